This is an optimization exercise on Yosys and OpenROAD, whose aim is small area, a short achievable clock period and few clock cycles, not a production implementation.
Only simulation tests tie the RTL to the original design; equivalence was not proved.
Runs are listed by start time; runs that overlapped did not see each other's results, and the first one shown may already differ from the original design.
Not every run is shown, and edits may drop behaviour that the tests do not exercise.
Power figures rest on the tool's default switching activity, not on a simulated workload.

[design.v]
module calc (
    input [7:0] a,
    input [7:0] b,
    output [14:0] res
);
wire [15:0] p1 = a * b[6:0];
wire [15:0] sq = a * a[6:0];
wire [15:0] p3 = sq[7:0] * a[6:0];
assign res = p1[14:0] + p3[14:0];
endmodule
module gun(
    input rst_i,
    input clk_i,
    input [15:0] sw_i,
    output busy,
    output [14:0] leds
);
wire [7:0] a = sw_i[15:8];
wire [7:0] b = sw_i[7:0];
reg first;       
reg [14:0] r;    
wire [14:0] f;
calc u_calc(.a(a), .b(b), .res(f));
assign busy = rst_i;
assign leds = first ? f : r;
always @(posedge clk_i) begin
    first <= rst_i;
    r <= leds;
end
endmodule
[run.sh]
#!/bin/bash
# synth_recipe.tcl (not shown) runs the flow's synth.tcl, then flattens the netlist and writes it again
# the make line also repeats each setting of config.mk as NAME=value (left out here)
make -C /OpenROAD-flow-scripts/flow DESIGN_CONFIG=/design/flow/config.mk WORK_HOME=/design/flow/orfs CLKGATE_MAP_FILE= SYNTH_SCRIPT=/design/flow/synth_recipe.tcl finish
[config.mk]
export PLATFORM = sky130hd
export DESIGN_NAME = gun
export DESIGN_NICKNAME = gun
export VERILOG_FILES = /design/flow/design.v
export SDC_FILE = /design/flow/constraint.sdc
export NUM_CORES = 4
export LEC_CHECK = 0
export CAP_MARGIN = 20
export CORE_MARGIN = 2
export CORE_UTILIZATION = 40
export SLEW_MARGIN = 20
[constraint.sdc]
create_clock -name core_clock -period 4.0 [get_ports {clk_i}]
set_input_delay 0.8000 -clock core_clock [delete_from_list [all_inputs] [get_ports {clk_i}]]
set_output_delay 0.8000 -clock core_clock [all_outputs]
set_load 0.01 [all_outputs]
==> results of run 1 <==
==> final timing paths <==
kind | end | slack (ns) | cells past startpoint
max reg2reg | r[12]$_DFF_P_ | 2.29 | 6
min reg2reg | r[8]$_DFF_P_ | 0.46 | 2
max | leds[13] | -5.25 | 29
min | r[8]$_DFF_P_ | 0.46 | 2
==> cell families (layout without fill, tap and decap cells) <==
group,Yosys count,after routing,share of synthesized area [%]
xor+xnor,18,18,3.40
simple gates,156,156,17.5
other cells,2,2,0.162
fa+ha+maj,150,150,53.6
flops,16,16,6.90
compound gates,49,49,7.12
buf+inv,118,241,9.63
mux,7,7,1.70
==> worst register-to-register path, delay by kind of cell, from the launching register on <==
family	cells	cell delay, ns
AND/OR/NAND/NOR	1	0.39
buffers and inverters	4	0.75
flip-flops	1	0.31
AO/OA/AOI/OAI	1	0.21
==> area by class of cell <==
class / count / area share, %
multi-input combinational: 382 / 67.3
sequential: 16 / 4.70
inverter: 103 / 5.79
clock buffer: 3 / 1.10
tap: 143 / 2.63
timing repair buffer: 135 / 18.4
==> sequential cells by signal (all words and copies together), names as in the netlist <==
| name | flops |
|---|---|
| r | 15 |
| first | 1 |
==> timing repair <==
action | 4_1_cts | 5_1_grt
resized for setup | 182 | 46
buffers inserted | 13 | 19
pin swaps | 66 | 30
cloned | 0 | 1
endpoints found under the setup margin | 26 | 25
==> per-stage QoR <==
step	util [%]	hold slack [ns]	setup TNS, ns
final	59.9	0.458	-95.26
after global routing	59.9	0.482	-100.09
after CTS	57.0	0.461	-95.30
after detailed placement	52.5	0.445	-118.60
after global placement	52.5	0.449	-117.40
after floorplan	-	0.467	-90.44
==> routing by layer <==
layer / track usage [%] / vias to the layer above
li1: - / 1863
met1: 26.3 / 1913
met2: 33.9 / 46
met3: 1.74 / 2
met4: 0.823 / 0
met5: 0 / -
==> placed cells by master, fill, tap and decap left out, types with 7 or more instances in the layout <==
cell type / n
inv_1: 86
fa_1: 77
buf_4: 72
nand2_1: 50
and2_1: 47
ha_1: 43
buf_6: 34
ha_4: 25
dfxtp_1: 16
inv_2: 15
nor2_1: 13
xnor2_1: 12
and2_4: 10
clkdlybuf4s50_1: 8
buf_2: 8
a21oi_1: 7
==> metrics.md, run 1 <==
| Metric | Value |
|---|---|
| Status | finished with violations |
| SO Viols | setup timing |
| DRC Markers | 0 |
| First-pass GRT wire length | between 15 and 20 mm |
| Via density | ~5 |
| Layout cells sized above 1 | 36.3% |
| Initial Utilization | about two fifths |
| Placer Congestion | 0.831 |
| Family with the most delay on the worst path | adder cells |
| Critical path data arrival time | 8.45 ns |
| FF+latch area | 320 sq um |
| Max-slew violation count | 0 |
| PnR worst setup slack | -5.25 ns |
| DRT iter0 DRCs | 123 |
| DIE AREA | 0.0125 sq mm |
| CTS Hold Buffers Added | 0 |
| Avg Cell Area, Syn | 8.99 sq um |
| Syn_nets | 684 |
| Final WL | 11.5 mm |
| Yosys top cell by area | fa_1 |
| Synth Flop Type | dfxtp_1 |
| Port Buffers | 32 |
| Synth cell types | 43 |
| GRT Total Usage | roughly a fifth |
| Dpl cell area | 0.00597 sq mm |
| Hold/Removal Path Class | flip-flop to flip-flop |
| Worst reg2reg startpoint | first$_DFF_P_ |
| Sequential share of the synthesized area | 6.90% |
| Max incr delay on CP | ~0.5 ns |
| Top cells by area, synth | fa_1, ha_1, inv_1 |
| Fill count | ~1,000 |
| Final net count | 809 |
| Mapped Cells | 516 |
| DP Wirelength | 9.04 mm |
| CTS Sinks | 16 |
| Place WS | -6.21 ns |
| Cell with the most instances after synthesis | inv_1 |
| Hold Path Origin | r[8]$_DFF_P_ |
| Commonest cells post-synth | inv_1, fa_1, ha_1, and2_1, nand2_1 |
| Most used cell, CP | fa_1 |
| Tcrit/Tclk final | 231% |
| Clock Path Buffers | 2 |
| Die X | 112 microns |
| Post-Place Cells | 749 |
| Tmin final | 9.25 ns |
| Area of the multi-input gates | about 0.0046 sq mm |
| Worst-path clk slew | 0.05 ns |
| Vias in the first global route | ~4,200 |
| Routed wire length per instance | 14.7 microns |
| CP Launch Point | sw_i[8] |
| Ant diodes | 0 |
| I/O Pins | 34 |
| Max cap viols | 0 |
| Rows | 39 |
| Initial antenna violation count | 0 |
| Final Non-Filler Cells | between 700 and 800 |
| M1 WL | 5.28 mm |
| CTS root buf | clkbuf_16 |
| Overflow after GRT | 0 |
| Skew-Pair Late Insertion Delay | 0.24 ns |
| Crit path capture type | output port |
| Slowest CP cell | fa_1 |
| CTS tree | built |
| Die Y | 112 microns |
| Top Layer Used | met4 |
| P&R area growth vs syn | 46.8% |
| Worst Skew | approximately 0.0024 ns |
| CTS buffer count | 3 |
| Worst EP required | 3.20 ns |
| Final Instance Area | between 0.006 and 0.007 sq mm |
| Yosys warns | 1 |
| Largest net degree at the start of global routing | 28 |
| RSZ-0062 raised after global routing | true |
| Ys async rst share | 0% |
| Largest fanout on the critical path | 4 |
| CP bufs+invs | 9 |
| Core area | 0.0114 sq mm |
| Top cell type's share of synthesized area | 35.0% |
| Via count | ~3,800 |
| Mapped Area | 0.00464 sq mm |
| Finish-stage setup viols | 26 |
| Worst setup SP type | input pin |
| H-tree levels | 1 |
| Drt pass-1 iters | 5 |
| Fmax | 108 MHz |
| Final hold violation count | 0 |
| DRT antenna net count | 0 |
| Met2 WL | 5.94 mm |
| Yosys reg bits | 16 |
| Post-synth EDFFs | 0 |
| CP Class | input pin to output port |
| Metal3 WL | 259 microns |
Testbench counts, summed over its fixed seeds: cycles 3,200.
Power of run 1 is left out: the tool's default activity adds up to more than one toggle a clock period on the data nets, which glitch-free logic cannot reach.
==> run 2: changes to the inputs <==
==> design.v (replaced) <==
module gun_st1(input [7:0] a, input [6:0] b, output [8:0] v);
    reg [7:0] s;
    always @(*) begin
        case (a)
            8'd0: s = 8'd0;
            8'd1: s = 8'd1;
            8'd2: s = 8'd4;
            8'd3: s = 8'd9;
            8'd4: s = 8'd16;
            8'd5: s = 8'd25;
            8'd6: s = 8'd36;
            8'd7: s = 8'd49;
            8'd8: s = 8'd64;
            8'd9: s = 8'd81;
            8'd10: s = 8'd100;
            8'd11: s = 8'd121;
            8'd12: s = 8'd144;
            8'd13: s = 8'd169;
            8'd14: s = 8'd196;
            8'd15: s = 8'd225;
            8'd16: s = 8'd0;
            8'd17: s = 8'd33;
            8'd18: s = 8'd68;
            8'd19: s = 8'd105;
            8'd20: s = 8'd144;
            8'd21: s = 8'd185;
            8'd22: s = 8'd228;
            8'd23: s = 8'd17;
            8'd24: s = 8'd64;
            8'd25: s = 8'd113;
            8'd26: s = 8'd164;
            8'd27: s = 8'd217;
            8'd28: s = 8'd16;
            8'd29: s = 8'd73;
            8'd30: s = 8'd132;
            8'd31: s = 8'd193;
            8'd32: s = 8'd0;
            8'd33: s = 8'd65;
            8'd34: s = 8'd132;
            8'd35: s = 8'd201;
            8'd36: s = 8'd16;
            8'd37: s = 8'd89;
            8'd38: s = 8'd164;
            8'd39: s = 8'd241;
            8'd40: s = 8'd64;
            8'd41: s = 8'd145;
            8'd42: s = 8'd228;
            8'd43: s = 8'd57;
            8'd44: s = 8'd144;
            8'd45: s = 8'd233;
            8'd46: s = 8'd68;
            8'd47: s = 8'd161;
            8'd48: s = 8'd0;
            8'd49: s = 8'd97;
            8'd50: s = 8'd196;
            8'd51: s = 8'd41;
            8'd52: s = 8'd144;
            8'd53: s = 8'd249;
            8'd54: s = 8'd100;
            8'd55: s = 8'd209;
            8'd56: s = 8'd64;
            8'd57: s = 8'd177;
            8'd58: s = 8'd36;
            8'd59: s = 8'd153;
            8'd60: s = 8'd16;
            8'd61: s = 8'd137;
            8'd62: s = 8'd4;
            8'd63: s = 8'd129;
            8'd64: s = 8'd0;
            8'd65: s = 8'd129;
            8'd66: s = 8'd4;
            8'd67: s = 8'd137;
            8'd68: s = 8'd16;
            8'd69: s = 8'd153;
            8'd70: s = 8'd36;
            8'd71: s = 8'd177;
            8'd72: s = 8'd64;
            8'd73: s = 8'd209;
            8'd74: s = 8'd100;
            8'd75: s = 8'd249;
            8'd76: s = 8'd144;
            8'd77: s = 8'd41;
            8'd78: s = 8'd196;
            8'd79: s = 8'd97;
            8'd80: s = 8'd0;
            8'd81: s = 8'd161;
            8'd82: s = 8'd68;
            8'd83: s = 8'd233;
            8'd84: s = 8'd144;
            8'd85: s = 8'd57;
            8'd86: s = 8'd228;
            8'd87: s = 8'd145;
            8'd88: s = 8'd64;
            8'd89: s = 8'd241;
            8'd90: s = 8'd164;
            8'd91: s = 8'd89;
            8'd92: s = 8'd16;
            8'd93: s = 8'd201;
            8'd94: s = 8'd132;
            8'd95: s = 8'd65;
            8'd96: s = 8'd0;
            8'd97: s = 8'd193;
            8'd98: s = 8'd132;
            8'd99: s = 8'd73;
            8'd100: s = 8'd16;
            8'd101: s = 8'd217;
            8'd102: s = 8'd164;
            8'd103: s = 8'd113;
            8'd104: s = 8'd64;
            8'd105: s = 8'd17;
            8'd106: s = 8'd228;
            8'd107: s = 8'd185;
            8'd108: s = 8'd144;
            8'd109: s = 8'd105;
            8'd110: s = 8'd68;
            8'd111: s = 8'd33;
            8'd112: s = 8'd0;
            8'd113: s = 8'd225;
            8'd114: s = 8'd196;
            8'd115: s = 8'd169;
            8'd116: s = 8'd144;
            8'd117: s = 8'd121;
            8'd118: s = 8'd100;
            8'd119: s = 8'd81;
            8'd120: s = 8'd64;
            8'd121: s = 8'd49;
            8'd122: s = 8'd36;
            8'd123: s = 8'd25;
            8'd124: s = 8'd16;
            8'd125: s = 8'd9;
            8'd126: s = 8'd4;
            8'd127: s = 8'd1;
            8'd128: s = 8'd0;
            8'd129: s = 8'd129;
            8'd130: s = 8'd4;
            8'd131: s = 8'd137;
            8'd132: s = 8'd16;
            8'd133: s = 8'd153;
            8'd134: s = 8'd36;
            8'd135: s = 8'd177;
            8'd136: s = 8'd64;
            8'd137: s = 8'd209;
            8'd138: s = 8'd100;
            8'd139: s = 8'd249;
            8'd140: s = 8'd144;
            8'd141: s = 8'd41;
            8'd142: s = 8'd196;
            8'd143: s = 8'd97;
            8'd144: s = 8'd0;
            8'd145: s = 8'd161;
            8'd146: s = 8'd68;
            8'd147: s = 8'd233;
            8'd148: s = 8'd144;
            8'd149: s = 8'd57;
            8'd150: s = 8'd228;
            8'd151: s = 8'd145;
            8'd152: s = 8'd64;
            8'd153: s = 8'd241;
            8'd154: s = 8'd164;
            8'd155: s = 8'd89;
            8'd156: s = 8'd16;
            8'd157: s = 8'd201;
            8'd158: s = 8'd132;
            8'd159: s = 8'd65;
            8'd160: s = 8'd0;
            8'd161: s = 8'd193;
            8'd162: s = 8'd132;
            8'd163: s = 8'd73;
            8'd164: s = 8'd16;
            8'd165: s = 8'd217;
            8'd166: s = 8'd164;
            8'd167: s = 8'd113;
            8'd168: s = 8'd64;
            8'd169: s = 8'd17;
            8'd170: s = 8'd228;
            8'd171: s = 8'd185;
            8'd172: s = 8'd144;
            8'd173: s = 8'd105;
            8'd174: s = 8'd68;
            8'd175: s = 8'd33;
            8'd176: s = 8'd0;
            8'd177: s = 8'd225;
            8'd178: s = 8'd196;
            8'd179: s = 8'd169;
            8'd180: s = 8'd144;
            8'd181: s = 8'd121;
            8'd182: s = 8'd100;
            8'd183: s = 8'd81;
            8'd184: s = 8'd64;
            8'd185: s = 8'd49;
            8'd186: s = 8'd36;
            8'd187: s = 8'd25;
            8'd188: s = 8'd16;
            8'd189: s = 8'd9;
            8'd190: s = 8'd4;
            8'd191: s = 8'd1;
            8'd192: s = 8'd0;
            8'd193: s = 8'd1;
            8'd194: s = 8'd4;
            8'd195: s = 8'd9;
            8'd196: s = 8'd16;
            8'd197: s = 8'd25;
            8'd198: s = 8'd36;
            8'd199: s = 8'd49;
            8'd200: s = 8'd64;
            8'd201: s = 8'd81;
            8'd202: s = 8'd100;
            8'd203: s = 8'd121;
            8'd204: s = 8'd144;
            8'd205: s = 8'd169;
            8'd206: s = 8'd196;
            8'd207: s = 8'd225;
            8'd208: s = 8'd0;
            8'd209: s = 8'd33;
            8'd210: s = 8'd68;
            8'd211: s = 8'd105;
            8'd212: s = 8'd144;
            8'd213: s = 8'd185;
            8'd214: s = 8'd228;
            8'd215: s = 8'd17;
            8'd216: s = 8'd64;
            8'd217: s = 8'd113;
            8'd218: s = 8'd164;
            8'd219: s = 8'd217;
            8'd220: s = 8'd16;
            8'd221: s = 8'd73;
            8'd222: s = 8'd132;
            8'd223: s = 8'd193;
            8'd224: s = 8'd0;
            8'd225: s = 8'd65;
            8'd226: s = 8'd132;
            8'd227: s = 8'd201;
            8'd228: s = 8'd16;
            8'd229: s = 8'd89;
            8'd230: s = 8'd164;
            8'd231: s = 8'd241;
            8'd232: s = 8'd64;
            8'd233: s = 8'd145;
            8'd234: s = 8'd228;
            8'd235: s = 8'd57;
            8'd236: s = 8'd144;
            8'd237: s = 8'd233;
            8'd238: s = 8'd68;
            8'd239: s = 8'd161;
            8'd240: s = 8'd0;
            8'd241: s = 8'd97;
            8'd242: s = 8'd196;
            8'd243: s = 8'd41;
            8'd244: s = 8'd144;
            8'd245: s = 8'd249;
            8'd246: s = 8'd100;
            8'd247: s = 8'd209;
            8'd248: s = 8'd64;
            8'd249: s = 8'd177;
            8'd250: s = 8'd36;
            8'd251: s = 8'd153;
            8'd252: s = 8'd16;
            8'd253: s = 8'd137;
            8'd254: s = 8'd4;
            8'd255: s = 8'd129;
        endcase
    end
    assign v = {2'b00, b} + {1'b0, s};
endmodule
module gun_st2(input [8:0] v, input [6:0] ap, input [6:0] y, output [14:0] sum, output [14:0] car);
    wire p1 = ap[0] & v[0];
    wire p2 = ap[0] & v[1];
    wire p3 = ap[0] & v[2];
    wire p4 = ap[0] & v[3];
    wire p5 = ap[0] & v[4];
    wire p6 = ap[0] & v[5];
    wire p7 = ap[0] & v[6];
    wire p8 = ap[0] & v[7];
    wire p9 = ap[0] & v[8];
    wire p10 = ap[1] & v[0];
    wire p11 = ap[1] & v[1];
    wire p12 = ap[1] & v[2];
    wire p13 = ap[1] & v[3];
    wire p14 = ap[1] & v[4];
    wire p15 = ap[1] & v[5];
    wire p16 = ap[1] & v[6];
    wire p17 = ap[1] & v[7];
    wire p18 = ap[1] & v[8];
    wire p19 = ap[2] & v[0];
    wire p20 = ap[2] & v[1];
    wire p21 = ap[2] & v[2];
    wire p22 = ap[2] & v[3];
    wire p23 = ap[2] & v[4];
    wire p24 = ap[2] & v[5];
    wire p25 = ap[2] & v[6];
    wire p26 = ap[2] & v[7];
    wire p27 = ap[2] & v[8];
    wire p28 = ap[3] & v[0];
    wire p29 = ap[3] & v[1];
    wire p30 = ap[3] & v[2];
    wire p31 = ap[3] & v[3];
    wire p32 = ap[3] & v[4];
    wire p33 = ap[3] & v[5];
    wire p34 = ap[3] & v[6];
    wire p35 = ap[3] & v[7];
    wire p36 = ap[3] & v[8];
    wire p37 = ap[4] & v[0];
    wire p38 = ap[4] & v[1];
    wire p39 = ap[4] & v[2];
    wire p40 = ap[4] & v[3];
    wire p41 = ap[4] & v[4];
    wire p42 = ap[4] & v[5];
    wire p43 = ap[4] & v[6];
    wire p44 = ap[4] & v[7];
    wire p45 = ap[4] & v[8];
    wire p46 = ap[5] & v[0];
    wire p47 = ap[5] & v[1];
    wire p48 = ap[5] & v[2];
    wire p49 = ap[5] & v[3];
    wire p50 = ap[5] & v[4];
    wire p51 = ap[5] & v[5];
    wire p52 = ap[5] & v[6];
    wire p53 = ap[5] & v[7];
    wire p54 = ap[5] & v[8];
    wire p55 = ap[6] & v[0];
    wire p56 = ap[6] & v[1];
    wire p57 = ap[6] & v[2];
    wire p58 = ap[6] & v[3];
    wire p59 = ap[6] & v[4];
    wire p60 = ap[6] & v[5];
    wire p61 = ap[6] & v[6];
    wire p62 = ap[6] & v[7];
    wire p63 = ap[6] & v[8];
    wire s64 = p7 ^ p15;
    wire c65 = p7 & p15;
    wire s66 = p8 ^ p16 ^ p24;
    wire c67 = (p8 & p16) | (p8 & p24) | (p16 & p24);
    wire s68 = p32 ^ p40;
    wire c69 = p32 & p40;
    wire s70 = p9 ^ p17 ^ p25;
    wire c71 = (p9 & p17) | (p9 & p25) | (p17 & p25);
    wire s72 = p33 ^ p41 ^ p49;
    wire c73 = (p33 & p41) | (p33 & p49) | (p41 & p49);
    wire s74 = p18 ^ p26 ^ p34;
    wire c75 = (p18 & p26) | (p18 & p34) | (p26 & p34);
    wire s76 = p42 ^ p50;
    wire c77 = p42 & p50;
    wire s78 = p27 ^ p35 ^ p43;
    wire c79 = (p27 & p35) | (p27 & p43) | (p35 & p43);
    wire s80 = p5 ^ p13;
    wire c81 = p5 & p13;
    wire s82 = p6 ^ p14 ^ p22;
    wire c83 = (p6 & p14) | (p6 & p22) | (p14 & p22);
    wire s84 = p30 ^ p38;
    wire c85 = p30 & p38;
    wire s86 = s64 ^ p23 ^ p31;
    wire c87 = (s64 & p23) | (s64 & p31) | (p23 & p31);
    wire s88 = p39 ^ p47 ^ p55;
    wire c89 = (p39 & p47) | (p39 & p55) | (p47 & p55);
    wire s90 = s66 ^ s68 ^ p48;
    wire c91 = (s66 & s68) | (s66 & p48) | (s68 & p48);
    wire s92 = p56 ^ y[0] ^ c65;
    wire c93 = (p56 & y[0]) | (p56 & c65) | (y[0] & c65);
    wire s94 = s70 ^ s72 ^ p57;
    wire c95 = (s70 & s72) | (s70 & p57) | (s72 & p57);
    wire s96 = y[1] ^ c67 ^ c69;
    wire c97 = (y[1] & c67) | (y[1] & c69) | (c67 & c69);
    wire s98 = s74 ^ s76 ^ p58;
    wire c99 = (s74 & s76) | (s74 & p58) | (s76 & p58);
    wire s100 = y[2] ^ c71 ^ c73;
    wire c101 = (y[2] & c71) | (y[2] & c73) | (c71 & c73);
    wire s102 = s78 ^ p51 ^ p59;
    wire c103 = (s78 & p51) | (s78 & p59) | (p51 & p59);
    wire s104 = y[3] ^ c75 ^ c77;
    wire c105 = (y[3] & c75) | (y[3] & c77) | (c75 & c77);
    wire s106 = p36 ^ p44 ^ p52;
    wire c107 = (p36 & p44) | (p36 & p52) | (p44 & p52);
    wire s108 = p60 ^ y[4] ^ c79;
    wire c109 = (p60 & y[4]) | (p60 & c79) | (y[4] & c79);
    wire s110 = p45 ^ p53 ^ p61;
    wire c111 = (p45 & p53) | (p45 & p61) | (p53 & p61);
    wire s112 = p4 ^ p12;
    wire c113 = p4 & p12;
    wire s114 = s80 ^ p21 ^ p29;
    wire c115 = (s80 & p21) | (s80 & p29) | (p21 & p29);
    wire s116 = s82 ^ s84 ^ p46;
    wire c117 = (s82 & s84) | (s82 & p46) | (s84 & p46);
    wire s118 = s86 ^ s88 ^ c83;
    wire c119 = (s86 & s88) | (s86 & c83) | (s88 & c83);
    wire s120 = s90 ^ s92 ^ c87;
    wire c121 = (s90 & s92) | (s90 & c87) | (s92 & c87);
    wire s122 = s94 ^ s96 ^ c91;
    wire c123 = (s94 & s96) | (s94 & c91) | (s96 & c91);
    wire s124 = s98 ^ s100 ^ c95;
    wire c125 = (s98 & s100) | (s98 & c95) | (s100 & c95);
    wire s126 = s102 ^ s104 ^ c99;
    wire c127 = (s102 & s104) | (s102 & c99) | (s104 & c99);
    wire s128 = s106 ^ s108 ^ c103;
    wire c129 = (s106 & s108) | (s106 & c103) | (s108 & c103);
    wire s130 = s110 ^ y[5] ^ c107;
    wire c131 = (s110 & y[5]) | (s110 & c107) | (y[5] & c107);
    wire s132 = p54 ^ p62 ^ y[6];
    wire c133 = (p54 & p62) | (p54 & y[6]) | (p62 & y[6]);
    wire s134 = p3 ^ p11;
    wire c135 = p3 & p11;
    wire s136 = s112 ^ p20 ^ p28;
    wire c137 = (s112 & p20) | (s112 & p28) | (p20 & p28);
    wire s138 = s114 ^ p37 ^ c113;
    wire c139 = (s114 & p37) | (s114 & c113) | (p37 & c113);
    wire s140 = s116 ^ c81 ^ c115;
    wire c141 = (s116 & c81) | (s116 & c115) | (c81 & c115);
    wire s142 = s118 ^ c85 ^ c117;
    wire c143 = (s118 & c85) | (s118 & c117) | (c85 & c117);
    wire s144 = s120 ^ c89 ^ c119;
    wire c145 = (s120 & c89) | (s120 & c119) | (c89 & c119);
    wire s146 = s122 ^ c93 ^ c121;
    wire c147 = (s122 & c93) | (s122 & c121) | (c93 & c121);
    wire s148 = s124 ^ c97 ^ c123;
    wire c149 = (s124 & c97) | (s124 & c123) | (c97 & c123);
    wire s150 = s126 ^ c101 ^ c125;
    wire c151 = (s126 & c101) | (s126 & c125) | (c101 & c125);
    wire s152 = s128 ^ c105 ^ c127;
    wire c153 = (s128 & c105) | (s128 & c127) | (c105 & c127);
    wire s154 = s130 ^ c109 ^ c129;
    wire c155 = (s130 & c109) | (s130 & c129) | (c109 & c129);
    wire s156 = s132 ^ c111 ^ c131;
    wire c157 = (s132 & c111) | (s132 & c131) | (c111 & c131);
    wire t158 = p63 ^ c133 ^ c157;
    assign sum = {t158, s156, s154, s152, s150, s148, s146, s144, s142, s140, s138, s136, s134, p2, p1};
    assign car = {1'b0, c155, c153, c151, c149, c147, c145, c143, c141, c139, c137, c135, p19, p10, 1'b0};
endmodule
module gun(
    input rst_i,
    input clk_i,
    input [15:0] sw_i,
    output busy,
    output [14:0] leds
);
wire [7:0] a = sw_i[15:8];
wire [6:0] b = sw_i[6:0];
reg c1, c2;           
reg [14:0] r0, r1;    
wire [8:0] v;
wire [14:0] sum, car;
gun_st1 st1(.a(a), .b(b), .v(v));
gun_st2 st2(.v(r0[8:0]), .ap(r1[6:0]), .y(r1[13:7]), .sum(sum), .car(car));
assign busy = rst_i | c1 | c2;
assign leds = r0 + r1;
always @(posedge clk_i) begin
    c1 <= rst_i;
    c2 <= c1 & ~rst_i;
    if (c2) begin
        r0 <= sum;
        r1 <= car;
    end else if (c1) begin
        r0[8:0] <= v;
        r1[13:0] <= {b & {7{a[7]}}, a[6:0]};
    end
end
endmodule
==> metrics.md, run 2 <==
| Metric | Value |
|---|---|
| Yosys reg bits | 31 |
| Synth Area in Adders | between 30% and 40% |
| Max-slew violation count | 0 |
| Worst-path clk slew | 0.07 ns |
| Slew headroom | around 58% |
| Via count | approximately 3,200 |
| Largest fanout on the critical path | 4 |
| Tightest Pin Transition | 0.631 ns |
| Synth Flop Type | edfxtp_1 |
| Max cap viols | 0 |
| Synth cell types | 62 |
| First-pass GRT wire length | 15.6 mm |
| Largest register FFs | 15 |
| Tmin final | between 3 and 4 ns |
| Skew-Pair Late Insertion Delay | ~0.29 ns |
| Die Y | 104 microns |
| Ant diodes | 0 |
| CP bufs+invs | 2 |
| Drt pass-1 iters | 4 |
| Finish-stage setup viols | 0 |
| RSZ-0062 raised after global routing | false |
| CTS root buf | clkbuf_8 |
| GRT Total Usage | ~18% |
| Hold/Removal Path Class | flip-flop to flip-flop |
| Initial antenna violation count | 0 |
| Cell with the most instances after synthesis | inv_1 |
| Most frequent cells in the layout | inv_1, and2_1, fa_1 |
| Ys async rst share | 0% |
| Tcrit/Tclk final | 94.7% |
| H-tree levels | 2 |
| Worst Skew | roughly 0.0082 ns |
| Dpl cell area | 0.00456 sq mm |
| CTS buffer count | 5 |
| CTS tree | built |
| Status | no timing/DRC/antenna violations |
| Avg Cell Area, Syn | 9.44 sq um |
| Largest net degree at the start of global routing | 48 |
| Post-Synth Simple-Gate Area | 18.6% |
| Final Instance Area | approximately 0.0047 sq mm |
| Routed wire length per instance | 15.4 microns |
| Fmax | 264 MHz |
| CP Class | input pin to flip-flop |
| Commonest non-fill, non-tap cell in the layout | inv_1 |
| I/O Pins | 34 |
| DP Wirelength | between 7 and 8 mm |
| Synth Area in XOR/XNOR | approximately 4% |
| Placer Congestion | 0.853 |
| Critical path data arrival time | a little under 4 ns |
| Final hold violation count | 0 |
| Worst setup SP type | input pin |
| P&R area growth vs syn | 16.4% |
| Rows | 36 |
| Mapped Cells | 423 |
| Layout cells sized above 1 | 7.46% |
| Hold Path Origin | c1$_DFF_P_ |
| Max incr delay on CP | around 0.48 ns |
| Syn_nets | between 500 and 600 |
| CP Launch Point | sw_i[8] |
| Post-synthesis compound-gate area fraction | 14.8% |
| Final net count | between 500 and 600 |
| Yosys top cell by area | edfxtp_1 |
| Crit path capture type | flip-flop |
| DRC Markers | 0 |
| Slowest CP cell | clkdlybuf4s50_1 |
| Via density | 5.23 |
| DRT antenna net count | 0 |
| Commonest cells post-synth | inv_1, and2_1, fa_1, ha_1, nand2_1 |
| Initial Utilization | 41.1% |
| WHS | 0.550 ns |
| Top cells by area, synth | edfxtp_1, fa_1, ha_1 |
| Largest Register | r0 |
| Post-synthesis mux area share | 1.97% |
| Worst VDD drop | 0.000224 V |
| Postcts setup bufs | 0 |
| Crit path cell chain | clkdlybuf4s50_1 -> inv_1 -> ha_1 -> and3_1 -> a2111oi_0 -> a21oi_1 -> mux2_2 -> ha_1 -> nand3_1 -> a21oi_1 -> a2111o_1 -> and4_4 -> o31ai_2 |
| Worst reg2reg startpoint | r0[7]$_DFFE_PP_ |
| Port Buffers | 32 |
| DRT iter0 DRCs | 104 |
| DIE AREA | 0.0108 sq mm |
| Sequential share of the synthesized area | a little under a quarter |
| Family with the most delay on the worst path | compound AO/OA/AOI/OAI gates |
| Worst EP required | 4.12 ns |
| Clock Path Buffers | 2 |
| Core area | 0.00973 sq mm |
| Static Leak | 2.06 nW |
| Largest family of logic cells by synthesized area | adder cells |
| PD cells | 454 mW/mm^2 |
| Vias in the first global route | 3,175 |
| Post-synth EDFFs | 28 |
| Mapped Area | between 0.003 and 0.004 sq mm |
| Final WL | 9.29 mm |
| CTS Sinks | 31 |
| Top cell type's share of synthesized area | 21.0% |
| Die X | just over 100 microns |
| Yosys warns | 2 |
| Overflow after GRT | 0 |
[run 2: metrics by stage]
step / setup slack [ns] / TNS, ns / util, % / power, mW / cells
after global routing: 0.00373 / 0 / 47.8 / 2.32 / 602
after floorplan: 0.640 / 0 / - / 1.37 / 423
after detailed placement: -0.100 / -0.100 / 46.9 / 1.89 / 594
final: 0.212 / 0 / 47.8 / 2.11 / 602
after global placement: 0.0113 / 0 / 46.9 / 1.85 / 594
after CTS: 0.120 / 0 / 47.7 / 2.15 / 602
[run 2: logic make-up (layout without fill, tap and decap cells)]
| kind of cell | count (synthesis) | count (layout) |
|---|---|---|
| XOR/XNOR | 18 | 18 |
| multiplexers | 7 | 7 |
| buffers and inverters | 64 | 110 |
| AO/OA/AOI/OAI | 87 | 87 |
| adder cells (fa/ha/maj) | 77 | 77 |
| flip-flops | 31 | 31 |
| AND/OR/NAND/NOR | 139 | 139 |
[run 2: path summary, 6_finish.rpt]
kind	slack, ns	end	cells past startpoint
hold reg to reg	0.55	c2$_DFF_P_	1
setup / recovery	0.21	r0[7]$_DFFE_PP_	13
setup reg to reg	0.67	r0[7]$_DFFE_PP_	7
hold / removal	0.55	c2$_DFF_P_	1
[run 2: cell type report]
cell class | instances | area [sq um]
Multi-Input combinational cell | 328 | 2850
Sequential cell | 31 | 901
Clock inverter | 3 | 15.0
Clock buffer | 5 | 68.8
Tap cell | 133 | 166
Fill cell | 975 | 5080
Inverter | 52 | 195
Timing Repair Buffer | 50 | 458
[run 2: timing repair]
| action | 4_1_cts | 5_1_grt |
|---|---|---|
| gates resized for setup | 0 | 2 |
| endpoints found under the setup margin | 0 | 2 |
| hold buffers | 0 | 0 |
[run 2: report_power, final]
part           internal, mW  switching (mW)  leakage [nW]
Sequential            0.455          0.0713         0.311
Combinational         0.662           0.672          1.71
Clock                 0.118           0.135        0.0392
[run 2: layer usage]
layer  vias to the layer above  wire length [microns]  GRT usage [%]
met4                         0                     66           3.96
met1                      1560                   4090           22.2
met3                         4                    327           2.69
met2                        48                   4810           33.1
li1                       1538                      -              -
met5                         -                      0              0
Testbench counts for the RTL of run 2, summed over its fixed seeds: cycles 6,400.
==> run 3: changes to the inputs <==
--- a/config.mk
+++ b/config.mk
@@ -8,4 +8,5 @@
 export CAP_MARGIN = 20
 export CORE_MARGIN = 2
 export CORE_UTILIZATION = 40
+export SETUP_SLACK_MARGIN = 0.5
 export SLEW_MARGIN = 20
==> metrics.md, run 3 <==
| Metric | Value |
|---|---|
| Status | no timing/DRC/antenna violations |
| CTS buffer count | 5 |
| GRT Total Usage | 18.8% |
| Via count | 3,250 |
| Metal3 WL | 452 microns |
| DRT antenna net count | 0 |
| Vias in the first global route | 3,265 |
| WHS | 0.554 ns |
| Rows | 36 |
| Routed wire length per instance | roughly 16 microns |
| First-pass GRT wire length | 16.1 mm |
| DIE AREA | between 0.01 and 0.015 sq mm |
| Worst setup SP type | input pin |
| Largest net degree at the start of global routing | between 40 and 50 |
| Met2 WL | 5.05 mm |
| Top Layer Used | met4 |
| Ant diodes | 0 |
| Static Leak | around 2.2 nW |
| Clock Path Buffers | 2 |
| R2R setup slack | 0.64 ns |
| Worst VDD drop | 0.000197 V |
| Port Buffers | 32 |
| CP Depth | 12 |
| Skew-Pair Late Insertion Delay | about 0.29 ns |
| Crit path capture type | flip-flop |
| Post-synth EDFFs | 28 |
| Via density | 5.25 |
| Final Power | about 2.2 mW |
| Final net count | 580 |
| Tmin final | 3.41 ns |
| Yosys top cell by area | edfxtp_1 |
| CTS Sinks | 31 |
| Max incr delay on CP | 0.49 ns |
| CP bufs+invs | 2 |
| Yosys reg bits | 31 |
| Initial antenna violation count | 0 |
| Max-slew violation count | 0 |
| Most frequent cells in the layout | and2_1, inv_1, fa_1 |
| Top cells by area, synth | edfxtp_1, fa_1, ha_1 |
| Worst reg2reg startpoint | r1[3]$_DFFE_PP_ |
| CP Class | input pin to flip-flop |
| Yosys warns | 2 |
| DP Wirelength | 7.50 mm |
| Overflow after GRT | 0 |
| Tightest Pin Transition | roughly 0.53 ns |
| H-tree levels | 2 |
| R2r worst-path depth | 8 |
| Worst-path clk slew | 0.07 ns |
| Worst Skew | around 0.0029 ns |
| Die Y | between 100 and 150 microns |
| Core area | 0.00973 sq mm |
| Initial Utilization | 41.1% |
| Final hold violation count | 0 |
| DRT iter0 DRCs | 121 |
| Largest Register | r0 |
| CTS root buf | clkbuf_8 |
| Critical path data arrival time | around 3.5 ns |
| Mapped Area | around 0.004 sq mm |
| Top cell type's share of synthesized area | 21.0% |
| DRC Markers | 0 |
| Crit path cell chain | clkdlybuf4s50_1 -> inv_2 -> ha_4 -> and3_1 -> a2111oi_4 -> a21oi_1 -> mux2_4 -> ha_4 -> and3_1 -> a2111o_1 -> and4_4 -> o31ai_2 |
| Slowest CP cell | clkdlybuf4s50_1 |
| I/O Pins | 34 |
| Commonest cells post-synth | inv_1, and2_1, fa_1, ha_1, nand2_1 |
| CTS tree | built |
| Drt pass-1 iters | 4 |
| PD cells | around 450 mW/mm^2 |
| Synth cell types | 62 |
| End of the critical path | r0[7]$_DFFE_PP_ |
| P&R area growth vs syn | 22.8% |
| M1 WL | 4.29 mm |
| Sequential share of the synthesized area | 22.5% |
| Hold/Removal Path Class | flip-flop to flip-flop |
| Slew headroom | 64.6% |
| Synth Flop Type | edfxtp_1 |
| Mapped Cells | between 400 and 500 |
| Syn_nets | 518 |
| Die X | 104 microns |
| Ys async rst share | 0% |
| Max cap viols | 0 |
| Fmax | around 290 MHz |
| Layout cells sized above 1 | 15.0% |
| CP Launch Point | sw_i[9] |
| Cell with the most instances after synthesis | inv_1 |
| Final WL | 9.94 mm |
| Worst EP required | 4.13 ns |
| Largest fanout on the critical path | 4 |
| Placer Congestion | 0.853 |
| Finish-stage setup viols | 0 |
| Tcrit/Tclk final | between 80% and 90% |
| Largest register FFs | 15 |
| Family with the most delay on the worst path | compound AO/OA/AOI/OAI gates |
| FF-to-FF End | r0[8]$_DFFE_PP_ |
| RSZ-0062 raised after global routing | true |
| Avg Cell Area, Syn | approximately 9.4 sq um |
-- run 3: report_power, final --
part	switching, mW	leakage, nW	internal, mW
Sequential	0.0496	0.311	0.454
Clock	0.138	0.0392	0.118
Combinational	0.734	1.81	0.691
Total	0.921	2.16	1.26
-- run 3: layout make-up --
cell class	count	area (sq um)
fillers	948	4820
repair buffers	67	573
multi-input cells	328	2990
well taps	133	166
inverters	52	195
flip-flops and latches	31	901
clock inverters	3	15.0
clock buffers	5	68.8
-- run 3: per-layer routing --
layer | track usage [%] | vias up
met1 | 23.4 | 1597
met4 | 4.15 | 0
met3 | 2.76 | 10
li1 | - | 1573
met5 | 0 | -
met2 | 34.6 | 70
-- run 3: worst min-delay path by stage --
stage,cells past startpoint,start,end,slack (ns)
6_report,1,c1$_DFF_P_,c2$_DFF_P_,0.55
5_1_grt,1,c1$_DFF_P_,c2$_DFF_P_,0.59
4_1_cts,1,c1$_DFF_P_,c2$_DFF_P_,0.57
3_5_place_dp,1,c1$_DFF_P_,c2$_DFF_P_,0.56
3_3_place_gp,1,c1$_DFF_P_,c2$_DFF_P_,0.57
2_1_floorplan,1,c1$_DFF_P_,c2$_DFF_P_,0.49
-- run 3: timing repair --
item,in CTS,in global routing
buffers inserted,8,9
pin swaps,3,5
gates resized for setup,15,22
setup endpoints to repair,9,8
hold buffers,0,0
-- run 3: kinds of logic (layout without fill, tap and decap cells) --
logic type,after synthesis,in the layout,synth area share (%)
simple gates,139,139,18.6
compound gates,87,87,14.8
fa+ha+maj,77,77,31.8
buf+inv,64,127,6.26
flops,31,31,22.5
xor+xnor,18,18,3.95
mux,7,7,1.97
-- run 3: through the flow --
stage | area [sq um] | instances | TNS [ns] | setup slack [ns] | util (%)
2_1_floorplan | 4000 | 423 | 0 | 0.640 | -
3_3_place_gp | 4560 | 594 | 0 | 0.0113 | 46.9
3_5_place_dp | 4560 | 594 | -0.100 | -0.100 | 46.9
4_1_cts | 4750 | 610 | 0 | 0.501 | 48.8
5_1_grt | 4910 | 619 | 0 | 0.448 | 50.4
6_report | 4910 | 619 | 0 | 0.594 | 50.4
==> run 4: changes to the inputs <==
--- a/config.mk
+++ b/config.mk
@@ -5,8 +5,9 @@
 export SDC_FILE = /design/flow/constraint.sdc
 export NUM_CORES = 4
 export LEC_CHECK = 0
+export ABC_CLOCK_PERIOD_IN_PS = 3000
 export CAP_MARGIN = 20
 export CORE_MARGIN = 2
 export CORE_UTILIZATION = 40
-export SETUP_SLACK_MARGIN = 0.5
+export SETUP_SLACK_MARGIN = 1.0
 export SLEW_MARGIN = 20
==> metrics.md, run 4 <==
| Metric | Value |
|---|---|
| Status | no timing/DRC/antenna violations |
| Synth Flop Type | edfxtp_1 |
| Routed wire length per instance | 16.1 microns |
| Commonest cells post-synth | inv_1, and2_1, fa_1, ha_1, nand2_1 |
| CTS Sinks | 31 |
| DIE AREA | 0.0108 sq mm |
| CTS root buf | clkbuf_8 |
| DRT antenna net count | 0 |
| Yosys warns | 2 |
| Mapped Area | 0.00400 sq mm |
| Initial antenna violation count | 0 |
| Commonest non-fill, non-tap cell in the layout | inv_1 |
| Via density | 5.19 |
| Initial Utilization | a little over 40% |
| Core area | 0.00973 sq mm |
| Ant diodes | 0 |
| Ys async rst share | 0% |
| H-tree levels | 2 |
| Final setup TNS | 0 ns |
| Top cell type's share of synthesized area | 21.0% |
| Max-slew violation count | 0 |
| Synth cell types | 62 |
| Drt pass-1 iters | 4 |
| Hold/Removal Path Class | flip-flop to flip-flop |
| Post-synth EDFFs | 28 |
| Crit path capture type | flip-flop |
| Largest register FFs | 15 |
| P&R area growth vs syn | 31.7% |
| Overflow after GRT | 0 |
| Yosys reg bits | 31 |
| CP Class | flip-flop to flip-flop |
| CTS tree | built |
| Tmin final | around 3.2 ns |
| RSZ-0062 raised after global routing | true |
| Worst EP required | 4.03 ns |
| Clock Path Buffers | 2 |
| Port Buffers | 32 |
| Most frequent cells in the layout | inv_1, and2_1, buf_4 |
| Syn_nets | 518 |
| Largest fanout on the critical path | 4 |
| DP Wirelength | 7.54 mm |
| DRC Markers | 0 |
| Worst VDD drop | 0.000199 V |
| Worst setup SP type | flip-flop |
| Via count | around 3,300 |
| Sequential share of the synthesized area | between 20% and 30% |
| Max cap viols | 0 |
| Placer Congestion | 0.858 |
| Tightest Pin Transition | 0.548 ns |
| Finish-stage setup viols | 0 |
| Final net count | 598 |
| Worst Skew | 0.00850 ns |
| First-pass GRT wire length | 17.0 mm |
| Final WL | 10.3 mm |
| Largest Register | r0 |
| Most used cell, CP | fa_1 |
| Final Non-Filler Cells | roughly 640 |
| Largest net degree at the start of global routing | 47 |
| Fmax | 311 MHz |
| Top cells by area, synth | edfxtp_1, fa_1, ha_1 |
| Crit path cell chain | buf_6 -> buf_6 -> and2_4 -> fa_1 -> fa_1 -> fa_1 -> fa_2 -> nand2_1 -> o21ai_2 |
| Layout cells sized above 1 | 28.2% |
| I/O Pins | 34 |
| PD cells | 442 mW/mm^2 |
| Slowest CP cell | fa_1 |
| GRT Total Usage | 19.6% |
| Final hold violation count | 0 |
| Critical path data arrival time | 3.24 ns |
| Die X | 104 microns |
| Post-Place Cells | just under 600 |
| DRT iter0 DRCs | between 100 and 150 |
| Mapped Cells | around 420 |
| Yosys top cell by area | edfxtp_1 |
| Vias in the first global route | 3,411 |
| Static Leak | 2.27 nW |
| Avg Cell Area, Syn | 9.44 sq um |
| CTS buffer count | 5 |
| Worst-path clk slew | 0.07 ns |
| Slew headroom | 63.4% |
| Rows | 36 |
| Skew-Pair Late Insertion Delay | between 0.2 and 0.3 ns |
| Die Y | approximately 100 microns |
| Cell with the most instances after synthesis | inv_1 |
| Max incr delay on CP | 0.58 ns |
| Tcrit/Tclk final | 80.3% |
## run 4: cell counts after synthesis
Identical to the previous run, type by type.
## run 4: report_power, final
part	internal [mW]	leakage, nW	switching [mW]
Clock	0.138	0.0459	0.125
Sequential	0.455	0.311	0.0485
Combinational	0.756	1.92	0.804
## run 4: area by class of cell
cell class	instances	area, sq um
Clock buffer	7	86.3
Clock inverter	1	3.75
Fill cell	898	4470
Inverter	52	203
Multi-Input combinational cell	328	3180
Sequential cell	31	901
Tap cell	133	166
Timing Repair Buffer	85	722
## run 4: critical path, delay by kind of cell (launching register included)
kind,cells,cell delay (ns)
flops,1,0.43
simple gates,2,0.21
buf+inv,2,0.27
fa+ha+maj,4,1.99
compound gates,1,0.06
## run 4: logic make-up (layout without fill, tap and decap cells)
logic type	Yosys count	after routing	share of synthesized area [%]
compound gates	87	87	14.8
xor+xnor	18	18	3.95
fa+ha+maj	77	77	31.8
buf+inv	64	145	6.26
flops	31	31	22.5
mux	7	7	1.97
simple gates	139	139	18.6
## run 4: worst paths after layout
path / startpoint / endpoint / slack, ns / cells after the start
max reg2reg: r1[1]$_DFFE_PP_ / r0[8]$_DFFE_PP_ / 0.79 / 9
min reg2reg: c1$_DFF_P_ / c2$_DFF_P_ / 0.57 / 1
max: r1[1]$_DFFE_PP_ / r0[8]$_DFFE_PP_ / 0.79 / 9
min: c1$_DFF_P_ / c2$_DFF_P_ / 0.57 / 1
## run 4: per-layer routing
| layer | track usage, % | vias to the layer above | part of all wire (%) |
|---|---|---|---|
| li1 | - | 1615 | - |
| met1 | 24.2 | 1634 | 44 |
| met2 | 35.6 | 41 | 52 |
| met3 | 2.94 | 13 | 2.4 |
| met4 | 5.21 | 0 | 1.9 |
| met5 | 0 | - | 0 |
## run 4: per-stage QoR
step	hold WS [ns]	utilization, %	area, sq um	setup WS (ns)	power [mW]
floorplan	0.489	-	4070	0.861	1.39
finish	0.571	54.1	5260	0.787	2.33
global placement	0.563	47.4	4610	0.175	1.86
detailed placement	0.573	47.4	4610	0.154	1.90
global route	0.598	54.1	5260	0.727	2.54
CTS	0.587	52.8	5140	0.815	2.28
## run 4: timing repair
action | 4_1_cts | 5_1_grt
resized for setup | 93 | 33
hold buffers | 0 | 0
setup endpoints to repair | 23 | 23
pin swaps | 39 | 27
buffers inserted | 34 | 4
==> run 5: changes to the inputs <==
--- a/design.v
+++ b/design.v
@@ -262,7 +262,7 @@
     end
     assign v = {2'b00, b} + {1'b0, s};
 endmodule
-module gun_st2(input [8:0] v, input [6:0] ap, input [6:0] y, output [14:0] sum, output [14:0] car);
+module gun_st2(input [8:0] v, input [6:0] ap, input a7, input [6:0] b, output [14:0] sum, output [14:0] car);
     wire p1 = ap[0] & v[0];
     wire p2 = ap[0] & v[1];
     wire p3 = ap[0] & v[2];
@@ -326,103 +326,110 @@
     wire p61 = ap[6] & v[6];
     wire p62 = ap[6] & v[7];
     wire p63 = ap[6] & v[8];
-    wire s64 = p7 ^ p15;
-    wire c65 = p7 & p15;
-    wire s66 = p8 ^ p16 ^ p24;
-    wire c67 = (p8 & p16) | (p8 & p24) | (p16 & p24);
-    wire s68 = p32 ^ p40;
-    wire c69 = p32 & p40;
-    wire s70 = p9 ^ p17 ^ p25;
-    wire c71 = (p9 & p17) | (p9 & p25) | (p17 & p25);
-    wire s72 = p33 ^ p41 ^ p49;
-    wire c73 = (p33 & p41) | (p33 & p49) | (p41 & p49);
-    wire s74 = p18 ^ p26 ^ p34;
-    wire c75 = (p18 & p26) | (p18 & p34) | (p26 & p34);
-    wire s76 = p42 ^ p50;
-    wire c77 = p42 & p50;
-    wire s78 = p27 ^ p35 ^ p43;
-    wire c79 = (p27 & p35) | (p27 & p43) | (p35 & p43);
-    wire s80 = p5 ^ p13;
-    wire c81 = p5 & p13;
-    wire s82 = p6 ^ p14 ^ p22;
-    wire c83 = (p6 & p14) | (p6 & p22) | (p14 & p22);
-    wire s84 = p30 ^ p38;
-    wire c85 = p30 & p38;
-    wire s86 = s64 ^ p23 ^ p31;
-    wire c87 = (s64 & p23) | (s64 & p31) | (p23 & p31);
-    wire s88 = p39 ^ p47 ^ p55;
-    wire c89 = (p39 & p47) | (p39 & p55) | (p47 & p55);
-    wire s90 = s66 ^ s68 ^ p48;
-    wire c91 = (s66 & s68) | (s66 & p48) | (s68 & p48);
-    wire s92 = p56 ^ y[0] ^ c65;
-    wire c93 = (p56 & y[0]) | (p56 & c65) | (y[0] & c65);
-    wire s94 = s70 ^ s72 ^ p57;
-    wire c95 = (s70 & s72) | (s70 & p57) | (s72 & p57);
-    wire s96 = y[1] ^ c67 ^ c69;
-    wire c97 = (y[1] & c67) | (y[1] & c69) | (c67 & c69);
-    wire s98 = s74 ^ s76 ^ p58;
-    wire c99 = (s74 & s76) | (s74 & p58) | (s76 & p58);
-    wire s100 = y[2] ^ c71 ^ c73;
-    wire c101 = (y[2] & c71) | (y[2] & c73) | (c71 & c73);
-    wire s102 = s78 ^ p51 ^ p59;
-    wire c103 = (s78 & p51) | (s78 & p59) | (p51 & p59);
-    wire s104 = y[3] ^ c75 ^ c77;
-    wire c105 = (y[3] & c75) | (y[3] & c77) | (c75 & c77);
-    wire s106 = p36 ^ p44 ^ p52;
-    wire c107 = (p36 & p44) | (p36 & p52) | (p44 & p52);
-    wire s108 = p60 ^ y[4] ^ c79;
-    wire c109 = (p60 & y[4]) | (p60 & c79) | (y[4] & c79);
-    wire s110 = p45 ^ p53 ^ p61;
-    wire c111 = (p45 & p53) | (p45 & p61) | (p53 & p61);
-    wire s112 = p4 ^ p12;
-    wire c113 = p4 & p12;
-    wire s114 = s80 ^ p21 ^ p29;
-    wire c115 = (s80 & p21) | (s80 & p29) | (p21 & p29);
-    wire s116 = s82 ^ s84 ^ p46;
-    wire c117 = (s82 & s84) | (s82 & p46) | (s84 & p46);
-    wire s118 = s86 ^ s88 ^ c83;
-    wire c119 = (s86 & s88) | (s86 & c83) | (s88 & c83);
-    wire s120 = s90 ^ s92 ^ c87;
-    wire c121 = (s90 & s92) | (s90 & c87) | (s92 & c87);
-    wire s122 = s94 ^ s96 ^ c91;
-    wire c123 = (s94 & s96) | (s94 & c91) | (s96 & c91);
-    wire s124 = s98 ^ s100 ^ c95;
-    wire c125 = (s98 & s100) | (s98 & c95) | (s100 & c95);
-    wire s126 = s102 ^ s104 ^ c99;
-    wire c127 = (s102 & s104) | (s102 & c99) | (s104 & c99);
-    wire s128 = s106 ^ s108 ^ c103;
-    wire c129 = (s106 & s108) | (s106 & c103) | (s108 & c103);
-    wire s130 = s110 ^ y[5] ^ c107;
-    wire c131 = (s110 & y[5]) | (s110 & c107) | (y[5] & c107);
-    wire s132 = p54 ^ p62 ^ y[6];
-    wire c133 = (p54 & p62) | (p54 & y[6]) | (p62 & y[6]);
-    wire s134 = p3 ^ p11;
-    wire c135 = p3 & p11;
-    wire s136 = s112 ^ p20 ^ p28;
-    wire c137 = (s112 & p20) | (s112 & p28) | (p20 & p28);
-    wire s138 = s114 ^ p37 ^ c113;
-    wire c139 = (s114 & p37) | (s114 & c113) | (p37 & c113);
-    wire s140 = s116 ^ c81 ^ c115;
-    wire c141 = (s116 & c81) | (s116 & c115) | (c81 & c115);
-    wire s142 = s118 ^ c85 ^ c117;
-    wire c143 = (s118 & c85) | (s118 & c117) | (c85 & c117);
-    wire s144 = s120 ^ c89 ^ c119;
-    wire c145 = (s120 & c89) | (s120 & c119) | (c89 & c119);
-    wire s146 = s122 ^ c93 ^ c121;
-    wire c147 = (s122 & c93) | (s122 & c121) | (c93 & c121);
-    wire s148 = s124 ^ c97 ^ c123;
-    wire c149 = (s124 & c97) | (s124 & c123) | (c97 & c123);
-    wire s150 = s126 ^ c101 ^ c125;
-    wire c151 = (s126 & c101) | (s126 & c125) | (c101 & c125);
-    wire s152 = s128 ^ c105 ^ c127;
-    wire c153 = (s128 & c105) | (s128 & c127) | (c105 & c127);
-    wire s154 = s130 ^ c109 ^ c129;
-    wire c155 = (s130 & c109) | (s130 & c129) | (c109 & c129);
-    wire s156 = s132 ^ c111 ^ c131;
-    wire c157 = (s132 & c111) | (s132 & c131) | (c111 & c131);
-    wire t158 = p63 ^ c133 ^ c157;
-    assign sum = {t158, s156, s154, s152, s150, s148, s146, s144, s142, s140, s138, s136, s134, p2, p1};
-    assign car = {1'b0, c155, c153, c151, c149, c147, c145, c143, c141, c139, c137, c135, p19, p10, 1'b0};
+    wire q64 = a7 & b[0];
+    wire q65 = a7 & b[1];
+    wire q66 = a7 & b[2];
+    wire q67 = a7 & b[3];
+    wire q68 = a7 & b[4];
+    wire q69 = a7 & b[5];
+    wire q70 = a7 & b[6];
+    wire s71 = p11 ^ p19 ^ p3;
+    wire c72 = (p11 & p19) | (p11 & p3) | (p19 & p3);
+    wire s73 = p12 ^ p20 ^ p28;
+    wire c74 = (p12 & p20) | (p12 & p28) | (p20 & p28);
+    wire s75 = p4 ^ c72 ^ s73;
+    wire c76 = (p4 & c72) | (p4 & s73) | (c72 & s73);
+    wire s77 = p13 ^ p21 ^ p29;
+    wire c78 = (p13 & p21) | (p13 & p29) | (p21 & p29);
+    wire s79 = p37 ^ p5 ^ c74;
+    wire c80 = (p37 & p5) | (p37 & c74) | (p5 & c74);
+    wire s81 = s77 ^ c76 ^ s79;
+    wire c82 = (s77 & c76) | (s77 & s79) | (c76 & s79);
+    wire s83 = p14 ^ p22 ^ p30;
+    wire c84 = (p14 & p22) | (p14 & p30) | (p22 & p30);
+    wire s85 = p38 ^ p46 ^ p6;
+    wire c86 = (p38 & p46) | (p38 & p6) | (p46 & p6);
+    wire s87 = c78 ^ s83 ^ s85;
+    wire c88 = (c78 & s83) | (c78 & s85) | (s83 & s85);
+    wire s89 = c80 ^ s87 ^ c82;
+    wire c90 = (c80 & s87) | (c80 & c82) | (s87 & c82);
+    wire s91 = p15 ^ p23 ^ p31;
+    wire c92 = (p15 & p23) | (p15 & p31) | (p23 & p31);
+    wire s93 = p39 ^ p47 ^ p55;
+    wire c94 = (p39 & p47) | (p39 & p55) | (p47 & p55);
+    wire s95 = p7 ^ c84 ^ c86;
+    wire c96 = (p7 & c84) | (p7 & c86) | (c84 & c86);
+    wire s97 = s91 ^ s93 ^ c88;
+    wire c98 = (s91 & s93) | (s91 & c88) | (s93 & c88);
+    wire s99 = s95 ^ s97 ^ c90;
+    wire c100 = (s95 & s97) | (s95 & c90) | (s97 & c90);
+    wire s101 = p16 ^ p24 ^ p32;
+    wire c102 = (p16 & p24) | (p16 & p32) | (p24 & p32);
+    wire s103 = p40 ^ p48 ^ p56;
+    wire c104 = (p40 & p48) | (p40 & p56) | (p48 & p56);
+    wire s105 = p8 ^ c92 ^ c94;
+    wire c106 = (p8 & c92) | (p8 & c94) | (c92 & c94);
+    wire s107 = s101 ^ s103 ^ c96;
+    wire c108 = (s101 & s103) | (s101 & c96) | (s103 & c96);
+    wire s109 = q64 ^ s105 ^ s107;
+    wire c110 = (q64 & s105) | (q64 & s107) | (s105 & s107);
+    wire s111 = c98 ^ s109 ^ c100;
+    wire c112 = (c98 & s109) | (c98 & c100) | (s109 & c100);
+    wire s113 = p17 ^ p25 ^ p33;
+    wire c114 = (p17 & p25) | (p17 & p33) | (p25 & p33);
+    wire s115 = p41 ^ p49 ^ p57;
+    wire c116 = (p41 & p49) | (p41 & p57) | (p49 & p57);
+    wire s117 = p9 ^ c102 ^ c104;
+    wire c118 = (p9 & c102) | (p9 & c104) | (c102 & c104);
+    wire s119 = s113 ^ s115 ^ c106;
+    wire c120 = (s113 & s115) | (s113 & c106) | (s115 & c106);
+    wire s121 = q65 ^ s117 ^ c108;
+    wire c122 = (q65 & s117) | (q65 & c108) | (s117 & c108);
+    wire s123 = s119 ^ c110 ^ s121;
+    wire c124 = (s119 & c110) | (s119 & s121) | (c110 & s121);
+    wire s125 = p18 ^ p26 ^ p34;
+    wire c126 = (p18 & p26) | (p18 & p34) | (p26 & p34);
+    wire s127 = p42 ^ p50 ^ p58;
+    wire c128 = (p42 & p50) | (p42 & p58) | (p50 & p58);
+    wire s129 = c114 ^ c116 ^ s125;
+    wire c130 = (c114 & c116) | (c114 & s125) | (c116 & s125);
+    wire s131 = s127 ^ c118 ^ q66;
+    wire c132 = (s127 & c118) | (s127 & q66) | (c118 & q66);
+    wire s133 = s129 ^ c120 ^ s131;
+    wire c134 = (s129 & c120) | (s129 & s131) | (c120 & s131);
+    wire s135 = c122 ^ s133 ^ c124;
+    wire c136 = (c122 & s133) | (c122 & c124) | (s133 & c124);
+    wire s137 = p27 ^ p35 ^ p43;
+    wire c138 = (p27 & p35) | (p27 & p43) | (p35 & p43);
+    wire s139 = p51 ^ p59 ^ c126;
+    wire c140 = (p51 & p59) | (p51 & c126) | (p59 & c126);
+    wire s141 = c128 ^ s137 ^ q67;
+    wire c142 = (c128 & s137) | (c128 & q67) | (s137 & q67);
+    wire s143 = c130 ^ s139 ^ c132;
+    wire c144 = (c130 & s139) | (c130 & c132) | (s139 & c132);
+    wire s145 = s141 ^ c134 ^ s143;
+    wire c146 = (s141 & c134) | (s141 & s143) | (c134 & s143);
+    wire s147 = p36 ^ p44 ^ p52;
+    wire c148 = (p36 & p44) | (p36 & p52) | (p44 & p52);
+    wire s149 = p60 ^ c138 ^ s147;
+    wire c150 = (p60 & c138) | (p60 & s147) | (c138 & s147);
+    wire s151 = c140 ^ q68 ^ s149;
+    wire c152 = (c140 & q68) | (c140 & s149) | (q68 & s149);
+    wire s153 = c142 ^ s151 ^ c144;
+    wire c154 = (c142 & s151) | (c142 & c144) | (s151 & c144);
+    wire s155 = p45 ^ p53 ^ p61;
+    wire c156 = (p45 & p53) | (p45 & p61) | (p53 & p61);
+    wire s157 = c148 ^ s155 ^ q69;
+    wire c158 = (c148 & s155) | (c148 & q69) | (s155 & q69);
+    wire s159 = c150 ^ s157 ^ c152;
+    wire c160 = (c150 & s157) | (c150 & c152) | (s157 & c152);
+    wire s161 = p54 ^ p62 ^ c156;
+    wire c162 = (p54 & p62) | (p54 & c156) | (p62 & c156);
+    wire s163 = q70 ^ s161 ^ c158;
+    wire c164 = (q70 & s161) | (q70 & c158) | (s161 & c158);
+    wire t165 = p63 ^ c162 ^ c164;
+    assign sum = {t165, s163, s159, c146, s145, s135, s123, s111, s99, s89, s81, s75, s71, p10, p1};
+    assign car = {1'b0, c160, c154, s153, c136, 1'b0, c112, 1'b0, 1'b0, 1'b0, 1'b0, 1'b0, 1'b0, p2, 1'b0};
 endmodule
 module gun(
     input rst_i,
@@ -433,23 +440,32 @@
 );
 wire [7:0] a = sw_i[15:8];
 wire [6:0] b = sw_i[6:0];
-reg c1, c2;           
-reg [14:0] r0, r1;    
+reg c1, c2;          
+reg [14:0] r0;
+reg [14:0] r1;        
 wire [8:0] v;
 wire [14:0] sum, car;
 gun_st1 st1(.a(a), .b(b), .v(v));
-gun_st2 st2(.v(r0[8:0]), .ap(r1[6:0]), .y(r1[13:7]), .sum(sum), .car(car));
+gun_st2 st2(.v(r0[8:0]), .ap({r1[0], r1[13], r1[12], r1[11], r1[10], r1[8], r1[1]}), .a7(a[7]), .b(b), .sum(sum), .car(car));
 assign busy = rst_i | c1 | c2;
-assign leds = r0 + r1;
+assign leds = r0 + {1'b0, r1[13], r1[12], r1[11], r1[10], 1'b0, r1[8], 1'b0, 1'b0, 1'b0, 1'b0, 1'b0, 1'b0, r1[1], 1'b0};
 always @(posedge clk_i) begin
     c1 <= rst_i;
     c2 <= c1 & ~rst_i;
-    if (c2) begin
+end
+always @(posedge clk_i) begin
+    if (c2)
         r0 <= sum;
-        r1 <= car;
-    end else if (c1) begin
+    else if (c1)
         r0[8:0] <= v;
-        r1[13:0] <= {b & {7{a[7]}}, a[6:0]};
-    end
+end
+always @(posedge clk_i) begin
+    if (c2) r1[0] <= 1'b0; else if (c1) r1[0] <= a[6];
+    if (c2) r1[1] <= car[1]; else if (c1) r1[1] <= a[0];
+    if (c2) r1[8] <= car[8]; else if (c1) r1[8] <= a[1];
+    if (c2) r1[10] <= car[10]; else if (c1) r1[10] <= a[2];
+    if (c2) r1[11] <= car[11]; else if (c1) r1[11] <= a[3];
+    if (c2) r1[12] <= car[12]; else if (c1) r1[12] <= a[4];
+    if (c2) r1[13] <= car[13]; else if (c1) r1[13] <= a[5];
 end
 endmodule
==> flow/run.sh (new file) <==
#!/bin/bash
set -euo pipefail
cd "$(dirname "${BASH_SOURCE[0]}")/.."
export ADDER_MAP_FILE=
bash standard.sh finish > standard_flow.log 2>&1
==> standard.sh (new file) <==
#!/bin/bash
# synth_recipe.tcl (not shown) runs the flow's synth.tcl, then flattens the netlist and writes it again
# the make line also repeats each setting of config.mk as NAME=value (left out here)
make -C /OpenROAD-flow-scripts/flow DESIGN_CONFIG=/design/flow/config.mk WORK_HOME=/design/flow/orfs CLKGATE_MAP_FILE= SYNTH_SCRIPT=/design/flow/synth_recipe.tcl "${@:-finish}"
==> config.mk (replaced) <==
export PLATFORM = sky130hd
export DESIGN_NAME = gun
export DESIGN_NICKNAME = gun
export VERILOG_FILES = /design/flow/design.v
export SDC_FILE = /design/flow/constraint.sdc
export NUM_CORES = 4
export LEC_CHECK = 0
export CAP_MARGIN = 20
export CORE_MARGIN = 2
export CORE_UTILIZATION = 40
export SLEW_MARGIN = 20
removed: run.sh
==> metrics.md, run 5 <==
| Metric | Value |
|---|---|
| DRC Markers | 0 |
| Fmax | 266 MHz |
| Hold/Removal Path Class | flip-flop to flip-flop |
| Synth cell types | 51 |
| Max-slew violation count | 0 |
| Port Buffers | 32 |
| Layout cells sized above 1 | approximately 8.4% |
| Ant diodes | 0 |
| Worst Skew | around 0.0024 ns |
| Crit path cell chain | and4_1 -> and4_1 -> maj3_2 -> a31oi_2 -> maj3_2 -> a21oi_1 -> maj3_1 -> xor2_1 -> dlygate4sd2_1 |
| Rows | 34 |
| Worst hold path depth | 1 |
| Slowest CP cell | edfxtp_1 |
| Final Non-Filler Cells | 572 |
| Largest register FFs | 15 |
| Clock Path Buffers | 2 |
| Mapped Cells | between 400 and 500 |
| Final Power | 3.52 mW |
| GRT Total Usage | 18.3% |
| Commonest non-fill, non-tap cell in the layout | xnor2_1 |
| Worst VDD drop | 0.000310 V |
| Avg Cell Area, Syn | 8.06 sq um |
| Yosys warns | 2 |
| H-tree levels | 1 |
| Synth Flop Type | edfxtp_1 |
| Static Leak | 1.45 nW |
| I/O Pins | 34 |
| Via density | approximately 5.4 |
| Via count | around 3,000 |
| Die X | 98.4 microns |
| First-pass GRT wire length | 14.5 mm |
| DP Wirelength | a little under 7 mm |
| Drt pass-1 iters | 4 |
| CTS Sinks | 24 |
| DIE AREA | 0.00967 sq mm |
| Top cell type's share of synthesized area | 20.2% |
| Max cap viols | 0 |
| Post-Place Cells | 567 |
| Core area | 0.00868 sq mm |
| Worst setup SP type | flip-flop |
| PD cells | approximately 860 mW/mm^2 |
| Placer Congestion | 0.805 |
| Final WL | slightly below 9 mm |
| Largest fanout on the critical path | 4 |
| R2r worst-path depth | 7 |
| Crit path capture type | output port |
| Yosys reg bits | 24 |
| Slew headroom | 55.6% |
| Syn_nets | 460 |
| Top cells by area, synth | xnor2_1, edfxtp_1, maj3_1 |
| Ys async rst share | 0% |
| Most frequent cells in the layout | xnor2_1, nand2_1, maj3_1 |
| Post-synth EDFFs | 21 |
| CTS Hold Buffers Added | 0 |
| Finish-stage setup viols | 0 |
| Overflow after GRT | 0 |
| Fin util | 46.9% |
| Die Y | 98.4 microns |
| DRT iter0 DRCs | 128 |
| Mapped Area | about 0.0036 sq mm |
| Final hold violation count | 0 |
| Tcrit/Tclk final | 93.9% |
| Status | no timing/DRC/antenna violations |
| Worst EP required | approximately 3.2 ns |
| Tightest Pin Transition | 0.664 ns |
| Commonest cells post-synth | xnor2_1, nand2_1, maj3_1, xor2_1, edfxtp_1 |
| Initial Utilization | 41.0% |
| Skew-Pair Late Insertion Delay | 0.27 ns |
| CP Class | flip-flop to output port |
| Final net count | 483 |
| DRT antenna net count | 0 |
| Largest net degree at the start of global routing | 26 |
| P&R area growth vs syn | 14.3% |
| Routed wire length per instance | between 15 and 20 microns |
| Worst-path clk slew | 0.09 ns |
| CTS root buf | clkbuf_8 |
| Max incr delay on CP | 0.39 ns |
| Largest Register | r0 |
| Sequential share of the synthesized area | 19.4% |
| CTS buffer count | 3 |
| Cell with the most instances after synthesis | xnor2_1 |
| R2R setup slack | 0.85 ns |
| RSZ-0062 raised after global routing | false |
| Final setup TNS | 0 ns |
| CTS tree | built |
| Yosys top cell by area | xnor2_1 |
| Initial antenna violation count | 0 |
| Critical path data arrival time | 2.95 ns |
| Vias in the first global route | 3,005 |
| Tmin final | 3.75 ns |
[run 5: cell count changes after synthesis, moves of 6 or more]
cell      before  now
edfxtp_1      28   21
maj3_2         0    7
buf_2          2   11
inv_1         51   14
and2_1        50    6
xnor2_1        9   82
fa_1          41    0
xor2_1         9   30
nand2_1       35   81
a31oi_1        2    8
ha_1          36    0
maj3_1         0   34
[run 5: worst paths after layout]
kind,start,endpoint
worst max-delay path,r0[3]$_DFFE_PP_,leds[14]
worst min-delay path,c1$_DFF_P_,c2$_DFF_P_
worst max register to register,r1[11]$_DFFE_PP_,r1[11]$_DFFE_PP_
worst min register to register,c1$_DFF_P_,c2$_DFF_P_
[run 5: repair_timing]
action,CTS,global route
setup buffers,1,0
resized for setup,4,0
setup endpoints to repair,1,0
endpoints found under the hold margin,0,0
[run 5: layout make-up]
| type | count | area (sq um) |
|---|---|---|
| flip-flops and latches | 24 | 691 |
| well taps | 108 | 135 |
| fillers | 875 | 4610 |
| clock buffers | 3 | 41.3 |
| multi-input cells | 374 | 2680 |
| clock inverters | 1 | 30.0 |
| inverters | 14 | 52.6 |
| repair buffers | 48 | 439 |
[run 5: critical path, delay by kind of cell, from the launching register on]
kind | cells | cell delay, ns
adder cells (fa/ha/maj) | 3 | 1.00
AND/OR/NAND/NOR | 2 | 0.51
XOR/XNOR | 1 | 0.15
buffers and inverters | 1 | 0.28
AO/OA/AOI/OAI | 2 | 0.35
flip-flops | 1 | 0.39
[run 5: logic make-up (layout without fill, tap and decap cells)]
group	count (synthesis)	in the layout	share of synthesized area, %
flops	24	24	19.4
simple gates	139	139	18.0
compound gates	69	69	11.8
xor+xnor	118	118	31.4
mux	7	7	2.07
buf+inv	44	66	5.55
fa+ha+maj	41	41	11.8
[run 5: metal layers]
metal	wire [microns]	GRT usage (%)
met3	377	2.00
met1	4120	24.5
met5	0	0
met2	4120	31.7
met4	72	4.64
[run 5: report_power, final]
| group | switching (mW) | total (mW) | internal [mW] |
|---|---|---|---|
| clock | 0.0878 | 0.222 | 0.134 |
| combinational | 1.42 | 2.79 | 1.37 |
| sequential | 0.0800 | 0.504 | 0.424 |
| total | 1.59 | 3.52 | 1.93 |
[run 5: per-stage QoR]
stage               cell area (sq um)  hold slack, ns  setup slack, ns
floorplan                        3560           0.474            0.642
global route                     4070           0.547           0.0779
finish                           4070           0.514            0.245
CTS                              4070           0.520            0.213
detailed placement               3980           0.500           0.0964
global placement                 3980           0.498            0.147
Testbench counts for the RTL of run 5, summed over its fixed seeds: cycles 6,400.
==> run 6: changes to the inputs <==
--- a/design.v
+++ b/design.v
@@ -333,103 +333,119 @@
     wire q68 = a7 & b[4];
     wire q69 = a7 & b[5];
     wire q70 = a7 & b[6];
-    wire s71 = p11 ^ p19 ^ p3;
-    wire c72 = (p11 & p19) | (p11 & p3) | (p19 & p3);
-    wire s73 = p12 ^ p20 ^ p28;
-    wire c74 = (p12 & p20) | (p12 & p28) | (p20 & p28);
-    wire s75 = p4 ^ c72 ^ s73;
-    wire c76 = (p4 & c72) | (p4 & s73) | (c72 & s73);
-    wire s77 = p13 ^ p21 ^ p29;
-    wire c78 = (p13 & p21) | (p13 & p29) | (p21 & p29);
-    wire s79 = p37 ^ p5 ^ c74;
-    wire c80 = (p37 & p5) | (p37 & c74) | (p5 & c74);
-    wire s81 = s77 ^ c76 ^ s79;
-    wire c82 = (s77 & c76) | (s77 & s79) | (c76 & s79);
-    wire s83 = p14 ^ p22 ^ p30;
-    wire c84 = (p14 & p22) | (p14 & p30) | (p22 & p30);
-    wire s85 = p38 ^ p46 ^ p6;
-    wire c86 = (p38 & p46) | (p38 & p6) | (p46 & p6);
-    wire s87 = c78 ^ s83 ^ s85;
-    wire c88 = (c78 & s83) | (c78 & s85) | (s83 & s85);
-    wire s89 = c80 ^ s87 ^ c82;
-    wire c90 = (c80 & s87) | (c80 & c82) | (s87 & c82);
-    wire s91 = p15 ^ p23 ^ p31;
-    wire c92 = (p15 & p23) | (p15 & p31) | (p23 & p31);
-    wire s93 = p39 ^ p47 ^ p55;
-    wire c94 = (p39 & p47) | (p39 & p55) | (p47 & p55);
-    wire s95 = p7 ^ c84 ^ c86;
-    wire c96 = (p7 & c84) | (p7 & c86) | (c84 & c86);
-    wire s97 = s91 ^ s93 ^ c88;
-    wire c98 = (s91 & s93) | (s91 & c88) | (s93 & c88);
-    wire s99 = s95 ^ s97 ^ c90;
-    wire c100 = (s95 & s97) | (s95 & c90) | (s97 & c90);
-    wire s101 = p16 ^ p24 ^ p32;
-    wire c102 = (p16 & p24) | (p16 & p32) | (p24 & p32);
-    wire s103 = p40 ^ p48 ^ p56;
-    wire c104 = (p40 & p48) | (p40 & p56) | (p48 & p56);
-    wire s105 = p8 ^ c92 ^ c94;
-    wire c106 = (p8 & c92) | (p8 & c94) | (c92 & c94);
+    wire s71 = p10 ^ p2;
+    wire c72 = p10 & p2;
+    wire s73 = p11 ^ p19 ^ p3;
+    wire c74 = (p11 & p19) | (p11 & p3) | (p19 & p3);
+    wire s75 = c72 ^ s73;
+    wire c76 = c72 & s73;
+    wire s77 = p12 ^ p20 ^ p28;
+    wire c78 = (p12 & p20) | (p12 & p28) | (p20 & p28);
+    wire s79 = p4 ^ c74 ^ s77;
+    wire c80 = (p4 & c74) | (p4 & s77) | (c74 & s77);
+    wire s81 = c76 ^ s79;
+    wire c82 = c76 & s79;
+    wire s83 = p13 ^ p21 ^ p29;
+    wire c84 = (p13 & p21) | (p13 & p29) | (p21 & p29);
+    wire s85 = p37 ^ p5 ^ c78;
+    wire c86 = (p37 & p5) | (p37 & c78) | (p5 & c78);
+    wire s87 = s83 ^ c80 ^ s85;
+    wire c88 = (s83 & c80) | (s83 & s85) | (c80 & s85);
+    wire s89 = c82 ^ s87;
+    wire c90 = c82 & s87;
+    wire s91 = p14 ^ p22 ^ p30;
+    wire c92 = (p14 & p22) | (p14 & p30) | (p22 & p30);
+    wire s93 = p38 ^ p46 ^ p6;
+    wire c94 = (p38 & p46) | (p38 & p6) | (p46 & p6);
+    wire s95 = c84 ^ s91 ^ s93;
+    wire c96 = (c84 & s91) | (c84 & s93) | (s91 & s93);
+    wire s97 = c86 ^ s95 ^ c88;
+    wire c98 = (c86 & s95) | (c86 & c88) | (s95 & c88);
+    wire s99 = c90 ^ s97;
+    wire c100 = c90 & s97;
+    wire s101 = p15 ^ p23 ^ p31;
+    wire c102 = (p15 & p23) | (p15 & p31) | (p23 & p31);
+    wire s103 = p39 ^ p47 ^ p55;
+    wire c104 = (p39 & p47) | (p39 & p55) | (p47 & p55);
+    wire s105 = p7 ^ c92 ^ c94;
+    wire c106 = (p7 & c92) | (p7 & c94) | (c92 & c94);
     wire s107 = s101 ^ s103 ^ c96;
     wire c108 = (s101 & s103) | (s101 & c96) | (s103 & c96);
-    wire s109 = q64 ^ s105 ^ s107;
-    wire c110 = (q64 & s105) | (q64 & s107) | (s105 & s107);
-    wire s111 = c98 ^ s109 ^ c100;
-    wire c112 = (c98 & s109) | (c98 & c100) | (s109 & c100);
-    wire s113 = p17 ^ p25 ^ p33;
-    wire c114 = (p17 & p25) | (p17 & p33) | (p25 & p33);
-    wire s115 = p41 ^ p49 ^ p57;
-    wire c116 = (p41 & p49) | (p41 & p57) | (p49 & p57);
-    wire s117 = p9 ^ c102 ^ c104;
-    wire c118 = (p9 & c102) | (p9 & c104) | (c102 & c104);
+    wire s109 = s105 ^ s107 ^ c98;
+    wire c110 = (s105 & s107) | (s105 & c98) | (s107 & c98);
+    wire s111 = c100 ^ s109;
+    wire c112 = c100 & s109;
+    wire s113 = p16 ^ p24 ^ p32;
+    wire c114 = (p16 & p24) | (p16 & p32) | (p24 & p32);
+    wire s115 = p40 ^ p48 ^ p56;
+    wire c116 = (p40 & p48) | (p40 & p56) | (p48 & p56);
+    wire s117 = p8 ^ c102 ^ c104;
+    wire c118 = (p8 & c102) | (p8 & c104) | (c102 & c104);
     wire s119 = s113 ^ s115 ^ c106;
     wire c120 = (s113 & s115) | (s113 & c106) | (s115 & c106);
-    wire s121 = q65 ^ s117 ^ c108;
-    wire c122 = (q65 & s117) | (q65 & c108) | (s117 & c108);
-    wire s123 = s119 ^ c110 ^ s121;
-    wire c124 = (s119 & c110) | (s119 & s121) | (c110 & s121);
-    wire s125 = p18 ^ p26 ^ p34;
-    wire c126 = (p18 & p26) | (p18 & p34) | (p26 & p34);
-    wire s127 = p42 ^ p50 ^ p58;
-    wire c128 = (p42 & p50) | (p42 & p58) | (p50 & p58);
-    wire s129 = c114 ^ c116 ^ s125;
-    wire c130 = (c114 & c116) | (c114 & s125) | (c116 & s125);
-    wire s131 = s127 ^ c118 ^ q66;
-    wire c132 = (s127 & c118) | (s127 & q66) | (c118 & q66);
-    wire s133 = s129 ^ c120 ^ s131;
-    wire c134 = (s129 & c120) | (s129 & s131) | (c120 & s131);
-    wire s135 = c122 ^ s133 ^ c124;
-    wire c136 = (c122 & s133) | (c122 & c124) | (s133 & c124);
-    wire s137 = p27 ^ p35 ^ p43;
-    wire c138 = (p27 & p35) | (p27 & p43) | (p35 & p43);
-    wire s139 = p51 ^ p59 ^ c126;
-    wire c140 = (p51 & p59) | (p51 & c126) | (p59 & c126);
-    wire s141 = c128 ^ s137 ^ q67;
-    wire c142 = (c128 & s137) | (c128 & q67) | (s137 & q67);
-    wire s143 = c130 ^ s139 ^ c132;
-    wire c144 = (c130 & s139) | (c130 & c132) | (s139 & c132);
-    wire s145 = s141 ^ c134 ^ s143;
-    wire c146 = (s141 & c134) | (s141 & s143) | (c134 & s143);
-    wire s147 = p36 ^ p44 ^ p52;
-    wire c148 = (p36 & p44) | (p36 & p52) | (p44 & p52);
-    wire s149 = p60 ^ c138 ^ s147;
-    wire c150 = (p60 & c138) | (p60 & s147) | (c138 & s147);
-    wire s151 = c140 ^ q68 ^ s149;
-    wire c152 = (c140 & q68) | (c140 & s149) | (q68 & s149);
-    wire s153 = c142 ^ s151 ^ c144;
-    wire c154 = (c142 & s151) | (c142 & c144) | (s151 & c144);
-    wire s155 = p45 ^ p53 ^ p61;
-    wire c156 = (p45 & p53) | (p45 & p61) | (p53 & p61);
-    wire s157 = c148 ^ s155 ^ q69;
-    wire c158 = (c148 & s155) | (c148 & q69) | (s155 & q69);
-    wire s159 = c150 ^ s157 ^ c152;
-    wire c160 = (c150 & s157) | (c150 & c152) | (s157 & c152);
-    wire s161 = p54 ^ p62 ^ c156;
-    wire c162 = (p54 & p62) | (p54 & c156) | (p62 & c156);
-    wire s163 = q70 ^ s161 ^ c158;
-    wire c164 = (q70 & s161) | (q70 & c158) | (s161 & c158);
-    wire t165 = p63 ^ c162 ^ c164;
-    assign sum = {t165, s163, s159, c146, s145, s135, s123, s111, s99, s89, s81, s75, s71, p10, p1};
-    assign car = {1'b0, c160, c154, s153, c136, 1'b0, c112, 1'b0, 1'b0, 1'b0, 1'b0, 1'b0, 1'b0, p2, 1'b0};
+    wire s121 = q64 ^ s117 ^ s119;
+    wire c122 = (q64 & s117) | (q64 & s119) | (s117 & s119);
+    wire s123 = c108 ^ s121 ^ c110;
+    wire c124 = (c108 & s121) | (c108 & c110) | (s121 & c110);
+    wire s125 = c112 ^ s123;
+    wire c126 = c112 & s123;
+    wire s127 = p17 ^ p25 ^ p33;
+    wire c128 = (p17 & p25) | (p17 & p33) | (p25 & p33);
+    wire s129 = p41 ^ p49 ^ p57;
+    wire c130 = (p41 & p49) | (p41 & p57) | (p49 & p57);
+    wire s131 = p9 ^ c114 ^ c116;
+    wire c132 = (p9 & c114) | (p9 & c116) | (c114 & c116);
+    wire s133 = s127 ^ s129 ^ c118;
+    wire c134 = (s127 & s129) | (s127 & c118) | (s129 & c118);
+    wire s135 = q65 ^ s131 ^ c120;
+    wire c136 = (q65 & s131) | (q65 & c120) | (s131 & c120);
+    wire s137 = s133 ^ c122 ^ s135;
+    wire c138 = (s133 & c122) | (s133 & s135) | (c122 & s135);
+    wire s139 = s137 ^ c124 ^ c126;
+    wire c140 = (s137 & c124) | (s137 & c126) | (c124 & c126);
+    wire s141 = p18 ^ p26 ^ p34;
+    wire c142 = (p18 & p26) | (p18 & p34) | (p26 & p34);
+    wire s143 = p42 ^ p50 ^ p58;
+    wire c144 = (p42 & p50) | (p42 & p58) | (p50 & p58);
+    wire s145 = c128 ^ c130 ^ s141;
+    wire c146 = (c128 & c130) | (c128 & s141) | (c130 & s141);
+    wire s147 = s143 ^ c132 ^ q66;
+    wire c148 = (s143 & c132) | (s143 & q66) | (c132 & q66);
+    wire s149 = s145 ^ c134 ^ s147;
+    wire c150 = (s145 & c134) | (s145 & s147) | (c134 & s147);
+    wire s151 = c136 ^ s149 ^ c138;
+    wire c152 = (c136 & s149) | (c136 & c138) | (s149 & c138);
+    wire s153 = p27 ^ p35 ^ p43;
+    wire c154 = (p27 & p35) | (p27 & p43) | (p35 & p43);
+    wire s155 = p51 ^ p59 ^ c142;
+    wire c156 = (p51 & p59) | (p51 & c142) | (p59 & c142);
+    wire s157 = c144 ^ s153 ^ q67;
+    wire c158 = (c144 & s153) | (c144 & q67) | (s153 & q67);
+    wire s159 = c146 ^ s155 ^ c148;
+    wire c160 = (c146 & s155) | (c146 & c148) | (s155 & c148);
+    wire s161 = s157 ^ c150 ^ s159;
+    wire c162 = (s157 & c150) | (s157 & s159) | (c150 & s159);
+    wire s163 = p36 ^ p44 ^ p52;
+    wire c164 = (p36 & p44) | (p36 & p52) | (p44 & p52);
+    wire s165 = p60 ^ c154 ^ s163;
+    wire c166 = (p60 & c154) | (p60 & s163) | (c154 & s163);
+    wire s167 = c156 ^ q68 ^ s165;
+    wire c168 = (c156 & q68) | (c156 & s165) | (q68 & s165);
+    wire s169 = c158 ^ s167 ^ c160;
+    wire c170 = (c158 & s167) | (c158 & c160) | (s167 & c160);
+    wire s171 = p45 ^ p53 ^ p61;
+    wire c172 = (p45 & p53) | (p45 & p61) | (p53 & p61);
+    wire s173 = c164 ^ s171 ^ q69;
+    wire c174 = (c164 & s171) | (c164 & q69) | (s171 & q69);
+    wire s175 = c166 ^ s173 ^ c168;
+    wire c176 = (c166 & s173) | (c166 & c168) | (s173 & c168);
+    wire s177 = p54 ^ p62 ^ c172;
+    wire c178 = (p54 & p62) | (p54 & c172) | (p62 & c172);
+    wire s179 = q70 ^ s177 ^ c174;
+    wire c180 = (q70 & s177) | (q70 & c174) | (s177 & c174);
+    wire t181 = p63 ^ c178 ^ c180;
+    assign sum = {t181, s179, s175, c162, s161, s151, s139, s125, s111, s99, s89, s81, s75, s71, p1};
+    assign car = {1'b0, c176, c170, s169, c152, c140, 1'b0, 1'b0, 1'b0, 1'b0, 1'b0, 1'b0, 1'b0, 1'b0, 1'b0};
 endmodule
 module gun(
     input rst_i,
@@ -446,9 +462,9 @@
 wire [8:0] v;
 wire [14:0] sum, car;
 gun_st1 st1(.a(a), .b(b), .v(v));
-gun_st2 st2(.v(r0[8:0]), .ap({r1[0], r1[13], r1[12], r1[11], r1[10], r1[8], r1[1]}), .a7(a[7]), .b(b), .sum(sum), .car(car));
+gun_st2 st2(.v(r0[8:0]), .ap({r1[1], r1[0], r1[13], r1[12], r1[11], r1[10], r1[9]}), .a7(a[7]), .b(b), .sum(sum), .car(car));
 assign busy = rst_i | c1 | c2;
-assign leds = r0 + {1'b0, r1[13], r1[12], r1[11], r1[10], 1'b0, r1[8], 1'b0, 1'b0, 1'b0, 1'b0, 1'b0, 1'b0, r1[1], 1'b0};
+assign leds = r0 + {1'b0, r1[13], r1[12], r1[11], r1[10], r1[9], 1'b0, 1'b0, 1'b0, 1'b0, 1'b0, 1'b0, 1'b0, 1'b0, 1'b0};
 always @(posedge clk_i) begin
     c1 <= rst_i;
     c2 <= c1 & ~rst_i;
@@ -460,12 +476,12 @@
         r0[8:0] <= v;
 end
 always @(posedge clk_i) begin
-    if (c2) r1[0] <= 1'b0; else if (c1) r1[0] <= a[6];
-    if (c2) r1[1] <= car[1]; else if (c1) r1[1] <= a[0];
-    if (c2) r1[8] <= car[8]; else if (c1) r1[8] <= a[1];
-    if (c2) r1[10] <= car[10]; else if (c1) r1[10] <= a[2];
-    if (c2) r1[11] <= car[11]; else if (c1) r1[11] <= a[3];
-    if (c2) r1[12] <= car[12]; else if (c1) r1[12] <= a[4];
-    if (c2) r1[13] <= car[13]; else if (c1) r1[13] <= a[5];
+    if (c2) r1[0] <= 1'b0; else if (c1) r1[0] <= a[5];
+    if (c2) r1[1] <= 1'b0; else if (c1) r1[1] <= a[6];
+    if (c2) r1[9] <= car[9]; else if (c1) r1[9] <= a[0];
+    if (c2) r1[10] <= car[10]; else if (c1) r1[10] <= a[1];
+    if (c2) r1[11] <= car[11]; else if (c1) r1[11] <= a[2];
+    if (c2) r1[12] <= car[12]; else if (c1) r1[12] <= a[3];
+    if (c2) r1[13] <= car[13]; else if (c1) r1[13] <= a[4];
 end
 endmodule
==> metrics.md, run 6 <==
| Metric | Value |
|---|---|
| CTS buffer count | 3 |
| R2r worst-path depth | 11 |
| Internal power | 1.75 mW |
| Most frequent cells in the layout | nand2_1, xnor2_1, maj3_1, xor2_1, clkdlybuf4s50_1 |
| Yosys warns | 2 |
| Mapped Cells | 452 |
| FF+latch area | around 680 sq um |
| First-pass GRT wire length | 14.4 mm |
| CP Launch Point | r1[10]$_DFFE_PP_ |
| Worst EP required | 3.20 ns |
| Mapped Area | 0.00363 sq mm |
| Sequential power share | 16.9% |
| Sw power | 1.52 mW |
| Clock Path Buffers | 2 |
| DRT antenna net count | 0 |
| Drt pass-1 iters | 4 |
| Synth Flop Type | edfxtp_1 |
| Final WL | 8.99 mm |
| Avg Cell Area, Syn | 8.04 sq um |
| Logic pwr share | 78.5% |
| Sequential share of the synthesized area | 18.7% |
| Worst hold path depth | 1 |
| Ant diodes | 0 |
| Worst VDD drop | 0.000339 V |
| Skew-Pair Late Insertion Delay | 0.26 ns |
| Tmin final | 3.59 ns |
| Area of the multi-input gates | 0.00271 sq mm |
| Final setup TNS | 0 ns |
| Rows | 34 |
| CTS resizes | 0 |
| Die Y | 99.3 microns |
| Commonest non-fill, non-tap cell in the layout | nand2_1 |
| Hold Path Origin | c1$_DFF_P_ |
| Core area | ~0.0088 sq mm |
| Fmax | 279 MHz |
| DIE AREA | 0.00986 sq mm |
| Top cell type's share of synthesized area | 16.5% |
| Largest Register | r0 |
| Commonest cells post-synth | nand2_1, xnor2_1, maj3_1, xor2_1 |
| DRT iter0 DRCs | 105 |
| Worst setup SP type | flip-flop |
| Initial antenna violation count | 0 |
| Ys async rst share | 0% |
| Finish-stage setup viols | 0 |
| GRT Total Usage | 17.8% |
| Clock power share | under 10% |
| Crit path capture type | output port |
| Max-slew violation count | 0 |
| Layout cells sized above 1 | 6.65% |
| Overflow after GRT | 0 |
| Status | no timing/DRC/antenna violations |
| Postcts setup bufs | 0 |
| Synth cell types | 54 |
| Yosys top cell by area | edfxtp_1 |
| Static Leak | 1.51 nW |
| Fin util | 46.2% |
| Vias in the first global route | between 2,000 and 3,000 |
| Slew headroom | 63.8% |
| Largest register FFs | 15 |
| Hold/Removal Path Class | flip-flop to flip-flop |
| H-tree levels | 1 |
| Tcrit/Tclk final | 89.6% |
| RSZ-0062 raised after global routing | false |
| Largest net degree at the start of global routing | 30 |
| Via density | 5.39 |
| Fill count | 872 |
| Sw frac | between 40% and 50% |
| P&R area growth vs syn | 11.5% |
| I/O Pins | 34 |
| CTS tree | built |
| Critical path data arrival time | 2.79 ns |
| Cell with the most instances after synthesis | nand2_1 |
| DP Wirelength | 6.90 mm |
| PD cells | 806 mW/mm^2 |
| DRC Markers | 0 |
| Port Buffers | 32 |
| Worst Skew | 0.00325 ns |
| CTS Sinks | 24 |
| Worst reg2reg startpoint | r1[11]$_DFFE_PP_ |
| CTS root buf | clkbuf_8 |
| Routed wire length per instance | 15.7 microns |
| Tightest Pin Transition | 0.543 ns |
| Final hold violation count | 0 |
| Initial Utilization | approximately two fifths |
| CP Class | flip-flop to output port |
| Largest fanout on the critical path | 3 |
| CTS Hold Buffers Added | 0 |
| Die X | between 90 and 100 microns |
| Max cap viols | 0 |
| Worst-path clk slew | 0.09 ns |
| Placer Congestion | 0.837 |
| Post-synth EDFFs | 20 |
| Yosys reg bits | 24 |
| Via count | 3,095 |
| Syn_nets | 470 |
| Top cells by area, synth | edfxtp_1, xnor2_1, maj3_1 |
| Final net count | 485 |
-- run 6: worst max-delay path, cell delays in order (launching register included) --
cell	delay, ns
edfxtp_1	0.46
nor2_1	0.12
a21oi_1	0.07
maj3_1	0.40
maj3_1	0.41
maj3_1	0.38
xor2_1	0.13
clkdlybuf4s50_1	0.54
-- run 6: power by group through the flow --
stage          sequential, mW  clock (mW)  combinational, mW
2_1_floorplan           0.450           0               2.12
3_3_place_gp            0.551           0               2.48
3_5_place_dp            0.552           0               2.53
4_1_cts                 0.548       0.154               2.56
5_1_grt                 0.560       0.161               2.79
6_report                0.551       0.152               2.57
-- run 6: path summary, 6_finish.rpt --
check | slack (ns) | end
hold reg to reg | 0.55 | c2$_DFF_P_
setup reg to reg | 0.56 | r0[8]$_DFFE_PP_
setup / recovery | 0.41 | leds[14]
hold / removal | 0.55 | c2$_DFF_P_
-- run 6: cells by family (layout without fill, tap and decap cells) --
group / after synthesis / in the layout / share of synthesized area [%]
AND/OR/NAND/NOR: 146 / 146 / 17.5
multiplexers: 6 / 6 / 1.69
flip-flops: 24 / 24 / 18.7
buffers and inverters: 50 / 64 / 6.58
AO/OA/AOI/OAI: 74 / 74 / 12.7
XOR/XNOR: 111 / 111 / 31.1
adder cells (fa/ha/maj): 41 / 41 / 11.7
-- run 6: final cells by class --
class / instances / share of cell area, %
Multi-Input combinational cell: 378 / 67.0
Clock buffer: 4 / 1.11
Timing Repair Buffer: 46 / 10.5
Tap cell: 108 / 3.33
Sequential cell: 24 / 16.8
Inverter: 14 / 1.30
-- run 6: per-layer routing --
metal,GRT usage [%],up-vias,part of all wire (%)
met1,24.4,1480,47
met5,0,-,0
met4,2.42,0,0.41
li1,-,1555,-
met2,31.3,58,48
met3,1.69,2,4.9
-- run 6: stage by stage --
| step | hold slack [ns] | instance area, sq um | cells | power, mW | setup slack (ns) |
|---|---|---|---|---|---|
| 2_1_floorplan | 0.498 | 3630 | 452 | 2.57 | 0.607 |
| 3_3_place_gp | 0.528 | 4010 | 570 | 3.03 | 0.109 |
| 3_5_place_dp | 0.534 | 4010 | 570 | 3.08 | 0.106 |
| 4_1_cts | 0.548 | 4050 | 574 | 3.26 | 0.385 |
| 5_1_grt | 0.565 | 4050 | 574 | 3.51 | 0.248 |
| 6_report | 0.547 | 4050 | 574 | 3.27 | 0.415 |
Testbench counts for the RTL of run 6, summed over its fixed seeds: cycles 6,400.
==> run 7: changes to the inputs <==
==> design.v (replaced) <==
module gun_st1(input [7:0] a, input [6:0] b, output [8:0] v);
    reg [7:0] s;
    always @(*) begin
        case (a)
            8'd0: s = 8'd0;
            8'd1: s = 8'd1;
            8'd2: s = 8'd4;
            8'd3: s = 8'd9;
            8'd4: s = 8'd16;
            8'd5: s = 8'd25;
            8'd6: s = 8'd36;
            8'd7: s = 8'd49;
            8'd8: s = 8'd64;
            8'd9: s = 8'd81;
            8'd10: s = 8'd100;
            8'd11: s = 8'd121;
            8'd12: s = 8'd144;
            8'd13: s = 8'd169;
            8'd14: s = 8'd196;
            8'd15: s = 8'd225;
            8'd16: s = 8'd0;
            8'd17: s = 8'd33;
            8'd18: s = 8'd68;
            8'd19: s = 8'd105;
            8'd20: s = 8'd144;
            8'd21: s = 8'd185;
            8'd22: s = 8'd228;
            8'd23: s = 8'd17;
            8'd24: s = 8'd64;
            8'd25: s = 8'd113;
            8'd26: s = 8'd164;
            8'd27: s = 8'd217;
            8'd28: s = 8'd16;
            8'd29: s = 8'd73;
            8'd30: s = 8'd132;
            8'd31: s = 8'd193;
            8'd32: s = 8'd0;
            8'd33: s = 8'd65;
            8'd34: s = 8'd132;
            8'd35: s = 8'd201;
            8'd36: s = 8'd16;
            8'd37: s = 8'd89;
            8'd38: s = 8'd164;
            8'd39: s = 8'd241;
            8'd40: s = 8'd64;
            8'd41: s = 8'd145;
            8'd42: s = 8'd228;
            8'd43: s = 8'd57;
            8'd44: s = 8'd144;
            8'd45: s = 8'd233;
            8'd46: s = 8'd68;
            8'd47: s = 8'd161;
            8'd48: s = 8'd0;
            8'd49: s = 8'd97;
            8'd50: s = 8'd196;
            8'd51: s = 8'd41;
            8'd52: s = 8'd144;
            8'd53: s = 8'd249;
            8'd54: s = 8'd100;
            8'd55: s = 8'd209;
            8'd56: s = 8'd64;
            8'd57: s = 8'd177;
            8'd58: s = 8'd36;
            8'd59: s = 8'd153;
            8'd60: s = 8'd16;
            8'd61: s = 8'd137;
            8'd62: s = 8'd4;
            8'd63: s = 8'd129;
            8'd64: s = 8'd0;
            8'd65: s = 8'd129;
            8'd66: s = 8'd4;
            8'd67: s = 8'd137;
            8'd68: s = 8'd16;
            8'd69: s = 8'd153;
            8'd70: s = 8'd36;
            8'd71: s = 8'd177;
            8'd72: s = 8'd64;
            8'd73: s = 8'd209;
            8'd74: s = 8'd100;
            8'd75: s = 8'd249;
            8'd76: s = 8'd144;
            8'd77: s = 8'd41;
            8'd78: s = 8'd196;
            8'd79: s = 8'd97;
            8'd80: s = 8'd0;
            8'd81: s = 8'd161;
            8'd82: s = 8'd68;
            8'd83: s = 8'd233;
            8'd84: s = 8'd144;
            8'd85: s = 8'd57;
            8'd86: s = 8'd228;
            8'd87: s = 8'd145;
            8'd88: s = 8'd64;
            8'd89: s = 8'd241;
            8'd90: s = 8'd164;
            8'd91: s = 8'd89;
            8'd92: s = 8'd16;
            8'd93: s = 8'd201;
            8'd94: s = 8'd132;
            8'd95: s = 8'd65;
            8'd96: s = 8'd0;
            8'd97: s = 8'd193;
            8'd98: s = 8'd132;
            8'd99: s = 8'd73;
            8'd100: s = 8'd16;
            8'd101: s = 8'd217;
            8'd102: s = 8'd164;
            8'd103: s = 8'd113;
            8'd104: s = 8'd64;
            8'd105: s = 8'd17;
            8'd106: s = 8'd228;
            8'd107: s = 8'd185;
            8'd108: s = 8'd144;
            8'd109: s = 8'd105;
            8'd110: s = 8'd68;
            8'd111: s = 8'd33;
            8'd112: s = 8'd0;
            8'd113: s = 8'd225;
            8'd114: s = 8'd196;
            8'd115: s = 8'd169;
            8'd116: s = 8'd144;
            8'd117: s = 8'd121;
            8'd118: s = 8'd100;
            8'd119: s = 8'd81;
            8'd120: s = 8'd64;
            8'd121: s = 8'd49;
            8'd122: s = 8'd36;
            8'd123: s = 8'd25;
            8'd124: s = 8'd16;
            8'd125: s = 8'd9;
            8'd126: s = 8'd4;
            8'd127: s = 8'd1;
            8'd128: s = 8'd0;
            8'd129: s = 8'd129;
            8'd130: s = 8'd4;
            8'd131: s = 8'd137;
            8'd132: s = 8'd16;
            8'd133: s = 8'd153;
            8'd134: s = 8'd36;
            8'd135: s = 8'd177;
            8'd136: s = 8'd64;
            8'd137: s = 8'd209;
            8'd138: s = 8'd100;
            8'd139: s = 8'd249;
            8'd140: s = 8'd144;
            8'd141: s = 8'd41;
            8'd142: s = 8'd196;
            8'd143: s = 8'd97;
            8'd144: s = 8'd0;
            8'd145: s = 8'd161;
            8'd146: s = 8'd68;
            8'd147: s = 8'd233;
            8'd148: s = 8'd144;
            8'd149: s = 8'd57;
            8'd150: s = 8'd228;
            8'd151: s = 8'd145;
            8'd152: s = 8'd64;
            8'd153: s = 8'd241;
            8'd154: s = 8'd164;
            8'd155: s = 8'd89;
            8'd156: s = 8'd16;
            8'd157: s = 8'd201;
            8'd158: s = 8'd132;
            8'd159: s = 8'd65;
            8'd160: s = 8'd0;
            8'd161: s = 8'd193;
            8'd162: s = 8'd132;
            8'd163: s = 8'd73;
            8'd164: s = 8'd16;
            8'd165: s = 8'd217;
            8'd166: s = 8'd164;
            8'd167: s = 8'd113;
            8'd168: s = 8'd64;
            8'd169: s = 8'd17;
            8'd170: s = 8'd228;
            8'd171: s = 8'd185;
            8'd172: s = 8'd144;
            8'd173: s = 8'd105;
            8'd174: s = 8'd68;
            8'd175: s = 8'd33;
            8'd176: s = 8'd0;
            8'd177: s = 8'd225;
            8'd178: s = 8'd196;
            8'd179: s = 8'd169;
            8'd180: s = 8'd144;
            8'd181: s = 8'd121;
            8'd182: s = 8'd100;
            8'd183: s = 8'd81;
            8'd184: s = 8'd64;
            8'd185: s = 8'd49;
            8'd186: s = 8'd36;
            8'd187: s = 8'd25;
            8'd188: s = 8'd16;
            8'd189: s = 8'd9;
            8'd190: s = 8'd4;
            8'd191: s = 8'd1;
            8'd192: s = 8'd0;
            8'd193: s = 8'd1;
            8'd194: s = 8'd4;
            8'd195: s = 8'd9;
            8'd196: s = 8'd16;
            8'd197: s = 8'd25;
            8'd198: s = 8'd36;
            8'd199: s = 8'd49;
            8'd200: s = 8'd64;
            8'd201: s = 8'd81;
            8'd202: s = 8'd100;
            8'd203: s = 8'd121;
            8'd204: s = 8'd144;
            8'd205: s = 8'd169;
            8'd206: s = 8'd196;
            8'd207: s = 8'd225;
            8'd208: s = 8'd0;
            8'd209: s = 8'd33;
            8'd210: s = 8'd68;
            8'd211: s = 8'd105;
            8'd212: s = 8'd144;
            8'd213: s = 8'd185;
            8'd214: s = 8'd228;
            8'd215: s = 8'd17;
            8'd216: s = 8'd64;
            8'd217: s = 8'd113;
            8'd218: s = 8'd164;
            8'd219: s = 8'd217;
            8'd220: s = 8'd16;
            8'd221: s = 8'd73;
            8'd222: s = 8'd132;
            8'd223: s = 8'd193;
            8'd224: s = 8'd0;
            8'd225: s = 8'd65;
            8'd226: s = 8'd132;
            8'd227: s = 8'd201;
            8'd228: s = 8'd16;
            8'd229: s = 8'd89;
            8'd230: s = 8'd164;
            8'd231: s = 8'd241;
            8'd232: s = 8'd64;
            8'd233: s = 8'd145;
            8'd234: s = 8'd228;
            8'd235: s = 8'd57;
            8'd236: s = 8'd144;
            8'd237: s = 8'd233;
            8'd238: s = 8'd68;
            8'd239: s = 8'd161;
            8'd240: s = 8'd0;
            8'd241: s = 8'd97;
            8'd242: s = 8'd196;
            8'd243: s = 8'd41;
            8'd244: s = 8'd144;
            8'd245: s = 8'd249;
            8'd246: s = 8'd100;
            8'd247: s = 8'd209;
            8'd248: s = 8'd64;
            8'd249: s = 8'd177;
            8'd250: s = 8'd36;
            8'd251: s = 8'd153;
            8'd252: s = 8'd16;
            8'd253: s = 8'd137;
            8'd254: s = 8'd4;
            8'd255: s = 8'd129;
        endcase
    end
    assign v = {2'b00, b} + {1'b0, s};
endmodule
module gun_out(input [14:0] r0, input [5:0] c, output [14:0] y);
    assign y = r0 + {1'b0, c[5], c[4], c[3], c[2], 1'b0, c[1], 1'b0, 1'b0, 1'b0, 1'b0, 1'b0, 1'b0, c[0], 1'b0};
endmodule
module gun(
    input rst_i,
    input clk_i,
    input [15:0] sw_i,
    output busy,
    output [14:0] leds
);
wire [7:0] a = sw_i[15:8];
wire [6:0] b = sw_i[6:0];
reg c1, c2;          
reg [14:0] r0;
reg [14:0] r1;       
wire [8:0] v;
wire [14:0] sum, car;
wire [6:0] ap = {r1[0], r1[13], r1[12], r1[11], r1[10], r1[8], r1[1]};
gun_st1 st1(.a(a), .b(b), .v(v));
gun_out out(.r0(r0), .c({r1[13], r1[12], r1[11], r1[10], r1[8], r1[1]}), .y(leds));
wire [8:0] v2 = r0[8:0];
wire xp1 = ap[0] & v2[0];
wire xp2 = ap[0] & v2[1];
wire xp3 = ap[0] & v2[2];
wire xp4 = ap[0] & v2[3];
wire xp5 = ap[0] & v2[4];
wire xp6 = ap[0] & v2[5];
wire xp7 = ap[0] & v2[6];
wire xp8 = ap[0] & v2[7];
wire xp9 = ap[0] & v2[8];
wire xp10 = ap[1] & v2[0];
wire xp11 = ap[1] & v2[1];
wire xp12 = ap[1] & v2[2];
wire xp13 = ap[1] & v2[3];
wire xp14 = ap[1] & v2[4];
wire xp15 = ap[1] & v2[5];
wire xp16 = ap[1] & v2[6];
wire xp17 = ap[1] & v2[7];
wire xp18 = ap[1] & v2[8];
wire xp19 = ap[2] & v2[0];
wire xp20 = ap[2] & v2[1];
wire xp21 = ap[2] & v2[2];
wire xp22 = ap[2] & v2[3];
wire xp23 = ap[2] & v2[4];
wire xp24 = ap[2] & v2[5];
wire xp25 = ap[2] & v2[6];
wire xp26 = ap[2] & v2[7];
wire xp27 = ap[2] & v2[8];
wire xp28 = ap[3] & v2[0];
wire xp29 = ap[3] & v2[1];
wire xp30 = ap[3] & v2[2];
wire xp31 = ap[3] & v2[3];
wire xp32 = ap[3] & v2[4];
wire xp33 = ap[3] & v2[5];
wire xp34 = ap[3] & v2[6];
wire xp35 = ap[3] & v2[7];
wire xp36 = ap[3] & v2[8];
wire xp37 = ap[4] & v2[0];
wire xp38 = ap[4] & v2[1];
wire xp39 = ap[4] & v2[2];
wire xp40 = ap[4] & v2[3];
wire xp41 = ap[4] & v2[4];
wire xp42 = ap[4] & v2[5];
wire xp43 = ap[4] & v2[6];
wire xp44 = ap[4] & v2[7];
wire xp45 = ap[4] & v2[8];
wire xp46 = ap[5] & v2[0];
wire xp47 = ap[5] & v2[1];
wire xp48 = ap[5] & v2[2];
wire xp49 = ap[5] & v2[3];
wire xp50 = ap[5] & v2[4];
wire xp51 = ap[5] & v2[5];
wire xp52 = ap[5] & v2[6];
wire xp53 = ap[5] & v2[7];
wire xp54 = ap[5] & v2[8];
wire xp55 = ap[6] & v2[0];
wire xp56 = ap[6] & v2[1];
wire xp57 = ap[6] & v2[2];
wire xp58 = ap[6] & v2[3];
wire xp59 = ap[6] & v2[4];
wire xp60 = ap[6] & v2[5];
wire xp61 = ap[6] & v2[6];
wire xp62 = ap[6] & v2[7];
wire xp63 = ap[6] & v2[8];
wire xq64 = a[7] & b[0];
wire xq65 = a[7] & b[1];
wire xq66 = a[7] & b[2];
wire xq67 = a[7] & b[3];
wire xq68 = a[7] & b[4];
wire xq69 = a[7] & b[5];
wire xq70 = a[7] & b[6];
wire xs71 = xp11 ^ xp19 ^ xp3;
wire xc72 = (xp11 & xp19) | (xp11 & xp3) | (xp19 & xp3);
wire xs73 = xp12 ^ xp20 ^ xp28;
wire xc74 = (xp12 & xp20) | (xp12 & xp28) | (xp20 & xp28);
wire xs75 = xp4 ^ xc72 ^ xs73;
wire xc76 = (xp4 & xc72) | (xp4 & xs73) | (xc72 & xs73);
wire xs77 = xp13 ^ xp21 ^ xp29;
wire xc78 = (xp13 & xp21) | (xp13 & xp29) | (xp21 & xp29);
wire xs79 = xp37 ^ xp5 ^ xc74;
wire xc80 = (xp37 & xp5) | (xp37 & xc74) | (xp5 & xc74);
wire xs81 = xs77 ^ xc76 ^ xs79;
wire xc82 = (xs77 & xc76) | (xs77 & xs79) | (xc76 & xs79);
wire xs83 = xp14 ^ xp22 ^ xp30;
wire xc84 = (xp14 & xp22) | (xp14 & xp30) | (xp22 & xp30);
wire xs85 = xp38 ^ xp46 ^ xp6;
wire xc86 = (xp38 & xp46) | (xp38 & xp6) | (xp46 & xp6);
wire xs87 = xc78 ^ xs83 ^ xs85;
wire xc88 = (xc78 & xs83) | (xc78 & xs85) | (xs83 & xs85);
wire xs89 = xc80 ^ xs87 ^ xc82;
wire xc90 = (xc80 & xs87) | (xc80 & xc82) | (xs87 & xc82);
wire xs91 = xp15 ^ xp23 ^ xp31;
wire xc92 = (xp15 & xp23) | (xp15 & xp31) | (xp23 & xp31);
wire xs93 = xp39 ^ xp47 ^ xp55;
wire xc94 = (xp39 & xp47) | (xp39 & xp55) | (xp47 & xp55);
wire xs95 = xp7 ^ xc84 ^ xc86;
wire xc96 = (xp7 & xc84) | (xp7 & xc86) | (xc84 & xc86);
wire xs97 = xs91 ^ xs93 ^ xc88;
wire xc98 = (xs91 & xs93) | (xs91 & xc88) | (xs93 & xc88);
wire xs99 = xs95 ^ xs97 ^ xc90;
wire xc100 = (xs95 & xs97) | (xs95 & xc90) | (xs97 & xc90);
wire xs101 = xp16 ^ xp24 ^ xp32;
wire xc102 = (xp16 & xp24) | (xp16 & xp32) | (xp24 & xp32);
wire xs103 = xp40 ^ xp48 ^ xp56;
wire xc104 = (xp40 & xp48) | (xp40 & xp56) | (xp48 & xp56);
wire xs105 = xp8 ^ xc92 ^ xc94;
wire xc106 = (xp8 & xc92) | (xp8 & xc94) | (xc92 & xc94);
wire xs107 = xs101 ^ xs103 ^ xc96;
wire xc108 = (xs101 & xs103) | (xs101 & xc96) | (xs103 & xc96);
wire xs109 = xq64 ^ xs105 ^ xs107;
wire xc110 = (xq64 & xs105) | (xq64 & xs107) | (xs105 & xs107);
wire xs111 = xc98 ^ xs109 ^ xc100;
wire xc112 = (xc98 & xs109) | (xc98 & xc100) | (xs109 & xc100);
wire xs113 = xp17 ^ xp25 ^ xp33;
wire xc114 = (xp17 & xp25) | (xp17 & xp33) | (xp25 & xp33);
wire xs115 = xp41 ^ xp49 ^ xp57;
wire xc116 = (xp41 & xp49) | (xp41 & xp57) | (xp49 & xp57);
wire xs117 = xp9 ^ xc102 ^ xc104;
wire xc118 = (xp9 & xc102) | (xp9 & xc104) | (xc102 & xc104);
wire xs119 = xs113 ^ xs115 ^ xc106;
wire xc120 = (xs113 & xs115) | (xs113 & xc106) | (xs115 & xc106);
wire xs121 = xq65 ^ xs117 ^ xc108;
wire xc122 = (xq65 & xs117) | (xq65 & xc108) | (xs117 & xc108);
wire xs123 = xs119 ^ xc110 ^ xs121;
wire xc124 = (xs119 & xc110) | (xs119 & xs121) | (xc110 & xs121);
wire xs125 = xp18 ^ xp26 ^ xp34;
wire xc126 = (xp18 & xp26) | (xp18 & xp34) | (xp26 & xp34);
wire xs127 = xp42 ^ xp50 ^ xp58;
wire xc128 = (xp42 & xp50) | (xp42 & xp58) | (xp50 & xp58);
wire xs129 = xc114 ^ xc116 ^ xs125;
wire xc130 = (xc114 & xc116) | (xc114 & xs125) | (xc116 & xs125);
wire xs131 = xs127 ^ xc118 ^ xq66;
wire xc132 = (xs127 & xc118) | (xs127 & xq66) | (xc118 & xq66);
wire xs133 = xs129 ^ xc120 ^ xs131;
wire xc134 = (xs129 & xc120) | (xs129 & xs131) | (xc120 & xs131);
wire xs135 = xc122 ^ xs133 ^ xc124;
wire xc136 = (xc122 & xs133) | (xc122 & xc124) | (xs133 & xc124);
wire xs137 = xp27 ^ xp35 ^ xp43;
wire xc138 = (xp27 & xp35) | (xp27 & xp43) | (xp35 & xp43);
wire xs139 = xp51 ^ xp59 ^ xc126;
wire xc140 = (xp51 & xp59) | (xp51 & xc126) | (xp59 & xc126);
wire xs141 = xc128 ^ xs137 ^ xq67;
wire xc142 = (xc128 & xs137) | (xc128 & xq67) | (xs137 & xq67);
wire xs143 = xc130 ^ xs139 ^ xc132;
wire xc144 = (xc130 & xs139) | (xc130 & xc132) | (xs139 & xc132);
wire xs145 = xs141 ^ xc134 ^ xs143;
wire xc146 = (xs141 & xc134) | (xs141 & xs143) | (xc134 & xs143);
wire xs147 = xp36 ^ xp44 ^ xp52;
wire xc148 = (xp36 & xp44) | (xp36 & xp52) | (xp44 & xp52);
wire xs149 = xp60 ^ xc138 ^ xs147;
wire xc150 = (xp60 & xc138) | (xp60 & xs147) | (xc138 & xs147);
wire xs151 = xc140 ^ xq68 ^ xs149;
wire xc152 = (xc140 & xq68) | (xc140 & xs149) | (xq68 & xs149);
wire xs153 = xc142 ^ xs151 ^ xc144;
wire xc154 = (xc142 & xs151) | (xc142 & xc144) | (xs151 & xc144);
wire xs155 = xp45 ^ xp53 ^ xp61;
wire xc156 = (xp45 & xp53) | (xp45 & xp61) | (xp53 & xp61);
wire xs157 = xc148 ^ xs155 ^ xq69;
wire xc158 = (xc148 & xs155) | (xc148 & xq69) | (xs155 & xq69);
wire xs159 = xc150 ^ xs157 ^ xc152;
wire xc160 = (xc150 & xs157) | (xc150 & xc152) | (xs157 & xc152);
wire xs161 = xp54 ^ xp62 ^ xc156;
wire xc162 = (xp54 & xp62) | (xp54 & xc156) | (xp62 & xc156);
wire xs163 = xq70 ^ xs161 ^ xc158;
wire xc164 = (xq70 & xs161) | (xq70 & xc158) | (xs161 & xc158);
wire xt165 = xp63 ^ xc162 ^ xc164;
assign sum = {xt165, xs163, xs159, xc146, xs145, xs135, xs123, xs111, xs99, xs89, xs81, xs75, xs71, xp10, xp1};
assign car = {1'b0, xc160, xc154, xs153, xc136, 1'b0, xc112, 1'b0, 1'b0, 1'b0, 1'b0, 1'b0, 1'b0, xp2, 1'b0};
assign busy = rst_i | c1 | c2;
always @(posedge clk_i) begin
    c1 <= rst_i;
    c2 <= c1 & ~rst_i;
end
always @(posedge clk_i) begin
    if (c2)
        r0 <= sum;
    else if (c1)
        r0[8:0] <= v;
end
always @(posedge clk_i) begin
    if (c2) r1[0] <= 1'b0; else if (c1) r1[0] <= a[6];
    if (c2) r1[1] <= car[1]; else if (c1) r1[1] <= a[0];
    if (c2) r1[8] <= car[8]; else if (c1) r1[8] <= a[1];
    if (c2) r1[10] <= car[10]; else if (c1) r1[10] <= a[2];
    if (c2) r1[11] <= car[11]; else if (c1) r1[11] <= a[3];
    if (c2) r1[12] <= car[12]; else if (c1) r1[12] <= a[4];
    if (c2) r1[13] <= car[13]; else if (c1) r1[13] <= a[5];
end
endmodule
--- a/config.mk
+++ b/config.mk
@@ -9,3 +9,5 @@
 export CORE_MARGIN = 2
 export CORE_UTILIZATION = 40
 export SLEW_MARGIN = 20
+export SYNTH_HIERARCHICAL = 1
+export SYNTH_MINIMUM_KEEP_SIZE = 0
==> metrics.md, run 7 <==
| Metric | Value |
|---|---|
| Worst setup SP type | flip-flop |
| DRT iter0 DRCs | about 140 |
| Sequential share of the synthesized area | between 10% and 20% |
| FF+latch area | between 600 and 700 sq um |
| Mapped Area | 0.00381 sq mm |
| Final setup TNS | 0 ns |
| Sw frac | 46.4% |
| Top cells by area, synth | edfxtp_1, xnor2_1, nand2_1 |
| Largest register FFs | 15 |
| GRT Total Usage | between 10% and 20% |
| CTS root buf | clkbuf_8 |
| Routed wire length per instance | 14.1 microns |
| Via count | 3,228 |
| Met1 Track Usage GR | 25.0% |
| Ant diodes | 0 |
| Via density | 5.26 |
| Sw power | 1.77 mW |
| Static Leak | 1.56 nW |
| Clock power share | 3.9% |
| Ys async rst share | 0% |
| DRT antenna net count | 0 |
| Drt pass-1 iters | 4 |
| Skew-Pair Late Insertion Delay | 0.27 ns |
| I/O Pins | 34 |
| Area of the multi-input gates | 0.00289 sq mm |
| Max cap viols | 0 |
| Tmin final | 3.51 ns |
| Max-slew violation count | 0 |
| CTS Sinks | 24 |
| Tcrit/Tclk final | ~88% |
| Met3 GRT Util | less than 1% |
| Final hold violation count | 0 |
| DP Wirelength | 6.74 mm |
| DIE AREA | 0.0103 sq mm |
| DRC Markers | 0 |
| Initial Utilization | 41.2% |
| Vias in the first global route | 2,970 |
| Synth Flop Type | edfxtp_1 |
| Die X | 102 microns |
| GR peak layer | met2 |
| Worst Skew | 0.00340 ns |
| Sequential power share | 16.1% |
| Die Y | just over 100 microns |
| Top cell type's share of synthesized area | 16.6% |
| Critical path data arrival time | 2.71 ns |
| Port Buffers | 32 |
| Met2 GRT Util | 29.0% |
| Slew headroom | about half |
| Initial antenna violation count | 0 |
| PD cells | 893 mW/mm^2 |
| First-pass GRT wire length | 14.6 mm |
| Largest net degree at the start of global routing | 26 |
| CTS Hold Buffers Added | 0 |
| Yosys reg bits | 24 |
| Status | no timing/DRC/antenna violations |
| Hold/Removal Path Class | flip-flop to flip-flop |
| Overflow after GRT | 0 |
| Placer Congestion | 0.846 |
| Postcts setup bufs | 0 |
| Avg Cell Area, Syn | 8.24 sq um |
| Cell with the most instances after synthesis | nand2_1 |
| Post-synth EDFFs | 21 |
| Final net count | 504 |
| CTS buffer count | 3 |
| Worst-path clk slew | 0.09 ns |
| Most frequent cells in the layout | nand2_1, xnor2_1, xor2_1 |
| H-tree levels | 1 |
| Yosys top cell by area | edfxtp_1 |
| Fmax | roughly 280 MHz |
| Commonest cells post-synth | nand2_1, xnor2_1, xor2_1, maj3_1, nor2_1 |
| Largest fanout on the critical path | 19 |
| Mapped Cells | 462 |
| CTS tree | built |
| Rows | 35 |
| P&R area growth vs syn | 12.3% |
| Synth cell types | between 60 and 70 |
| Tightest Pin Transition | between 0.7 and 0.8 ns |
| Fill count | around 930 |
| Core area | 0.00924 sq mm |
| Finish-stage setup viols | 0 |
| CTS resizes | 0 |
| Dpl cell area | between 0.004 and 0.005 sq mm |
| Worst EP required | 3.20 ns |
| Final WL | 8.68 mm |
| Largest Register | r0 |
| Clock Path Buffers | 2 |
| Final Instance Area | around 0.0043 sq mm |
| CP Class | flip-flop to output port |
| Syn_nets | 480 |
| Yosys warns | 8 |
| Layout cells sized above 1 | 10.5% |
| Worst VDD drop | 0.000385 V |
| Logic pwr share | approximately 80% |
| Internal power | 2.05 mW |
| Commonest non-fill, non-tap cell in the layout | nand2_1 |
| RSZ-0062 raised after global routing | false |
| Crit path capture type | output port |
run 7: final timing paths:
path / end / slack [ns] / depth (start not counted) / start
setup / recovery: leds[14] / 0.49 / 6 / ap[2]$_DFFE_PP_
hold reg to reg: c2$_DFF_P_ / 0.51 / 1 / c1$_DFF_P_
setup reg to reg: ap[2]$_DFFE_PP_ / 0.79 / 8 / ap[2]$_DFFE_PP_
hold / removal: c2$_DFF_P_ / 0.51 / 1 / c1$_DFF_P_
run 7: layout make-up:
| cell class | instances | share of cell area, % |
|---|---|---|
| Multi-Input combinational cell | 395 | 67.5 |
| Sequential cell | 24 | 16.1 |
| Timing Repair Buffer | 48 | 10.3 |
| Tap cell | 129 | 3.77 |
| Inverter | 14 | 1.23 |
| Clock buffer | 4 | 1.05 |
run 7: worst max-delay path: stages, from the launching register on:
cell             delay, ns
edfxtp_1              0.84
xnor2_1               0.23
nor2_1                0.06
a41o_1                0.27
maj3_1                0.37
xor2_1                0.13
clkdlybuf4s50_1       0.55
run 7: Yosys stat by module, one instance, submodules excluded:
module / cells inside / cell area (sq um) / flops+latches / copies in the design
gun: 316 / 2780 / 24 / 1
gun_out: 49 / 375 / 0 / 1
gun_st1: 97 / 657 / 0 / 1
run 7: cells by family after synthesis:
kind of cell	count (synthesis)	synth area share (%)
AND/OR/NAND/NOR	158	19.1
XOR/XNOR	115	30.1
AO/OA/AOI/OAI	76	14.0
buffers and inverters	43	6.05
adder cells (fa/ha/maj)	40	10.9
flip-flops	24	18.1
multiplexers	6	1.74
run 7: power by group through the flow:
| stage | clock network [mW] | registers, mW | logic, mW |
|---|---|---|---|
| after floorplan | 0 | 0.532 | 2.44 |
| after global placement | 0 | 0.619 | 2.97 |
| after detailed placement | 0 | 0.622 | 3.02 |
| after CTS | 0.153 | 0.616 | 3.05 |
| after global routing | 0.162 | 0.636 | 3.35 |
| final | 0.150 | 0.617 | 3.05 |
run 7: through the flow:
stage               instances  hold slack (ns)  util [%]  setup slack (ns)  total power [mW]
global route              614            0.540      46.3             0.340              4.15
detailed placement        610            0.504      45.8             0.529              3.65
floorplan                 462            0.474         -              1.26              2.97
finish                    614            0.513      46.3             0.485              3.82
CTS                       614            0.516      46.3             0.463              3.82
global placement          610            0.495      45.8             0.544              3.58
run 7: per-layer routing:
| metal | share of wire (%) | up-vias |
|---|---|---|
| met2 | 46 | 58 |
| li1 | - | 1644 |
| met3 | 2.5 | 6 |
| met4 | 1.2 | 0 |
| met5 | 0 | - |
| met1 | 50 | 1520 |
Testbench counts for the RTL of run 7, summed over its fixed seeds: cycles 6,400.
==> run 8: changes to the inputs <==
--- a/config.mk
+++ b/config.mk
@@ -8,6 +8,7 @@
 export CAP_MARGIN = 20
 export CORE_MARGIN = 2
 export CORE_UTILIZATION = 40
+export SETUP_SLACK_MARGIN = 0.5
 export SLEW_MARGIN = 20
 export SYNTH_HIERARCHICAL = 1
 export SYNTH_MINIMUM_KEEP_SIZE = 0
==> metrics.md, run 8 <==
| Metric | Value |
|---|---|
| Port Buffers | 32 |
| Crit path capture type | output port |
| Top cells by area, synth | edfxtp_1, xnor2_1, nand2_1 |
| Most frequent cells in the layout | nand2_1, xnor2_1, xor2_1 |
| Tmin final | 3.35 ns |
| Max-slew violation count | 0 |
| Top cell type's share of synthesized area | 16.6% |
| Synth cell types | 68 |
| Max cap viols | 0 |
| Drt pass-1 iters | 5 |
| Fill count | ~930 |
| Max incr delay on CP | 0.59 ns |
| DRT antenna net count | 0 |
| Clock Path Buffers | 2 |
| Syn_nets | 480 |
| Largest Register | r0 |
| DRC Markers | 0 |
| Crit path cell chain | o2111ai_1 -> o211ai_1 -> a41o_1 -> maj3_1 -> xor2_1 -> clkdlybuf4s50_1 |
| Via count | 3,258 |
| Synth Flop Type | edfxtp_1 |
| Ys async rst share | 0% |
| Yosys top cell by area | edfxtp_1 |
| Fmax | 299 MHz |
| Mapped Area | 0.00381 sq mm |
| I/O Pins | 34 |
| Largest fanout on the critical path | 10 |
| CTS root buf | clkbuf_8 |
| Post-synth EDFFs | 21 |
| Worst-path clk slew | about 0.080 ns |
| H-tree levels | 1 |
| PD cells | 896 mW/mm^2 |
| Critical path data arrival time | about 2.6 ns |
| Ant diodes | 0 |
| Fin util | 46.9% |
| Overflow after GRT | 0 |
| Routed wire length per instance | 14.2 microns |
| DP Wirelength | a little under 7 mm |
| Avg Cell Area, Syn | 8.24 sq um |
| Yosys reg bits | 24 |
| P&R area growth vs syn | 13.9% |
| CP Class | flip-flop to output port |
| CTS resizes | 0 |
| CTS buffer count | 3 |
| WHS | 0.511 ns |
| Yosys warns | 8 |
| Rows | 35 |
| Static Leak | 1.60 nW |
| Post-Place Cells | 610 |
| Final Instance Area | 0.00434 sq mm |
| Tightest Pin Transition | 0.657 ns |
| Worst VDD drop | about 0.00038 V |
| Placer Congestion | about 0.85 |
| Cell with the most instances after synthesis | nand2_1 |
| CTS tree | built |
| Status | no timing/DRC/antenna violations |
| Hold/Removal Path Class | flip-flop to flip-flop |
| Sequential share of the synthesized area | a little under a fifth |
| Worst Skew | 0.00312 ns |
| Final WL | 8.84 mm |
| Slew headroom | 56.2% |
| CTS Sinks | 24 |
| Final setup TNS | 0 ns |
| Largest register FFs | 15 |
| Slowest CP cell | edfxtp_1 |
| Layout cells sized above 1 | 12.0% |
| Initial antenna violation count | 0 |
| RSZ-0062 raised after global routing | false |
| Core area | about 0.0092 sq mm |
| Area of the multi-input gates | 0.00289 sq mm |
| DIE AREA | between 0.01 and 0.015 sq mm |
| FF+latch area | 691 sq um |
| Via density | 5.24 |
| Die Y | 102 microns |
| Skew-Pair Late Insertion Delay | 0.27 ns |
| Dpl cell area | 0.00423 sq mm |
| Vias in the first global route | 2,997 |
| Mapped Cells | about 460 |
| Commonest cells post-synth | nand2_1, xnor2_1, xor2_1, maj3_1, nor2_1 |
| Commonest non-fill, non-tap cell in the layout | nand2_1 |
| Finish-stage setup viols | 0 |
| First-pass GRT wire length | 14.7 mm |
| Tcrit/Tclk final | 83.7% |
| GRT Total Usage | 17.6% |
| Largest net degree at the start of global routing | 26 |
| Final net count | between 500 and 600 |
| Die X | 102 microns |
| Final hold violation count | 0 |
| Worst EP required | 3.20 ns |
| Initial Utilization | 41.2% |
| DRT iter0 DRCs | 159 |
| Worst setup SP type | flip-flop |
| Final Non-Filler Cells | between 600 and 700 |
run 8: report_power, final:
part | switching (mW) | leakage [nW] | internal (mW) | total (mW)
Sequential | 0.133 | 0.234 | 0.440 | 0.572
Clock | 0.0791 | 0.0228 | 0.0712 | 0.150
Combinational | 1.59 | 1.34 | 1.58 | 3.16
run 8: critical path: cells and delay by family (launching register included):
family	cells	cell delay (ns)
buf+inv	1	0.55
fa+ha+maj	1	0.37
flops	1	0.59
xor+xnor	1	0.13
compound gates	3	0.65
run 8: path summary, 6_finish.rpt:
path	slack (ns)	depth (start not counted)	start	end
min	0.51	1	c1$_DFF_P_	c2$_DFF_P_
max reg2reg	0.88	8	ap[5]$_DFFE_PP_	ap[2]$_DFFE_PP_
max	0.65	6	ap[4]$_DFFE_PP_	leds[14]
min reg2reg	0.51	1	c1$_DFF_P_	c2$_DFF_P_
run 8: logic make-up (layout without fill, tap and decap cells):
logic type | count (synthesis) | after routing | share of synthesized area, %
buffers and inverters | 43 | 74 | 6.05
DFF | 24 | 24 | 18.1
AOI/OAI and AO/OA | 76 | 76 | 14.0
adders and majority gates | 40 | 40 | 10.9
and+or+nand+nor | 158 | 158 | 19.1
xor gates and xnor gates | 115 | 115 | 30.1
muxes | 6 | 6 | 1.74
run 8: Yosys stat by module, one instance, submodules excluded:
module	flops+latches	cell area, sq um	cells	times used
gun	24	2780	316	1
gun_out	0	375	49	1
gun_st1	0	657	97	1
run 8: metrics by stage:
step,power (mW),worst slack [ns]
global placement,3.58,0.544
CTS,3.83,0.567
global route,4.21,0.505
floorplan,2.97,1.26
detailed placement,3.65,0.529
finish,3.88,0.652
run 8: final cells by class:
type / count / share of cell area (%)
multi-input combinational: 395 / 66.6
sequential: 24 / 15.9
timing repair buffer: 56 / 11.5
tap: 129 / 3.72
inverter: 14 / 1.21
clock buffer: 4 / 1.04
run 8: metal layers:
layer | GRT usage (%) | share of wire [%] | vias up
met5 | 0 | 0 | -
met4 | 5.20 | 1.7 | 0
met3 | 1.38 | 4.0 | 8
met2 | 28.6 | 46 | 66
met1 | 25.0 | 49 | 1527
li1 | - | - | 1657
run 8: what timing repair did:
action / 4_1_cts / 5_1_grt
setup endpoints to repair: 1 / 2
hold buffers: 0 / 0
setup buffers: 1 / 7
==> run 9: changes to the inputs <==
--- a/design.v
+++ b/design.v
@@ -279,7 +279,7 @@
 reg [14:0] r1;       
 wire [8:0] v;
 wire [14:0] sum, car;
-wire [6:0] ap = {r1[0], r1[13], r1[12], r1[11], r1[10], r1[8], r1[1]};
+wire [6:0] ap = {r1[13], r0[14], r0[13], r0[12], r0[11], r0[10], r0[9]};
 gun_st1 st1(.a(a), .b(b), .v(v));
 gun_out out(.r0(r0), .c({r1[13], r1[12], r1[11], r1[10], r1[8], r1[1]}), .y(leds));
 wire [8:0] v2 = r0[8:0];
@@ -459,15 +459,14 @@
     if (c2)
         r0 <= sum;
     else if (c1)
-        r0[8:0] <= v;
+        r0 <= {a[5:0], v};
 end
 always @(posedge clk_i) begin
-    if (c2) r1[0] <= 1'b0; else if (c1) r1[0] <= a[6];
-    if (c2) r1[1] <= car[1]; else if (c1) r1[1] <= a[0];
-    if (c2) r1[8] <= car[8]; else if (c1) r1[8] <= a[1];
-    if (c2) r1[10] <= car[10]; else if (c1) r1[10] <= a[2];
-    if (c2) r1[11] <= car[11]; else if (c1) r1[11] <= a[3];
-    if (c2) r1[12] <= car[12]; else if (c1) r1[12] <= a[4];
-    if (c2) r1[13] <= car[13]; else if (c1) r1[13] <= a[5];
+    if (c2) r1[1] <= car[1];
+    if (c2) r1[8] <= car[8];
+    if (c2) r1[10] <= car[10];
+    if (c2) r1[11] <= car[11];
+    if (c2) r1[12] <= car[12];
+    if (c2) r1[13] <= car[13]; else if (c1) r1[13] <= a[6];
 end
 endmodule
==> flow/run.sh (replaced) <==
#!/bin/bash
set -euo pipefail
cd "$(dirname "${BASH_SOURCE[0]}")/.."
bash standard.sh finish ADDER_MAP_FILE= "BUFFER_PORTS_ARGS=-buffer_cell sky130_fd_sc_hd__buf_2" > standard_flow.log 2>&1
==> metrics.md, run 9 <==
| Metric | Value |
|---|---|
| Yosys top cell by area | edfxtp_1 |
| Worst setup SP type | flip-flop |
| Commonest non-fill, non-tap cell in the layout | nand2_1 |
| Tcrit/Tclk final | 82.9% |
| Ant diodes | 0 |
| Overflow after GRT | 0 |
| Core area | approximately 0.0092 sq mm |
| Worst Skew | 0.00895 ns |
| Finish-stage setup viols | 0 |
| Syn_nets | 462 |
| Crit path cell chain | nand4_4 -> o41ai_4 -> a41o_1 -> maj3_1 -> xor2_1 -> buf_2 |
| GRT Total Usage | between 10% and 20% |
| DRT iter0 DRCs | 159 |
| DRC Markers | 0 |
| Top cell type's share of synthesized area | 16.9% |
| Final net count | 475 |
| Largest register FFs | 15 |
| Max cap viols | 0 |
| H-tree levels | 1 |
| Avg Cell Area, Syn | 8.41 sq um |
| Worst-path clk slew | around 0.10 ns |
| Place WS | 0.819 ns |
| DP Wirelength | 6.86 mm |
| Die Y | just over 100 microns |
| Status | no timing/DRC/antenna violations |
| Final setup TNS | 0 ns |
| DRT antenna net count | 0 |
| Largest fanout on the critical path | 11 |
| Critical path data arrival time | 2.52 ns |
| DIE AREA | 0.0101 sq mm |
| Vias in the first global route | 3,001 |
| Final WL | ~9 mm |
| Cell with the most instances after synthesis | nand2_1 |
| Routed wire length per instance | 16.2 microns |
| Clock Path Buffers | 2 |
| Via density | 5.67 |
| Port Buffers | 32 |
| Worst EP required | 3.20 ns |
| Family with the most delay on the worst path | compound AO/OA/AOI/OAI gates |
| Fmax | 301 MHz |
| First-pass GRT wire length | 14.9 mm |
| CTS root buf | clkbuf_8 |
| Initial antenna violation count | 0 |
| Postcts setup bufs | 0 |
| Commonest cells post-synth | nand2_1, xnor2_1, xor2_1, maj3_1, nor2_1 |
| Via count | 3,214 |
| Max incr delay on CP | about 0.69 ns |
| Largest Register | r0 |
| Drt pass-1 iters | 4 |
| Die X | 101 microns |
| Tightest Pin Transition | 0.659 ns |
| I/O Pins | 34 |
| Mapped Area | 0.00373 sq mm |
| Synth cell types | 65 |
| CP Class | flip-flop to output port |
| Yosys reg bits | 23 |
| CP bufs+invs | 1 |
| Ys async rst share | 0% |
| Initial Utilization | 40.8% |
| Most frequent cells in the layout | nand2_1, xnor2_1, buf_2 |
| Yosys warns | 8 |
| Largest net degree at the start of global routing | 30 |
| Fill count | 929 |
| CTS tree | built |
| PnR worst setup slack | 0.683 ns |
| Slowest CP cell | edfxtp_1 |
| RSZ-0062 raised after global routing | false |
| Skew-Pair Late Insertion Delay | 0.28 ns |
| CTS buffer count | 3 |
| CTS Hold Buffers Added | 0 |
| Max-slew violation count | 0 |
| Top cells by area, synth | edfxtp_1, xnor2_1, nand2_1 |
| P&R area growth vs syn | 5.63% |
| Mapped Cells | 444 |
| Slew headroom | 56.1% |
| Crit path capture type | output port |
| Rows | 35 |
| CTS Sinks | 23 |
| Layout cells sized above 1 | 15.8% |
| Final hold violation count | 0 |
| CTS resizes | 0 |
| Placer Congestion | just over 0.8 |
| Synth Flop Type | edfxtp_1 |
| Hold/Removal Path Class | flip-flop to flip-flop |
| Sequential share of the synthesized area | 18.0% |
| Post-synth EDFFs | 21 |
| Tmin final | 3.32 ns |
run 9: changes by cell type after synthesis, moves of 3 or more:
cell | previous run | this run
nand2_1 | 91 | 86
xor2_1 | 35 | 30
o21ai_0 | 16 | 20
o21ai_1 | 6 | 2
nor3_1 | 4 | 1
run 9: routing by layer:
layer | GRT usage, % | share of wire [%] | up-vias
met1 | 25.2 | 45 | 1580
met2 | 32.9 | 51 | 67
met5 | 0 | 0 | -
met3 | 1.60 | 3.6 | 6
met4 | 1.90 | 0.35 | 0
li1 | - | - | 1561
run 9: per-module statistics from Yosys (local to each module, per instance):
module	copies in the design	cells	flip-flops and latches	area, sq um
gun	1	298	23	2700
gun_st1	1	97	0	657
gun_out	1	49	0	375
run 9: kinds of logic after synthesis:
group,after synthesis,share of synthesized area (%)
simple gates,147,17.9
xor+xnor,114,31.8
compound gates,72,13.5
buf+inv,41,5.63
fa+ha+maj,40,11.2
flops,23,18.0
mux,7,2.11
run 9: per-stage QoR:
| stage | util, % | instance area, sq um | cells | hold slack [ns] |
|---|---|---|---|---|
| final | 43.1 | 3950 | 567 | 0.479 |
| after global routing | 43.1 | 3950 | 567 | 0.506 |
| after CTS | 43.1 | 3950 | 567 | 0.482 |
| after detailed placement | 42.6 | 3900 | 563 | 0.469 |
| after global placement | 42.6 | 3900 | 563 | 0.457 |
| after floorplan | - | 3730 | 444 | 0.446 |
run 9: final timing paths:
kind	start	endpoint	slack, ns	depth (start not counted)
max	r0[3]$_DFFE_PP_	leds[14]	0.68	6
min	c1$_DFF_P_	c2$_DFF_P_	0.48	1
max reg2reg	r0[10]$_DFFE_PP_	r0[9]$_DFFE_PP_	0.78	8
min reg2reg	c1$_DFF_P_	c2$_DFF_P_	0.48	1
run 9: area by class of cell:
cell class	instances	area [sq um]	share of cell area, %
Timing Repair Buffer	35	183	4.63
Multi-Input combinational cell	380	2850	72.3
Tap cell	111	139	3.52
Sequential cell	23	671	17.0
Clock inverter	1	5.00	0.127
Inverter	14	52.6	1.33
Clock buffer	3	41.3	1.05
Testbench counts for the RTL of run 9, summed over its fixed seeds: cycles 6,400.
Power of run 9 is not shown: the default activity estimate is doubtful for this run.
==> run 10: changes to the inputs <==
--- a/config.mk
+++ b/config.mk
@@ -8,7 +8,6 @@
 export CAP_MARGIN = 20
 export CORE_MARGIN = 2
 export CORE_UTILIZATION = 40
-export SETUP_SLACK_MARGIN = 0.5
 export SLEW_MARGIN = 20
 export SYNTH_HIERARCHICAL = 1
 export SYNTH_MINIMUM_KEEP_SIZE = 0
==> metrics.md, run 10 <==
| Metric | Value |
|---|---|
| Fmax | around 300 MHz |
| Layout cells sized above 1 | 15.8% |
| Hold endpoint | c2$_DFF_P_ |
| Slowest CP cell | edfxtp_1 |
| Initial antenna violation count | 0 |
| Largest register FFs | 15 |
| Synth Flop Type | edfxtp_1 |
| CTS buffer count | 3 |
| CP bufs+invs | 1 |
| Mapped Area | between 0.003 and 0.004 sq mm |
| Largest fanout on the critical path | 11 |
| CTS Hold Buffers Added | 0 |
| Ant diodes | 0 |
| Top cells by area, synth | edfxtp_1, xnor2_1, nand2_1 |
| CTS Sinks | 23 |
| Ys async rst share | 0% |
| Vias in the first global route | 3,001 |
| Worst Skew | approximately 0.0089 ns |
| Largest Register | r0 |
| DP Wirelength | about 6.9 mm |
| Final hold violation count | 0 |
| Commonest cells post-synth | nand2_1, xnor2_1, xor2_1, maj3_1, nor2_1 |
| CTS tree | built |
| Yosys warns | 8 |
| Cell with the most instances after synthesis | nand2_1 |
| Die X | 101 microns |
| Die Y | 101 microns |
| Synth cell types | 65 |
| Skew-Pair Late Insertion Delay | between 0.2 and 0.3 ns |
| Clock Path Buffers | 2 |
| Post-synth EDFFs | 21 |
| RSZ-0062 raised after global routing | false |
| Routed wire length per instance | 16.2 microns |
| Max-slew violation count | 0 |
| First-pass GRT wire length | 14.9 mm |
| DRT iter0 DRCs | 159 |
| Max cap viols | 0 |
| Worst reg2reg startpoint | r0[10]$_DFFE_PP_ |
| DRT antenna net count | 0 |
| Tmin final | roughly 3.3 ns |
| Initial Utilization | ~41% |
| Placer Congestion | 0.828 |
| Commonest non-fill, non-tap cell in the layout | nand2_1 |
| Hold/Removal Path Class | flip-flop to flip-flop |
| Mapped Cells | 444 |
| Worst EP required | between 3 and 4 ns |
| Slew headroom | between 50% and 60% |
| Final WL | 9.16 mm |
| Max incr delay on CP | 0.69 ns |
| Crit path capture type | output port |
| Fill count | 929 |
| Yosys reg bits | 23 |
| Postcts setup bufs | 0 |
| Via count | roughly 3,200 |
| P&R area growth vs syn | 5.63% |
| Worst setup SP type | flip-flop |
| Avg Cell Area, Syn | around 8.4 sq um |
| R2R setup slack | ~0.8 ns |
| Largest net degree at the start of global routing | 30 |
| Final setup TNS | 0 ns |
| Syn_nets | 462 |
| Port Buffers | 32 |
| H-tree levels | 1 |
| Drt pass-1 iters | 4 |
| DIE AREA | between 0.01 and 0.015 sq mm |
| Finish-stage setup viols | 0 |
| Status | no timing/DRC/antenna violations |
| Via density | 5.67 |
| Hold Path Origin | c1$_DFF_P_ |
| Tcrit/Tclk final | 82.9% |
| Top cell type's share of synthesized area | 16.9% |
| Tightest Pin Transition | between 0.6 and 0.7 ns |
| FF-to-FF End | r0[9]$_DFFE_PP_ |
| Final net count | 475 |
| Overflow after GRT | 0 |
| CTS root buf | clkbuf_8 |
| Yosys top cell by area | edfxtp_1 |
| WHS | 0.479 ns |
| Worst hold path depth | 1 |
| CTS resizes | 0 |
| Rows | 35 |
| R2r worst-path depth | 8 |
| DRC Markers | 0 |
| Family with the most delay on the worst path | compound AO/OA/AOI/OAI gates |
| Sequential share of the synthesized area | ~18% |
| GRT Total Usage | 18.5% |
| Core area | 0.00915 sq mm |
| CP Class | flip-flop to output port |
| Worst-path clk slew | 0.10 ns |
| Critical path data arrival time | roughly 2.5 ns |
| I/O Pins | 34 |
| Crit path cell chain | nand4_4 -> o41ai_4 -> a41o_1 -> maj3_1 -> xor2_1 -> buf_2 |
| Most frequent cells in the layout | nand2_1, xnor2_1, buf_2 |
run 10: cell counts after synthesis:
Identical to the previous run, type by type.
run 10: cell type report:
type                            count  area, sq um  share of cell area (%)
Multi-Input combinational cell    380         2850                    72.3
Sequential cell                    23          671                    17.0
Timing Repair Buffer               35          183                    4.63
Tap cell                          111          139                    3.52
Inverter                           14         52.6                    1.33
Clock buffer                        3         41.3                    1.05
Clock inverter                      1         5.00                   0.127
run 10: kinds of logic after synthesis:
family | after synthesis | share of synthesized area, %
and+or+nand+nor | 147 | 17.9
xor gates and xnor gates | 114 | 31.8
AOI/OAI and AO/OA | 72 | 13.5
buffers and inverters | 41 | 5.63
adders and majority gates | 40 | 11.2
DFF | 23 | 18.0
muxes | 7 | 2.11
run 10: worst max path at each step:
stage	from	to	slack [ns]	cells past startpoint
after global placement	r0[10]$_DFFE_PP_	r0[9]$_DFFE_PP_	0.83	8
after CTS	r0[3]$_DFFE_PP_	leds[14]	0.66	6
after floorplan	r0[3]$_DFFE_PP_	r0[9]$_DFFE_PP_	1.20	9
final	r0[3]$_DFFE_PP_	leds[14]	0.68	6
after global routing	r0[3]$_DFFE_PP_	leds[14]	0.56	6
after detailed placement	r0[10]$_DFFE_PP_	r0[9]$_DFFE_PP_	0.82	8
run 10: metrics by stage:
step | setup WS (ns) | util, % | cell area [sq um] | instances
after floorplan | 1.20 | - | 3730 | 444
after global placement | 0.826 | 42.6 | 3900 | 563
after detailed placement | 0.819 | 42.6 | 3900 | 563
after CTS | 0.664 | 43.1 | 3950 | 567
after global routing | 0.560 | 43.1 | 3950 | 567
final | 0.683 | 43.1 | 3950 | 567
run 10: modules after synthesis (local to each module, per instance):
module | cell area (sq um) | flip-flops and latches
gun | 2700 | 23
gun_out | 375 | 0
gun_st1 | 657 | 0
run 10: metal layers:
layer  up-vias  GRT usage [%]  part of all wire (%)
li1       1561              -                     -
met1      1580           25.2                    45
met2        67           32.9                    51
met3         6           1.60                   3.6
met4         0           1.90                  0.35
met5         -              0                     0
Power of run 10 is not shown: the default activity estimate is doubtful for this run.
==> run 11: changes to the inputs <==
==> design.v (replaced) <==
module gun_st1(input [7:0] a, input [6:0] b, output [8:0] v);
    reg [5:0] sq;    
    reg [4:0] tr;    
    always @(*) begin
        case (a[5:1])
            5'd0: sq = 6'd0;
            5'd1: sq = 6'd1;
            5'd2: sq = 6'd4;
            5'd3: sq = 6'd9;
            5'd4: sq = 6'd16;
            5'd5: sq = 6'd25;
            5'd6: sq = 6'd36;
            5'd7: sq = 6'd49;
            5'd8: sq = 6'd0;
            5'd9: sq = 6'd17;
            5'd10: sq = 6'd36;
            5'd11: sq = 6'd57;
            5'd12: sq = 6'd16;
            5'd13: sq = 6'd41;
            5'd14: sq = 6'd4;
            5'd15: sq = 6'd33;
            5'd16: sq = 6'd0;
            5'd17: sq = 6'd33;
            5'd18: sq = 6'd4;
            5'd19: sq = 6'd41;
            5'd20: sq = 6'd16;
            5'd21: sq = 6'd57;
            5'd22: sq = 6'd36;
            5'd23: sq = 6'd17;
            5'd24: sq = 6'd0;
            5'd25: sq = 6'd49;
            5'd26: sq = 6'd36;
            5'd27: sq = 6'd25;
            5'd28: sq = 6'd16;
            5'd29: sq = 6'd9;
            5'd30: sq = 6'd4;
            5'd31: sq = 6'd1;
        endcase
        case (a[6:1])
            6'd0: tr = 5'd0;
            6'd1: tr = 5'd1;
            6'd2: tr = 5'd3;
            6'd3: tr = 5'd6;
            6'd4: tr = 5'd10;
            6'd5: tr = 5'd15;
            6'd6: tr = 5'd21;
            6'd7: tr = 5'd28;
            6'd8: tr = 5'd4;
            6'd9: tr = 5'd13;
            6'd10: tr = 5'd23;
            6'd11: tr = 5'd2;
            6'd12: tr = 5'd14;
            6'd13: tr = 5'd27;
            6'd14: tr = 5'd9;
            6'd15: tr = 5'd24;
            6'd16: tr = 5'd8;
            6'd17: tr = 5'd25;
            6'd18: tr = 5'd11;
            6'd19: tr = 5'd30;
            6'd20: tr = 5'd18;
            6'd21: tr = 5'd7;
            6'd22: tr = 5'd29;
            6'd23: tr = 5'd20;
            6'd24: tr = 5'd12;
            6'd25: tr = 5'd5;
            6'd26: tr = 5'd31;
            6'd27: tr = 5'd26;
            6'd28: tr = 5'd22;
            6'd29: tr = 5'd19;
            6'd30: tr = 5'd17;
            6'd31: tr = 5'd16;
            6'd32: tr = 5'd16;
            6'd33: tr = 5'd17;
            6'd34: tr = 5'd19;
            6'd35: tr = 5'd22;
            6'd36: tr = 5'd26;
            6'd37: tr = 5'd31;
            6'd38: tr = 5'd5;
            6'd39: tr = 5'd12;
            6'd40: tr = 5'd20;
            6'd41: tr = 5'd29;
            6'd42: tr = 5'd7;
            6'd43: tr = 5'd18;
            6'd44: tr = 5'd30;
            6'd45: tr = 5'd11;
            6'd46: tr = 5'd25;
            6'd47: tr = 5'd8;
            6'd48: tr = 5'd24;
            6'd49: tr = 5'd9;
            6'd50: tr = 5'd27;
            6'd51: tr = 5'd14;
            6'd52: tr = 5'd2;
            6'd53: tr = 5'd23;
            6'd54: tr = 5'd13;
            6'd55: tr = 5'd4;
            6'd56: tr = 5'd28;
            6'd57: tr = 5'd21;
            6'd58: tr = 5'd15;
            6'd59: tr = 5'd10;
            6'd60: tr = 5'd6;
            6'd61: tr = 5'd3;
            6'd62: tr = 5'd1;
            6'd63: tr = 5'd0;
        endcase
    end
    wire [7:0] s = a[0] ? {tr ^ {a[7], 4'b0000}, 3'b001} : {sq, 2'b00};
    assign v = {2'b00, b} + {1'b0, s};
endmodule
module gun_out(input [14:0] r0, input [5:0] c, output [14:0] y);
    assign y = r0 + {1'b0, c[5], c[4], c[3], c[2], 1'b0, c[1], 1'b0, 1'b0, 1'b0, 1'b0, 1'b0, 1'b0, c[0], 1'b0};
endmodule
module gun(
    input rst_i,
    input clk_i,
    input [15:0] sw_i,
    output busy,
    output [14:0] leds
);
wire [7:0] a = sw_i[15:8];
wire [6:0] b = sw_i[6:0];
reg c1, c2;          
reg [14:0] r0;
reg [14:0] r1;       
wire [8:0] v;
wire [14:0] sum, car;
reg [8:0] vq;         
reg [6:0] aq;         
wire [6:0] ap = {aq[6], aq[5], aq[4], aq[3], aq[2], aq[1], aq[0]};
gun_st1 st1(.a(a), .b(b), .v(v));
gun_out out(.r0(r0), .c({r1[13], r1[12], r1[11], r1[10], r1[8], r1[1]}), .y(leds));
wire [8:0] v2 = vq;
wire xp1 = ap[0] & v2[0];
wire xp2 = ap[0] & v2[1];
wire xp3 = ap[0] & v2[2];
wire xp4 = ap[0] & v2[3];
wire xp5 = ap[0] & v2[4];
wire xp6 = ap[0] & v2[5];
wire xp7 = ap[0] & v2[6];
wire xp8 = ap[0] & v2[7];
wire xp9 = ap[0] & v2[8];
wire xp10 = ap[1] & v2[0];
wire xp11 = ap[1] & v2[1];
wire xp12 = ap[1] & v2[2];
wire xp13 = ap[1] & v2[3];
wire xp14 = ap[1] & v2[4];
wire xp15 = ap[1] & v2[5];
wire xp16 = ap[1] & v2[6];
wire xp17 = ap[1] & v2[7];
wire xp18 = ap[1] & v2[8];
wire xp19 = ap[2] & v2[0];
wire xp20 = ap[2] & v2[1];
wire xp21 = ap[2] & v2[2];
wire xp22 = ap[2] & v2[3];
wire xp23 = ap[2] & v2[4];
wire xp24 = ap[2] & v2[5];
wire xp25 = ap[2] & v2[6];
wire xp26 = ap[2] & v2[7];
wire xp27 = ap[2] & v2[8];
wire xp28 = ap[3] & v2[0];
wire xp29 = ap[3] & v2[1];
wire xp30 = ap[3] & v2[2];
wire xp31 = ap[3] & v2[3];
wire xp32 = ap[3] & v2[4];
wire xp33 = ap[3] & v2[5];
wire xp34 = ap[3] & v2[6];
wire xp35 = ap[3] & v2[7];
wire xp36 = ap[3] & v2[8];
wire xp37 = ap[4] & v2[0];
wire xp38 = ap[4] & v2[1];
wire xp39 = ap[4] & v2[2];
wire xp40 = ap[4] & v2[3];
wire xp41 = ap[4] & v2[4];
wire xp42 = ap[4] & v2[5];
wire xp43 = ap[4] & v2[6];
wire xp44 = ap[4] & v2[7];
wire xp45 = ap[4] & v2[8];
wire xp46 = ap[5] & v2[0];
wire xp47 = ap[5] & v2[1];
wire xp48 = ap[5] & v2[2];
wire xp49 = ap[5] & v2[3];
wire xp50 = ap[5] & v2[4];
wire xp51 = ap[5] & v2[5];
wire xp52 = ap[5] & v2[6];
wire xp53 = ap[5] & v2[7];
wire xp54 = ap[5] & v2[8];
wire xp55 = ap[6] & v2[0];
wire xp56 = ap[6] & v2[1];
wire xp57 = ap[6] & v2[2];
wire xp58 = ap[6] & v2[3];
wire xp59 = ap[6] & v2[4];
wire xp60 = ap[6] & v2[5];
wire xp61 = ap[6] & v2[6];
wire xp62 = ap[6] & v2[7];
wire xp63 = ap[6] & v2[8];
wire xq64 = a[7] & b[0];
wire xq65 = a[7] & b[1];
wire xq66 = a[7] & b[2];
wire xq67 = a[7] & b[3];
wire xq68 = a[7] & b[4];
wire xq69 = a[7] & b[5];
wire xq70 = a[7] & b[6];
wire xs71 = xp11 ^ xp19 ^ xp3;
wire xc72 = (xp11 & xp19) | (xp11 & xp3) | (xp19 & xp3);
wire xs73 = xp12 ^ xp20 ^ xp28;
wire xc74 = (xp12 & xp20) | (xp12 & xp28) | (xp20 & xp28);
wire xs75 = xp4 ^ xc72 ^ xs73;
wire xc76 = (xp4 & xc72) | (xp4 & xs73) | (xc72 & xs73);
wire xs77 = xp13 ^ xp21 ^ xp29;
wire xc78 = (xp13 & xp21) | (xp13 & xp29) | (xp21 & xp29);
wire xs79 = xp37 ^ xp5 ^ xc74;
wire xc80 = (xp37 & xp5) | (xp37 & xc74) | (xp5 & xc74);
wire xs81 = xs77 ^ xc76 ^ xs79;
wire xc82 = (xs77 & xc76) | (xs77 & xs79) | (xc76 & xs79);
wire xs83 = xp14 ^ xp22 ^ xp30;
wire xc84 = (xp14 & xp22) | (xp14 & xp30) | (xp22 & xp30);
wire xs85 = xp38 ^ xp46 ^ xp6;
wire xc86 = (xp38 & xp46) | (xp38 & xp6) | (xp46 & xp6);
wire xs87 = xc78 ^ xs83 ^ xs85;
wire xc88 = (xc78 & xs83) | (xc78 & xs85) | (xs83 & xs85);
wire xs89 = xc80 ^ xs87 ^ xc82;
wire xc90 = (xc80 & xs87) | (xc80 & xc82) | (xs87 & xc82);
wire xs91 = xp15 ^ xp23 ^ xp31;
wire xc92 = (xp15 & xp23) | (xp15 & xp31) | (xp23 & xp31);
wire xs93 = xp39 ^ xp47 ^ xp55;
wire xc94 = (xp39 & xp47) | (xp39 & xp55) | (xp47 & xp55);
wire xs95 = xp7 ^ xc84 ^ xc86;
wire xc96 = (xp7 & xc84) | (xp7 & xc86) | (xc84 & xc86);
wire xs97 = xs91 ^ xs93 ^ xc88;
wire xc98 = (xs91 & xs93) | (xs91 & xc88) | (xs93 & xc88);
wire xs99 = xs95 ^ xs97 ^ xc90;
wire xc100 = (xs95 & xs97) | (xs95 & xc90) | (xs97 & xc90);
wire xs101 = xp16 ^ xp24 ^ xp32;
wire xc102 = (xp16 & xp24) | (xp16 & xp32) | (xp24 & xp32);
wire xs103 = xp40 ^ xp48 ^ xp56;
wire xc104 = (xp40 & xp48) | (xp40 & xp56) | (xp48 & xp56);
wire xs105 = xp8 ^ xc92 ^ xc94;
wire xc106 = (xp8 & xc92) | (xp8 & xc94) | (xc92 & xc94);
wire xs107 = xs101 ^ xs103 ^ xc96;
wire xc108 = (xs101 & xs103) | (xs101 & xc96) | (xs103 & xc96);
wire xs109 = xq64 ^ xs105 ^ xs107;
wire xc110 = (xq64 & xs105) | (xq64 & xs107) | (xs105 & xs107);
wire xs111 = xc98 ^ xs109 ^ xc100;
wire xc112 = (xc98 & xs109) | (xc98 & xc100) | (xs109 & xc100);
wire xs113 = xp17 ^ xp25 ^ xp33;
wire xc114 = (xp17 & xp25) | (xp17 & xp33) | (xp25 & xp33);
wire xs115 = xp41 ^ xp49 ^ xp57;
wire xc116 = (xp41 & xp49) | (xp41 & xp57) | (xp49 & xp57);
wire xs117 = xp9 ^ xc102 ^ xc104;
wire xc118 = (xp9 & xc102) | (xp9 & xc104) | (xc102 & xc104);
wire xs119 = xs113 ^ xs115 ^ xc106;
wire xc120 = (xs113 & xs115) | (xs113 & xc106) | (xs115 & xc106);
wire xs121 = xq65 ^ xs117 ^ xc108;
wire xc122 = (xq65 & xs117) | (xq65 & xc108) | (xs117 & xc108);
wire xs123 = xs119 ^ xc110 ^ xs121;
wire xc124 = (xs119 & xc110) | (xs119 & xs121) | (xc110 & xs121);
wire xs125 = xp18 ^ xp26 ^ xp34;
wire xc126 = (xp18 & xp26) | (xp18 & xp34) | (xp26 & xp34);
wire xs127 = xp42 ^ xp50 ^ xp58;
wire xc128 = (xp42 & xp50) | (xp42 & xp58) | (xp50 & xp58);
wire xs129 = xc114 ^ xc116 ^ xs125;
wire xc130 = (xc114 & xc116) | (xc114 & xs125) | (xc116 & xs125);
wire xs131 = xs127 ^ xc118 ^ xq66;
wire xc132 = (xs127 & xc118) | (xs127 & xq66) | (xc118 & xq66);
wire xs133 = xs129 ^ xc120 ^ xs131;
wire xc134 = (xs129 & xc120) | (xs129 & xs131) | (xc120 & xs131);
wire xs135 = xc122 ^ xs133 ^ xc124;
wire xc136 = (xc122 & xs133) | (xc122 & xc124) | (xs133 & xc124);
wire xs137 = xp27 ^ xp35 ^ xp43;
wire xc138 = (xp27 & xp35) | (xp27 & xp43) | (xp35 & xp43);
wire xs139 = xp51 ^ xp59 ^ xc126;
wire xc140 = (xp51 & xp59) | (xp51 & xc126) | (xp59 & xc126);
wire xs141 = xc128 ^ xs137 ^ xq67;
wire xc142 = (xc128 & xs137) | (xc128 & xq67) | (xs137 & xq67);
wire xs143 = xc130 ^ xs139 ^ xc132;
wire xc144 = (xc130 & xs139) | (xc130 & xc132) | (xs139 & xc132);
wire xs145 = xs141 ^ xc134 ^ xs143;
wire xc146 = (xs141 & xc134) | (xs141 & xs143) | (xc134 & xs143);
wire xs147 = xp36 ^ xp44 ^ xp52;
wire xc148 = (xp36 & xp44) | (xp36 & xp52) | (xp44 & xp52);
wire xs149 = xp60 ^ xc138 ^ xs147;
wire xc150 = (xp60 & xc138) | (xp60 & xs147) | (xc138 & xs147);
wire xs151 = xc140 ^ xq68 ^ xs149;
wire xc152 = (xc140 & xq68) | (xc140 & xs149) | (xq68 & xs149);
wire xs153 = xc142 ^ xs151 ^ xc144;
wire xc154 = (xc142 & xs151) | (xc142 & xc144) | (xs151 & xc144);
wire xs155 = xp45 ^ xp53 ^ xp61;
wire xc156 = (xp45 & xp53) | (xp45 & xp61) | (xp53 & xp61);
wire xs157 = xc148 ^ xs155 ^ xq69;
wire xc158 = (xc148 & xs155) | (xc148 & xq69) | (xs155 & xq69);
wire xs159 = xc150 ^ xs157 ^ xc152;
wire xc160 = (xc150 & xs157) | (xc150 & xc152) | (xs157 & xc152);
wire xs161 = xp54 ^ xp62 ^ xc156;
wire xc162 = (xp54 & xp62) | (xp54 & xc156) | (xp62 & xc156);
wire xs163 = xq70 ^ xs161 ^ xc158;
wire xc164 = (xq70 & xs161) | (xq70 & xc158) | (xs161 & xc158);
wire xt165 = xp63 ^ xc162 ^ xc164;
assign sum = {xt165, xs163, xs159, xc146, xs145, xs135, xs123, xs111, xs99, xs89, xs81, xs75, xs71, xp10, xp1};
assign car = {1'b0, xc160, xc154, xs153, xc136, 1'b0, xc112, 1'b0, 1'b0, 1'b0, 1'b0, 1'b0, 1'b0, xp2, 1'b0};
always @(posedge clk_i) begin
    vq <= v;
    aq <= a[6:0];
end
assign busy = rst_i | c1 | c2;
always @(posedge clk_i) begin
    c1 <= rst_i;
    c2 <= c1 & ~rst_i;
end
always @(posedge clk_i) begin
    if (c2)
        r0 <= sum;
end
always @(posedge clk_i) begin
    if (c2) r1[1] <= car[1];
    if (c2) r1[8] <= car[8];
    if (c2) r1[10] <= car[10];
    if (c2) r1[11] <= car[11];
    if (c2) r1[12] <= car[12];
    if (c2) r1[13] <= car[13];
end
endmodule
--- a/config.mk
+++ b/config.mk
@@ -8,6 +8,7 @@
 export CAP_MARGIN = 20
 export CORE_MARGIN = 2
 export CORE_UTILIZATION = 40
+export SETUP_SLACK_MARGIN = 0.5
 export SLEW_MARGIN = 20
 export SYNTH_HIERARCHICAL = 1
 export SYNTH_MINIMUM_KEEP_SIZE = 0
==> metrics.md, run 11 <==
| Metric | Value |
|---|---|
| Finish-stage setup viols | 0 |
| R2r worst-path depth | 9 |
| Synth Area in XOR/XNOR | between 20 and 30% |
| Core area | 0.00964 sq mm |
| Fmax | 317 MHz |
| Post-synthesis mux area share | 1.38% |
| GRT Total Usage | around 17% |
| Clock Path Buffers | 2 |
| Postcts setup bufs | 0 |
| PD cells | 589 mW/mm^2 |
| Post-Synth Simple-Gate Area | 20.0% |
| DRC Markers | 0 |
| DRT iter0 DRCs | 141 |
| Max-slew violation count | 0 |
| Die Y | ~100 microns |
| Worst Skew | around 0.0091 ns |
| Most frequent cells in the layout | nand2_1, xnor2_1, xor2_1 |
| I/O Pins | 34 |
| DP Wirelength | between 6 and 7 mm |
| Synth Flop Type | edfxtp_1 |
| Largest register FFs | 15 |
| CTS resizes | 0 |
| Yosys reg bits | 39 |
| Placer Congestion | about 0.84 |
| Cell with the most instances after synthesis | nand2_1 |
| Fin util | a little over two fifths |
| Initial antenna violation count | 0 |
| Avg Cell Area, Syn | 8.31 sq um |
| CTS Hold Buffers Added | 0 |
| Overflow after GRT | 0 |
| Max cap viols | 0 |
| CTS tree | built |
| Worst EP required | 4.06 ns |
| Layout cells sized above 1 | 13.2% |
| Worst-path clk slew | 0.09 ns |
| Post-synth EDFFs | 21 |
| Drt pass-1 iters | 4 |
| Tmin final | ~3.2 ns |
| Ys async rst share | 0% |
| Worst setup SP type | flip-flop |
| Slew headroom | between 30 and 40% |
| CTS buffer count | 5 |
| P&R area growth vs syn | 7.05% |
| DIE AREA | 0.0106 sq mm |
| Worst VDD drop | 0.000226 V |
| Largest fanout on the critical path | 15 |
| Tcrit/Tclk final | between 70 and 80% |
| Mapped Area | 0.00391 sq mm |
| Initial Utilization | 40.5% |
| Yosys top cell by area | xnor2_1 |
| Final setup TNS | 0 ns |
| Largest net degree at the start of global routing | 23 |
| Rows | 36 |
| Hold Path Origin | c1$_DFF_P_ |
| Vias in the first global route | 3,068 |
| Hold/Removal Path Class | flip-flop to flip-flop |
| CP Class | flip-flop to flip-flop |
| Synth cell types | 59 |
| Mapped Cells | between 400 and 500 |
| RSZ-0062 raised after global routing | false |
| Crit path capture type | flip-flop |
| Final net count | 503 |
| Hold endpoint | c2$_DFF_P_ |
| Worst hold path depth | 1 |
| Static Leak | 1.53 nW |
| Tightest Pin Transition | just over 0.9 ns |
| CTS root buf | clkbuf_8 |
| First-pass GRT wire length | 14.1 mm |
| CTS Sinks | 39 |
| Final WL | 8.22 mm |
| H-tree levels | 2 |
| Via density | 5.11 |
| Commonest cells post-synth | nand2_1, xnor2_1, xor2_1, maj3_1, nor2_1 |
| Die X | 103 microns |
| Sequential share of the synthesized area | 25.4% |
| Ant diodes | 0 |
| R2R setup slack | 0.85 ns |
| FF-to-FF End | r0[9]$_DFFE_PP_ |
| Worst reg2reg startpoint | aq[5]$_DFF_P_ |
| Synth Area in Adders | under 10% |
| Post-synthesis compound-gate area fraction | 12.3% |
| Routed wire length per instance | 13.3 microns |
| Critical path data arrival time | 3.21 ns |
| Port Buffers | 32 |
| Top cells by area, synth | xnor2_1, edfxtp_1, nand2_1 |
| Via count | 3,163 |
| Largest family of logic cells by synthesized area | XOR/XNOR gates |
| Top cell type's share of synthesized area | between 10% and 20% |
| Yosys warns | 8 |
| Status | no timing/DRC/antenna violations |
| Syn_nets | 488 |
| DRT antenna net count | 0 |
| Fill count | 976 |
| Commonest non-fill, non-tap cell in the layout | nand2_1 |
| Largest Register | r0 |
| Final hold violation count | 0 |
| Skew-Pair Late Insertion Delay | 0.30 ns |
==> run 11: cell types whose count changed in the layout (fill, tap and decap cells not counted), sizes merged, moves of 8 or more <==
cell,previous run,this run
xnor2,72,84
maj3,40,32
o21ai,23,15
dfxtp,2,18
nand2,87,102
==> run 11: kinds of logic after synthesis <==
group / Yosys count
flops: 39
fa+ha+maj: 32
mux: 5
xor+xnor: 120
compound gates: 69
buf+inv: 34
simple gates: 171
==> run 11: metrics by stage <==
step / setup slack, ns / hold WS [ns] / instances / total power [mW] / cell area, sq um
detailed placement: 0.870 / 0.453 / 611 / 2.20 / 4090
floorplan: 1.38 / 0.431 / 470 / 1.91 / 3910
global route: 0.551 / 0.488 / 619 / 2.69 / 4180
CTS: 0.871 / 0.468 / 619 / 2.48 / 4180
global placement: 0.965 / 0.451 / 611 / 2.15 / 4090
finish: 0.846 / 0.467 / 619 / 2.46 / 4180
==> run 11: final cells by class <==
class,count,area [sq um],area share (%)
Multi-Input combinational cell,397,2740,65.4
Clock inverter,3,21.3,0.509
Inverter,10,37.5,0.898
Clock buffer,5,68.8,1.65
Timing Repair Buffer,32,160,3.83
Sequential cell,39,991,23.7
Tap cell,133,166,3.98
==> run 11: critical path, cell delays in order (launching register included) <==
cell and delay [ns]:
dfxtp_1 0.68, nand2_1 0.17, maj3_2 0.36, maj3_2 0.32, xor3_2 0.46, nor3_1 0.37
a22oi_1 0.19, o2111ai_1 0.13, nand2_1 0.10, xnor2_1 0.13
==> run 11: metal layers <==
layer | part of all wire [%] | global-route usage (%)
met4 | 1.3 | 4.76
met2 | 48 | 30.0
met5 | 0 | 0
met1 | 46 | 21.6
met3 | 4.4 | 2.31
==> run 11: worst max path at each step <==
stage | start | end | cells after the start
5_1_grt | aq[5]$_DFF_P_ | r0[9]$_DFFE_PP_ | 9
3_5_place_dp | aq[5]$_DFF_P_ | r0[9]$_DFFE_PP_ | 9
6_report | aq[5]$_DFF_P_ | r0[9]$_DFFE_PP_ | 9
3_3_place_gp | aq[5]$_DFF_P_ | r0[9]$_DFFE_PP_ | 9
2_1_floorplan | aq[2]$_DFF_P_ | r0[9]$_DFFE_PP_ | 10
4_1_cts | aq[5]$_DFF_P_ | r0[9]$_DFFE_PP_ | 9
==> run 11: report_power, final <==
part / total, mW / switching, mW / internal (mW)
clock network: 0.282 / 0.157 / 0.126
logic: 1.47 / 0.761 / 0.712
registers: 0.708 / 0.130 / 0.578
==> run 11: modules after synthesis (local to each module, per instance) <==
module / flip-flops and latches / cell area, sq um
gun: 39 / 2950
gun_out: 0 / 380
gun_st1: 0 / 576
Testbench counts for the RTL of run 11, summed over its fixed seeds: cycles 6,400.
==> run 12: changes to the inputs <==
--- a/design.v
+++ b/design.v
@@ -107,7 +107,7 @@
     assign v = {2'b00, b} + {1'b0, s};
 endmodule
 module gun_out(input [14:0] r0, input [5:0] c, output [14:0] y);
-    assign y = r0 + {1'b0, c[5], c[4], c[3], c[2], 1'b0, c[1], 1'b0, 1'b0, 1'b0, 1'b0, 1'b0, 1'b0, c[0], 1'b0};
+    assign y = r0 + {1'b0, c[5], c[4], c[3], c[2], 1'b0, c[1], 1'b0, 1'b0, c[0], 1'b0, 1'b0, 1'b0, 1'b0, 1'b0};
 endmodule
 module gun(
     input rst_i,
@@ -127,7 +127,7 @@
 reg [6:0] aq;         
 wire [6:0] ap = {aq[6], aq[5], aq[4], aq[3], aq[2], aq[1], aq[0]};
 gun_st1 st1(.a(a), .b(b), .v(v));
-gun_out out(.r0(r0), .c({r1[13], r1[12], r1[11], r1[10], r1[8], r1[1]}), .y(leds));
+gun_out out(.r0(r0), .c({r1[13], r1[12], r1[11], r1[10], r1[8], r1[5]}), .y(leds));
 wire [8:0] v2 = vq;
 wire xp1 = ap[0] & v2[0];
 wire xp2 = ap[0] & v2[1];
@@ -199,103 +199,111 @@
 wire xq68 = a[7] & b[4];
 wire xq69 = a[7] & b[5];
 wire xq70 = a[7] & b[6];
-wire xs71 = xp11 ^ xp19 ^ xp3;
-wire xc72 = (xp11 & xp19) | (xp11 & xp3) | (xp19 & xp3);
-wire xs73 = xp12 ^ xp20 ^ xp28;
-wire xc74 = (xp12 & xp20) | (xp12 & xp28) | (xp20 & xp28);
-wire xs75 = xp4 ^ xc72 ^ xs73;
-wire xc76 = (xp4 & xc72) | (xp4 & xs73) | (xc72 & xs73);
-wire xs77 = xp13 ^ xp21 ^ xp29;
-wire xc78 = (xp13 & xp21) | (xp13 & xp29) | (xp21 & xp29);
-wire xs79 = xp37 ^ xp5 ^ xc74;
-wire xc80 = (xp37 & xp5) | (xp37 & xc74) | (xp5 & xc74);
-wire xs81 = xs77 ^ xc76 ^ xs79;
-wire xc82 = (xs77 & xc76) | (xs77 & xs79) | (xc76 & xs79);
-wire xs83 = xp14 ^ xp22 ^ xp30;
-wire xc84 = (xp14 & xp22) | (xp14 & xp30) | (xp22 & xp30);
-wire xs85 = xp38 ^ xp46 ^ xp6;
-wire xc86 = (xp38 & xp46) | (xp38 & xp6) | (xp46 & xp6);
-wire xs87 = xc78 ^ xs83 ^ xs85;
-wire xc88 = (xc78 & xs83) | (xc78 & xs85) | (xs83 & xs85);
-wire xs89 = xc80 ^ xs87 ^ xc82;
-wire xc90 = (xc80 & xs87) | (xc80 & xc82) | (xs87 & xc82);
-wire xs91 = xp15 ^ xp23 ^ xp31;
-wire xc92 = (xp15 & xp23) | (xp15 & xp31) | (xp23 & xp31);
-wire xs93 = xp39 ^ xp47 ^ xp55;
-wire xc94 = (xp39 & xp47) | (xp39 & xp55) | (xp47 & xp55);
-wire xs95 = xp7 ^ xc84 ^ xc86;
-wire xc96 = (xp7 & xc84) | (xp7 & xc86) | (xc84 & xc86);
-wire xs97 = xs91 ^ xs93 ^ xc88;
-wire xc98 = (xs91 & xs93) | (xs91 & xc88) | (xs93 & xc88);
-wire xs99 = xs95 ^ xs97 ^ xc90;
-wire xc100 = (xs95 & xs97) | (xs95 & xc90) | (xs97 & xc90);
-wire xs101 = xp16 ^ xp24 ^ xp32;
-wire xc102 = (xp16 & xp24) | (xp16 & xp32) | (xp24 & xp32);
-wire xs103 = xp40 ^ xp48 ^ xp56;
-wire xc104 = (xp40 & xp48) | (xp40 & xp56) | (xp48 & xp56);
-wire xs105 = xp8 ^ xc92 ^ xc94;
-wire xc106 = (xp8 & xc92) | (xp8 & xc94) | (xc92 & xc94);
-wire xs107 = xs101 ^ xs103 ^ xc96;
-wire xc108 = (xs101 & xs103) | (xs101 & xc96) | (xs103 & xc96);
-wire xs109 = xq64 ^ xs105 ^ xs107;
-wire xc110 = (xq64 & xs105) | (xq64 & xs107) | (xs105 & xs107);
-wire xs111 = xc98 ^ xs109 ^ xc100;
-wire xc112 = (xc98 & xs109) | (xc98 & xc100) | (xs109 & xc100);
-wire xs113 = xp17 ^ xp25 ^ xp33;
-wire xc114 = (xp17 & xp25) | (xp17 & xp33) | (xp25 & xp33);
-wire xs115 = xp41 ^ xp49 ^ xp57;
-wire xc116 = (xp41 & xp49) | (xp41 & xp57) | (xp49 & xp57);
-wire xs117 = xp9 ^ xc102 ^ xc104;
-wire xc118 = (xp9 & xc102) | (xp9 & xc104) | (xc102 & xc104);
-wire xs119 = xs113 ^ xs115 ^ xc106;
-wire xc120 = (xs113 & xs115) | (xs113 & xc106) | (xs115 & xc106);
-wire xs121 = xq65 ^ xs117 ^ xc108;
-wire xc122 = (xq65 & xs117) | (xq65 & xc108) | (xs117 & xc108);
-wire xs123 = xs119 ^ xc110 ^ xs121;
-wire xc124 = (xs119 & xc110) | (xs119 & xs121) | (xc110 & xs121);
-wire xs125 = xp18 ^ xp26 ^ xp34;
-wire xc126 = (xp18 & xp26) | (xp18 & xp34) | (xp26 & xp34);
-wire xs127 = xp42 ^ xp50 ^ xp58;
-wire xc128 = (xp42 & xp50) | (xp42 & xp58) | (xp50 & xp58);
-wire xs129 = xc114 ^ xc116 ^ xs125;
-wire xc130 = (xc114 & xc116) | (xc114 & xs125) | (xc116 & xs125);
-wire xs131 = xs127 ^ xc118 ^ xq66;
-wire xc132 = (xs127 & xc118) | (xs127 & xq66) | (xc118 & xq66);
-wire xs133 = xs129 ^ xc120 ^ xs131;
-wire xc134 = (xs129 & xc120) | (xs129 & xs131) | (xc120 & xs131);
-wire xs135 = xc122 ^ xs133 ^ xc124;
-wire xc136 = (xc122 & xs133) | (xc122 & xc124) | (xs133 & xc124);
-wire xs137 = xp27 ^ xp35 ^ xp43;
-wire xc138 = (xp27 & xp35) | (xp27 & xp43) | (xp35 & xp43);
-wire xs139 = xp51 ^ xp59 ^ xc126;
-wire xc140 = (xp51 & xp59) | (xp51 & xc126) | (xp59 & xc126);
-wire xs141 = xc128 ^ xs137 ^ xq67;
-wire xc142 = (xc128 & xs137) | (xc128 & xq67) | (xs137 & xq67);
-wire xs143 = xc130 ^ xs139 ^ xc132;
-wire xc144 = (xc130 & xs139) | (xc130 & xc132) | (xs139 & xc132);
-wire xs145 = xs141 ^ xc134 ^ xs143;
-wire xc146 = (xs141 & xc134) | (xs141 & xs143) | (xc134 & xs143);
-wire xs147 = xp36 ^ xp44 ^ xp52;
-wire xc148 = (xp36 & xp44) | (xp36 & xp52) | (xp44 & xp52);
-wire xs149 = xp60 ^ xc138 ^ xs147;
-wire xc150 = (xp60 & xc138) | (xp60 & xs147) | (xc138 & xs147);
-wire xs151 = xc140 ^ xq68 ^ xs149;
-wire xc152 = (xc140 & xq68) | (xc140 & xs149) | (xq68 & xs149);
-wire xs153 = xc142 ^ xs151 ^ xc144;
-wire xc154 = (xc142 & xs151) | (xc142 & xc144) | (xs151 & xc144);
-wire xs155 = xp45 ^ xp53 ^ xp61;
-wire xc156 = (xp45 & xp53) | (xp45 & xp61) | (xp53 & xp61);
-wire xs157 = xc148 ^ xs155 ^ xq69;
-wire xc158 = (xc148 & xs155) | (xc148 & xq69) | (xs155 & xq69);
-wire xs159 = xc150 ^ xs157 ^ xc152;
-wire xc160 = (xc150 & xs157) | (xc150 & xc152) | (xs157 & xc152);
-wire xs161 = xp54 ^ xp62 ^ xc156;
-wire xc162 = (xp54 & xp62) | (xp54 & xc156) | (xp62 & xc156);
-wire xs163 = xq70 ^ xs161 ^ xc158;
-wire xc164 = (xq70 & xs161) | (xq70 & xc158) | (xs161 & xc158);
-wire xt165 = xp63 ^ xc162 ^ xc164;
-assign sum = {xt165, xs163, xs159, xc146, xs145, xs135, xs123, xs111, xs99, xs89, xs81, xs75, xs71, xp10, xp1};
-assign car = {1'b0, xc160, xc154, xs153, xc136, 1'b0, xc112, 1'b0, 1'b0, 1'b0, 1'b0, 1'b0, 1'b0, xp2, 1'b0};
+wire xs71 = xp10 ^ xp2;
+wire xc72 = xp10 & xp2;
+wire xs73 = xp11 ^ xp19 ^ xp3;
+wire xc74 = (xp11 & xp19) | (xp11 & xp3) | (xp19 & xp3);
+wire xs75 = xc72 ^ xs73;
+wire xc76 = xc72 & xs73;
+wire xs77 = xp12 ^ xp20 ^ xp28;
+wire xc78 = (xp12 & xp20) | (xp12 & xp28) | (xp20 & xp28);
+wire xs79 = xp4 ^ xc74 ^ xs77;
+wire xc80 = (xp4 & xc74) | (xp4 & xs77) | (xc74 & xs77);
+wire xs81 = xc76 ^ xs79;
+wire xc82 = xc76 & xs79;
+wire xs83 = xp13 ^ xp21 ^ xp29;
+wire xc84 = (xp13 & xp21) | (xp13 & xp29) | (xp21 & xp29);
+wire xs85 = xp37 ^ xp5 ^ xc78;
+wire xc86 = (xp37 & xp5) | (xp37 & xc78) | (xp5 & xc78);
+wire xs87 = xs83 ^ xc80 ^ xs85;
+wire xc88 = (xs83 & xc80) | (xs83 & xs85) | (xc80 & xs85);
+wire xs89 = xc82 ^ xs87;
+wire xc90 = xc82 & xs87;
+wire xs91 = xp14 ^ xp22 ^ xp30;
+wire xc92 = (xp14 & xp22) | (xp14 & xp30) | (xp22 & xp30);
+wire xs93 = xp38 ^ xp46 ^ xp6;
+wire xc94 = (xp38 & xp46) | (xp38 & xp6) | (xp46 & xp6);
+wire xs95 = xc84 ^ xs91 ^ xs93;
+wire xc96 = (xc84 & xs91) | (xc84 & xs93) | (xs91 & xs93);
+wire xs97 = xc86 ^ xs95 ^ xc88;
+wire xc98 = (xc86 & xs95) | (xc86 & xc88) | (xs95 & xc88);
+wire xs99 = xp15 ^ xp23 ^ xp31;
+wire xc100 = (xp15 & xp23) | (xp15 & xp31) | (xp23 & xp31);
+wire xs101 = xp39 ^ xp47 ^ xp55;
+wire xc102 = (xp39 & xp47) | (xp39 & xp55) | (xp47 & xp55);
+wire xs103 = xp7 ^ xc92 ^ xc94;
+wire xc104 = (xp7 & xc92) | (xp7 & xc94) | (xc92 & xc94);
+wire xs105 = xs101 ^ xs99 ^ xc96;
+wire xc106 = (xs101 & xs99) | (xs101 & xc96) | (xs99 & xc96);
+wire xs107 = xs103 ^ xs105 ^ xc98;
+wire xc108 = (xs103 & xs105) | (xs103 & xc98) | (xs105 & xc98);
+wire xs109 = xp16 ^ xp24 ^ xp32;
+wire xc110 = (xp16 & xp24) | (xp16 & xp32) | (xp24 & xp32);
+wire xs111 = xp40 ^ xp48 ^ xp56;
+wire xc112 = (xp40 & xp48) | (xp40 & xp56) | (xp48 & xp56);
+wire xs113 = xp8 ^ xc100 ^ xc102;
+wire xc114 = (xp8 & xc100) | (xp8 & xc102) | (xc100 & xc102);
+wire xs115 = xs109 ^ xs111 ^ xc104;
+wire xc116 = (xs109 & xs111) | (xs109 & xc104) | (xs111 & xc104);
+wire xs117 = xq64 ^ xs113 ^ xs115;
+wire xc118 = (xq64 & xs113) | (xq64 & xs115) | (xs113 & xs115);
+wire xs119 = xc106 ^ xs117 ^ xc108;
+wire xc120 = (xc106 & xs117) | (xc106 & xc108) | (xs117 & xc108);
+wire xs121 = xp17 ^ xp25 ^ xp33;
+wire xc122 = (xp17 & xp25) | (xp17 & xp33) | (xp25 & xp33);
+wire xs123 = xp41 ^ xp49 ^ xp57;
+wire xc124 = (xp41 & xp49) | (xp41 & xp57) | (xp49 & xp57);
+wire xs125 = xp9 ^ xc110 ^ xc112;
+wire xc126 = (xp9 & xc110) | (xp9 & xc112) | (xc110 & xc112);
+wire xs127 = xs121 ^ xs123 ^ xc114;
+wire xc128 = (xs121 & xs123) | (xs121 & xc114) | (xs123 & xc114);
+wire xs129 = xq65 ^ xs125 ^ xc116;
+wire xc130 = (xq65 & xs125) | (xq65 & xc116) | (xs125 & xc116);
+wire xs131 = xs127 ^ xc118 ^ xs129;
+wire xc132 = (xs127 & xc118) | (xs127 & xs129) | (xc118 & xs129);
+wire xs133 = xp18 ^ xp26 ^ xp34;
+wire xc134 = (xp18 & xp26) | (xp18 & xp34) | (xp26 & xp34);
+wire xs135 = xp42 ^ xp50 ^ xp58;
+wire xc136 = (xp42 & xp50) | (xp42 & xp58) | (xp50 & xp58);
+wire xs137 = xc122 ^ xc124 ^ xs133;
+wire xc138 = (xc122 & xc124) | (xc122 & xs133) | (xc124 & xs133);
+wire xs139 = xs135 ^ xc126 ^ xq66;
+wire xc140 = (xs135 & xc126) | (xs135 & xq66) | (xc126 & xq66);
+wire xs141 = xs137 ^ xc128 ^ xs139;
+wire xc142 = (xs137 & xc128) | (xs137 & xs139) | (xc128 & xs139);
+wire xs143 = xc130 ^ xs141 ^ xc132;
+wire xc144 = (xc130 & xs141) | (xc130 & xc132) | (xs141 & xc132);
+wire xs145 = xp27 ^ xp35 ^ xp43;
+wire xc146 = (xp27 & xp35) | (xp27 & xp43) | (xp35 & xp43);
+wire xs147 = xp51 ^ xp59 ^ xc134;
+wire xc148 = (xp51 & xp59) | (xp51 & xc134) | (xp59 & xc134);
+wire xs149 = xc136 ^ xs145 ^ xq67;
+wire xc150 = (xc136 & xs145) | (xc136 & xq67) | (xs145 & xq67);
+wire xs151 = xc138 ^ xs147 ^ xc140;
+wire xc152 = (xc138 & xs147) | (xc138 & xc140) | (xs147 & xc140);
+wire xs153 = xs149 ^ xc142 ^ xs151;
+wire xc154 = (xs149 & xc142) | (xs149 & xs151) | (xc142 & xs151);
+wire xs155 = xp36 ^ xp44 ^ xp52;
+wire xc156 = (xp36 & xp44) | (xp36 & xp52) | (xp44 & xp52);
+wire xs157 = xp60 ^ xc146 ^ xs155;
+wire xc158 = (xp60 & xc146) | (xp60 & xs155) | (xc146 & xs155);
+wire xs159 = xc148 ^ xq68 ^ xs157;
+wire xc160 = (xc148 & xq68) | (xc148 & xs157) | (xq68 & xs157);
+wire xs161 = xc150 ^ xs159 ^ xc152;
+wire xc162 = (xc150 & xs159) | (xc150 & xc152) | (xs159 & xc152);
+wire xs163 = xp45 ^ xp53 ^ xp61;
+wire xc164 = (xp45 & xp53) | (xp45 & xp61) | (xp53 & xp61);
+wire xs165 = xc156 ^ xs163 ^ xq69;
+wire xc166 = (xc156 & xs163) | (xc156 & xq69) | (xs163 & xq69);
+wire xs167 = xc158 ^ xs165 ^ xc160;
+wire xc168 = (xc158 & xs165) | (xc158 & xc160) | (xs165 & xc160);
+wire xs169 = xp54 ^ xp62 ^ xc164;
+wire xc170 = (xp54 & xp62) | (xp54 & xc164) | (xp62 & xc164);
+wire xs171 = xq70 ^ xs169 ^ xc166;
+wire xc172 = (xq70 & xs169) | (xq70 & xc166) | (xs169 & xc166);
+wire xt173 = xp63 ^ xc170 ^ xc172;
+assign sum = {xt173, xs171, xs167, xc154, xs153, xs143, xs131, xs119, xs107, xc90, xs89, xs81, xs75, xs71, xp1};
+assign car = {1'b0, xc168, xc162, xs161, xc144, 1'b0, xc120, 1'b0, 1'b0, xs97, 1'b0, 1'b0, 1'b0, 1'b0, 1'b0};
 always @(posedge clk_i) begin
     vq <= v;
     aq <= a[6:0];
@@ -310,7 +318,7 @@
         r0 <= sum;
 end
 always @(posedge clk_i) begin
-    if (c2) r1[1] <= car[1];
+    if (c2) r1[5] <= car[5];
     if (c2) r1[8] <= car[8];
     if (c2) r1[10] <= car[10];
     if (c2) r1[11] <= car[11];
==> metrics.md, run 12 <==
| Metric | Value |
|---|---|
| Status | no timing/DRC/antenna violations |
| Avg Cell Area, Syn | 8.57 sq um |
| Top cell type's share of synthesized area | roughly 15% |
| Worst EP required | 4.15 ns |
| Worst-path clk slew | 0.08 ns |
| Fmax | 333 MHz |
| Final WL | between 8 and 9 mm |
| Synth Area in XOR/XNOR | about 28% |
| Layout cells sized above 1 | ~12% |
| Post-synth EDFFs | 21 |
| Final Power | 2.56 mW |
| Largest family of logic cells by synthesized area | XOR/XNOR gates |
| Synth Flop Type | edfxtp_1 |
| Largest Register | r0 |
| Synth cell types | 66 |
| Clock power share | around a tenth |
| Largest net degree at the start of global routing | 23 |
| Mapped Area | 0.00414 sq mm |
| Commonest cells post-synth | nand2_1, xnor2_1, xor2_1, maj3_1, edfxtp_1 |
| Port Buffers | 32 |
| Post-synthesis mux area share | 1.57% |
| DRT iter0 DRCs | 224 |
| Ys async rst share | 0% |
| GRT Total Usage | 15.5% |
| Largest fanout on the critical path | 13 |
| Most frequent cells in the layout | nand2_1, xnor2_1, xor2_1, buf_2, maj3_1 |
| Worst Skew | 0.00742 ns |
| Max incr delay on CP | approximately 0.61 ns |
| Slowest CP cell | dfxtp_1 |
| Sw power | roughly 1.0 mW |
| Internal power | 1.51 mW |
| First-pass GRT wire length | 14.2 mm |
| Sequential power share | 28.3% |
| Initial antenna violation count | 0 |
| Max-slew violation count | 0 |
| Initial Utilization | between 40 and 50% |
| Placer Congestion | 0.789 |
| DP Wirelength | ~6.4 mm |
| Synth Area in Adders | a little under a tenth |
| Worst setup SP type | flip-flop |
| DIE AREA | 0.0112 sq mm |
| Worst VDD drop | 0.000210 V |
| Max cap viols | 0 |
| Final setup TNS | 0 ns |
| Crit path cell chain | nand2_1 -> xnor3_1 -> maj3_2 -> maj3_2 -> maj3_2 -> maj3_2 -> inv_2 -> maj3_1 |
| Crit path capture type | flip-flop |
| CP Class | flip-flop to flip-flop |
| Yosys warns | 8 |
| Tmin final | 3.00 ns |
| Largest register FFs | 15 |
| WHS | 0.458 ns |
| I/O Pins | 34 |
| RSZ-0062 raised after global routing | false |
| Final net count | 509 |
| Sequential share of the synthesized area | 23.9% |
| Rows | 37 |
| Final hold violation count | 0 |
| Logic pwr share | 61.7% |
| CTS tree | built |
| Hold/Removal Path Class | flip-flop to flip-flop |
| CTS buffer count | 5 |
| Die X | 106 microns |
| Finish-stage setup viols | 0 |
| Via count | 3,215 |
| Yosys reg bits | 39 |
| Place WS | just under 1 ns |
| Overflow after GRT | 0 |
| H-tree levels | 2 |
| Routed wire length per instance | 13.0 microns |
| CTS Hold Buffers Added | 0 |
| Slew headroom | about two fifths |
| Commonest non-fill, non-tap cell in the layout | nand2_1 |
| CTS resizes | 0 |
| CP bufs+invs | 1 |
| Drt pass-1 iters | 5 |
| Die Y | 106 microns |
| Via density | 5.12 |
| Mapped Cells | a little under 500 |
| Most used cell, CP | maj3_2 |
| Static Leak | 1.73 nW |
| PnR worst setup slack | 0.995 ns |
| Core area | 0.0102 sq mm |
| Family with the most delay on the worst path | adder cells |
| Syn_nets | 501 |
| Ant diodes | 0 |
| Tcrit/Tclk final | 75.1% |
| Cell with the most instances after synthesis | nand2_1 |
| Critical path data arrival time | 3.15 ns |
| Clock Path Buffers | 2 |
| DRT antenna net count | 0 |
| Post-Synth Simple-Gate Area | 19.3% |
| Postcts setup bufs | 0 |
| Top cells by area, synth | edfxtp_1, xnor2_1, dfxtp_1 |
| Tightest Pin Transition | ~0.89 ns |
| Sw frac | 40.8% |
| Skew-Pair Late Insertion Delay | 0.30 ns |
| Post-synthesis compound-gate area fraction | 12.3% |
| CTS root buf | clkbuf_8 |
| P&R area growth vs syn | 5.38% |
| Yosys top cell by area | edfxtp_1 |
| DRC Markers | 0 |
| Vias in the first global route | 3,007 |
| CTS Sinks | 39 |
| PD cells | 586 mW/mm^2 |
## run 12: stage by stage
| step | instances | area (sq um) | util [%] |
|---|---|---|---|
| global placement | 620 | 4280 | 42.0 |
| global route | 628 | 4360 | 42.8 |
| finish | 628 | 4360 | 42.8 |
| detailed placement | 620 | 4280 | 42.0 |
| floorplan | 483 | 4140 | - |
| CTS | 628 | 4360 | 42.8 |
## run 12: Yosys stat by module, one instance, submodules excluded
module   times used  flops+latches  cell area, sq um
gun               1             39              3200
gun_st1           1              0               576
gun_out           1              0               365
## run 12: layout make-up
type	count	area (sq um)
Fill cell	1032	5820
Multi-Input combinational cell	403	2920
Sequential cell	39	991
Tap cell	136	170
Timing Repair Buffer	32	160
Clock buffer	6	72.6
Inverter	10	37.5
Clock inverter	2	8.76
## run 12: final timing paths
kind,from,endpoint,slack (ns),depth (start not counted)
setup / recovery,aq[3]$_DFF_P_,r1[8]$_DFFE_PP_,1.0,8
hold / removal,c1$_DFF_P_,c2$_DFF_P_,0.46,1
setup reg to reg,aq[3]$_DFF_P_,r1[8]$_DFFE_PP_,1.0,8
hold reg to reg,c1$_DFF_P_,c2$_DFF_P_,0.46,1
## run 12: cells by family (layout without fill, tap and decap cells)
kind of cell | Yosys count | count (layout)
simple gates | 171 | 171
xor+xnor | 110 | 110
compound gates | 78 | 78
buf+inv | 41 | 50
flops | 39 | 39
fa+ha+maj | 38 | 38
mux | 6 | 6
## run 12: power by group through the flow
| stage | sequential [mW] | clock (mW) | combinational [mW] |
|---|---|---|---|
| floorplan | 0.657 | 0 | 1.38 |
| finish | 0.725 | 0.255 | 1.58 |
| CTS | 0.724 | 0.262 | 1.60 |
| global placement | 0.730 | 0 | 1.56 |
| detailed placement | 0.734 | 0 | 1.59 |
| global route | 0.746 | 0.281 | 1.77 |
## run 12: per-layer routing
layer	GRT usage [%]	vias up	part of all wire, %
li1	-	1679	-
met2	25.2	63	46
met4	6.20	0	1.9
met1	20.7	1465	47
met5	0	-	0
met3	2.35	8	4.3
Testbench counts for the RTL of run 12, summed over its fixed seeds: cycles 6,400.
==> run 13: changes to the inputs <==
--- a/config.mk
+++ b/config.mk
@@ -8,7 +8,7 @@
 export CAP_MARGIN = 20
 export CORE_MARGIN = 2
 export CORE_UTILIZATION = 40
-export SETUP_SLACK_MARGIN = 0.5
+export SETUP_SLACK_MARGIN = 1.0
 export SLEW_MARGIN = 20
 export SYNTH_HIERARCHICAL = 1
 export SYNTH_MINIMUM_KEEP_SIZE = 0
==> metrics.md, run 13 <==
| Metric | Value |
|---|---|
| Layout cells sized above 1 | 14.4% |
| Worst-path clk slew | 0.08 ns |
| PD cells | 585 mW/mm^2 |
| Final hold violation count | 0 |
| CP Depth | 8 |
| Syn_nets | 501 |
| CTS Hold Buffers Added | 0 |
| Rows | 37 |
| Largest fanout on the critical path | 10 |
| Top cells by area, synth | edfxtp_1, xnor2_1, dfxtp_1 |
| Final net count | 509 |
| Tmin final | 2.87 ns |
| Via density | 5.13 |
| Critical path data arrival time | 3.02 ns |
| Yosys top cell by area | edfxtp_1 |
| Sequential share of the synthesized area | 23.9% |
| Cell with the most instances after synthesis | nand2_1 |
| Skew-Pair Late Insertion Delay | 0.30 ns |
| First-pass GRT wire length | 14.2 mm |
| Most used cell, CP | maj3_2 |
| Mapped Area | 0.00414 sq mm |
| Core area | 0.0102 sq mm |
| Crit path cell chain | nand2_1 -> maj3_2 -> maj3_2 -> maj3_2 -> maj3_2 -> maj3_2 -> inv_2 -> maj3_1 |
| Static Leak | 1.73 nW |
| Met3 GRT Util | 2.35% |
| Yosys warns | 8 |
| P&R area growth vs syn | 5.68% |
| Top cell type's share of synthesized area | 15.2% |
| DIE AREA | about 0.011 sq mm |
| Worst EP required | 4.15 ns |
| Synth cell types | 66 |
| Finish-stage setup viols | 0 |
| Worst reg2reg startpoint | vq[1]$_DFF_P_ |
| Slew headroom | about two fifths |
| FF-to-FF End | r1[8]$_DFFE_PP_ |
| Slowest CP cell | dfxtp_1 |
| CTS tree | built |
| RSZ-0062 raised after global routing | false |
| I/O Pins | 34 |
| DRT iter0 DRCs | 185 |
| CP bufs+invs | 1 |
| Worst setup SP type | flip-flop |
| Overflow after GRT | 0 |
| Met1 Track Usage GR | 20.7% |
| H-tree levels | 2 |
| Largest Register | r0 |
| Max cap viols | 0 |
| GRT Total Usage | 15.5% |
| Synth Flop Type | edfxtp_1 |
| DRC Markers | 0 |
| End of the critical path | r1[8]$_DFFE_PP_ |
| DRT antenna net count | 0 |
| Worst Skew | 0.00774 ns |
| Status | no timing/DRC/antenna violations |
| Postcts setup bufs | 0 |
| Largest net degree at the start of global routing | 23 |
| Crit path capture type | flip-flop |
| Yosys reg bits | 39 |
| DP Wirelength | 6.38 mm |
| Via count | 3,219 |
| CTS buffer count | 5 |
| Most frequent cells in the layout | nand2_1, xnor2_1, xor2_1, buf_2, maj3_1 |
| Placer Congestion | 0.789 |
| R2r worst-path depth | 8 |
| Commonest cells post-synth | nand2_1, xnor2_1, xor2_1, maj3_1, edfxtp_1 |
| Initial Utilization | 40.7% |
| CTS resizes | 2 |
| Largest register FFs | 15 |
| Routed wire length per instance | about 13 microns |
| GR peak layer | met2 |
| Worst hold path depth | 1 |
| Place WS | 0.971 ns |
| Avg Cell Area, Syn | 8.57 sq um |
| Final WL | around 8 mm |
| PnR worst setup slack | 1.13 ns |
| Tightest Pin Transition | 0.895 ns |
| Tcrit/Tclk final | between 70% and 80% |
| Port Buffers | 32 |
| Vias in the first global route | 3,007 |
| R2R setup slack | 1.13 ns |
| Max-slew violation count | 0 |
| Family with the most delay on the worst path | adder cells |
| Commonest non-fill, non-tap cell in the layout | nand2_1 |
| CTS root buf | clkbuf_8 |
| Max incr delay on CP | between 0.5 and 0.6 ns |
| Worst VDD drop | between 0.0002 and 0.00025 V |
| Ys async rst share | 0% |
| Initial antenna violation count | 0 |
| Met2 GRT Util | 25.2% |
| Post-synth EDFFs | 21 |
| Drt pass-1 iters | 5 |
| Hold/Removal Path Class | flip-flop to flip-flop |
| Final setup TNS | 0 ns |
| Die X | ~110 microns |
| Fmax | 348 MHz |
| CP Launch Point | vq[1]$_DFF_P_ |
| Ant diodes | 0 |
| Clock Path Buffers | 2 |
| CP Class | flip-flop to flip-flop |
| CTS Sinks | 39 |
| Die Y | roughly 110 microns |
| Mapped Cells | 483 |
run 13: cell counts after synthesis:
Identical to the previous run, type by type.
run 13: area by class of cell:
class / instances / area, sq um
repair buffers: 32 / 160
inverters: 10 / 37.5
multi-input cells: 403 / 2920
well taps: 136 / 170
flip-flops and latches: 39 / 1000
clock buffers: 6 / 72.6
fillers: 1030 / 5810
clock inverters: 2 / 8.76
run 13: cells by family after synthesis:
group | share of synthesized area [%]
AOI/OAI and AO/OA | 12.3
xor gates and xnor gates | 27.9
adders and majority gates | 9.55
buffers and inverters | 5.47
DFF | 23.9
muxes | 1.57
and+or+nand+nor | 19.3
run 13: worst min path at each step:
stage,to,start,slack [ns]
after global placement,c2$_DFF_P_,c1$_DFF_P_,0.45
after global routing,c2$_DFF_P_,c1$_DFF_P_,0.47
final,c2$_DFF_P_,c1$_DFF_P_,0.46
after floorplan,c2$_DFF_P_,c1$_DFF_P_,0.43
after CTS,c2$_DFF_P_,c1$_DFF_P_,0.46
after detailed placement,c2$_DFF_P_,c1$_DFF_P_,0.45
run 13: layer usage:
layer	up-vias	wire, microns
met2	66	3750
met4	0	153
li1	1680	-
met3	8	363
met1	1465	3830
met5	-	0
run 13: worst reg2reg max path: stages (launching register included):
cell,delay (ns)
dfxtp_1,0.55
nand2_1,0.21
maj3_2,0.40
maj3_2,0.32
maj3_2,0.33
maj3_2,0.33
maj3_2,0.34
inv_2,0.05
maj3_1,0.20
run 13: stage by stage:
step           hold slack [ns]  instances  total power, mW  util, %  cell area [sq um]
2_1_floorplan            0.431        483             2.04        -               4140
3_3_place_gp             0.449        620             2.29     42.0               4280
3_5_place_dp             0.449        620             2.33     42.0               4280
4_1_cts                  0.461        628             2.58     42.9               4370
5_1_grt                  0.472        628             2.80     43.0               4380
6_report                 0.458        628             2.56     43.0               4380
run 13: modules after synthesis, one instance, submodules excluded:
module   area, sq um  times used
gun_out          365           1
gun_st1          576           1
gun             3200           1
run 13: power by group:
part	internal, mW	switching, mW	total, mW
Sequential	0.587	0.141	0.728
Combinational	0.811	0.768	1.58
Clock	0.120	0.134	0.253
Total	1.52	1.04	2.56
==> run 14: changes to the inputs <==
--- a/config.mk
+++ b/config.mk
@@ -7,8 +7,8 @@
 export LEC_CHECK = 0
 export CAP_MARGIN = 20
 export CORE_MARGIN = 2
-export CORE_UTILIZATION = 40
-export SETUP_SLACK_MARGIN = 1.0
+export CORE_UTILIZATION = 60
+export SETUP_SLACK_MARGIN = 0.5
 export SLEW_MARGIN = 20
 export SYNTH_HIERARCHICAL = 1
 export SYNTH_MINIMUM_KEEP_SIZE = 0
==> metrics.md, run 14 <==
| Metric | Value |
|---|---|
| Status | no timing/DRC/antenna violations |
| Post-synth EDFFs | 21 |
| Syn_nets | roughly 500 |
| P&R area growth vs syn | 4.53% |
| Synth Flop Type | edfxtp_1 |
| Routed wire length per instance | 13.9 microns |
| CTS tree | built |
| Ant diodes | 0 |
| Sw frac | 40.9% |
| DRT antenna net count | 0 |
| Largest family of logic cells by synthesized area | XOR/XNOR gates |
| Rows | 30 |
| Finish-stage setup viols | 0 |
| Post-synthesis compound-gate area fraction | 12.3% |
| Hold/Removal Path Class | flip-flop to flip-flop |
| Worst VDD drop | 0.000407 V |
| Clock Path Buffers | 2 |
| Slew headroom | 43.3% |
| Overflow after GRT | 0 |
| Max cap viols | 0 |
| Via density | 5.69 |
| Final net count | 509 |
| DIE AREA | about 0.0076 sq mm |
| Vias in the first global route | 2,932 |
| Synth cell types | 66 |
| Clock power share | 12.0% |
| Crit path capture type | flip-flop |
| Fmax | 324 MHz |
| Die X | 87.1 microns |
| Internal power | ~1.6 mW |
| Placer Congestion | 0.852 |
| Yosys reg bits | 39 |
| Largest register FFs | 15 |
| Mapped Area | 0.00414 sq mm |
| Sequential power share | 27.0% |
| Top cell type's share of synthesized area | between 15 and 20% |
| I/O Pins | 34 |
| CTS Hold Buffers Added | 0 |
| CTS resizes | 0 |
| Port Buffers | 32 |
| Core area | around 0.0067 sq mm |
| CP Class | flip-flop to flip-flop |
| Worst setup SP type | flip-flop |
| Sequential share of the synthesized area | 23.9% |
| Layout cells sized above 1 | 12.8% |
| DRT iter0 DRCs | between 150 and 200 |
| Fin util | 64.4% |
| Commonest non-fill, non-tap cell in the layout | nand2_1 |
| CTS buffer count | 5 |
| Initial Utilization | 61.6% |
| First-pass GRT wire length | roughly 14 mm |
| Critical path data arrival time | 3.17 ns |
| Commonest cells post-synth | nand2_1, xnor2_1, xor2_1, maj3_1, edfxtp_1 |
| Sw power | 1.09 mW |
| Mapped Cells | 483 |
| Worst Skew | 0.00806 ns |
| Post-synthesis mux area share | about 1.6% |
| Largest fanout on the critical path | 16 |
| Worst EP required | about 4 ns |
| Tightest Pin Transition | 0.850 ns |
| Tmin final | 3.09 ns |
| DRC Markers | 0 |
| Final hold violation count | 0 |
| Logic pwr share | 61.0% |
| Yosys top cell by area | edfxtp_1 |
| Postcts setup bufs | 0 |
| Max-slew violation count | 0 |
| Drt pass-1 iters | 5 |
| Top cells by area, synth | edfxtp_1, xnor2_1, dfxtp_1 |
| Skew-Pair Late Insertion Delay | 0.30 ns |
| Initial antenna violation count | 0 |
| CTS Sinks | 39 |
| Synth Area in Adders | under 10% |
| RSZ-0062 raised after global routing | false |
| Final WL | 7.93 mm |
| Largest Register | r0 |
| Die Y | 87.1 microns |
| Cell with the most instances after synthesis | nand2_1 |
| Largest net degree at the start of global routing | 23 |
| Ys async rst share | 0% |
| GRT Total Usage | 22.6% |
| Most frequent cells in the layout | nand2_1, xnor2_1, xor2_1, buf_2, maj3_1 |
| Static Leak | 1.74 nW |
| Avg Cell Area, Syn | 8.57 sq um |
| Tcrit/Tclk final | between 70 and 80% |
| PD cells | 616 mW/mm^2 |
| H-tree levels | 2 |
| DP Wirelength | 6.06 mm |
| Worst-path clk slew | ~0.080 ns |
| Synth Area in XOR/XNOR | 27.9% |
| Via count | 3,256 |
| Final setup TNS | 0 ns |
| Post-Synth Simple-Gate Area | 19.3% |
| Yosys warns | 8 |
| CTS root buf | clkbuf_8 |
-- run 14: cells by family after synthesis --
kind of cell	count (synthesis)
xor+xnor	110
fa+ha+maj	38
buf+inv	41
flops	39
simple gates	171
compound gates	78
mux	6
-- run 14: power by group through the flow --
stage / sequential [mW] / combinational [mW] / clock, mW
finish: 0.719 / 1.63 / 0.320
detailed placement: 0.728 / 1.63 / 0
CTS: 0.719 / 1.64 / 0.325
global route: 0.737 / 1.81 / 0.341
global placement: 0.725 / 1.59 / 0
floorplan: 0.657 / 1.38 / 0
-- run 14: path summary, 6_finish.rpt --
kind | startpoint | endpoint | slack (ns) | cells after the start
max | aq[2]$_DFF_P_ | r0[9]$_DFFE_PP_ | 0.91 | 8
min | c1$_DFF_P_ | c2$_DFF_P_ | 0.46 | 1
max reg2reg | aq[2]$_DFF_P_ | r0[9]$_DFFE_PP_ | 0.91 | 8
min reg2reg | c1$_DFF_P_ | c2$_DFF_P_ | 0.46 | 1
-- run 14: layout make-up --
| cell class | count | area, sq um |
|---|---|---|
| clock inverters | 1 | 8.76 |
| well taps | 80 | 100 |
| repair buffers | 32 | 160 |
| multi-input cells | 403 | 2920 |
| clock buffers | 7 | 108 |
| flip-flops and latches | 39 | 991 |
| fillers | 603 | 2390 |
| inverters | 10 | 37.5 |
-- run 14: stage by stage --
step                      total power [mW]  setup WS [ns]  area [sq um]  instances  hold WS, ns
after detailed placement              2.36          0.911          4210        564        0.452
after global routing                  2.89          0.620          4330        572        0.474
after CTS                             2.68          0.896          4330        572        0.466
after global placement                2.32          0.959          4210        564        0.451
final                                 2.67          0.909          4330        572        0.463
after floorplan                       2.04           1.43          4140        483        0.431
-- run 14: worst max-delay path, cell delays in order (launching register included) --
cell and delay [ns]:
dfxtp_1 0.70, a22oi_1 0.22, o21a_1 0.22, a221oi_1 0.50, and3_1 0.29, o31a_1 0.24
mux2i_1 0.20, o221ai_1 0.15, xnor2_1 0.35
-- run 14: per-module statistics from Yosys, one instance, submodules excluded --
module | cell area, sq um | times used
gun | 3200 | 1
gun_out | 365 | 1
gun_st1 | 576 | 1
-- run 14: metal layers --
layer  global-route usage, %  up-vias  wire length (microns)
met1                    30.8     1484                   3730
met4                    5.54        0                     90
met2                    38.4       89                   3730
li1                        -     1675                      -
met3                    2.56        8                    375
met5                       0        -                      0
==> run 15: changes to the inputs <==
--- a/config.mk
+++ b/config.mk
@@ -7,8 +7,8 @@
 export LEC_CHECK = 0
 export CAP_MARGIN = 20
 export CORE_MARGIN = 2
-export CORE_UTILIZATION = 60
-export SETUP_SLACK_MARGIN = 0.5
+export CORE_UTILIZATION = 40
+export SETUP_SLACK_MARGIN = 1.5
 export SLEW_MARGIN = 20
 export SYNTH_HIERARCHICAL = 1
 export SYNTH_MINIMUM_KEEP_SIZE = 0
==> metrics.md, run 15 <==
| Metric | Value |
|---|---|
| Tmin final | 2.69 ns |
| DIE AREA | 0.0112 sq mm |
| CTS Sinks | 39 |
| Finish-stage setup viols | 0 |
| Worst EP required | between 3 and 4 ns |
| Ys async rst share | 0% |
| Initial antenna violation count | 0 |
| DRT antenna net count | 0 |
| Drt pass-1 iters | 4 |
| Fill count | 932 |
| Initial Utilization | about two fifths |
| Tcrit/Tclk final | slightly below 70% |
| Skew-Pair Late Insertion Delay | 0.29 ns |
| Top cells by area, synth | edfxtp_1, xnor2_1, dfxtp_1 |
| PD cells | slightly below 600 mW/mm^2 |
| Largest Register | r0 |
| Largest net degree at the start of global routing | 23 |
| Final Instance Area | 0.00525 sq mm |
| Final WL | 9.80 mm |
| Top cell type's share of synthesized area | 15.2% |
| Syn_nets | between 500 and 600 |
| CTS root buf | clkbuf_8 |
| Static Leak | between 2 and 2.5 nW |
| Mapped Area | roughly 0.0041 sq mm |
| CTS Hold Buffers Added | 0 |
| CP bufs+invs | 1 |
| Final setup TNS | 0 ns |
| Max-slew violation count | 0 |
| Final net count | 570 |
| Synth Flop Type | edfxtp_1 |
| Max cap viols | 0 |
| R2R setup slack | 1.37 ns |
| Clock Path Buffers | 2 |
| Placer Congestion | 0.810 |
| Slew headroom | 66.7% |
| Routed wire length per instance | 14.2 microns |
| DP Wirelength | 6.50 mm |
| Port Buffers | 32 |
| Worst VDD drop | 0.000259 V |
| Rows | 37 |
| Yosys warns | 8 |
| Crit path cell chain | o21ai_2 -> a21oi_4 -> maj3_4 -> maj3_2 -> xor2_1 -> buf_2 |
| DRT iter0 DRCs | between 200 and 250 |
| Vias in the first global route | between 3,000 and 4,000 |
| Cell with the most instances after synthesis | nand2_1 |
| First-pass GRT wire length | 15.7 mm |
| Commonest non-fill, non-tap cell in the layout | nand2_1 |
| Via density | 5.21 |
| Post-Place Cells | 620 |
| Layout cells sized above 1 | 35.6% |
| Tightest Pin Transition | 0.499 ns |
| RSZ-0062 raised after global routing | true |
| Ant diodes | 0 |
| Max incr delay on CP | roughly 0.43 ns |
| Crit path capture type | output port |
| H-tree levels | 2 |
| GRT Total Usage | 17.4% |
| Largest register FFs | 15 |
| Fmax | around 370 MHz |
| Slowest CP cell | edfxtp_1 |
| Status | no timing/DRC/antenna violations |
| Sequential share of the synthesized area | 23.9% |
| CP Class | flip-flop to output port |
| CTS buffer count | 5 |
| DRC Markers | 0 |
| Worst Skew | 0.00402 ns |
| Largest fanout on the critical path | 3 |
| Worst setup SP type | flip-flop |
| Die X | around 110 microns |
| Commonest cells post-synth | nand2_1, xnor2_1, xor2_1, maj3_1, edfxtp_1 |
| Overflow after GRT | 0 |
| Avg Cell Area, Syn | 8.57 sq um |
| Yosys reg bits | 39 |
| Core area | 0.0102 sq mm |
| Post-synth EDFFs | 21 |
| CTS tree | built |
| Most frequent cells in the layout | nand2_1, xnor2_1, buf_4 |
| Worst-path clk slew | 0.08 ns |
| Critical path data arrival time | between 1.5 and 2 ns |
| Die Y | 106 microns |
| Final hold violation count | 0 |
| WHS | roughly 0.45 ns |
| Dpl cell area | 0.00429 sq mm |
| Hold/Removal Path Class | flip-flop to flip-flop |
| Final Non-Filler Cells | just under 700 |
| Mapped Cells | 483 |
| Family with the most delay on the worst path | adder cells |
| P&R area growth vs syn | 26.8% |
| Synth cell types | 66 |
| Via count | 3,590 |
| I/O Pins | 34 |
| Yosys top cell by area | edfxtp_1 |
run 15: cell counts after synthesis:
Identical to the previous run, type by type.
run 15: modules after synthesis (local to each module, per instance):
module | area (sq um) | cells inside
gun | 3200 | 349
gun_st1 | 576 | 84
gun_out | 365 | 50
run 15: worst paths after layout:
| check | endpoint | depth (start not counted) | from |
|---|---|---|---|
| max | leds[12] | 6 | r1[8]$_DFFE_PP_ |
| min | c2$_DFF_P_ | 1 | c1$_DFF_P_ |
| max reg2reg | r1[8]$_DFFE_PP_ | 8 | vq[0]$_DFF_P_ |
| min reg2reg | c2$_DFF_P_ | 1 | c1$_DFF_P_ |
run 15: final cells by class:
| class | instances | area (sq um) | area share (%) |
|---|---|---|---|
| multi-input combinational | 403 | 3200 | 60.9 |
| sequential | 39 | 1050 | 20.0 |
| timing repair buffer | 93 | 689 | 13.1 |
| tap | 136 | 170 | 3.24 |
| clock buffer | 8 | 105 | 2.00 |
| inverter | 10 | 37.5 | 0.715 |
run 15: metrics by stage:
step / setup WS (ns) / power [mW] / util [%]
after CTS: 1.29 / 2.92 / 48.6
after global routing: 1.24 / 3.36 / 51.5
final: 1.31 / 3.12 / 51.5
after global placement: 1.04 / 2.29 / 42.1
after floorplan: 1.47 / 2.04 / -
after detailed placement: 0.986 / 2.33 / 42.1
run 15: metal layers:
metal / up-vias / share of wire, % / track usage [%]
met5: - / 0 / 0
met4: 0 / 2.2 / 4.98
met3: 14 / 4.7 / 3.28
met2: 85 / 49 / 30.5
met1: 1688 / 44 / 21.6
li1: 1803 / - / -
run 15: cell families after synthesis:
family | synth area share (%)
adders and majority gates | 9.55
and+or+nand+nor | 19.3
AOI/OAI and AO/OA | 12.3
muxes | 1.57
buffers and inverters | 5.47
DFF | 23.9
xor gates and xnor gates | 27.9
run 15: worst register-to-register path, cell delays in order (launching register included):
cell     delay (ns)
dfxtp_4        0.41
and2_1         0.19
xor3_1         0.49
xor2_1         0.24
xnor2_2        0.16
maj3_2         0.25
maj3_2         0.21
inv_2          0.03
maj3_1         0.38
run 15: what timing repair did:
item,in CTS,in global routing
gates cloned,1,0
setup endpoints to repair,18,20
buffers inserted,41,19
pin swaps,39,33
gates resized for setup,67,46
run 15: power by group:
group / switching [mW] / internal (mW) / total, mW
Combinational: 0.970 / 1.12 / 2.09
Clock: 0.139 / 0.168 / 0.308
Sequential: 0.130 / 0.591 / 0.720
==> run 16: changes to the inputs <==
--- a/config.mk
+++ b/config.mk
@@ -8,7 +8,7 @@
 export CAP_MARGIN = 20
 export CORE_MARGIN = 2
 export CORE_UTILIZATION = 40
-export SETUP_SLACK_MARGIN = 1.5
+export SETUP_SLACK_MARGIN = 2.0
 export SLEW_MARGIN = 20
 export SYNTH_HIERARCHICAL = 1
 export SYNTH_MINIMUM_KEEP_SIZE = 0
==> metrics.md, run 16 <==
| Metric | Value |
|---|---|
| Most frequent cells in the layout | nand2_1, buf_4, xnor2_1 |
| Yosys reg bits | 39 |
| Max cap viols | 0 |
| CTS buffer count | 5 |
| Final hold violation count | 0 |
| Die Y | approximately 110 microns |
| Slowest CP cell | edfxtp_1 |
| CTS Hold Buffers Added | 0 |
| Routed wire length per instance | 14.7 microns |
| DRT antenna net count | 0 |
| Cell with the most instances after synthesis | nand2_1 |
| Mapped Area | around 0.0041 sq mm |
| Yosys top cell by area | edfxtp_1 |
| Drt pass-1 iters | 7 |
| GRT Total Usage | 19.0% |
| Via count | 3,732 |
| Largest fanout on the critical path | 3 |
| Max-slew violation count | 0 |
| Skew-Pair Late Insertion Delay | 0.30 ns |
| Dpl cell area | between 0.004 and 0.005 sq mm |
| P&R area growth vs syn | 44.6% |
| Placer Congestion | 0.821 |
| Slew headroom | 67.0% |
| Final Power | 3.42 mW |
| Largest register FFs | 15 |
| Yosys warns | 8 |
| First-pass GRT wire length | 17.2 mm |
| Overflow after GRT | 0 |
| Ant diodes | 0 |
| Worst VDD drop | about 0.00026 V |
| Ys async rst share | 0% |
| Fmax | ~360 MHz |
| PnR worst setup slack | 1.26 ns |
| Hold/Removal Path Class | flip-flop to flip-flop |
| RSZ-0062 raised after global routing | true |
| Syn_nets | 501 |
| Final setup TNS | 0 ns |
| Port Buffers | 32 |
| Status | no timing/DRC/antenna violations |
| H-tree levels | 2 |
| Place WS | between 1 and 1.5 ns |
| Initial antenna violation count | 0 |
| Clock power share | 7.7% |
| CP bufs+invs | 1 |
| Worst Skew | 0.00826 ns |
| Crit path capture type | output port |
| Static Leak | 2.50 nW |
| Avg Cell Area, Syn | around 8.6 sq um |
| Clock Path Buffers | 2 |
| Commonest cells post-synth | nand2_1, xnor2_1, xor2_1, maj3_1, edfxtp_1 |
| Largest net degree at the start of global routing | 23 |
| Max incr delay on CP | 0.47 ns |
| Tcrit/Tclk final | between 60 and 70% |
| DP Wirelength | 6.68 mm |
| Layout cells sized above 1 | 47.6% |
| CTS root buf | clkbuf_8 |
| DIE AREA | 0.0112 sq mm |
| Sequential power share | 21.2% |
| Commonest non-fill, non-tap cell in the layout | nand2_1 |
| PD cells | 571 mW/mm^2 |
| Rows | 37 |
| Synth Flop Type | edfxtp_1 |
| Final WL | between 10 and 15 mm |
| Top cells by area, synth | edfxtp_1, xnor2_1, dfxtp_1 |
| Finish-stage setup viols | 0 |
| Fin util | 58.8% |
| Final Instance Area | 0.00599 sq mm |
| DRT iter0 DRCs | 174 |
| CTS Sinks | 39 |
| Crit path cell chain | o21ai_2 -> a21oi_2 -> maj3_4 -> maj3_2 -> xor2_2 -> buf_2 |
| Vias in the first global route | ~3,700 |
| Largest Register | r0 |
| Via density | around 5.2 |
| Sequential share of the synthesized area | 23.9% |
| Logic pwr share | 71.0% |
| Sw power | 1.36 mW |
| Tmin final | between 2 and 3 ns |
| Critical path data arrival time | 1.94 ns |
| Post-synth EDFFs | 21 |
| Initial Utilization | 40.7% |
| Tightest Pin Transition | between 0.4 and 0.5 ns |
| Fill count | 870 |
| Family with the most delay on the worst path | adder cells |
| Die X | about 110 microns |
| Worst setup SP type | flip-flop |
| I/O Pins | 34 |
| Top cell type's share of synthesized area | between 10% and 20% |
| Sw frac | roughly two fifths |
| Internal power | 2.06 mW |
| Core area | between 0.01 and 0.015 sq mm |
| DRC Markers | 0 |
| Worst EP required | 3.20 ns |
| Worst-path clk slew | 0.07 ns |
| Mapped Cells | between 400 and 500 |
| Final net count | 603 |
| CTS tree | built |
| CP Class | flip-flop to output port |
| Synth cell types | 66 |
[run 16: cell counts after synthesis]
No cell type changed its count.
[run 16: logic make-up after synthesis]
logic type               Yosys count  share of synthesized area (%)
AO/OA/AOI/OAI                     78                           12.3
XOR/XNOR                         110                           27.9
adder cells (fa/ha/maj)           38                           9.55
buffers and inverters             41                           5.47
flip-flops                        39                           23.9
multiplexers                       6                           1.57
AND/OR/NAND/NOR                  171                           19.3
[run 16: power groups by stage]
stage | Sequential, mW | Combinational [mW] | Clock (mW)
3_5_place_dp | 0.748 | 1.70 | 0
5_1_grt | 0.737 | 2.64 | 0.288
4_1_cts | 0.717 | 2.15 | 0.271
2_1_floorplan | 0.663 | 1.51 | 0
6_report | 0.726 | 2.43 | 0.265
3_3_place_gp | 0.743 | 1.65 | 0
[run 16: what timing repair did]
| item | in CTS | in global routing |
|---|---|---|
| resized for setup | 101 | 50 |
| endpoints found under the setup margin | 29 | 30 |
| buffers inserted | 65 | 27 |
| pin swaps | 56 | 51 |
| cloned | 1 | 1 |
| endpoints found under the hold margin | 0 | 0 |
[run 16: per-module statistics from Yosys (local to each module, per instance)]
module   area (sq um)  copies in the design  cells inside  flops+latches
gun              3200                     1           349             39
gun_st1           576                     1            84              0
gun_out           365                     1            50              0
[run 16: final cells by class]
| cell class | count | area, sq um | area share [%] |
|---|---|---|---|
| clock buffers | 6 | 72.6 | 1.21 |
| clock inverters | 2 | 12.5 | 0.209 |
| inverters | 10 | 37.5 | 0.627 |
| multi-input cells | 403 | 3520 | 58.9 |
| flip-flops and latches | 39 | 1050 | 17.5 |
| well taps | 136 | 170 | 2.84 |
| repair buffers | 126 | 1120 | 18.7 |
[run 16: worst register-to-register path: stages (launching register included)]
cell     delay, ns
dfxtp_4       0.36
buf_6         0.11
nand2_4       0.07
xnor3_1       0.41
maj3_2        0.35
maj3_2        0.34
maj3_2        0.34
maj3_2        0.34
xnor2_1       0.12
[run 16: worst paths after layout]
kind                                 startpoint         endpoint  slack (ns)  cells after the start
worst min-delay path                 c1$_DFF_P_       c2$_DFF_P_        0.45                      1
worst max-delay path            r1[8]$_DFFE_PP_         leds[12]        1.26                      6
worst min register to register       c1$_DFF_P_       c2$_DFF_P_        0.45                      1
worst max register to register    aq[3]$_DFF_P_  r0[7]$_DFFE_PP_        1.31                      8
[run 16: metrics by stage]
step,std cells,hold WS (ns)
after CTS,694,0.458
after global placement,620,0.449
after global routing,722,0.470
final,722,0.453
after floorplan,483,0.431
after detailed placement,620,0.453
[run 16: routing by layer]
| layer | wire (microns) | vias to the layer above | track usage (%) | part of all wire [%] |
|---|---|---|---|---|
| met5 | 0 | - | 0 | 0 |
| met4 | 233 | 0 | 7.33 | 2.2 |
| met3 | 282 | 15 | 2.78 | 2.7 |
| met2 | 5590 | 61 | 34.1 | 53 |
| met1 | 4530 | 1799 | 22.8 | 43 |
| li1 | - | 1857 | - | - |
==> run 17: changes to the inputs <==
--- a/design.v
+++ b/design.v
@@ -124,8 +124,7 @@
 wire [8:0] v;
 wire [14:0] sum, car;
 reg [8:0] vq;         
-reg [6:0] aq;         
-wire [6:0] ap = {aq[6], aq[5], aq[4], aq[3], aq[2], aq[1], aq[0]};
+wire [6:0] ap = {a[6], a[5], a[4], a[3], a[2], a[1], a[0]};
 gun_st1 st1(.a(a), .b(b), .v(v));
 gun_out out(.r0(r0), .c({r1[13], r1[12], r1[11], r1[10], r1[8], r1[5]}), .y(leds));
 wire [8:0] v2 = vq;
@@ -306,7 +305,6 @@
 assign car = {1'b0, xc168, xc162, xs161, xc144, 1'b0, xc120, 1'b0, 1'b0, xs97, 1'b0, 1'b0, 1'b0, 1'b0, 1'b0};
 always @(posedge clk_i) begin
     vq <= v;
-    aq <= a[6:0];
 end
 assign busy = rst_i | c1 | c2;
 always @(posedge clk_i) begin
--- a/config.mk
+++ b/config.mk
@@ -8,7 +8,7 @@
 export CAP_MARGIN = 20
 export CORE_MARGIN = 2
 export CORE_UTILIZATION = 40
-export SETUP_SLACK_MARGIN = 2.0
+export SETUP_SLACK_MARGIN = 1.0
 export SLEW_MARGIN = 20
 export SYNTH_HIERARCHICAL = 1
 export SYNTH_MINIMUM_KEEP_SIZE = 0
==> metrics.md, run 17 <==
| Metric | Value |
|---|---|
| Status | no timing/DRC/antenna violations |
| Postcts setup bufs | 0 |
| CTS root buf | clkbuf_8 |
| Syn_nets | 494 |
| CTS Hold Buffers Added | 0 |
| Top cells by area, synth | edfxtp_1, xnor2_1, nand2_1 |
| Worst reg2reg startpoint | vq[1]$_DFF_P_ |
| Die X | 104 microns |
| Worst hold path depth | 1 |
| Largest Register | r0 |
| Commonest non-fill, non-tap cell in the layout | nand2_1 |
| Cell with the most instances after synthesis | nand2_1 |
| Post-synth EDFFs | 21 |
| Logic pwr share | between 60% and 70% |
| CTS Sinks | 32 |
| Worst-path clk slew | 0.07 ns |
| Port Buffers | 32 |
| Fin util | 44.7% |
| P&R area growth vs syn | 8.66% |
| Yosys warns | 8 |
| Synth Flop Type | edfxtp_1 |
| Tightest Pin Transition | ~0.9 ns |
| Final setup TNS | 0 ns |
| Max cap viols | 0 |
| Worst EP required | 4.03 ns |
| Final hold violation count | 0 |
| Top cell type's share of synthesized area | 15.8% |
| DIE AREA | ~0.011 sq mm |
| First-pass GRT wire length | 14.1 mm |
| Post-Place Cells | 613 |
| Max incr delay on CP | 0.43 ns |
| I/O Pins | 34 |
| Crit path capture type | flip-flop |
| Place WS | approximately 0.50 ns |
| Final Power | around 2.6 mW |
| Final WL | 8.27 mm |
| Fill count | 1,013 |
| DRT antenna net count | 0 |
| Worst Skew | between 0.005 and 0.006 ns |
| FF-to-FF End | r0[7]$_DFFE_PP_ |
| Drt pass-1 iters | 4 |
| Sequential share of the synthesized area | 21.3% |
| Sequential power share | 24.4% |
| Largest fanout on the critical path | 16 |
| Routed wire length per instance | 13.3 microns |
| Sw power | 1.07 mW |
| Yosys reg bits | 32 |
| Static Leak | 1.71 nW |
| Slew headroom | 39.7% |
| Rows | 36 |
| Ant diodes | 0 |
| Mapped Cells | 476 |
| Tmin final | 2.94 ns |
| H-tree levels | 2 |
| Hold endpoint | c2$_DFF_P_ |
| Final Instance Area | between 0.004 and 0.005 sq mm |
| Commonest cells post-synth | nand2_1, xnor2_1, xor2_1, maj3_1, edfxtp_1 |
| DRT iter0 DRCs | 133 |
| Max-slew violation count | 0 |
| GRT Total Usage | 15.7% |
| Critical path data arrival time | 2.97 ns |
| Internal power | 1.55 mW |
| WHS | 0.459 ns |
| Fmax | 340 MHz |
| Skew-Pair Late Insertion Delay | 0.28 ns |
| Sw frac | approximately 41% |
| Via density | 5.30 |
| Slowest CP cell | xnor3_1 |
| Initial Utilization | 41.1% |
| CTS tree | built |
| Crit path cell chain | clkbuf_4 -> nand2_1 -> xnor3_1 -> or2_0 -> a31o_2 -> maj3_1 -> a21oi_1 -> o221ai_1 -> xnor2_1 |
| Tcrit/Tclk final | 73.4% |
| Largest net degree at the start of global routing | 29 |
| DP Wirelength | between 6 and 7 mm |
| Largest register FFs | 15 |
| Final net count | 505 |
| RSZ-0062 raised after global routing | true |
| Worst setup SP type | input pin |
| Initial antenna violation count | 0 |
| Family with the most delay on the worst path | compound AO/OA/AOI/OAI gates |
| Overflow after GRT | 0 |
| Hold/Removal Path Class | flip-flop to flip-flop |
| Vias in the first global route | 3,064 |
| CTS buffer count | 5 |
| Synth cell types | 66 |
| Worst VDD drop | 0.000218 V |
| Finish-stage setup viols | 0 |
| PnR worst setup slack | 1.06 ns |
| Avg Cell Area, Syn | 8.40 sq um |
| R2R setup slack | 1.12 ns |
| Via count | 3,292 |
| Placer Congestion | 0.786 |
| Final Non-Filler Cells | 621 |
| PD cells | slightly above 600 mW/mm^2 |
| CP bufs+invs | 1 |
| Ys async rst share | 0% |
| DRC Markers | 0 |
| R2r worst-path depth | 7 |
| Core area | between 0.009 and 0.01 sq mm |
| Clock Path Buffers | 2 |
| Clock power share | 11.7% |
| CP Class | input pin to flip-flop |
| Most frequent cells in the layout | nand2_1, xnor2_1, xor2_1 |
| Layout cells sized above 1 | 15.4% |
| Dpl cell area | 0.00416 sq mm |
| Die Y | 104 microns |
| Yosys top cell by area | edfxtp_1 |
| Hold Path Origin | c1$_DFF_P_ |
| Mapped Area | between 0.004 and 0.005 sq mm |
==> run 17: worst reg2reg max path, stage by stage (launching register included) <==
cell	delay, ns
dfxtp_1	0.58
and2_4	0.25
xnor3_2	0.36
maj3_2	0.33
maj3_2	0.34
maj3_2	0.32
maj3_2	0.33
xnor2_1	0.13
==> run 17: timing repair <==
action,in CTS,in global routing
resized for setup,7,12
setup endpoints to repair,7,6
pin swaps,1,0
cloned,0,0
==> run 17: power by group through the flow <==
stage,clock network (mW),registers [mW],logic (mW)
2_1_floorplan,0,0.581,1.42
3_3_place_gp,0,0.644,1.61
3_5_place_dp,0,0.648,1.65
4_1_cts,0.315,0.641,1.67
5_1_grt,0.331,0.657,1.86
6_report,0.308,0.641,1.68
==> run 17: metal layers <==
layer  vias to the layer above  part of all wire [%]  track usage, %
met5                         -                     0               0
met2                        73                    48            27.8
met4                         0                   1.6            4.73
li1                       1659                     -               -
met1                      1551                    46            19.8
met3                         9                   4.5            2.32
==> run 17: worst max path at each step <==
stage | from | to | slack, ns | depth (start not counted)
5_1_grt | sw_i[14] | r0[9]$_DFFE_PP_ | 0.98 | 9
4_1_cts | sw_i[12] | r1[10]$_DFFE_PP_ | 1.0 | 9
3_5_place_dp | sw_i[12] | r1[10]$_DFFE_PP_ | 0.50 | 9
6_report | sw_i[14] | r0[9]$_DFFE_PP_ | 1.06 | 9
2_1_floorplan | sw_i[10] | r0[7]$_DFFE_PP_ | 1.01 | 7
3_3_place_gp | sw_i[9] | r0[7]$_DFFE_PP_ | 0.54 | 8
==> run 17: layout make-up <==
type	instances	area, sq um	share of cell area (%)
clock buffers	6	72.6	1.67
well taps	133	166	3.83
inverters	10	37.5	0.864
multi-input cells	403	2970	68.2
flip-flops and latches	32	852	19.6
clock inverters	2	35.0	0.806
repair buffers	35	216	4.98
==> run 17: logic make-up (layout without fill, tap and decap cells) <==
logic type | Yosys count | count (layout) | share of synthesized area, %
and+or+nand+nor | 171 | 171 | 20.0
xor gates and xnor gates | 110 | 110 | 28.9
AOI/OAI and AO/OA | 78 | 78 | 12.7
buffers and inverters | 41 | 53 | 5.66
adders and majority gates | 38 | 38 | 9.88
DFF | 32 | 32 | 21.3
muxes | 6 | 6 | 1.63
==> run 17: per-module statistics from Yosys (local to each module, per instance) <==
module	cells	flops+latches	times used
gun	342	32	1
gun_out	50	0	1
gun_st1	84	0	1
Testbench counts for the RTL of run 17, summed over its fixed seeds: cycles 6,400.
==> run 18: changes to the inputs <==
--- a/design.v
+++ b/design.v
@@ -124,7 +124,8 @@
 wire [8:0] v;
 wire [14:0] sum, car;
 reg [8:0] vq;         
-wire [6:0] ap = {a[6], a[5], a[4], a[3], a[2], a[1], a[0]};
+reg [6:0] aq;         
+wire [6:0] ap = {aq[6], aq[5], aq[4], aq[3], aq[2], aq[1], aq[0]};
 gun_st1 st1(.a(a), .b(b), .v(v));
 gun_out out(.r0(r0), .c({r1[13], r1[12], r1[11], r1[10], r1[8], r1[5]}), .y(leds));
 wire [8:0] v2 = vq;
@@ -305,6 +306,7 @@
 assign car = {1'b0, xc168, xc162, xs161, xc144, 1'b0, xc120, 1'b0, 1'b0, xs97, 1'b0, 1'b0, 1'b0, 1'b0, 1'b0};
 always @(posedge clk_i) begin
     vq <= v;
+    aq <= a[6:0];
 end
 assign busy = rst_i | c1 | c2;
 always @(posedge clk_i) begin
--- a/config.mk
+++ b/config.mk
@@ -8,7 +8,7 @@
 export CAP_MARGIN = 20
 export CORE_MARGIN = 2
 export CORE_UTILIZATION = 40
-export SETUP_SLACK_MARGIN = 1.0
+export SETUP_SLACK_MARGIN = 1.2
 export SLEW_MARGIN = 20
 export SYNTH_HIERARCHICAL = 1
 export SYNTH_MINIMUM_KEEP_SIZE = 0
==> metrics.md, run 18 <==
| Metric | Value |
|---|---|
| Status | no timing/DRC/antenna violations |
| Initial antenna violation count | 0 |
| Synth cell types | 66 |
| Mapped Cells | 483 |
| CP Class | flip-flop to flip-flop |
| CTS root buf | clkbuf_8 |
| Largest Register | r0 |
| Worst-path clk slew | ~0.080 ns |
| Top cells by area, synth | edfxtp_1, xnor2_1, dfxtp_1 |
| Placer Congestion | between 0.7 and 0.8 |
| RSZ-0062 raised after global routing | false |
| PD cells | 574 mW/mm^2 |
| CTS Sinks | 39 |
| Max-slew violation count | 0 |
| Most frequent cells in the layout | nand2_1, xnor2_1, buf_2 |
| Final hold violation count | 0 |
| Worst Skew | 0.00697 ns |
| Drt pass-1 iters | 4 |
| Final setup TNS | 0 ns |
| Die X | 106 microns |
| Post-Synth Simple-Gate Area | 19.3% |
| Fmax | 368 MHz |
| GRT Total Usage | 15.6% |
| Post-synthesis mux area share | 1.57% |
| Tmin final | 2.72 ns |
| DIE AREA | 0.0112 sq mm |
| Initial Utilization | 40.7% |
| Critical path data arrival time | 2.86 ns |
| Overflow after GRT | 0 |
| Largest family of logic cells by synthesized area | XOR/XNOR gates |
| Yosys reg bits | 39 |
| Port Buffers | 32 |
| Post-synthesis compound-gate area fraction | 12.3% |
| Layout cells sized above 1 | 18.8% |
| Top cell type's share of synthesized area | about 15% |
| Commonest cells post-synth | nand2_1, xnor2_1, xor2_1, maj3_1, edfxtp_1 |
| Yosys top cell by area | edfxtp_1 |
| DRT antenna net count | 0 |
| Slowest CP cell | xnor3_2 |
| Post-synth EDFFs | 21 |
| Max cap viols | 0 |
| CTS tree | built |
| Largest register FFs | 15 |
| Final net count | roughly 520 |
| Via count | 3,332 |
| Yosys warns | 8 |
| Max incr delay on CP | ~0.43 ns |
| DRT iter0 DRCs | around 210 |
| Sequential share of the synthesized area | 23.9% |
| Static Leak | between 1.5 and 2 nW |
| Final WL | 8.39 mm |
| Slew headroom | roughly 40% |
| Avg Cell Area, Syn | about 8.6 sq um |
| DRC Markers | 0 |
| Cell with the most instances after synthesis | nand2_1 |
| Synth Flop Type | edfxtp_1 |
| Core area | 0.0102 sq mm |
| P&R area growth vs syn | 9.64% |
| Rows | 37 |
| Hold/Removal Path Class | flip-flop to flip-flop |
| Crit path cell chain | and2_4 -> xnor3_2 -> maj3_2 -> maj3_2 -> maj3_2 -> maj3_2 -> inv_2 -> maj3_1 |
| Tcrit/Tclk final | 67.9% |
| Most used cell, CP | maj3_2 |
| Ant diodes | 0 |
| Mapped Area | ~0.0041 sq mm |
| Skew-Pair Late Insertion Delay | 0.29 ns |
| Largest fanout on the critical path | 6 |
| Dpl cell area | 0.00428 sq mm |
| I/O Pins | 34 |
| Commonest non-fill, non-tap cell in the layout | nand2_1 |
| Final Instance Area | about 0.0045 sq mm |
| Finish-stage setup viols | 0 |
| Worst EP required | 4.14 ns |
| Routed wire length per instance | 13.1 microns |
| Via density | approximately 5.2 |
| H-tree levels | 2 |
| Clock Path Buffers | 2 |
| Worst setup SP type | flip-flop |
| Die Y | 106 microns |
| First-pass GRT wire length | 14.2 mm |
| Worst VDD drop | slightly above 0.0002 V |
| Tightest Pin Transition | ~0.89 ns |
| Synth Area in XOR/XNOR | 27.9% |
| Ys async rst share | 0% |
| DP Wirelength | approximately 6.4 mm |
| Synth Area in Adders | 9.55% |
| Crit path capture type | flip-flop |
| Vias in the first global route | 3,033 |
| CTS buffer count | 5 |
| Syn_nets | 501 |
| Largest net degree at the start of global routing | 23 |
## run 18: cell type report
class                   instances  area, sq um
flip-flops and latches         39         1040
fillers                      1018         5650
multi-input cells             403         2940
well taps                     136          170
clock buffers                   6         72.6
repair buffers                 45          268
inverters                      10         37.5
clock inverters                 2         8.76
## run 18: what timing repair did
item	CTS	global route
hold buffers	0	0
resized for setup	16	17
endpoints found under the setup margin	7	6
buffers inserted	0	13
pin swaps	0	4
## run 18: path summary, 6_finish.rpt
check	depth (start not counted)	to	slack [ns]	from
setup / recovery	8	r1[8]$_DFFE_PP_	1.28	aq[2]$_DFF_P_
hold / removal	1	c2$_DFF_P_	0.46	c1$_DFF_P_
setup reg to reg	8	r1[8]$_DFFE_PP_	1.28	aq[2]$_DFF_P_
hold reg to reg	1	c2$_DFF_P_	0.46	c1$_DFF_P_
## run 18: modules after synthesis (local to each module, per instance)
module,cells inside,copies in the design,area (sq um),flip-flops and latches
gun_out,50,1,365,0
gun_st1,84,1,576,0
gun,349,1,3200,39
## run 18: cell families after synthesis
logic type / Yosys count
xor+xnor: 110
buf+inv: 41
compound gates: 78
simple gates: 171
fa+ha+maj: 38
mux: 6
flops: 39
## run 18: worst max-delay path, delay by kind of cell (launching register included)
family / cells / cell delay, ns
adders and majority gates: 5 / 1.54
xor gates and xnor gates: 1 / 0.43
and+or+nand+nor: 1 / 0.16
DFF: 1 / 0.39
buffers and inverters: 1 / 0.05
## run 18: report_power, final
part           internal, mW  switching (mW)  total [mW]  leakage (nW)
registers             0.590           0.136       0.726         0.358
logic                 0.840           0.787        1.63          1.41
clock network         0.120           0.132       0.252        0.0426
## run 18: layer usage
layer / GRT usage (%) / wire length, microns / vias to the layer above
li1: - / - / 1706
met3: 2.54 / 343 / 12
met4: 6.39 / 203 / 0
met2: 25.4 / 3850 / 79
met1: 20.5 / 3990 / 1535
met5: 0 / 0 / -
## run 18: per-stage QoR
stage               std cells  power [mW]  util [%]  worst slack [ns]  hold WS, ns
CTS                       628        2.59      43.1              1.20        0.461
finish                    641        2.60      44.6              1.28        0.458
detailed placement        620        2.33      42.0             0.971        0.449
global route              641        2.85      44.6              1.20        0.472
global placement          620        2.29      42.0              1.04        0.449
floorplan                 483        2.04         -              1.43        0.431
Testbench counts for the RTL of run 18, summed over its fixed seeds: cycles 6,400.
==> run 19: changes to the inputs <==
--- a/config.mk
+++ b/config.mk
@@ -8,7 +8,7 @@
 export CAP_MARGIN = 20
 export CORE_MARGIN = 2
 export CORE_UTILIZATION = 40
-export SETUP_SLACK_MARGIN = 1.2
+export SETUP_SLACK_MARGIN = 1.3
 export SLEW_MARGIN = 20
 export SYNTH_HIERARCHICAL = 1
 export SYNTH_MINIMUM_KEEP_SIZE = 0
==> metrics.md, run 19 <==
| Metric | Value |
|---|---|
| Top cell type's share of synthesized area | 15.2% |
| Largest net degree at the start of global routing | 23 |
| Sequential share of the synthesized area | between 20% and 30% |
| Syn_nets | 501 |
| Worst-path clk slew | 0.08 ns |
| Max cap viols | 0 |
| Yosys warns | 8 |
| PD cells | 578 mW/mm^2 |
| Worst VDD drop | 0.000223 V |
| DIE AREA | 0.0112 sq mm |
| P&R area growth vs syn | 12.7% |
| Synth Area in XOR/XNOR | around 28% |
| Initial Utilization | 40.7% |
| Commonest non-fill, non-tap cell in the layout | nand2_1 |
| Clock Path Buffers | 2 |
| Routed wire length per instance | 13.3 microns |
| Yosys reg bits | 39 |
| Via count | 3,378 |
| Die Y | between 100 and 150 microns |
| Final net count | between 500 and 600 |
| Placer Congestion | 0.789 |
| Worst reg2reg startpoint | aq[3]$_DFF_P_ |
| Crit path capture type | output port |
| CTS buffer count | 5 |
| Critical path data arrival time | 1.88 ns |
| Skew-Pair Late Insertion Delay | 0.30 ns |
| Post-Synth Simple-Gate Area | 19.3% |
| Mapped Area | just over 0.004 sq mm |
| Rows | 37 |
| PnR worst setup slack | approximately 1.3 ns |
| DRC Markers | 0 |
| Via density | 5.16 |
| Post-synthesis mux area share | 1.57% |
| Worst setup SP type | flip-flop |
| Worst EP required | 3.20 ns |
| Dpl cell area | 0.00428 sq mm |
| Post-Place Cells | slightly above 600 |
| Commonest cells post-synth | nand2_1, xnor2_1, xor2_1, maj3_1, edfxtp_1 |
| Largest register FFs | 15 |
| Post-synth EDFFs | 21 |
| DP Wirelength | 6.38 mm |
| First-pass GRT wire length | 14.5 mm |
| Max-slew violation count | 0 |
| H-tree levels | 2 |
| Post-synthesis compound-gate area fraction | 12.3% |
| Yosys top cell by area | edfxtp_1 |
| Top cells by area, synth | edfxtp_1, xnor2_1, dfxtp_1 |
| Port Buffers | 32 |
| Worst Skew | 0.00631 ns |
| Die X | between 100 and 150 microns |
| DRT iter0 DRCs | 208 |
| Layout cells sized above 1 | about 22% |
| Final setup TNS | 0 ns |
| Avg Cell Area, Syn | 8.57 sq um |
| Place WS | around 0.97 ns |
| Overflow after GRT | 0 |
| Most frequent cells in the layout | nand2_1, xnor2_1, buf_2 |
| Largest fanout on the critical path | 3 |
| Slew headroom | 40.1% |
| Tcrit/Tclk final | 67.1% |
| I/O Pins | 34 |
| Tmin final | 2.68 ns |
| Synth Flop Type | edfxtp_1 |
| Initial antenna violation count | 0 |
| CTS root buf | clkbuf_8 |
| GRT Total Usage | 15.9% |
| Drt pass-1 iters | 5 |
| CTS Sinks | 39 |
| R2r worst-path depth | 8 |
| Final Instance Area | ~0.0047 sq mm |
| Vias in the first global route | between 3,000 and 4,000 |
| Worst hold path depth | 1 |
| Final Power | around 2.7 mW |
| Largest Register | r0 |
| Ant diodes | 0 |
| CP Class | flip-flop to output port |
| RSZ-0062 raised after global routing | true |
| Synth Area in Adders | 9.55% |
| Synth cell types | 66 |
| Largest family of logic cells by synthesized area | XOR/XNOR gates |
| CP Launch Point | r1[8]$_DFFE_PP_ |
| Ys async rst share | 0% |
| Status | no timing/DRC/antenna violations |
| Final WL | 8.70 mm |
| DRT antenna net count | 0 |
| Final Non-Filler Cells | 655 |
| Fin util | a little under half |
| WHS | 0.458 ns |
| Fmax | 373 MHz |
| Finish-stage setup viols | 0 |
| Core area | around 0.01 sq mm |
| Static Leak | 1.88 nW |
| Mapped Cells | 483 |
| Hold Path Origin | c1$_DFF_P_ |
| Final hold violation count | 0 |
| CTS tree | built |
| Tightest Pin Transition | 0.897 ns |
| Hold/Removal Path Class | flip-flop to flip-flop |
| Cell with the most instances after synthesis | nand2_1 |
[run 19: cell counts after synthesis]
Identical to the previous run, type by type.
[run 19: per-module statistics from Yosys, one instance, submodules excluded]
module	cells	area, sq um
gun_out	50	365
gun	349	3200
gun_st1	84	576
[run 19: logic make-up (layout without fill, tap and decap cells)]
| group | count (synthesis) | after routing |
|---|---|---|
| simple gates | 171 | 171 |
| fa+ha+maj | 38 | 38 |
| compound gates | 78 | 78 |
| buf+inv | 41 | 77 |
| xor+xnor | 110 | 110 |
| mux | 6 | 6 |
| flops | 39 | 39 |
[run 19: worst paths after layout]
path / endpoint / slack [ns]
hold reg to reg: c2$_DFF_P_ / 0.46
setup / recovery: leds[12] / 1.32
setup reg to reg: r1[8]$_DFFE_PP_ / 1.37
hold / removal: c2$_DFF_P_ / 0.46
[run 19: what timing repair did]
action | 4_1_cts | 5_1_grt
pin swaps | 7 | 12
setup buffers | 12 | 15
endpoints found under the setup margin | 9 | 7
hold buffers | 0 | 0
gates resized for setup | 30 | 11
[run 19: final cells by class]
| cell class | instances | area, sq um |
|---|---|---|
| clock buffer | 6 | 72.6 |
| multi-input combinational | 403 | 2970 |
| tap | 136 | 170 |
| inverter | 10 | 37.5 |
| clock inverter | 2 | 8.76 |
| timing repair buffer | 59 | 368 |
| fill | 1010 | 5520 |
| sequential | 39 | 1040 |
[run 19: per-layer routing]
| layer | vias to the layer above | share of wire [%] | track usage [%] |
|---|---|---|---|
| li1 | 1736 | - | - |
| met1 | 1555 | 46 | 20.6 |
| met2 | 74 | 48 | 26.1 |
| met3 | 13 | 3.9 | 2.54 |
| met4 | 0 | 2.3 | 6.67 |
| met5 | - | 0 | 0 |
[run 19: where the power goes]
group	total, mW	switching [mW]	internal (mW)
Clock	0.254	0.135	0.120
Sequential	0.719	0.130	0.589
Combinational	1.73	0.822	0.903
Total	2.70	1.09	1.61
[run 19: critical path, cell delays in order, from the launching register on]
cell and delay [ns]:
edfxtp_1 0.43, o21ai_2 0.20, a21oi_4 0.05, maj3_4 0.33, maj3_2 0.31, xor2_1 0.14, buf_2 0.14
==> run 20: changes to the inputs <==
==> flow/run.sh (replaced) <==
#!/bin/bash
set -euo pipefail
cd "$(dirname "${BASH_SOURCE[0]}")/.."
bash standard.sh finish ADDER_MAP_FILE= "BUFFER_PORTS_ARGS=-buffer_cell sky130_fd_sc_hd__buf_1" > standard_flow.log 2>&1
--- a/config.mk
+++ b/config.mk
@@ -8,7 +8,7 @@
 export CAP_MARGIN = 20
 export CORE_MARGIN = 2
 export CORE_UTILIZATION = 40
-export SETUP_SLACK_MARGIN = 1.3
+export SETUP_SLACK_MARGIN = 1.2
 export SLEW_MARGIN = 20
 export SYNTH_HIERARCHICAL = 1
 export SYNTH_MINIMUM_KEEP_SIZE = 0
==> metrics.md, run 20 <==
| Metric | Value |
|---|---|
| Status | no timing/DRC/antenna violations |
| Yosys warns | 8 |
| Skew-Pair Late Insertion Delay | 0.29 ns |
| Dpl cell area | 0.00424 sq mm |
| Final Non-Filler Cells | 645 |
| Worst EP required | 4.14 ns |
| Via density | 5.16 |
| Slew headroom | 40.5% |
| Worst setup SP type | flip-flop |
| FF+latch area | 0.00105 sq mm |
| Vias in the first global route | 3,081 |
| DIE AREA | between 0.01 and 0.015 sq mm |
| Worst Skew | 0.00569 ns |
| DRC Markers | 0 |
| Top cell type's share of synthesized area | ~15% |
| Final Instance Area | around 0.0045 sq mm |
| RSZ-0062 raised after global routing | true |
| H-tree levels | 2 |
| Ant diodes | 0 |
| CTS tree | built |
| Mapped Area | 0.00414 sq mm |
| GRT Total Usage | 15.9% |
| Fmax | approximately 370 MHz |
| Synth cell types | 66 |
| Placer Congestion | 0.791 |
| Drt pass-1 iters | 4 |
| DP Wirelength | 6.43 mm |
| Most frequent cells in the layout | nand2_1, xnor2_1, xor2_1 |
| Tightest Pin Transition | just under 0.9 ns |
| Critical path data arrival time | around 2.9 ns |
| Final net count | ~530 |
| Worst VDD drop | 0.000212 V |
| Place WS | 0.975 ns |
| Port Buffers | 32 |
| Clock Path Buffers | 2 |
| Syn_nets | around 500 |
| CTS Sinks | 39 |
| CTS root buf | clkbuf_8 |
| Post-Place Cells | slightly above 600 |
| Cell with the most instances after synthesis | nand2_1 |
| Finish-stage setup viols | 0 |
| Commonest non-fill, non-tap cell in the layout | nand2_1 |
| Largest fanout on the critical path | 7 |
| Tcrit/Tclk final | 68.0% |
| P&R area growth vs syn | 9.79% |
| Synth Flop Type | edfxtp_1 |
| Max cap viols | 0 |
| Mapped Cells | ~480 |
| Area of the multi-input gates | 0.00293 sq mm |
| Largest net degree at the start of global routing | 23 |
| Worst-path clk slew | 0.07 ns |
| Layout cells sized above 1 | 13.8% |
| Rows | 37 |
| DRT antenna net count | 0 |
| Static Leak | ~1.8 nW |
| Largest Register | r0 |
| CP Class | flip-flop to flip-flop |
| Initial Utilization | 40.7% |
| Die X | 106 microns |
| Ys async rst share | 0% |
| Initial antenna violation count | 0 |
| CTS buffer count | 5 |
| PnR worst setup slack | between 1 and 1.5 ns |
| Yosys reg bits | 39 |
| Overflow after GRT | 0 |
| Die Y | 106 microns |
| Final Power | roughly 2.7 mW |
| Final hold violation count | 0 |
| PD cells | around 600 mW/mm^2 |
| Via count | ~3,300 |
| Largest register FFs | 15 |
| Fill count | about 1,000 |
| Avg Cell Area, Syn | roughly 8.6 sq um |
| Crit path capture type | flip-flop |
| Tmin final | around 2.7 ns |
| First-pass GRT wire length | 14.6 mm |
| DRT iter0 DRCs | 195 |
| Final setup TNS | 0 ns |
| Yosys top cell by area | edfxtp_1 |
| Final WL | approximately 8.6 mm |
| Top cells by area, synth | edfxtp_1, xnor2_1, dfxtp_1 |
| Max-slew violation count | 0 |
| Hold/Removal Path Class | flip-flop to flip-flop |
| I/O Pins | 34 |
| Sequential share of the synthesized area | 23.9% |
| Commonest cells post-synth | nand2_1, xnor2_1, xor2_1, maj3_1, edfxtp_1 |
| Routed wire length per instance | between 10 and 15 microns |
| Core area | 0.0102 sq mm |
| Post-synth EDFFs | 21 |
run 20: critical path, stage by stage, from the launching register on:
cell and delay, ns:
dfxtp_4 0.39, and2_4 0.16, xnor3_2 0.44, maj3_2 0.34, maj3_2 0.33, maj3_2 0.32
maj3_2 0.34, inv_2 0.05, maj3_1 0.19
run 20: area by class of cell:
class                   count  area share, %
clock buffers               8           2.31
inverters                  10          0.826
multi-input cells         403           64.5
flip-flops and latches     39           23.1
well taps                 136           3.74
repair buffers             49           5.51
run 20: what timing repair did:
action / in CTS / in global routing
pin swaps: 0 / 2
resized for setup: 17 / 22
gates cloned: 0 / 0
hold endpoints to repair: 0 / 0
hold buffers: 0 / 0
buffers inserted: 2 / 15
endpoints found under the setup margin: 8 / 8
run 20: cell families after synthesis:
kind of cell    count (synthesis)  synth area share, %
simple gates                  171                 19.3
mux                             6                 1.57
compound gates                 78                 12.3
xor+xnor                      110                 27.9
flops                          39                 23.9
fa+ha+maj                      38                 9.55
buf+inv                        41                 5.47
run 20: metrics by stage:
step | hold WS (ns) | util, %
final | 0.465 | 44.6
after global routing | 0.490 | 44.6
after CTS | 0.470 | 43.1
after detailed placement | 0.455 | 41.6
after global placement | 0.449 | 41.6
after floorplan | 0.431 | -
run 20: Yosys stat by module (local to each module, per instance):
| module | cell area [sq um] | cells inside | times used | flip-flops and latches |
|---|---|---|---|---|
| gun_st1 | 576 | 84 | 1 | 0 |
| gun | 3200 | 349 | 1 | 39 |
| gun_out | 365 | 50 | 1 | 0 |
run 20: final timing paths:
| check | endpoint | slack (ns) | cells past startpoint | from |
|---|---|---|---|---|
| worst max-delay path | r1[8]$_DFFE_PP_ | 1.28 | 8 | aq[2]$_DFF_P_ |
| worst min-delay path | c2$_DFF_P_ | 0.46 | 1 | c1$_DFF_P_ |
| worst max register to register | r1[8]$_DFFE_PP_ | 1.28 | 8 | aq[2]$_DFF_P_ |
| worst min register to register | c2$_DFF_P_ | 0.46 | 1 | c1$_DFF_P_ |
run 20: power by group:
group	internal, mW	switching [mW]	leakage, nW	total (mW)
clock	0.168	0.138	0.0541	0.307
sequential	0.591	0.130	0.359	0.721
combinational	0.833	0.801	1.34	1.63
total	1.59	1.07	1.76	2.66
run 20: layer usage:
| metal | GRT usage [%] | up-vias | wire, microns |
|---|---|---|---|
| met5 | 0 | - | 0 |
| met1 | 21.4 | 1542 | 4190 |
| li1 | - | 1708 | - |
| met2 | 26.5 | 66 | 3980 |
| met3 | 1.92 | 10 | 266 |
| met4 | 5.36 | 0 | 138 |
==> run 21: changes to the inputs <==
==> design.v: back to that of run 11 <==
==> flow/run.sh (replaced) <==
#!/bin/bash
set -euo pipefail
cd "$(dirname "${BASH_SOURCE[0]}")/.."
bash standard.sh finish ADDER_MAP_FILE= "BUFFER_PORTS_ARGS=-buffer_cell sky130_fd_sc_hd__buf_2" > standard_flow.log 2>&1
==> metrics.md, run 21 <==
| Metric | Value |
|---|---|
| DRC Markers | 0 |
| Post-synth EDFFs | 21 |
| Crit path cell chain | nand2_1 -> maj3_1 -> xnor2_1 -> xnor2_2 -> or4_1 -> o21ai_1 -> nand4bb_1 -> nand2_1 -> xnor2_1 |
| Vias in the first global route | a little over 3,000 |
| Post-synthesis compound-gate area fraction | 12.3% |
| Largest register FFs | 15 |
| GRT Total Usage | 16.9% |
| Area of the multi-input gates | 0.00277 sq mm |
| Final Power | 2.52 mW |
| Fmax | between 300 and 400 MHz |
| Drt pass-1 iters | 4 |
| Synth Flop Type | edfxtp_1 |
| Yosys top cell by area | xnor2_1 |
| Worst EP required | 4.06 ns |
| Yosys reg bits | 39 |
| Largest Register | r0 |
| Family with the most delay on the worst path | simple AND/OR/NAND/NOR gates |
| CP bufs+invs | 0 |
| Top cell type's share of synthesized area | 18.8% |
| Hold/Removal Path Class | flip-flop to flip-flop |
| Post-synthesis mux area share | about 1.4% |
| Post-Synth Simple-Gate Area | 20.0% |
| Mapped Cells | 470 |
| CP Class | flip-flop to flip-flop |
| Max incr delay on CP | 0.55 ns |
| Synth cell types | 59 |
| Tightest Pin Transition | 0.916 ns |
| Clock Path Buffers | 2 |
| CTS root buf | clkbuf_8 |
| Initial antenna violation count | 0 |
| DP Wirelength | 6.33 mm |
| Fin util | 44.4% |
| Largest fanout on the critical path | 13 |
| Final WL | 8.28 mm |
| Crit path capture type | flip-flop |
| Layout cells sized above 1 | roughly 18% |
| CTS Sinks | 39 |
| FF+latch area | 0.00103 sq mm |
| Largest net degree at the start of global routing | 23 |
| Place WS | 0.870 ns |
| Tcrit/Tclk final | about two thirds |
| CTS buffer count | 5 |
| Core area | 0.00964 sq mm |
| Via density | 5.10 |
| Yosys warns | 8 |
| PnR worst setup slack | 1.32 ns |
| PD cells | 590 mW/mm^2 |
| Synth Area in XOR/XNOR | 28.0% |
| Sequential share of the synthesized area | 25.4% |
| Routed wire length per instance | 13.3 microns |
| Die Y | 103 microns |
| CTS Hold Buffers Added | 0 |
| Worst-path clk slew | 0.09 ns |
| Port Buffers | 32 |
| CTS tree | built |
| I/O Pins | 34 |
| Fill count | 973 |
| Avg Cell Area, Syn | 8.31 sq um |
| Skew-Pair Late Insertion Delay | 0.30 ns |
| Tmin final | 2.68 ns |
| Mapped Area | 0.00391 sq mm |
| Synth Area in Adders | under 10% |
| P&R area growth vs syn | 9.58% |
| RSZ-0062 raised after global routing | true |
| Worst Skew | around 0.0096 ns |
| Most frequent cells in the layout | nand2_1, xnor2_1, xor2_1 |
| Ant diodes | 0 |
| Overflow after GRT | 0 |
| Die X | between 100 and 150 microns |
| Slowest CP cell | or4_1 |
| Status | no timing/DRC/antenna violations |
| Rows | 36 |
| Max-slew violation count | 0 |
| Final hold violation count | 0 |
| Top cells by area, synth | xnor2_1, edfxtp_1, nand2_1 |
| First-pass GRT wire length | 14.1 mm |
| Finish-stage setup viols | 0 |
| DRT iter0 DRCs | 113 |
| Worst setup SP type | flip-flop |
| Cell with the most instances after synthesis | nand2_1 |
| Static Leak | 1.57 nW |
| Final net count | 506 |
| Via count | roughly 3,200 |
| DIE AREA | 0.0106 sq mm |
| Commonest cells post-synth | nand2_1, xnor2_1, xor2_1, maj3_1, nor2_1 |
| Placer Congestion | 0.837 |
| Max cap viols | 0 |
| Syn_nets | 488 |
| H-tree levels | 2 |
| DRT antenna net count | 0 |
| Final setup TNS | 0 ns |
| Worst VDD drop | 0.000227 V |
| Ys async rst share | 0% |
| Initial Utilization | about two fifths |
| Largest family of logic cells by synthesized area | XOR/XNOR gates |
| Commonest non-fill, non-tap cell in the layout | nand2_1 |
| Critical path data arrival time | 2.74 ns |
| Slew headroom | 38.8% |
==> run 21: stage by stage <==
stage	instances	hold WS, ns	area (sq um)
after global routing	622	0.488	4280
after detailed placement	611	0.453	4090
after CTS	621	0.468	4230
after floorplan	470	0.431	3910
after global placement	611	0.451	4090
final	622	0.466	4280
==> run 21: metal layers <==
metal	global-route usage, %	share of wire, %	vias up
li1	-	-	1630
met4	4.76	1.1	0
met3	2.31	3.1	7
met5	0	0	-
met2	30.1	49	55
met1	21.6	47	1478
==> run 21: final cells by class <==
cell class / instances / area share [%]
multi-input cells: 397 / 64.7
repair buffers: 35 / 4.27
well taps: 133 / 3.89
inverters: 10 / 0.877
clock inverters: 3 / 0.497
flip-flops and latches: 39 / 24.2
clock buffers: 5 / 1.61
==> run 21: cell families after synthesis <==
family                   Yosys count
AO/OA/AOI/OAI                     69
XOR/XNOR                         120
adder cells (fa/ha/maj)           32
buffers and inverters             34
flip-flops                        39
multiplexers                       5
AND/OR/NAND/NOR                  171
==> run 21: power breakdown <==
group	total, mW	switching [mW]	leakage [nW]	internal (mW)
Sequential	0.710	0.128	0.356	0.582
Clock	0.284	0.158	0.0494	0.126
Combinational	1.53	0.782	1.16	0.747
Total	2.52	1.07	1.57	1.45
==> run 21: timing repair <==
| item | 4_1_cts | 5_1_grt |
|---|---|---|
| buffers inserted | 2 | 1 |
| setup endpoints to repair | 6 | 6 |
| gates resized for setup | 18 | 16 |
| pin swaps | 1 | 3 |
==> run 21: path summary, 6_finish.rpt <==
path	startpoint	endpoint	slack, ns	cells after the start
worst max register to register	vq[6]$_DFF_P_	r0[9]$_DFFE_PP_	1.32	9
worst max-delay path	vq[6]$_DFF_P_	r0[9]$_DFFE_PP_	1.32	9
worst min register to register	c1$_DFF_P_	c2$_DFF_P_	0.47	1
worst min-delay path	c1$_DFF_P_	c2$_DFF_P_	0.47	1
==> run 21: Yosys stat by module, one instance, submodules excluded <==
module	cell area, sq um	cells inside	copies in the design
gun_st1	576	84	1
gun	2950	333	1
gun_out	380	53	1
Testbench counts for the RTL of run 21, summed over its fixed seeds: cycles 6,400.
==> run 22: changes to the inputs <==
==> design.v: back to that of run 12 <==
--- a/config.mk
+++ b/config.mk
@@ -12,3 +12,4 @@
 export SLEW_MARGIN = 20
 export SYNTH_HIERARCHICAL = 1
 export SYNTH_MINIMUM_KEEP_SIZE = 0
+export TNS_END_PERCENT = 10
==> metrics.md, run 22 <==
| Metric | Value |
|---|---|
| Status | no timing/DRC/antenna violations |
| Via count | between 3,000 and 4,000 |
| Worst-path clk slew | approximately 0.080 ns |
| Tightest Pin Transition | 0.897 ns |
| First-pass GRT wire length | ~14 mm |
| Fin util | ~44% |
| Overflow after GRT | 0 |
| GRT Total Usage | 15.6% |
| Fill count | 1,018 |
| Die X | 106 microns |
| Mapped Area | 0.00414 sq mm |
| Largest net degree at the start of global routing | 23 |
| Slowest CP cell | xnor3_2 |
| CTS root buf | clkbuf_8 |
| Largest fanout on the critical path | 10 |
| Rows | 37 |
| Initial antenna violation count | 0 |
| CTS Sinks | 39 |
| Synth Flop Type | edfxtp_1 |
| Crit path cell chain | and2_4 -> xnor3_2 -> maj3_2 -> maj3_2 -> maj3_2 -> maj3_2 -> inv_2 -> maj3_1 |
| Post-synth EDFFs | 21 |
| Worst VDD drop | 0.000206 V |
| Via density | 5.19 |
| Placer Congestion | 0.789 |
| Most frequent cells in the layout | nand2_1, xnor2_1, xor2_1, buf_2, maj3_1 |
| FF+latch area | between 0.001 and 0.0015 sq mm |
| DIE AREA | 0.0112 sq mm |
| Final hold violation count | 0 |
| Finish-stage setup viols | 0 |
| P&R area growth vs syn | 9.34% |
| Sequential share of the synthesized area | 23.9% |
| Worst EP required | 4.14 ns |
| Post-synthesis compound-gate area fraction | 12.3% |
| Top cells by area, synth | edfxtp_1, xnor2_1, dfxtp_1 |
| Max-slew violation count | 0 |
| Vias in the first global route | 3,033 |
| Slew headroom | 40.1% |
| Max cap viols | 0 |
| Yosys reg bits | 39 |
| DP Wirelength | 6.38 mm |
| Critical path data arrival time | 2.90 ns |
| Mapped Cells | 483 |
| Crit path capture type | flip-flop |
| I/O Pins | 34 |
| H-tree levels | 2 |
| CTS buffer count | 5 |
| Avg Cell Area, Syn | between 8 and 9 sq um |
| Largest register FFs | 15 |
| Hold/Removal Path Class | flip-flop to flip-flop |
| Final setup TNS | 0 ns |
| Post-Synth Simple-Gate Area | 19.3% |
| CP bufs+invs | 1 |
| Synth cell types | 66 |
| DRC Markers | 0 |
| Synth Area in Adders | 9.55% |
| DRT antenna net count | 0 |
| Largest Register | r0 |
| Port Buffers | 32 |
| Drt pass-1 iters | 4 |
| Skew-Pair Late Insertion Delay | 0.29 ns |
| Most used cell, CP | maj3_2 |
| CP Class | flip-flop to flip-flop |
| Final WL | 8.33 mm |
| Clock Path Buffers | 2 |
| PD cells | roughly 580 mW/mm^2 |
| Yosys top cell by area | edfxtp_1 |
| Yosys warns | 8 |
| Tmin final | 2.76 ns |
| DRT iter0 DRCs | 201 |
| Ant diodes | 0 |
| Tcrit/Tclk final | 69.0% |
| Fmax | about 360 MHz |
| Post-synthesis mux area share | roughly 1.6% |
| Initial Utilization | 40.7% |
| Max incr delay on CP | about 0.43 ns |
| CTS Hold Buffers Added | 0 |
| Commonest cells post-synth | nand2_1, xnor2_1, xor2_1, maj3_1, edfxtp_1 |
| Cell with the most instances after synthesis | nand2_1 |
| Core area | 0.0102 sq mm |
| Area of the multi-input gates | roughly 0.0029 sq mm |
| Worst Skew | 0.00713 ns |
| Largest family of logic cells by synthesized area | XOR/XNOR gates |
| RSZ-0062 raised after global routing | true |
| Synth Area in XOR/XNOR | about 28% |
| Layout cells sized above 1 | 18.5% |
| Static Leak | 1.80 nW |
| Worst setup SP type | flip-flop |
| Top cell type's share of synthesized area | 15.2% |
| CTS tree | built |
| Final net count | 520 |
| Family with the most delay on the worst path | adder cells |
| Ys async rst share | 0% |
| Syn_nets | 501 |
| Die Y | approximately 110 microns |
| Routed wire length per instance | between 10 and 15 microns |
| Commonest non-fill, non-tap cell in the layout | nand2_1 |
run 22: cell count changes after synthesis, sizes merged, moves of 3 or more:
| cell | change |
|---|---|
| nor2 | -4 |
| maj3 | +6 |
| nand2 | -8 |
| a21oi | +6 |
| xor3 | +3 |
| xnor3 | +7 |
| buf | +5 |
| xnor2 | -19 |
| nor2b | +4 |
| and2 | +3 |
| o21ai | +5 |
run 22: path summary, 6_finish.rpt:
check | start | end | slack (ns) | depth (start not counted)
worst max register to register | vq[1]$_DFF_P_ | r1[8]$_DFFE_PP_ | 1.24 | 8
worst min-delay path | c1$_DFF_P_ | c2$_DFF_P_ | 0.46 | 1
worst max-delay path | vq[1]$_DFF_P_ | r1[8]$_DFFE_PP_ | 1.24 | 8
worst min register to register | c1$_DFF_P_ | c2$_DFF_P_ | 0.46 | 1
run 22: per-layer routing:
| layer | part of all wire, % | global-route usage [%] | wire (microns) | up-vias |
|---|---|---|---|---|
| met2 | 46 | 25.4 | 3860 | 75 |
| met5 | 0 | 0 | 0 | - |
| met1 | 47 | 20.5 | 3880 | 1523 |
| met3 | 4.7 | 2.54 | 390 | 12 |
| li1 | - | - | - | 1704 |
| met4 | 2.4 | 6.39 | 200 | 0 |
run 22: layout make-up:
cell class / count / area share, %
Timing Repair Buffer: 43 / 5.64
Multi-Input combinational cell: 403 / 65.0
Clock inverter: 2 / 0.193
Clock buffer: 6 / 1.60
Inverter: 10 / 0.829
Tap cell: 136 / 3.76
Sequential cell: 39 / 23.0
run 22: timing repair:
action                                  CTS  global route
gates cloned                              0             0
buffers inserted                          0            11
endpoints found under the setup margin    7             6
pin swaps                                 0             4
resized for setup                        16            17
run 22: cell families (layout without fill, tap and decap cells):
family,count (synthesis),after routing
AOI/OAI and AO/OA,78,78
xor gates and xnor gates,110,110
adders and majority gates,38,38
buffers and inverters,41,61
DFF,39,39
muxes,6,6
and+or+nand+nor,171,171
run 22: power breakdown:
part | internal [mW] | leakage [nW] | total [mW] | switching, mW
Combinational | 0.839 | 1.40 | 1.62 | 0.784
Sequential | 0.590 | 0.358 | 0.727 | 0.137
Clock | 0.120 | 0.0426 | 0.254 | 0.134
Total | 1.55 | 1.80 | 2.60 | 1.06
run 22: modules after synthesis, one instance, submodules excluded:
module	cell area, sq um	copies in the design	cells	flops+latches
gun_out	365	1	50	0
gun_st1	576	1	84	0
gun	3200	1	349	39
run 22: per-stage QoR:
step	hold WS, ns	instances	instance area, sq um	worst slack [ns]	total power [mW]
after floorplan	0.431	483	4140	1.43	2.04
after global placement	0.449	620	4280	1.04	2.29
after detailed placement	0.449	620	4280	0.971	2.33
after CTS	0.461	628	4390	1.20	2.59
after global routing	0.472	639	4530	1.18	2.85
final	0.458	639	4530	1.24	2.60
Testbench counts for the RTL of run 22, summed over its fixed seeds: cycles 6,400.
==> run 23: changes to the inputs <==
==> design.v: back to that of run 11 <==
--- a/config.mk
+++ b/config.mk
@@ -8,8 +8,7 @@
 export CAP_MARGIN = 20
 export CORE_MARGIN = 2
 export CORE_UTILIZATION = 40
-export SETUP_SLACK_MARGIN = 1.2
+export SETUP_SLACK_MARGIN = 1.3
 export SLEW_MARGIN = 20
 export SYNTH_HIERARCHICAL = 1
 export SYNTH_MINIMUM_KEEP_SIZE = 0
-export TNS_END_PERCENT = 10
==> metrics.md, run 23 <==
| Metric | Value |
|---|---|
| Status | no timing/DRC/antenna violations |
| Ys async rst share | 0% |
| First-pass GRT wire length | approximately 14 mm |
| Yosys warns | 8 |
| Worst hold path depth | 1 |
| Overflow after GRT | 0 |
| Sw power | approximately 1.1 mW |
| Sequential share of the synthesized area | 25.4% |
| Sequential power share | between 20% and 30% |
| Ant diodes | 0 |
| Fill count | roughly 950 |
| CTS tree | built |
| Port Buffers | 32 |
| Worst VDD drop | 0.000229 V |
| Worst reg2reg startpoint | vq[6]$_DFF_P_ |
| Synth cell types | a little under 60 |
| FF-to-FF End | r0[9]$_DFFE_PP_ |
| Top cell type's share of synthesized area | 18.8% |
| H-tree levels | 2 |
| Rows | 36 |
| Clock power share | 10.8% |
| Most frequent cells in the layout | nand2_1, xnor2_1, xor2_1, buf_2, maj3_1 |
| Tcrit/Tclk final | 65.2% |
| R2R setup slack | 1.39 ns |
| Worst EP required | 4.06 ns |
| Largest net degree at the start of global routing | 23 |
| Max cap viols | 0 |
| Place WS | 0.870 ns |
| Final Power | 2.62 mW |
| Final net count | 526 |
| Post-synthesis compound-gate area fraction | about 12% |
| Final setup TNS | 0 ns |
| CP Class | flip-flop to flip-flop |
| Worst setup SP type | flip-flop |
| Largest fanout on the critical path | 13 |
| Post-Synth Simple-Gate Area | 20.0% |
| Fin util | 47.1% |
| Initial antenna violation count | 0 |
| Core area | 0.00964 sq mm |
| Largest family of logic cells by synthesized area | XOR/XNOR gates |
| Fmax | 384 MHz |
| Yosys reg bits | 39 |
| Tmin final | 2.61 ns |
| Drt pass-1 iters | 4 |
| Clock Path Buffers | 2 |
| Worst Skew | 0.00779 ns |
| Max-slew violation count | 0 |
| Placer Congestion | 0.837 |
| PnR worst setup slack | 1.39 ns |
| Largest register FFs | 15 |
| WHS | 0.467 ns |
| Synth Flop Type | edfxtp_1 |
| Critical path data arrival time | approximately 2.7 ns |
| Commonest non-fill, non-tap cell in the layout | nand2_1 |
| Avg Cell Area, Syn | 8.31 sq um |
| DRT iter0 DRCs | 160 |
| P&R area growth vs syn | 16.1% |
| Vias in the first global route | 3,073 |
| GRT Total Usage | between 10% and 20% |
| CP Launch Point | vq[6]$_DFF_P_ |
| Commonest cells post-synth | nand2_1, xnor2_1, xor2_1, maj3_1, nor2_1 |
| Hold Path Origin | c1$_DFF_P_ |
| Syn_nets | 488 |
| DP Wirelength | between 6 and 7 mm |
| Mapped Cells | 470 |
| Yosys top cell by area | xnor2_1 |
| Cell with the most instances after synthesis | nand2_1 |
| R2r worst-path depth | 9 |
| PD cells | 578 mW/mm^2 |
| Synth Area in Adders | approximately 8.4% |
| DIE AREA | approximately 0.011 sq mm |
| DRT antenna net count | 0 |
| Post-synthesis mux area share | 1.38% |
| Largest Register | r0 |
| CTS buffer count | 5 |
| Final Non-Filler Cells | 642 |
| Crit path capture type | flip-flop |
| Dpl cell area | 0.00409 sq mm |
| CTS Sinks | 39 |
| Synth Area in XOR/XNOR | 28.0% |
| Internal power | 1.53 mW |
| Final hold violation count | 0 |
| Mapped Area | 0.00391 sq mm |
| Worst-path clk slew | 0.08 ns |
| Final Instance Area | 0.00454 sq mm |
| Routed wire length per instance | 13.3 microns |
| CTS root buf | clkbuf_8 |
| Die Y | 103 microns |
| Initial Utilization | about 40% |
| Layout cells sized above 1 | 22.8% |
| Finish-stage setup viols | 0 |
| Skew-Pair Late Insertion Delay | 0.30 ns |
| Hold/Removal Path Class | flip-flop to flip-flop |
| Die X | 103 microns |
| I/O Pins | 34 |
| Post-Place Cells | 611 |
| Logic pwr share | 62.4% |
| Hold endpoint | c2$_DFF_P_ |
| Top cells by area, synth | xnor2_1, edfxtp_1, nand2_1 |
| Final WL | between 8 and 9 mm |
| Sw frac | 41.8% |
| Via count | 3,275 |
| CTS Hold Buffers Added | 0 |
| Via density | 5.10 |
| Slew headroom | between 30% and 40% |
| DRC Markers | 0 |
| Tightest Pin Transition | 0.915 ns |
| Post-synth EDFFs | 21 |
| RSZ-0062 raised after global routing | true |
| Static Leak | 1.70 nW |
## run 23: changes by cell type after synthesis, moves of 5 or more
cell / before / now
o21ai_1: 7 / 2
nand2_1: 93 / 100
xnor2_1: 64 / 84
xnor3_1: 9 / 2
a21oi_1: 17 / 12
## run 23: cell type report
cell class	instances	area (sq um)	area share, %
inverters	10	37.5	0.828
clock inverters	3	21.3	0.469
multi-input cells	397	2820	62.2
well taps	133	166	3.67
clock buffers	5	68.8	1.52
repair buffers	55	380	8.39
flip-flops and latches	39	1040	23.0
## run 23: worst max-delay path: stages (launching register included)
cell and delay [ns]:
dfxtp_4 0.44, nand2_1 0.11, maj3_1 0.42, xnor2_2 0.18
xnor2_2 0.23, or4_1 0.55, o21ai_1 0.08, nand4bb_1 0.13
nand2_1 0.08, xnor2_1 0.13
## run 23: per-layer routing
metal	global-route usage [%]	wire [microns]	vias up	part of all wire (%)
met3	2.31	283	10	3.3
met1	21.6	3950	1534	46
met5	0	0	-	0
met2	30.3	4180	61	49
li1	-	-	1670	-
met4	4.76	133	0	1.6
## run 23: logic make-up after synthesis
kind of cell	Yosys count
DFF	39
and+or+nand+nor	171
adders and majority gates	32
AOI/OAI and AO/OA	69
buffers and inverters	34
xor gates and xnor gates	120
muxes	5
## run 23: timing repair
action	CTS	global route
pin swaps	1	9
setup endpoints to repair	9	8
setup buffers	2	21
gates resized for setup	27	20
## run 23: how the worst max path moves through the flow
stage	to	slack [ns]
3_5_place_dp	r0[9]$_DFFE_PP_	0.87
5_1_grt	r0[9]$_DFFE_PP_	1.24
2_1_floorplan	r0[9]$_DFFE_PP_	1.38
6_report	r0[9]$_DFFE_PP_	1.39
3_3_place_gp	r0[9]$_DFFE_PP_	0.96
4_1_cts	r0[9]$_DFFE_PP_	1.23
## run 23: modules after synthesis (local to each module, per instance)
| module | copies in the design | flops+latches | cells inside |
|---|---|---|---|
| gun_st1 | 1 | 0 | 84 |
| gun_out | 1 | 0 | 53 |
| gun | 1 | 39 | 333 |
## run 23: power groups by stage
stage | sequential (mW) | clock, mW | combinational [mW]
4_1_cts | 0.710 | 0.289 | 1.52
5_1_grt | 0.720 | 0.306 | 1.83
6_report | 0.705 | 0.282 | 1.63
2_1_floorplan | 0.648 | 0 | 1.26
3_3_place_gp | 0.714 | 0 | 1.44
3_5_place_dp | 0.717 | 0 | 1.48
Testbench counts for the RTL of run 23, summed over its fixed seeds: cycles 6,400.
==> run 24: changes to the inputs <==
--- a/config.mk
+++ b/config.mk
@@ -5,10 +5,11 @@
 export SDC_FILE = /design/flow/constraint.sdc
 export NUM_CORES = 4
 export LEC_CHECK = 0
+export ABC_AREA = 1
 export CAP_MARGIN = 20
 export CORE_MARGIN = 2
 export CORE_UTILIZATION = 40
-export SETUP_SLACK_MARGIN = 1.3
+export SETUP_SLACK_MARGIN = 1.2
 export SLEW_MARGIN = 20
 export SYNTH_HIERARCHICAL = 1
 export SYNTH_MINIMUM_KEEP_SIZE = 0
==> metrics.md, run 24 <==
| Metric | Value |
|---|---|
| Rows | 38 |
| PnR worst setup slack | about 1.5 ns |
| Mapped Cells | 779 |
| I/O Pins | 34 |
| Via density | approximately 4.7 |
| DIE AREA | 0.0121 sq mm |
| Sequential share of the synthesized area | 22.1% |
| Routed wire length per instance | 10.5 microns |
| CTS buffer count | 5 |
| Largest fanout on the critical path | 4 |
| Largest net degree at the start of global routing | 23 |
| DRT antenna net count | 0 |
| Clock Path Buffers | 2 |
| Post-synth EDFFs | 21 |
| Max-slew violation count | 0 |
| Core area | 0.0109 sq mm |
| Drt pass-1 iters | 4 |
| Max cap viols | 0 |
| Port Buffers | 32 |
| Place WS | 1.72 ns |
| Status | no timing/DRC/antenna violations |
| Placer Congestion | 0.887 |
| CTS root buf | clkbuf_8 |
| Tmin final | 2.52 ns |
| Met2 GRT Util | a little under a third |
| Sw frac | a little under half |
| Tightest Pin Transition | approximately 0.96 ns |
| PD cells | 427 mW/mm^2 |
| Post-Place Cells | a little over 900 |
| CTS Hold Buffers Added | 0 |
| Final WL | 9.87 mm |
| Mapped Area | 0.00448 sq mm |
| Final Power | 2.04 mW |
| CP Class | flip-flop to output port |
| Die X | 110 microns |
| Layout cells sized above 1 | 16.2% |
| Clock power share | 14.0% |
| Ys async rst share | 0% |
| Avg Cell Area, Syn | 5.75 sq um |
| GR peak layer | met2 |
| Logic pwr share | 55.8% |
| Largest register FFs | 15 |
| Fmax | around 400 MHz |
| Final Non-Filler Cells | 941 |
| Worst-path clk slew | approximately 0.09 ns |
| GRT Total Usage | 17.4% |
| Yosys warns | 8 |
| Yosys top cell by area | nand2_1 |
| P&R area growth vs syn | 6.42% |
| H-tree levels | 2 |
| Critical path data arrival time | roughly 1.7 ns |
| Finish-stage setup viols | 0 |
| Sw power | 970 uW |
| Met1 Track Usage GR | approximately a fifth |
| Initial antenna violation count | 0 |
| Most frequent cells in the layout | nand2_1, inv_1, nand3_1 |
| Tcrit/Tclk final | 62.9% |
| Final setup TNS | 0 ns |
| Slew headroom | 36.0% |
| CTS Sinks | 39 |
| Synth cell types | 34 |
| Final hold violation count | 0 |
| Vias in the first global route | just under 4,000 |
| Worst EP required | 3.20 ns |
| Top cell type's share of synthesized area | 29.7% |
| Crit path capture type | output port |
| Synth Flop Type | edfxtp_1 |
| WHS | approximately 0.43 ns |
| Met3 GRT Util | 1.96% |
| DP Wirelength | 8.10 mm |
| Initial Utilization | 41.2% |
| Fill count | 1,153 |
| Worst setup SP type | flip-flop |
| Skew-Pair Late Insertion Delay | 0.30 ns |
| RSZ-0062 raised after global routing | false |
| DRT iter0 DRCs | ~240 |
| CTS resizes | 0 |
| Via count | about 4,400 |
| First-pass GRT wire length | 16.6 mm |
| Commonest cells post-synth | nand2_1, inv_1, nand3_1, nand2_2, nor2_1 |
| Yosys reg bits | 39 |
| Commonest non-fill, non-tap cell in the layout | nand2_1 |
| Final net count | between 800 and 900 |
| Ant diodes | 0 |
| Postcts setup bufs | 0 |
| Worst Skew | 0.0116 ns |
| Cell with the most instances after synthesis | nand2_1 |
| Overflow after GRT | 0 |
| Die Y | approximately 110 microns |
| CTS tree | built |
| Worst VDD drop | 0.000170 V |
| Sequential power share | 30.2% |
| Internal power | between 1 and 1.5 mW |
| Static Leak | 2.87 nW |
| Syn_nets | 797 |
| Top cells by area, synth | nand2_1, edfxtp_1, dfxtp_1 |
| Largest Register | r0 |
| Hold/Removal Path Class | flip-flop to flip-flop |
| DRC Markers | 0 |
-- run 24: cell types whose count changed in the layout (fill, tap and decap cells not counted), sizes merged, moves of 5 or more --
cell / previous run / this run
nand3: 8 / 73
nand4: 2 / 7
xnor2: 84 / 11
o2111ai: 5 / 0
xor2: 33 / 27
and3: 5 / 0
and2: 7 / 0
nor2: 24 / 48
maj3: 32 / 0
nand2: 102 / 407
inv: 13 / 108
buf: 54 / 32
-- run 24: modules after synthesis, one instance, submodules excluded --
module	copies in the design	cell area, sq um	cells inside
gun_st1	1	596	118
gun_out	1	465	93
gun	1	3420	568
-- run 24: final timing paths --
| kind | startpoint | endpoint | slack [ns] | cells past startpoint |
|---|---|---|---|---|
| setup / recovery | r0[12]$_DFFE_PP_ | leds[13] | 1.48 | 10 |
| hold / removal | c1$_DFF_P_ | c2$_DFF_P_ | 0.43 | 2 |
| setup reg to reg | aq[2]$_DFF_P_ | r0[10]$_DFFE_PP_ | 1.75 | 13 |
| hold reg to reg | c1$_DFF_P_ | c2$_DFF_P_ | 0.43 | 2 |
-- run 24: cell type report --
cell class / instances / area, sq um / share of cell area (%)
repair buffers: 32 / 160 / 3.36
well taps: 140 / 175 / 3.67
multi-input cells: 613 / 2950 / 61.8
inverters: 109 / 409 / 8.58
clock inverters: 3 / 17.5 / 0.367
clock buffers: 5 / 68.8 / 1.44
flip-flops and latches: 39 / 991 / 20.8
-- run 24: cells by family (layout without fill, tap and decap cells) --
kind of cell,count (synthesis),count (layout),synth area share (%)
xor gates and xnor gates,38,38,8.09
DFF,39,39,22.1
AOI/OAI and AO/OA,33,33,4.30
buffers and inverters,127,149,12.1
and+or+nand+nor,542,542,53.4
-- run 24: critical path, stage by stage, from the launching register on --
cell	delay [ns]
edfxtp_1	0.42
nand2_1	0.12
inv_1	0.04
nor2_1	0.22
nand2_1	0.12
o21bai_1	0.16
inv_1	0.07
nand2_1	0.05
nand2_1	0.04
nand2_1	0.05
buf_2	0.12
-- run 24: power by group through the flow --
stage	Sequential (mW)	Clock [mW]	Combinational (mW)
floorplan	0.566	0	0.979
global placement	0.620	0	1.11
detailed placement	0.624	0	1.14
CTS	0.614	0.293	1.14
global route	0.624	0.310	1.33
finish	0.615	0.285	1.14
-- run 24: layer usage --
| layer | wire (microns) | vias to the layer above |
|---|---|---|
| li1 | - | 2418 |
| met1 | 4770 | 1933 |
| met2 | 4750 | 64 |
| met3 | 260 | 6 |
| met4 | 90 | 0 |
| met5 | 0 | - |
-- run 24: stage by stage --
stage,util (%),area [sq um]
floorplan,-,4480
global placement,43.0,4680
detailed placement,43.0,4680
CTS,43.8,4770
global route,43.8,4770
finish,43.8,4770
==> run 25: changes to the inputs <==
--- a/config.mk
+++ b/config.mk
@@ -5,11 +5,10 @@
 export SDC_FILE = /design/flow/constraint.sdc
 export NUM_CORES = 4
 export LEC_CHECK = 0
-export ABC_AREA = 1
 export CAP_MARGIN = 20
 export CORE_MARGIN = 2
 export CORE_UTILIZATION = 40
-export SETUP_SLACK_MARGIN = 1.2
+export SETUP_SLACK_MARGIN = 1.1
 export SLEW_MARGIN = 20
 export SYNTH_HIERARCHICAL = 1
 export SYNTH_MINIMUM_KEEP_SIZE = 0
==> metrics.md, run 25 <==
| Metric | Value |
|---|---|
| Status | no timing/DRC/antenna violations |
| Synth cell types | 59 |
| Largest register FFs | 15 |
| CTS Sinks | 39 |
| Most frequent cells in the layout | nand2_1, xnor2_1, xor2_1 |
| Postcts setup bufs | 0 |
| P&R area growth vs syn | 8.46% |
| Slew headroom | roughly two fifths |
| Syn_nets | 488 |
| DRT antenna net count | 0 |
| Finish-stage setup viols | 0 |
| R2R setup slack | 1.18 ns |
| Largest fanout on the critical path | 9 |
| Cell with the most instances after synthesis | nand2_1 |
| Drt pass-1 iters | 4 |
| DRT iter0 DRCs | 124 |
| I/O Pins | 34 |
| Avg Cell Area, Syn | between 8 and 9 sq um |
| Core area | around 0.0096 sq mm |
| Top cell type's share of synthesized area | 18.8% |
| Critical path data arrival time | around 2.9 ns |
| Sequential share of the synthesized area | 25.4% |
| Worst setup SP type | flip-flop |
| Largest Register | r0 |
| H-tree levels | 2 |
| Fmax | 354 MHz |
| Skew-Pair Late Insertion Delay | 0.30 ns |
| CP Class | flip-flop to flip-flop |
| CTS buffer count | 5 |
| Commonest cells post-synth | nand2_1, xnor2_1, xor2_1, maj3_1, nor2_1 |
| Max-slew violation count | 0 |
| Layout cells sized above 1 | 16.9% |
| Commonest non-fill, non-tap cell in the layout | nand2_1 |
| FF+latch area | 0.00103 sq mm |
| PD cells | 585 mW/mm^2 |
| Via count | 3,161 |
| Final WL | 8.24 mm |
| Hold/Removal Path Class | flip-flop to flip-flop |
| DP Wirelength | about 6.3 mm |
| Post-synth EDFFs | 21 |
| R2r worst-path depth | 9 |
| Yosys top cell by area | xnor2_1 |
| Placer Congestion | 0.837 |
| Final Non-Filler Cells | 619 |
| Final setup TNS | 0 ns |
| Tightest Pin Transition | 0.914 ns |
| Routed wire length per instance | between 10 and 15 microns |
| Hold endpoint | c2$_DFF_P_ |
| Final net count | 503 |
| Worst-path clk slew | 0.09 ns |
| Area of the multi-input gates | between 0.002 and 0.003 sq mm |
| Via density | 5.11 |
| Max cap viols | 0 |
| Clock Path Buffers | 2 |
| First-pass GRT wire length | 14.1 mm |
| Overflow after GRT | 0 |
| Rows | 36 |
| Worst hold path depth | 1 |
| Tcrit/Tclk final | 70.6% |
| Largest net degree at the start of global routing | 23 |
| DIE AREA | 0.0106 sq mm |
| Worst EP required | 4.06 ns |
| Yosys warns | 8 |
| Static Leak | 1.54 nW |
| CTS root buf | clkbuf_8 |
| GRT Total Usage | 17.0% |
| RSZ-0062 raised after global routing | true |
| Mapped Cells | 470 |
| Fill count | 975 |
| Die Y | 103 microns |
| Worst Skew | 0.00978 ns |
| Initial antenna violation count | 0 |
| Post-Place Cells | between 600 and 700 |
| Ys async rst share | 0% |
| Synth Flop Type | edfxtp_1 |
| Final hold violation count | 0 |
| Tmin final | 2.82 ns |
| Fin util | 44.0% |
| Yosys reg bits | 39 |
| Die X | about 100 microns |
| Crit path capture type | flip-flop |
| Hold Path Origin | c1$_DFF_P_ |
| CTS tree | built |
| Vias in the first global route | 3,074 |
| Port Buffers | 32 |
| FF-to-FF End | r0[9]$_DFFE_PP_ |
| Mapped Area | 0.00391 sq mm |
| Ant diodes | 0 |
| Top cells by area, synth | xnor2_1, edfxtp_1, nand2_1 |
| DRC Markers | 0 |
| Worst VDD drop | 0.000226 V |
| Initial Utilization | between 40% and 50% |
| Worst reg2reg startpoint | vq[5]$_DFF_P_ |
-- run 25: cell count changes after synthesis, moves of 6 or more --
cell | before | now
nand3_1 | 65 | 8
inv_1 | 95 | 10
nand2_1 | 355 | 100
inv_2 | 11 | 0
clkbuf_1 | 0 | 6
and2_1 | 0 | 7
nand3_2 | 8 | 0
nor2_1 | 39 | 23
xor2_1 | 23 | 33
nand2_2 | 51 | 2
maj3_1 | 0 | 26
maj3_2 | 0 | 6
xnor2_1 | 11 | 84
-- run 25: worst max path at each step --
stage,start,to,slack (ns)
2_1_floorplan,aq[2]$_DFF_P_,r0[9]$_DFFE_PP_,1.38
3_3_place_gp,aq[5]$_DFF_P_,r0[9]$_DFFE_PP_,0.96
3_5_place_dp,aq[5]$_DFF_P_,r0[9]$_DFFE_PP_,0.87
4_1_cts,aq[5]$_DFF_P_,r0[9]$_DFFE_PP_,1.14
5_1_grt,vq[5]$_DFF_P_,r0[9]$_DFFE_PP_,1.04
6_report,vq[5]$_DFF_P_,r0[9]$_DFFE_PP_,1.18
-- run 25: power by group --
part	switching [mW]	leakage [nW]	total, mW	internal (mW)
clock network	0.158	0.0494	0.284	0.126
registers	0.130	0.355	0.711	0.581
logic	0.768	1.14	1.49	0.718
total	1.06	1.54	2.48	1.42
-- run 25: kinds of logic (layout without fill, tap and decap cells) --
family | count (synthesis) | in the layout | share of synthesized area, %
AND/OR/NAND/NOR | 171 | 171 | 20.0
XOR/XNOR | 120 | 120 | 28.0
AO/OA/AOI/OAI | 69 | 69 | 12.3
flip-flops | 39 | 39 | 25.4
multiplexers | 5 | 5 | 1.38
adder cells (fa/ha/maj) | 32 | 32 | 8.39
buffers and inverters | 34 | 50 | 4.58
-- run 25: per-module statistics from Yosys, one instance, submodules excluded --
module | flops+latches | cell area (sq um) | cells
gun_st1 | 0 | 576 | 84
gun | 39 | 2950 | 333
gun_out | 0 | 380 | 53
-- run 25: final cells by class --
| class | instances | share of cell area, % |
|---|---|---|
| timing repair buffer | 32 | 3.78 |
| multi-input combinational | 397 | 65.1 |
| clock inverter | 3 | 0.502 |
| sequential | 39 | 24.2 |
| tap | 133 | 3.93 |
| clock buffer | 5 | 1.62 |
| inverter | 10 | 0.886 |
-- run 25: metrics by stage --
step | worst slack (ns) | hold WS (ns) | cell area [sq um] | power [mW]
after floorplan | 1.38 | 0.431 | 3910 | 1.91
after global placement | 0.965 | 0.451 | 4090 | 2.15
after detailed placement | 0.870 | 0.453 | 4090 | 2.20
after CTS | 1.14 | 0.468 | 4200 | 2.49
after global routing | 1.04 | 0.488 | 4240 | 2.71
final | 1.18 | 0.467 | 4240 | 2.48
-- run 25: what timing repair did --
action,4_1_cts,5_1_grt
setup endpoints to repair,4,6
hold buffers,0,0
resized for setup,13,12
-- run 25: worst max-delay path, stage by stage, from the launching register on --
cell and delay (ns):
dfxtp_2 0.46, nand2_1 0.13, maj3_2 0.34, maj3_2 0.33
xor3_2 0.47, or4_1 0.42, o21ai_1 0.08, nand4bb_1 0.13
nand2_1 0.08, xnor2_1 0.13
-- run 25: layer usage --
metal | track usage [%] | wire [microns] | part of all wire, % | vias up
met5 | 0 | 0 | 0 | -
met4 | 4.76 | 97 | 1.2 | 0
met3 | 2.31 | 327 | 4.0 | 6
met2 | 30.1 | 3960 | 48 | 63
met1 | 21.6 | 3850 | 47 | 1469
li1 | - | - | - | 1623
==> run 26: changes to the inputs <==
--- a/config.mk
+++ b/config.mk
@@ -8,7 +8,8 @@
 export CAP_MARGIN = 20
 export CORE_MARGIN = 2
 export CORE_UTILIZATION = 40
-export SETUP_SLACK_MARGIN = 1.1
+export PLACE_DENSITY = 0.75
+export SETUP_SLACK_MARGIN = 1.2
 export SLEW_MARGIN = 20
 export SYNTH_HIERARCHICAL = 1
 export SYNTH_MINIMUM_KEEP_SIZE = 0
==> metrics.md, run 26 <==
| Metric | Value |
|---|---|
| Worst Skew | roughly 0.0096 ns |
| Layout cells sized above 1 | 19.0% |
| Final Instance Area | ~0.0043 sq mm |
| Clock Path Buffers | 2 |
| Vias in the first global route | 3,051 |
| Worst VDD drop | ~0.00024 V |
| Max cap viols | 0 |
| CTS tree | built |
| Syn_nets | 488 |
| Crit path capture type | flip-flop |
| FF-to-FF End | r0[9]$_DFFE_PP_ |
| Avg Cell Area, Syn | 8.31 sq um |
| Routed wire length per instance | between 10 and 15 microns |
| Skew-Pair Late Insertion Delay | between 0.2 and 0.3 ns |
| M1 WL | 3.62 mm |
| Top cells by area, synth | xnor2_1, edfxtp_1, nand2_1 |
| Most frequent cells in the layout | nand2_1, xnor2_1, xor2_1 |
| Final Power | approximately 2.5 mW |
| Final Non-Filler Cells | 627 |
| R2R setup slack | 1.33 ns |
| End of the critical path | r0[9]$_DFFE_PP_ |
| Synth Area in Adders | 8.39% |
| Yosys warns | 8 |
| Largest register FFs | 15 |
| Worst setup SP type | flip-flop |
| Placer Congestion | 0.916 |
| Mapped Area | approximately 0.0039 sq mm |
| CP Launch Point | vq[2]$_DFF_P_ |
| Largest fanout on the critical path | 7 |
| Initial antenna violation count | 0 |
| Critical path data arrival time | 2.71 ns |
| CTS Sinks | 39 |
| Hold/Removal Path Class | flip-flop to flip-flop |
| Ys async rst share | 0% |
| Metal3 WL | 363 microns |
| Drt pass-1 iters | 4 |
| Top Layer Used | met4 |
| Yosys reg bits | 39 |
| DP Wirelength | 6.07 mm |
| R2r worst-path depth | 10 |
| Overflow after GRT | 0 |
| First-pass GRT wire length | 13.4 mm |
| Top cell type's share of synthesized area | between 10% and 20% |
| Largest family of logic cells by synthesized area | XOR/XNOR gates |
| Via count | 3,242 |
| Cell with the most instances after synthesis | nand2_1 |
| Worst-path clk slew | 0.08 ns |
| DRC Markers | 0 |
| Slew headroom | between 40% and 50% |
| Initial Utilization | 40.5% |
| Worst EP required | 4.04 ns |
| Worst reg2reg startpoint | vq[2]$_DFF_P_ |
| DRT antenna net count | 0 |
| Core area | 0.00964 sq mm |
| Commonest non-fill, non-tap cell in the layout | nand2_1 |
| WHS | 0.465 ns |
| Synth cell types | 59 |
| CTS Hold Buffers Added | 0 |
| Yosys top cell by area | xnor2_1 |
| DIE AREA | ~0.011 sq mm |
| Logic pwr share | 61.3% |
| Final WL | between 7 and 8 mm |
| Finish-stage setup viols | 0 |
| H-tree levels | 2 |
| Commonest cells post-synth | nand2_1, xnor2_1, xor2_1, maj3_1, nor2_1 |
| CP Class | flip-flop to flip-flop |
| RSZ-0062 raised after global routing | true |
| Internal power | ~1.5 mW |
| Synth Flop Type | edfxtp_1 |
| Sequential share of the synthesized area | 25.4% |
| I/O Pins | 34 |
| Clock power share | 10.4% |
| Post-synthesis mux area share | around 1.4% |
| Static Leak | 1.59 nW |
| Via density | between 5 and 6 |
| Dpl cell area | roughly 0.004 sq mm |
| Port Buffers | 32 |
| CTS root buf | clkbuf_8 |
| Final hold violation count | 0 |
| Final setup TNS | 0 ns |
| Tcrit/Tclk final | 66.7% |
| Rows | 36 |
| Mapped Cells | 470 |
| Sequential power share | 28.3% |
| CTS buffer count | 5 |
| Post-Place Cells | 611 |
| Tightest Pin Transition | 0.881 ns |
| Max-slew violation count | 0 |
| Largest Register | r0 |
| Ant diodes | 0 |
| Final net count | 511 |
| Post-synthesis compound-gate area fraction | 12.3% |
| Synth Area in XOR/XNOR | about 28% |
| Die X | roughly 100 microns |
| Met2 WL | 3.85 mm |
| PD cells | between 500 and 600 mW/mm^2 |
| Fmax | between 300 and 400 MHz |
| Tmin final | 2.67 ns |
| Largest net degree at the start of global routing | 23 |
| Status | no timing/DRC/antenna violations |
| Sw power | 1.04 mW |
| GRT Total Usage | 15.7% |
| Post-Synth Simple-Gate Area | about a fifth |
| Sw frac | 41.5% |
| Post-synth EDFFs | 21 |
| Die Y | 103 microns |
| Fill count | between 900 and 1,000 |
| DRT iter0 DRCs | approximately 200 |
| P&R area growth vs syn | 10.7% |
-- run 26: Yosys stat by module (local to each module, per instance) --
module	cell area [sq um]	flops+latches	cells
gun	2950	39	333
gun_st1	576	0	84
gun_out	380	0	53
-- run 26: cells by family (layout without fill, tap and decap cells) --
| family | Yosys count | in the layout |
|---|---|---|
| xor gates and xnor gates | 120 | 120 |
| and+or+nand+nor | 171 | 171 |
| buffers and inverters | 34 | 58 |
| AOI/OAI and AO/OA | 69 | 69 |
| adders and majority gates | 32 | 32 |
| muxes | 5 | 5 |
| DFF | 39 | 39 |
-- run 26: final cells by class --
class,instances,area [sq um],area share (%)
Timing Repair Buffer,40,220,5.09
Tap cell,133,166,3.85
Multi-Input combinational cell,397,2780,64.3
Inverter,10,37.5,0.868
Clock buffer,6,72.6,1.68
Sequential cell,39,1030,23.9
Clock inverter,2,12.5,0.289
-- run 26: worst min path at each step --
stage / to / cells after the start / startpoint
floorplan: c2$_DFF_P_ / 1 / c1$_DFF_P_
global placement: c2$_DFF_P_ / 1 / c1$_DFF_P_
detailed placement: c2$_DFF_P_ / 1 / c1$_DFF_P_
CTS: c2$_DFF_P_ / 1 / c1$_DFF_P_
global route: c2$_DFF_P_ / 1 / c1$_DFF_P_
finish: c2$_DFF_P_ / 1 / c1$_DFF_P_
-- run 26: critical path: stages, from the launching register on --
cell and delay [ns]:
dfxtp_2 0.41, nand2_1 0.10, maj3_1 0.42, a221oi_2 0.33
nand2_1 0.14, xnor2_2 0.17, maj3_2 0.38, buf_4 0.17
o2111ai_1 0.07, nand2_1 0.09, xnor2_1 0.12
-- run 26: power by group through the flow --
stage | Sequential, mW | Combinational [mW] | Clock (mW)
6_report | 0.711 | 1.54 | 0.262
5_1_grt | 0.724 | 1.72 | 0.286
4_1_cts | 0.707 | 1.48 | 0.267
3_5_place_dp | 0.713 | 1.45 | 0
3_3_place_gp | 0.705 | 1.41 | 0
2_1_floorplan | 0.648 | 1.26 | 0
-- run 26: repair_timing --
item	4_1_cts	5_1_grt
setup buffers	1	7
endpoints found under the setup margin	5	7
gates resized for setup	19	15
pin swaps	1	4
-- run 26: metrics by stage --
| step | setup WS (ns) | util, % |
|---|---|---|
| after floorplan | 1.38 | - |
| after global placement | 1.02 | 42.4 |
| after detailed placement | 0.870 | 42.4 |
| after CTS | 1.20 | 43.8 |
| after global routing | 1.12 | 44.9 |
| final | 1.33 | 44.9 |
-- run 26: per-layer routing --
layer | global-route usage, % | up-vias
li1 | - | 1639
met1 | 19.1 | 1506
met2 | 28.5 | 86
met3 | 1.90 | 11
met4 | 5.67 | 0
met5 | 0 | -
==> run 27: changes to the inputs <==
--- a/config.mk
+++ b/config.mk
@@ -8,7 +8,7 @@
 export CAP_MARGIN = 20
 export CORE_MARGIN = 2
 export CORE_UTILIZATION = 40
-export PLACE_DENSITY = 0.75
+export PLACE_DENSITY = 0.45
 export SETUP_SLACK_MARGIN = 1.2
 export SLEW_MARGIN = 20
 export SYNTH_HIERARCHICAL = 1
==> metrics.md, run 27 <==
| Metric | Value |
|---|---|
| Initial Utilization | 40.5% |
| CTS buffer count | 5 |
| Port Buffers | 32 |
| Area of the multi-input gates | approximately 0.0028 sq mm |
| Slowest CP cell | or4_1 |
| Worst VDD drop | between 0.0002 and 0.00025 V |
| Final WL | 8.68 mm |
| Initial antenna violation count | 0 |
| Vias in the first global route | 2,936 |
| GRT Total Usage | 17.5% |
| Final net count | 514 |
| DRT iter0 DRCs | 133 |
| Tcrit/Tclk final | 67.8% |
| DRT antenna net count | 0 |
| Yosys top cell by area | xnor2_1 |
| Tmin final | 2.71 ns |
| Worst Skew | 0.00618 ns |
| Final Instance Area | 0.00437 sq mm |
| Critical path data arrival time | 2.77 ns |
| Ys async rst share | 0% |
| Synth cell types | 59 |
| Crit path cell chain | nand2_1 -> maj3_2 -> a221oi_4 -> a22oi_2 -> or4_1 -> o21ai_1 -> nand4bb_1 -> nand2_1 -> xnor2_1 |
| Max-slew violation count | 0 |
| CP bufs+invs | 0 |
| Worst EP required | around 4.1 ns |
| Die X | 103 microns |
| Mapped Cells | between 400 and 500 |
| Hold Path Origin | c1$_DFF_P_ |
| Largest Register | r0 |
| Rows | 36 |
| Final setup TNS | 0 ns |
| Clock Path Buffers | 2 |
| Layout cells sized above 1 | between 20% and 30% |
| Hold endpoint | c2$_DFF_P_ |
| Commonest non-fill, non-tap cell in the layout | nand2_1 |
| Crit path capture type | flip-flop |
| Ant diodes | 0 |
| Post-synth EDFFs | 21 |
| CTS Hold Buffers Added | 0 |
| Core area | ~0.0096 sq mm |
| Fmax | 369 MHz |
| Drt pass-1 iters | 5 |
| Static Leak | 1.62 nW |
| DIE AREA | 0.0106 sq mm |
| Hold/Removal Path Class | flip-flop to flip-flop |
| CTS tree | built |
| Via density | a little over 5 |
| Top cells by area, synth | xnor2_1, edfxtp_1, nand2_1 |
| PD cells | around 590 mW/mm^2 |
| Top cell type's share of synthesized area | 18.8% |
| Sequential share of the synthesized area | approximately a quarter |
| Max incr delay on CP | 0.53 ns |
| R2R setup slack | approximately 1.3 ns |
| DRC Markers | 0 |
| Yosys warns | 8 |
| Die Y | 103 microns |
| Largest net degree at the start of global routing | 23 |
| Overflow after GRT | 0 |
| Worst-path clk slew | roughly 0.080 ns |
| CTS Sinks | 39 |
| R2r worst-path depth | 9 |
| Family with the most delay on the worst path | simple AND/OR/NAND/NOR gates |
| Avg Cell Area, Syn | 8.31 sq um |
| Placer Congestion | 0.772 |
| Largest register FFs | 15 |
| Finish-stage setup viols | 0 |
| RSZ-0062 raised after global routing | false |
| PnR worst setup slack | 1.29 ns |
| Max cap viols | 0 |
| DP Wirelength | 6.67 mm |
| Worst reg2reg startpoint | vq[3]$_DFF_P_ |
| Place WS | ~0.8 ns |
| CTS root buf | clkbuf_8 |
| Routed wire length per instance | 13.8 microns |
| I/O Pins | 34 |
| Final hold violation count | 0 |
| Via count | 3,181 |
| Most used cell, CP | nand2_1 |
| Largest fanout on the critical path | 7 |
| Final Non-Filler Cells | 630 |
| FF+latch area | 0.00102 sq mm |
| Worst setup SP type | flip-flop |
| Tightest Pin Transition | 0.941 ns |
| WHS | 0.461 ns |
| H-tree levels | 2 |
| Most frequent cells in the layout | nand2_1, xnor2_1, xor2_1, buf_2 |
| P&R area growth vs syn | 11.9% |
| Syn_nets | about 490 |
| Status | no timing/DRC/antenna violations |
| Yosys reg bits | 39 |
| Fill count | around 1,000 |
| Synth Flop Type | edfxtp_1 |
| Mapped Area | about 0.004 sq mm |
| FF-to-FF End | r0[9]$_DFFE_PP_ |
| Commonest cells post-synth | nand2_1, xnor2_1, xor2_1, maj3_1, nor2_1 |
| Dpl cell area | roughly 0.004 sq mm |
| Post-Place Cells | 613 |
| First-pass GRT wire length | 14.2 mm |
| CP Depth | 9 |
| CP Class | flip-flop to flip-flop |
| Skew-Pair Late Insertion Delay | 0.31 ns |
| Cell with the most instances after synthesis | nand2_1 |
| Worst hold path depth | 1 |
| Slew headroom | 37.2% |
-- run 27: cells by family (layout without fill, tap and decap cells) --
kind of cell / count (synthesis) / count (layout) / synth area share [%]
and+or+nand+nor: 171 / 171 / 20.0
adders and majority gates: 32 / 32 / 8.39
AOI/OAI and AO/OA: 69 / 69 / 12.3
buffers and inverters: 34 / 61 / 4.58
xor gates and xnor gates: 120 / 120 / 28.0
DFF: 39 / 39 / 25.4
muxes: 5 / 5 / 1.38
-- run 27: report_power, final --
part	internal, mW	switching (mW)	leakage, nW
clock network	0.122	0.148	0.0455
logic	0.805	0.806	1.22
registers	0.582	0.126	0.355
total	1.51	1.08	1.62
-- run 27: what timing repair did --
action	CTS	global route
gates resized for setup	26	11
pin swaps	2	6
setup endpoints to repair	7	5
endpoints found under the hold margin	0	0
setup buffers	0	9
-- run 27: worst max-delay path by stage --
stage / end / slack, ns / from
final: r0[9]$_DFFE_PP_ / 1.29 / vq[3]$_DFF_P_
after CTS: r1[10]$_DFFE_PP_ / 1.20 / vq[4]$_DFF_P_
after detailed placement: r1[10]$_DFFE_PP_ / 0.82 / aq[3]$_DFF_P_
after global placement: r0[9]$_DFFE_PP_ / 0.90 / aq[1]$_DFF_P_
after global routing: r1[10]$_DFFE_PP_ / 1.17 / vq[4]$_DFF_P_
after floorplan: r0[9]$_DFFE_PP_ / 1.38 / aq[2]$_DFF_P_
-- run 27: metrics by stage --
stage	util (%)	power, mW
detailed placement	42.6	2.21
global route	45.4	2.81
CTS	44.2	2.52
global placement	42.6	2.18
floorplan	-	1.91
finish	45.4	2.59
-- run 27: modules after synthesis, one instance, submodules excluded --
| module | cells inside | flops+latches | area [sq um] |
|---|---|---|---|
| gun_out | 53 | 0 | 380 |
| gun | 333 | 39 | 2950 |
| gun_st1 | 84 | 0 | 576 |
-- run 27: final cells by class --
class                   instances  share of cell area, %
multi-input cells             397                   64.4
flip-flops and latches         39                   23.4
repair buffers                 43                   5.64
well taps                     133                   3.81
clock buffers                   6                   1.66
inverters                      10                  0.858
clock inverters                 2                  0.258
-- run 27: routing by layer --
metal  part of all wire, %  track usage [%]  up-vias
li1                      -                -     1641
met1                    47             22.3     1476
met2                    47             29.0       49
met3                   3.0             3.39       15
met4                   3.0             7.29        0
met5                     0                0        -
-- run 27: worst register-to-register path: stages, from the launching register on --
cell and delay, ns:
dfxtp_2 0.45, nand2_1 0.12, maj3_2 0.36, a221oi_4 0.37, a22oi_2 0.16, or4_1 0.53, o21ai_1 0.10, nand4bb_1 0.14
nand2_1 0.10, xnor2_1 0.14
==> run 28: changes to the inputs <==
==> flow/run.sh (replaced) <==
#!/bin/bash
set -euo pipefail
cd "$(dirname "${BASH_SOURCE[0]}")/.."
bash standard.sh finish "BUFFER_PORTS_ARGS=-buffer_cell sky130_fd_sc_hd__buf_2" > standard_flow.log 2>&1
--- a/config.mk
+++ b/config.mk
@@ -8,7 +8,6 @@
 export CAP_MARGIN = 20
 export CORE_MARGIN = 2
 export CORE_UTILIZATION = 40
-export PLACE_DENSITY = 0.45
 export SETUP_SLACK_MARGIN = 1.2
 export SLEW_MARGIN = 20
 export SYNTH_HIERARCHICAL = 1
==> metrics.md, run 28 <==
| Metric | Value |
|---|---|
| Status | no timing/DRC/antenna violations |
| Worst setup SP type | flip-flop |
| CP Launch Point | aq[1]$_DFF_P_ |
| Max incr delay on CP | 0.56 ns |
| Syn_nets | approximately 440 |
| Synth cell types | 53 |
| Port Buffers | 32 |
| Hold Path Origin | c1$_DFF_P_ |
| Via count | between 2,000 and 3,000 |
| Routed wire length per instance | 14.0 microns |
| DRC Markers | 0 |
| Ys async rst share | 0% |
| Critical path data arrival time | approximately 3.1 ns |
| Placer Congestion | 0.858 |
| Slew headroom | 43.0% |
| CP Class | flip-flop to flip-flop |
| RSZ-0062 raised after global routing | true |
| Most frequent cells in the layout | inv_1, and2_1, buf_2 |
| Tmin final | 3.08 ns |
| H-tree levels | 2 |
| CTS Sinks | 39 |
| Cell with the most instances after synthesis | inv_1 |
| Yosys top cell by area | fa_1 |
| GRT Total Usage | 15.6% |
| CTS root buf | clkbuf_8 |
| Crit path capture type | flip-flop |
| Final setup TNS | 0 ns |
| DRT antenna net count | 0 |
| Die Y | around 99 microns |
| Tcrit/Tclk final | 77.0% |
| Core area | 0.00872 sq mm |
| Mapped Cells | 346 |
| Final Power | approximately 2.2 mW |
| Layout cells sized above 1 | 32.2% |
| Fin util | between 40% and 50% |
| Initial antenna violation count | 0 |
| Fmax | 325 MHz |
| DP Wirelength | 5.52 mm |
| Ant diodes | 0 |
| Hold/Removal Path Class | flip-flop to flip-flop |
| Dpl cell area | 0.00393 sq mm |
| Largest Register | r0 |
| Crit path cell chain | and2_4 -> fa_2 -> inv_2 -> fa_2 -> fa_1 -> inv_1 -> fa_2 -> fa_2 |
| Skew-Pair Late Insertion Delay | 0.29 ns |
| Via density | 4.91 |
| P&R area growth vs syn | 19.6% |
| Rows | 34 |
| Die X | 98.9 microns |
| I/O Pins | 34 |
| CP bufs+invs | 2 |
| Drt pass-1 iters | 4 |
| Final WL | 7.18 mm |
| WHS | 0.462 ns |
| CTS Hold Buffers Added | 0 |
| Largest fanout on the critical path | 5 |
| Clock Path Buffers | 2 |
| Worst EP required | around 4.0 ns |
| PD cells | 520 mW/mm^2 |
| Static Leak | 1.86 nW |
| Initial Utilization | 41.3% |
| Yosys reg bits | 39 |
| Final Instance Area | 0.00431 sq mm |
| Finish-stage setup viols | 0 |
| Max-slew violation count | 0 |
| Post-synth EDFFs | 21 |
| Sequential share of the synthesized area | 27.5% |
| Avg Cell Area, Syn | 10.4 sq um |
| Top cell type's share of synthesized area | about a quarter |
| Worst reg2reg startpoint | aq[1]$_DFF_P_ |
| DRT iter0 DRCs | between 90 and 100 |
| First-pass GRT wire length | approximately 12 mm |
| CTS tree | built |
| Worst Skew | around 0.0057 ns |
| Yosys warns | 8 |
| Tightest Pin Transition | 0.854 ns |
| Final net count | approximately 490 |
| Max cap viols | 0 |
| Largest register FFs | 15 |
| DIE AREA | between 0.009 and 0.01 sq mm |
| Mapped Area | 0.00360 sq mm |
| Worst-path clk slew | 0.07 ns |
| Worst VDD drop | 0.000205 V |
| Top cells by area, synth | fa_1, edfxtp_1, dfxtp_1 |
| Overflow after GRT | 0 |
| Vias in the first global route | 2,588 |
| Most used cell, CP | fa_2 |
| Slowest CP cell | fa_2 |
| Synth Flop Type | edfxtp_1 |
| Final hold violation count | 0 |
| CTS buffer count | 5 |
| Largest net degree at the start of global routing | 23 |
| Commonest cells post-synth | inv_1, fa_1, and2_1, nand2_1, ha_1 |
| Commonest non-fill, non-tap cell in the layout | inv_1 |
| Family with the most delay on the worst path | adder cells |
## run 28: cell types whose count changed after synthesis, sizes merged, moves of 24 or more
cell   delta
xnor2    -73
nand2    -70
xor2     -25
inv      +38
maj3     -32
ha       +24
fa       +47
and2     +43
## run 28: Yosys stat by module, one instance, submodules excluded
module	cell area, sq um	flip-flops and latches	copies in the design
gun	2500	39	1
gun_out	434	0	1
gun_st1	663	0	1
## run 28: cell families after synthesis
family                     synth area share (%)
DFF                                        27.5
AOI/OAI and AO/OA                          8.44
adders and majority gates                  34.5
muxes                                     0.590
and+or+nand+nor                            18.7
xor gates and xnor gates                   4.62
buffers and inverters                      5.66
## run 28: through the flow
stage,setup slack [ns],std cells
global placement,0.858,481
CTS,0.912,505
global route,0.842,512
detailed placement,0.809,481
floorplan,1.02,346
finish,0.919,512
## run 28: power by group
part / switching (mW) / internal (mW) / leakage [nW]
registers: 0.0861 / 0.594 / 0.356
logic: 0.671 / 0.637 / 1.46
clock network: 0.132 / 0.120 / 0.0426
## run 28: layer usage
| layer | wire (microns) | global-route usage (%) |
|---|---|---|
| met1 | 2970 | 18.6 |
| met2 | 3710 | 27.8 |
| met3 | 378 | 3.48 |
| met4 | 116 | 4.85 |
| met5 | 0 | 0 |
## run 28: area by class of cell
type / instances / area [sq um]
clock buffer: 6 / 72.6
inverter: 48 / 180
multi-input combinational: 254 / 2530
clock inverter: 2 / 8.76
timing repair buffer: 55 / 337
sequential: 39 / 1040
tap: 108 / 135
fill: 797 / 4410
## run 28: path summary, 6_finish.rpt
kind	to	slack [ns]	cells after the start
max reg2reg	r0[9]$_DFFE_PP_	0.92	8
max	r0[9]$_DFFE_PP_	0.92	8
min reg2reg	c2$_DFF_P_	0.46	1
min	c2$_DFF_P_	0.46	1
## run 28: what timing repair did
action	4_1_cts	5_1_grt
buffers inserted	16	7
gates resized for setup	29	13
cloned	0	0
pin swaps	6	11
endpoints found under the setup margin	12	15
## run 28: worst reg2reg max path, stage by stage, from the launching register on
cell     delay, ns
dfxtp_4       0.37
and2_4        0.15
fa_2          0.56
inv_2         0.04
fa_2          0.38
fa_1          0.50
inv_1         0.06
fa_2          0.37
fa_2          0.42
==> run 29: changes to the inputs <==
==> flow/run.sh (replaced) <==
#!/bin/bash
set -euo pipefail
cd "$(dirname "${BASH_SOURCE[0]}")/.."
bash standard.sh finish ADDER_MAP_FILE= "BUFFER_PORTS_ARGS=-buffer_cell sky130_fd_sc_hd__buf_2" > standard_flow.log 2>&1
--- a/config.mk
+++ b/config.mk
@@ -5,10 +5,10 @@
 export SDC_FILE = /design/flow/constraint.sdc
 export NUM_CORES = 4
 export LEC_CHECK = 0
-export CAP_MARGIN = 20
+export CAP_MARGIN = 0
 export CORE_MARGIN = 2
 export CORE_UTILIZATION = 40
 export SETUP_SLACK_MARGIN = 1.2
-export SLEW_MARGIN = 20
+export SLEW_MARGIN = 0
 export SYNTH_HIERARCHICAL = 1
 export SYNTH_MINIMUM_KEEP_SIZE = 0
==> metrics.md, run 29 <==
| Metric | Value |
|---|---|
| Ant diodes | 0 |
| Max-slew violation count | 0 |
| Ys async rst share | 0% |
| Dpl cell area | roughly 0.004 sq mm |
| Final WL | slightly above 8 mm |
| Initial Utilization | between 40% and 50% |
| Vias in the first global route | around 3,100 |
| Post-Synth Simple-Gate Area | 20.0% |
| Largest Register | r0 |
| I/O Pins | 34 |
| CP Class | flip-flop to flip-flop |
| Largest fanout on the critical path | 13 |
| Post-synthesis compound-gate area fraction | 12.3% |
| R2R setup slack | roughly 1.3 ns |
| Syn_nets | 488 |
| Via count | roughly 3,200 |
| Top cells by area, synth | xnor2_1, edfxtp_1, nand2_1 |
| Placer Congestion | 0.837 |
| DP Wirelength | 6.33 mm |
| Final hold violation count | 0 |
| Critical path data arrival time | about 2.7 ns |
| Finish-stage setup viols | 0 |
| Crit path cell chain | nand2_1 -> maj3_1 -> xnor2_1 -> xnor2_2 -> or4_1 -> o21ai_1 -> nand4bb_1 -> nand2_1 -> xnor2_1 |
| Worst setup SP type | flip-flop |
| DRC Markers | 0 |
| Fmax | 373 MHz |
| Crit path capture type | flip-flop |
| Die Y | just over 100 microns |
| CTS root buf | clkbuf_8 |
| Routed wire length per instance | 13.3 microns |
| Post-synthesis mux area share | 1.38% |
| Worst reg2reg startpoint | vq[6]$_DFF_P_ |
| CTS buffer count | 5 |
| Worst Skew | 0.00964 ns |
| Fin util | 44.4% |
| Most frequent cells in the layout | nand2_1, xnor2_1, xor2_1 |
| Drt pass-1 iters | 4 |
| DRT iter0 DRCs | 113 |
| Static Leak | 1.57 nW |
| CTS tree | built |
| Place WS | between 0.8 and 0.9 ns |
| CP bufs+invs | 0 |
| Tmin final | about 2.7 ns |
| Largest family of logic cells by synthesized area | XOR/XNOR gates |
| Final Instance Area | ~0.0043 sq mm |
| Initial antenna violation count | 0 |
| Via density | about 5.1 |
| R2r worst-path depth | 9 |
| Cell with the most instances after synthesis | nand2_1 |
| Hold endpoint | c2$_DFF_P_ |
| Worst VDD drop | 0.000227 V |
| Die X | 103 microns |
| Logic pwr share | 60.6% |
| Clock Path Buffers | 2 |
| CP Launch Point | vq[6]$_DFF_P_ |
| Layout cells sized above 1 | 18.2% |
| Slew headroom | 38.8% |
| GRT Total Usage | approximately 17% |
| Worst EP required | a little over 4 ns |
| Rows | 36 |
| Core area | a little under 0.01 sq mm |
| Sw frac | between 40% and 50% |
| Final net count | 506 |
| DRT antenna net count | 0 |
| Largest register FFs | 15 |
| Synth Flop Type | edfxtp_1 |
| Worst hold path depth | 1 |
| Mapped Cells | 470 |
| Hold Path Origin | c1$_DFF_P_ |
| Synth cell types | 59 |
| Yosys top cell by area | xnor2_1 |
| RSZ-0062 raised after global routing | true |
| Post-Place Cells | about 610 |
| Max cap viols | 0 |
| First-pass GRT wire length | 14.1 mm |
| Final Power | 2.52 mW |
| Final Non-Filler Cells | 622 |
| WHS | 0.466 ns |
| PnR worst setup slack | 1.32 ns |
| Final setup TNS | 0 ns |
| Skew-Pair Late Insertion Delay | 0.30 ns |
| Yosys warns | 8 |
| Sw power | around 1.1 mW |
| Top cell type's share of synthesized area | 18.8% |
| Tcrit/Tclk final | 67.1% |
| Avg Cell Area, Syn | 8.31 sq um |
| FF-to-FF End | r0[9]$_DFFE_PP_ |
| DIE AREA | roughly 0.011 sq mm |
| Yosys reg bits | 39 |
| Hold/Removal Path Class | flip-flop to flip-flop |
| H-tree levels | 2 |
| Max incr delay on CP | 0.55 ns |
| P&R area growth vs syn | 9.58% |
| Synth Area in XOR/XNOR | 28.0% |
| PD cells | 590 mW/mm^2 |
| Status | no timing/DRC/antenna violations |
| CTS Hold Buffers Added | 0 |
| Fill count | 973 |
| Mapped Area | 0.00391 sq mm |
| Synth Area in Adders | 8.39% |
| Post-synth EDFFs | 21 |
| Clock power share | 11.3% |
| Commonest cells post-synth | nand2_1, xnor2_1, xor2_1, maj3_1, nor2_1 |
| Internal power | 1.45 mW |
| Commonest non-fill, non-tap cell in the layout | nand2_1 |
| Sequential power share | 28.2% |
| Tightest Pin Transition | 0.916 ns |
| Slowest CP cell | or4_1 |
| CTS Sinks | 39 |
| Sequential share of the synthesized area | 25.4% |
| Overflow after GRT | 0 |
| Family with the most delay on the worst path | simple AND/OR/NAND/NOR gates |
| Port Buffers | 32 |
| Largest net degree at the start of global routing | 23 |
| Worst-path clk slew | around 0.09 ns |
## run 29: cell types whose count changed in the layout (fill, tap and decap cells not counted), sizes merged, moves of 25 or more
cell	previous run	this run
maj3	0	32
fa	47	0
inv	48	13
nand2	32	102
and2	50	7
xnor2	11	84
xor2	8	33
## run 29: layout make-up
cell class / count / area (sq um) / share of cell area (%)
Multi-Input combinational cell: 397 / 2770 / 64.7
Clock inverter: 3 / 21.3 / 0.497
Timing Repair Buffer: 35 / 183 / 4.27
Sequential cell: 39 / 1030 / 24.2
Clock buffer: 5 / 68.8 / 1.61
Inverter: 10 / 37.5 / 0.877
Tap cell: 133 / 166 / 3.89
## run 29: worst max path at each step
stage                     cells past startpoint  slack, ns         endpoint
after floorplan                              10       1.38  r0[9]$_DFFE_PP_
after CTS                                     9       1.16  r0[9]$_DFFE_PP_
after global placement                        9       0.96  r0[9]$_DFFE_PP_
after detailed placement                      9       0.87  r0[9]$_DFFE_PP_
final                                         9       1.32  r0[9]$_DFFE_PP_
after global routing                          9       1.16  r0[9]$_DFFE_PP_
## run 29: power groups by stage
stage	sequential [mW]	clock, mW	combinational [mW]
2_1_floorplan	0.648	0	1.26
6_report	0.710	0.284	1.53
5_1_grt	0.730	0.306	1.72
3_3_place_gp	0.714	0	1.44
4_1_cts	0.710	0.289	1.51
3_5_place_dp	0.717	0	1.48
## run 29: routing by layer
layer	up-vias	global-route usage [%]	part of all wire [%]
li1	1630	-	-
met4	0	4.76	1.1
met2	55	30.1	49
met5	-	0	0
met3	7	2.31	3.1
met1	1478	21.6	47
## run 29: kinds of logic after synthesis
| logic type | Yosys count |
|---|---|
| AO/OA/AOI/OAI | 69 |
| adder cells (fa/ha/maj) | 32 |
| flip-flops | 39 |
| multiplexers | 5 |
| buffers and inverters | 34 |
| XOR/XNOR | 120 |
| AND/OR/NAND/NOR | 171 |
## run 29: worst reg2reg max path, cell delays in order, from the launching register on
cell and delay (ns):
dfxtp_2 0.48, nand2_1 0.13, maj3_1 0.40, xnor2_1 0.26, xnor2_2 0.19, or4_1 0.55
o21ai_1 0.08, nand4bb_1 0.14, nand2_1 0.08, xnor2_1 0.13
## run 29: Yosys stat by module (local to each module, per instance)
module / area [sq um] / flip-flops and latches / cells inside / copies in the design
gun: 2950 / 39 / 333 / 1
gun_st1: 576 / 0 / 84 / 1
gun_out: 380 / 0 / 53 / 1
## run 29: timing repair
action,4_1_cts,5_1_grt
buffers inserted,2,1
setup endpoints to repair,6,6
pin swaps,1,3
resized for setup,18,16
==> run 30: changes to the inputs <==
--- a/config.mk
+++ b/config.mk
@@ -5,10 +5,12 @@
 export SDC_FILE = /design/flow/constraint.sdc
 export NUM_CORES = 4
 export LEC_CHECK = 0
-export CAP_MARGIN = 0
+export CAP_MARGIN = 20
 export CORE_MARGIN = 2
 export CORE_UTILIZATION = 40
+export CTS_CLUSTER_DIAMETER = 100
+export CTS_CLUSTER_SIZE = 30
 export SETUP_SLACK_MARGIN = 1.2
-export SLEW_MARGIN = 0
+export SLEW_MARGIN = 20
 export SYNTH_HIERARCHICAL = 1
 export SYNTH_MINIMUM_KEEP_SIZE = 0
==> metrics.md, run 30 <==
| Metric | Value |
|---|---|
| CTS Hold Buffers Added | 0 |
| Top cell type's share of synthesized area | 18.8% |
| Post-synthesis compound-gate area fraction | 12.3% |
| Worst-path clk slew | 0.09 ns |
| Worst Skew | between 0.009 and 0.01 ns |
| FF+latch area | roughly 0.0010 sq mm |
| Layout cells sized above 1 | approximately 18% |
| Largest Register | r0 |
| First-pass GRT wire length | between 10 and 15 mm |
| Synth Area in Adders | approximately 8.4% |
| Final hold violation count | 0 |
| DRT iter0 DRCs | 113 |
| CTS tree | built |
| Met2 WL | 4.07 mm |
| Hold Path Origin | c1$_DFF_P_ |
| CP Class | flip-flop to flip-flop |
| I/O Pins | 34 |
| Fmax | roughly 370 MHz |
| Skew-Pair Late Insertion Delay | 0.30 ns |
| Final Power | 2.52 mW |
| Via count | 3,170 |
| CTS Sinks | 39 |
| Largest register FFs | 15 |
| Fin util | 44.4% |
| Ys async rst share | 0% |
| Slowest CP cell | or4_1 |
| Avg Cell Area, Syn | 8.31 sq um |
| Vias in the first global route | 3,073 |
| CTS root buf | clkbuf_8 |
| Largest net degree at the start of global routing | 23 |
| Tightest Pin Transition | 0.916 ns |
| CTS buffer count | 5 |
| GRT Total Usage | 16.9% |
| R2R setup slack | 1.32 ns |
| Tmin final | 2.68 ns |
| Final Instance Area | 0.00428 sq mm |
| Max-slew violation count | 0 |
| DIE AREA | 0.0106 sq mm |
| Top Layer Used | met4 |
| Largest family of logic cells by synthesized area | XOR/XNOR gates |
| FF-to-FF End | r0[9]$_DFFE_PP_ |
| Synth Area in XOR/XNOR | 28.0% |
| Synth cell types | 59 |
| Final setup TNS | 0 ns |
| Worst VDD drop | ~0.00023 V |
| Top cells by area, synth | xnor2_1, edfxtp_1, nand2_1 |
| Hold endpoint | c2$_DFF_P_ |
| Tcrit/Tclk final | 67.1% |
| Yosys reg bits | 39 |
| H-tree levels | 2 |
| Post-synth EDFFs | 21 |
| Critical path data arrival time | 2.74 ns |
| DRT antenna net count | 0 |
| Sequential share of the synthesized area | 25.4% |
| P&R area growth vs syn | 9.58% |
| WHS | 0.466 ns |
| Via density | between 5 and 6 |
| Initial antenna violation count | 0 |
| Port Buffers | 32 |
| Commonest non-fill, non-tap cell in the layout | nand2_1 |
| CP bufs+invs | 0 |
| Area of the multi-input gates | 0.00277 sq mm |
| Hold/Removal Path Class | flip-flop to flip-flop |
| Placer Congestion | 0.837 |
| Mapped Cells | 470 |
| Commonest cells post-synth | nand2_1, xnor2_1, xor2_1, maj3_1, nor2_1 |
| Overflow after GRT | 0 |
| Final net count | 506 |
| R2r worst-path depth | 9 |
| Cell with the most instances after synthesis | nand2_1 |
| Dpl cell area | 0.00409 sq mm |
| Post-synthesis mux area share | 1.38% |
| Die Y | 103 microns |
| Status | no timing/DRC/antenna violations |
| Worst hold path depth | 1 |
| Family with the most delay on the worst path | simple AND/OR/NAND/NOR gates |
| Finish-stage setup viols | 0 |
| Worst reg2reg startpoint | vq[6]$_DFF_P_ |
| Syn_nets | 488 |
| Worst EP required | 4.06 ns |
| Max incr delay on CP | 0.55 ns |
| Initial Utilization | 40.5% |
| Crit path cell chain | nand2_1 -> maj3_1 -> xnor2_1 -> xnor2_2 -> or4_1 -> o21ai_1 -> nand4bb_1 -> nand2_1 -> xnor2_1 |
| RSZ-0062 raised after global routing | true |
| Ant diodes | 0 |
| Post-Synth Simple-Gate Area | 20.0% |
| Largest fanout on the critical path | 13 |
| Drt pass-1 iters | 4 |
| Die X | 103 microns |
| Rows | 36 |
| Most frequent cells in the layout | nand2_1, xnor2_1, xor2_1 |
| DRC Markers | 0 |
| Yosys warns | 8 |
| Mapped Area | roughly 0.004 sq mm |
| Static Leak | 1.57 nW |
| DP Wirelength | 6.33 mm |
| Clock Path Buffers | 2 |
| PD cells | 590 mW/mm^2 |
| Yosys top cell by area | xnor2_1 |
| Worst setup SP type | flip-flop |
| Metal3 WL | 255 microns |
| Slew headroom | 38.8% |
| Fill count | 973 |
| Core area | 0.00964 sq mm |
| Routed wire length per instance | 13.3 microns |
| Synth Flop Type | edfxtp_1 |
| Max cap viols | 0 |
| Final WL | 8.28 mm |
| M1 WL | 3.86 mm |
| Crit path capture type | flip-flop |
-- run 30: how the worst max path moves through the flow --
stage                             start              end  cells after the start
after detailed placement  aq[5]$_DFF_P_  r0[9]$_DFFE_PP_                      9
after floorplan           aq[2]$_DFF_P_  r0[9]$_DFFE_PP_                     10
final                     vq[6]$_DFF_P_  r0[9]$_DFFE_PP_                      9
after global placement    aq[5]$_DFF_P_  r0[9]$_DFFE_PP_                      9
after CTS                 aq[4]$_DFF_P_  r0[9]$_DFFE_PP_                      9
after global routing      vq[6]$_DFF_P_  r0[9]$_DFFE_PP_                      9
-- run 30: repair_timing --
item | 4_1_cts | 5_1_grt
pin swaps | 1 | 3
gates resized for setup | 18 | 16
endpoints found under the setup margin | 6 | 6
buffers inserted | 2 | 1
-- run 30: Yosys stat by module (local to each module, per instance) --
module,cell area (sq um),flops+latches,times used,cells inside
gun_out,380,0,1,53
gun,2950,39,1,333
gun_st1,576,0,1,84
-- run 30: cell type report --
cell class / count / share of cell area, %
Sequential cell: 39 / 24.2
Tap cell: 133 / 3.89
Clock buffer: 5 / 1.61
Clock inverter: 3 / 0.497
Inverter: 10 / 0.877
Timing Repair Buffer: 35 / 4.27
Multi-Input combinational cell: 397 / 64.7
-- run 30: kinds of logic (layout without fill, tap and decap cells) --
| group | count (synthesis) | after routing |
|---|---|---|
| adder cells (fa/ha/maj) | 32 | 32 |
| AO/OA/AOI/OAI | 69 | 69 |
| multiplexers | 5 | 5 |
| XOR/XNOR | 120 | 120 |
| buffers and inverters | 34 | 53 |
| flip-flops | 39 | 39 |
| AND/OR/NAND/NOR | 171 | 171 |
-- run 30: report_power, final --
group	internal (mW)	switching [mW]	leakage, nW
registers	0.582	0.128	0.356
clock network	0.126	0.158	0.0494
logic	0.747	0.782	1.16
total	1.45	1.07	1.57
-- run 30: metal layers --
metal	up-vias	global-route usage, %
met5	-	0
met2	55	30.1
li1	1630	-
met3	7	2.31
met4	0	4.76
met1	1478	21.6
-- run 30: per-stage QoR --
step	worst slack (ns)	std cells
after CTS	1.16	621
after global routing	1.16	622
final	1.32	622
after detailed placement	0.870	611
after global placement	0.965	611
after floorplan	1.38	470
==> run 31: changes to the inputs <==
--- a/design.v
+++ b/design.v
@@ -1,111 +1,3 @@
-module gun_st1(input [7:0] a, input [6:0] b, output [8:0] v);
-    reg [5:0] sq;    
-    reg [4:0] tr;    
-    always @(*) begin
-        case (a[5:1])
-            5'd0: sq = 6'd0;
-            5'd1: sq = 6'd1;
-            5'd2: sq = 6'd4;
-            5'd3: sq = 6'd9;
-            5'd4: sq = 6'd16;
-            5'd5: sq = 6'd25;
-            5'd6: sq = 6'd36;
-            5'd7: sq = 6'd49;
-            5'd8: sq = 6'd0;
-            5'd9: sq = 6'd17;
-            5'd10: sq = 6'd36;
-            5'd11: sq = 6'd57;
-            5'd12: sq = 6'd16;
-            5'd13: sq = 6'd41;
-            5'd14: sq = 6'd4;
-            5'd15: sq = 6'd33;
-            5'd16: sq = 6'd0;
-            5'd17: sq = 6'd33;
-            5'd18: sq = 6'd4;
-            5'd19: sq = 6'd41;
-            5'd20: sq = 6'd16;
-            5'd21: sq = 6'd57;
-            5'd22: sq = 6'd36;
-            5'd23: sq = 6'd17;
-            5'd24: sq = 6'd0;
-            5'd25: sq = 6'd49;
-            5'd26: sq = 6'd36;
-            5'd27: sq = 6'd25;
-            5'd28: sq = 6'd16;
-            5'd29: sq = 6'd9;
-            5'd30: sq = 6'd4;
-            5'd31: sq = 6'd1;
-        endcase
-        case (a[6:1])
-            6'd0: tr = 5'd0;
-            6'd1: tr = 5'd1;
-            6'd2: tr = 5'd3;
-            6'd3: tr = 5'd6;
-            6'd4: tr = 5'd10;
-            6'd5: tr = 5'd15;
-            6'd6: tr = 5'd21;
-            6'd7: tr = 5'd28;
-            6'd8: tr = 5'd4;
-            6'd9: tr = 5'd13;
-            6'd10: tr = 5'd23;
-            6'd11: tr = 5'd2;
-            6'd12: tr = 5'd14;
-            6'd13: tr = 5'd27;
-            6'd14: tr = 5'd9;
-            6'd15: tr = 5'd24;
-            6'd16: tr = 5'd8;
-            6'd17: tr = 5'd25;
-            6'd18: tr = 5'd11;
-            6'd19: tr = 5'd30;
-            6'd20: tr = 5'd18;
-            6'd21: tr = 5'd7;
-            6'd22: tr = 5'd29;
-            6'd23: tr = 5'd20;
-            6'd24: tr = 5'd12;
-            6'd25: tr = 5'd5;
-            6'd26: tr = 5'd31;
-            6'd27: tr = 5'd26;
-            6'd28: tr = 5'd22;
-            6'd29: tr = 5'd19;
-            6'd30: tr = 5'd17;
-            6'd31: tr = 5'd16;
-            6'd32: tr = 5'd16;
-            6'd33: tr = 5'd17;
-            6'd34: tr = 5'd19;
-            6'd35: tr = 5'd22;
-            6'd36: tr = 5'd26;
-            6'd37: tr = 5'd31;
-            6'd38: tr = 5'd5;
-            6'd39: tr = 5'd12;
-            6'd40: tr = 5'd20;
-            6'd41: tr = 5'd29;
-            6'd42: tr = 5'd7;
-            6'd43: tr = 5'd18;
-            6'd44: tr = 5'd30;
-            6'd45: tr = 5'd11;
-            6'd46: tr = 5'd25;
-            6'd47: tr = 5'd8;
-            6'd48: tr = 5'd24;
-            6'd49: tr = 5'd9;
-            6'd50: tr = 5'd27;
-            6'd51: tr = 5'd14;
-            6'd52: tr = 5'd2;
-            6'd53: tr = 5'd23;
-            6'd54: tr = 5'd13;
-            6'd55: tr = 5'd4;
-            6'd56: tr = 5'd28;
-            6'd57: tr = 5'd21;
-            6'd58: tr = 5'd15;
-            6'd59: tr = 5'd10;
-            6'd60: tr = 5'd6;
-            6'd61: tr = 5'd3;
-            6'd62: tr = 5'd1;
-            6'd63: tr = 5'd0;
-        endcase
-    end
-    wire [7:0] s = a[0] ? {tr ^ {a[7], 4'b0000}, 3'b001} : {sq, 2'b00};
-    assign v = {2'b00, b} + {1'b0, s};
-endmodule
 module gun_out(input [14:0] r0, input [5:0] c, output [14:0] y);
     assign y = r0 + {1'b0, c[5], c[4], c[3], c[2], 1'b0, c[1], 1'b0, 1'b0, 1'b0, 1'b0, 1'b0, 1'b0, c[0], 1'b0};
 endmodule
@@ -126,7 +18,112 @@
 reg [8:0] vq;         
 reg [6:0] aq;         
 wire [6:0] ap = {aq[6], aq[5], aq[4], aq[3], aq[2], aq[1], aq[0]};
-gun_st1 st1(.a(a), .b(b), .v(v));
+reg [5:0] sq;    
+reg [4:0] tr;    
+always @(*) begin
+    case (a[5:1])
+        5'd0: sq = 6'd0;
+        5'd1: sq = 6'd1;
+        5'd2: sq = 6'd4;
+        5'd3: sq = 6'd9;
+        5'd4: sq = 6'd16;
+        5'd5: sq = 6'd25;
+        5'd6: sq = 6'd36;
+        5'd7: sq = 6'd49;
+        5'd8: sq = 6'd0;
+        5'd9: sq = 6'd17;
+        5'd10: sq = 6'd36;
+        5'd11: sq = 6'd57;
+        5'd12: sq = 6'd16;
+        5'd13: sq = 6'd41;
+        5'd14: sq = 6'd4;
+        5'd15: sq = 6'd33;
+        5'd16: sq = 6'd0;
+        5'd17: sq = 6'd33;
+        5'd18: sq = 6'd4;
+        5'd19: sq = 6'd41;
+        5'd20: sq = 6'd16;
+        5'd21: sq = 6'd57;
+        5'd22: sq = 6'd36;
+        5'd23: sq = 6'd17;
+        5'd24: sq = 6'd0;
+        5'd25: sq = 6'd49;
+        5'd26: sq = 6'd36;
+        5'd27: sq = 6'd25;
+        5'd28: sq = 6'd16;
+        5'd29: sq = 6'd9;
+        5'd30: sq = 6'd4;
+        5'd31: sq = 6'd1;
+    endcase
+    case (a[6:1])
+        6'd0: tr = 5'd0;
+        6'd1: tr = 5'd1;
+        6'd2: tr = 5'd3;
+        6'd3: tr = 5'd6;
+        6'd4: tr = 5'd10;
+        6'd5: tr = 5'd15;
+        6'd6: tr = 5'd21;
+        6'd7: tr = 5'd28;
+        6'd8: tr = 5'd4;
+        6'd9: tr = 5'd13;
+        6'd10: tr = 5'd23;
+        6'd11: tr = 5'd2;
+        6'd12: tr = 5'd14;
+        6'd13: tr = 5'd27;
+        6'd14: tr = 5'd9;
+        6'd15: tr = 5'd24;
+        6'd16: tr = 5'd8;
+        6'd17: tr = 5'd25;
+        6'd18: tr = 5'd11;
+        6'd19: tr = 5'd30;
+        6'd20: tr = 5'd18;
+        6'd21: tr = 5'd7;
+        6'd22: tr = 5'd29;
+        6'd23: tr = 5'd20;
+        6'd24: tr = 5'd12;
+        6'd25: tr = 5'd5;
+        6'd26: tr = 5'd31;
+        6'd27: tr = 5'd26;
+        6'd28: tr = 5'd22;
+        6'd29: tr = 5'd19;
+        6'd30: tr = 5'd17;
+        6'd31: tr = 5'd16;
+        6'd32: tr = 5'd16;
+        6'd33: tr = 5'd17;
+        6'd34: tr = 5'd19;
+        6'd35: tr = 5'd22;
+        6'd36: tr = 5'd26;
+        6'd37: tr = 5'd31;
+        6'd38: tr = 5'd5;
+        6'd39: tr = 5'd12;
+        6'd40: tr = 5'd20;
+        6'd41: tr = 5'd29;
+        6'd42: tr = 5'd7;
+        6'd43: tr = 5'd18;
+        6'd44: tr = 5'd30;
+        6'd45: tr = 5'd11;
+        6'd46: tr = 5'd25;
+        6'd47: tr = 5'd8;
+        6'd48: tr = 5'd24;
+        6'd49: tr = 5'd9;
+        6'd50: tr = 5'd27;
+        6'd51: tr = 5'd14;
+        6'd52: tr = 5'd2;
+        6'd53: tr = 5'd23;
+        6'd54: tr = 5'd13;
+        6'd55: tr = 5'd4;
+        6'd56: tr = 5'd28;
+        6'd57: tr = 5'd21;
+        6'd58: tr = 5'd15;
+        6'd59: tr = 5'd10;
+        6'd60: tr = 5'd6;
+        6'd61: tr = 5'd3;
+        6'd62: tr = 5'd1;
+        6'd63: tr = 5'd0;
+    endcase
+end
+wire [7:0] s = a[0] ? {tr ^ {a[7], 4'b0000}, 3'b001} : {sq, 2'b00};
+assign v = {2'b00, b} + {1'b0, s};
 gun_out out(.r0(r0), .c({r1[13], r1[12], r1[11], r1[10], r1[8], r1[1]}), .y(leds));
 wire [8:0] v2 = vq;
 wire xp1 = ap[0] & v2[0];
--- a/config.mk
+++ b/config.mk
@@ -8,8 +8,6 @@
 export CAP_MARGIN = 20
 export CORE_MARGIN = 2
 export CORE_UTILIZATION = 40
-export CTS_CLUSTER_DIAMETER = 100
-export CTS_CLUSTER_SIZE = 30
 export SETUP_SLACK_MARGIN = 1.2
 export SLEW_MARGIN = 20
 export SYNTH_HIERARCHICAL = 1
==> metrics.md, run 31 <==
| Metric | Value |
|---|---|
| Final WL | 8.41 mm |
| Worst Skew | roughly 0.012 ns |
| CTS Sinks | 39 |
| Via count | 3,322 |
| Slowest CP cell | dfxtp_2 |
| Hold Path Origin | c1$_DFF_P_ |
| Post-Synth Simple-Gate Area | ~20% |
| Max cap viols | 0 |
| Largest family of logic cells by synthesized area | XOR/XNOR gates |
| Fill count | 990 |
| DP Wirelength | between 6 and 7 mm |
| Initial antenna violation count | 0 |
| Critical path data arrival time | 2.83 ns |
| Worst hold path depth | 1 |
| Vias in the first global route | 3,032 |
| Hold/Removal Path Class | flip-flop to flip-flop |
| Status | no timing/DRC/antenna violations |
| Die X | ~100 microns |
| Finish-stage setup viols | 0 |
| Final Power | 2.70 mW |
| Most frequent cells in the layout | nand2_1, xnor2_1, nor2_1 |
| Avg Cell Area, Syn | 8.16 sq um |
| I/O Pins | 34 |
| CP Class | flip-flop to flip-flop |
| Synth Flop Type | edfxtp_1 |
| Dpl cell area | 0.00410 sq mm |
| Place WS | approximately 0.71 ns |
| Final net count | 526 |
| Synth Area in Adders | under 10% |
| Most used cell, CP | xor2_1 |
| Layout cells sized above 1 | 17.9% |
| Commonest non-fill, non-tap cell in the layout | nand2_1 |
| PnR worst setup slack | 1.20 ns |
| DIE AREA | between 0.01 and 0.015 sq mm |
| Synth cell types | 57 |
| Yosys top cell by area | xnor2_1 |
| CTS root buf | clkbuf_8 |
| Worst setup SP type | flip-flop |
| Yosys reg bits | 39 |
| Max incr delay on CP | 0.44 ns |
| Top cell type's share of synthesized area | between 15 and 20% |
| P&R area growth vs syn | 13.7% |
| Largest Register | r0 |
| R2R setup slack | 1.20 ns |
| GRT Total Usage | ~17% |
| Ant diodes | 0 |
| Worst VDD drop | roughly 0.00021 V |
| Clock Path Buffers | 2 |
| Final Instance Area | between 0.004 and 0.005 sq mm |
| Worst EP required | between 4 and 5 ns |
| Mapped Area | 0.00391 sq mm |
| Static Leak | 1.68 nW |
| Yosys warns | 7 |
| Crit path capture type | flip-flop |
| Post-synthesis mux area share | 0.256% |
| Crit path cell chain | nand2_1 -> xnor3_1 -> xor2_1 -> or3_4 -> a32oi_2 -> or2_4 -> a2111oi_2 -> nor4_2 -> xor2_1 |
| Routed wire length per instance | between 10 and 15 microns |
| Synth Area in XOR/XNOR | 28.3% |
| Tcrit/Tclk final | between 70 and 80% |
| RSZ-0062 raised after global routing | true |
| Skew-Pair Late Insertion Delay | 0.30 ns |
| H-tree levels | 2 |
| Core area | 0.00964 sq mm |
| PD cells | 607 mW/mm^2 |
| FF-to-FF End | r0[9]$_DFFE_PP_ |
| Port Buffers | 32 |
| Tmin final | 2.80 ns |
| Slew headroom | 41.1% |
| Die Y | just over 100 microns |
| Hold endpoint | c2$_DFF_P_ |
| Sequential share of the synthesized area | 25.4% |
| Ys async rst share | 0% |
| DRT iter0 DRCs | 137 |
| DRT antenna net count | 0 |
| DRC Markers | 0 |
| Worst reg2reg startpoint | vq[4]$_DFF_P_ |
| Final hold violation count | 0 |
| Drt pass-1 iters | 4 |
| Commonest cells post-synth | nand2_1, xnor2_1, nor2_1, xor2_1, maj3_1 |
| Largest register FFs | 15 |
| Initial Utilization | 40.5% |
| Post-synthesis compound-gate area fraction | between 10 and 15% |
| Top cells by area, synth | xnor2_1, edfxtp_1, dfxtp_1 |
| Tightest Pin Transition | roughly 0.88 ns |
| Placer Congestion | 0.830 |
| Via density | 5.17 |
| Largest net degree at the start of global routing | 23 |
| CTS buffer count | 5 |
| Post-synth EDFFs | 21 |
| Mapped Cells | 479 |
| Overflow after GRT | 0 |
| Max-slew violation count | 0 |
| Syn_nets | 497 |
| Final setup TNS | 0 ns |
| Cell with the most instances after synthesis | nand2_1 |
| Fmax | 357 MHz |
| Rows | 36 |
| CTS tree | built |
| Worst-path clk slew | 0.08 ns |
| First-pass GRT wire length | 14.1 mm |
| Largest fanout on the critical path | 7 |
| R2r worst-path depth | 9 |
run 31: changes by cell type after synthesis, moves of 6 or more:
cell | previous run | this run
xnor2_1 | 84 | 74
nor2_1 | 23 | 34
clkbuf_1 | 6 | 14
buf_2 | 11 | 5
o21ai_0 | 13 | 25
a21oi_1 | 12 | 23
run 31: cells by family after synthesis:
logic type	Yosys count
AND/OR/NAND/NOR	173
XOR/XNOR	115
AO/OA/AOI/OAI	87
flip-flops	39
buffers and inverters	37
adder cells (fa/ha/maj)	27
multiplexers	1
run 31: modules after synthesis, one instance, submodules excluded:
module | flip-flops and latches | cell area (sq um) | times used
gun | 39 | 3530 | 1
gun_out | 0 | 380 | 1
run 31: report_power, final:
part | total [mW] | switching (mW) | internal [mW]
combinational | 1.67 | 0.867 | 0.807
sequential | 0.717 | 0.131 | 0.585
clock | 0.305 | 0.143 | 0.162
run 31: per-layer routing:
layer	vias to the layer above	wire, microns	track usage, %
li1	1688	-	-
met2	80	3990	28.5
met1	1542	3890	22.7
met4	0	108	4.66
met3	12	414	2.58
met5	-	0	0
run 31: timing repair:
item | CTS | global route
endpoints found under the setup margin | 6 | 6
pin swaps | 5 | 3
hold buffers | 0 | 0
gates resized for setup | 24 | 21
buffers inserted | 7 | 7
run 31: worst max-delay path, delay by kind of cell (launching register included):
kind	cells	cell delay (ns)
compound gates	2	0.50
xor+xnor	3	0.86
flops	1	0.44
simple gates	4	0.72
run 31: how the worst max path moves through the flow:
stage	from	end	slack, ns	cells past startpoint
finish	vq[4]$_DFF_P_	r0[9]$_DFFE_PP_	1.20	9
global placement	aq[5]$_DFF_P_	r0[9]$_DFFE_PP_	0.78	9
global route	vq[6]$_DFF_P_	r0[9]$_DFFE_PP_	1.11	9
CTS	vq[2]$_DFF_P_	r0[9]$_DFFE_PP_	1.20	10
floorplan	aq[2]$_DFF_P_	r1[8]$_DFFE_PP_	1.30	9
detailed placement	aq[5]$_DFF_P_	r0[9]$_DFFE_PP_	0.71	9
run 31: cell type report:
type	instances	area, sq um	area share [%]
Clock buffer	8	101	2.28
Inverter	13	48.8	1.10
Multi-Input combinational cell	403	2820	63.5
Sequential cell	39	1040	23.4
Tap cell	133	166	3.75
Timing Repair Buffer	46	268	6.03
run 31: metrics by stage:
| step | instances | util, % | hold WS, ns |
|---|---|---|---|
| floorplan | 479 | - | 0.431 |
| global placement | 620 | 42.6 | 0.453 |
| detailed placement | 620 | 42.6 | 0.470 |
| CTS | 635 | 44.8 | 0.483 |
| global route | 642 | 46.1 | 0.499 |
| finish | 642 | 46.1 | 0.479 |
Testbench counts for the RTL of run 31, summed over its fixed seeds: cycles 6,400.
==> run 32: changes to the inputs <==
==> design.v (replaced) <==
module gun_st1(input [7:0] a, input [6:0] b, output [8:0] v);
    reg [5:0] sq;    
    reg [4:0] tr;    
    always @(*) begin
        case (a[5:1])
            5'd0: sq = 6'd0;
            5'd1: sq = 6'd1;
            5'd2: sq = 6'd4;
            5'd3: sq = 6'd9;
            5'd4: sq = 6'd16;
            5'd5: sq = 6'd25;
            5'd6: sq = 6'd36;
            5'd7: sq = 6'd49;
            5'd8: sq = 6'd0;
            5'd9: sq = 6'd17;
            5'd10: sq = 6'd36;
            5'd11: sq = 6'd57;
            5'd12: sq = 6'd16;
            5'd13: sq = 6'd41;
            5'd14: sq = 6'd4;
            5'd15: sq = 6'd33;
            5'd16: sq = 6'd0;
            5'd17: sq = 6'd33;
            5'd18: sq = 6'd4;
            5'd19: sq = 6'd41;
            5'd20: sq = 6'd16;
            5'd21: sq = 6'd57;
            5'd22: sq = 6'd36;
            5'd23: sq = 6'd17;
            5'd24: sq = 6'd0;
            5'd25: sq = 6'd49;
            5'd26: sq = 6'd36;
            5'd27: sq = 6'd25;
            5'd28: sq = 6'd16;
            5'd29: sq = 6'd9;
            5'd30: sq = 6'd4;
            5'd31: sq = 6'd1;
        endcase
        case (a[6:1])
            6'd0: tr = 5'd0;
            6'd1: tr = 5'd1;
            6'd2: tr = 5'd3;
            6'd3: tr = 5'd6;
            6'd4: tr = 5'd10;
            6'd5: tr = 5'd15;
            6'd6: tr = 5'd21;
            6'd7: tr = 5'd28;
            6'd8: tr = 5'd4;
            6'd9: tr = 5'd13;
            6'd10: tr = 5'd23;
            6'd11: tr = 5'd2;
            6'd12: tr = 5'd14;
            6'd13: tr = 5'd27;
            6'd14: tr = 5'd9;
            6'd15: tr = 5'd24;
            6'd16: tr = 5'd8;
            6'd17: tr = 5'd25;
            6'd18: tr = 5'd11;
            6'd19: tr = 5'd30;
            6'd20: tr = 5'd18;
            6'd21: tr = 5'd7;
            6'd22: tr = 5'd29;
            6'd23: tr = 5'd20;
            6'd24: tr = 5'd12;
            6'd25: tr = 5'd5;
            6'd26: tr = 5'd31;
            6'd27: tr = 5'd26;
            6'd28: tr = 5'd22;
            6'd29: tr = 5'd19;
            6'd30: tr = 5'd17;
            6'd31: tr = 5'd16;
            6'd32: tr = 5'd16;
            6'd33: tr = 5'd17;
            6'd34: tr = 5'd19;
            6'd35: tr = 5'd22;
            6'd36: tr = 5'd26;
            6'd37: tr = 5'd31;
            6'd38: tr = 5'd5;
            6'd39: tr = 5'd12;
            6'd40: tr = 5'd20;
            6'd41: tr = 5'd29;
            6'd42: tr = 5'd7;
            6'd43: tr = 5'd18;
            6'd44: tr = 5'd30;
            6'd45: tr = 5'd11;
            6'd46: tr = 5'd25;
            6'd47: tr = 5'd8;
            6'd48: tr = 5'd24;
            6'd49: tr = 5'd9;
            6'd50: tr = 5'd27;
            6'd51: tr = 5'd14;
            6'd52: tr = 5'd2;
            6'd53: tr = 5'd23;
            6'd54: tr = 5'd13;
            6'd55: tr = 5'd4;
            6'd56: tr = 5'd28;
            6'd57: tr = 5'd21;
            6'd58: tr = 5'd15;
            6'd59: tr = 5'd10;
            6'd60: tr = 5'd6;
            6'd61: tr = 5'd3;
            6'd62: tr = 5'd1;
            6'd63: tr = 5'd0;
        endcase
    end
    wire [7:0] s = a[0] ? {tr ^ {a[7], 4'b0000}, 3'b001} : {sq, 2'b00};
    assign v = {2'b00, b} + {1'b0, s};
endmodule
module gun_out(input [14:0] r0, input [5:0] c, output [14:0] y);
    assign y = r0 + {1'b0, c[5], c[4], c[3], c[2], 1'b0, c[1], 1'b0, 1'b0, 1'b0, 1'b0, 1'b0, c[0], 1'b0, 1'b0};
endmodule
module gun(
    input rst_i,
    input clk_i,
    input [15:0] sw_i,
    output busy,
    output [14:0] leds
);
wire [7:0] a = sw_i[15:8];
wire [6:0] b = sw_i[6:0];
reg c1, c2;          
reg [14:0] r0;
reg [14:0] r1;       
wire [8:0] v;
wire [14:0] sum, car;
reg [8:0] vq;         
reg [6:0] aq;         
wire [6:0] ap = {aq[6], aq[5], aq[4], aq[3], aq[2], aq[1], aq[0]};
gun_st1 st1(.a(a), .b(b), .v(v));
gun_out out(.r0(r0), .c({r1[13], r1[12], r1[11], r1[10], r1[8], r1[2]}), .y(leds));
wire [8:0] v2 = vq;
wire xp1 = ap[0] & v2[0];
wire xp2 = ap[0] & v2[1];
wire xp3 = ap[0] & v2[2];
wire xp4 = ap[0] & v2[3];
wire xp5 = ap[0] & v2[4];
wire xp6 = ap[0] & v2[5];
wire xp7 = ap[0] & v2[6];
wire xp8 = ap[0] & v2[7];
wire xp9 = ap[0] & v2[8];
wire xp10 = ap[1] & v2[0];
wire xp11 = ap[1] & v2[1];
wire xp12 = ap[1] & v2[2];
wire xp13 = ap[1] & v2[3];
wire xp14 = ap[1] & v2[4];
wire xp15 = ap[1] & v2[5];
wire xp16 = ap[1] & v2[6];
wire xp17 = ap[1] & v2[7];
wire xp18 = ap[1] & v2[8];
wire xp19 = ap[2] & v2[0];
wire xp20 = ap[2] & v2[1];
wire xp21 = ap[2] & v2[2];
wire xp22 = ap[2] & v2[3];
wire xp23 = ap[2] & v2[4];
wire xp24 = ap[2] & v2[5];
wire xp25 = ap[2] & v2[6];
wire xp26 = ap[2] & v2[7];
wire xp27 = ap[2] & v2[8];
wire xp28 = ap[3] & v2[0];
wire xp29 = ap[3] & v2[1];
wire xp30 = ap[3] & v2[2];
wire xp31 = ap[3] & v2[3];
wire xp32 = ap[3] & v2[4];
wire xp33 = ap[3] & v2[5];
wire xp34 = ap[3] & v2[6];
wire xp35 = ap[3] & v2[7];
wire xp36 = ap[3] & v2[8];
wire xp37 = ap[4] & v2[0];
wire xp38 = ap[4] & v2[1];
wire xp39 = ap[4] & v2[2];
wire xp40 = ap[4] & v2[3];
wire xp41 = ap[4] & v2[4];
wire xp42 = ap[4] & v2[5];
wire xp43 = ap[4] & v2[6];
wire xp44 = ap[4] & v2[7];
wire xp45 = ap[4] & v2[8];
wire xp46 = ap[5] & v2[0];
wire xp47 = ap[5] & v2[1];
wire xp48 = ap[5] & v2[2];
wire xp49 = ap[5] & v2[3];
wire xp50 = ap[5] & v2[4];
wire xp51 = ap[5] & v2[5];
wire xp52 = ap[5] & v2[6];
wire xp53 = ap[5] & v2[7];
wire xp54 = ap[5] & v2[8];
wire xp55 = ap[6] & v2[0];
wire xp56 = ap[6] & v2[1];
wire xp57 = ap[6] & v2[2];
wire xp58 = ap[6] & v2[3];
wire xp59 = ap[6] & v2[4];
wire xp60 = ap[6] & v2[5];
wire xp61 = ap[6] & v2[6];
wire xp62 = ap[6] & v2[7];
wire xp63 = ap[6] & v2[8];
wire xq64 = a[7] & b[0];
wire xq65 = a[7] & b[1];
wire xq66 = a[7] & b[2];
wire xq67 = a[7] & b[3];
wire xq68 = a[7] & b[4];
wire xq69 = a[7] & b[5];
wire xq70 = a[7] & b[6];
wire xs71 = xp10 ^ xp2;
wire xc72 = xp10 & xp2;
wire xs73 = xp11 ^ xp19 ^ xp3;
wire xc74 = (xp11 & xp19) | (xp11 & xp3) | (xp19 & xp3);
wire xs75 = xp12 ^ xp20 ^ xp28;
wire xc76 = (xp12 & xp20) | (xp12 & xp28) | (xp20 & xp28);
wire xs77 = xp4 ^ xc74 ^ xs75;
wire xc78 = (xp4 & xc74) | (xp4 & xs75) | (xc74 & xs75);
wire xs79 = xp13 ^ xp21 ^ xp29;
wire xc80 = (xp13 & xp21) | (xp13 & xp29) | (xp21 & xp29);
wire xs81 = xp37 ^ xp5 ^ xc76;
wire xc82 = (xp37 & xp5) | (xp37 & xc76) | (xp5 & xc76);
wire xs83 = xs79 ^ xc78 ^ xs81;
wire xc84 = (xs79 & xc78) | (xs79 & xs81) | (xc78 & xs81);
wire xs85 = xp14 ^ xp22 ^ xp30;
wire xc86 = (xp14 & xp22) | (xp14 & xp30) | (xp22 & xp30);
wire xs87 = xp38 ^ xp46 ^ xp6;
wire xc88 = (xp38 & xp46) | (xp38 & xp6) | (xp46 & xp6);
wire xs89 = xc80 ^ xs85 ^ xs87;
wire xc90 = (xc80 & xs85) | (xc80 & xs87) | (xs85 & xs87);
wire xs91 = xc82 ^ xs89 ^ xc84;
wire xc92 = (xc82 & xs89) | (xc82 & xc84) | (xs89 & xc84);
wire xs93 = xp15 ^ xp23 ^ xp31;
wire xc94 = (xp15 & xp23) | (xp15 & xp31) | (xp23 & xp31);
wire xs95 = xp39 ^ xp47 ^ xp55;
wire xc96 = (xp39 & xp47) | (xp39 & xp55) | (xp47 & xp55);
wire xs97 = xp7 ^ xc86 ^ xc88;
wire xc98 = (xp7 & xc86) | (xp7 & xc88) | (xc86 & xc88);
wire xs99 = xs93 ^ xs95 ^ xc90;
wire xc100 = (xs93 & xs95) | (xs93 & xc90) | (xs95 & xc90);
wire xs101 = xs97 ^ xs99 ^ xc92;
wire xc102 = (xs97 & xs99) | (xs97 & xc92) | (xs99 & xc92);
wire xs103 = xp16 ^ xp24 ^ xp32;
wire xc104 = (xp16 & xp24) | (xp16 & xp32) | (xp24 & xp32);
wire xs105 = xp40 ^ xp48 ^ xp56;
wire xc106 = (xp40 & xp48) | (xp40 & xp56) | (xp48 & xp56);
wire xs107 = xp8 ^ xc94 ^ xc96;
wire xc108 = (xp8 & xc94) | (xp8 & xc96) | (xc94 & xc96);
wire xs109 = xs103 ^ xs105 ^ xc98;
wire xc110 = (xs103 & xs105) | (xs103 & xc98) | (xs105 & xc98);
wire xs111 = xq64 ^ xs107 ^ xs109;
wire xc112 = (xq64 & xs107) | (xq64 & xs109) | (xs107 & xs109);
wire xs113 = xc100 ^ xs111 ^ xc102;
wire xc114 = (xc100 & xs111) | (xc100 & xc102) | (xs111 & xc102);
wire xs115 = xp17 ^ xp25 ^ xp33;
wire xc116 = (xp17 & xp25) | (xp17 & xp33) | (xp25 & xp33);
wire xs117 = xp41 ^ xp49 ^ xp57;
wire xc118 = (xp41 & xp49) | (xp41 & xp57) | (xp49 & xp57);
wire xs119 = xp9 ^ xc104 ^ xc106;
wire xc120 = (xp9 & xc104) | (xp9 & xc106) | (xc104 & xc106);
wire xs121 = xs115 ^ xs117 ^ xc108;
wire xc122 = (xs115 & xs117) | (xs115 & xc108) | (xs117 & xc108);
wire xs123 = xq65 ^ xs119 ^ xc110;
wire xc124 = (xq65 & xs119) | (xq65 & xc110) | (xs119 & xc110);
wire xs125 = xs121 ^ xc112 ^ xs123;
wire xc126 = (xs121 & xc112) | (xs121 & xs123) | (xc112 & xs123);
wire xs127 = xp18 ^ xp26 ^ xp34;
wire xc128 = (xp18 & xp26) | (xp18 & xp34) | (xp26 & xp34);
wire xs129 = xp42 ^ xp50 ^ xp58;
wire xc130 = (xp42 & xp50) | (xp42 & xp58) | (xp50 & xp58);
wire xs131 = xc116 ^ xc118 ^ xs127;
wire xc132 = (xc116 & xc118) | (xc116 & xs127) | (xc118 & xs127);
wire xs133 = xs129 ^ xc120 ^ xq66;
wire xc134 = (xs129 & xc120) | (xs129 & xq66) | (xc120 & xq66);
wire xs135 = xs131 ^ xc122 ^ xs133;
wire xc136 = (xs131 & xc122) | (xs131 & xs133) | (xc122 & xs133);
wire xs137 = xc124 ^ xs135 ^ xc126;
wire xc138 = (xc124 & xs135) | (xc124 & xc126) | (xs135 & xc126);
wire xs139 = xp27 ^ xp35 ^ xp43;
wire xc140 = (xp27 & xp35) | (xp27 & xp43) | (xp35 & xp43);
wire xs141 = xp51 ^ xp59 ^ xc128;
wire xc142 = (xp51 & xp59) | (xp51 & xc128) | (xp59 & xc128);
wire xs143 = xc130 ^ xs139 ^ xq67;
wire xc144 = (xc130 & xs139) | (xc130 & xq67) | (xs139 & xq67);
wire xs145 = xc132 ^ xs141 ^ xc134;
wire xc146 = (xc132 & xs141) | (xc132 & xc134) | (xs141 & xc134);
wire xs147 = xs143 ^ xc136 ^ xs145;
wire xc148 = (xs143 & xc136) | (xs143 & xs145) | (xc136 & xs145);
wire xs149 = xp36 ^ xp44 ^ xp52;
wire xc150 = (xp36 & xp44) | (xp36 & xp52) | (xp44 & xp52);
wire xs151 = xp60 ^ xc140 ^ xs149;
wire xc152 = (xp60 & xc140) | (xp60 & xs149) | (xc140 & xs149);
wire xs153 = xc142 ^ xq68 ^ xs151;
wire xc154 = (xc142 & xq68) | (xc142 & xs151) | (xq68 & xs151);
wire xs155 = xc144 ^ xs153 ^ xc146;
wire xc156 = (xc144 & xs153) | (xc144 & xc146) | (xs153 & xc146);
wire xs157 = xp45 ^ xp53 ^ xp61;
wire xc158 = (xp45 & xp53) | (xp45 & xp61) | (xp53 & xp61);
wire xs159 = xc150 ^ xs157 ^ xq69;
wire xc160 = (xc150 & xs157) | (xc150 & xq69) | (xs157 & xq69);
wire xs161 = xc152 ^ xs159 ^ xc154;
wire xc162 = (xc152 & xs159) | (xc152 & xc154) | (xs159 & xc154);
wire xs163 = xp54 ^ xp62 ^ xc158;
wire xc164 = (xp54 & xp62) | (xp54 & xc158) | (xp62 & xc158);
wire xs165 = xq70 ^ xs163 ^ xc160;
wire xc166 = (xq70 & xs163) | (xq70 & xc160) | (xs163 & xc160);
wire xt167 = xp63 ^ xc164 ^ xc166;
assign sum = {xt167, xs165, xs161, xc148, xs147, xs137, xs125, xs113, xs101, xs91, xs83, xs77, xc72, xs71, xp1};
assign car = {1'b0, xc162, xc156, xs155, xc138, 1'b0, xc114, 1'b0, 1'b0, 1'b0, 1'b0, 1'b0, xs73, 1'b0, 1'b0};
always @(posedge clk_i) begin
    vq <= v;
    aq <= a[6:0];
end
assign busy = rst_i | c1 | c2;
always @(posedge clk_i) begin
    c1 <= rst_i;
    c2 <= c1 & ~rst_i;
end
always @(posedge clk_i) begin
    if (c2)
        r0 <= sum;
end
always @(posedge clk_i) begin
    if (c2) r1[2] <= car[2];
    if (c2) r1[8] <= car[8];
    if (c2) r1[10] <= car[10];
    if (c2) r1[11] <= car[11];
    if (c2) r1[12] <= car[12];
    if (c2) r1[13] <= car[13];
end
endmodule
==> metrics.md, run 32 <==
| Metric | Value |
|---|---|
| Fill count | 998 |
| Synth Flop Type | edfxtp_1 |
| Die X | 104 microns |
| DRT iter0 DRCs | 145 |
| WHS | around 0.46 ns |
| Tightest Pin Transition | 0.888 ns |
| Tcrit/Tclk final | 67.4% |
| Largest net degree at the start of global routing | 23 |
| Yosys reg bits | 39 |
| FF+latch area | roughly 0.0010 sq mm |
| Final setup TNS | 0 ns |
| GRT Total Usage | approximately 15% |
| Max-slew violation count | 0 |
| CP Class | flip-flop to output port |
| Final net count | 512 |
| Worst VDD drop | 0.000243 V |
| Yosys top cell by area | xnor2_1 |
| Worst-path clk slew | 0.07 ns |
| First-pass GRT wire length | 13.3 mm |
| Mapped Cells | 480 |
| Final hold violation count | 0 |
| Layout cells sized above 1 | 18.0% |
| Yosys warns | 8 |
| Fmax | approximately 370 MHz |
| Largest fanout on the critical path | 4 |
| Area of the multi-input gates | about 0.0028 sq mm |
| PnR worst setup slack | 1.30 ns |
| I/O Pins | 34 |
| Syn_nets | 498 |
| Worst setup SP type | flip-flop |
| DIE AREA | 0.0108 sq mm |
| Dpl cell area | around 0.0041 sq mm |
| Crit path cell chain | nand4_1 -> or3_4 -> a222oi_1 -> nor2_1 -> xor2_1 -> buf_2 |
| Overflow after GRT | 0 |
| Commonest non-fill, non-tap cell in the layout | nand2_1 |
| Mapped Area | 0.00400 sq mm |
| CTS root buf | clkbuf_8 |
| Cell with the most instances after synthesis | nand2_1 |
| H-tree levels | 2 |
| Drt pass-1 iters | 4 |
| Sequential share of the synthesized area | 24.8% |
| DRT antenna net count | 0 |
| Max cap viols | 0 |
| Status | no timing/DRC/antenna violations |
| Via density | 5.05 |
| CTS Sinks | 39 |
| Ant diodes | 0 |
| Final WL | 7.73 mm |
| Initial Utilization | 41.1% |
| Ys async rst share | 0% |
| Top cells by area, synth | xnor2_1, edfxtp_1, dfxtp_1 |
| DP Wirelength | between 5 and 6 mm |
| Avg Cell Area, Syn | 8.34 sq um |
| Tmin final | 2.70 ns |
| Static Leak | 1.57 nW |
| Slew headroom | 40.7% |
| Largest Register | r0 |
| Post-synth EDFFs | 21 |
| Slowest CP cell | or3_4 |
| CTS tree | built |
| Clock Path Buffers | 2 |
| R2r worst-path depth | 7 |
| Die Y | 104 microns |
| Worst Skew | 0.00762 ns |
| Finish-stage setup viols | 0 |
| Rows | 36 |
| Max incr delay on CP | 0.43 ns |
| Place WS | 1.19 ns |
| Skew-Pair Late Insertion Delay | 0.29 ns |
| Worst hold path depth | 1 |
| Crit path capture type | output port |
| Placer Congestion | ~0.84 |
| Vias in the first global route | 2,987 |
| Largest register FFs | 15 |
| Port Buffers | 32 |
| RSZ-0062 raised after global routing | true |
| Hold/Removal Path Class | flip-flop to flip-flop |
| Core area | 0.00973 sq mm |
| Top cell type's share of synthesized area | approximately 17% |
| Final Instance Area | 0.00427 sq mm |
| PD cells | 584 mW/mm^2 |
| P&R area growth vs syn | 6.63% |
| CTS buffer count | 5 |
| Routed wire length per instance | 12.3 microns |
| Initial antenna violation count | 0 |
| Most frequent cells in the layout | nand2_1, xnor2_1, xor2_1 |
| DRC Markers | 0 |
| Critical path data arrival time | 1.90 ns |
| Worst EP required | 3.20 ns |
| Synth cell types | 65 |
| Commonest cells post-synth | nand2_1, xnor2_1, xor2_1, edfxtp_1, nor2_1 |
| Via count | ~3,200 |
| CTS Hold Buffers Added | 0 |
==> run 32: area by class of cell <==
type	instances	share of cell area [%]
Multi-Input combinational cell	397	64.9
Sequential cell	39	23.5
Timing Repair Buffer	35	4.28
Tap cell	133	3.90
Clock buffer	5	1.61
Inverter	16	1.41
Clock inverter	3	0.352
==> run 32: worst max-delay path: cells and delay by family, from the launching register on <==
| family | cells | cell delay, ns |
|---|---|---|
| buffers and inverters | 1 | 0.14 |
| AND/OR/NAND/NOR | 3 | 0.69 |
| AO/OA/AOI/OAI | 1 | 0.22 |
| flip-flops | 1 | 0.41 |
| XOR/XNOR | 1 | 0.14 |
==> run 32: layer usage <==
metal	share of wire [%]	vias to the layer above	track usage (%)	routed length [microns]
met1	48	1433	19.0	3720
met2	46	68	24.8	3560
met5	0	-	0	0
met3	3.2	18	2.13	247
met4	2.7	0	5.50	207
li1	-	1651	-	-
==> run 32: per-module statistics from Yosys (local to each module, per instance) <==
| module | flops+latches | copies in the design |
|---|---|---|
| gun_out | 0 | 1 |
| gun | 39 | 1 |
| gun_st1 | 0 | 1 |
==> run 32: stage by stage <==
step | total power [mW] | util (%) | cells
after floorplan | 1.99 | - | 480
after global routing | 2.71 | 43.9 | 628
after CTS | 2.49 | 43.4 | 625
after detailed placement | 2.23 | 42.6 | 617
after global placement | 2.20 | 42.6 | 617
final | 2.49 | 43.9 | 628
==> run 32: cells by family (layout without fill, tap and decap cells) <==
group	count (synthesis)	after routing	synth area share, %
AND/OR/NAND/NOR	167	167	18.9
XOR/XNOR	122	122	28.0
AO/OA/AOI/OAI	75	75	13.4
buffers and inverters	44	59	6.22
flip-flops	39	39	24.8
adder cells (fa/ha/maj)	29	29	7.66
multiplexers	4	4	1.09
==> run 32: path summary, 6_finish.rpt <==
kind / startpoint / end / slack [ns]
setup / recovery: r1[2]$_DFFE_PP_ / leds[13] / 1.30
setup reg to reg: vq[1]$_DFF_P_ / r1[8]$_DFFE_PP_ / 1.40
hold / removal: c1$_DFF_P_ / c2$_DFF_P_ / 0.46
hold reg to reg: c1$_DFF_P_ / c2$_DFF_P_ / 0.46
==> run 32: power breakdown <==
part | switching, mW | internal [mW]
sequential | 0.148 | 0.586
combinational | 0.756 | 0.744
clock | 0.138 | 0.119
total | 1.04 | 1.45
==> run 32: what timing repair did <==
action | CTS | global route
setup endpoints to repair | 1 | 8
cloned | 0 | 0
pin swaps | 0 | 2
gates resized for setup | 1 | 11
buffers inserted | 0 | 3
Testbench counts for the RTL of run 32, summed over its fixed seeds: cycles 6,400.
==> run 33: changes to the inputs <==
--- a/config.mk
+++ b/config.mk
@@ -8,7 +8,7 @@
 export CAP_MARGIN = 20
 export CORE_MARGIN = 2
 export CORE_UTILIZATION = 40
-export SETUP_SLACK_MARGIN = 1.2
+export SETUP_SLACK_MARGIN = 1.25
 export SLEW_MARGIN = 20
 export SYNTH_HIERARCHICAL = 1
 export SYNTH_MINIMUM_KEEP_SIZE = 0
==> metrics.md, run 33 <==
| Metric | Value |
|---|---|
| Status | no timing/DRC/antenna violations |
| Worst-path clk slew | 0.07 ns |
| Synth cell types | 65 |
| Sequential share of the synthesized area | 24.8% |
| Tightest Pin Transition | 0.891 ns |
| Sequential power share | approximately 29% |
| Largest register FFs | 15 |
| CP Class | flip-flop to output port |
| Crit path capture type | output port |
| DP Wirelength | 5.86 mm |
| Tmin final | 2.66 ns |
| Port Buffers | 32 |
| Routed wire length per instance | ~12 microns |
| Largest Register | r0 |
| Worst Skew | 0.00793 ns |
| Clock Path Buffers | 2 |
| CTS root buf | clkbuf_8 |
| Skew-Pair Late Insertion Delay | 0.29 ns |
| I/O Pins | 34 |
| Post-synth EDFFs | 21 |
| Synth Flop Type | edfxtp_1 |
| Final setup TNS | 0 ns |
| CP bufs+invs | 1 |
| DRT iter0 DRCs | 173 |
| Fmax | 376 MHz |
| CTS tree | built |
| H-tree levels | 2 |
| PnR worst setup slack | 1.34 ns |
| M1 WL | 3.68 mm |
| Die X | 104 microns |
| Mapped Cells | 480 |
| Clock power share | roughly 10% |
| Worst VDD drop | about 0.00024 V |
| Top cells by area, synth | xnor2_1, edfxtp_1, dfxtp_1 |
| Logic pwr share | 60.3% |
| PD cells | 585 mW/mm^2 |
| FF+latch area | 0.00101 sq mm |
| Yosys warns | 8 |
| Final WL | 7.73 mm |
| Area of the multi-input gates | 0.00278 sq mm |
| Mapped Area | between 0.004 and 0.005 sq mm |
| Final hold violation count | 0 |
| RSZ-0062 raised after global routing | true |
| CTS buffer count | 5 |
| Initial Utilization | 41.1% |
| CTS Sinks | 39 |
| Finish-stage setup viols | 0 |
| Met2 WL | 3.61 mm |
| Rows | 36 |
| Top cell type's share of synthesized area | 16.6% |
| Layout cells sized above 1 | a little under a fifth |
| Via count | 3,182 |
| Yosys reg bits | 39 |
| Syn_nets | 498 |
| Crit path cell chain | nand4_1 -> or3_4 -> a222oi_1 -> nor2_1 -> xor2_1 -> buf_2 |
| DRC Markers | 0 |
| Via density | 5.06 |
| Initial antenna violation count | 0 |
| Tcrit/Tclk final | between 60 and 70% |
| Final net count | 513 |
| GRT Total Usage | 14.7% |
| Max-slew violation count | 0 |
| Static Leak | 1.58 nW |
| Ys async rst share | 0% |
| Worst EP required | 3.20 ns |
| Commonest non-fill, non-tap cell in the layout | nand2_1 |
| Hold/Removal Path Class | flip-flop to flip-flop |
| Metal3 WL | between 200 and 250 microns |
| Largest fanout on the critical path | 4 |
| Sw frac | about two fifths |
| Family with the most delay on the worst path | simple AND/OR/NAND/NOR gates |
| Most frequent cells in the layout | nand2_1, xnor2_1, xor2_1 |
| Cell with the most instances after synthesis | nand2_1 |
| WHS | 0.461 ns |
| Fill count | between 900 and 1,000 |
| Max incr delay on CP | between 0.4 and 0.5 ns |
| Vias in the first global route | 2,991 |
| Internal power | ~1.5 mW |
| First-pass GRT wire length | 13.3 mm |
| Place WS | 1.19 ns |
| R2R setup slack | 1.40 ns |
| Drt pass-1 iters | 4 |
| Ant diodes | 0 |
| Die Y | around 100 microns |
| Overflow after GRT | 0 |
| Max cap viols | 0 |
| Slowest CP cell | or3_4 |
| Slew headroom | 40.5% |
| Sw power | 1.05 mW |
| DRT antenna net count | 0 |
| Commonest cells post-synth | nand2_1, xnor2_1, xor2_1, edfxtp_1, nor2_1 |
| Top Layer Used | met4 |
| Avg Cell Area, Syn | 8.34 sq um |
| Placer Congestion | 0.838 |
| Yosys top cell by area | xnor2_1 |
| P&R area growth vs syn | 7.16% |
| Critical path data arrival time | approximately 1.9 ns |
| Core area | 0.00973 sq mm |
| Largest net degree at the start of global routing | 23 |
| Worst setup SP type | flip-flop |
| DIE AREA | 0.0108 sq mm |
| Fin util | 44.1% |
## run 33: cell counts after synthesis
No cell type changed its count.
## run 33: cell type report
| cell class | count | area share (%) |
|---|---|---|
| Clock buffer | 5 | 1.60 |
| Clock inverter | 3 | 0.350 |
| Inverter | 16 | 1.40 |
| Multi-Input combinational cell | 397 | 64.9 |
| Sequential cell | 39 | 23.5 |
| Tap cell | 133 | 3.88 |
| Timing Repair Buffer | 36 | 4.43 |
## run 33: cell families (layout without fill, tap and decap cells)
group           Yosys count  count (layout)  synth area share [%]
flops                    39              39                  24.8
simple gates            167             167                  18.9
compound gates           75              75                  13.4
buf+inv                  44              60                  6.22
fa+ha+maj                29              29                  7.66
mux                       4               4                  1.09
xor+xnor                122             122                  28.0
## run 33: power groups by stage
stage	clock (mW)	combinational (mW)	sequential, mW
after global placement	0	1.46	0.738
final	0.259	1.51	0.737
after detailed placement	0	1.49	0.741
after global routing	0.283	1.69	0.755
after floorplan	0	1.33	0.659
after CTS	0.266	1.50	0.732
## run 33: final timing paths
path	from	end	cells after the start
setup / recovery	r1[2]$_DFFE_PP_	leds[13]	6
hold / removal	c1$_DFF_P_	c2$_DFF_P_	1
setup reg to reg	aq[5]$_DFF_P_	r0[9]$_DFFE_PP_	9
hold reg to reg	c1$_DFF_P_	c2$_DFF_P_	1
## run 33: metal layers
metal  global-route usage (%)  up-vias
li1                         -     1653
met1                     19.0     1452
met2                     24.9       60
met3                     2.13       17
met4                     5.50        0
met5                        0        -
## run 33: through the flow
step	std cells	cell area [sq um]	total power, mW
floorplan	480	4000	1.99
global placement	617	4140	2.20
detailed placement	617	4140	2.23
CTS	626	4230	2.49
global route	629	4290	2.73
finish	629	4290	2.51
## run 33: worst reg2reg max path, stage by stage, from the launching register on
cell	delay, ns
dfxtp_2	0.54
and4_1	0.28
o21bai_1	0.15
a21oi_1	0.14
nor3_4	0.22
xnor2_1	0.15
maj3_2	0.40
a211o_1	0.31
nand4b_1	0.10
xnor2_1	0.07
## run 33: Yosys stat by module, one instance, submodules excluded
module	cells inside	area (sq um)
gun	338	3030
gun_out	58	402
gun_st1	84	576
## run 33: timing repair
| item | in CTS | in global routing |
|---|---|---|
| setup endpoints to repair | 4 | 9 |
| resized for setup | 2 | 15 |
| pin swaps | 2 | 5 |
| hold buffers | 0 | 0 |
| buffers inserted | 1 | 3 |
==> run 34: changes to the inputs <==
--- a/config.mk
+++ b/config.mk
@@ -8,7 +8,8 @@
 export CAP_MARGIN = 20
 export CORE_MARGIN = 2
 export CORE_UTILIZATION = 40
-export SETUP_SLACK_MARGIN = 1.25
+export PLACE_DENSITY = 0.75
+export SETUP_SLACK_MARGIN = 1.2
 export SLEW_MARGIN = 20
 export SYNTH_HIERARCHICAL = 1
 export SYNTH_MINIMUM_KEEP_SIZE = 0
==> metrics.md, run 34 <==
| Metric | Value |
|---|---|
| Top cells by area, synth | xnor2_1, edfxtp_1, dfxtp_1 |
| Final net count | 519 |
| Finish-stage setup viols | 0 |
| I/O Pins | 34 |
| Via density | a little over 5 |
| Clock power share | between 10% and 20% |
| Family with the most delay on the worst path | simple AND/OR/NAND/NOR gates |
| Max cap viols | 0 |
| DRT antenna net count | 0 |
| CTS Sinks | 39 |
| Final hold violation count | 0 |
| Largest net degree at the start of global routing | 23 |
| DP Wirelength | 5.99 mm |
| Mapped Area | 0.00400 sq mm |
| H-tree levels | 2 |
| Vias in the first global route | 3,041 |
| Top cell type's share of synthesized area | between 10% and 20% |
| Commonest cells post-synth | nand2_1, xnor2_1, xor2_1, edfxtp_1, nor2_1 |
| Syn_nets | 498 |
| Core area | 0.00973 sq mm |
| CP bufs+invs | 1 |
| Die X | 104 microns |
| Placer Congestion | roughly 0.84 |
| Routed wire length per instance | about 13 microns |
| Post-synth EDFFs | 21 |
| Tmin final | 2.71 ns |
| Most frequent cells in the layout | nand2_1, xnor2_1, xor2_1 |
| Hold/Removal Path Class | flip-flop to flip-flop |
| Largest register FFs | 15 |
| Die Y | 104 microns |
| Largest fanout on the critical path | 4 |
| Fmax | ~370 MHz |
| Internal power | about 1.6 mW |
| Slew headroom | 42.9% |
| First-pass GRT wire length | 13.5 mm |
| Sequential power share | 27.8% |
| DRC Markers | 0 |
| CTS root buf | clkbuf_8 |
| Yosys reg bits | 39 |
| Final setup TNS | 0 ns |
| PD cells | slightly above 600 mW/mm^2 |
| Critical path data arrival time | 1.91 ns |
| Worst Skew | about 0.0066 ns |
| RSZ-0062 raised after global routing | true |
| Logic pwr share | 59.5% |
| DIE AREA | 0.0108 sq mm |
| Max-slew violation count | 0 |
| Yosys top cell by area | xnor2_1 |
| CTS tree | built |
| Mapped Cells | 480 |
| Worst setup SP type | flip-flop |
| Slowest CP cell | or3_4 |
| Commonest non-fill, non-tap cell in the layout | nand2_1 |
| Synth Flop Type | edfxtp_1 |
| WHS | 0.462 ns |
| Layout cells sized above 1 | 19.3% |
| CTS Hold Buffers Added | 0 |
| PnR worst setup slack | 1.29 ns |
| Tightest Pin Transition | 0.855 ns |
| Final WL | 8.00 mm |
| Worst-path clk slew | 0.07 ns |
| Place WS | around 1.2 ns |
| Port Buffers | 32 |
| CTS buffer count | 5 |
| Final Power | roughly 2.6 mW |
| Yosys warns | 8 |
| Crit path cell chain | nand4_1 -> or3_4 -> a222oi_1 -> nor2_1 -> xor2_1 -> buf_2 |
| Post-Place Cells | about 620 |
| Skew-Pair Late Insertion Delay | 0.29 ns |
| Static Leak | roughly 1.6 nW |
| Ys async rst share | 0% |
| CP Class | flip-flop to output port |
| Status | no timing/DRC/antenna violations |
| DRT iter0 DRCs | roughly 220 |
| Avg Cell Area, Syn | 8.34 sq um |
| Largest Register | r0 |
| GRT Total Usage | 14.7% |
| P&R area growth vs syn | 8.82% |
| Tcrit/Tclk final | 67.8% |
| Cell with the most instances after synthesis | nand2_1 |
| Sw power | 1.08 mW |
| Max incr delay on CP | between 0.4 and 0.5 ns |
| Initial Utilization | 41.1% |
| Ant diodes | 0 |
| Final Non-Filler Cells | 635 |
| Drt pass-1 iters | 4 |
| Clock Path Buffers | 2 |
| Via count | 3,298 |
| Crit path capture type | output port |
| Synth cell types | 65 |
| Sequential share of the synthesized area | 24.8% |
| Overflow after GRT | 0 |
| Rows | 36 |
| Worst VDD drop | between 0.0002 and 0.0003 V |
| Sw frac | 41.1% |
| Worst EP required | 3.20 ns |
| Initial antenna violation count | 0 |
-- run 34: cell counts after synthesis --
No cell type changed its count.
-- run 34: layout make-up --
type	count	area [sq um]
Fill cell	960	5370
Multi-Input combinational cell	397	2770
Sequential cell	39	1000
Timing Repair Buffer	42	235
Tap cell	133	166
Clock buffer	6	82.6
Inverter	16	60.1
Clock inverter	2	35.0
-- run 34: power groups by stage --
stage                     Sequential [mW]  Combinational (mW)  Clock (mW)
final                               0.731                1.57       0.337
after global routing                0.746                1.73       0.363
after CTS                           0.728                1.53       0.345
after detailed placement            0.739                1.51           0
after global placement              0.732                1.45           0
after floorplan                     0.659                1.33           0
-- run 34: stage by stage --
step	instance area (sq um)	utilization, %
floorplan	4000	-
global placement	4140	42.6
detailed placement	4140	42.6
CTS	4260	43.8
global route	4360	44.8
finish	4360	44.8
-- run 34: routing by layer --
| metal | share of wire [%] | track usage [%] |
|---|---|---|
| met5 | 0 | 0 |
| met4 | 1.3 | 4.83 |
| met3 | 4.8 | 2.19 |
| met2 | 49 | 25.0 |
| met1 | 45 | 19.1 |
-- run 34: worst paths after layout --
kind | startpoint | end | slack (ns) | depth (start not counted)
max | r0[2]$_DFFE_PP_ | leds[13] | 1.29 | 6
min | c1$_DFF_P_ | c2$_DFF_P_ | 0.46 | 1
min reg2reg | c1$_DFF_P_ | c2$_DFF_P_ | 0.46 | 1
max reg2reg | vq[5]$_DFF_P_ | r0[9]$_DFFE_PP_ | 1.36 | 9
-- run 34: per-module statistics from Yosys, one instance, submodules excluded --
module   area [sq um]  cells  flops+latches  times used
gun              3030    338             39           1
gun_st1           576     84              0           1
gun_out           402     58              0           1
-- run 34: cells by family (layout without fill, tap and decap cells) --
kind of cell | count (synthesis) | in the layout | share of synthesized area [%]
buf+inv | 44 | 66 | 6.22
simple gates | 167 | 167 | 18.9
compound gates | 75 | 75 | 13.4
xor+xnor | 122 | 122 | 28.0
mux | 4 | 4 | 1.09
flops | 39 | 39 | 24.8
fa+ha+maj | 29 | 29 | 7.66
-- run 34: what timing repair did --
action,in CTS,in global routing
gates resized for setup,0,13
endpoints found under the setup margin,0,10
buffers inserted,0,10
-- run 34: worst register-to-register path, cell delays in order, from the launching register on --
cell and delay (ns):
dfxtp_1 0.57, nand2_1 0.17, maj3_2 0.35, xor2_1 0.24
xnor2_2 0.16, inv_1 0.06, maj3_2 0.37, a211o_1 0.31
nand4b_1 0.10, xnor2_1 0.07

-- port drivers added, routing unchanged --
Ports are ideal in the flow. The routed layouts listed here were re-timed in OpenROAD.
Step 1 assumes that a clkbuf_16 drives the clock port and a buf_2 every other input.
Step 2 adds t to the input delays and takes it off the output delays; t is the mean of the earliest and latest rising clock arrival at the registers after step 1. Input paths then give back, and output paths get back, about the clock's delay inside the block.
Three values: ideal, step 1, step 2; two values: the first two.
run | t (ns) | slack for setup (ns) | worst register clock-pin slew, ns | worst slew at a driven data input, ns | cell pins on the clock port's net
run 1 | 0.267 | -5.246 / -5.314 / -5.314 | 0.05 / 0.05 | 0.07 | 1
run 2 | 0.316 | 0.212 / 0.217 / -0.098 | 0.08 / 0.08 | 0.03 | 1
run 3 | 0.321 | 0.594 / 0.602 / 0.282 | 0.08 / 0.08 | 0.04 | 1
run 4 | 0.310 | 0.787 / 0.787 / 0.516 | 0.07 / 0.07 | 0.04 | 1
run 5 | 0.301 | 0.245 / 0.217 / 0.519 | 0.09 / 0.09 | 0.03 | 1
run 6 | 0.289 | 0.415 / 0.388 / 0.129 | 0.09 / 0.09 | 0.03 | 1
run 7 | 0.296 | 0.485 / 0.454 / 0.537 | 0.09 / 0.09 | 0.03 | 1
run 8 | 0.298 | 0.652 / 0.619 / 0.538 | 0.09 / 0.09 | 0.03 | 1
run 9 | 0.302 | 0.683 / 0.655 / 0.782 | 0.10 / 0.10 | 0.03 | 1
run 10 | 0.302 | 0.683 / 0.655 / 0.782 | 0.10 / 0.10 | 0.03 | 1
run 11 | 0.331 | 0.846 / 0.846 / 0.846 | 0.09 / 0.09 | 0.03 | 1
run 12 | 0.328 | 0.995 / 0.995 / 0.995 | 0.08 / 0.08 | 0.03 | 1
run 13 | 0.328 | 1.127 / 1.127 / 1.127 | 0.08 / 0.08 | 0.03 | 1
run 14 | 0.321 | 0.909 / 0.909 / 0.909 | 0.08 / 0.08 | 0.03 | 1
run 15 | 0.322 | 1.311 / 1.280 / 1.217 | 0.08 / 0.08 | 0.03 | 1
run 16 | 0.335 | 1.259 / 1.224 / 1.314 | 0.08 / 0.08 | 0.06 | 1
run 17 | 0.314 | 1.063 / 1.070 / 0.756 | 0.07 / 0.07 | 0.05 | 1
run 18 | 0.325 | 1.283 / 1.255 / 1.260 | 0.08 / 0.08 | 0.03 | 1
run 19 | 0.331 | 1.316 / 1.279 / 1.243 | 0.08 / 0.08 | 0.03 | 1
run 20 | 0.324 | 1.278 / 1.268 / 1.161 | 0.08 / 0.08 | 0.03 | 1
run 21 | 0.329 | 1.317 / 1.317 / 1.300 | 0.09 / 0.09 | 0.03 | 1
run 22 | 0.324 | 1.239 / 1.239 / 1.239 | 0.08 / 0.08 | 0.03 | 1
run 23 | 0.332 | 1.394 / 1.372 / 1.293 | 0.09 / 0.09 | 0.03 | 1
run 24 | 0.331 | 1.484 / 1.451 / 1.718 | 0.09 / 0.09 | 0.03 | 1
run 25 | 0.332 | 1.176 / 1.176 / 1.176 | 0.09 / 0.09 | 0.03 | 1
run 26 | 0.318 | 1.334 / 1.330 / 1.299 | 0.08 / 0.08 | 0.04 | 1
run 27 | 0.336 | 1.288 / 1.288 / 1.288 | 0.08 / 0.08 | 0.03 | 1
run 28 | 0.322 | 0.919 / 0.919 / 0.919 | 0.07 / 0.07 | 0.04 | 1
run 29 | 0.329 | 1.317 / 1.317 / 1.300 | 0.09 / 0.09 | 0.03 | 1
run 30 | 0.329 | 1.317 / 1.317 / 1.300 | 0.09 / 0.09 | 0.03 | 1
run 31 | 0.322 | 1.197 / 1.197 / 1.018 | 0.08 / 0.08 | 0.03 | 1
run 32 | 0.315 | 1.304 / 1.277 / 1.259 | 0.08 / 0.08 | 0.03 | 1
run 33 | 0.317 | 1.338 / 1.310 / 1.260 | 0.08 / 0.08 | 0.03 | 1
run 34 | 0.316 | 1.289 / 1.262 / 1.244 | 0.08 / 0.08 | 0.03 | 1
With both steps, setup timing fails in run 2, where it was met with ideal ports. For run 3, which loses most, drivers alone change the setup slack by +0.008 ns; drivers and shift together by -0.312 ns.
